From an optimization exercise on the open Yosys and OpenROAD flow, aimed at small area; shortcuts taken in it are not production practice.
Where RTL was checked, it was by simulation tests only, not by an equivalence proof against the original.
Runs are listed by start time; runs that overlapped did not see each other's results, and the first one shown may already differ from the original design.
Not every run is shown, and edits may drop behaviour that the tests do not exercise.
For run 4, only the layout was checked, not whether the RTL still works.
The flow treats the clock pin as an ideal source, which a real chip does not have.

[design/flow/design.v]
`timescale 1ns / 1ps
module get_values(
    input clk,
    input rst,
    input [15:0] tdata_in,
    input tvalid_in,
    output tready_out,
    output [15:0] data_to_mult_a,
    output [11:0] data_to_mult_b0,
    output [11:0] data_to_mult_b1,
    output [11:0] data_to_mult_b2,
    output [11:0] data_to_mult_b3,
    output [11:0] data_to_mult_b4,
    output [11:0] data_to_mult_b5,
    output [11:0] data_to_mult_b6,
    output [11:0] data_to_mult_b7,
    output [11:0] data_to_mult_b8,
    output [11:0] data_to_mult_b9,
    output [11:0] data_to_mult_b10,
    output [11:0] data_to_mult_b11,
    output [11:0] data_to_mult_b12,
    output mult_valid
    );
    assign tready_out = 1'b1;
    reg [11:0] lookup0 [14:0];
    reg [11:0] lookup1 [14:0];
    reg [11:0] lookup2 [14:0];
    reg [11:0] lookup3 [14:0];
    reg [11:0] lookup4 [14:0];
    reg [11:0] lookup5 [14:0];
    reg [11:0] lookup6 [14:0];
    reg [11:0] lookup7 [14:0];
    reg [11:0] lookup8 [14:0];
    reg [11:0] lookup9 [14:0];
    reg [11:0] lookup10 [14:0];
    reg [11:0] lookup11 [14:0];
    reg [11:0] lookup12 [14:0];
    initial begin
        $readmemh("spec_cos0.mem", lookup0);
        $readmemh("spec_cos1.mem", lookup1);
        $readmemh("spec_cos2.mem", lookup2);
        $readmemh("spec_cos3.mem", lookup3);
        $readmemh("spec_cos4.mem", lookup4);
        $readmemh("spec_cos5.mem", lookup5);
        $readmemh("spec_cos6.mem", lookup6);
        $readmemh("spec_cos7.mem", lookup7);
        $readmemh("spec_cos8.mem", lookup8);
        $readmemh("spec_cos9.mem", lookup9);
        $readmemh("spec_cos10.mem", lookup10);
        $readmemh("spec_cos11.mem", lookup11);
        $readmemh("spec_cos12.mem", lookup12);
    end
    reg [15:0] data_to_mult_a_r;
    assign data_to_mult_a = data_to_mult_a_r;
    reg [3:0] filter_num_counter;
    assign data_to_mult_b0 = lookup0[filter_num_counter];
    assign data_to_mult_b1 = lookup1[filter_num_counter];
    assign data_to_mult_b2 = lookup2[filter_num_counter];
    assign data_to_mult_b3 = lookup3[filter_num_counter];
    assign data_to_mult_b4 = lookup4[filter_num_counter];
    assign data_to_mult_b5 = lookup5[filter_num_counter];
    assign data_to_mult_b6 = lookup6[filter_num_counter];
    assign data_to_mult_b7 = lookup7[filter_num_counter];
    assign data_to_mult_b8 = lookup8[filter_num_counter];
    assign data_to_mult_b9 = lookup9[filter_num_counter];
    assign data_to_mult_b10 = lookup10[filter_num_counter];
    assign data_to_mult_b11 = lookup11[filter_num_counter];
    assign data_to_mult_b12 = lookup12[filter_num_counter];
    reg mult_valid_r, mult_valid_rr, mult_valid_rrr, mult_valid_rrrr;
    assign mult_valid = mult_valid_rrrr;
    always @(posedge clk) begin
        if (rst) begin
            filter_num_counter <= 4'h0;
        end
        else if (tvalid_in) begin
            data_to_mult_a_r <= tdata_in;
            if (filter_num_counter == 4'he) begin
                filter_num_counter <= 4'h0;
            end
            else begin
                filter_num_counter <= filter_num_counter + 1;
            end
        end
        if (rst) begin
            mult_valid_rrrr <= 1'b0;
            mult_valid_rrr <= 1'b0;
            mult_valid_rr <= 1'b0;
            mult_valid_r <= 1'b0;
        end
        else begin
            mult_valid_rrrr <= mult_valid_rrr;
            mult_valid_rrr <= mult_valid_rr;
            mult_valid_rr <= mult_valid_r;
            mult_valid_r <= tvalid_in;
        end
    end
endmodule
`timescale 1ns / 1ps
module dct_mult(
    input clk,
    input [15:0] A,
    input [11:0] B,
    output [31:0] P
    );
    reg [15:0] a_r;
    reg [11:0] b_r;
    reg [31:0] p_r, p_rr;
    always @(posedge clk) begin
        a_r <= A;
        b_r <= B;
        p_r <= $signed({1'b0, a_r}) * $signed(b_r);
        p_rr <= p_r;
    end
    assign P = p_rr;
endmodule
`timescale 1ns / 1ps
module accumulate15(
    input clk,
    input rst,
    input mult_valid,
    input [31:0] mult_data,
    output [31:0] data_out,
    output valid_out
    );
    reg [3:0] counter;
    reg [31:0] sum;
    reg [31:0] sum_r;
    reg valid_out_r;
    always @(posedge clk) begin
        valid_out_r <= 1'b0;
        if (rst) begin
            counter <= 4'h0;
            sum <= 32'h0;
        end
        else if (mult_valid) begin
            sum <= sum + mult_data;
            if (counter == 4'he) begin
                counter <= 4'h0;
                sum_r <= sum + mult_data;
                sum <= 32'h0;
                valid_out_r <= 1'b1;
            end
            else begin
                counter <= counter + 4'h1;
            end
        end
    end
    assign data_out = sum_r;
    assign valid_out = valid_out_r;
endmodule
`timescale 1ns / 1ps
module deriv_maker(
    input clk,
    input rst,
    input [31:0] data_in,
    input valid_in,
    output valid_out,
    output [31:0] data_out
    );
parameter CEPSTRALS = 2'b00;
parameter DCEPSTRALS = 2'b01;
parameter DDCEPSTRALS = 2'b10;
reg [31:0] cep0, cep1, cep2, dcep0, dcep1, dcep2;
reg [5:0] counter;
reg [1:0] state;
reg valid_out_r;
reg [31:0] data_out_r;
always @(posedge clk) begin
  if (rst) begin
    counter <= 6'b0;
    state <= CEPSTRALS;
    valid_out_r <= 1'b0;
  end
  else begin
    case (state)
    CEPSTRALS: begin
        valid_out_r <= valid_in;
        data_out_r <= data_in;
        if (valid_in) begin
            cep0 <= data_in;
            cep1 <= cep0;
            cep2 <= cep1;
            counter <= counter + 1;
            if (counter >= 6'h2) begin
                state <= DCEPSTRALS;
            end
        end
    end
    DCEPSTRALS: begin
        valid_out_r <= 1'b1;
        data_out_r <= cep0 - cep2;
        dcep0 <= cep0 - cep2;
        dcep1 <= dcep0;
        dcep2 <= dcep1;
        if (counter > 6'h4 || counter == 6'h0) begin
            state <= DDCEPSTRALS;
        end
        else begin
            state <= CEPSTRALS;
        end
    end
    DDCEPSTRALS: begin
        valid_out_r <= 1'b1;
        data_out_r <= dcep0 - dcep2;
        state <= CEPSTRALS;
    end
    endcase
  end
end
assign valid_out = valid_out_r;
assign data_out = data_out_r;
endmodule
`timescale 1ns / 1ps
module mfcc_dct(
    input         clk,
    input         rst,
    input  [15:0] in_data,
    input         in_valid,
    output        c0_valid,
    output [31:0] c0_data,
    output        c1_valid,
    output [31:0] c1_data,
    output        c2_valid,
    output [31:0] c2_data,
    output        c3_valid,
    output [31:0] c3_data,
    output        c4_valid,
    output [31:0] c4_data,
    output        c5_valid,
    output [31:0] c5_data,
    output        c6_valid,
    output [31:0] c6_data,
    output        c7_valid,
    output [31:0] c7_data,
    output        c8_valid,
    output [31:0] c8_data,
    output        c9_valid,
    output [31:0] c9_data,
    output        c10_valid,
    output [31:0] c10_data,
    output        c11_valid,
    output [31:0] c11_data,
    output        c12_valid,
    output [31:0] c12_data
    );
    wire [15:0] mult_a;
    wire [11:0] mult_b [0:12];
    wire        mult_valid;
    get_values u_get_values(
        .clk(clk),
        .rst(rst),
        .tdata_in(in_data),
        .tvalid_in(in_valid),
        .tready_out(),
        .data_to_mult_a(mult_a),
        .data_to_mult_b0(mult_b[0]),
        .data_to_mult_b1(mult_b[1]),
        .data_to_mult_b2(mult_b[2]),
        .data_to_mult_b3(mult_b[3]),
        .data_to_mult_b4(mult_b[4]),
        .data_to_mult_b5(mult_b[5]),
        .data_to_mult_b6(mult_b[6]),
        .data_to_mult_b7(mult_b[7]),
        .data_to_mult_b8(mult_b[8]),
        .data_to_mult_b9(mult_b[9]),
        .data_to_mult_b10(mult_b[10]),
        .data_to_mult_b11(mult_b[11]),
        .data_to_mult_b12(mult_b[12]),
        .mult_valid(mult_valid)
    );
    wire [31:0] prod0, acc0;
    wire        acc_valid0;
    dct_mult u_mult0(.clk(clk), .A(mult_a), .B(mult_b[0]), .P(prod0));
    accumulate15 u_acc0(.clk(clk), .rst(rst), .mult_valid(mult_valid), .mult_data(prod0),
        .data_out(acc0), .valid_out(acc_valid0));
    deriv_maker u_deriv0(.clk(clk), .rst(rst), .data_in(acc0), .valid_in(acc_valid0),
        .valid_out(c0_valid), .data_out(c0_data));
    wire [31:0] prod1, acc1;
    wire        acc_valid1;
    dct_mult u_mult1(.clk(clk), .A(mult_a), .B(mult_b[1]), .P(prod1));
    accumulate15 u_acc1(.clk(clk), .rst(rst), .mult_valid(mult_valid), .mult_data(prod1),
        .data_out(acc1), .valid_out(acc_valid1));
    deriv_maker u_deriv1(.clk(clk), .rst(rst), .data_in(acc1), .valid_in(acc_valid1),
        .valid_out(c1_valid), .data_out(c1_data));
    wire [31:0] prod2, acc2;
    wire        acc_valid2;
    dct_mult u_mult2(.clk(clk), .A(mult_a), .B(mult_b[2]), .P(prod2));
    accumulate15 u_acc2(.clk(clk), .rst(rst), .mult_valid(mult_valid), .mult_data(prod2),
        .data_out(acc2), .valid_out(acc_valid2));
    deriv_maker u_deriv2(.clk(clk), .rst(rst), .data_in(acc2), .valid_in(acc_valid2),
        .valid_out(c2_valid), .data_out(c2_data));
    wire [31:0] prod3, acc3;
    wire        acc_valid3;
    dct_mult u_mult3(.clk(clk), .A(mult_a), .B(mult_b[3]), .P(prod3));
    accumulate15 u_acc3(.clk(clk), .rst(rst), .mult_valid(mult_valid), .mult_data(prod3),
        .data_out(acc3), .valid_out(acc_valid3));
    deriv_maker u_deriv3(.clk(clk), .rst(rst), .data_in(acc3), .valid_in(acc_valid3),
        .valid_out(c3_valid), .data_out(c3_data));
    wire [31:0] prod4, acc4;
    wire        acc_valid4;
    dct_mult u_mult4(.clk(clk), .A(mult_a), .B(mult_b[4]), .P(prod4));
    accumulate15 u_acc4(.clk(clk), .rst(rst), .mult_valid(mult_valid), .mult_data(prod4),
        .data_out(acc4), .valid_out(acc_valid4));
    deriv_maker u_deriv4(.clk(clk), .rst(rst), .data_in(acc4), .valid_in(acc_valid4),
        .valid_out(c4_valid), .data_out(c4_data));
    wire [31:0] prod5, acc5;
    wire        acc_valid5;
    dct_mult u_mult5(.clk(clk), .A(mult_a), .B(mult_b[5]), .P(prod5));
    accumulate15 u_acc5(.clk(clk), .rst(rst), .mult_valid(mult_valid), .mult_data(prod5),
        .data_out(acc5), .valid_out(acc_valid5));
    deriv_maker u_deriv5(.clk(clk), .rst(rst), .data_in(acc5), .valid_in(acc_valid5),
        .valid_out(c5_valid), .data_out(c5_data));
    wire [31:0] prod6, acc6;
    wire        acc_valid6;
    dct_mult u_mult6(.clk(clk), .A(mult_a), .B(mult_b[6]), .P(prod6));
    accumulate15 u_acc6(.clk(clk), .rst(rst), .mult_valid(mult_valid), .mult_data(prod6),
        .data_out(acc6), .valid_out(acc_valid6));
    deriv_maker u_deriv6(.clk(clk), .rst(rst), .data_in(acc6), .valid_in(acc_valid6),
        .valid_out(c6_valid), .data_out(c6_data));
    wire [31:0] prod7, acc7;
    wire        acc_valid7;
    dct_mult u_mult7(.clk(clk), .A(mult_a), .B(mult_b[7]), .P(prod7));
    accumulate15 u_acc7(.clk(clk), .rst(rst), .mult_valid(mult_valid), .mult_data(prod7),
        .data_out(acc7), .valid_out(acc_valid7));
    deriv_maker u_deriv7(.clk(clk), .rst(rst), .data_in(acc7), .valid_in(acc_valid7),
        .valid_out(c7_valid), .data_out(c7_data));
    wire [31:0] prod8, acc8;
    wire        acc_valid8;
    dct_mult u_mult8(.clk(clk), .A(mult_a), .B(mult_b[8]), .P(prod8));
    accumulate15 u_acc8(.clk(clk), .rst(rst), .mult_valid(mult_valid), .mult_data(prod8),
        .data_out(acc8), .valid_out(acc_valid8));
    deriv_maker u_deriv8(.clk(clk), .rst(rst), .data_in(acc8), .valid_in(acc_valid8),
        .valid_out(c8_valid), .data_out(c8_data));
    wire [31:0] prod9, acc9;
    wire        acc_valid9;
    dct_mult u_mult9(.clk(clk), .A(mult_a), .B(mult_b[9]), .P(prod9));
    accumulate15 u_acc9(.clk(clk), .rst(rst), .mult_valid(mult_valid), .mult_data(prod9),
        .data_out(acc9), .valid_out(acc_valid9));
    deriv_maker u_deriv9(.clk(clk), .rst(rst), .data_in(acc9), .valid_in(acc_valid9),
        .valid_out(c9_valid), .data_out(c9_data));
    wire [31:0] prod10, acc10;
    wire        acc_valid10;
    dct_mult u_mult10(.clk(clk), .A(mult_a), .B(mult_b[10]), .P(prod10));
    accumulate15 u_acc10(.clk(clk), .rst(rst), .mult_valid(mult_valid), .mult_data(prod10),
        .data_out(acc10), .valid_out(acc_valid10));
    deriv_maker u_deriv10(.clk(clk), .rst(rst), .data_in(acc10), .valid_in(acc_valid10),
        .valid_out(c10_valid), .data_out(c10_data));
    wire [31:0] prod11, acc11;
    wire        acc_valid11;
    dct_mult u_mult11(.clk(clk), .A(mult_a), .B(mult_b[11]), .P(prod11));
    accumulate15 u_acc11(.clk(clk), .rst(rst), .mult_valid(mult_valid), .mult_data(prod11),
        .data_out(acc11), .valid_out(acc_valid11));
    deriv_maker u_deriv11(.clk(clk), .rst(rst), .data_in(acc11), .valid_in(acc_valid11),
        .valid_out(c11_valid), .data_out(c11_data));
    wire [31:0] prod12, acc12;
    wire        acc_valid12;
    dct_mult u_mult12(.clk(clk), .A(mult_a), .B(mult_b[12]), .P(prod12));
    accumulate15 u_acc12(.clk(clk), .rst(rst), .mult_valid(mult_valid), .mult_data(prod12),
        .data_out(acc12), .valid_out(acc_valid12));
    deriv_maker u_deriv12(.clk(clk), .rst(rst), .data_in(acc12), .valid_in(acc_valid12),
        .valid_out(c12_valid), .data_out(c12_data));
endmodule
[design/flow/spec_cos0.mem]
400
400
400
400
400
400
400
400
400
400
400
400
400
400
400
[design/flow/spec_cos1.mem]
3fa
3fa
3cd
376
2f8
259
1a0
0d4
000
f2c
e60
da7
d08
c8a
c33
[design/flow/spec_cos10.mem]
200
200
c00
200
200
c00
200
200
c00
200
1ff
c00
200
200
c00
[design/flow/spec_cos11.mem]
1a0
1a0
c33
376
f2c
da7
3fa
d08
000
2f8
c06
259
0d4
c8a
3cd
[design/flow/spec_cos12.mem]
13c
13c
cc4
400
cc4
13c
13c
cc4
400
cc4
13c
13c
cc4
400
cc4
[design/flow/spec_cos2.mem]
3e9
3e9
33c
200
06b
ec4
d53
c59
c00
c59
d53
ec4
06b
200
33c
[design/flow/spec_cos3.mem]
3cd
3cd
259
000
da7
c33
c33
da7
000
259
3cd
3cd
259
000
da7
[design/flow/spec_cos4.mem]
3a7
3a7
13c
e01
c17
cc4
f95
2ad
400
2ad
f95
cc4
c17
e01
13c
[design/flow/spec_cos5.mem]
376
376
000
c8a
c8a
000
376
376
000
c8a
c8a
000
376
376
000
[design/flow/spec_cos6.mem]
33c
33c
ec4
c00
ec4
33c
33c
ec4
c00
ec4
33c
33c
ec4
c00
ec4
[design/flow/spec_cos7.mem]
2f8
2f8
da7
c8a
1a0
3cd
f2c
c06
000
3fa
0d4
c33
e60
376
259
[design/flow/spec_cos8.mem]
2ad
2ad
cc4
e00
3a7
13c
c17
f95
400
f95
c17
13c
3a7
e00
cc4
[design/flow/spec_cos9.mem]
259
259
c33
000
3cd
da7
da7
3cd
000
c33
259
259
c33
000
3cd
[design/flow/run.sh]
#!/bin/bash
# synth_recipe.tcl (not shown) runs the flow's synth.tcl, then flattens the netlist and writes it again
# the make line also repeats each setting of config.mk as NAME=value (left out here)
make -C /OpenROAD-flow-scripts/flow DESIGN_CONFIG=/design/flow/config.mk WORK_HOME=/design/flow/orfs CLKGATE_MAP_FILE= SYNTH_SCRIPT=/design/flow/synth_recipe.tcl finish
[design/flow/config.mk]
export PLATFORM = sky130hd
export DESIGN_NAME = mfcc_dct
export DESIGN_NICKNAME = mfcc_dct
export VERILOG_FILES = /design/flow/design.v
export SDC_FILE = /design/flow/constraint.sdc
export NUM_CORES = 4
export LEC_CHECK = 0
export CAP_MARGIN = 20
export CORE_MARGIN = 2
export CORE_UTILIZATION = 40
export PLACE_DENSITY = 0.6
export SLEW_MARGIN = 20
[design/flow/constraint.sdc]
create_clock -name core_clock -period 10.0 [get_ports {clk}]
set_input_delay 2.0000 -clock core_clock [delete_from_list [all_inputs] [get_ports {clk}]]
set_output_delay 2.0000 -clock core_clock [all_outputs]
set_load 0.01 [all_outputs]
==> results of run 1 <==
-- worst max-delay path by stage --
stage                          startpoint           endpoint  slack, ns  cells after the start
after CTS                 u_mult12.a_r[3]   u_mult12.p_r[30]       2.51                     23
after global routing      u_mult12.a_r[1]    u_mult3.p_r[27]       2.09                     24
after global placement    u_mult12.a_r[3]   u_mult12.p_r[30]       2.58                     23
final                     u_mult12.a_r[3]   u_mult12.p_r[30]       2.54                     23
after detailed placement  u_mult12.a_r[3]   u_mult12.p_r[30]       2.58                     23
after floorplan                       rst  u_deriv1.dcep0[0]       2.87                      3
-- cells in the final DEF (no fill, tap or decap), types with 533 or more instances in the layout --
cell,netlist,routed
a21oi_1,1468,1468
xnor2_1,909,909
nor2_1,1723,1676
dfxtp_1,1369,1351
nand2_1,1346,1346
a21o_1,620,620
inv_1,3417,3415
fa_1,1524,1524
clkbuf_16,0,533
edfxtp_1,3248,3248
ha_1,2309,2301
-- per-layer routing --
metal  vias to the layer above  share of wire  track usage
met1                     86400           0.47        0.284
met3                      1028          0.055       0.0291
met4                        32          0.031       0.0578
met2                      4399           0.45        0.310
met5                         -        0.00031            0
li1                      83600              -            -
-- critical path, cell delays in order (launching register included) --
cell	delay [ns]
dfxtp_4	0.90
buf_4	0.50
nand2_1	0.19
inv_1	0.21
fa_1	0.42
inv_1	0.08
fa_1	0.41
inv_1	0.06
ha_1	0.23
fa_1	0.48
inv_1	0.05
fa_1	0.48
inv_1	0.04
ha_1	0.33
a21o_1	0.24
a31o_2	0.29
a2111oi_1	0.61
o311ai_1	0.22
a21oi_1	0.27
o21ai_1	0.12
a21o_1	0.20
a221o_1	0.34
and4_1	0.21
or4_1	0.40
-- logic make-up after synthesis --
kind of cell | share of synthesized area
buf+inv | 0.0571
fa+ha+maj | 0.221
compound gates | 0.117
mux | 0.00115
flops | 0.466
simple gates | 0.0915
other cells | 0.0000280
xor+xnor | 0.0463
-- through the flow --
stage / worst slack, ns / instances / util / hold slack, ns
after floorplan: 2.87 / 24000 / - / 0.310
after global placement: 2.58 / 32800 / 0.424 / 0.310
after detailed placement: 2.58 / 32800 / 0.424 / 0.312
after CTS: 2.51 / 33800 / 0.451 / 0.305
after global routing: 2.09 / 33800 / 0.451 / 0.312
final: 2.54 / 33800 / 0.451 / 0.309
-- layout make-up --
class                   instances  area share
clock buffers                 681      0.0473
inverters                    3422      0.0427
well taps                    8909      0.0370
clock inverters               283      0.0115
multi-input cells           15300       0.427
flip-flops and latches       4617       0.415
diodes                         25    0.000208
repair buffers                619      0.0195
==> flow_metrics.env, run 1 <==
export IMPL_drc=0
export IMPL_layout_min_cycle_time_ns=7.46
export IMPL_synth_seq_cells=4617
export IMPL_crit_required_ns=10.93
export IMPL_post_cts_setup_buffer_count=0
export IMPL_drive_gt1_frac=0.0467
export IMPL_seq_area_frac_synth=0.466
export IMPL_netlist_cell_type_count=94
export IMPL_min_path_cells=0
export IMPL_regToRegEndpoint="u_mult12.p_r[30]"
export IMPL_grt_setup_unrepaired="false"
export IMPL_period_share=0.746
export IMPL_globalplace_congestion=0.928
export IMPL_cts_made_buffers=527
export IMPL_place_area_um2=283000
export IMPL_grt_pass1_vias=176000
export IMPL_grt_usage=0.197
export IMPL_vias=175000
export IMPL_grt_first_pass_wirelength_um=1050000
export IMPL_cts_root_buf="clkbuf_16"
export IMPL_worstHoldStart="u_mult8.p_r[13]"
export IMPL_maxCapViolCount=0
export IMPL_status="finished clean"
export IMPL_worst_hold_path_type="reg2reg"
export IMPL_report_final_slew_viol_count=0
export IMPL_ant_nets=0
export IMPL_clockBufferDepth=4
export IMPL_syn_instance_count=24000
export IMPL_nets=28300
export IMPL_port_buffers=447
export IMPL_regToRegSetupSlack_ns=2.54
export IMPL_cp_end_kind="flip-flop"
export IMPL_dr_pass1_iters=6
export IMPL_routed_wl_um=683000
export IMPL_die_y_um=823
export IMPL_fin_area_um2=301000
export IMPL_postSynthAreaPerCell_um2=11.2
export IMPL_synthArstFlopShare=0
export IMPL_synth_edf_count=3248
export IMPL_cts_htree_levels=6
export IMPL_dieArea_um2=677000
export IMPL_cts_tree="yes"
export IMPL_grt_max_degree=109
export IMPL_critPathLaunchType="flip-flop"
export IMPL_maxClockFrequency_mhz=134
export IMPL_r2r_start="u_mult12.a_r[3]"
export IMPL_start_util=0.402
export IMPL_tns_ns=0
export IMPL_hold_violations=0
export IMPL_multiInputGateArea_um2=128000
export IMPL_finalClockSkew_ns=0.0645
export IMPL_ios=448
export IMPL_yosys_cell_count_top_type="inv_1"
export IMPL_cts_resized=0
export IMPL_syn_to_final_growth_pct=12.2
export IMPL_clkLatencyLatePin_ns=1.11
export IMPL_ys_flop_type="edfxtp_1"
export IMPL_setup_viol=0
export IMPL_rows=300
export IMPL_fill_cells=61500
export IMPL_viasPerCell=5.19
export IMPL_synth_warnings=5
export IMPL_worst_slew_pin_slew_ns=1.12
export IMPL_coreArea_um2=668000
export IMPL_critPathMaxFanout=46
export IMPL_ctsHoldBuffers=0
export IMPL_drt_iter0_drc=13100
export IMPL_synth_area_leader_cell="edfxtp_1"
export IMPL_synth_top_area_frac=0.363
export IMPL_antenna_found_initial=55
export IMPL_synth_area_leaders="edfxtp_1, fa_1, ha_1"
export IMPL_arrival_ns=8.39
export IMPL_relSlewSlack=0.250
export IMPL_seqCellArea_um2=125000
export IMPL_globalRouteOverflowTotal=0
export IMPL_worstSetupPathType="reg2reg"
export IMPL_cts_sinks=4617
export IMPL_hpwl_um=513000
export IMPL_die_w_um=823
export IMPL_worstRegToRegCells=23
export IMPL_min_to="u_mult8.p_rr[13]"
export IMPL_syn_cell_area_um2=268000
export IMPL_path_clk_slew_ns=0.06
export IMPL_wl_per_cell_um=20.2
export IMPL_synth_commonest_cells="inv_1, edfxtp_1, ha_1, nor2_1, fa_1"
Power of run 1 is not shown: the default activity estimate is doubtful for this run.
==> run 2: too many edits to list; what changed since run 1 <==
design/flow/design.v: 362 -> 1654 lines; modules unchanged: 0
  mfcc_dct: edited, 149 -> 1653 lines, shown in part
  removed: get_values, dct_mult, accumulate15, deriv_maker
  code outside the modules changed too, not shown
==> module mfcc_dct as of run 2, first 61 of 1653 lines <==
module mfcc_dct(
    input         clk,
    input         rst,
    input  [15:0] in_data,
    input         in_valid,
    output        c0_valid,
    output [31:0] c0_data,
    output        c1_valid,
    output [31:0] c1_data,
    output        c2_valid,
    output [31:0] c2_data,
    output        c3_valid,
    output [31:0] c3_data,
    output        c4_valid,
    output [31:0] c4_data,
    output        c5_valid,
    output [31:0] c5_data,
    output        c6_valid,
    output [31:0] c6_data,
    output        c7_valid,
    output [31:0] c7_data,
    output        c8_valid,
    output [31:0] c8_data,
    output        c9_valid,
    output [31:0] c9_data,
    output        c10_valid,
    output [31:0] c10_data,
    output        c11_valid,
    output [31:0] c11_data,
    output        c12_valid,
    output [31:0] c12_data
    );
    reg [3:0] ph;
    reg [12:0] oh;           
    always @(posedge clk) begin
        if (rst) begin
            ph <= 4'd0;
            oh <= 13'd1;
        end else begin
            ph <= (ph == 4'd12) ? 4'd0 : ph + 4'd1;
            oh <= {oh[11:0], oh[12]};
        end
    end
    wire [12:0] oh1 = {oh[0], oh[12:1]};
    wire [12:0] oh2 = {oh1[0], oh1[12:1]};
    wire [12:0] oh3 = {oh2[0], oh2[12:1]};
    reg [3:0] n;             
    reg [5:0] fcnt;          
    reg [15:0] st0, st1, st2, st3, st4, st5, st6;    
    reg [15:0] x9;
    wire push = in_valid & (n <= 4'd6);
    wire pop  = in_valid & (n >= 4'd8);
    always @(posedge clk) begin
        if (rst) begin
            n <= 4'd0;
            fcnt <= 6'd0;
        end else if (in_valid) begin
            n <= (n == 4'd14) ? 4'd0 : n + 4'd1;
            if (n == 4'd14) fcnt <= fcnt + 6'd1;
        end
        if (push) begin
removed: design/flow/spec_cos0.mem
removed: design/flow/spec_cos1.mem
removed: design/flow/spec_cos10.mem
removed: design/flow/spec_cos11.mem
removed: design/flow/spec_cos12.mem
removed: design/flow/spec_cos2.mem
removed: design/flow/spec_cos3.mem
removed: design/flow/spec_cos4.mem
removed: design/flow/spec_cos5.mem
removed: design/flow/spec_cos6.mem
removed: design/flow/spec_cos7.mem
removed: design/flow/spec_cos8.mem
removed: design/flow/spec_cos9.mem
--- a/design/flow/config.mk
+++ b/design/flow/config.mk
@@ -5,6 +5,7 @@
 export SDC_FILE = /design/flow/constraint.sdc
 export NUM_CORES = 4
 export LEC_CHECK = 0
+export ABC_AREA = 1
 export CAP_MARGIN = 20
 export CORE_MARGIN = 2
 export CORE_UTILIZATION = 40
==> run 2 against run 1 <==
Final cell count decreased by 69%. Die area shrank 69%. Worst hold slack lost 0.020 ns. Clock skew is 0.0040 ns lower. Register-to-register slack got worse by 2.3 ns. Flip-flop and latch count decreased by 2125. Global-route usage decreased by 1.8 points. Synthesized cell count shrank 70%. Via count shrank 73%. Critical endpoint is now rA[1][30].
==> flow_metrics.env, run 2 <==
export IMPL_crit_top_cell="fa_2"
export IMPL_cts_root_buf="clkbuf_16"
export IMPL_path_clk_slew_ns=0.06
export IMPL_clockBufferDepth=3
export IMPL_antenna_found_initial=2
export IMPL_finalClockSkew_ns=0.0604
export IMPL_whs_ns=0.289
export IMPL_routed_wl_um=188000
export IMPL_layout_min_cycle_time_ns=9.72
export IMPL_drc=0
export IMPL_globalplace_congestion=0.870
export IMPL_netlist_cell_type_count=64
export IMPL_rows=165
export IMPL_drt_iter0_drc=3629
export IMPL_synth_edf_count=321
export IMPL_drive_gt1_frac=0.124
export IMPL_layout_common_cells="dfxtp_1, nand2_1, inv_1"
export IMPL_slowest_delay_ns=0.56
export IMPL_grt_setup_unrepaired="true"
export IMPL_synth_top_area_frac=0.532
export IMPL_start_util=0.403
export IMPL_fin_area_um2=97500
export IMPL_top_regs="rA x403, rD1 x403, rD2 x403"
export IMPL_fill_cells=18000
export IMPL_port_buffers=447
export IMPL_critPathLaunchType="flip-flop"
export IMPL_synth_area_leader_cell="dfxtp_1"
export IMPL_syn_to_final_growth_pct=19.3
export IMPL_cp_end_kind="flip-flop"
export IMPL_die_y_um=456
export IMPL_grt_first_pass_wirelength_um=289000
export IMPL_status="finished clean"
export IMPL_wl_per_cell_um=18.0
export IMPL_min_path_cells=0
export IMPL_yosys_cell_count_top_type="dfxtp_1"
export IMPL_synthArstFlopShare=0
export IMPL_syn_cell_area_um2=81700
export IMPL_grt_pass1_vias=48800
export IMPL_setup_viol=0
export IMPL_worst_hold_path_type="reg2reg"
export IMPL_vias=48200
export IMPL_ios=448
export IMPL_cts_tree="yes"
export IMPL_ys_flop_type="dfxtp_1"
export IMPL_worstRegToRegCells=50
export IMPL_ant_nets=0
export IMPL_crit_path_top_delay_cell="fa_1"
export IMPL_place_area_um2=88900
export IMPL_grt_usage=0.179
export IMPL_cts_sinks=2492
export IMPL_maxCapViolCount=0
export IMPL_postSynthAreaPerCell_um2=11.5
export IMPL_nets=7996
export IMPL_dieArea_um2=208000
export IMPL_synth_area_leaders="dfxtp_1, edfxtp_1, fa_1"
export IMPL_cts_made_buffers=229
export IMPL_coreArea_um2=203000
export IMPL_clkLatencyLatePin_ns=0.87
export IMPL_synth_commonest_cells="dfxtp_1, nand2_1, inv_1, o21ai_0, edfxtp_1"
export IMPL_synth_seq_cells=2492
export IMPL_worstSetupPathType="reg2reg"
export IMPL_hold_violations=0
export IMPL_report_final_slew_viol_count=0
export IMPL_arrival_ns=10.44
export IMPL_crit_required_ns=10.71
export IMPL_maxClockFrequency_mhz=103
export IMPL_dr_pass1_iters=6
export IMPL_globalRouteOverflowTotal=0
export IMPL_hpwl_um=133000
export IMPL_cts_htree_levels=4
export IMPL_seq_area_frac_synth=0.650
export IMPL_syn_instance_count=7099
export IMPL_layout_commonest_cell="dfxtp_1"
export IMPL_critPathMaxFanout=5
export IMPL_regToRegSetupSlack_ns=0.28
export IMPL_grt_max_degree=79
export IMPL_period_share=0.972
export IMPL_worst_slew_pin_slew_ns=1.05
export IMPL_die_w_um=456
export IMPL_relSlewSlack=0.301
export IMPL_viasPerCell=4.63
export IMPL_synth_warnings=6
run 2: cell type report:
class	instances	area (µm²)	area share
diodes	4	10.0	0.000103
flip-flops and latches	2492	53100	0.545
clock inverters	107	1390	0.0142
well taps	2672	3340	0.0343
clock buffers	315	6550	0.0672
repair buffers	780	7100	0.0728
multi-input cells	3332	23300	0.239
inverters	718	2710	0.0278
run 2: metal layers:
| metal | up-vias | track usage | share of wire |
|---|---|---|---|
| met2 | 1208 | 0.285 | 0.46 |
| li1 | 23400 | - | - |
| met1 | 23300 | 0.250 | 0.47 |
| met4 | 0 | 0.0615 | 0.027 |
| met3 | 283 | 0.0268 | 0.045 |
| met5 | - | 0 | 0 |
run 2: critical path, delay by kind of cell, from the launching register on:
kind	cells	cell delay, ns
DFF	1	0.49
xor gates and xnor gates	1	0.21
AOI/OAI and AO/OA	5	0.57
buffers and inverters	11	0.84
adders and majority gates	17	6.14
and+or+nand+nor	16	1.32
run 2: logic make-up after synthesis:
group | count (synthesis) | synth area share
DFF | 2492 | 0.650
xor gates and xnor gates | 283 | 0.0305
AOI/OAI and AO/OA | 1161 | 0.0806
muxes | 29 | 0.00355
buffers and inverters | 1275 | 0.0732
adders and majority gates | 424 | 0.0918
and+or+nand+nor | 1435 | 0.0705
run 2: what timing repair did:
| item | CTS | global route |
|---|---|---|
| pin swaps | 25 | 79 |
| gates resized for setup | 26 | 141 |
| endpoints found under the setup margin | 5 | 14 |
| buffers inserted | 3 | 11 |
| hold endpoints to repair | 0 | 0 |
| hold buffers | 0 | 0 |
run 2: final timing paths:
kind / end / start
min reg2reg: rA[10][1] / rA[9][1]
max reg2reg: rA[1][30] / j1[0]
min: rA[10][1] / rA[9][1]
max: rA[1][30] / j1[0]
run 2: stage by stage:
stage	cells	setup slack, ns	util	TNS, ns
global placement	9979	-0.414	0.439	-1.01
detailed placement	9981	-0.480	0.439	-1.39
finish	10400	0.275	0.481	0
global route	10400	-0.245	0.481	-0.470
floorplan	7099	0.0278	-	0
CTS	10400	0.0239	0.479	0
Power of run 2 is not shown: the default activity estimate is doubtful for this run.
==> run 3: changes to the inputs <==
--- a/design/flow/design.v
+++ b/design/flow/design.v
@@ -45,6 +45,7 @@
     wire [12:0] oh1 = {oh[0], oh[12:1]};
     wire [12:0] oh2 = {oh1[0], oh1[12:1]};
     wire [12:0] oh3 = {oh2[0], oh2[12:1]};
+    wire [12:0] oh4 = {oh3[0], oh3[12:1]};
     reg [3:0] n;             
     reg [5:0] fcnt;          
     reg [15:0] st0, st1, st2, st3, st4, st5, st6;    
@@ -368,20 +369,23 @@
     wire [30:0] dval = {g_m1082, g_m1081, g_m1080, g_m1079, g_m1078, g_m1077, g_m1076, g_m1075, g_m1074, g_m1073, g_m1072, g_m1071, g_m1070, g_m1069, g_m1068, g_s1006, g_s1004, g_s1002, g_s1000, g_s998, g_s996, g_s994, g_s992, g_s990, g_s988, g_s986, g_s984, g_s982, g_s980, g_s978, g_s976};
     wire [31:0] ddval = {g_m1194, g_m1193, g_m1192, g_m1191, g_m1190, g_m1189, g_m1188, g_m1187, g_m1186, g_m1185, g_m1184, g_m1183, g_m1182, g_m1181, g_m1180, g_m1179, g_s1113, g_s1111, g_s1109, g_s1107, g_s1105, g_s1103, g_s1101, g_s1099, g_s1097, g_s1095, g_s1093, g_s1091, g_s1089, g_s1087, g_s1085, g_s1083};
     wire act0 = (ocnt != 4'd0) && (ocnt != 4'd14);
-    reg act1, act2;
+    reg act1, act2, act3;
     reg [3:0] flc;
     wire flush = (flc != 4'd0);
     always @(posedge clk) begin
         if (rst) begin
             act1 <= 1'b0;
             act2 <= 1'b0;
+            act3 <= 1'b0;
             flc <= 4'd13;
         end else begin
             act1 <= act0;
             act2 <= act1;
+            act3 <= act2;
             if (flc != 4'd0) flc <= flc - 4'd1;
         end
     end
+    reg rA4h;    
     integer p;
     always @(posedge clk) begin
         for (p = 0; p < 12; p = p + 1) begin
@@ -403,31 +407,32 @@
             rC2[3] <= rC1[2];
         end
         if (act2) begin
+            rA[4] <= ddval[30:0];
             rD1[4] <= rA[3];
             rD2[4] <= rD1[3];
         end
-        if (act2 | flush | rst) rA[4] <= 31'd0;
+        rA4h <= ddval[31];
+        if (act3 | flush | rst) rA[5] <= 31'd0;
     end
-    wire [31:0] srcC = {rA[1][30], rA[1]};
-    wire [31:0] srcD = {dval[30], dval};
-    wire [31:0] srcDD = ddval;
+    wire [31:0] srcC = {rA[2][30], rA[2]};
+    wire [31:0] srcD = {rA[3][30], rA[3]};
+    wire [31:0] srcDD = {rA4h, rA[4]};
     wire den = ~(fcnt == 6'd1 || fcnt == 6'd2);
     wire dden = den & ~(fcnt == 6'd3 || fcnt == 6'd4);
-    reg [31:0] bus0, bus1, bus2, bus3;
     reg [12:0] vld;
-    wire bs0_c = oh1[0] | oh1[3] | oh1[6] | oh1[9];
-    wire bs0_d = oh2[0] | oh2[3] | oh2[6] | oh2[9];
-    wire bs1_c = oh1[1] | oh1[4] | oh1[7] | oh1[10];
-    wire bs1_d = oh2[1] | oh2[4] | oh2[7] | oh2[10];
-    wire bs2_c = oh1[2] | oh1[5] | oh1[8] | oh1[11];
-    wire bs2_d = oh2[2] | oh2[5] | oh2[8] | oh2[11];
-    wire bs3_c = oh1[12];
-    wire bs3_d = oh2[12];
+    wire bs0_c = oh2[0] | oh2[3] | oh2[6] | oh2[9];
+    wire bs0_d = oh3[0] | oh3[3] | oh3[6] | oh3[9];
+    wire [31:0] bus0 = bs0_c ? srcC : bs0_d ? srcD : srcDD;
+    wire bs1_c = oh2[1] | oh2[4] | oh2[7] | oh2[10];
+    wire bs1_d = oh3[1] | oh3[4] | oh3[7] | oh3[10];
+    wire [31:0] bus1 = bs1_c ? srcC : bs1_d ? srcD : srcDD;
+    wire bs2_c = oh2[2] | oh2[5] | oh2[8] | oh2[11];
+    wire bs2_d = oh3[2] | oh3[5] | oh3[8] | oh3[11];
+    wire [31:0] bus2 = bs2_c ? srcC : bs2_d ? srcD : srcDD;
+    wire bs3_c = oh2[12];
+    wire bs3_d = oh3[12];
+    wire [31:0] bus3 = bs3_c ? srcC : bs3_d ? srcD : srcDD;
     always @(posedge clk) begin
-        bus0 <= bs0_c ? srcC : bs0_d ? srcD : srcDD;
-        bus1 <= bs1_c ? srcC : bs1_d ? srcD : srcDD;
-        bus2 <= bs2_c ? srcC : bs2_d ? srcD : srcDD;
-        bus3 <= bs3_c ? srcC : bs3_d ? srcD : srcDD;
         if (rst) vld <= 13'd0;
         else vld <= ({13{act0}} & oh1) | ({13{act1 & den}} & oh2) | ({13{act2 & dden}} & oh3);
     end
--- a/design/flow/config.mk
+++ b/design/flow/config.mk
@@ -8,6 +8,8 @@
 export ABC_AREA = 1
 export CAP_MARGIN = 20
 export CORE_MARGIN = 2
-export CORE_UTILIZATION = 40
-export PLACE_DENSITY = 0.6
+export CORE_UTILIZATION = 65
+export CTS_BUF_LIST = sky130_fd_sc_hd__clkbuf_8
+export CTS_CLUSTER_SIZE = 30
+export PLACE_DENSITY = 0.75
 export SLEW_MARGIN = 20
==> run 3 against run 2 <==
First-iteration DRC count up 36%. Setup slack better by 0.094 ns. Register-to-register slack better by 0.09 ns. Core utilization up 28 points. Critical path depth down 4. Still clean. Count of clock-buffer cells in the layout up 105. Flip-flop and latch count down 126. Maximum frequency up 0.98%. Sequential share of layout area up 0.44 points. Worst hold slack worse by 0.027 ns. Synthesized cell count down 1.2%.
==> flow_metrics.env, run 3 <==
export IMPL_status="finished clean"
export IMPL_crit_required_ns=10.85
export IMPL_arrival_ns=10.48
export IMPL_ctsHoldBuffers=0
export IMPL_layout_common_cells="dfxtp_1, nand2_1, inv_1"
export IMPL_setup_viol=0
export IMPL_antenna_found_initial=13
export IMPL_seq_area_frac_synth=0.637
export IMPL_critPathMaxFanout=17
export IMPL_final_cells=9455
export IMPL_start_util=0.654
export IMPL_globalplace_congestion=1.01
export IMPL_critPathLaunchType="flip-flop"
export IMPL_grt_usage=0.318
export IMPL_synth_area_leader_cell="dfxtp_1"
export IMPL_vias=50700
export IMPL_routed_wl_um=198000
export IMPL_rows=128
export IMPL_finalClockSkew_ns=0.116
export IMPL_crit_top_cell="fa_2"
export IMPL_met1_usage=0.424
export IMPL_yosys_cell_count_top_type="dfxtp_1"
export IMPL_synth_edf_count=321
export IMPL_syn_cell_area_um2=79300
export IMPL_dp_cells=8844
export IMPL_drt_iter0_drc=4930
export IMPL_syn_instance_count=7014
export IMPL_ant_nets=0
export IMPL_relSlewSlack=0.197
export IMPL_grt_max_degree=111
export IMPL_dieArea_um2=125000
export IMPL_drc=0
export IMPL_worst_hold_path_type="reg2reg"
export IMPL_cts_made_buffers=349
export IMPL_grt_first_pass_wirelength_um=302000
export IMPL_synth_area_leaders="dfxtp_1, edfxtp_1, fa_1"
export IMPL_nets=8020
export IMPL_dr_pass1_iters=6
export IMPL_hpwl_um=136000
export IMPL_clockBufferDepth=4
export IMPL_cp_end_kind="flip-flop"
export IMPL_crit_path_top_delay_cell="fa_1"
export IMPL_cts_root_buf="clkbuf_8"
export IMPL_wl_per_cell_um=20.9
export IMPL_die_w_um=353
export IMPL_synth_seq_cells=2366
export IMPL_synth_top_area_frac=0.516
export IMPL_fill_cells=7775
export IMPL_globalRouteOverflowTotal=0
export IMPL_top_usage_layer="met2"
export IMPL_port_buffers=447
export IMPL_drive_gt1_frac=0.129
export IMPL_slowest_delay_ns=0.52
export IMPL_grt_use_met3=0.0697
export IMPL_worst_slew_pin_slew_ns=1.18
export IMPL_viasPerCell=5.36
export IMPL_ys_flop_type="dfxtp_1"
export IMPL_grt_pass1_vias=51700
export IMPL_met2_usage=0.496
export IMPL_report_final_slew_viol_count=0
export IMPL_clkLatencyLatePin_ns=1.01
export IMPL_cts_htree_levels=5
export IMPL_pre_cts_slack_ns=-0.393
export IMPL_synth_commonest_cells="dfxtp_1, nand2_1, o21ai_0, inv_1, edfxtp_1"
export IMPL_multiInputGateArea_um2=23300
export IMPL_cts_tree="yes"
export IMPL_worstSetupPathType="reg2reg"
export IMPL_synth_warnings=6
export IMPL_maxCapViolCount=0
export IMPL_period_share=0.963
export IMPL_cts_sinks=2366
export IMPL_coreArea_um2=121000
export IMPL_finalWorstSetupSlack_ns=0.369
export IMPL_die_y_um=353
export IMPL_tns_ns=0
export IMPL_ios=448
export IMPL_netlist_cell_type_count=58
export IMPL_path_clk_slew_ns=0.06
export IMPL_hold_violations=0
export IMPL_top_regs="rA x403, rD1 x403, rD2 x403"
export IMPL_postSynthAreaPerCell_um2=11.3
export IMPL_layout_min_cycle_time_ns=9.63
export IMPL_layout_commonest_cell="dfxtp_1"
export IMPL_synthArstFlopShare=0
export IMPL_maxClockFrequency_mhz=104
export IMPL_syn_to_final_growth_pct=16.1
export IMPL_seqCellArea_um2=50600
-- run 3: cell types whose count changed after synthesis, moves of 14 or more --
cell      previous run  this run
nand2_1           1082      1026
xnor2_1             47        61
o21ai_0            608       667
nor2_1             190       207
o211ai_1            81        22
a21oi_1            170       266
inv_1              684       652
dfxtp_1           2171      2045
-- run 3: final timing paths --
kind / from / endpoint / slack (ns) / cells after the start
max: j1[0] / rA[1][29] / 0.37 / 46
min: rC2[8][27] / rC2[9][27] / 0.26 / 0
max reg2reg: j1[0] / rA[1][29] / 0.37 / 46
min reg2reg: rC2[8][27] / rC2[9][27] / 0.26 / 0
-- run 3: cells by family after synthesis --
family                     count (synthesis)  synth area share
and+or+nand+nor                         1406            0.0713
xor gates and xnor gates                 282            0.0311
DFF                                     2366             0.637
AOI/OAI and AO/OA                       1257            0.0873
buffers and inverters                   1249            0.0744
muxes                                     30           0.00378
adders and majority gates                424            0.0946
-- run 3: metrics by stage --
stage           util  hold slack (ns)  cell area (µm²)
6_report       0.759            0.263            92100
5_1_grt        0.759            0.268            92100
4_1_cts        0.756            0.250            91800
3_5_place_dp   0.701            0.312            85100
3_3_place_gp   0.701            0.310            85100
2_1_floorplan      -            0.310            79400
-- run 3: worst max-delay path: cells and delay by family, from the launching register on --
kind                       cells  cell delay (ns)
buffers and inverters         12             1.47
AOI/OAI and AO/OA              5             0.65
and+or+nand+nor               11             0.95
adders and majority gates     16             5.74
DFF                            1             0.47
xor gates and xnor gates       2             0.28
-- run 3: metal layers --
metal | vias up | part of all wire
met4 | 10 | 0.046
met1 | 24400 | 0.42
met2 | 2305 | 0.46
met5 | - | 0.00029
met3 | 577 | 0.079
li1 | 23400 | -
-- run 3: what timing repair did --
action	in CTS	in global routing
pin swaps	9	41
resized for setup	11	64
cloned	0	0
setup endpoints to repair	4	17
setup buffers	2	5
-- run 3: cell type report --
type | count | share of cell area
sequential | 2366 | 0.549
inverter | 686 | 0.0281
clock inverter | 179 | 0.00970
antenna | 5 | 0.000136
tap | 1625 | 0.0221
multi-input combinational | 3399 | 0.253
clock buffer | 420 | 0.0628
timing repair buffer | 775 | 0.0755
Power of run 3 is not shown: the default activity estimate is doubtful for this run.
==> run 4: changes to the inputs <==
--- a/design/flow/design.v
+++ b/design/flow/design.v
@@ -51,7 +51,18 @@
     reg [15:0] st0, st1, st2, st3, st4, st5, st6;    
     reg [15:0] x9;
     wire push = in_valid & (n <= 4'd6);
-    wire pop  = in_valid & (n >= 4'd8);
+    reg [15:0] stk;      
+    always @(*) begin
+        case (n[2:0])
+        3'd0: stk = st0;
+        3'd1: stk = st1;
+        3'd2: stk = st2;
+        3'd3: stk = st3;
+        3'd4: stk = st4;
+        3'd5: stk = st5;
+        default: stk = st6;
+        endcase
+    end
     always @(posedge clk) begin
         if (rst) begin
             n <= 4'd0;
@@ -63,22 +74,21 @@
         if (push) begin
             st0 <= in_data; st1 <= st0; st2 <= st1; st3 <= st2;
             st4 <= st3; st5 <= st4; st6 <= st5;
-        end else if (pop) begin
-            st0 <= st1; st1 <= st2; st2 <= st3; st3 <= st4;
-            st4 <= st5; st5 <= st6;
         end
         if (in_valid && n == 4'd9) x9 <= in_data;
     end
     wire        nv = in_valid & (n >= 4'd7);
-    wire [2:0]  nj = (n == 4'd7) ? 3'd7 : (n == 4'd14) ? 3'd0 : 3'd6 - n[2:0];
     wire [16:0] u_add = {g_s33, g_s31, g_s29, g_s27, g_s25, g_s23, g_s21, g_s19, g_s17, g_s15, g_s13, g_s11, g_s9, g_s7, g_s5, g_s3, g_s1};
     wire [16:0] v_sub = {g_s67, g_s65, g_s63, g_s61, g_s59, g_s57, g_s55, g_s53, g_s51, g_s49, g_s47, g_s45, g_s43, g_s41, g_s39, g_s37, g_s35};
     wire [16:0] nu = (n == 4'd7) ? {1'b0, in_data} : u_add;
     wire [16:0] nvv = v_sub;
     reg [16:0] qu0, qu1, qu2;
     reg [16:0] qv0, qv1, qv2;
-    reg [2:0]  qj0, qj1, qj2;
+    reg [2:0]  dj;               
     reg [1:0]  qn;               
+    reg [1:0]  wp, rp;
+    wire [16:0] qhu = (rp == 2'd0) ? qu0 : (rp == 2'd1) ? qu1 : qu2;
+    wire [16:0] qhv = (rp == 2'd0) ? qv0 : (rp == 2'd1) ? qv1 : qv2;
     reg        b1, b2;           
     reg [3:0]  k1, k2;           
     reg [16:0] u1, v1, u2, v2;
@@ -87,9 +97,9 @@
     wire f1 = ~b1 | (k1 == 4'd12);
     wire f2 = ~b2 | (k2 == 4'd12);
     wire       have = (qn != 2'd0) | nv;
-    wire [16:0] hu = (qn != 2'd0) ? qu0 : nu;
-    wire [16:0] hv = (qn != 2'd0) ? qv0 : nvv;
-    wire [2:0]  hj = (qn != 2'd0) ? qj0 : nj;
+    wire [16:0] hu = (qn != 2'd0) ? qhu : nu;
+    wire [16:0] hv = (qn != 2'd0) ? qhv : nvv;
+    wire [2:0]  hj = dj;
     wire ld1 = have & f1;
     wire ld2 = have & ~f1 & f2;
     wire disp = ld1 | ld2;
@@ -98,22 +108,24 @@
     always @(posedge clk) begin
         if (rst) begin
             qn <= 2'd0;
+            wp <= 2'd0;
+            rp <= 2'd0;
+            dj <= 3'd7;
             b1 <= 1'b0;
             b2 <= 1'b0;
             ocnt <= 4'd0;
         end else begin
-            if (deq) begin
-                qu0 <= qu1; qv0 <= qv1; qj0 <= qj1;
-                qu1 <= qu2; qv1 <= qv2; qj1 <= qj2;
-            end
             if (enq) begin
-                case (qn - {1'b0, deq})
-                2'd0: begin qu0 <= nu; qv0 <= nvv; qj0 <= nj; end
-                2'd1: begin qu1 <= nu; qv1 <= nvv; qj1 <= nj; end
-                default: begin qu2 <= nu; qv2 <= nvv; qj2 <= nj; end
+                case (wp)
+                2'd0: begin qu0 <= nu; qv0 <= nvv; end
+                2'd1: begin qu1 <= nu; qv1 <= nvv; end
+                default: begin qu2 <= nu; qv2 <= nvv; end
                 endcase
+                wp <= (wp == 2'd2) ? 2'd0 : wp + 2'd1;
             end
+            if (deq) rp <= (rp == 2'd2) ? 2'd0 : rp + 2'd1;
             qn <= qn + {1'b0, enq} - {1'b0, deq};
+            if (disp) dj <= dj - 3'd1;
             if (ld1) begin
                 b1 <= 1'b1; k1 <= 4'd0; u1 <= hu; v1 <= hv; j1 <= hj;
             end else if (b1) begin
@@ -366,8 +378,8 @@
     reg [30:0] rD2 [0:12];
     wire [30:0] macA = {g_m975, g_m974, g_m973, g_m972, g_m971, g_m970, g_m969, g_m968, g_m967, g_m966, g_m965, g_m964, g_m963, g_m962, g_m961, g_s899, g_s897, g_s895, g_s893, g_s891, g_s889, g_s887, g_s885, g_s883, g_s881, g_s879, g_s877, g_s875, g_s873, g_s871, g_s869};
     wire c2x = oh2[0] ? 1'b0 : rC2[2][29];
-    wire [30:0] dval = {g_m1082, g_m1081, g_m1080, g_m1079, g_m1078, g_m1077, g_m1076, g_m1075, g_m1074, g_m1073, g_m1072, g_m1071, g_m1070, g_m1069, g_m1068, g_s1006, g_s1004, g_s1002, g_s1000, g_s998, g_s996, g_s994, g_s992, g_s990, g_s988, g_s986, g_s984, g_s982, g_s980, g_s978, g_s976};
-    wire [31:0] ddval = {g_m1194, g_m1193, g_m1192, g_m1191, g_m1190, g_m1189, g_m1188, g_m1187, g_m1186, g_m1185, g_m1184, g_m1183, g_m1182, g_m1181, g_m1180, g_m1179, g_s1113, g_s1111, g_s1109, g_s1107, g_s1105, g_s1103, g_s1101, g_s1099, g_s1097, g_s1095, g_s1093, g_s1091, g_s1089, g_s1087, g_s1085, g_s1083};
+    wire [30:0] dval = {g_s1036, g_s1034, g_s1032, g_s1030, g_s1028, g_s1026, g_s1024, g_s1022, g_s1020, g_s1018, g_s1016, g_s1014, g_s1012, g_s1010, g_s1008, g_s1006, g_s1004, g_s1002, g_s1000, g_s998, g_s996, g_s994, g_s992, g_s990, g_s988, g_s986, g_s984, g_s982, g_s980, g_s978, g_s976};
+    wire [31:0] ddval = {g_s1100, g_s1098, g_s1096, g_s1094, g_s1092, g_s1090, g_s1088, g_s1086, g_s1084, g_s1082, g_s1080, g_s1078, g_s1076, g_s1074, g_s1072, g_s1070, g_s1068, g_s1066, g_s1064, g_s1062, g_s1060, g_s1058, g_s1056, g_s1054, g_s1052, g_s1050, g_s1048, g_s1046, g_s1044, g_s1042, g_s1040, g_s1038};
     wire act0 = (ocnt != 4'd0) && (ocnt != 4'd14);
     reg act1, act2, act3;
     reg [3:0] flc;
@@ -419,7 +431,6 @@
     wire [31:0] srcDD = {rA4h, rA[4]};
     wire den = ~(fcnt == 6'd1 || fcnt == 6'd2);
     wire dden = den & ~(fcnt == 6'd3 || fcnt == 6'd4);
-    reg [12:0] vld;
     wire bs0_c = oh2[0] | oh2[3] | oh2[6] | oh2[9];
     wire bs0_d = oh3[0] | oh3[3] | oh3[6] | oh3[9];
     wire [31:0] bus0 = bs0_c ? srcC : bs0_d ? srcD : srcDD;
@@ -432,10 +443,7 @@
     wire bs3_c = oh2[12];
     wire bs3_d = oh3[12];
     wire [31:0] bus3 = bs3_c ? srcC : bs3_d ? srcD : srcDD;
-    always @(posedge clk) begin
-        if (rst) vld <= 13'd0;
-        else vld <= ({13{act0}} & oh1) | ({13{act1 & den}} & oh2) | ({13{act2 & dden}} & oh3);
-    end
+    wire [12:0] vld = ({13{act1}} & oh2) | ({13{act2 & den}} & oh3) | ({13{act3 & dden}} & oh4);
     assign c0_valid = vld[0];
     assign c0_data = bus0;
     assign c1_valid = vld[1];
@@ -462,72 +470,72 @@
     assign c11_data = bus2;
     assign c12_valid = vld[12];
     assign c12_data = bus3;
-  wire g_s1 = st0[0] ^ in_data[0] ^ 1'b0;
-  wire g_c2 = (st0[0] & in_data[0]) | (st0[0] & 1'b0) | (in_data[0] & 1'b0);
-  wire g_s3 = st0[1] ^ in_data[1] ^ g_c2;
-  wire g_c4 = (st0[1] & in_data[1]) | (st0[1] & g_c2) | (in_data[1] & g_c2);
-  wire g_s5 = st0[2] ^ in_data[2] ^ g_c4;
-  wire g_c6 = (st0[2] & in_data[2]) | (st0[2] & g_c4) | (in_data[2] & g_c4);
-  wire g_s7 = st0[3] ^ in_data[3] ^ g_c6;
-  wire g_c8 = (st0[3] & in_data[3]) | (st0[3] & g_c6) | (in_data[3] & g_c6);
-  wire g_s9 = st0[4] ^ in_data[4] ^ g_c8;
-  wire g_c10 = (st0[4] & in_data[4]) | (st0[4] & g_c8) | (in_data[4] & g_c8);
-  wire g_s11 = st0[5] ^ in_data[5] ^ g_c10;
-  wire g_c12 = (st0[5] & in_data[5]) | (st0[5] & g_c10) | (in_data[5] & g_c10);
-  wire g_s13 = st0[6] ^ in_data[6] ^ g_c12;
-  wire g_c14 = (st0[6] & in_data[6]) | (st0[6] & g_c12) | (in_data[6] & g_c12);
-  wire g_s15 = st0[7] ^ in_data[7] ^ g_c14;
-  wire g_c16 = (st0[7] & in_data[7]) | (st0[7] & g_c14) | (in_data[7] & g_c14);
-  wire g_s17 = st0[8] ^ in_data[8] ^ g_c16;
-  wire g_c18 = (st0[8] & in_data[8]) | (st0[8] & g_c16) | (in_data[8] & g_c16);
-  wire g_s19 = st0[9] ^ in_data[9] ^ g_c18;
-  wire g_c20 = (st0[9] & in_data[9]) | (st0[9] & g_c18) | (in_data[9] & g_c18);
-  wire g_s21 = st0[10] ^ in_data[10] ^ g_c20;
-  wire g_c22 = (st0[10] & in_data[10]) | (st0[10] & g_c20) | (in_data[10] & g_c20);
-  wire g_s23 = st0[11] ^ in_data[11] ^ g_c22;
-  wire g_c24 = (st0[11] & in_data[11]) | (st0[11] & g_c22) | (in_data[11] & g_c22);
-  wire g_s25 = st0[12] ^ in_data[12] ^ g_c24;
-  wire g_c26 = (st0[12] & in_data[12]) | (st0[12] & g_c24) | (in_data[12] & g_c24);
-  wire g_s27 = st0[13] ^ in_data[13] ^ g_c26;
-  wire g_c28 = (st0[13] & in_data[13]) | (st0[13] & g_c26) | (in_data[13] & g_c26);
-  wire g_s29 = st0[14] ^ in_data[14] ^ g_c28;
-  wire g_c30 = (st0[14] & in_data[14]) | (st0[14] & g_c28) | (in_data[14] & g_c28);
-  wire g_s31 = st0[15] ^ in_data[15] ^ g_c30;
-  wire g_c32 = (st0[15] & in_data[15]) | (st0[15] & g_c30) | (in_data[15] & g_c30);
+  wire g_s1 = stk[0] ^ in_data[0] ^ 1'b0;
+  wire g_c2 = (stk[0] & in_data[0]) | (stk[0] & 1'b0) | (in_data[0] & 1'b0);
+  wire g_s3 = stk[1] ^ in_data[1] ^ g_c2;
+  wire g_c4 = (stk[1] & in_data[1]) | (stk[1] & g_c2) | (in_data[1] & g_c2);
+  wire g_s5 = stk[2] ^ in_data[2] ^ g_c4;
+  wire g_c6 = (stk[2] & in_data[2]) | (stk[2] & g_c4) | (in_data[2] & g_c4);
+  wire g_s7 = stk[3] ^ in_data[3] ^ g_c6;
+  wire g_c8 = (stk[3] & in_data[3]) | (stk[3] & g_c6) | (in_data[3] & g_c6);
+  wire g_s9 = stk[4] ^ in_data[4] ^ g_c8;
+  wire g_c10 = (stk[4] & in_data[4]) | (stk[4] & g_c8) | (in_data[4] & g_c8);
+  wire g_s11 = stk[5] ^ in_data[5] ^ g_c10;
+  wire g_c12 = (stk[5] & in_data[5]) | (stk[5] & g_c10) | (in_data[5] & g_c10);
+  wire g_s13 = stk[6] ^ in_data[6] ^ g_c12;
+  wire g_c14 = (stk[6] & in_data[6]) | (stk[6] & g_c12) | (in_data[6] & g_c12);
+  wire g_s15 = stk[7] ^ in_data[7] ^ g_c14;
+  wire g_c16 = (stk[7] & in_data[7]) | (stk[7] & g_c14) | (in_data[7] & g_c14);
+  wire g_s17 = stk[8] ^ in_data[8] ^ g_c16;
+  wire g_c18 = (stk[8] & in_data[8]) | (stk[8] & g_c16) | (in_data[8] & g_c16);
+  wire g_s19 = stk[9] ^ in_data[9] ^ g_c18;
+  wire g_c20 = (stk[9] & in_data[9]) | (stk[9] & g_c18) | (in_data[9] & g_c18);
+  wire g_s21 = stk[10] ^ in_data[10] ^ g_c20;
+  wire g_c22 = (stk[10] & in_data[10]) | (stk[10] & g_c20) | (in_data[10] & g_c20);
+  wire g_s23 = stk[11] ^ in_data[11] ^ g_c22;
+  wire g_c24 = (stk[11] & in_data[11]) | (stk[11] & g_c22) | (in_data[11] & g_c22);
+  wire g_s25 = stk[12] ^ in_data[12] ^ g_c24;
+  wire g_c26 = (stk[12] & in_data[12]) | (stk[12] & g_c24) | (in_data[12] & g_c24);
+  wire g_s27 = stk[13] ^ in_data[13] ^ g_c26;
+  wire g_c28 = (stk[13] & in_data[13]) | (stk[13] & g_c26) | (in_data[13] & g_c26);
+  wire g_s29 = stk[14] ^ in_data[14] ^ g_c28;
+  wire g_c30 = (stk[14] & in_data[14]) | (stk[14] & g_c28) | (in_data[14] & g_c28);
+  wire g_s31 = stk[15] ^ in_data[15] ^ g_c30;
+  wire g_c32 = (stk[15] & in_data[15]) | (stk[15] & g_c30) | (in_data[15] & g_c30);
   wire g_s33 = 1'b0 ^ 1'b0 ^ g_c32;
   wire g_c34 = (1'b0 & 1'b0) | (1'b0 & g_c32) | (1'b0 & g_c32);
-  wire g_s35 = st0[0] ^ ~in_data[0] ^ 1'b1;
-  wire g_c36 = (st0[0] & ~in_data[0]) | (st0[0] & 1'b1) | (~in_data[0] & 1'b1);
-  wire g_s37 = st0[1] ^ ~in_data[1] ^ g_c36;
-  wire g_c38 = (st0[1] & ~in_data[1]) | (st0[1] & g_c36) | (~in_data[1] & g_c36);
-  wire g_s39 = st0[2] ^ ~in_data[2] ^ g_c38;
-  wire g_c40 = (st0[2] & ~in_data[2]) | (st0[2] & g_c38) | (~in_data[2] & g_c38);
-  wire g_s41 = st0[3] ^ ~in_data[3] ^ g_c40;
-  wire g_c42 = (st0[3] & ~in_data[3]) | (st0[3] & g_c40) | (~in_data[3] & g_c40);
-  wire g_s43 = st0[4] ^ ~in_data[4] ^ g_c42;
-  wire g_c44 = (st0[4] & ~in_data[4]) | (st0[4] & g_c42) | (~in_data[4] & g_c42);
-  wire g_s45 = st0[5] ^ ~in_data[5] ^ g_c44;
-  wire g_c46 = (st0[5] & ~in_data[5]) | (st0[5] & g_c44) | (~in_data[5] & g_c44);
-  wire g_s47 = st0[6] ^ ~in_data[6] ^ g_c46;
-  wire g_c48 = (st0[6] & ~in_data[6]) | (st0[6] & g_c46) | (~in_data[6] & g_c46);
-  wire g_s49 = st0[7] ^ ~in_data[7] ^ g_c48;
-  wire g_c50 = (st0[7] & ~in_data[7]) | (st0[7] & g_c48) | (~in_data[7] & g_c48);
-  wire g_s51 = st0[8] ^ ~in_data[8] ^ g_c50;
-  wire g_c52 = (st0[8] & ~in_data[8]) | (st0[8] & g_c50) | (~in_data[8] & g_c50);
-  wire g_s53 = st0[9] ^ ~in_data[9] ^ g_c52;
-  wire g_c54 = (st0[9] & ~in_data[9]) | (st0[9] & g_c52) | (~in_data[9] & g_c52);
-  wire g_s55 = st0[10] ^ ~in_data[10] ^ g_c54;
-  wire g_c56 = (st0[10] & ~in_data[10]) | (st0[10] & g_c54) | (~in_data[10] & g_c54);
-  wire g_s57 = st0[11] ^ ~in_data[11] ^ g_c56;
-  wire g_c58 = (st0[11] & ~in_data[11]) | (st0[11] & g_c56) | (~in_data[11] & g_c56);
-  wire g_s59 = st0[12] ^ ~in_data[12] ^ g_c58;
-  wire g_c60 = (st0[12] & ~in_data[12]) | (st0[12] & g_c58) | (~in_data[12] & g_c58);
-  wire g_s61 = st0[13] ^ ~in_data[13] ^ g_c60;
-  wire g_c62 = (st0[13] & ~in_data[13]) | (st0[13] & g_c60) | (~in_data[13] & g_c60);
-  wire g_s63 = st0[14] ^ ~in_data[14] ^ g_c62;
-  wire g_c64 = (st0[14] & ~in_data[14]) | (st0[14] & g_c62) | (~in_data[14] & g_c62);
-  wire g_s65 = st0[15] ^ ~in_data[15] ^ g_c64;
-  wire g_c66 = (st0[15] & ~in_data[15]) | (st0[15] & g_c64) | (~in_data[15] & g_c64);
+  wire g_s35 = stk[0] ^ ~in_data[0] ^ 1'b1;
+  wire g_c36 = (stk[0] & ~in_data[0]) | (stk[0] & 1'b1) | (~in_data[0] & 1'b1);
+  wire g_s37 = stk[1] ^ ~in_data[1] ^ g_c36;
+  wire g_c38 = (stk[1] & ~in_data[1]) | (stk[1] & g_c36) | (~in_data[1] & g_c36);
+  wire g_s39 = stk[2] ^ ~in_data[2] ^ g_c38;
+  wire g_c40 = (stk[2] & ~in_data[2]) | (stk[2] & g_c38) | (~in_data[2] & g_c38);
+  wire g_s41 = stk[3] ^ ~in_data[3] ^ g_c40;
+  wire g_c42 = (stk[3] & ~in_data[3]) | (stk[3] & g_c40) | (~in_data[3] & g_c40);
+  wire g_s43 = stk[4] ^ ~in_data[4] ^ g_c42;
+  wire g_c44 = (stk[4] & ~in_data[4]) | (stk[4] & g_c42) | (~in_data[4] & g_c42);
+  wire g_s45 = stk[5] ^ ~in_data[5] ^ g_c44;
+  wire g_c46 = (stk[5] & ~in_data[5]) | (stk[5] & g_c44) | (~in_data[5] & g_c44);
+  wire g_s47 = stk[6] ^ ~in_data[6] ^ g_c46;
+  wire g_c48 = (stk[6] & ~in_data[6]) | (stk[6] & g_c46) | (~in_data[6] & g_c46);
+  wire g_s49 = stk[7] ^ ~in_data[7] ^ g_c48;
+  wire g_c50 = (stk[7] & ~in_data[7]) | (stk[7] & g_c48) | (~in_data[7] & g_c48);
+  wire g_s51 = stk[8] ^ ~in_data[8] ^ g_c50;
+  wire g_c52 = (stk[8] & ~in_data[8]) | (stk[8] & g_c50) | (~in_data[8] & g_c50);
+  wire g_s53 = stk[9] ^ ~in_data[9] ^ g_c52;
+  wire g_c54 = (stk[9] & ~in_data[9]) | (stk[9] & g_c52) | (~in_data[9] & g_c52);
+  wire g_s55 = stk[10] ^ ~in_data[10] ^ g_c54;
+  wire g_c56 = (stk[10] & ~in_data[10]) | (stk[10] & g_c54) | (~in_data[10] & g_c54);
+  wire g_s57 = stk[11] ^ ~in_data[11] ^ g_c56;
+  wire g_c58 = (stk[11] & ~in_data[11]) | (stk[11] & g_c56) | (~in_data[11] & g_c56);
+  wire g_s59 = stk[12] ^ ~in_data[12] ^ g_c58;
+  wire g_c60 = (stk[12] & ~in_data[12]) | (stk[12] & g_c58) | (~in_data[12] & g_c58);
+  wire g_s61 = stk[13] ^ ~in_data[13] ^ g_c60;
+  wire g_c62 = (stk[13] & ~in_data[13]) | (stk[13] & g_c60) | (~in_data[13] & g_c60);
+  wire g_s63 = stk[14] ^ ~in_data[14] ^ g_c62;
+  wire g_c64 = (stk[14] & ~in_data[14]) | (stk[14] & g_c62) | (~in_data[14] & g_c62);
+  wire g_s65 = stk[15] ^ ~in_data[15] ^ g_c64;
+  wire g_c66 = (stk[15] & ~in_data[15]) | (stk[15] & g_c64) | (~in_data[15] & g_c64);
   wire g_s67 = 1'b0 ^ 1'b1 ^ g_c66;
   wire g_c68 = (1'b0 & 1'b1) | (1'b0 & g_c66) | (1'b1 & g_c66);
   wire g_ng69 = c1[1] & ~(c1[0] & 1'b0);
@@ -1469,8 +1477,8 @@
   wire g_c1005 = (rA[2][14] & ~rC2[2][14]) | (rA[2][14] & g_c1003) | (~rC2[2][14] & g_c1003);
   wire g_s1006 = rA[2][15] ^ ~rC2[2][15] ^ g_c1005;
   wire g_c1007 = (rA[2][15] & ~rC2[2][15]) | (rA[2][15] & g_c1005) | (~rC2[2][15] & g_c1005);
-  wire g_s1008 = rA[2][16] ^ ~rC2[2][16] ^ 1'b0;
-  wire g_c1009 = (rA[2][16] & ~rC2[2][16]) | (rA[2][16] & 1'b0) | (~rC2[2][16] & 1'b0);
+  wire g_s1008 = rA[2][16] ^ ~rC2[2][16] ^ g_c1007;
+  wire g_c1009 = (rA[2][16] & ~rC2[2][16]) | (rA[2][16] & g_c1007) | (~rC2[2][16] & g_c1007);
   wire g_s1010 = rA[2][17] ^ ~rC2[2][17] ^ g_c1009;
   wire g_c1011 = (rA[2][17] & ~rC2[2][17]) | (rA[2][17] & g_c1009) | (~rC2[2][17] & g_c1009);
   wire g_s1012 = rA[2][18] ^ ~rC2[2][18] ^ g_c1011;
@@ -1499,161 +1507,68 @@
   wire g_c1035 = (rA[2][29] & ~rC2[2][29]) | (rA[2][29] & g_c1033) | (~rC2[2][29] & g_c1033);
   wire g_s1036 = rA[2][30] ^ ~c2x ^ g_c1035;
   wire g_c1037 = (rA[2][30] & ~c2x) | (rA[2][30] & g_c1035) | (~c2x & g_c1035);
-  wire g_s1038 = rA[2][16] ^ ~rC2[2][16] ^ 1'b1;
-  wire g_c1039 = (rA[2][16] & ~rC2[2][16]) | (rA[2][16] & 1'b1) | (~rC2[2][16] & 1'b1);
-  wire g_s1040 = rA[2][17] ^ ~rC2[2][17] ^ g_c1039;
-  wire g_c1041 = (rA[2][17] & ~rC2[2][17]) | (rA[2][17] & g_c1039) | (~rC2[2][17] & g_c1039);
-  wire g_s1042 = rA[2][18] ^ ~rC2[2][18] ^ g_c1041;
-  wire g_c1043 = (rA[2][18] & ~rC2[2][18]) | (rA[2][18] & g_c1041) | (~rC2[2][18] & g_c1041);
-  wire g_s1044 = rA[2][19] ^ ~rC2[2][19] ^ g_c1043;
-  wire g_c1045 = (rA[2][19] & ~rC2[2][19]) | (rA[2][19] & g_c1043) | (~rC2[2][19] & g_c1043);
-  wire g_s1046 = rA[2][20] ^ ~rC2[2][20] ^ g_c1045;
-  wire g_c1047 = (rA[2][20] & ~rC2[2][20]) | (rA[2][20] & g_c1045) | (~rC2[2][20] & g_c1045);
-  wire g_s1048 = rA[2][21] ^ ~rC2[2][21] ^ g_c1047;
-  wire g_c1049 = (rA[2][21] & ~rC2[2][21]) | (rA[2][21] & g_c1047) | (~rC2[2][21] & g_c1047);
-  wire g_s1050 = rA[2][22] ^ ~rC2[2][22] ^ g_c1049;
-  wire g_c1051 = (rA[2][22] & ~rC2[2][22]) | (rA[2][22] & g_c1049) | (~rC2[2][22] & g_c1049);
-  wire g_s1052 = rA[2][23] ^ ~rC2[2][23] ^ g_c1051;
-  wire g_c1053 = (rA[2][23] & ~rC2[2][23]) | (rA[2][23] & g_c1051) | (~rC2[2][23] & g_c1051);
-  wire g_s1054 = rA[2][24] ^ ~rC2[2][24] ^ g_c1053;
-  wire g_c1055 = (rA[2][24] & ~rC2[2][24]) | (rA[2][24] & g_c1053) | (~rC2[2][24] & g_c1053);
-  wire g_s1056 = rA[2][25] ^ ~rC2[2][25] ^ g_c1055;
-  wire g_c1057 = (rA[2][25] & ~rC2[2][25]) | (rA[2][25] & g_c1055) | (~rC2[2][25] & g_c1055);
-  wire g_s1058 = rA[2][26] ^ ~rC2[2][26] ^ g_c1057;
-  wire g_c1059 = (rA[2][26] & ~rC2[2][26]) | (rA[2][26] & g_c1057) | (~rC2[2][26] & g_c1057);
-  wire g_s1060 = rA[2][27] ^ ~rC2[2][27] ^ g_c1059;
-  wire g_c1061 = (rA[2][27] & ~rC2[2][27]) | (rA[2][27] & g_c1059) | (~rC2[2][27] & g_c1059);
-  wire g_s1062 = rA[2][28] ^ ~rC2[2][28] ^ g_c1061;
-  wire g_c1063 = (rA[2][28] & ~rC2[2][28]) | (rA[2][28] & g_c1061) | (~rC2[2][28] & g_c1061);
-  wire g_s1064 = rA[2][29] ^ ~rC2[2][29] ^ g_c1063;
-  wire g_c1065 = (rA[2][29] & ~rC2[2][29]) | (rA[2][29] & g_c1063) | (~rC2[2][29] & g_c1063);
-  wire g_s1066 = rA[2][30] ^ ~c2x ^ g_c1065;
-  wire g_c1067 = (rA[2][30] & ~c2x) | (rA[2][30] & g_c1065) | (~c2x & g_c1065);
-  wire g_m1068 = g_c1007 ? g_s1038 : g_s1008;
-  wire g_m1069 = g_c1007 ? g_s1040 : g_s1010;
-  wire g_m1070 = g_c1007 ? g_s1042 : g_s1012;
-  wire g_m1071 = g_c1007 ? g_s1044 : g_s1014;
-  wire g_m1072 = g_c1007 ? g_s1046 : g_s1016;
-  wire g_m1073 = g_c1007 ? g_s1048 : g_s1018;
-  wire g_m1074 = g_c1007 ? g_s1050 : g_s1020;
-  wire g_m1075 = g_c1007 ? g_s1052 : g_s1022;
-  wire g_m1076 = g_c1007 ? g_s1054 : g_s1024;
-  wire g_m1077 = g_c1007 ? g_s1056 : g_s1026;
-  wire g_m1078 = g_c1007 ? g_s1058 : g_s1028;
-  wire g_m1079 = g_c1007 ? g_s1060 : g_s1030;
-  wire g_m1080 = g_c1007 ? g_s1062 : g_s1032;
-  wire g_m1081 = g_c1007 ? g_s1064 : g_s1034;
-  wire g_m1082 = g_c1007 ? g_s1066 : g_s1036;
-  wire g_s1083 = rA[3][0] ^ ~rD2[3][0] ^ 1'b1;
-  wire g_c1084 = (rA[3][0] & ~rD2[3][0]) | (rA[3][0] & 1'b1) | (~rD2[3][0] & 1'b1);
-  wire g_s1085 = rA[3][1] ^ ~rD2[3][1] ^ g_c1084;
-  wire g_c1086 = (rA[3][1] & ~rD2[3][1]) | (rA[3][1] & g_c1084) | (~rD2[3][1] & g_c1084);
-  wire g_s1087 = rA[3][2] ^ ~rD2[3][2] ^ g_c1086;
-  wire g_c1088 = (rA[3][2] & ~rD2[3][2]) | (rA[3][2] & g_c1086) | (~rD2[3][2] & g_c1086);
-  wire g_s1089 = rA[3][3] ^ ~rD2[3][3] ^ g_c1088;
-  wire g_c1090 = (rA[3][3] & ~rD2[3][3]) | (rA[3][3] & g_c1088) | (~rD2[3][3] & g_c1088);
-  wire g_s1091 = rA[3][4] ^ ~rD2[3][4] ^ g_c1090;
-  wire g_c1092 = (rA[3][4] & ~rD2[3][4]) | (rA[3][4] & g_c1090) | (~rD2[3][4] & g_c1090);
-  wire g_s1093 = rA[3][5] ^ ~rD2[3][5] ^ g_c1092;
-  wire g_c1094 = (rA[3][5] & ~rD2[3][5]) | (rA[3][5] & g_c1092) | (~rD2[3][5] & g_c1092);
-  wire g_s1095 = rA[3][6] ^ ~rD2[3][6] ^ g_c1094;
-  wire g_c1096 = (rA[3][6] & ~rD2[3][6]) | (rA[3][6] & g_c1094) | (~rD2[3][6] & g_c1094);
-  wire g_s1097 = rA[3][7] ^ ~rD2[3][7] ^ g_c1096;
-  wire g_c1098 = (rA[3][7] & ~rD2[3][7]) | (rA[3][7] & g_c1096) | (~rD2[3][7] & g_c1096);
-  wire g_s1099 = rA[3][8] ^ ~rD2[3][8] ^ g_c1098;
-  wire g_c1100 = (rA[3][8] & ~rD2[3][8]) | (rA[3][8] & g_c1098) | (~rD2[3][8] & g_c1098);
-  wire g_s1101 = rA[3][9] ^ ~rD2[3][9] ^ g_c1100;
-  wire g_c1102 = (rA[3][9] & ~rD2[3][9]) | (rA[3][9] & g_c1100) | (~rD2[3][9] & g_c1100);
-  wire g_s1103 = rA[3][10] ^ ~rD2[3][10] ^ g_c1102;
-  wire g_c1104 = (rA[3][10] & ~rD2[3][10]) | (rA[3][10] & g_c1102) | (~rD2[3][10] & g_c1102);
-  wire g_s1105 = rA[3][11] ^ ~rD2[3][11] ^ g_c1104;
-  wire g_c1106 = (rA[3][11] & ~rD2[3][11]) | (rA[3][11] & g_c1104) | (~rD2[3][11] & g_c1104);
-  wire g_s1107 = rA[3][12] ^ ~rD2[3][12] ^ g_c1106;
-  wire g_c1108 = (rA[3][12] & ~rD2[3][12]) | (rA[3][12] & g_c1106) | (~rD2[3][12] & g_c1106);
-  wire g_s1109 = rA[3][13] ^ ~rD2[3][13] ^ g_c1108;
-  wire g_c1110 = (rA[3][13] & ~rD2[3][13]) | (rA[3][13] & g_c1108) | (~rD2[3][13] & g_c1108);
-  wire g_s1111 = rA[3][14] ^ ~rD2[3][14] ^ g_c1110;
-  wire g_c1112 = (rA[3][14] & ~rD2[3][14]) | (rA[3][14] & g_c1110) | (~rD2[3][14] & g_c1110);
-  wire g_s1113 = rA[3][15] ^ ~rD2[3][15] ^ g_c1112;
-  wire g_c1114 = (rA[3][15] & ~rD2[3][15]) | (rA[3][15] & g_c1112) | (~rD2[3][15] & g_c1112);
-  wire g_s1115 = rA[3][16] ^ ~rD2[3][16] ^ 1'b0;
-  wire g_c1116 = (rA[3][16] & ~rD2[3][16]) | (rA[3][16] & 1'b0) | (~rD2[3][16] & 1'b0);
-  wire g_s1117 = rA[3][17] ^ ~rD2[3][17] ^ g_c1116;
-  wire g_c1118 = (rA[3][17] & ~rD2[3][17]) | (rA[3][17] & g_c1116) | (~rD2[3][17] & g_c1116);
-  wire g_s1119 = rA[3][18] ^ ~rD2[3][18] ^ g_c1118;
-  wire g_c1120 = (rA[3][18] & ~rD2[3][18]) | (rA[3][18] & g_c1118) | (~rD2[3][18] & g_c1118);
-  wire g_s1121 = rA[3][19] ^ ~rD2[3][19] ^ g_c1120;
-  wire g_c1122 = (rA[3][19] & ~rD2[3][19]) | (rA[3][19] & g_c1120) | (~rD2[3][19] & g_c1120);
-  wire g_s1123 = rA[3][20] ^ ~rD2[3][20] ^ g_c1122;
-  wire g_c1124 = (rA[3][20] & ~rD2[3][20]) | (rA[3][20] & g_c1122) | (~rD2[3][20] & g_c1122);
-  wire g_s1125 = rA[3][21] ^ ~rD2[3][21] ^ g_c1124;
-  wire g_c1126 = (rA[3][21] & ~rD2[3][21]) | (rA[3][21] & g_c1124) | (~rD2[3][21] & g_c1124);
-  wire g_s1127 = rA[3][22] ^ ~rD2[3][22] ^ g_c1126;
-  wire g_c1128 = (rA[3][22] & ~rD2[3][22]) | (rA[3][22] & g_c1126) | (~rD2[3][22] & g_c1126);
-  wire g_s1129 = rA[3][23] ^ ~rD2[3][23] ^ g_c1128;
-  wire g_c1130 = (rA[3][23] & ~rD2[3][23]) | (rA[3][23] & g_c1128) | (~rD2[3][23] & g_c1128);
-  wire g_s1131 = rA[3][24] ^ ~rD2[3][24] ^ g_c1130;
-  wire g_c1132 = (rA[3][24] & ~rD2[3][24]) | (rA[3][24] & g_c1130) | (~rD2[3][24] & g_c1130);
-  wire g_s1133 = rA[3][25] ^ ~rD2[3][25] ^ g_c1132;
-  wire g_c1134 = (rA[3][25] & ~rD2[3][25]) | (rA[3][25] & g_c1132) | (~rD2[3][25] & g_c1132);
-  wire g_s1135 = rA[3][26] ^ ~rD2[3][26] ^ g_c1134;
-  wire g_c1136 = (rA[3][26] & ~rD2[3][26]) | (rA[3][26] & g_c1134) | (~rD2[3][26] & g_c1134);
-  wire g_s1137 = rA[3][27] ^ ~rD2[3][27] ^ g_c1136;
-  wire g_c1138 = (rA[3][27] & ~rD2[3][27]) | (rA[3][27] & g_c1136) | (~rD2[3][27] & g_c1136);
-  wire g_s1139 = rA[3][28] ^ ~rD2[3][28] ^ g_c1138;
-  wire g_c1140 = (rA[3][28] & ~rD2[3][28]) | (rA[3][28] & g_c1138) | (~rD2[3][28] & g_c1138);
-  wire g_s1141 = rA[3][29] ^ ~rD2[3][29] ^ g_c1140;
-  wire g_c1142 = (rA[3][29] & ~rD2[3][29]) | (rA[3][29] & g_c1140) | (~rD2[3][29] & g_c1140);
-  wire g_s1143 = rA[3][30] ^ ~rD2[3][30] ^ g_c1142;
-  wire g_c1144 = (rA[3][30] & ~rD2[3][30]) | (rA[3][30] & g_c1142) | (~rD2[3][30] & g_c1142);
-  wire g_s1145 = rA[3][30] ^ ~rD2[3][30] ^ g_c1144;
-  wire g_c1146 = (rA[3][30] & ~rD2[3][30]) | (rA[3][30] & g_c1144) | (~rD2[3][30] & g_c1144);
-  wire g_s1147 = rA[3][16] ^ ~rD2[3][16] ^ 1'b1;
-  wire g_c1148 = (rA[3][16] & ~rD2[3][16]) | (rA[3][16] & 1'b1) | (~rD2[3][16] & 1'b1);
-  wire g_s1149 = rA[3][17] ^ ~rD2[3][17] ^ g_c1148;
-  wire g_c1150 = (rA[3][17] & ~rD2[3][17]) | (rA[3][17] & g_c1148) | (~rD2[3][17] & g_c1148);
-  wire g_s1151 = rA[3][18] ^ ~rD2[3][18] ^ g_c1150;
-  wire g_c1152 = (rA[3][18] & ~rD2[3][18]) | (rA[3][18] & g_c1150) | (~rD2[3][18] & g_c1150);
-  wire g_s1153 = rA[3][19] ^ ~rD2[3][19] ^ g_c1152;
-  wire g_c1154 = (rA[3][19] & ~rD2[3][19]) | (rA[3][19] & g_c1152) | (~rD2[3][19] & g_c1152);
-  wire g_s1155 = rA[3][20] ^ ~rD2[3][20] ^ g_c1154;
-  wire g_c1156 = (rA[3][20] & ~rD2[3][20]) | (rA[3][20] & g_c1154) | (~rD2[3][20] & g_c1154);
-  wire g_s1157 = rA[3][21] ^ ~rD2[3][21] ^ g_c1156;
-  wire g_c1158 = (rA[3][21] & ~rD2[3][21]) | (rA[3][21] & g_c1156) | (~rD2[3][21] & g_c1156);
-  wire g_s1159 = rA[3][22] ^ ~rD2[3][22] ^ g_c1158;
-  wire g_c1160 = (rA[3][22] & ~rD2[3][22]) | (rA[3][22] & g_c1158) | (~rD2[3][22] & g_c1158);
-  wire g_s1161 = rA[3][23] ^ ~rD2[3][23] ^ g_c1160;
-  wire g_c1162 = (rA[3][23] & ~rD2[3][23]) | (rA[3][23] & g_c1160) | (~rD2[3][23] & g_c1160);
-  wire g_s1163 = rA[3][24] ^ ~rD2[3][24] ^ g_c1162;
-  wire g_c1164 = (rA[3][24] & ~rD2[3][24]) | (rA[3][24] & g_c1162) | (~rD2[3][24] & g_c1162);
-  wire g_s1165 = rA[3][25] ^ ~rD2[3][25] ^ g_c1164;
-  wire g_c1166 = (rA[3][25] & ~rD2[3][25]) | (rA[3][25] & g_c1164) | (~rD2[3][25] & g_c1164);
-  wire g_s1167 = rA[3][26] ^ ~rD2[3][26] ^ g_c1166;
-  wire g_c1168 = (rA[3][26] & ~rD2[3][26]) | (rA[3][26] & g_c1166) | (~rD2[3][26] & g_c1166);
-  wire g_s1169 = rA[3][27] ^ ~rD2[3][27] ^ g_c1168;
-  wire g_c1170 = (rA[3][27] & ~rD2[3][27]) | (rA[3][27] & g_c1168) | (~rD2[3][27] & g_c1168);
-  wire g_s1171 = rA[3][28] ^ ~rD2[3][28] ^ g_c1170;
-  wire g_c1172 = (rA[3][28] & ~rD2[3][28]) | (rA[3][28] & g_c1170) | (~rD2[3][28] & g_c1170);
-  wire g_s1173 = rA[3][29] ^ ~rD2[3][29] ^ g_c1172;
-  wire g_c1174 = (rA[3][29] & ~rD2[3][29]) | (rA[3][29] & g_c1172) | (~rD2[3][29] & g_c1172);
-  wire g_s1175 = rA[3][30] ^ ~rD2[3][30] ^ g_c1174;
-  wire g_c1176 = (rA[3][30] & ~rD2[3][30]) | (rA[3][30] & g_c1174) | (~rD2[3][30] & g_c1174);
-  wire g_s1177 = rA[3][30] ^ ~rD2[3][30] ^ g_c1176;
-  wire g_c1178 = (rA[3][30] & ~rD2[3][30]) | (rA[3][30] & g_c1176) | (~rD2[3][30] & g_c1176);
-  wire g_m1179 = g_c1114 ? g_s1147 : g_s1115;
-  wire g_m1180 = g_c1114 ? g_s1149 : g_s1117;
-  wire g_m1181 = g_c1114 ? g_s1151 : g_s1119;
-  wire g_m1182 = g_c1114 ? g_s1153 : g_s1121;
-  wire g_m1183 = g_c1114 ? g_s1155 : g_s1123;
-  wire g_m1184 = g_c1114 ? g_s1157 : g_s1125;
-  wire g_m1185 = g_c1114 ? g_s1159 : g_s1127;
-  wire g_m1186 = g_c1114 ? g_s1161 : g_s1129;
-  wire g_m1187 = g_c1114 ? g_s1163 : g_s1131;
-  wire g_m1188 = g_c1114 ? g_s1165 : g_s1133;
-  wire g_m1189 = g_c1114 ? g_s1167 : g_s1135;
-  wire g_m1190 = g_c1114 ? g_s1169 : g_s1137;
-  wire g_m1191 = g_c1114 ? g_s1171 : g_s1139;
-  wire g_m1192 = g_c1114 ? g_s1173 : g_s1141;
-  wire g_m1193 = g_c1114 ? g_s1175 : g_s1143;
-  wire g_m1194 = g_c1114 ? g_s1177 : g_s1145;
+  wire g_s1038 = rA[3][0] ^ ~rD2[3][0] ^ 1'b1;
+  wire g_c1039 = (rA[3][0] & ~rD2[3][0]) | (rA[3][0] & 1'b1) | (~rD2[3][0] & 1'b1);
+  wire g_s1040 = rA[3][1] ^ ~rD2[3][1] ^ g_c1039;
+  wire g_c1041 = (rA[3][1] & ~rD2[3][1]) | (rA[3][1] & g_c1039) | (~rD2[3][1] & g_c1039);
+  wire g_s1042 = rA[3][2] ^ ~rD2[3][2] ^ g_c1041;
+  wire g_c1043 = (rA[3][2] & ~rD2[3][2]) | (rA[3][2] & g_c1041) | (~rD2[3][2] & g_c1041);
+  wire g_s1044 = rA[3][3] ^ ~rD2[3][3] ^ g_c1043;
+  wire g_c1045 = (rA[3][3] & ~rD2[3][3]) | (rA[3][3] & g_c1043) | (~rD2[3][3] & g_c1043);
+  wire g_s1046 = rA[3][4] ^ ~rD2[3][4] ^ g_c1045;
+  wire g_c1047 = (rA[3][4] & ~rD2[3][4]) | (rA[3][4] & g_c1045) | (~rD2[3][4] & g_c1045);
+  wire g_s1048 = rA[3][5] ^ ~rD2[3][5] ^ g_c1047;
+  wire g_c1049 = (rA[3][5] & ~rD2[3][5]) | (rA[3][5] & g_c1047) | (~rD2[3][5] & g_c1047);
+  wire g_s1050 = rA[3][6] ^ ~rD2[3][6] ^ g_c1049;
+  wire g_c1051 = (rA[3][6] & ~rD2[3][6]) | (rA[3][6] & g_c1049) | (~rD2[3][6] & g_c1049);
+  wire g_s1052 = rA[3][7] ^ ~rD2[3][7] ^ g_c1051;
+  wire g_c1053 = (rA[3][7] & ~rD2[3][7]) | (rA[3][7] & g_c1051) | (~rD2[3][7] & g_c1051);
+  wire g_s1054 = rA[3][8] ^ ~rD2[3][8] ^ g_c1053;
+  wire g_c1055 = (rA[3][8] & ~rD2[3][8]) | (rA[3][8] & g_c1053) | (~rD2[3][8] & g_c1053);
+  wire g_s1056 = rA[3][9] ^ ~rD2[3][9] ^ g_c1055;
+  wire g_c1057 = (rA[3][9] & ~rD2[3][9]) | (rA[3][9] & g_c1055) | (~rD2[3][9] & g_c1055);
+  wire g_s1058 = rA[3][10] ^ ~rD2[3][10] ^ g_c1057;
+  wire g_c1059 = (rA[3][10] & ~rD2[3][10]) | (rA[3][10] & g_c1057) | (~rD2[3][10] & g_c1057);
+  wire g_s1060 = rA[3][11] ^ ~rD2[3][11] ^ g_c1059;
+  wire g_c1061 = (rA[3][11] & ~rD2[3][11]) | (rA[3][11] & g_c1059) | (~rD2[3][11] & g_c1059);
+  wire g_s1062 = rA[3][12] ^ ~rD2[3][12] ^ g_c1061;
+  wire g_c1063 = (rA[3][12] & ~rD2[3][12]) | (rA[3][12] & g_c1061) | (~rD2[3][12] & g_c1061);
+  wire g_s1064 = rA[3][13] ^ ~rD2[3][13] ^ g_c1063;
+  wire g_c1065 = (rA[3][13] & ~rD2[3][13]) | (rA[3][13] & g_c1063) | (~rD2[3][13] & g_c1063);
+  wire g_s1066 = rA[3][14] ^ ~rD2[3][14] ^ g_c1065;
+  wire g_c1067 = (rA[3][14] & ~rD2[3][14]) | (rA[3][14] & g_c1065) | (~rD2[3][14] & g_c1065);
+  wire g_s1068 = rA[3][15] ^ ~rD2[3][15] ^ g_c1067;
+  wire g_c1069 = (rA[3][15] & ~rD2[3][15]) | (rA[3][15] & g_c1067) | (~rD2[3][15] & g_c1067);
+  wire g_s1070 = rA[3][16] ^ ~rD2[3][16] ^ g_c1069;
+  wire g_c1071 = (rA[3][16] & ~rD2[3][16]) | (rA[3][16] & g_c1069) | (~rD2[3][16] & g_c1069);
+  wire g_s1072 = rA[3][17] ^ ~rD2[3][17] ^ g_c1071;
+  wire g_c1073 = (rA[3][17] & ~rD2[3][17]) | (rA[3][17] & g_c1071) | (~rD2[3][17] & g_c1071);
+  wire g_s1074 = rA[3][18] ^ ~rD2[3][18] ^ g_c1073;
+  wire g_c1075 = (rA[3][18] & ~rD2[3][18]) | (rA[3][18] & g_c1073) | (~rD2[3][18] & g_c1073);
+  wire g_s1076 = rA[3][19] ^ ~rD2[3][19] ^ g_c1075;
+  wire g_c1077 = (rA[3][19] & ~rD2[3][19]) | (rA[3][19] & g_c1075) | (~rD2[3][19] & g_c1075);
+  wire g_s1078 = rA[3][20] ^ ~rD2[3][20] ^ g_c1077;
+  wire g_c1079 = (rA[3][20] & ~rD2[3][20]) | (rA[3][20] & g_c1077) | (~rD2[3][20] & g_c1077);
+  wire g_s1080 = rA[3][21] ^ ~rD2[3][21] ^ g_c1079;
+  wire g_c1081 = (rA[3][21] & ~rD2[3][21]) | (rA[3][21] & g_c1079) | (~rD2[3][21] & g_c1079);
+  wire g_s1082 = rA[3][22] ^ ~rD2[3][22] ^ g_c1081;
+  wire g_c1083 = (rA[3][22] & ~rD2[3][22]) | (rA[3][22] & g_c1081) | (~rD2[3][22] & g_c1081);
+  wire g_s1084 = rA[3][23] ^ ~rD2[3][23] ^ g_c1083;
+  wire g_c1085 = (rA[3][23] & ~rD2[3][23]) | (rA[3][23] & g_c1083) | (~rD2[3][23] & g_c1083);
+  wire g_s1086 = rA[3][24] ^ ~rD2[3][24] ^ g_c1085;
+  wire g_c1087 = (rA[3][24] & ~rD2[3][24]) | (rA[3][24] & g_c1085) | (~rD2[3][24] & g_c1085);
+  wire g_s1088 = rA[3][25] ^ ~rD2[3][25] ^ g_c1087;
+  wire g_c1089 = (rA[3][25] & ~rD2[3][25]) | (rA[3][25] & g_c1087) | (~rD2[3][25] & g_c1087);
+  wire g_s1090 = rA[3][26] ^ ~rD2[3][26] ^ g_c1089;
+  wire g_c1091 = (rA[3][26] & ~rD2[3][26]) | (rA[3][26] & g_c1089) | (~rD2[3][26] & g_c1089);
+  wire g_s1092 = rA[3][27] ^ ~rD2[3][27] ^ g_c1091;
+  wire g_c1093 = (rA[3][27] & ~rD2[3][27]) | (rA[3][27] & g_c1091) | (~rD2[3][27] & g_c1091);
+  wire g_s1094 = rA[3][28] ^ ~rD2[3][28] ^ g_c1093;
+  wire g_c1095 = (rA[3][28] & ~rD2[3][28]) | (rA[3][28] & g_c1093) | (~rD2[3][28] & g_c1093);
+  wire g_s1096 = rA[3][29] ^ ~rD2[3][29] ^ g_c1095;
+  wire g_c1097 = (rA[3][29] & ~rD2[3][29]) | (rA[3][29] & g_c1095) | (~rD2[3][29] & g_c1095);
+  wire g_s1098 = rA[3][30] ^ ~rD2[3][30] ^ g_c1097;
+  wire g_c1099 = (rA[3][30] & ~rD2[3][30]) | (rA[3][30] & g_c1097) | (~rD2[3][30] & g_c1097);
+  wire g_s1100 = rA[3][30] ^ ~rD2[3][30] ^ g_c1099;
+  wire g_c1101 = (rA[3][30] & ~rD2[3][30]) | (rA[3][30] & g_c1099) | (~rD2[3][30] & g_c1099);
 endmodule
--- a/design/flow/config.mk
+++ b/design/flow/config.mk
@@ -10,6 +10,6 @@
 export CORE_MARGIN = 2
 export CORE_UTILIZATION = 65
 export CTS_BUF_LIST = sky130_fd_sc_hd__clkbuf_8
-export CTS_CLUSTER_SIZE = 30
+export CTS_CLUSTER_SIZE = 14
 export PLACE_DENSITY = 0.75
 export SLEW_MARGIN = 20
==> run 4 against run 3 <==
The layout now fails its checks (setup timing). Setup slack got worse by 2.3 ns. Synthesized area down 3.3%. Sequential share of layout area rose by 0.78 points. Global-route usage fell by 1.1 points. Core utilization increased by 0.75 points. Via count decreased by 6.8%. First-iteration DRC count shrank 17%. Worst hold slack worse by 0.0098 ns. Count of clock-buffer cells in the layout decreased by 4. Critical path type unchanged. Highest routed layer unchanged.
==> flow_metrics.env, run 4 <==
export IMPL_layout_common_cells="dfxtp_1, inv_1, nand2_1"
export IMPL_grt_first_pass_wirelength_um=283000
export IMPL_top_regs="rA x403, rD1 x403, rD2 x403"
export IMPL_regToRegEndpoint="rA[4][30]"
export IMPL_ctsHoldBuffers=0
export IMPL_vias=47200
export IMPL_maxCapViolCount=0
export IMPL_checkFailReasons="setup timing"
export IMPL_critPathMaxFanout=2
export IMPL_globalplace_congestion=1.01
export IMPL_clockBufferDepth=4
export IMPL_grt_usage=0.307
export IMPL_synth_area_leaders="dfxtp_1, edfxtp_1, fa_1"
export IMPL_regToRegSetupSlack_ns=-1.92
export IMPL_min_to="rD2[1][4]"
export IMPL_slowest_delay_ns=0.53
export IMPL_drive_gt1_frac=0.148
export IMPL_worst_hold_path_type="reg2reg"
export IMPL_synth_area_leader_cell="dfxtp_1"
export IMPL_routed_wl_um=185000
export IMPL_postSynthAreaPerCell_um2=12.0
export IMPL_start_util=0.653
export IMPL_layout_commonest_cell="dfxtp_1"
export IMPL_status="complete, but fails checks"
export IMPL_synth_top_area_frac=0.532
export IMPL_maxClockFrequency_mhz=83.9
export IMPL_die_w_um=348
export IMPL_report_final_slew_viol_count=0
export IMPL_grt_setup_unrepaired="true"
export IMPL_yosys_cell_count_top_type="dfxtp_1"
export IMPL_hpwl_um=126000
export IMPL_nets=7464
export IMPL_synthArstFlopShare=0
export IMPL_globalRouteOverflowTotal=0
export IMPL_crit_required_ns=10.85
export IMPL_rows=126
export IMPL_relSlewSlack=0.269
export IMPL_min_path_cells=0
export IMPL_critPathLaunchType="flip-flop"
export IMPL_setup_viol=11
export IMPL_synth_warnings=6
export IMPL_worst_slew_pin_slew_ns=1.08
export IMPL_seqCellArea_um2=50200
export IMPL_crit_top_cell="fa_2"
export IMPL_cts_root_buf="clkbuf_8"
export IMPL_clkLatencyLatePin_ns=0.99
export IMPL_multiInputGateArea_um2=21400
export IMPL_path_clk_slew_ns=0.07
export IMPL_dr_pass1_iters=6
export IMPL_ios=448
export IMPL_port_buffers=447
export IMPL_synth_edf_count=312
export IMPL_syn_instance_count=6384
export IMPL_wl_per_cell_um=21.1
export IMPL_crit_path_top_delay_cell="fa_1"
export IMPL_grt_pass1_vias=48800
export IMPL_fill_cells=7178
export IMPL_whs_ns=0.253
export IMPL_hold_violations=0
export IMPL_pre_cts_slack_ns=-1.72
export IMPL_period_share=1.19
export IMPL_seq_area_frac_synth=0.654
export IMPL_cp_end_kind="flip-flop"
export IMPL_syn_to_final_growth_pct=17.4
export IMPL_cts_htree_levels=5
export IMPL_finalClockSkew_ns=0.116
export IMPL_ys_flop_type="dfxtp_1"
export IMPL_die_y_um=348
export IMPL_antenna_found_initial=9
export IMPL_worstRegToRegCells=33
export IMPL_worstSetupPathType="reg2reg"
export IMPL_finalWorstSetupSlack_ns=-1.92
export IMPL_synth_seq_cells=2351
export IMPL_drc=0
export IMPL_drt_iter0_drc=4099
export IMPL_arrival_ns=12.77
export IMPL_syn_cell_area_um2=76700
export IMPL_ant_nets=0
export IMPL_r2r_start="rA[3][0]"
export IMPL_viasPerCell=5.38
export IMPL_cts_tree="yes"
export IMPL_worstHoldStart="rD2[0][4]"
export IMPL_synth_commonest_cells="dfxtp_1, inv_1, nand2_1, o21ai_0, fa_1"
export IMPL_dieArea_um2=121000
export IMPL_cts_made_buffers=340
export IMPL_cts_sinks=2351
export IMPL_grt_max_degree=86
export IMPL_coreArea_um2=118000
export IMPL_layout_min_cycle_time_ns=11.92
export IMPL_netlist_cell_type_count=63
==> run 4: cell types whose count changed after synthesis, moves of 24 or more <==
cell and change:
fa_1 +30, ha_1 -29, o21ai_0 -106, xor2_1 -34, a22oi_1 +33, a221oi_1 +36, nand2_1 -435, inv_1 -42
nor2_1 +24
==> run 4: kinds of logic after synthesis <==
| kind of cell | Yosys count | share of synthesized area |
|---|---|---|
| multiplexers | 31 | 0.00404 |
| flip-flops | 2351 | 0.654 |
| AO/OA/AOI/OAI | 1185 | 0.0883 |
| buffers and inverters | 1177 | 0.0734 |
| adder cells (fa/ha/maj) | 425 | 0.101 |
| XOR/XNOR | 247 | 0.0282 |
| AND/OR/NAND/NOR | 968 | 0.0512 |
==> run 4: worst max path at each step <==
stage	startpoint	end	cells after the start	slack, ns
after global routing	rA[3][0]	rA[4][30]	33	-2.08
after global placement	rA[3][0]	rA[4][30]	33	-1.67
after floorplan	rA[3][0]	rA[4][30]	33	-1.07
final	rA[3][0]	rA[4][30]	33	-1.92
after detailed placement	rA[3][0]	rA[4][30]	33	-1.72
after CTS	rA[3][0]	rA[4][30]	33	-1.91
==> run 4: repair_timing <==
action	in CTS	in global routing
gates cloned	0	1
pin swaps	8	35
endpoints found under the setup margin	27	29
gates resized for setup	22	65
setup buffers	6	7
==> run 4: per-stage QoR <==
step,TNS (ns),utilization,cell area (µm²),instances
floorplan,-4.88,-,76900,6384
detailed placement,-18.31,0.706,83100,8201
CTS,-11.93,0.764,89800,8776
global route,-14.03,0.766,90100,8784
global placement,-14.85,0.706,83100,8201
finish,-12.02,0.766,90100,8785
==> run 4: layout make-up <==
type	instances	share of cell area
well taps	1536	0.0213
multi-input cells	2856	0.238
inverters	641	0.0269
clock inverters	153	0.0103
diodes	2	0.0000555
flip-flops and latches	2351	0.557
clock buffers	416	0.0635
repair buffers	830	0.0832
==> run 4: per-layer routing <==
metal,GRT usage,share of wire,up-vias
met5,0,0.000070,-
met4,0.112,0.033,2
met3,0.0556,0.069,450
met2,0.489,0.47,2045
met1,0.425,0.43,23000
li1,-,-,21700
==> run 4: critical path, delay by kind of cell (launching register included) <==
kind,cells,cell delay (ns)
adders and majority gates,31,11.28
AOI/OAI and AO/OA,1,0.08
DFF,1,0.34
buffers and inverters,1,0.05
Power of run 4 is not shown: the default activity estimate is doubtful for this run.
--- run 5: outline of the changes from run 4 ---
design/flow/design.v: 1574 -> 1633 lines; modules unchanged: 0
  mfcc_dct: edited, 1573 -> 1632 lines, shown in part
==> module mfcc_dct as of run 5, first 65 of 1632 lines <==
module mfcc_dct(
    input         clk,
    input         rst,
    input  [15:0] in_data,
    input         in_valid,
    output        c0_valid,
    output [31:0] c0_data,
    output        c1_valid,
    output [31:0] c1_data,
    output        c2_valid,
    output [31:0] c2_data,
    output        c3_valid,
    output [31:0] c3_data,
    output        c4_valid,
    output [31:0] c4_data,
    output        c5_valid,
    output [31:0] c5_data,
    output        c6_valid,
    output [31:0] c6_data,
    output        c7_valid,
    output [31:0] c7_data,
    output        c8_valid,
    output [31:0] c8_data,
    output        c9_valid,
    output [31:0] c9_data,
    output        c10_valid,
    output [31:0] c10_data,
    output        c11_valid,
    output [31:0] c11_data,
    output        c12_valid,
    output [31:0] c12_data
    );
    reg [3:0] ph;
    reg [12:0] oh;           
    always @(posedge clk) begin
        if (rst) begin
            ph <= 4'd0;
            oh <= 13'd1;
        end else begin
            ph <= (ph == 4'd12) ? 4'd0 : ph + 4'd1;
            oh <= {oh[11:0], oh[12]};
        end
    end
    wire [12:0] oh1 = {oh[0], oh[12:1]};
    wire [12:0] oh2 = {oh1[0], oh1[12:1]};
    wire [12:0] oh3 = {oh2[0], oh2[12:1]};
    wire [12:0] oh4 = {oh3[0], oh3[12:1]};
    reg [3:0] n;             
    reg [5:0] fcnt;          
    reg [15:0] st0, st1, st2, st3, st4, st5, st6;    
    reg [15:0] x9;
    wire push = in_valid & (n <= 4'd6);
    reg [15:0] stk;      
    always @(*) begin
        case (n[2:0])
        3'd0: stk = st0;
        3'd1: stk = st1;
        3'd2: stk = st2;
        3'd3: stk = st3;
        3'd4: stk = st4;
        3'd5: stk = st5;
        default: stk = st6;
        endcase
    end
    always @(posedge clk) begin
--- a/design/flow/config.mk
+++ b/design/flow/config.mk
@@ -10,6 +10,6 @@
 export CORE_MARGIN = 2
 export CORE_UTILIZATION = 65
 export CTS_BUF_LIST = sky130_fd_sc_hd__clkbuf_8
-export CTS_CLUSTER_SIZE = 14
+export CTS_CLUSTER_SIZE = 30
 export PLACE_DENSITY = 0.75
 export SLEW_MARGIN = 20
==> run 5 against run 4 <==
The run now finishes clean. Count of clock-buffer cells in the layout rose by 3. Synthesized area rose by 1.4%. Sequential share of layout area fell by 0.32 points. First-iteration DRC count rose by 15%. Clock skew rose by 0.0071 ns. Highest routed layer unchanged.
==> flow_metrics.env, run 5 <==
export IMPL_dieArea_um2=122000
export IMPL_pre_cts_slack_ns=-0.374
export IMPL_vias=48600
export IMPL_relSlewSlack=0.123
export IMPL_viasPerCell=5.40
export IMPL_finalClockSkew_ns=0.123
export IMPL_drc=0
export IMPL_worst_hold_path_type="reg2reg"
export IMPL_synth_seq_cells=2351
export IMPL_cp_end_kind="flip-flop"
export IMPL_critPathLaunchType="flip-flop"
export IMPL_cts_htree_levels=5
export IMPL_worstSetupPathType="reg2reg"
export IMPL_synth_commonest_cells="dfxtp_1, nand2_1, inv_1, o21ai_0, edfxtp_1"
export IMPL_synth_edf_count=312
export IMPL_cts_sinks=2351
export IMPL_hold_violations=0
export IMPL_maxCapViolCount=0
export IMPL_crit_path_top_delay_cell="fa_1"
export IMPL_yosys_cell_count_top_type="dfxtp_1"
export IMPL_cts_made_buffers=343
export IMPL_globalplace_congestion=0.945
export IMPL_nets=7568
export IMPL_dr_pass1_iters=6
export IMPL_syn_cell_area_um2=77800
export IMPL_fill_cells=7261
export IMPL_wl_per_cell_um=22.3
export IMPL_crit_required_ns=10.81
export IMPL_slowest_delay_ns=0.53
export IMPL_report_final_slew_viol_count=0
export IMPL_clockBufferDepth=4
export IMPL_place_area_um2=83400
export IMPL_port_buffers=447
export IMPL_grt_usage=0.326
export IMPL_grt_setup_unrepaired="true"
export IMPL_layout_min_cycle_time_ns=9.84
export IMPL_ios=448
export IMPL_grt_first_pass_wirelength_um=299000
export IMPL_arrival_ns=10.65
export IMPL_critPathMaxFanout=4
export IMPL_netlist_cell_type_count=75
export IMPL_antenna_found_initial=8
export IMPL_cts_tree="yes"
export IMPL_multiInputGateArea_um2=22200
export IMPL_postSynthAreaPerCell_um2=11.9
export IMPL_layout_common_cells="dfxtp_1, inv_1, nand2_1"
export IMPL_ys_flop_type="dfxtp_1"
export IMPL_top_regs="rA x403, rD1 x403, rD2 x403"
export IMPL_rows=126
export IMPL_period_share=0.984
export IMPL_die_w_um=350
export IMPL_layout_commonest_cell="dfxtp_1"
export IMPL_worst_slew_pin_slew_ns=1.30
export IMPL_syn_to_final_growth_pct=16.5
export IMPL_drive_gt1_frac=0.145
export IMPL_finalWorstSetupSlack_ns=0.157
export IMPL_synth_area_leader_cell="dfxtp_1"
export IMPL_routed_wl_um=200000
export IMPL_seqCellArea_um2=50200
export IMPL_ctsHoldBuffers=0
export IMPL_hpwl_um=140000
export IMPL_die_y_um=350
export IMPL_coreArea_um2=118000
export IMPL_clkLatencyLatePin_ns=1.01
export IMPL_grt_max_degree=84
export IMPL_start_util=0.657
export IMPL_status="finished clean"
export IMPL_setup_viol=0
export IMPL_synth_warnings=6
export IMPL_synth_top_area_frac=0.525
export IMPL_grt_pass1_vias=50000
export IMPL_drt_iter0_drc=4707
export IMPL_path_clk_slew_ns=0.07
export IMPL_globalRouteOverflowTotal=0
export IMPL_syn_instance_count=6551
export IMPL_synth_area_leaders="dfxtp_1, edfxtp_1, fa_1"
export IMPL_seq_area_frac_synth=0.645
export IMPL_ant_nets=0
export IMPL_cts_root_buf="clkbuf_8"
export IMPL_fin_area_um2=90600
export IMPL_maxClockFrequency_mhz=102
export IMPL_crit_top_cell="fa_2"
export IMPL_synthArstFlopShare=0
run 5: kinds of logic (layout without fill, tap and decap cells):
| family | after synthesis | after routing | synth area share |
|---|---|---|---|
| flip-flops | 2351 | 2351 | 0.645 |
| AO/OA/AOI/OAI | 1215 | 1215 | 0.0948 |
| buffers and inverters | 1201 | 2032 | 0.0748 |
| AND/OR/NAND/NOR | 1066 | 1066 | 0.0566 |
| adder cells (fa/ha/maj) | 414 | 414 | 0.0939 |
| XOR/XNOR | 275 | 275 | 0.0311 |
| multiplexers | 29 | 29 | 0.00373 |
| other | 0 | 3 | 0 |
run 5: final cells by class:
cell class	count	share of cell area
repair buffers	780	0.0779
diodes	3	0.0000828
clock inverters	173	0.0105
well taps	1600	0.0221
flip-flops and latches	2351	0.554
multi-input cells	2999	0.244
clock buffers	419	0.0636
inverters	660	0.0276
run 5: path summary, 6_finish.rpt:
kind / start / to / cells past startpoint / slack [ns]
setup / recovery: j1[0] / rA[1][29] / 47 / 0.16
hold / removal: rA[11][27] / rA[12][27] / 0 / 0.22
hold reg to reg: rA[11][27] / rA[12][27] / 0 / 0.22
setup reg to reg: j1[0] / rA[1][29] / 47 / 0.16
run 5: metrics by stage:
stage | util | setup TNS (ns) | instances | hold slack (ns)
final | 0.766 | 0 | 8985 | 0.220
after global routing | 0.766 | -0.564 | 8983 | 0.232
after CTS | 0.762 | 0 | 8964 | 0.220
after detailed placement | 0.704 | -3.25 | 8362 | 0.312
after global placement | 0.704 | -1.55 | 8362 | 0.310
after floorplan | - | -0.0549 | 6551 | 0.310
run 5: worst max-delay path: cells and delay by family (launching register included):
family	cells	cell delay, ns
XOR/XNOR	2	0.31
AO/OA/AOI/OAI	6	0.95
adder cells (fa/ha/maj)	18	6.44
flip-flops	1	0.44
buffers and inverters	11	0.80
AND/OR/NAND/NOR	10	0.78
run 5: what timing repair did:
item,in CTS,in global routing
pin swaps,22,51
gates resized for setup,14,73
setup endpoints to repair,7,9
buffers inserted,10,17
endpoints found under the hold margin,0,0
run 5: layer usage:
| metal | vias to the layer above | global-route usage | share of wire |
|---|---|---|---|
| li1 | 22200 | - | - |
| met1 | 23600 | 0.445 | 0.42 |
| met2 | 2269 | 0.500 | 0.45 |
| met3 | 488 | 0.0803 | 0.084 |
| met4 | 2 | 0.139 | 0.041 |
| met5 | - | 0 | 0.000035 |
Power of run 5 is not shown: the default activity estimate is doubtful for this run.
==> run 6: changes to the inputs <==
==> design/flow/flow/run.sh (new file) <==
#!/bin/bash
# Own flow: the standard layout (standard.sh: standard synthesis, floorplan, placement,
# CTS, routing) with two changes passed to ORFS through its own variables:
#  - the port buffers that buffer_ports inserts are sky130_fd_sc_hd__buf_1 (ORFS otherwise picks
#    clkdlybuf4s50_1, 10 um2 each); every port still gets its buffer;
#  - clock_tree_synthesis runs without dummy loads.
set -euo pipefail
cd "$(dirname "$0")/.."
export BUFFER_PORTS_ARGS="-buffer_cell sky130_fd_sc_hd__buf_1"
export CTS_ARGS="-sink_clustering_enable -repair_clock_nets -dont_use_dummy_load -buf_list sky130_fd_sc_hd__clkbuf_16 -sink_clustering_size 30 -sink_clustering_max_diameter 60"
bash standard.sh > standard_flow.log 2>&1
==> design/flow/standard.sh (new file) <==
#!/bin/bash
# synth_recipe.tcl (not shown) runs the flow's synth.tcl, then flattens the netlist and writes it again
# the make line also repeats each setting of config.mk as NAME=value (left out here)
make -C /OpenROAD-flow-scripts/flow DESIGN_CONFIG=/design/flow/config.mk WORK_HOME=/design/flow/orfs CLKGATE_MAP_FILE= SYNTH_SCRIPT=/design/flow/synth_recipe.tcl "${@:-finish}"
--- a/design/flow/config.mk
+++ b/design/flow/config.mk
@@ -9,7 +9,8 @@
 export CAP_MARGIN = 20
 export CORE_MARGIN = 2
 export CORE_UTILIZATION = 65
-export CTS_BUF_LIST = sky130_fd_sc_hd__clkbuf_8
+export CTS_BUF_LIST = sky130_fd_sc_hd__clkbuf_16
+export CTS_CLUSTER_DIAMETER = 60
 export CTS_CLUSTER_SIZE = 30
 export PLACE_DENSITY = 0.75
 export SLEW_MARGIN = 20
removed: design/flow/run.sh
==> run 6 against run 5 <==
Critical path depth up 2. Highest routed layer unchanged. Setup slack better by 0.11 ns. Register-to-register slack better by 0.11 ns. Critical endpoint is now rA[1][30]. Critical path type unchanged.
==> flow_metrics.env, run 6 <==
export IMPL_setup_viol=0
export IMPL_layout_common_cells="dfxtp_1, nand2_1, inv_1"
export IMPL_cts_tree="yes"
export IMPL_ios=448
export IMPL_yosys_cell_count_top_type="dfxtp_1"
export IMPL_layout_commonest_cell="dfxtp_1"
export IMPL_dieArea_um2=122000
export IMPL_synth_warnings=6
export IMPL_maxClockFrequency_mhz=103
export IMPL_syn_cell_area_um2=77800
export IMPL_die_w_um=350
export IMPL_report_final_slew_viol_count=0
export IMPL_whs_ns=0.256
export IMPL_wl_per_cell_um=22.1
export IMPL_critPathLaunchType="flip-flop"
export IMPL_hold_violations=0
export IMPL_worstRegToRegCells=49
export IMPL_cp_end_kind="flip-flop"
export IMPL_synth_top_area_frac=0.525
export IMPL_synth_edf_count=312
export IMPL_status="finished clean"
export IMPL_globalplace_congestion=0.990
export IMPL_relSlewSlack=0.120
export IMPL_seq_area_frac_synth=0.645
export IMPL_dr_pass1_iters=6
export IMPL_syn_instance_count=6551
export IMPL_clkLatencyLatePin_ns=0.72
export IMPL_ys_flop_type="dfxtp_1"
export IMPL_path_clk_slew_ns=0.10
export IMPL_period_share=0.973
export IMPL_layout_min_cycle_time_ns=9.73
export IMPL_worstSetupPathType="reg2reg"
export IMPL_postSynthAreaPerCell_um2=11.9
export IMPL_drt_iter0_drc=4885
export IMPL_grt_max_degree=86
export IMPL_grt_pass1_vias=45600
export IMPL_syn_to_final_growth_pct=7.47
export IMPL_synthArstFlopShare=0
export IMPL_crit_required_ns=10.59
export IMPL_top_regs="rA x403, rD1 x403, rD2 x403"
export IMPL_start_util=0.657
export IMPL_drc=0
export IMPL_antenna_found_initial=12
export IMPL_crit_path_top_delay_cell="fa_1"
export IMPL_coreArea_um2=118000
export IMPL_synth_area_leaders="dfxtp_1, edfxtp_1, fa_1"
export IMPL_worst_slew_pin_slew_ns=1.31
export IMPL_crit_top_cell="fa_2"
export IMPL_place_area_um2=80700
export IMPL_ant_nets=0
export IMPL_port_buffers=447
export IMPL_synth_area_leader_cell="dfxtp_1"
export IMPL_maxCapViolCount=0
export IMPL_grt_first_pass_wirelength_um=280000
export IMPL_cts_sinks=2351
export IMPL_die_y_um=350
export IMPL_finalClockSkew_ns=0.119
export IMPL_rows=126
export IMPL_critPathMaxFanout=4
export IMPL_arrival_ns=10.33
export IMPL_nets=7323
export IMPL_drive_gt1_frac=0.0996
export IMPL_globalRouteOverflowTotal=0
export IMPL_min_path_cells=0
export IMPL_grt_usage=0.305
export IMPL_routed_wl_um=188000
export IMPL_fin_area_um2=83600
export IMPL_slowest_delay_ns=0.55
export IMPL_cts_made_buffers=103
export IMPL_viasPerCell=5.49
export IMPL_worst_hold_path_type="reg2reg"
export IMPL_synth_seq_cells=2351
export IMPL_hpwl_um=138000
export IMPL_vias=46600
export IMPL_netlist_cell_type_count=75
export IMPL_synth_commonest_cells="dfxtp_1, nand2_1, inv_1, o21ai_0, edfxtp_1"
==> run 6: cell counts after synthesis <==
No cell type changed its count.
==> run 6: stage by stage <==
step	std cells	util	TNS (ns)	worst slack [ns]
6_report	8492	0.706	0	0.266
5_1_grt	8489	0.706	-0.0658	-0.0658
4_1_cts	8480	0.704	0	0.00655
3_5_place_dp	8376	0.682	-0.361	-0.227
3_3_place_gp	8376	0.682	-0.187	-0.153
2_1_floorplan	6551	-	-0.0549	-0.0549
==> run 6: layout make-up <==
type	instances	area [µm²]
Sequential cell	2351	50200
Fill cell	8216	34800
Multi-Input combinational cell	2999	22100
Timing Repair Buffer	775	4210
Clock buffer	103	2580
Inverter	660	2500
Tap cell	1600	2000
Antenna cell	4	10.0
==> run 6: kinds of logic (layout without fill, tap and decap cells) <==
| family | after synthesis | after routing | synth area share |
|---|---|---|---|
| DFF | 2351 | 2351 | 0.645 |
| xor gates and xnor gates | 275 | 275 | 0.0311 |
| AOI/OAI and AO/OA | 1215 | 1215 | 0.0948 |
| and+or+nand+nor | 1066 | 1066 | 0.0566 |
| other | 0 | 4 | 0 |
| buffers and inverters | 1201 | 1538 | 0.0748 |
| muxes | 29 | 29 | 0.00373 |
| adders and majority gates | 414 | 414 | 0.0939 |
==> run 6: worst max-delay path: cells and delay by family (launching register included) <==
kind,cells,cell delay [ns]
adders and majority gates,18,6.51
DFF,1,0.44
xor gates and xnor gates,1,0.19
buffers and inverters,9,0.63
AOI/OAI and AO/OA,7,0.80
and+or+nand+nor,14,1.09
==> run 6: what timing repair did <==
item | in CTS | in global routing
setup endpoints to repair | 2 | 14
buffers inserted | 1 | 6
hold buffers | 0 | 0
gates resized for setup | 4 | 63
pin swaps | 14 | 41
==> run 6: per-layer routing <==
layer / up-vias / part of all wire / global-route usage
met5: - / 0.00048 / 0.00275
met4: 12 / 0.035 / 0.101
met3: 369 / 0.092 / 0.0639
met2: 2096 / 0.44 / 0.462
met1: 22600 / 0.43 / 0.440
li1: 21500 / - / -
==> run 6: final timing paths <==
path,startpoint,end,slack [ns]
max,j1[1],rA[1][30],0.27
min reg2reg,rA[11][5],rA[12][5],0.26
min,rA[11][5],rA[12][5],0.26
max reg2reg,j1[1],rA[1][30],0.27
Power of run 6 is not shown: the default activity estimate is doubtful for this run.
==> run 7: changes to the inputs <==
==> design/flow/run.sh (new file) <==
#!/bin/bash
# synth_recipe.tcl (not shown) runs the flow's synth.tcl, then flattens the netlist and writes it again
# the make line also repeats each setting of config.mk as NAME=value (left out here)
make -C /OpenROAD-flow-scripts/flow DESIGN_CONFIG=/design/flow/config.mk WORK_HOME=/design/flow/orfs CLKGATE_MAP_FILE= SYNTH_SCRIPT=/design/flow/synth_recipe.tcl finish
removed: design/flow/flow/run.sh
removed: design/flow/standard.sh
==> run 7 against run 6 <==
Still clean on timing, DRC and antenna. Global-route usage is 0.79 points higher. Wire length is 2.8% higher. Setup slack worse by 0.046 ns. Count of clock-buffer cells in the layout is 5 higher. Critical endpoint is now rA[1][29].
==> flow_metrics.env, run 7 <==
export IMPL_layout_commonest_cell="dfxtp_1"
export IMPL_r2r_start="j1[0]"
export IMPL_cts_sinks=2351
export IMPL_relSlewSlack=0.130
export IMPL_wl_per_cell_um=22.5
export IMPL_port_buffers=447
export IMPL_syn_instance_count=6551
export IMPL_coreArea_um2=118000
export IMPL_clkLatencyLatePin_ns=0.76
export IMPL_synth_top_family_by_area="compound AO/OA/AOI/OAI gates"
export IMPL_report_final_slew_viol_count=0
export IMPL_grt_setup_unrepaired="true"
export IMPL_clockBufferDepth=3
export IMPL_netlist_cell_type_count=75
export IMPL_arrival_ns=10.40
export IMPL_drt_iter0_drc=4553
export IMPL_cts_made_buffers=108
export IMPL_layout_min_cycle_time_ns=9.78
export IMPL_path_clk_slew_ns=0.10
export IMPL_syn_cell_area_um2=77800
export IMPL_synth_compound_area_share=0.0948
export IMPL_synth_area_leader_cell="dfxtp_1"
export IMPL_final_cells=8562
export IMPL_rows=126
export IMPL_synth_warnings=6
export IMPL_crit_required_ns=10.62
export IMPL_worst_hold_path_type="reg2reg"
export IMPL_ios=448
export IMPL_layout_common_cells="dfxtp_1, nand2_1, inv_1"
export IMPL_antenna_found_initial=8
export IMPL_synth_area_leaders="dfxtp_1, edfxtp_1, fa_1"
export IMPL_maxCapViolCount=0
export IMPL_dp_cells=8362
export IMPL_globalRouteOverflowTotal=0
export IMPL_top_regs="rA x403, rD1 x403, rD2 x403"
export IMPL_crit_top_cell="fa_2"
export IMPL_synth_edf_count=312
export IMPL_grt_usage=0.313
export IMPL_drive_gt1_frac=0.108
export IMPL_vias=46600
export IMPL_startpoint="j1[0]"
export IMPL_grt_max_degree=84
export IMPL_ant_nets=0
export IMPL_synth_xor_area_frac=0.0311
export IMPL_worst_slew_pin_slew_ns=1.29
export IMPL_synth_commonest_cells="dfxtp_1, nand2_1, inv_1, o21ai_0, edfxtp_1"
export IMPL_hpwl_um=140000
export IMPL_finalClockSkew_ns=0.0867
export IMPL_drc=0
export IMPL_slowest_delay_ns=0.57
export IMPL_worstSetupPathType="reg2reg"
export IMPL_cts_root_buf="clkbuf_16"
export IMPL_die_y_um=350
export IMPL_synthArstFlopShare=0
export IMPL_syn_to_final_growth_pct=12.4
export IMPL_worstHoldStart="rD2[6][6]"
export IMPL_setup_viol=0
export IMPL_synthSimpleGateAreaFrac=0.0566
export IMPL_hold_violations=0
export IMPL_yosys_cell_count_top_type="dfxtp_1"
export IMPL_viasPerCell=5.44
export IMPL_globalplace_congestion=0.945
export IMPL_maxClockFrequency_mhz=102
export IMPL_seq_area_frac_synth=0.645
export IMPL_cp_end_kind="flip-flop"
export IMPL_yosys_area_share_adder=0.0939
export IMPL_critPathMaxFanout=4
export IMPL_period_share=0.978
export IMPL_synth_seq_cells=2351
export IMPL_postSynthAreaPerCell_um2=11.9
export IMPL_critPathLaunchType="flip-flop"
export IMPL_cts_htree_levels=3
export IMPL_grt_pass1_vias=46700
export IMPL_die_w_um=350
export IMPL_crit_path_top_delay_cell="fa_1"
export IMPL_ys_flop_type="dfxtp_1"
export IMPL_start_util=0.657
export IMPL_grt_first_pass_wirelength_um=287000
export IMPL_dr_pass1_iters=9
export IMPL_routed_wl_um=193000
export IMPL_nets=7333
export IMPL_dieArea_um2=122000
export IMPL_synth_top_area_frac=0.525
export IMPL_synth_mux_area_fraction=0.00373
export IMPL_cts_tree="yes"
export IMPL_status="finished clean"
==> run 7: final timing paths <==
check,end,slack (ns),cells after the start
min reg2reg,rD2[7][6],0.32,0
max reg2reg,rA[1][29],0.22,45
min,rD2[7][6],0.32,0
max,rA[1][29],0.22,45
==> run 7: worst max-delay path, delay by kind of cell (launching register included) <==
kind,cells,cell delay [ns]
flops,1,0.46
buf+inv,10,0.89
fa+ha+maj,17,6.36
xor+xnor,2,0.27
compound gates,7,0.91
simple gates,9,0.76
==> run 7: stage by stage <==
| stage | util | setup slack, ns | TNS, ns | cell area [µm²] | hold WS [ns] |
|---|---|---|---|---|---|
| floorplan | - | -0.0549 | -0.0549 | 77900 | 0.310 |
| global placement | 0.704 | -0.244 | -1.55 | 83400 | 0.310 |
| detailed placement | 0.704 | -0.374 | -3.25 | 83400 | 0.312 |
| CTS | 0.735 | 0.0432 | 0 | 87000 | 0.312 |
| global route | 0.738 | -0.207 | -0.609 | 87400 | 0.313 |
| finish | 0.738 | 0.221 | 0 | 87400 | 0.321 |
==> run 7: cells by family after synthesis <==
| logic type | after synthesis |
|---|---|
| compound gates | 1215 |
| fa+ha+maj | 414 |
| mux | 29 |
| simple gates | 1066 |
| xor+xnor | 275 |
| flops | 2351 |
| buf+inv | 1201 |
==> run 7: repair_timing <==
| item | 4_1_cts | 5_1_grt |
|---|---|---|
| endpoints found under the setup margin | 11 | 13 |
| resized for setup | 14 | 73 |
| hold endpoints to repair | 0 | 0 |
| pin swaps | 22 | 55 |
| hold buffers | 0 | 0 |
| buffers inserted | 10 | 18 |
==> run 7: area by class of cell <==
cell class	instances	area (µm²)
flip-flops and latches	2351	50200
fillers	7796	31000
multi-input cells	2999	22200
repair buffers	780	7060
clock buffers	108	2700
inverters	660	2500
well taps	1600	2000
clock inverters	61	815
diodes	3	7.51
==> run 7: per-layer routing <==
layer / routed length (µm) / up-vias / global-route usage
met3: 15400 / 403 / 0.0648
met2: 85700 / 1999 / 0.477
met1: 84400 / 22600 / 0.446
li1: - / 21600 / -
met4: 7420 / 0 / 0.112
met5: 0 / - / 0
Power of run 7 is not shown: the default activity estimate is doubtful for this run.
==> run 8: changes to the inputs <==
--- a/design/flow/design.v
+++ b/design/flow/design.v
@@ -376,10 +376,10 @@
     reg [29:0] rC2 [0:12];
     reg [30:0] rD1 [0:12];
     reg [30:0] rD2 [0:12];
-    wire [30:0] macA = {g_m941, g_m940, g_m939, g_m938, g_m937, g_m936, g_m935, g_m934, g_m933, g_m932, g_m931, g_m930, g_m929, g_m928, g_m927, g_s865, g_s863, g_s861, g_s859, g_s857, g_s855, g_s853, g_s851, g_s849, g_s847, g_s845, g_s843, g_s841, g_s839, g_s837, g_s835};
+    wire [30:0] macA = {g_m964, g_m963, g_m962, g_m961, g_m960, g_m959, g_m958, g_m957, g_m923, g_m922, g_m921, g_m920, g_m919, g_m918, g_m917, g_m887, g_m886, g_m885, g_m884, g_m883, g_m882, g_m881, g_s851, g_s849, g_s847, g_s845, g_s843, g_s841, g_s839, g_s837, g_s835};
     wire c2x = oh2[0] ? 1'b0 : rC2[2][29];
-    wire [30:0] dval = {g_m1048, g_m1047, g_m1046, g_m1045, g_m1044, g_m1043, g_m1042, g_m1041, g_m1040, g_m1039, g_m1038, g_m1037, g_m1036, g_m1035, g_m1034, g_s972, g_s970, g_s968, g_s966, g_s964, g_s962, g_s960, g_s958, g_s956, g_s954, g_s952, g_s950, g_s948, g_s946, g_s944, g_s942};
-    wire [31:0] ddval = {g_m1160, g_m1159, g_m1158, g_m1157, g_m1156, g_m1155, g_m1154, g_m1153, g_m1152, g_m1151, g_m1150, g_m1149, g_m1148, g_m1147, g_m1146, g_m1145, g_s1079, g_s1077, g_s1075, g_s1073, g_s1071, g_s1069, g_s1067, g_s1065, g_s1063, g_s1061, g_s1059, g_s1057, g_s1055, g_s1053, g_s1051, g_s1049};
+    wire [30:0] dval = {g_m1072, g_m1071, g_m1070, g_m1069, g_m1068, g_m1067, g_m1066, g_m1065, g_m1064, g_m1063, g_m1062, g_m1061, g_m1060, g_m1059, g_m1058, g_s996, g_s994, g_s992, g_s990, g_s988, g_s986, g_s984, g_s982, g_s980, g_s978, g_s976, g_s974, g_s972, g_s970, g_s968, g_s966};
+    wire [31:0] ddval = {g_m1184, g_m1183, g_m1182, g_m1181, g_m1180, g_m1179, g_m1178, g_m1177, g_m1176, g_m1175, g_m1174, g_m1173, g_m1172, g_m1171, g_m1170, g_m1169, g_s1103, g_s1101, g_s1099, g_s1097, g_s1095, g_s1093, g_s1091, g_s1089, g_s1087, g_s1085, g_s1083, g_s1081, g_s1079, g_s1077, g_s1075, g_s1073};
     wire act0 = (ocnt != 4'd0) && (ocnt != 4'd14);
     reg act1, act2, act3;
     reg [3:0] flc;
@@ -1322,8 +1322,8 @@
   wire g_c850 = (g_s787 & g_c786) | (g_s787 & g_c848) | (g_c786 & g_c848);
   wire g_s851 = g_s789 ^ g_c788 ^ g_c850;
   wire g_c852 = (g_s789 & g_c788) | (g_s789 & g_c850) | (g_c788 & g_c850);
-  wire g_s853 = g_s791 ^ g_c790 ^ g_c852;
-  wire g_c854 = (g_s791 & g_c790) | (g_s791 & g_c852) | (g_c790 & g_c852);
+  wire g_s853 = g_s791 ^ g_c790 ^ 1'b0;
+  wire g_c854 = (g_s791 & g_c790) | (g_s791 & 1'b0) | (g_c790 & 1'b0);
   wire g_s855 = g_s793 ^ g_c792 ^ g_c854;
   wire g_c856 = (g_s793 & g_c792) | (g_s793 & g_c854) | (g_c792 & g_c854);
   wire g_s857 = g_s795 ^ g_c794 ^ g_c856;
@@ -1336,298 +1336,322 @@
   wire g_c864 = (g_s801 & g_c800) | (g_s801 & g_c862) | (g_c800 & g_c862);
   wire g_s865 = g_s803 ^ g_c802 ^ g_c864;
   wire g_c866 = (g_s803 & g_c802) | (g_s803 & g_c864) | (g_c802 & g_c864);
-  wire g_s867 = g_s805 ^ g_c804 ^ 1'b0;
-  wire g_c868 = (g_s805 & g_c804) | (g_s805 & 1'b0) | (g_c804 & 1'b0);
-  wire g_s869 = g_s807 ^ g_c806 ^ g_c868;
-  wire g_c870 = (g_s807 & g_c806) | (g_s807 & g_c868) | (g_c806 & g_c868);
-  wire g_s871 = g_s809 ^ g_c808 ^ g_c870;
-  wire g_c872 = (g_s809 & g_c808) | (g_s809 & g_c870) | (g_c808 & g_c870);
-  wire g_s873 = g_s811 ^ g_c810 ^ g_c872;
-  wire g_c874 = (g_s811 & g_c810) | (g_s811 & g_c872) | (g_c810 & g_c872);
-  wire g_s875 = g_s813 ^ g_c812 ^ g_c874;
-  wire g_c876 = (g_s813 & g_c812) | (g_s813 & g_c874) | (g_c812 & g_c874);
-  wire g_s877 = g_s815 ^ g_c814 ^ g_c876;
-  wire g_c878 = (g_s815 & g_c814) | (g_s815 & g_c876) | (g_c814 & g_c876);
-  wire g_s879 = g_s817 ^ g_c816 ^ g_c878;
-  wire g_c880 = (g_s817 & g_c816) | (g_s817 & g_c878) | (g_c816 & g_c878);
-  wire g_s881 = g_s819 ^ g_c818 ^ g_c880;
-  wire g_c882 = (g_s819 & g_c818) | (g_s819 & g_c880) | (g_c818 & g_c880);
-  wire g_s883 = g_s821 ^ g_c820 ^ g_c882;
-  wire g_c884 = (g_s821 & g_c820) | (g_s821 & g_c882) | (g_c820 & g_c882);
-  wire g_s885 = g_s823 ^ g_c822 ^ g_c884;
-  wire g_c886 = (g_s823 & g_c822) | (g_s823 & g_c884) | (g_c822 & g_c884);
-  wire g_s887 = g_s825 ^ g_c824 ^ g_c886;
-  wire g_c888 = (g_s825 & g_c824) | (g_s825 & g_c886) | (g_c824 & g_c886);
-  wire g_s889 = g_s827 ^ g_c826 ^ g_c888;
-  wire g_c890 = (g_s827 & g_c826) | (g_s827 & g_c888) | (g_c826 & g_c888);
-  wire g_s891 = g_s829 ^ g_c828 ^ g_c890;
-  wire g_c892 = (g_s829 & g_c828) | (g_s829 & g_c890) | (g_c828 & g_c890);
-  wire g_s893 = g_s831 ^ g_c830 ^ g_c892;
-  wire g_c894 = (g_s831 & g_c830) | (g_s831 & g_c892) | (g_c830 & g_c892);
-  wire g_s895 = g_s833 ^ g_c832 ^ g_c894;
-  wire g_c896 = (g_s833 & g_c832) | (g_s833 & g_c894) | (g_c832 & g_c894);
-  wire g_s897 = g_s805 ^ g_c804 ^ 1'b1;
-  wire g_c898 = (g_s805 & g_c804) | (g_s805 & 1'b1) | (g_c804 & 1'b1);
-  wire g_s899 = g_s807 ^ g_c806 ^ g_c898;
-  wire g_c900 = (g_s807 & g_c806) | (g_s807 & g_c898) | (g_c806 & g_c898);
-  wire g_s901 = g_s809 ^ g_c808 ^ g_c900;
-  wire g_c902 = (g_s809 & g_c808) | (g_s809 & g_c900) | (g_c808 & g_c900);
-  wire g_s903 = g_s811 ^ g_c810 ^ g_c902;
-  wire g_c904 = (g_s811 & g_c810) | (g_s811 & g_c902) | (g_c810 & g_c902);
-  wire g_s905 = g_s813 ^ g_c812 ^ g_c904;
-  wire g_c906 = (g_s813 & g_c812) | (g_s813 & g_c904) | (g_c812 & g_c904);
-  wire g_s907 = g_s815 ^ g_c814 ^ g_c906;
-  wire g_c908 = (g_s815 & g_c814) | (g_s815 & g_c906) | (g_c814 & g_c906);
-  wire g_s909 = g_s817 ^ g_c816 ^ g_c908;
-  wire g_c910 = (g_s817 & g_c816) | (g_s817 & g_c908) | (g_c816 & g_c908);
-  wire g_s911 = g_s819 ^ g_c818 ^ g_c910;
-  wire g_c912 = (g_s819 & g_c818) | (g_s819 & g_c910) | (g_c818 & g_c910);
-  wire g_s913 = g_s821 ^ g_c820 ^ g_c912;
-  wire g_c914 = (g_s821 & g_c820) | (g_s821 & g_c912) | (g_c820 & g_c912);
-  wire g_s915 = g_s823 ^ g_c822 ^ g_c914;
-  wire g_c916 = (g_s823 & g_c822) | (g_s823 & g_c914) | (g_c822 & g_c914);
-  wire g_s917 = g_s825 ^ g_c824 ^ g_c916;
-  wire g_c918 = (g_s825 & g_c824) | (g_s825 & g_c916) | (g_c824 & g_c916);
-  wire g_s919 = g_s827 ^ g_c826 ^ g_c918;
-  wire g_c920 = (g_s827 & g_c826) | (g_s827 & g_c918) | (g_c826 & g_c918);
-  wire g_s921 = g_s829 ^ g_c828 ^ g_c920;
-  wire g_c922 = (g_s829 & g_c828) | (g_s829 & g_c920) | (g_c828 & g_c920);
-  wire g_s923 = g_s831 ^ g_c830 ^ g_c922;
-  wire g_c924 = (g_s831 & g_c830) | (g_s831 & g_c922) | (g_c830 & g_c922);
-  wire g_s925 = g_s833 ^ g_c832 ^ g_c924;
-  wire g_c926 = (g_s833 & g_c832) | (g_s833 & g_c924) | (g_c832 & g_c924);
-  wire g_m927 = g_c866 ? g_s897 : g_s867;
-  wire g_m928 = g_c866 ? g_s899 : g_s869;
-  wire g_m929 = g_c866 ? g_s901 : g_s871;
-  wire g_m930 = g_c866 ? g_s903 : g_s873;
-  wire g_m931 = g_c866 ? g_s905 : g_s875;
-  wire g_m932 = g_c866 ? g_s907 : g_s877;
-  wire g_m933 = g_c866 ? g_s909 : g_s879;
-  wire g_m934 = g_c866 ? g_s911 : g_s881;
-  wire g_m935 = g_c866 ? g_s913 : g_s883;
-  wire g_m936 = g_c866 ? g_s915 : g_s885;
-  wire g_m937 = g_c866 ? g_s917 : g_s887;
-  wire g_m938 = g_c866 ? g_s919 : g_s889;
-  wire g_m939 = g_c866 ? g_s921 : g_s891;
-  wire g_m940 = g_c866 ? g_s923 : g_s893;
-  wire g_m941 = g_c866 ? g_s925 : g_s895;
-  wire g_s942 = rA[2][0] ^ ~rC2[2][0] ^ 1'b1;
-  wire g_c943 = (rA[2][0] & ~rC2[2][0]) | (rA[2][0] & 1'b1) | (~rC2[2][0] & 1'b1);
-  wire g_s944 = rA[2][1] ^ ~rC2[2][1] ^ g_c943;
-  wire g_c945 = (rA[2][1] & ~rC2[2][1]) | (rA[2][1] & g_c943) | (~rC2[2][1] & g_c943);
-  wire g_s946 = rA[2][2] ^ ~rC2[2][2] ^ g_c945;
-  wire g_c947 = (rA[2][2] & ~rC2[2][2]) | (rA[2][2] & g_c945) | (~rC2[2][2] & g_c945);
-  wire g_s948 = rA[2][3] ^ ~rC2[2][3] ^ g_c947;
-  wire g_c949 = (rA[2][3] & ~rC2[2][3]) | (rA[2][3] & g_c947) | (~rC2[2][3] & g_c947);
-  wire g_s950 = rA[2][4] ^ ~rC2[2][4] ^ g_c949;
-  wire g_c951 = (rA[2][4] & ~rC2[2][4]) | (rA[2][4] & g_c949) | (~rC2[2][4] & g_c949);
-  wire g_s952 = rA[2][5] ^ ~rC2[2][5] ^ g_c951;
-  wire g_c953 = (rA[2][5] & ~rC2[2][5]) | (rA[2][5] & g_c951) | (~rC2[2][5] & g_c951);
-  wire g_s954 = rA[2][6] ^ ~rC2[2][6] ^ g_c953;
-  wire g_c955 = (rA[2][6] & ~rC2[2][6]) | (rA[2][6] & g_c953) | (~rC2[2][6] & g_c953);
-  wire g_s956 = rA[2][7] ^ ~rC2[2][7] ^ g_c955;
-  wire g_c957 = (rA[2][7] & ~rC2[2][7]) | (rA[2][7] & g_c955) | (~rC2[2][7] & g_c955);
-  wire g_s958 = rA[2][8] ^ ~rC2[2][8] ^ g_c957;
-  wire g_c959 = (rA[2][8] & ~rC2[2][8]) | (rA[2][8] & g_c957) | (~rC2[2][8] & g_c957);
-  wire g_s960 = rA[2][9] ^ ~rC2[2][9] ^ g_c959;
-  wire g_c961 = (rA[2][9] & ~rC2[2][9]) | (rA[2][9] & g_c959) | (~rC2[2][9] & g_c959);
-  wire g_s962 = rA[2][10] ^ ~rC2[2][10] ^ g_c961;
-  wire g_c963 = (rA[2][10] & ~rC2[2][10]) | (rA[2][10] & g_c961) | (~rC2[2][10] & g_c961);
-  wire g_s964 = rA[2][11] ^ ~rC2[2][11] ^ g_c963;
-  wire g_c965 = (rA[2][11] & ~rC2[2][11]) | (rA[2][11] & g_c963) | (~rC2[2][11] & g_c963);
-  wire g_s966 = rA[2][12] ^ ~rC2[2][12] ^ g_c965;
-  wire g_c967 = (rA[2][12] & ~rC2[2][12]) | (rA[2][12] & g_c965) | (~rC2[2][12] & g_c965);
-  wire g_s968 = rA[2][13] ^ ~rC2[2][13] ^ g_c967;
-  wire g_c969 = (rA[2][13] & ~rC2[2][13]) | (rA[2][13] & g_c967) | (~rC2[2][13] & g_c967);
-  wire g_s970 = rA[2][14] ^ ~rC2[2][14] ^ g_c969;
-  wire g_c971 = (rA[2][14] & ~rC2[2][14]) | (rA[2][14] & g_c969) | (~rC2[2][14] & g_c969);
-  wire g_s972 = rA[2][15] ^ ~rC2[2][15] ^ g_c971;
-  wire g_c973 = (rA[2][15] & ~rC2[2][15]) | (rA[2][15] & g_c971) | (~rC2[2][15] & g_c971);
-  wire g_s974 = rA[2][16] ^ ~rC2[2][16] ^ 1'b0;
-  wire g_c975 = (rA[2][16] & ~rC2[2][16]) | (rA[2][16] & 1'b0) | (~rC2[2][16] & 1'b0);
-  wire g_s976 = rA[2][17] ^ ~rC2[2][17] ^ g_c975;
-  wire g_c977 = (rA[2][17] & ~rC2[2][17]) | (rA[2][17] & g_c975) | (~rC2[2][17] & g_c975);
-  wire g_s978 = rA[2][18] ^ ~rC2[2][18] ^ g_c977;
-  wire g_c979 = (rA[2][18] & ~rC2[2][18]) | (rA[2][18] & g_c977) | (~rC2[2][18] & g_c977);
-  wire g_s980 = rA[2][19] ^ ~rC2[2][19] ^ g_c979;
-  wire g_c981 = (rA[2][19] & ~rC2[2][19]) | (rA[2][19] & g_c979) | (~rC2[2][19] & g_c979);
-  wire g_s982 = rA[2][20] ^ ~rC2[2][20] ^ g_c981;
-  wire g_c983 = (rA[2][20] & ~rC2[2][20]) | (rA[2][20] & g_c981) | (~rC2[2][20] & g_c981);
-  wire g_s984 = rA[2][21] ^ ~rC2[2][21] ^ g_c983;
-  wire g_c985 = (rA[2][21] & ~rC2[2][21]) | (rA[2][21] & g_c983) | (~rC2[2][21] & g_c983);
-  wire g_s986 = rA[2][22] ^ ~rC2[2][22] ^ g_c985;
-  wire g_c987 = (rA[2][22] & ~rC2[2][22]) | (rA[2][22] & g_c985) | (~rC2[2][22] & g_c985);
-  wire g_s988 = rA[2][23] ^ ~rC2[2][23] ^ g_c987;
-  wire g_c989 = (rA[2][23] & ~rC2[2][23]) | (rA[2][23] & g_c987) | (~rC2[2][23] & g_c987);
-  wire g_s990 = rA[2][24] ^ ~rC2[2][24] ^ g_c989;
-  wire g_c991 = (rA[2][24] & ~rC2[2][24]) | (rA[2][24] & g_c989) | (~rC2[2][24] & g_c989);
-  wire g_s992 = rA[2][25] ^ ~rC2[2][25] ^ g_c991;
-  wire g_c993 = (rA[2][25] & ~rC2[2][25]) | (rA[2][25] & g_c991) | (~rC2[2][25] & g_c991);
-  wire g_s994 = rA[2][26] ^ ~rC2[2][26] ^ g_c993;
-  wire g_c995 = (rA[2][26] & ~rC2[2][26]) | (rA[2][26] & g_c993) | (~rC2[2][26] & g_c993);
-  wire g_s996 = rA[2][27] ^ ~rC2[2][27] ^ g_c995;
-  wire g_c997 = (rA[2][27] & ~rC2[2][27]) | (rA[2][27] & g_c995) | (~rC2[2][27] & g_c995);
-  wire g_s998 = rA[2][28] ^ ~rC2[2][28] ^ g_c997;
-  wire g_c999 = (rA[2][28] & ~rC2[2][28]) | (rA[2][28] & g_c997) | (~rC2[2][28] & g_c997);
-  wire g_s1000 = rA[2][29] ^ ~rC2[2][29] ^ g_c999;
-  wire g_c1001 = (rA[2][29] & ~rC2[2][29]) | (rA[2][29] & g_c999) | (~rC2[2][29] & g_c999);
-  wire g_s1002 = rA[2][30] ^ ~c2x ^ g_c1001;
-  wire g_c1003 = (rA[2][30] & ~c2x) | (rA[2][30] & g_c1001) | (~c2x & g_c1001);
-  wire g_s1004 = rA[2][16] ^ ~rC2[2][16] ^ 1'b1;
-  wire g_c1005 = (rA[2][16] & ~rC2[2][16]) | (rA[2][16] & 1'b1) | (~rC2[2][16] & 1'b1);
-  wire g_s1006 = rA[2][17] ^ ~rC2[2][17] ^ g_c1005;
-  wire g_c1007 = (rA[2][17] & ~rC2[2][17]) | (rA[2][17] & g_c1005) | (~rC2[2][17] & g_c1005);
-  wire g_s1008 = rA[2][18] ^ ~rC2[2][18] ^ g_c1007;
-  wire g_c1009 = (rA[2][18] & ~rC2[2][18]) | (rA[2][18] & g_c1007) | (~rC2[2][18] & g_c1007);
-  wire g_s1010 = rA[2][19] ^ ~rC2[2][19] ^ g_c1009;
-  wire g_c1011 = (rA[2][19] & ~rC2[2][19]) | (rA[2][19] & g_c1009) | (~rC2[2][19] & g_c1009);
-  wire g_s1012 = rA[2][20] ^ ~rC2[2][20] ^ g_c1011;
-  wire g_c1013 = (rA[2][20] & ~rC2[2][20]) | (rA[2][20] & g_c1011) | (~rC2[2][20] & g_c1011);
-  wire g_s1014 = rA[2][21] ^ ~rC2[2][21] ^ g_c1013;
-  wire g_c1015 = (rA[2][21] & ~rC2[2][21]) | (rA[2][21] & g_c1013) | (~rC2[2][21] & g_c1013);
-  wire g_s1016 = rA[2][22] ^ ~rC2[2][22] ^ g_c1015;
-  wire g_c1017 = (rA[2][22] & ~rC2[2][22]) | (rA[2][22] & g_c1015) | (~rC2[2][22] & g_c1015);
-  wire g_s1018 = rA[2][23] ^ ~rC2[2][23] ^ g_c1017;
-  wire g_c1019 = (rA[2][23] & ~rC2[2][23]) | (rA[2][23] & g_c1017) | (~rC2[2][23] & g_c1017);
-  wire g_s1020 = rA[2][24] ^ ~rC2[2][24] ^ g_c1019;
-  wire g_c1021 = (rA[2][24] & ~rC2[2][24]) | (rA[2][24] & g_c1019) | (~rC2[2][24] & g_c1019);
-  wire g_s1022 = rA[2][25] ^ ~rC2[2][25] ^ g_c1021;
-  wire g_c1023 = (rA[2][25] & ~rC2[2][25]) | (rA[2][25] & g_c1021) | (~rC2[2][25] & g_c1021);
-  wire g_s1024 = rA[2][26] ^ ~rC2[2][26] ^ g_c1023;
-  wire g_c1025 = (rA[2][26] & ~rC2[2][26]) | (rA[2][26] & g_c1023) | (~rC2[2][26] & g_c1023);
-  wire g_s1026 = rA[2][27] ^ ~rC2[2][27] ^ g_c1025;
-  wire g_c1027 = (rA[2][27] & ~rC2[2][27]) | (rA[2][27] & g_c1025) | (~rC2[2][27] & g_c1025);
-  wire g_s1028 = rA[2][28] ^ ~rC2[2][28] ^ g_c1027;
-  wire g_c1029 = (rA[2][28] & ~rC2[2][28]) | (rA[2][28] & g_c1027) | (~rC2[2][28] & g_c1027);
-  wire g_s1030 = rA[2][29] ^ ~rC2[2][29] ^ g_c1029;
-  wire g_c1031 = (rA[2][29] & ~rC2[2][29]) | (rA[2][29] & g_c1029) | (~rC2[2][29] & g_c1029);
-  wire g_s1032 = rA[2][30] ^ ~c2x ^ g_c1031;
-  wire g_c1033 = (rA[2][30] & ~c2x) | (rA[2][30] & g_c1031) | (~c2x & g_c1031);
-  wire g_m1034 = g_c973 ? g_s1004 : g_s974;
-  wire g_m1035 = g_c973 ? g_s1006 : g_s976;
-  wire g_m1036 = g_c973 ? g_s1008 : g_s978;
-  wire g_m1037 = g_c973 ? g_s1010 : g_s980;
-  wire g_m1038 = g_c973 ? g_s1012 : g_s982;
-  wire g_m1039 = g_c973 ? g_s1014 : g_s984;
-  wire g_m1040 = g_c973 ? g_s1016 : g_s986;
-  wire g_m1041 = g_c973 ? g_s1018 : g_s988;
-  wire g_m1042 = g_c973 ? g_s1020 : g_s990;
-  wire g_m1043 = g_c973 ? g_s1022 : g_s992;
-  wire g_m1044 = g_c973 ? g_s1024 : g_s994;
-  wire g_m1045 = g_c973 ? g_s1026 : g_s996;
-  wire g_m1046 = g_c973 ? g_s1028 : g_s998;
-  wire g_m1047 = g_c973 ? g_s1030 : g_s1000;
-  wire g_m1048 = g_c973 ? g_s1032 : g_s1002;
-  wire g_s1049 = rA[3][0] ^ ~rD2[3][0] ^ 1'b1;
-  wire g_c1050 = (rA[3][0] & ~rD2[3][0]) | (rA[3][0] & 1'b1) | (~rD2[3][0] & 1'b1);
-  wire g_s1051 = rA[3][1] ^ ~rD2[3][1] ^ g_c1050;
-  wire g_c1052 = (rA[3][1] & ~rD2[3][1]) | (rA[3][1] & g_c1050) | (~rD2[3][1] & g_c1050);
-  wire g_s1053 = rA[3][2] ^ ~rD2[3][2] ^ g_c1052;
-  wire g_c1054 = (rA[3][2] & ~rD2[3][2]) | (rA[3][2] & g_c1052) | (~rD2[3][2] & g_c1052);
-  wire g_s1055 = rA[3][3] ^ ~rD2[3][3] ^ g_c1054;
-  wire g_c1056 = (rA[3][3] & ~rD2[3][3]) | (rA[3][3] & g_c1054) | (~rD2[3][3] & g_c1054);
-  wire g_s1057 = rA[3][4] ^ ~rD2[3][4] ^ g_c1056;
-  wire g_c1058 = (rA[3][4] & ~rD2[3][4]) | (rA[3][4] & g_c1056) | (~rD2[3][4] & g_c1056);
-  wire g_s1059 = rA[3][5] ^ ~rD2[3][5] ^ g_c1058;
-  wire g_c1060 = (rA[3][5] & ~rD2[3][5]) | (rA[3][5] & g_c1058) | (~rD2[3][5] & g_c1058);
-  wire g_s1061 = rA[3][6] ^ ~rD2[3][6] ^ g_c1060;
-  wire g_c1062 = (rA[3][6] & ~rD2[3][6]) | (rA[3][6] & g_c1060) | (~rD2[3][6] & g_c1060);
-  wire g_s1063 = rA[3][7] ^ ~rD2[3][7] ^ g_c1062;
-  wire g_c1064 = (rA[3][7] & ~rD2[3][7]) | (rA[3][7] & g_c1062) | (~rD2[3][7] & g_c1062);
-  wire g_s1065 = rA[3][8] ^ ~rD2[3][8] ^ g_c1064;
-  wire g_c1066 = (rA[3][8] & ~rD2[3][8]) | (rA[3][8] & g_c1064) | (~rD2[3][8] & g_c1064);
-  wire g_s1067 = rA[3][9] ^ ~rD2[3][9] ^ g_c1066;
-  wire g_c1068 = (rA[3][9] & ~rD2[3][9]) | (rA[3][9] & g_c1066) | (~rD2[3][9] & g_c1066);
-  wire g_s1069 = rA[3][10] ^ ~rD2[3][10] ^ g_c1068;
-  wire g_c1070 = (rA[3][10] & ~rD2[3][10]) | (rA[3][10] & g_c1068) | (~rD2[3][10] & g_c1068);
-  wire g_s1071 = rA[3][11] ^ ~rD2[3][11] ^ g_c1070;
-  wire g_c1072 = (rA[3][11] & ~rD2[3][11]) | (rA[3][11] & g_c1070) | (~rD2[3][11] & g_c1070);
-  wire g_s1073 = rA[3][12] ^ ~rD2[3][12] ^ g_c1072;
-  wire g_c1074 = (rA[3][12] & ~rD2[3][12]) | (rA[3][12] & g_c1072) | (~rD2[3][12] & g_c1072);
-  wire g_s1075 = rA[3][13] ^ ~rD2[3][13] ^ g_c1074;
-  wire g_c1076 = (rA[3][13] & ~rD2[3][13]) | (rA[3][13] & g_c1074) | (~rD2[3][13] & g_c1074);
-  wire g_s1077 = rA[3][14] ^ ~rD2[3][14] ^ g_c1076;
-  wire g_c1078 = (rA[3][14] & ~rD2[3][14]) | (rA[3][14] & g_c1076) | (~rD2[3][14] & g_c1076);
-  wire g_s1079 = rA[3][15] ^ ~rD2[3][15] ^ g_c1078;
-  wire g_c1080 = (rA[3][15] & ~rD2[3][15]) | (rA[3][15] & g_c1078) | (~rD2[3][15] & g_c1078);
-  wire g_s1081 = rA[3][16] ^ ~rD2[3][16] ^ 1'b0;
-  wire g_c1082 = (rA[3][16] & ~rD2[3][16]) | (rA[3][16] & 1'b0) | (~rD2[3][16] & 1'b0);
-  wire g_s1083 = rA[3][17] ^ ~rD2[3][17] ^ g_c1082;
-  wire g_c1084 = (rA[3][17] & ~rD2[3][17]) | (rA[3][17] & g_c1082) | (~rD2[3][17] & g_c1082);
-  wire g_s1085 = rA[3][18] ^ ~rD2[3][18] ^ g_c1084;
-  wire g_c1086 = (rA[3][18] & ~rD2[3][18]) | (rA[3][18] & g_c1084) | (~rD2[3][18] & g_c1084);
-  wire g_s1087 = rA[3][19] ^ ~rD2[3][19] ^ g_c1086;
-  wire g_c1088 = (rA[3][19] & ~rD2[3][19]) | (rA[3][19] & g_c1086) | (~rD2[3][19] & g_c1086);
-  wire g_s1089 = rA[3][20] ^ ~rD2[3][20] ^ g_c1088;
-  wire g_c1090 = (rA[3][20] & ~rD2[3][20]) | (rA[3][20] & g_c1088) | (~rD2[3][20] & g_c1088);
-  wire g_s1091 = rA[3][21] ^ ~rD2[3][21] ^ g_c1090;
-  wire g_c1092 = (rA[3][21] & ~rD2[3][21]) | (rA[3][21] & g_c1090) | (~rD2[3][21] & g_c1090);
-  wire g_s1093 = rA[3][22] ^ ~rD2[3][22] ^ g_c1092;
-  wire g_c1094 = (rA[3][22] & ~rD2[3][22]) | (rA[3][22] & g_c1092) | (~rD2[3][22] & g_c1092);
-  wire g_s1095 = rA[3][23] ^ ~rD2[3][23] ^ g_c1094;
-  wire g_c1096 = (rA[3][23] & ~rD2[3][23]) | (rA[3][23] & g_c1094) | (~rD2[3][23] & g_c1094);
-  wire g_s1097 = rA[3][24] ^ ~rD2[3][24] ^ g_c1096;
-  wire g_c1098 = (rA[3][24] & ~rD2[3][24]) | (rA[3][24] & g_c1096) | (~rD2[3][24] & g_c1096);
-  wire g_s1099 = rA[3][25] ^ ~rD2[3][25] ^ g_c1098;
-  wire g_c1100 = (rA[3][25] & ~rD2[3][25]) | (rA[3][25] & g_c1098) | (~rD2[3][25] & g_c1098);
-  wire g_s1101 = rA[3][26] ^ ~rD2[3][26] ^ g_c1100;
-  wire g_c1102 = (rA[3][26] & ~rD2[3][26]) | (rA[3][26] & g_c1100) | (~rD2[3][26] & g_c1100);
-  wire g_s1103 = rA[3][27] ^ ~rD2[3][27] ^ g_c1102;
-  wire g_c1104 = (rA[3][27] & ~rD2[3][27]) | (rA[3][27] & g_c1102) | (~rD2[3][27] & g_c1102);
-  wire g_s1105 = rA[3][28] ^ ~rD2[3][28] ^ g_c1104;
-  wire g_c1106 = (rA[3][28] & ~rD2[3][28]) | (rA[3][28] & g_c1104) | (~rD2[3][28] & g_c1104);
-  wire g_s1107 = rA[3][29] ^ ~rD2[3][29] ^ g_c1106;
-  wire g_c1108 = (rA[3][29] & ~rD2[3][29]) | (rA[3][29] & g_c1106) | (~rD2[3][29] & g_c1106);
-  wire g_s1109 = rA[3][30] ^ ~rD2[3][30] ^ g_c1108;
-  wire g_c1110 = (rA[3][30] & ~rD2[3][30]) | (rA[3][30] & g_c1108) | (~rD2[3][30] & g_c1108);
-  wire g_s1111 = rA[3][30] ^ ~rD2[3][30] ^ g_c1110;
-  wire g_c1112 = (rA[3][30] & ~rD2[3][30]) | (rA[3][30] & g_c1110) | (~rD2[3][30] & g_c1110);
-  wire g_s1113 = rA[3][16] ^ ~rD2[3][16] ^ 1'b1;
-  wire g_c1114 = (rA[3][16] & ~rD2[3][16]) | (rA[3][16] & 1'b1) | (~rD2[3][16] & 1'b1);
-  wire g_s1115 = rA[3][17] ^ ~rD2[3][17] ^ g_c1114;
-  wire g_c1116 = (rA[3][17] & ~rD2[3][17]) | (rA[3][17] & g_c1114) | (~rD2[3][17] & g_c1114);
-  wire g_s1117 = rA[3][18] ^ ~rD2[3][18] ^ g_c1116;
-  wire g_c1118 = (rA[3][18] & ~rD2[3][18]) | (rA[3][18] & g_c1116) | (~rD2[3][18] & g_c1116);
-  wire g_s1119 = rA[3][19] ^ ~rD2[3][19] ^ g_c1118;
-  wire g_c1120 = (rA[3][19] & ~rD2[3][19]) | (rA[3][19] & g_c1118) | (~rD2[3][19] & g_c1118);
-  wire g_s1121 = rA[3][20] ^ ~rD2[3][20] ^ g_c1120;
-  wire g_c1122 = (rA[3][20] & ~rD2[3][20]) | (rA[3][20] & g_c1120) | (~rD2[3][20] & g_c1120);
-  wire g_s1123 = rA[3][21] ^ ~rD2[3][21] ^ g_c1122;
-  wire g_c1124 = (rA[3][21] & ~rD2[3][21]) | (rA[3][21] & g_c1122) | (~rD2[3][21] & g_c1122);
-  wire g_s1125 = rA[3][22] ^ ~rD2[3][22] ^ g_c1124;
-  wire g_c1126 = (rA[3][22] & ~rD2[3][22]) | (rA[3][22] & g_c1124) | (~rD2[3][22] & g_c1124);
-  wire g_s1127 = rA[3][23] ^ ~rD2[3][23] ^ g_c1126;
-  wire g_c1128 = (rA[3][23] & ~rD2[3][23]) | (rA[3][23] & g_c1126) | (~rD2[3][23] & g_c1126);
-  wire g_s1129 = rA[3][24] ^ ~rD2[3][24] ^ g_c1128;
-  wire g_c1130 = (rA[3][24] & ~rD2[3][24]) | (rA[3][24] & g_c1128) | (~rD2[3][24] & g_c1128);
-  wire g_s1131 = rA[3][25] ^ ~rD2[3][25] ^ g_c1130;
-  wire g_c1132 = (rA[3][25] & ~rD2[3][25]) | (rA[3][25] & g_c1130) | (~rD2[3][25] & g_c1130);
-  wire g_s1133 = rA[3][26] ^ ~rD2[3][26] ^ g_c1132;
-  wire g_c1134 = (rA[3][26] & ~rD2[3][26]) | (rA[3][26] & g_c1132) | (~rD2[3][26] & g_c1132);
-  wire g_s1135 = rA[3][27] ^ ~rD2[3][27] ^ g_c1134;
-  wire g_c1136 = (rA[3][27] & ~rD2[3][27]) | (rA[3][27] & g_c1134) | (~rD2[3][27] & g_c1134);
-  wire g_s1137 = rA[3][28] ^ ~rD2[3][28] ^ g_c1136;
-  wire g_c1138 = (rA[3][28] & ~rD2[3][28]) | (rA[3][28] & g_c1136) | (~rD2[3][28] & g_c1136);
-  wire g_s1139 = rA[3][29] ^ ~rD2[3][29] ^ g_c1138;
-  wire g_c1140 = (rA[3][29] & ~rD2[3][29]) | (rA[3][29] & g_c1138) | (~rD2[3][29] & g_c1138);
-  wire g_s1141 = rA[3][30] ^ ~rD2[3][30] ^ g_c1140;
-  wire g_c1142 = (rA[3][30] & ~rD2[3][30]) | (rA[3][30] & g_c1140) | (~rD2[3][30] & g_c1140);
-  wire g_s1143 = rA[3][30] ^ ~rD2[3][30] ^ g_c1142;
-  wire g_c1144 = (rA[3][30] & ~rD2[3][30]) | (rA[3][30] & g_c1142) | (~rD2[3][30] & g_c1142);
-  wire g_m1145 = g_c1080 ? g_s1113 : g_s1081;
-  wire g_m1146 = g_c1080 ? g_s1115 : g_s1083;
-  wire g_m1147 = g_c1080 ? g_s1117 : g_s1085;
-  wire g_m1148 = g_c1080 ? g_s1119 : g_s1087;
-  wire g_m1149 = g_c1080 ? g_s1121 : g_s1089;
-  wire g_m1150 = g_c1080 ? g_s1123 : g_s1091;
-  wire g_m1151 = g_c1080 ? g_s1125 : g_s1093;
-  wire g_m1152 = g_c1080 ? g_s1127 : g_s1095;
-  wire g_m1153 = g_c1080 ? g_s1129 : g_s1097;
-  wire g_m1154 = g_c1080 ? g_s1131 : g_s1099;
-  wire g_m1155 = g_c1080 ? g_s1133 : g_s1101;
-  wire g_m1156 = g_c1080 ? g_s1135 : g_s1103;
-  wire g_m1157 = g_c1080 ? g_s1137 : g_s1105;
-  wire g_m1158 = g_c1080 ? g_s1139 : g_s1107;
-  wire g_m1159 = g_c1080 ? g_s1141 : g_s1109;
-  wire g_m1160 = g_c1080 ? g_s1143 : g_s1111;
+  wire g_s867 = g_s791 ^ g_c790 ^ 1'b1;
+  wire g_c868 = (g_s791 & g_c790) | (g_s791 & 1'b1) | (g_c790 & 1'b1);
+  wire g_s869 = g_s793 ^ g_c792 ^ g_c868;
+  wire g_c870 = (g_s793 & g_c792) | (g_s793 & g_c868) | (g_c792 & g_c868);
+  wire g_s871 = g_s795 ^ g_c794 ^ g_c870;
+  wire g_c872 = (g_s795 & g_c794) | (g_s795 & g_c870) | (g_c794 & g_c870);
+  wire g_s873 = g_s797 ^ g_c796 ^ g_c872;
+  wire g_c874 = (g_s797 & g_c796) | (g_s797 & g_c872) | (g_c796 & g_c872);
+  wire g_s875 = g_s799 ^ g_c798 ^ g_c874;
+  wire g_c876 = (g_s799 & g_c798) | (g_s799 & g_c874) | (g_c798 & g_c874);
+  wire g_s877 = g_s801 ^ g_c800 ^ g_c876;
+  wire g_c878 = (g_s801 & g_c800) | (g_s801 & g_c876) | (g_c800 & g_c876);
+  wire g_s879 = g_s803 ^ g_c802 ^ g_c878;
+  wire g_c880 = (g_s803 & g_c802) | (g_s803 & g_c878) | (g_c802 & g_c878);
+  wire g_m881 = g_c852 ? g_s867 : g_s853;
+  wire g_m882 = g_c852 ? g_s869 : g_s855;
+  wire g_m883 = g_c852 ? g_s871 : g_s857;
+  wire g_m884 = g_c852 ? g_s873 : g_s859;
+  wire g_m885 = g_c852 ? g_s875 : g_s861;
+  wire g_m886 = g_c852 ? g_s877 : g_s863;
+  wire g_m887 = g_c852 ? g_s879 : g_s865;
+  wire g_k888 = g_c866 | (g_c852 & g_c880);
+  wire g_s889 = g_s805 ^ g_c804 ^ 1'b0;
+  wire g_c890 = (g_s805 & g_c804) | (g_s805 & 1'b0) | (g_c804 & 1'b0);
+  wire g_s891 = g_s807 ^ g_c806 ^ g_c890;
+  wire g_c892 = (g_s807 & g_c806) | (g_s807 & g_c890) | (g_c806 & g_c890);
+  wire g_s893 = g_s809 ^ g_c808 ^ g_c892;
+  wire g_c894 = (g_s809 & g_c808) | (g_s809 & g_c892) | (g_c808 & g_c892);
+  wire g_s895 = g_s811 ^ g_c810 ^ g_c894;
+  wire g_c896 = (g_s811 & g_c810) | (g_s811 & g_c894) | (g_c810 & g_c894);
+  wire g_s897 = g_s813 ^ g_c812 ^ g_c896;
+  wire g_c898 = (g_s813 & g_c812) | (g_s813 & g_c896) | (g_c812 & g_c896);
+  wire g_s899 = g_s815 ^ g_c814 ^ g_c898;
+  wire g_c900 = (g_s815 & g_c814) | (g_s815 & g_c898) | (g_c814 & g_c898);
+  wire g_s901 = g_s817 ^ g_c816 ^ g_c900;
+  wire g_c902 = (g_s817 & g_c816) | (g_s817 & g_c900) | (g_c816 & g_c900);
+  wire g_s903 = g_s805 ^ g_c804 ^ 1'b1;
+  wire g_c904 = (g_s805 & g_c804) | (g_s805 & 1'b1) | (g_c804 & 1'b1);
+  wire g_s905 = g_s807 ^ g_c806 ^ g_c904;
+  wire g_c906 = (g_s807 & g_c806) | (g_s807 & g_c904) | (g_c806 & g_c904);
+  wire g_s907 = g_s809 ^ g_c808 ^ g_c906;
+  wire g_c908 = (g_s809 & g_c808) | (g_s809 & g_c906) | (g_c808 & g_c906);
+  wire g_s909 = g_s811 ^ g_c810 ^ g_c908;
+  wire g_c910 = (g_s811 & g_c810) | (g_s811 & g_c908) | (g_c810 & g_c908);
+  wire g_s911 = g_s813 ^ g_c812 ^ g_c910;
+  wire g_c912 = (g_s813 & g_c812) | (g_s813 & g_c910) | (g_c812 & g_c910);
+  wire g_s913 = g_s815 ^ g_c814 ^ g_c912;
+  wire g_c914 = (g_s815 & g_c814) | (g_s815 & g_c912) | (g_c814 & g_c912);
+  wire g_s915 = g_s817 ^ g_c816 ^ g_c914;
+  wire g_c916 = (g_s817 & g_c816) | (g_s817 & g_c914) | (g_c816 & g_c914);
+  wire g_m917 = g_k888 ? g_s903 : g_s889;
+  wire g_m918 = g_k888 ? g_s905 : g_s891;
+  wire g_m919 = g_k888 ? g_s907 : g_s893;
+  wire g_m920 = g_k888 ? g_s909 : g_s895;
+  wire g_m921 = g_k888 ? g_s911 : g_s897;
+  wire g_m922 = g_k888 ? g_s913 : g_s899;
+  wire g_m923 = g_k888 ? g_s915 : g_s901;
+  wire g_k924 = g_c902 | (g_k888 & g_c916);
+  wire g_s925 = g_s819 ^ g_c818 ^ 1'b0;
+  wire g_c926 = (g_s819 & g_c818) | (g_s819 & 1'b0) | (g_c818 & 1'b0);
+  wire g_s927 = g_s821 ^ g_c820 ^ g_c926;
+  wire g_c928 = (g_s821 & g_c820) | (g_s821 & g_c926) | (g_c820 & g_c926);
+  wire g_s929 = g_s823 ^ g_c822 ^ g_c928;
+  wire g_c930 = (g_s823 & g_c822) | (g_s823 & g_c928) | (g_c822 & g_c928);
+  wire g_s931 = g_s825 ^ g_c824 ^ g_c930;
+  wire g_c932 = (g_s825 & g_c824) | (g_s825 & g_c930) | (g_c824 & g_c930);
+  wire g_s933 = g_s827 ^ g_c826 ^ g_c932;
+  wire g_c934 = (g_s827 & g_c826) | (g_s827 & g_c932) | (g_c826 & g_c932);
+  wire g_s935 = g_s829 ^ g_c828 ^ g_c934;
+  wire g_c936 = (g_s829 & g_c828) | (g_s829 & g_c934) | (g_c828 & g_c934);
+  wire g_s937 = g_s831 ^ g_c830 ^ g_c936;
+  wire g_c938 = (g_s831 & g_c830) | (g_s831 & g_c936) | (g_c830 & g_c936);
+  wire g_s939 = g_s833 ^ g_c832 ^ g_c938;
+  wire g_c940 = (g_s833 & g_c832) | (g_s833 & g_c938) | (g_c832 & g_c938);
+  wire g_s941 = g_s819 ^ g_c818 ^ 1'b1;
+  wire g_c942 = (g_s819 & g_c818) | (g_s819 & 1'b1) | (g_c818 & 1'b1);
+  wire g_s943 = g_s821 ^ g_c820 ^ g_c942;
+  wire g_c944 = (g_s821 & g_c820) | (g_s821 & g_c942) | (g_c820 & g_c942);
+  wire g_s945 = g_s823 ^ g_c822 ^ g_c944;
+  wire g_c946 = (g_s823 & g_c822) | (g_s823 & g_c944) | (g_c822 & g_c944);
+  wire g_s947 = g_s825 ^ g_c824 ^ g_c946;
+  wire g_c948 = (g_s825 & g_c824) | (g_s825 & g_c946) | (g_c824 & g_c946);
+  wire g_s949 = g_s827 ^ g_c826 ^ g_c948;
+  wire g_c950 = (g_s827 & g_c826) | (g_s827 & g_c948) | (g_c826 & g_c948);
+  wire g_s951 = g_s829 ^ g_c828 ^ g_c950;
+  wire g_c952 = (g_s829 & g_c828) | (g_s829 & g_c950) | (g_c828 & g_c950);
+  wire g_s953 = g_s831 ^ g_c830 ^ g_c952;
+  wire g_c954 = (g_s831 & g_c830) | (g_s831 & g_c952) | (g_c830 & g_c952);
+  wire g_s955 = g_s833 ^ g_c832 ^ g_c954;
+  wire g_c956 = (g_s833 & g_c832) | (g_s833 & g_c954) | (g_c832 & g_c954);
+  wire g_m957 = g_k924 ? g_s941 : g_s925;
+  wire g_m958 = g_k924 ? g_s943 : g_s927;
+  wire g_m959 = g_k924 ? g_s945 : g_s929;
+  wire g_m960 = g_k924 ? g_s947 : g_s931;
+  wire g_m961 = g_k924 ? g_s949 : g_s933;
+  wire g_m962 = g_k924 ? g_s951 : g_s935;
+  wire g_m963 = g_k924 ? g_s953 : g_s937;
+  wire g_m964 = g_k924 ? g_s955 : g_s939;
+  wire g_k965 = g_c940 | (g_k924 & g_c956);
+  wire g_s966 = rA[2][0] ^ ~rC2[2][0] ^ 1'b1;
+  wire g_c967 = (rA[2][0] & ~rC2[2][0]) | (rA[2][0] & 1'b1) | (~rC2[2][0] & 1'b1);
+  wire g_s968 = rA[2][1] ^ ~rC2[2][1] ^ g_c967;
+  wire g_c969 = (rA[2][1] & ~rC2[2][1]) | (rA[2][1] & g_c967) | (~rC2[2][1] & g_c967);
+  wire g_s970 = rA[2][2] ^ ~rC2[2][2] ^ g_c969;
+  wire g_c971 = (rA[2][2] & ~rC2[2][2]) | (rA[2][2] & g_c969) | (~rC2[2][2] & g_c969);
+  wire g_s972 = rA[2][3] ^ ~rC2[2][3] ^ g_c971;
+  wire g_c973 = (rA[2][3] & ~rC2[2][3]) | (rA[2][3] & g_c971) | (~rC2[2][3] & g_c971);
+  wire g_s974 = rA[2][4] ^ ~rC2[2][4] ^ g_c973;
+  wire g_c975 = (rA[2][4] & ~rC2[2][4]) | (rA[2][4] & g_c973) | (~rC2[2][4] & g_c973);
+  wire g_s976 = rA[2][5] ^ ~rC2[2][5] ^ g_c975;
+  wire g_c977 = (rA[2][5] & ~rC2[2][5]) | (rA[2][5] & g_c975) | (~rC2[2][5] & g_c975);
+  wire g_s978 = rA[2][6] ^ ~rC2[2][6] ^ g_c977;
+  wire g_c979 = (rA[2][6] & ~rC2[2][6]) | (rA[2][6] & g_c977) | (~rC2[2][6] & g_c977);
+  wire g_s980 = rA[2][7] ^ ~rC2[2][7] ^ g_c979;
+  wire g_c981 = (rA[2][7] & ~rC2[2][7]) | (rA[2][7] & g_c979) | (~rC2[2][7] & g_c979);
+  wire g_s982 = rA[2][8] ^ ~rC2[2][8] ^ g_c981;
+  wire g_c983 = (rA[2][8] & ~rC2[2][8]) | (rA[2][8] & g_c981) | (~rC2[2][8] & g_c981);
+  wire g_s984 = rA[2][9] ^ ~rC2[2][9] ^ g_c983;
+  wire g_c985 = (rA[2][9] & ~rC2[2][9]) | (rA[2][9] & g_c983) | (~rC2[2][9] & g_c983);
+  wire g_s986 = rA[2][10] ^ ~rC2[2][10] ^ g_c985;
+  wire g_c987 = (rA[2][10] & ~rC2[2][10]) | (rA[2][10] & g_c985) | (~rC2[2][10] & g_c985);
+  wire g_s988 = rA[2][11] ^ ~rC2[2][11] ^ g_c987;
+  wire g_c989 = (rA[2][11] & ~rC2[2][11]) | (rA[2][11] & g_c987) | (~rC2[2][11] & g_c987);
+  wire g_s990 = rA[2][12] ^ ~rC2[2][12] ^ g_c989;
+  wire g_c991 = (rA[2][12] & ~rC2[2][12]) | (rA[2][12] & g_c989) | (~rC2[2][12] & g_c989);
+  wire g_s992 = rA[2][13] ^ ~rC2[2][13] ^ g_c991;
+  wire g_c993 = (rA[2][13] & ~rC2[2][13]) | (rA[2][13] & g_c991) | (~rC2[2][13] & g_c991);
+  wire g_s994 = rA[2][14] ^ ~rC2[2][14] ^ g_c993;
+  wire g_c995 = (rA[2][14] & ~rC2[2][14]) | (rA[2][14] & g_c993) | (~rC2[2][14] & g_c993);
+  wire g_s996 = rA[2][15] ^ ~rC2[2][15] ^ g_c995;
+  wire g_c997 = (rA[2][15] & ~rC2[2][15]) | (rA[2][15] & g_c995) | (~rC2[2][15] & g_c995);
+  wire g_s998 = rA[2][16] ^ ~rC2[2][16] ^ 1'b0;
+  wire g_c999 = (rA[2][16] & ~rC2[2][16]) | (rA[2][16] & 1'b0) | (~rC2[2][16] & 1'b0);
+  wire g_s1000 = rA[2][17] ^ ~rC2[2][17] ^ g_c999;
+  wire g_c1001 = (rA[2][17] & ~rC2[2][17]) | (rA[2][17] & g_c999) | (~rC2[2][17] & g_c999);
+  wire g_s1002 = rA[2][18] ^ ~rC2[2][18] ^ g_c1001;
+  wire g_c1003 = (rA[2][18] & ~rC2[2][18]) | (rA[2][18] & g_c1001) | (~rC2[2][18] & g_c1001);
+  wire g_s1004 = rA[2][19] ^ ~rC2[2][19] ^ g_c1003;
+  wire g_c1005 = (rA[2][19] & ~rC2[2][19]) | (rA[2][19] & g_c1003) | (~rC2[2][19] & g_c1003);
+  wire g_s1006 = rA[2][20] ^ ~rC2[2][20] ^ g_c1005;
+  wire g_c1007 = (rA[2][20] & ~rC2[2][20]) | (rA[2][20] & g_c1005) | (~rC2[2][20] & g_c1005);
+  wire g_s1008 = rA[2][21] ^ ~rC2[2][21] ^ g_c1007;
+  wire g_c1009 = (rA[2][21] & ~rC2[2][21]) | (rA[2][21] & g_c1007) | (~rC2[2][21] & g_c1007);
+  wire g_s1010 = rA[2][22] ^ ~rC2[2][22] ^ g_c1009;
+  wire g_c1011 = (rA[2][22] & ~rC2[2][22]) | (rA[2][22] & g_c1009) | (~rC2[2][22] & g_c1009);
+  wire g_s1012 = rA[2][23] ^ ~rC2[2][23] ^ g_c1011;
+  wire g_c1013 = (rA[2][23] & ~rC2[2][23]) | (rA[2][23] & g_c1011) | (~rC2[2][23] & g_c1011);
+  wire g_s1014 = rA[2][24] ^ ~rC2[2][24] ^ g_c1013;
+  wire g_c1015 = (rA[2][24] & ~rC2[2][24]) | (rA[2][24] & g_c1013) | (~rC2[2][24] & g_c1013);
+  wire g_s1016 = rA[2][25] ^ ~rC2[2][25] ^ g_c1015;
+  wire g_c1017 = (rA[2][25] & ~rC2[2][25]) | (rA[2][25] & g_c1015) | (~rC2[2][25] & g_c1015);
+  wire g_s1018 = rA[2][26] ^ ~rC2[2][26] ^ g_c1017;
+  wire g_c1019 = (rA[2][26] & ~rC2[2][26]) | (rA[2][26] & g_c1017) | (~rC2[2][26] & g_c1017);
+  wire g_s1020 = rA[2][27] ^ ~rC2[2][27] ^ g_c1019;
+  wire g_c1021 = (rA[2][27] & ~rC2[2][27]) | (rA[2][27] & g_c1019) | (~rC2[2][27] & g_c1019);
+  wire g_s1022 = rA[2][28] ^ ~rC2[2][28] ^ g_c1021;
+  wire g_c1023 = (rA[2][28] & ~rC2[2][28]) | (rA[2][28] & g_c1021) | (~rC2[2][28] & g_c1021);
+  wire g_s1024 = rA[2][29] ^ ~rC2[2][29] ^ g_c1023;
+  wire g_c1025 = (rA[2][29] & ~rC2[2][29]) | (rA[2][29] & g_c1023) | (~rC2[2][29] & g_c1023);
+  wire g_s1026 = rA[2][30] ^ ~c2x ^ g_c1025;
+  wire g_c1027 = (rA[2][30] & ~c2x) | (rA[2][30] & g_c1025) | (~c2x & g_c1025);
+  wire g_s1028 = rA[2][16] ^ ~rC2[2][16] ^ 1'b1;
+  wire g_c1029 = (rA[2][16] & ~rC2[2][16]) | (rA[2][16] & 1'b1) | (~rC2[2][16] & 1'b1);
+  wire g_s1030 = rA[2][17] ^ ~rC2[2][17] ^ g_c1029;
+  wire g_c1031 = (rA[2][17] & ~rC2[2][17]) | (rA[2][17] & g_c1029) | (~rC2[2][17] & g_c1029);
+  wire g_s1032 = rA[2][18] ^ ~rC2[2][18] ^ g_c1031;
+  wire g_c1033 = (rA[2][18] & ~rC2[2][18]) | (rA[2][18] & g_c1031) | (~rC2[2][18] & g_c1031);
+  wire g_s1034 = rA[2][19] ^ ~rC2[2][19] ^ g_c1033;
+  wire g_c1035 = (rA[2][19] & ~rC2[2][19]) | (rA[2][19] & g_c1033) | (~rC2[2][19] & g_c1033);
+  wire g_s1036 = rA[2][20] ^ ~rC2[2][20] ^ g_c1035;
+  wire g_c1037 = (rA[2][20] & ~rC2[2][20]) | (rA[2][20] & g_c1035) | (~rC2[2][20] & g_c1035);
+  wire g_s1038 = rA[2][21] ^ ~rC2[2][21] ^ g_c1037;
+  wire g_c1039 = (rA[2][21] & ~rC2[2][21]) | (rA[2][21] & g_c1037) | (~rC2[2][21] & g_c1037);
+  wire g_s1040 = rA[2][22] ^ ~rC2[2][22] ^ g_c1039;
+  wire g_c1041 = (rA[2][22] & ~rC2[2][22]) | (rA[2][22] & g_c1039) | (~rC2[2][22] & g_c1039);
+  wire g_s1042 = rA[2][23] ^ ~rC2[2][23] ^ g_c1041;
+  wire g_c1043 = (rA[2][23] & ~rC2[2][23]) | (rA[2][23] & g_c1041) | (~rC2[2][23] & g_c1041);
+  wire g_s1044 = rA[2][24] ^ ~rC2[2][24] ^ g_c1043;
+  wire g_c1045 = (rA[2][24] & ~rC2[2][24]) | (rA[2][24] & g_c1043) | (~rC2[2][24] & g_c1043);
+  wire g_s1046 = rA[2][25] ^ ~rC2[2][25] ^ g_c1045;
+  wire g_c1047 = (rA[2][25] & ~rC2[2][25]) | (rA[2][25] & g_c1045) | (~rC2[2][25] & g_c1045);
+  wire g_s1048 = rA[2][26] ^ ~rC2[2][26] ^ g_c1047;
+  wire g_c1049 = (rA[2][26] & ~rC2[2][26]) | (rA[2][26] & g_c1047) | (~rC2[2][26] & g_c1047);
+  wire g_s1050 = rA[2][27] ^ ~rC2[2][27] ^ g_c1049;
+  wire g_c1051 = (rA[2][27] & ~rC2[2][27]) | (rA[2][27] & g_c1049) | (~rC2[2][27] & g_c1049);
+  wire g_s1052 = rA[2][28] ^ ~rC2[2][28] ^ g_c1051;
+  wire g_c1053 = (rA[2][28] & ~rC2[2][28]) | (rA[2][28] & g_c1051) | (~rC2[2][28] & g_c1051);
+  wire g_s1054 = rA[2][29] ^ ~rC2[2][29] ^ g_c1053;
+  wire g_c1055 = (rA[2][29] & ~rC2[2][29]) | (rA[2][29] & g_c1053) | (~rC2[2][29] & g_c1053);
+  wire g_s1056 = rA[2][30] ^ ~c2x ^ g_c1055;
+  wire g_c1057 = (rA[2][30] & ~c2x) | (rA[2][30] & g_c1055) | (~c2x & g_c1055);
+  wire g_m1058 = g_c997 ? g_s1028 : g_s998;
+  wire g_m1059 = g_c997 ? g_s1030 : g_s1000;
+  wire g_m1060 = g_c997 ? g_s1032 : g_s1002;
+  wire g_m1061 = g_c997 ? g_s1034 : g_s1004;
+  wire g_m1062 = g_c997 ? g_s1036 : g_s1006;
+  wire g_m1063 = g_c997 ? g_s1038 : g_s1008;
+  wire g_m1064 = g_c997 ? g_s1040 : g_s1010;
+  wire g_m1065 = g_c997 ? g_s1042 : g_s1012;
+  wire g_m1066 = g_c997 ? g_s1044 : g_s1014;
+  wire g_m1067 = g_c997 ? g_s1046 : g_s1016;
+  wire g_m1068 = g_c997 ? g_s1048 : g_s1018;
+  wire g_m1069 = g_c997 ? g_s1050 : g_s1020;
+  wire g_m1070 = g_c997 ? g_s1052 : g_s1022;
+  wire g_m1071 = g_c997 ? g_s1054 : g_s1024;
+  wire g_m1072 = g_c997 ? g_s1056 : g_s1026;
+  wire g_s1073 = rA[3][0] ^ ~rD2[3][0] ^ 1'b1;
+  wire g_c1074 = (rA[3][0] & ~rD2[3][0]) | (rA[3][0] & 1'b1) | (~rD2[3][0] & 1'b1);
+  wire g_s1075 = rA[3][1] ^ ~rD2[3][1] ^ g_c1074;
+  wire g_c1076 = (rA[3][1] & ~rD2[3][1]) | (rA[3][1] & g_c1074) | (~rD2[3][1] & g_c1074);
+  wire g_s1077 = rA[3][2] ^ ~rD2[3][2] ^ g_c1076;
+  wire g_c1078 = (rA[3][2] & ~rD2[3][2]) | (rA[3][2] & g_c1076) | (~rD2[3][2] & g_c1076);
+  wire g_s1079 = rA[3][3] ^ ~rD2[3][3] ^ g_c1078;
+  wire g_c1080 = (rA[3][3] & ~rD2[3][3]) | (rA[3][3] & g_c1078) | (~rD2[3][3] & g_c1078);
+  wire g_s1081 = rA[3][4] ^ ~rD2[3][4] ^ g_c1080;
+  wire g_c1082 = (rA[3][4] & ~rD2[3][4]) | (rA[3][4] & g_c1080) | (~rD2[3][4] & g_c1080);
+  wire g_s1083 = rA[3][5] ^ ~rD2[3][5] ^ g_c1082;
+  wire g_c1084 = (rA[3][5] & ~rD2[3][5]) | (rA[3][5] & g_c1082) | (~rD2[3][5] & g_c1082);
+  wire g_s1085 = rA[3][6] ^ ~rD2[3][6] ^ g_c1084;
+  wire g_c1086 = (rA[3][6] & ~rD2[3][6]) | (rA[3][6] & g_c1084) | (~rD2[3][6] & g_c1084);
+  wire g_s1087 = rA[3][7] ^ ~rD2[3][7] ^ g_c1086;
+  wire g_c1088 = (rA[3][7] & ~rD2[3][7]) | (rA[3][7] & g_c1086) | (~rD2[3][7] & g_c1086);
+  wire g_s1089 = rA[3][8] ^ ~rD2[3][8] ^ g_c1088;
+  wire g_c1090 = (rA[3][8] & ~rD2[3][8]) | (rA[3][8] & g_c1088) | (~rD2[3][8] & g_c1088);
+  wire g_s1091 = rA[3][9] ^ ~rD2[3][9] ^ g_c1090;
+  wire g_c1092 = (rA[3][9] & ~rD2[3][9]) | (rA[3][9] & g_c1090) | (~rD2[3][9] & g_c1090);
+  wire g_s1093 = rA[3][10] ^ ~rD2[3][10] ^ g_c1092;
+  wire g_c1094 = (rA[3][10] & ~rD2[3][10]) | (rA[3][10] & g_c1092) | (~rD2[3][10] & g_c1092);
+  wire g_s1095 = rA[3][11] ^ ~rD2[3][11] ^ g_c1094;
+  wire g_c1096 = (rA[3][11] & ~rD2[3][11]) | (rA[3][11] & g_c1094) | (~rD2[3][11] & g_c1094);
+  wire g_s1097 = rA[3][12] ^ ~rD2[3][12] ^ g_c1096;
+  wire g_c1098 = (rA[3][12] & ~rD2[3][12]) | (rA[3][12] & g_c1096) | (~rD2[3][12] & g_c1096);
+  wire g_s1099 = rA[3][13] ^ ~rD2[3][13] ^ g_c1098;
+  wire g_c1100 = (rA[3][13] & ~rD2[3][13]) | (rA[3][13] & g_c1098) | (~rD2[3][13] & g_c1098);
+  wire g_s1101 = rA[3][14] ^ ~rD2[3][14] ^ g_c1100;
+  wire g_c1102 = (rA[3][14] & ~rD2[3][14]) | (rA[3][14] & g_c1100) | (~rD2[3][14] & g_c1100);
+  wire g_s1103 = rA[3][15] ^ ~rD2[3][15] ^ g_c1102;
+  wire g_c1104 = (rA[3][15] & ~rD2[3][15]) | (rA[3][15] & g_c1102) | (~rD2[3][15] & g_c1102);
+  wire g_s1105 = rA[3][16] ^ ~rD2[3][16] ^ 1'b0;
+  wire g_c1106 = (rA[3][16] & ~rD2[3][16]) | (rA[3][16] & 1'b0) | (~rD2[3][16] & 1'b0);
+  wire g_s1107 = rA[3][17] ^ ~rD2[3][17] ^ g_c1106;
+  wire g_c1108 = (rA[3][17] & ~rD2[3][17]) | (rA[3][17] & g_c1106) | (~rD2[3][17] & g_c1106);
+  wire g_s1109 = rA[3][18] ^ ~rD2[3][18] ^ g_c1108;
+  wire g_c1110 = (rA[3][18] & ~rD2[3][18]) | (rA[3][18] & g_c1108) | (~rD2[3][18] & g_c1108);
+  wire g_s1111 = rA[3][19] ^ ~rD2[3][19] ^ g_c1110;
+  wire g_c1112 = (rA[3][19] & ~rD2[3][19]) | (rA[3][19] & g_c1110) | (~rD2[3][19] & g_c1110);
+  wire g_s1113 = rA[3][20] ^ ~rD2[3][20] ^ g_c1112;
+  wire g_c1114 = (rA[3][20] & ~rD2[3][20]) | (rA[3][20] & g_c1112) | (~rD2[3][20] & g_c1112);
+  wire g_s1115 = rA[3][21] ^ ~rD2[3][21] ^ g_c1114;
+  wire g_c1116 = (rA[3][21] & ~rD2[3][21]) | (rA[3][21] & g_c1114) | (~rD2[3][21] & g_c1114);
+  wire g_s1117 = rA[3][22] ^ ~rD2[3][22] ^ g_c1116;
+  wire g_c1118 = (rA[3][22] & ~rD2[3][22]) | (rA[3][22] & g_c1116) | (~rD2[3][22] & g_c1116);
+  wire g_s1119 = rA[3][23] ^ ~rD2[3][23] ^ g_c1118;
+  wire g_c1120 = (rA[3][23] & ~rD2[3][23]) | (rA[3][23] & g_c1118) | (~rD2[3][23] & g_c1118);
+  wire g_s1121 = rA[3][24] ^ ~rD2[3][24] ^ g_c1120;
+  wire g_c1122 = (rA[3][24] & ~rD2[3][24]) | (rA[3][24] & g_c1120) | (~rD2[3][24] & g_c1120);
+  wire g_s1123 = rA[3][25] ^ ~rD2[3][25] ^ g_c1122;
+  wire g_c1124 = (rA[3][25] & ~rD2[3][25]) | (rA[3][25] & g_c1122) | (~rD2[3][25] & g_c1122);
+  wire g_s1125 = rA[3][26] ^ ~rD2[3][26] ^ g_c1124;
+  wire g_c1126 = (rA[3][26] & ~rD2[3][26]) | (rA[3][26] & g_c1124) | (~rD2[3][26] & g_c1124);
+  wire g_s1127 = rA[3][27] ^ ~rD2[3][27] ^ g_c1126;
+  wire g_c1128 = (rA[3][27] & ~rD2[3][27]) | (rA[3][27] & g_c1126) | (~rD2[3][27] & g_c1126);
+  wire g_s1129 = rA[3][28] ^ ~rD2[3][28] ^ g_c1128;
+  wire g_c1130 = (rA[3][28] & ~rD2[3][28]) | (rA[3][28] & g_c1128) | (~rD2[3][28] & g_c1128);
+  wire g_s1131 = rA[3][29] ^ ~rD2[3][29] ^ g_c1130;
+  wire g_c1132 = (rA[3][29] & ~rD2[3][29]) | (rA[3][29] & g_c1130) | (~rD2[3][29] & g_c1130);
+  wire g_s1133 = rA[3][30] ^ ~rD2[3][30] ^ g_c1132;
+  wire g_c1134 = (rA[3][30] & ~rD2[3][30]) | (rA[3][30] & g_c1132) | (~rD2[3][30] & g_c1132);
+  wire g_s1135 = rA[3][30] ^ ~rD2[3][30] ^ g_c1134;
+  wire g_c1136 = (rA[3][30] & ~rD2[3][30]) | (rA[3][30] & g_c1134) | (~rD2[3][30] & g_c1134);
+  wire g_s1137 = rA[3][16] ^ ~rD2[3][16] ^ 1'b1;
+  wire g_c1138 = (rA[3][16] & ~rD2[3][16]) | (rA[3][16] & 1'b1) | (~rD2[3][16] & 1'b1);
+  wire g_s1139 = rA[3][17] ^ ~rD2[3][17] ^ g_c1138;
+  wire g_c1140 = (rA[3][17] & ~rD2[3][17]) | (rA[3][17] & g_c1138) | (~rD2[3][17] & g_c1138);
+  wire g_s1141 = rA[3][18] ^ ~rD2[3][18] ^ g_c1140;
+  wire g_c1142 = (rA[3][18] & ~rD2[3][18]) | (rA[3][18] & g_c1140) | (~rD2[3][18] & g_c1140);
+  wire g_s1143 = rA[3][19] ^ ~rD2[3][19] ^ g_c1142;
+  wire g_c1144 = (rA[3][19] & ~rD2[3][19]) | (rA[3][19] & g_c1142) | (~rD2[3][19] & g_c1142);
+  wire g_s1145 = rA[3][20] ^ ~rD2[3][20] ^ g_c1144;
+  wire g_c1146 = (rA[3][20] & ~rD2[3][20]) | (rA[3][20] & g_c1144) | (~rD2[3][20] & g_c1144);
+  wire g_s1147 = rA[3][21] ^ ~rD2[3][21] ^ g_c1146;
+  wire g_c1148 = (rA[3][21] & ~rD2[3][21]) | (rA[3][21] & g_c1146) | (~rD2[3][21] & g_c1146);
+  wire g_s1149 = rA[3][22] ^ ~rD2[3][22] ^ g_c1148;
+  wire g_c1150 = (rA[3][22] & ~rD2[3][22]) | (rA[3][22] & g_c1148) | (~rD2[3][22] & g_c1148);
+  wire g_s1151 = rA[3][23] ^ ~rD2[3][23] ^ g_c1150;
+  wire g_c1152 = (rA[3][23] & ~rD2[3][23]) | (rA[3][23] & g_c1150) | (~rD2[3][23] & g_c1150);
+  wire g_s1153 = rA[3][24] ^ ~rD2[3][24] ^ g_c1152;
+  wire g_c1154 = (rA[3][24] & ~rD2[3][24]) | (rA[3][24] & g_c1152) | (~rD2[3][24] & g_c1152);
+  wire g_s1155 = rA[3][25] ^ ~rD2[3][25] ^ g_c1154;
+  wire g_c1156 = (rA[3][25] & ~rD2[3][25]) | (rA[3][25] & g_c1154) | (~rD2[3][25] & g_c1154);
+  wire g_s1157 = rA[3][26] ^ ~rD2[3][26] ^ g_c1156;
+  wire g_c1158 = (rA[3][26] & ~rD2[3][26]) | (rA[3][26] & g_c1156) | (~rD2[3][26] & g_c1156);
+  wire g_s1159 = rA[3][27] ^ ~rD2[3][27] ^ g_c1158;
+  wire g_c1160 = (rA[3][27] & ~rD2[3][27]) | (rA[3][27] & g_c1158) | (~rD2[3][27] & g_c1158);
+  wire g_s1161 = rA[3][28] ^ ~rD2[3][28] ^ g_c1160;
+  wire g_c1162 = (rA[3][28] & ~rD2[3][28]) | (rA[3][28] & g_c1160) | (~rD2[3][28] & g_c1160);
+  wire g_s1163 = rA[3][29] ^ ~rD2[3][29] ^ g_c1162;
+  wire g_c1164 = (rA[3][29] & ~rD2[3][29]) | (rA[3][29] & g_c1162) | (~rD2[3][29] & g_c1162);
+  wire g_s1165 = rA[3][30] ^ ~rD2[3][30] ^ g_c1164;
+  wire g_c1166 = (rA[3][30] & ~rD2[3][30]) | (rA[3][30] & g_c1164) | (~rD2[3][30] & g_c1164);
+  wire g_s1167 = rA[3][30] ^ ~rD2[3][30] ^ g_c1166;
+  wire g_c1168 = (rA[3][30] & ~rD2[3][30]) | (rA[3][30] & g_c1166) | (~rD2[3][30] & g_c1166);
+  wire g_m1169 = g_c1104 ? g_s1137 : g_s1105;
+  wire g_m1170 = g_c1104 ? g_s1139 : g_s1107;
+  wire g_m1171 = g_c1104 ? g_s1141 : g_s1109;
+  wire g_m1172 = g_c1104 ? g_s1143 : g_s1111;
+  wire g_m1173 = g_c1104 ? g_s1145 : g_s1113;
+  wire g_m1174 = g_c1104 ? g_s1147 : g_s1115;
+  wire g_m1175 = g_c1104 ? g_s1149 : g_s1117;
+  wire g_m1176 = g_c1104 ? g_s1151 : g_s1119;
+  wire g_m1177 = g_c1104 ? g_s1153 : g_s1121;
+  wire g_m1178 = g_c1104 ? g_s1155 : g_s1123;
+  wire g_m1179 = g_c1104 ? g_s1157 : g_s1125;
+  wire g_m1180 = g_c1104 ? g_s1159 : g_s1127;
+  wire g_m1181 = g_c1104 ? g_s1161 : g_s1129;
+  wire g_m1182 = g_c1104 ? g_s1163 : g_s1131;
+  wire g_m1183 = g_c1104 ? g_s1165 : g_s1133;
+  wire g_m1184 = g_c1104 ? g_s1167 : g_s1135;
 endmodule
==> design/flow/flow/run.sh (new file) <==
#!/bin/bash
# Own flow: the standard layout (standard.sh: standard synthesis, floorplan, placement,
# CTS, routing) with two changes passed to ORFS through its own variables:
#  - the port buffers that buffer_ports inserts are sky130_fd_sc_hd__buf_1 (ORFS otherwise picks
#    clkdlybuf4s50_1, 10 um2 each); every port still gets its buffer;
#  - clock_tree_synthesis runs without dummy loads.
set -euo pipefail
cd "$(dirname "$0")/.."
export BUFFER_PORTS_ARGS="-buffer_cell sky130_fd_sc_hd__buf_1"
export CTS_ARGS="-sink_clustering_enable -repair_clock_nets -dont_use_dummy_load -buf_list sky130_fd_sc_hd__clkbuf_16 -sink_clustering_size 30 -sink_clustering_max_diameter 60"
bash standard.sh > standard_flow.log 2>&1
==> design/flow/standard.sh (new file) <==
#!/bin/bash
# synth_recipe.tcl (not shown) runs the flow's synth.tcl, then flattens the netlist and writes it again
# the make line also repeats each setting of config.mk as NAME=value (left out here)
make -C /OpenROAD-flow-scripts/flow DESIGN_CONFIG=/design/flow/config.mk WORK_HOME=/design/flow/orfs CLKGATE_MAP_FILE= SYNTH_SCRIPT=/design/flow/synth_recipe.tcl "${@:-finish}"
removed: design/flow/run.sh
==> run 8 against run 7 <==
Still clean. Via count is 0.17% lower. Maximum frequency rose by 3.3%. Die area is 0.46% lower. Synthesized area fell by 0.46%. Critical endpoint is now rA4h.
==> flow_metrics.env, run 8 <==
export IMPL_relSlewSlack=0.0679
export IMPL_slowest_delay_ns=0.63
export IMPL_grt_max_degree=98
export IMPL_layout_commonest_cell="dfxtp_1"
export IMPL_netlist_cell_type_count=61
export IMPL_synth_commonest_cells="dfxtp_1, nand2_1, inv_1, o21ai_0, edfxtp_1"
export IMPL_clkLatencyLatePin_ns=0.76
export IMPL_drc=0
export IMPL_cpLargestDelayFamily="adder cells"
export IMPL_synth_top_family_by_area="adder cells"
export IMPL_synth_top_area_frac=0.527
export IMPL_yosys_cell_count_top_type="dfxtp_1"
export IMPL_maxCapViolCount=0
export IMPL_seq_area_frac_synth=0.648
export IMPL_ios=448
export IMPL_dr_pass1_iters=6
export IMPL_drt_iter0_drc=5176
export IMPL_setup_viol=0
export IMPL_start_util=0.656
export IMPL_cts_tree="yes"
export IMPL_critPathMaxFanout=12
export IMPL_grt_usage=0.297
export IMPL_cts_sinks=2351
export IMPL_cts_made_buffers=107
export IMPL_ys_flop_type="dfxtp_1"
export IMPL_ctsHoldBuffers=0
export IMPL_synth_warnings=6
export IMPL_status="finished clean"
export IMPL_synth_compound_area_share=0.0925
export IMPL_hpwl_um=131000
export IMPL_drive_gt1_frac=0.0522
export IMPL_routed_wl_um=183000
export IMPL_regToRegEndpoint="rA4h"
export IMPL_arrival_ns=10.06
export IMPL_grt_first_pass_wirelength_um=271000
export IMPL_syn_to_final_growth_pct=5.33
export IMPL_tns_ns=0
export IMPL_syn_instance_count=6598
export IMPL_grt_pass1_vias=45100
export IMPL_antenna_found_initial=6
export IMPL_synth_xor_area_frac=0.0321
export IMPL_synth_edf_count=312
export IMPL_worstSetupPathType="reg2reg"
export IMPL_layout_common_cells="dfxtp_1, nand2_1, inv_1"
export IMPL_crit_required_ns=10.60
export IMPL_cp_end_kind="flip-flop"
export IMPL_critPathLaunchType="flip-flop"
export IMPL_nets=7173
export IMPL_min_to="rC1[12][21]"
export IMPL_cts_resized=0
export IMPL_post_cts_setup_buffer_count=0
export IMPL_die_w_um=349
export IMPL_postSynthAreaPerCell_um2=11.7
export IMPL_worstRegToRegCells=35
export IMPL_critical_path_buf_inv_count=2
export IMPL_syn_cell_area_um2=77400
export IMPL_vias=46500
export IMPL_grt_setup_unrepaired="false"
export IMPL_synthArstFlopShare=0
export IMPL_worst_path_stages=35
export IMPL_yosys_area_share_adder=0.0938
export IMPL_die_y_um=349
export IMPL_period_share=0.947
export IMPL_synthSimpleGateAreaFrac=0.0545
export IMPL_crit_path_top_delay_cell="fa_1"
export IMPL_coreArea_um2=118000
export IMPL_dieArea_um2=122000
export IMPL_synth_seq_cells=2351
export IMPL_synth_area_leader_cell="dfxtp_1"
export IMPL_path_clk_slew_ns=0.10
export IMPL_hold_violations=0
export IMPL_layout_min_cycle_time_ns=9.47
export IMPL_globalplace_congestion=1.03
export IMPL_port_buffers=447
export IMPL_synth_area_leaders="dfxtp_1, edfxtp_1, fa_1"
export IMPL_rows=126
export IMPL_finalClockSkew_ns=0.144
export IMPL_synth_mux_area_fraction=0.00454
export IMPL_min_path_cells=0
export IMPL_wl_per_cell_um=22.2
export IMPL_worst_hold_path_type="reg2reg"
export IMPL_report_final_slew_viol_count=0
export IMPL_worst_slew_pin_slew_ns=1.38
export IMPL_regToRegSetupSlack_ns=0.53
export IMPL_worstHoldStart="rC1[11][21]"
export IMPL_viasPerCell=5.62
export IMPL_maxClockFrequency_mhz=106
export IMPL_globalRouteOverflowTotal=0
export IMPL_top_regs="rA x403, rD1 x403, rD2 x403"
export IMPL_ant_nets=0
export IMPL_r2r_start="rA[3][0]"
run 8: cell count changes after synthesis, sizes merged, moves of 9 or more:
cell   previous run  this run
a21oi           238       302
a22oi            37        46
buf             365       351
inv             647       667
nand2           721       691
nand3            80        65
nor2            204       236
o21ai           596       569
xor2            214       231
run 8: through the flow:
stage / cell area [µm²] / cells / hold WS (ns) / setup WS, ns / utilization
finish: 81600 / 8275 / 0.249 / 0.533 / 0.691
detailed placement: 78900 / 8166 / 0.312 / 0.165 / 0.668
CTS: 81600 / 8273 / 0.252 / 0.638 / 0.691
global route: 81600 / 8274 / 0.261 / 0.211 / 0.691
floorplan: 77400 / 6598 / 0.310 / 0.761 / -
global placement: 78900 / 8166 / 0.310 / 0.260 / 0.668
run 8: how the worst max path moves through the flow:
stage                          start      to  slack (ns)
after floorplan                 n[2]  u1[15]        0.76
after detailed placement  in_data[1]  u2[15]        0.17
after global placement    in_data[0]  u1[15]        0.26
after global routing        rA[3][0]    rA4h        0.21
after CTS                   rA[3][0]    rA4h        0.64
final                       rA[3][0]    rA4h        0.53
run 8: area by class of cell:
| class | instances | area, µm² |
|---|---|---|
| Sequential cell | 2351 | 50200 |
| Antenna cell | 2 | 5.00 |
| Tap cell | 1536 | 1920 |
| Clock buffer | 107 | 2680 |
| Inverter | 684 | 2570 |
| Timing Repair Buffer | 567 | 2580 |
| Fill cell | 8337 | 36500 |
| Multi-Input combinational cell | 3028 | 21600 |
run 8: metal layers:
| metal | GRT usage | wire, µm | up-vias |
|---|---|---|---|
| met5 | 0.00640 | 103 | - |
| met1 | 0.427 | 79100 | 22600 |
| li1 | - | - | 21300 |
| met3 | 0.0614 | 17000 | 404 |
| met4 | 0.112 | 7480 | 2 |
| met2 | 0.447 | 79800 | 2186 |
run 8: cells by family after synthesis:
family                     count (synthesis)
DFF                                     2351
AOI/OAI and AO/OA                       1246
buffers and inverters                   1219
and+or+nand+nor                         1048
adders and majority gates                415
xor gates and xnor gates                 284
muxes                                     35
Power of run 8 is not shown: the default activity estimate is doubtful for this run.
==> run 9: changes to the inputs <==
==> design/flow/flow/run.sh (replaced) <==
#!/bin/bash
# Own flow: the standard layout (standard.sh: standard synthesis, floorplan, placement,
# CTS, routing) with these changes passed to ORFS through its own variables:
#  - the port buffers that buffer_ports inserts are sky130_fd_sc_hd__buf_1 (ORFS otherwise picks
#    clkdlybuf4s50_1, 10 um2 each); every port still gets its buffer;
#  - clock_tree_synthesis: clkbuf_16 sink clusters of up to 30 registers within 60 um, and no
#    dummy loads.
set -euo pipefail
cd "$(dirname "$0")/.."
export REMOVE_ABC_BUFFERS=1
export BUFFER_PORTS_ARGS="-buffer_cell sky130_fd_sc_hd__buf_1"
export CTS_ARGS="-sink_clustering_enable -repair_clock_nets -dont_use_dummy_load -buf_list sky130_fd_sc_hd__clkbuf_16 -sink_clustering_size 30 -sink_clustering_max_diameter 60"
bash standard.sh > standard_flow.log 2>&1
--- a/design/flow/config.mk
+++ b/design/flow/config.mk
@@ -9,8 +9,6 @@
 export CAP_MARGIN = 20
 export CORE_MARGIN = 2
 export CORE_UTILIZATION = 65
-export CTS_BUF_LIST = sky130_fd_sc_hd__clkbuf_16
-export CTS_CLUSTER_DIAMETER = 60
-export CTS_CLUSTER_SIZE = 30
+export GPL_TIMING_DRIVEN = 0
 export PLACE_DENSITY = 0.75
 export SLEW_MARGIN = 20
==> run 9 against run 8 <==
Synthesized area did not move. Maximum frequency fell by 0.70%. Setup slack got worse by 0.067 ns. First-iteration DRC count fell by 4.7%. Clock skew rose by 0.0027 ns. Core utilization rose by 0.65 points. Final cell count barely moved. Register-to-register slack got worse by 0.07 ns. Critical endpoint is now rA[1][30].
==> flow_metrics.env, run 9 <==
export IMPL_status="finished clean"
export IMPL_fill_cells=8303
export IMPL_syn_instance_count=6598
export IMPL_port_buffers=447
export IMPL_postSynthAreaPerCell_um2=11.7
export IMPL_die_y_um=349
export IMPL_critPathLaunchType="flip-flop"
export IMPL_layout_min_cycle_time_ns=9.53
export IMPL_grt_max_degree=98
export IMPL_grt_pass1_vias=44400
export IMPL_synth_area_leaders="dfxtp_1, edfxtp_1, fa_1"
export IMPL_vias=45800
export IMPL_yosys_cell_count_top_type="dfxtp_1"
export IMPL_synth_commonest_cells="dfxtp_1, nand2_1, inv_1, o21ai_0, edfxtp_1"
export IMPL_ios=448
export IMPL_synth_area_leader_cell="dfxtp_1"
export IMPL_hold_violations=0
export IMPL_synth_top_area_frac=0.527
export IMPL_syn_cell_area_um2=77400
export IMPL_crit_path_top_delay_cell="dfxtp_1"
export IMPL_place_area_um2=79100
export IMPL_path_clk_slew_ns=0.10
export IMPL_maxClockFrequency_mhz=105
export IMPL_whs_ns=0.260
export IMPL_worst_slew_pin_slew_ns=1.19
export IMPL_top_regs="rA x403, rD1 x403, rD2 x403"
export IMPL_crit_required_ns=10.62
export IMPL_ctsHoldBuffers=0
export IMPL_synth_edf_count=312
export IMPL_worstSetupPathType="reg2reg"
export IMPL_relSlewSlack=0.198
export IMPL_crit_top_cell="fa_1"
export IMPL_period_share=0.953
export IMPL_synth_warnings=6
export IMPL_ys_flop_type="dfxtp_1"
export IMPL_regToRegSetupSlack_ns=0.47
export IMPL_layout_commonest_cell="dfxtp_1"
export IMPL_arrival_ns=10.15
export IMPL_cts_tree="yes"
export IMPL_die_w_um=349
export IMPL_dieArea_um2=122000
export IMPL_antenna_found_initial=6
export IMPL_clkLatencyLatePin_ns=0.74
export IMPL_dr_pass1_iters=6
export IMPL_synthArstFlopShare=0
export IMPL_viasPerCell=5.54
export IMPL_cts_made_buffers=109
export IMPL_cts_sinks=2351
export IMPL_worstRegToRegCells=35
export IMPL_globalRouteOverflowTotal=0
export IMPL_nets=7168
export IMPL_endpoint="rA[1][30]"
export IMPL_report_final_slew_viol_count=0
export IMPL_finalWorstSetupSlack_ns=0.467
export IMPL_maxCapViolCount=0
export IMPL_globalplace_congestion=1.00
export IMPL_layout_common_cells="dfxtp_1, nand2_1, inv_1"
export IMPL_finalClockSkew_ns=0.147
export IMPL_routed_wl_um=176000
export IMPL_coreArea_um2=118000
export IMPL_wl_per_cell_um=21.2
export IMPL_grt_setup_unrepaired="false"
export IMPL_drive_gt1_frac=0.0593
export IMPL_worst_hold_path_type="reg2reg"
export IMPL_rows=126
export IMPL_pre_cts_slack_ns=-1.24
export IMPL_slowest_delay_ns=0.79
export IMPL_grt_first_pass_wirelength_um=263000
export IMPL_syn_to_final_growth_pct=6.31
export IMPL_seq_area_frac_synth=0.648
export IMPL_cp_end_kind="flip-flop"
export IMPL_start_util=0.656
export IMPL_regToRegEndpoint="rA[1][30]"
export IMPL_netlist_cell_type_count=61
export IMPL_drc=0
export IMPL_drt_iter0_drc=4932
export IMPL_fin_area_um2=82300
export IMPL_setup_viol=0
export IMPL_tns_ns=0
export IMPL_grt_usage=0.286
export IMPL_hpwl_um=126000
export IMPL_synth_seq_cells=2351
export IMPL_ant_nets=0
export IMPL_critPathMaxFanout=17
export IMPL_startpoint="ph[3]"
export IMPL_r2r_start="ph[3]"
run 9: layer usage:
| layer | global-route usage | vias to the layer above | wire (µm) |
|---|---|---|---|
| met5 | 0.00520 | - | 102 |
| met4 | 0.102 | 4 | 6760 |
| met3 | 0.0439 | 377 | 12500 |
| met2 | 0.449 | 1797 | 80100 |
| met1 | 0.405 | 22300 | 76100 |
| li1 | - | 21300 | - |
run 9: worst min-delay path by stage:
stage / to / from / cells after the start / slack [ns]
floorplan: rA[0][0] / rA[12][0] / 0 / 0.31
global placement: rA[8][23] / rA[7][23] / 0 / 0.31
detailed placement: rC1[2][27] / rC1[1][27] / 0 / 0.31
CTS: rC1[12][2] / rC1[11][2] / 0 / 0.26
global route: rC1[12][2] / rC1[11][2] / 0 / 0.26
finish: rC1[12][2] / rC1[11][2] / 0 / 0.26
run 9: worst max-delay path, delay by kind of cell, from the launching register on:
kind	cells	cell delay, ns
AO/OA/AOI/OAI	9	2.11
AND/OR/NAND/NOR	10	1.69
adder cells (fa/ha/maj)	7	3.16
XOR/XNOR	2	0.41
flip-flops	1	0.79
buffers and inverters	7	1.27
run 9: area by class of cell:
type | instances | area [µm²] | share of cell area
flip-flops and latches | 2351 | 50200 | 0.610
multi-input cells | 3029 | 21800 | 0.265
repair buffers | 558 | 3020 | 0.0367
clock buffers | 109 | 2730 | 0.0331
inverters | 684 | 2620 | 0.0318
well taps | 1536 | 1920 | 0.0233
diodes | 3 | 7.51 | 0.0000912
repair inverters | 1 | 5.00 | 0.0000608
run 9: timing repair:
item | in CTS | in global routing
endpoints found under the hold margin | 0 | 0
endpoints found under the setup margin | 52 | 20
pin swaps | 4 | 4
buffers inserted | 8 | 31
resized for setup | 10 | 16
gates cloned | 2 | 0
run 9: kinds of logic (layout without fill, tap and decap cells):
kind of cell	Yosys count	count (layout)	synth area share
AOI/OAI and AO/OA	1246	1246	0.0925
adders and majority gates	415	415	0.0938
xor gates and xnor gates	284	284	0.0321
other	0	3	0
buffers and inverters	1219	1352	0.0744
and+or+nand+nor	1048	1049	0.0545
muxes	35	35	0.00454
DFF	2351	2351	0.648
run 9: stage by stage:
step,cells,utilization
CTS,8236,0.694
finish,8271,0.697
global placement,8046,0.659
global route,8269,0.697
detailed placement,8117,0.670
floorplan,6063,-
Power of run 9 is not shown: the default activity estimate is doubtful for this run.
==> run 10: changes to the inputs <==
==> design/flow/flow/run.sh (replaced) <==
#!/bin/bash
# Own flow: the standard layout (standard.sh: standard synthesis, floorplan, placement,
# CTS, routing) with two changes passed to ORFS through its own variables:
#  - the port buffers that buffer_ports inserts are sky130_fd_sc_hd__buf_1 (ORFS otherwise picks
#    clkdlybuf4s50_1, 10 um2 each); every port still gets its buffer;
#  - clock_tree_synthesis runs without dummy loads.
set -euo pipefail
cd "$(dirname "$0")/.."
export BUFFER_PORTS_ARGS="-buffer_cell sky130_fd_sc_hd__buf_1"
export CTS_ARGS="-sink_clustering_enable -repair_clock_nets -dont_use_dummy_load -buf_list sky130_fd_sc_hd__clkbuf_16 -sink_clustering_size 30 -sink_clustering_max_diameter 60"
bash standard.sh > standard_flow.log 2>&1
--- a/design/flow/config.mk
+++ b/design/flow/config.mk
@@ -8,7 +8,6 @@
 export ABC_AREA = 1
 export CAP_MARGIN = 20
 export CORE_MARGIN = 2
-export CORE_UTILIZATION = 65
-export GPL_TIMING_DRIVEN = 0
-export PLACE_DENSITY = 0.75
+export CORE_UTILIZATION = 75
+export PLACE_DENSITY = 0.85
 export SLEW_MARGIN = 20
==> run 10 against run 9 <==
Still clean. Non-clock buffer count is 4 lower. Clock skew is 0.0023 ns lower. First-iteration DRC count is 35% higher. Critical path depth is 3 higher. Synthesized cell count stayed put. Maximum frequency is 1.1% higher. Flip-flop and latch count stayed put. Via count is 7.7% higher. Worst hold slack worse by 0.011 ns. Critical path type unchanged. Critical endpoint unchanged. Highest routed layer unchanged.
==> flow_metrics.env, run 10 <==
export IMPL_dieArea_um2=106000
export IMPL_synth_edf_count=312
export IMPL_nets=7158
export IMPL_maxCapViolCount=0
export IMPL_grt_max_degree=98
export IMPL_rows=117
export IMPL_met2_usage=0.601
export IMPL_routed_wl_um=203000
export IMPL_die_w_um=325
export IMPL_synth_area_leaders="dfxtp_1, edfxtp_1, fa_1"
export IMPL_grt_setup_unrepaired="false"
export IMPL_worstHoldStart="rA[11][29]"
export IMPL_place_area_um2=78500
export IMPL_synthArstFlopShare=0
export IMPL_layout_common_cells="dfxtp_1, nand2_1, inv_1"
export IMPL_synth_top_area_frac=0.527
export IMPL_worst_slew_pin_slew_ns=1.23
export IMPL_synth_commonest_cells="dfxtp_1, nand2_1, inv_1, o21ai_0, edfxtp_1"
export IMPL_synth_area_leader_cell="dfxtp_1"
export IMPL_status="finished clean"
export IMPL_fin_area_um2=81200
export IMPL_dr_pass1_iters=10
export IMPL_netlist_cell_type_count=61
export IMPL_layout_commonest_cell="dfxtp_1"
export IMPL_seq_area_frac_synth=0.648
export IMPL_globalRouteOverflowTotal=0
export IMPL_postSynthAreaPerCell_um2=11.7
export IMPL_pre_cts_slack_ns=0.209
export IMPL_cts_sinks=2351
export IMPL_drive_gt1_frac=0.0492
export IMPL_worst_hold_path_type="reg2reg"
export IMPL_r2r_start="j2[0]"
export IMPL_cts_resized=0
export IMPL_worstSetupPathType="reg2reg"
export IMPL_syn_cell_area_um2=77400
export IMPL_ant_nets=0
export IMPL_clkLatencyLatePin_ns=0.79
export IMPL_crit_required_ns=10.64
export IMPL_grt_first_pass_wirelength_um=302000
export IMPL_arrival_ns=10.06
export IMPL_tns_ns=0
export IMPL_hpwl_um=134000
export IMPL_startpoint="j2[0]"
export IMPL_relSlewSlack=0.171
export IMPL_ys_flop_type="dfxtp_1"
export IMPL_period_share=0.942
export IMPL_finalWorstSetupSlack_ns=0.575
export IMPL_wl_per_cell_um=25.1
export IMPL_grt_use_met3=0.110
export IMPL_synth_warnings=6
export IMPL_maxClockFrequency_mhz=106
export IMPL_grt_usage=0.381
export IMPL_start_util=0.759
export IMPL_cp_end_kind="flip-flop"
export IMPL_layout_min_cycle_time_ns=9.42
export IMPL_setup_viol=0
export IMPL_whs_ns=0.249
export IMPL_hold_violations=0
export IMPL_ctsHoldBuffers=0
export IMPL_synth_seq_cells=2351
export IMPL_crit_path_top_delay_cell="clkinv_1"
export IMPL_slowest_delay_ns=0.61
export IMPL_vias=49300
export IMPL_path_clk_slew_ns=0.11
export IMPL_syn_to_final_growth_pct=4.83
export IMPL_ios=448
export IMPL_viasPerCell=6.10
export IMPL_port_buffers=447
export IMPL_antenna_found_initial=11
export IMPL_globalplace_congestion=1.03
export IMPL_finalClockSkew_ns=0.145
export IMPL_drc=0
export IMPL_critical_path_buf_inv_count=6
export IMPL_cts_made_buffers=105
export IMPL_met1_usage=0.476
export IMPL_top_regs="rA x403, rD1 x403, rD2 x403"
export IMPL_drt_iter0_drc=6672
export IMPL_cpLargestDelayFamily="adder cells"
export IMPL_fill_cells=5405
export IMPL_report_final_slew_viol_count=0
export IMPL_syn_instance_count=6598
export IMPL_critPathMaxFanout=18
export IMPL_critPathLaunchType="flip-flop"
export IMPL_cts_tree="yes"
export IMPL_coreArea_um2=102000
export IMPL_die_y_um=325
export IMPL_yosys_cell_count_top_type="dfxtp_1"
export IMPL_grt_pass1_vias=50000
export IMPL_post_cts_setup_buffer_count=0
export IMPL_top_usage_layer="met2"
==> run 10: cell counts after synthesis <==
Identical to the previous run, type by type.
==> run 10: layout make-up <==
cell class / count / area (µm²) / area share
clock buffer: 105 / 2630 / 0.0324
timing repair buffer: 554 / 2480 / 0.0306
multi-input combinational: 3028 / 21600 / 0.266
inverter: 684 / 2570 / 0.0317
sequential: 2351 / 50200 / 0.618
antenna: 1 / 2.50 / 0.0000308
tap: 1368 / 1710 / 0.0211
==> run 10: path summary, 6_finish.rpt <==
kind                end  slack, ns  depth (start not counted)
max reg2reg   rA[1][30]       0.58                         38
min reg2reg  rA[12][29]       0.25                          0
max           rA[1][30]       0.58                         38
min          rA[12][29]       0.25                          0
==> run 10: kinds of logic (layout without fill, tap and decap cells) <==
group	after synthesis	in the layout	share of synthesized area
DFF	2351	2351	0.648
other	0	1	0
muxes	35	35	0.00454
adders and majority gates	415	415	0.0938
buffers and inverters	1219	1343	0.0744
AOI/OAI and AO/OA	1246	1246	0.0925
and+or+nand+nor	1048	1048	0.0545
xor gates and xnor gates	284	284	0.0321
==> run 10: metal layers <==
metal	share of wire	up-vias	wire length [µm]
met5	0.00042	-	85
met1	0.36	23600	73900
met3	0.11	1043	22600
met4	0.065	12	13300
met2	0.46	3437	93200
li1	-	21200	-
==> run 10: stage by stage <==
| step | utilization | std cells |
|---|---|---|
| after floorplan | - | 6598 |
| after global placement | 0.770 | 7984 |
| after detailed placement | 0.770 | 7985 |
| after CTS | 0.796 | 8090 |
| after global routing | 0.796 | 8090 |
| final | 0.796 | 8091 |
==> run 10: worst register-to-register path, delay by kind of cell, from the launching register on <==
kind	cells	cell delay [ns]
XOR/XNOR	2	0.34
buffers and inverters	6	1.31
AO/OA/AOI/OAI	13	2.61
adder cells (fa/ha/maj)	8	3.28
flip-flops	1	0.53
AND/OR/NAND/NOR	9	1.34
Power of run 10 is not shown: the default activity estimate is doubtful for this run.
==> run 11: changes to the inputs <==
--- a/design/flow/design.v
+++ b/design/flow/design.v
@@ -32,16 +32,15 @@
     output [31:0] c12_data
     );
     reg [3:0] ph;
-    reg [12:0] oh;           
     always @(posedge clk) begin
-        if (rst) begin
-            ph <= 4'd0;
-            oh <= 13'd1;
-        end else begin
-            ph <= (ph == 4'd12) ? 4'd0 : ph + 4'd1;
-            oh <= {oh[11:0], oh[12]};
-        end
+        if (rst) ph <= 4'd0;
+        else ph <= (ph == 4'd12) ? 4'd0 : ph + 4'd1;
     end
+    wire [12:0] oh;          
+    genvar gk;
+    generate for (gk = 0; gk < 13; gk = gk + 1) begin : g_oh
+        assign oh[gk] = (ph == gk);
+    end endgenerate
     wire [12:0] oh1 = {oh[0], oh[12:1]};
     wire [12:0] oh2 = {oh1[0], oh1[12:1]};
     wire [12:0] oh3 = {oh2[0], oh2[12:1]};
@@ -145,14 +144,14 @@
     reg [11:0] cr1;
     always @(*) begin
         case ({ph, j1})
-        {4'd0, 3'd0}: cr1 = 12'h400;
-        {4'd0, 3'd1}: cr1 = 12'h400;
-        {4'd0, 3'd2}: cr1 = 12'h400;
-        {4'd0, 3'd3}: cr1 = 12'h400;
-        {4'd0, 3'd4}: cr1 = 12'h400;
-        {4'd0, 3'd5}: cr1 = 12'h400;
-        {4'd0, 3'd6}: cr1 = 12'h400;
-        {4'd0, 3'd7}: cr1 = 12'h400;
+        {4'd0, 3'd0}: cr1 = 12'h200;
+        {4'd0, 3'd1}: cr1 = 12'h200;
+        {4'd0, 3'd2}: cr1 = 12'h200;
+        {4'd0, 3'd3}: cr1 = 12'h200;
+        {4'd0, 3'd4}: cr1 = 12'h200;
+        {4'd0, 3'd5}: cr1 = 12'h200;
+        {4'd0, 3'd6}: cr1 = 12'h200;
+        {4'd0, 3'd7}: cr1 = 12'h200;
         {4'd1, 3'd0}: cr1 = 12'h3fa;
         {4'd1, 3'd1}: cr1 = 12'h3cd;
         {4'd1, 3'd2}: cr1 = 12'h376;
@@ -255,14 +254,14 @@
     reg [11:0] cr2;
     always @(*) begin
         case ({ph, j2})
-        {4'd0, 3'd0}: cr2 = 12'h400;
-        {4'd0, 3'd1}: cr2 = 12'h400;
-        {4'd0, 3'd2}: cr2 = 12'h400;
-        {4'd0, 3'd3}: cr2 = 12'h400;
-        {4'd0, 3'd4}: cr2 = 12'h400;
-        {4'd0, 3'd5}: cr2 = 12'h400;
-        {4'd0, 3'd6}: cr2 = 12'h400;
-        {4'd0, 3'd7}: cr2 = 12'h400;
+        {4'd0, 3'd0}: cr2 = 12'h200;
+        {4'd0, 3'd1}: cr2 = 12'h200;
+        {4'd0, 3'd2}: cr2 = 12'h200;
+        {4'd0, 3'd3}: cr2 = 12'h200;
+        {4'd0, 3'd4}: cr2 = 12'h200;
+        {4'd0, 3'd5}: cr2 = 12'h200;
+        {4'd0, 3'd6}: cr2 = 12'h200;
+        {4'd0, 3'd7}: cr2 = 12'h200;
         {4'd1, 3'd0}: cr2 = 12'h3fa;
         {4'd1, 3'd1}: cr2 = 12'h3cd;
         {4'd1, 3'd2}: cr2 = 12'h376;
@@ -371,15 +370,14 @@
     wire [17:0] z1 = useu1 ? {1'b0, u1} : {v1[16], v1};
     wire [17:0] z2 = useu2 ? {1'b0, u2} : {v2[16], v2};
     wire [17:0] zx = {2'b0, x9};
-    reg [30:0] rA [0:12];
+    reg [29:0] rA [0:12];
     reg [29:0] rC1 [0:12];
     reg [29:0] rC2 [0:12];
     reg [30:0] rD1 [0:12];
     reg [30:0] rD2 [0:12];
-    wire [30:0] macA = {g_m964, g_m963, g_m962, g_m961, g_m960, g_m959, g_m958, g_m957, g_m923, g_m922, g_m921, g_m920, g_m919, g_m918, g_m917, g_m887, g_m886, g_m885, g_m884, g_m883, g_m882, g_m881, g_s851, g_s849, g_s847, g_s845, g_s843, g_s841, g_s839, g_s837, g_s835};
-    wire c2x = oh2[0] ? 1'b0 : rC2[2][29];
-    wire [30:0] dval = {g_m1072, g_m1071, g_m1070, g_m1069, g_m1068, g_m1067, g_m1066, g_m1065, g_m1064, g_m1063, g_m1062, g_m1061, g_m1060, g_m1059, g_m1058, g_s996, g_s994, g_s992, g_s990, g_s988, g_s986, g_s984, g_s982, g_s980, g_s978, g_s976, g_s974, g_s972, g_s970, g_s968, g_s966};
-    wire [31:0] ddval = {g_m1184, g_m1183, g_m1182, g_m1181, g_m1180, g_m1179, g_m1178, g_m1177, g_m1176, g_m1175, g_m1174, g_m1173, g_m1172, g_m1171, g_m1170, g_m1169, g_s1103, g_s1101, g_s1099, g_s1097, g_s1095, g_s1093, g_s1091, g_s1089, g_s1087, g_s1085, g_s1083, g_s1081, g_s1079, g_s1077, g_s1075, g_s1073};
+    wire [29:0] macA = {g_m957, g_m956, g_m955, g_m954, g_m953, g_m952, g_m951, g_m921, g_m920, g_m919, g_m918, g_m917, g_m916, g_m915, g_m885, g_m884, g_m883, g_m882, g_m881, g_m880, g_m879, g_s849, g_s847, g_s845, g_s843, g_s841, g_s839, g_s837, g_s835, g_s833};
+    wire [30:0] dval = {g_m1065, g_m1064, g_m1063, g_m1062, g_m1061, g_m1060, g_m1059, g_m1058, g_m1057, g_m1056, g_m1055, g_m1054, g_m1053, g_m1052, g_m1051, g_s989, g_s987, g_s985, g_s983, g_s981, g_s979, g_s977, g_s975, g_s973, g_s971, g_s969, g_s967, g_s965, g_s963, g_s961, g_s959};
+    wire [31:0] ddval = {g_m1177, g_m1176, g_m1175, g_m1174, g_m1173, g_m1172, g_m1171, g_m1170, g_m1169, g_m1168, g_m1167, g_m1166, g_m1165, g_m1164, g_m1163, g_m1162, g_s1096, g_s1094, g_s1092, g_s1090, g_s1088, g_s1086, g_s1084, g_s1082, g_s1080, g_s1078, g_s1076, g_s1074, g_s1072, g_s1070, g_s1068, g_s1066};
     wire act0 = (ocnt != 4'd0) && (ocnt != 4'd14);
     reg act1, act2, act3;
     reg [3:0] flc;
@@ -397,7 +395,8 @@
             if (flc != 4'd0) flc <= flc - 4'd1;
         end
     end
-    reg rA4h;    
+    reg rA3x;         
+    reg [1:0] rA4x;   
     integer p;
     always @(posedge clk) begin
         for (p = 0; p < 12; p = p + 1) begin
@@ -414,21 +413,22 @@
         rD2[0] <= rD2[12];
         rA[1] <= macA;
         if (act1) begin
-            rA[3] <= dval;
+            rA[3] <= dval[29:0];
             rC1[3] <= rA[2][29:0];
             rC2[3] <= rC1[2];
         end
         if (act2) begin
-            rA[4] <= ddval[30:0];
-            rD1[4] <= rA[3];
+            rA[4] <= ddval[29:0];
+            rD1[4] <= {rA3x, rA[3]};
             rD2[4] <= rD1[3];
         end
-        rA4h <= ddval[31];
-        if (act3 | flush | rst) rA[5] <= 31'd0;
+        rA3x <= dval[30];
+        rA4x <= ddval[31:30];
+        if (act3 | flush | rst) rA[5] <= 30'd0;
     end
-    wire [31:0] srcC = {rA[2][30], rA[2]};
-    wire [31:0] srcD = {rA[3][30], rA[3]};
-    wire [31:0] srcDD = {rA4h, rA[4]};
+    wire [31:0] srcC = {{2{rA[2][29]}}, rA[2]};
+    wire [31:0] srcD = {rA3x, rA3x, rA[3]};
+    wire [31:0] srcDD = {rA4x, rA[4]};
     wire den = ~(fcnt == 6'd1 || fcnt == 6'd2);
     wire dden = den & ~(fcnt == 6'd3 || fcnt == 6'd4);
     wire bs0_c = oh2[0] | oh2[3] | oh2[6] | oh2[9];
@@ -445,7 +445,7 @@
     wire [31:0] bus3 = bs3_c ? srcC : bs3_d ? srcD : srcDD;
     wire [12:0] vld = ({13{act1}} & oh2) | ({13{act2 & den}} & oh3) | ({13{act3 & dden}} & oh4);
     assign c0_valid = vld[0];
-    assign c0_data = bus0;
+    assign c0_data = {bus0[30:0], 1'b0};   
     assign c1_valid = vld[1];
     assign c1_data = bus1;
     assign c2_valid = vld[2];
@@ -1302,356 +1302,349 @@
   wire g_c830 = (g_c712 & g_s771) | (g_c712 & g_c770) | (g_s771 & g_c770);
   wire g_s831 = rA[0][29] ^ g_c714 ^ g_c772;
   wire g_c832 = (rA[0][29] & g_c714) | (rA[0][29] & g_c772) | (g_c714 & g_c772);
-  wire g_s833 = 1'b1 ^ rA[0][30];
-  wire g_c834 = 1'b1 & rA[0][30];
-  wire g_s835 = g_s715 ^ g_s773 ^ 1'b0;
-  wire g_c836 = (g_s715 & g_s773) | (g_s715 & 1'b0) | (g_s773 & 1'b0);
-  wire g_s837 = g_s775 ^ g_c774 ^ g_c836;
-  wire g_c838 = (g_s775 & g_c774) | (g_s775 & g_c836) | (g_c774 & g_c836);
-  wire g_s839 = g_s777 ^ g_c776 ^ g_c838;
-  wire g_c840 = (g_s777 & g_c776) | (g_s777 & g_c838) | (g_c776 & g_c838);
-  wire g_s841 = g_s779 ^ g_c778 ^ g_c840;
-  wire g_c842 = (g_s779 & g_c778) | (g_s779 & g_c840) | (g_c778 & g_c840);
-  wire g_s843 = g_s781 ^ g_c780 ^ g_c842;
-  wire g_c844 = (g_s781 & g_c780) | (g_s781 & g_c842) | (g_c780 & g_c842);
-  wire g_s845 = g_s783 ^ g_c782 ^ g_c844;
-  wire g_c846 = (g_s783 & g_c782) | (g_s783 & g_c844) | (g_c782 & g_c844);
-  wire g_s847 = g_s785 ^ g_c784 ^ g_c846;
-  wire g_c848 = (g_s785 & g_c784) | (g_s785 & g_c846) | (g_c784 & g_c846);
-  wire g_s849 = g_s787 ^ g_c786 ^ g_c848;
-  wire g_c850 = (g_s787 & g_c786) | (g_s787 & g_c848) | (g_c786 & g_c848);
-  wire g_s851 = g_s789 ^ g_c788 ^ g_c850;
-  wire g_c852 = (g_s789 & g_c788) | (g_s789 & g_c850) | (g_c788 & g_c850);
-  wire g_s853 = g_s791 ^ g_c790 ^ 1'b0;
-  wire g_c854 = (g_s791 & g_c790) | (g_s791 & 1'b0) | (g_c790 & 1'b0);
-  wire g_s855 = g_s793 ^ g_c792 ^ g_c854;
-  wire g_c856 = (g_s793 & g_c792) | (g_s793 & g_c854) | (g_c792 & g_c854);
-  wire g_s857 = g_s795 ^ g_c794 ^ g_c856;
-  wire g_c858 = (g_s795 & g_c794) | (g_s795 & g_c856) | (g_c794 & g_c856);
-  wire g_s859 = g_s797 ^ g_c796 ^ g_c858;
-  wire g_c860 = (g_s797 & g_c796) | (g_s797 & g_c858) | (g_c796 & g_c858);
-  wire g_s861 = g_s799 ^ g_c798 ^ g_c860;
-  wire g_c862 = (g_s799 & g_c798) | (g_s799 & g_c860) | (g_c798 & g_c860);
-  wire g_s863 = g_s801 ^ g_c800 ^ g_c862;
-  wire g_c864 = (g_s801 & g_c800) | (g_s801 & g_c862) | (g_c800 & g_c862);
-  wire g_s865 = g_s803 ^ g_c802 ^ g_c864;
-  wire g_c866 = (g_s803 & g_c802) | (g_s803 & g_c864) | (g_c802 & g_c864);
-  wire g_s867 = g_s791 ^ g_c790 ^ 1'b1;
-  wire g_c868 = (g_s791 & g_c790) | (g_s791 & 1'b1) | (g_c790 & 1'b1);
-  wire g_s869 = g_s793 ^ g_c792 ^ g_c868;
-  wire g_c870 = (g_s793 & g_c792) | (g_s793 & g_c868) | (g_c792 & g_c868);
-  wire g_s871 = g_s795 ^ g_c794 ^ g_c870;
-  wire g_c872 = (g_s795 & g_c794) | (g_s795 & g_c870) | (g_c794 & g_c870);
-  wire g_s873 = g_s797 ^ g_c796 ^ g_c872;
-  wire g_c874 = (g_s797 & g_c796) | (g_s797 & g_c872) | (g_c796 & g_c872);
-  wire g_s875 = g_s799 ^ g_c798 ^ g_c874;
-  wire g_c876 = (g_s799 & g_c798) | (g_s799 & g_c874) | (g_c798 & g_c874);
-  wire g_s877 = g_s801 ^ g_c800 ^ g_c876;
-  wire g_c878 = (g_s801 & g_c800) | (g_s801 & g_c876) | (g_c800 & g_c876);
-  wire g_s879 = g_s803 ^ g_c802 ^ g_c878;
-  wire g_c880 = (g_s803 & g_c802) | (g_s803 & g_c878) | (g_c802 & g_c878);
-  wire g_m881 = g_c852 ? g_s867 : g_s853;
-  wire g_m882 = g_c852 ? g_s869 : g_s855;
-  wire g_m883 = g_c852 ? g_s871 : g_s857;
-  wire g_m884 = g_c852 ? g_s873 : g_s859;
-  wire g_m885 = g_c852 ? g_s875 : g_s861;
-  wire g_m886 = g_c852 ? g_s877 : g_s863;
-  wire g_m887 = g_c852 ? g_s879 : g_s865;
-  wire g_k888 = g_c866 | (g_c852 & g_c880);
-  wire g_s889 = g_s805 ^ g_c804 ^ 1'b0;
-  wire g_c890 = (g_s805 & g_c804) | (g_s805 & 1'b0) | (g_c804 & 1'b0);
-  wire g_s891 = g_s807 ^ g_c806 ^ g_c890;
-  wire g_c892 = (g_s807 & g_c806) | (g_s807 & g_c890) | (g_c806 & g_c890);
-  wire g_s893 = g_s809 ^ g_c808 ^ g_c892;
-  wire g_c894 = (g_s809 & g_c808) | (g_s809 & g_c892) | (g_c808 & g_c892);
-  wire g_s895 = g_s811 ^ g_c810 ^ g_c894;
-  wire g_c896 = (g_s811 & g_c810) | (g_s811 & g_c894) | (g_c810 & g_c894);
-  wire g_s897 = g_s813 ^ g_c812 ^ g_c896;
-  wire g_c898 = (g_s813 & g_c812) | (g_s813 & g_c896) | (g_c812 & g_c896);
-  wire g_s899 = g_s815 ^ g_c814 ^ g_c898;
-  wire g_c900 = (g_s815 & g_c814) | (g_s815 & g_c898) | (g_c814 & g_c898);
-  wire g_s901 = g_s817 ^ g_c816 ^ g_c900;
-  wire g_c902 = (g_s817 & g_c816) | (g_s817 & g_c900) | (g_c816 & g_c900);
-  wire g_s903 = g_s805 ^ g_c804 ^ 1'b1;
-  wire g_c904 = (g_s805 & g_c804) | (g_s805 & 1'b1) | (g_c804 & 1'b1);
-  wire g_s905 = g_s807 ^ g_c806 ^ g_c904;
-  wire g_c906 = (g_s807 & g_c806) | (g_s807 & g_c904) | (g_c806 & g_c904);
-  wire g_s907 = g_s809 ^ g_c808 ^ g_c906;
-  wire g_c908 = (g_s809 & g_c808) | (g_s809 & g_c906) | (g_c808 & g_c906);
-  wire g_s909 = g_s811 ^ g_c810 ^ g_c908;
-  wire g_c910 = (g_s811 & g_c810) | (g_s811 & g_c908) | (g_c810 & g_c908);
-  wire g_s911 = g_s813 ^ g_c812 ^ g_c910;
-  wire g_c912 = (g_s813 & g_c812) | (g_s813 & g_c910) | (g_c812 & g_c910);
-  wire g_s913 = g_s815 ^ g_c814 ^ g_c912;
-  wire g_c914 = (g_s815 & g_c814) | (g_s815 & g_c912) | (g_c814 & g_c912);
-  wire g_s915 = g_s817 ^ g_c816 ^ g_c914;
-  wire g_c916 = (g_s817 & g_c816) | (g_s817 & g_c914) | (g_c816 & g_c914);
-  wire g_m917 = g_k888 ? g_s903 : g_s889;
-  wire g_m918 = g_k888 ? g_s905 : g_s891;
-  wire g_m919 = g_k888 ? g_s907 : g_s893;
-  wire g_m920 = g_k888 ? g_s909 : g_s895;
-  wire g_m921 = g_k888 ? g_s911 : g_s897;
-  wire g_m922 = g_k888 ? g_s913 : g_s899;
-  wire g_m923 = g_k888 ? g_s915 : g_s901;
-  wire g_k924 = g_c902 | (g_k888 & g_c916);
-  wire g_s925 = g_s819 ^ g_c818 ^ 1'b0;
-  wire g_c926 = (g_s819 & g_c818) | (g_s819 & 1'b0) | (g_c818 & 1'b0);
-  wire g_s927 = g_s821 ^ g_c820 ^ g_c926;
-  wire g_c928 = (g_s821 & g_c820) | (g_s821 & g_c926) | (g_c820 & g_c926);
-  wire g_s929 = g_s823 ^ g_c822 ^ g_c928;
-  wire g_c930 = (g_s823 & g_c822) | (g_s823 & g_c928) | (g_c822 & g_c928);
-  wire g_s931 = g_s825 ^ g_c824 ^ g_c930;
-  wire g_c932 = (g_s825 & g_c824) | (g_s825 & g_c930) | (g_c824 & g_c930);
-  wire g_s933 = g_s827 ^ g_c826 ^ g_c932;
-  wire g_c934 = (g_s827 & g_c826) | (g_s827 & g_c932) | (g_c826 & g_c932);
-  wire g_s935 = g_s829 ^ g_c828 ^ g_c934;
-  wire g_c936 = (g_s829 & g_c828) | (g_s829 & g_c934) | (g_c828 & g_c934);
-  wire g_s937 = g_s831 ^ g_c830 ^ g_c936;
-  wire g_c938 = (g_s831 & g_c830) | (g_s831 & g_c936) | (g_c830 & g_c936);
-  wire g_s939 = g_s833 ^ g_c832 ^ g_c938;
-  wire g_c940 = (g_s833 & g_c832) | (g_s833 & g_c938) | (g_c832 & g_c938);
-  wire g_s941 = g_s819 ^ g_c818 ^ 1'b1;
-  wire g_c942 = (g_s819 & g_c818) | (g_s819 & 1'b1) | (g_c818 & 1'b1);
-  wire g_s943 = g_s821 ^ g_c820 ^ g_c942;
-  wire g_c944 = (g_s821 & g_c820) | (g_s821 & g_c942) | (g_c820 & g_c942);
-  wire g_s945 = g_s823 ^ g_c822 ^ g_c944;
-  wire g_c946 = (g_s823 & g_c822) | (g_s823 & g_c944) | (g_c822 & g_c944);
-  wire g_s947 = g_s825 ^ g_c824 ^ g_c946;
-  wire g_c948 = (g_s825 & g_c824) | (g_s825 & g_c946) | (g_c824 & g_c946);
-  wire g_s949 = g_s827 ^ g_c826 ^ g_c948;
-  wire g_c950 = (g_s827 & g_c826) | (g_s827 & g_c948) | (g_c826 & g_c948);
-  wire g_s951 = g_s829 ^ g_c828 ^ g_c950;
-  wire g_c952 = (g_s829 & g_c828) | (g_s829 & g_c950) | (g_c828 & g_c950);
-  wire g_s953 = g_s831 ^ g_c830 ^ g_c952;
-  wire g_c954 = (g_s831 & g_c830) | (g_s831 & g_c952) | (g_c830 & g_c952);
-  wire g_s955 = g_s833 ^ g_c832 ^ g_c954;
-  wire g_c956 = (g_s833 & g_c832) | (g_s833 & g_c954) | (g_c832 & g_c954);
-  wire g_m957 = g_k924 ? g_s941 : g_s925;
-  wire g_m958 = g_k924 ? g_s943 : g_s927;
-  wire g_m959 = g_k924 ? g_s945 : g_s929;
-  wire g_m960 = g_k924 ? g_s947 : g_s931;
-  wire g_m961 = g_k924 ? g_s949 : g_s933;
-  wire g_m962 = g_k924 ? g_s951 : g_s935;
-  wire g_m963 = g_k924 ? g_s953 : g_s937;
-  wire g_m964 = g_k924 ? g_s955 : g_s939;
-  wire g_k965 = g_c940 | (g_k924 & g_c956);
-  wire g_s966 = rA[2][0] ^ ~rC2[2][0] ^ 1'b1;
-  wire g_c967 = (rA[2][0] & ~rC2[2][0]) | (rA[2][0] & 1'b1) | (~rC2[2][0] & 1'b1);
-  wire g_s968 = rA[2][1] ^ ~rC2[2][1] ^ g_c967;
-  wire g_c969 = (rA[2][1] & ~rC2[2][1]) | (rA[2][1] & g_c967) | (~rC2[2][1] & g_c967);
-  wire g_s970 = rA[2][2] ^ ~rC2[2][2] ^ g_c969;
-  wire g_c971 = (rA[2][2] & ~rC2[2][2]) | (rA[2][2] & g_c969) | (~rC2[2][2] & g_c969);
-  wire g_s972 = rA[2][3] ^ ~rC2[2][3] ^ g_c971;
-  wire g_c973 = (rA[2][3] & ~rC2[2][3]) | (rA[2][3] & g_c971) | (~rC2[2][3] & g_c971);
-  wire g_s974 = rA[2][4] ^ ~rC2[2][4] ^ g_c973;
-  wire g_c975 = (rA[2][4] & ~rC2[2][4]) | (rA[2][4] & g_c973) | (~rC2[2][4] & g_c973);
-  wire g_s976 = rA[2][5] ^ ~rC2[2][5] ^ g_c975;
-  wire g_c977 = (rA[2][5] & ~rC2[2][5]) | (rA[2][5] & g_c975) | (~rC2[2][5] & g_c975);
-  wire g_s978 = rA[2][6] ^ ~rC2[2][6] ^ g_c977;
-  wire g_c979 = (rA[2][6] & ~rC2[2][6]) | (rA[2][6] & g_c977) | (~rC2[2][6] & g_c977);
-  wire g_s980 = rA[2][7] ^ ~rC2[2][7] ^ g_c979;
-  wire g_c981 = (rA[2][7] & ~rC2[2][7]) | (rA[2][7] & g_c979) | (~rC2[2][7] & g_c979);
-  wire g_s982 = rA[2][8] ^ ~rC2[2][8] ^ g_c981;
-  wire g_c983 = (rA[2][8] & ~rC2[2][8]) | (rA[2][8] & g_c981) | (~rC2[2][8] & g_c981);
-  wire g_s984 = rA[2][9] ^ ~rC2[2][9] ^ g_c983;
-  wire g_c985 = (rA[2][9] & ~rC2[2][9]) | (rA[2][9] & g_c983) | (~rC2[2][9] & g_c983);
-  wire g_s986 = rA[2][10] ^ ~rC2[2][10] ^ g_c985;
-  wire g_c987 = (rA[2][10] & ~rC2[2][10]) | (rA[2][10] & g_c985) | (~rC2[2][10] & g_c985);
-  wire g_s988 = rA[2][11] ^ ~rC2[2][11] ^ g_c987;
-  wire g_c989 = (rA[2][11] & ~rC2[2][11]) | (rA[2][11] & g_c987) | (~rC2[2][11] & g_c987);
-  wire g_s990 = rA[2][12] ^ ~rC2[2][12] ^ g_c989;
-  wire g_c991 = (rA[2][12] & ~rC2[2][12]) | (rA[2][12] & g_c989) | (~rC2[2][12] & g_c989);
-  wire g_s992 = rA[2][13] ^ ~rC2[2][13] ^ g_c991;
-  wire g_c993 = (rA[2][13] & ~rC2[2][13]) | (rA[2][13] & g_c991) | (~rC2[2][13] & g_c991);
-  wire g_s994 = rA[2][14] ^ ~rC2[2][14] ^ g_c993;
-  wire g_c995 = (rA[2][14] & ~rC2[2][14]) | (rA[2][14] & g_c993) | (~rC2[2][14] & g_c993);
-  wire g_s996 = rA[2][15] ^ ~rC2[2][15] ^ g_c995;
-  wire g_c997 = (rA[2][15] & ~rC2[2][15]) | (rA[2][15] & g_c995) | (~rC2[2][15] & g_c995);
-  wire g_s998 = rA[2][16] ^ ~rC2[2][16] ^ 1'b0;
-  wire g_c999 = (rA[2][16] & ~rC2[2][16]) | (rA[2][16] & 1'b0) | (~rC2[2][16] & 1'b0);
-  wire g_s1000 = rA[2][17] ^ ~rC2[2][17] ^ g_c999;
-  wire g_c1001 = (rA[2][17] & ~rC2[2][17]) | (rA[2][17] & g_c999) | (~rC2[2][17] & g_c999);
-  wire g_s1002 = rA[2][18] ^ ~rC2[2][18] ^ g_c1001;
-  wire g_c1003 = (rA[2][18] & ~rC2[2][18]) | (rA[2][18] & g_c1001) | (~rC2[2][18] & g_c1001);
-  wire g_s1004 = rA[2][19] ^ ~rC2[2][19] ^ g_c1003;
-  wire g_c1005 = (rA[2][19] & ~rC2[2][19]) | (rA[2][19] & g_c1003) | (~rC2[2][19] & g_c1003);
-  wire g_s1006 = rA[2][20] ^ ~rC2[2][20] ^ g_c1005;
-  wire g_c1007 = (rA[2][20] & ~rC2[2][20]) | (rA[2][20] & g_c1005) | (~rC2[2][20] & g_c1005);
-  wire g_s1008 = rA[2][21] ^ ~rC2[2][21] ^ g_c1007;
-  wire g_c1009 = (rA[2][21] & ~rC2[2][21]) | (rA[2][21] & g_c1007) | (~rC2[2][21] & g_c1007);
-  wire g_s1010 = rA[2][22] ^ ~rC2[2][22] ^ g_c1009;
-  wire g_c1011 = (rA[2][22] & ~rC2[2][22]) | (rA[2][22] & g_c1009) | (~rC2[2][22] & g_c1009);
-  wire g_s1012 = rA[2][23] ^ ~rC2[2][23] ^ g_c1011;
-  wire g_c1013 = (rA[2][23] & ~rC2[2][23]) | (rA[2][23] & g_c1011) | (~rC2[2][23] & g_c1011);
-  wire g_s1014 = rA[2][24] ^ ~rC2[2][24] ^ g_c1013;
-  wire g_c1015 = (rA[2][24] & ~rC2[2][24]) | (rA[2][24] & g_c1013) | (~rC2[2][24] & g_c1013);
-  wire g_s1016 = rA[2][25] ^ ~rC2[2][25] ^ g_c1015;
-  wire g_c1017 = (rA[2][25] & ~rC2[2][25]) | (rA[2][25] & g_c1015) | (~rC2[2][25] & g_c1015);
-  wire g_s1018 = rA[2][26] ^ ~rC2[2][26] ^ g_c1017;
-  wire g_c1019 = (rA[2][26] & ~rC2[2][26]) | (rA[2][26] & g_c1017) | (~rC2[2][26] & g_c1017);
-  wire g_s1020 = rA[2][27] ^ ~rC2[2][27] ^ g_c1019;
-  wire g_c1021 = (rA[2][27] & ~rC2[2][27]) | (rA[2][27] & g_c1019) | (~rC2[2][27] & g_c1019);
-  wire g_s1022 = rA[2][28] ^ ~rC2[2][28] ^ g_c1021;
-  wire g_c1023 = (rA[2][28] & ~rC2[2][28]) | (rA[2][28] & g_c1021) | (~rC2[2][28] & g_c1021);
-  wire g_s1024 = rA[2][29] ^ ~rC2[2][29] ^ g_c1023;
-  wire g_c1025 = (rA[2][29] & ~rC2[2][29]) | (rA[2][29] & g_c1023) | (~rC2[2][29] & g_c1023);
-  wire g_s1026 = rA[2][30] ^ ~c2x ^ g_c1025;
-  wire g_c1027 = (rA[2][30] & ~c2x) | (rA[2][30] & g_c1025) | (~c2x & g_c1025);
-  wire g_s1028 = rA[2][16] ^ ~rC2[2][16] ^ 1'b1;
-  wire g_c1029 = (rA[2][16] & ~rC2[2][16]) | (rA[2][16] & 1'b1) | (~rC2[2][16] & 1'b1);
-  wire g_s1030 = rA[2][17] ^ ~rC2[2][17] ^ g_c1029;
-  wire g_c1031 = (rA[2][17] & ~rC2[2][17]) | (rA[2][17] & g_c1029) | (~rC2[2][17] & g_c1029);
-  wire g_s1032 = rA[2][18] ^ ~rC2[2][18] ^ g_c1031;
-  wire g_c1033 = (rA[2][18] & ~rC2[2][18]) | (rA[2][18] & g_c1031) | (~rC2[2][18] & g_c1031);
-  wire g_s1034 = rA[2][19] ^ ~rC2[2][19] ^ g_c1033;
-  wire g_c1035 = (rA[2][19] & ~rC2[2][19]) | (rA[2][19] & g_c1033) | (~rC2[2][19] & g_c1033);
-  wire g_s1036 = rA[2][20] ^ ~rC2[2][20] ^ g_c1035;
-  wire g_c1037 = (rA[2][20] & ~rC2[2][20]) | (rA[2][20] & g_c1035) | (~rC2[2][20] & g_c1035);
-  wire g_s1038 = rA[2][21] ^ ~rC2[2][21] ^ g_c1037;
-  wire g_c1039 = (rA[2][21] & ~rC2[2][21]) | (rA[2][21] & g_c1037) | (~rC2[2][21] & g_c1037);
-  wire g_s1040 = rA[2][22] ^ ~rC2[2][22] ^ g_c1039;
-  wire g_c1041 = (rA[2][22] & ~rC2[2][22]) | (rA[2][22] & g_c1039) | (~rC2[2][22] & g_c1039);
-  wire g_s1042 = rA[2][23] ^ ~rC2[2][23] ^ g_c1041;
-  wire g_c1043 = (rA[2][23] & ~rC2[2][23]) | (rA[2][23] & g_c1041) | (~rC2[2][23] & g_c1041);
-  wire g_s1044 = rA[2][24] ^ ~rC2[2][24] ^ g_c1043;
-  wire g_c1045 = (rA[2][24] & ~rC2[2][24]) | (rA[2][24] & g_c1043) | (~rC2[2][24] & g_c1043);
-  wire g_s1046 = rA[2][25] ^ ~rC2[2][25] ^ g_c1045;
-  wire g_c1047 = (rA[2][25] & ~rC2[2][25]) | (rA[2][25] & g_c1045) | (~rC2[2][25] & g_c1045);
-  wire g_s1048 = rA[2][26] ^ ~rC2[2][26] ^ g_c1047;
-  wire g_c1049 = (rA[2][26] & ~rC2[2][26]) | (rA[2][26] & g_c1047) | (~rC2[2][26] & g_c1047);
-  wire g_s1050 = rA[2][27] ^ ~rC2[2][27] ^ g_c1049;
-  wire g_c1051 = (rA[2][27] & ~rC2[2][27]) | (rA[2][27] & g_c1049) | (~rC2[2][27] & g_c1049);
-  wire g_s1052 = rA[2][28] ^ ~rC2[2][28] ^ g_c1051;
-  wire g_c1053 = (rA[2][28] & ~rC2[2][28]) | (rA[2][28] & g_c1051) | (~rC2[2][28] & g_c1051);
-  wire g_s1054 = rA[2][29] ^ ~rC2[2][29] ^ g_c1053;
-  wire g_c1055 = (rA[2][29] & ~rC2[2][29]) | (rA[2][29] & g_c1053) | (~rC2[2][29] & g_c1053);
-  wire g_s1056 = rA[2][30] ^ ~c2x ^ g_c1055;
-  wire g_c1057 = (rA[2][30] & ~c2x) | (rA[2][30] & g_c1055) | (~c2x & g_c1055);
-  wire g_m1058 = g_c997 ? g_s1028 : g_s998;
-  wire g_m1059 = g_c997 ? g_s1030 : g_s1000;
-  wire g_m1060 = g_c997 ? g_s1032 : g_s1002;
-  wire g_m1061 = g_c997 ? g_s1034 : g_s1004;
-  wire g_m1062 = g_c997 ? g_s1036 : g_s1006;
-  wire g_m1063 = g_c997 ? g_s1038 : g_s1008;
-  wire g_m1064 = g_c997 ? g_s1040 : g_s1010;
-  wire g_m1065 = g_c997 ? g_s1042 : g_s1012;
-  wire g_m1066 = g_c997 ? g_s1044 : g_s1014;
-  wire g_m1067 = g_c997 ? g_s1046 : g_s1016;
-  wire g_m1068 = g_c997 ? g_s1048 : g_s1018;
-  wire g_m1069 = g_c997 ? g_s1050 : g_s1020;
-  wire g_m1070 = g_c997 ? g_s1052 : g_s1022;
-  wire g_m1071 = g_c997 ? g_s1054 : g_s1024;
-  wire g_m1072 = g_c997 ? g_s1056 : g_s1026;
-  wire g_s1073 = rA[3][0] ^ ~rD2[3][0] ^ 1'b1;
-  wire g_c1074 = (rA[3][0] & ~rD2[3][0]) | (rA[3][0] & 1'b1) | (~rD2[3][0] & 1'b1);
-  wire g_s1075 = rA[3][1] ^ ~rD2[3][1] ^ g_c1074;
-  wire g_c1076 = (rA[3][1] & ~rD2[3][1]) | (rA[3][1] & g_c1074) | (~rD2[3][1] & g_c1074);
-  wire g_s1077 = rA[3][2] ^ ~rD2[3][2] ^ g_c1076;
-  wire g_c1078 = (rA[3][2] & ~rD2[3][2]) | (rA[3][2] & g_c1076) | (~rD2[3][2] & g_c1076);
-  wire g_s1079 = rA[3][3] ^ ~rD2[3][3] ^ g_c1078;
-  wire g_c1080 = (rA[3][3] & ~rD2[3][3]) | (rA[3][3] & g_c1078) | (~rD2[3][3] & g_c1078);
-  wire g_s1081 = rA[3][4] ^ ~rD2[3][4] ^ g_c1080;
-  wire g_c1082 = (rA[3][4] & ~rD2[3][4]) | (rA[3][4] & g_c1080) | (~rD2[3][4] & g_c1080);
-  wire g_s1083 = rA[3][5] ^ ~rD2[3][5] ^ g_c1082;
-  wire g_c1084 = (rA[3][5] & ~rD2[3][5]) | (rA[3][5] & g_c1082) | (~rD2[3][5] & g_c1082);
-  wire g_s1085 = rA[3][6] ^ ~rD2[3][6] ^ g_c1084;
-  wire g_c1086 = (rA[3][6] & ~rD2[3][6]) | (rA[3][6] & g_c1084) | (~rD2[3][6] & g_c1084);
-  wire g_s1087 = rA[3][7] ^ ~rD2[3][7] ^ g_c1086;
-  wire g_c1088 = (rA[3][7] & ~rD2[3][7]) | (rA[3][7] & g_c1086) | (~rD2[3][7] & g_c1086);
-  wire g_s1089 = rA[3][8] ^ ~rD2[3][8] ^ g_c1088;
-  wire g_c1090 = (rA[3][8] & ~rD2[3][8]) | (rA[3][8] & g_c1088) | (~rD2[3][8] & g_c1088);
-  wire g_s1091 = rA[3][9] ^ ~rD2[3][9] ^ g_c1090;
-  wire g_c1092 = (rA[3][9] & ~rD2[3][9]) | (rA[3][9] & g_c1090) | (~rD2[3][9] & g_c1090);
-  wire g_s1093 = rA[3][10] ^ ~rD2[3][10] ^ g_c1092;
-  wire g_c1094 = (rA[3][10] & ~rD2[3][10]) | (rA[3][10] & g_c1092) | (~rD2[3][10] & g_c1092);
-  wire g_s1095 = rA[3][11] ^ ~rD2[3][11] ^ g_c1094;
-  wire g_c1096 = (rA[3][11] & ~rD2[3][11]) | (rA[3][11] & g_c1094) | (~rD2[3][11] & g_c1094);
-  wire g_s1097 = rA[3][12] ^ ~rD2[3][12] ^ g_c1096;
-  wire g_c1098 = (rA[3][12] & ~rD2[3][12]) | (rA[3][12] & g_c1096) | (~rD2[3][12] & g_c1096);
-  wire g_s1099 = rA[3][13] ^ ~rD2[3][13] ^ g_c1098;
-  wire g_c1100 = (rA[3][13] & ~rD2[3][13]) | (rA[3][13] & g_c1098) | (~rD2[3][13] & g_c1098);
-  wire g_s1101 = rA[3][14] ^ ~rD2[3][14] ^ g_c1100;
-  wire g_c1102 = (rA[3][14] & ~rD2[3][14]) | (rA[3][14] & g_c1100) | (~rD2[3][14] & g_c1100);
-  wire g_s1103 = rA[3][15] ^ ~rD2[3][15] ^ g_c1102;
-  wire g_c1104 = (rA[3][15] & ~rD2[3][15]) | (rA[3][15] & g_c1102) | (~rD2[3][15] & g_c1102);
-  wire g_s1105 = rA[3][16] ^ ~rD2[3][16] ^ 1'b0;
-  wire g_c1106 = (rA[3][16] & ~rD2[3][16]) | (rA[3][16] & 1'b0) | (~rD2[3][16] & 1'b0);
-  wire g_s1107 = rA[3][17] ^ ~rD2[3][17] ^ g_c1106;
-  wire g_c1108 = (rA[3][17] & ~rD2[3][17]) | (rA[3][17] & g_c1106) | (~rD2[3][17] & g_c1106);
-  wire g_s1109 = rA[3][18] ^ ~rD2[3][18] ^ g_c1108;
-  wire g_c1110 = (rA[3][18] & ~rD2[3][18]) | (rA[3][18] & g_c1108) | (~rD2[3][18] & g_c1108);
-  wire g_s1111 = rA[3][19] ^ ~rD2[3][19] ^ g_c1110;
-  wire g_c1112 = (rA[3][19] & ~rD2[3][19]) | (rA[3][19] & g_c1110) | (~rD2[3][19] & g_c1110);
-  wire g_s1113 = rA[3][20] ^ ~rD2[3][20] ^ g_c1112;
-  wire g_c1114 = (rA[3][20] & ~rD2[3][20]) | (rA[3][20] & g_c1112) | (~rD2[3][20] & g_c1112);
-  wire g_s1115 = rA[3][21] ^ ~rD2[3][21] ^ g_c1114;
-  wire g_c1116 = (rA[3][21] & ~rD2[3][21]) | (rA[3][21] & g_c1114) | (~rD2[3][21] & g_c1114);
-  wire g_s1117 = rA[3][22] ^ ~rD2[3][22] ^ g_c1116;
-  wire g_c1118 = (rA[3][22] & ~rD2[3][22]) | (rA[3][22] & g_c1116) | (~rD2[3][22] & g_c1116);
-  wire g_s1119 = rA[3][23] ^ ~rD2[3][23] ^ g_c1118;
-  wire g_c1120 = (rA[3][23] & ~rD2[3][23]) | (rA[3][23] & g_c1118) | (~rD2[3][23] & g_c1118);
-  wire g_s1121 = rA[3][24] ^ ~rD2[3][24] ^ g_c1120;
-  wire g_c1122 = (rA[3][24] & ~rD2[3][24]) | (rA[3][24] & g_c1120) | (~rD2[3][24] & g_c1120);
-  wire g_s1123 = rA[3][25] ^ ~rD2[3][25] ^ g_c1122;
-  wire g_c1124 = (rA[3][25] & ~rD2[3][25]) | (rA[3][25] & g_c1122) | (~rD2[3][25] & g_c1122);
-  wire g_s1125 = rA[3][26] ^ ~rD2[3][26] ^ g_c1124;
-  wire g_c1126 = (rA[3][26] & ~rD2[3][26]) | (rA[3][26] & g_c1124) | (~rD2[3][26] & g_c1124);
-  wire g_s1127 = rA[3][27] ^ ~rD2[3][27] ^ g_c1126;
-  wire g_c1128 = (rA[3][27] & ~rD2[3][27]) | (rA[3][27] & g_c1126) | (~rD2[3][27] & g_c1126);
-  wire g_s1129 = rA[3][28] ^ ~rD2[3][28] ^ g_c1128;
-  wire g_c1130 = (rA[3][28] & ~rD2[3][28]) | (rA[3][28] & g_c1128) | (~rD2[3][28] & g_c1128);
-  wire g_s1131 = rA[3][29] ^ ~rD2[3][29] ^ g_c1130;
-  wire g_c1132 = (rA[3][29] & ~rD2[3][29]) | (rA[3][29] & g_c1130) | (~rD2[3][29] & g_c1130);
-  wire g_s1133 = rA[3][30] ^ ~rD2[3][30] ^ g_c1132;
-  wire g_c1134 = (rA[3][30] & ~rD2[3][30]) | (rA[3][30] & g_c1132) | (~rD2[3][30] & g_c1132);
-  wire g_s1135 = rA[3][30] ^ ~rD2[3][30] ^ g_c1134;
-  wire g_c1136 = (rA[3][30] & ~rD2[3][30]) | (rA[3][30] & g_c1134) | (~rD2[3][30] & g_c1134);
-  wire g_s1137 = rA[3][16] ^ ~rD2[3][16] ^ 1'b1;
-  wire g_c1138 = (rA[3][16] & ~rD2[3][16]) | (rA[3][16] & 1'b1) | (~rD2[3][16] & 1'b1);
-  wire g_s1139 = rA[3][17] ^ ~rD2[3][17] ^ g_c1138;
-  wire g_c1140 = (rA[3][17] & ~rD2[3][17]) | (rA[3][17] & g_c1138) | (~rD2[3][17] & g_c1138);
-  wire g_s1141 = rA[3][18] ^ ~rD2[3][18] ^ g_c1140;
-  wire g_c1142 = (rA[3][18] & ~rD2[3][18]) | (rA[3][18] & g_c1140) | (~rD2[3][18] & g_c1140);
-  wire g_s1143 = rA[3][19] ^ ~rD2[3][19] ^ g_c1142;
-  wire g_c1144 = (rA[3][19] & ~rD2[3][19]) | (rA[3][19] & g_c1142) | (~rD2[3][19] & g_c1142);
-  wire g_s1145 = rA[3][20] ^ ~rD2[3][20] ^ g_c1144;
-  wire g_c1146 = (rA[3][20] & ~rD2[3][20]) | (rA[3][20] & g_c1144) | (~rD2[3][20] & g_c1144);
-  wire g_s1147 = rA[3][21] ^ ~rD2[3][21] ^ g_c1146;
-  wire g_c1148 = (rA[3][21] & ~rD2[3][21]) | (rA[3][21] & g_c1146) | (~rD2[3][21] & g_c1146);
-  wire g_s1149 = rA[3][22] ^ ~rD2[3][22] ^ g_c1148;
-  wire g_c1150 = (rA[3][22] & ~rD2[3][22]) | (rA[3][22] & g_c1148) | (~rD2[3][22] & g_c1148);
-  wire g_s1151 = rA[3][23] ^ ~rD2[3][23] ^ g_c1150;
-  wire g_c1152 = (rA[3][23] & ~rD2[3][23]) | (rA[3][23] & g_c1150) | (~rD2[3][23] & g_c1150);
-  wire g_s1153 = rA[3][24] ^ ~rD2[3][24] ^ g_c1152;
-  wire g_c1154 = (rA[3][24] & ~rD2[3][24]) | (rA[3][24] & g_c1152) | (~rD2[3][24] & g_c1152);
-  wire g_s1155 = rA[3][25] ^ ~rD2[3][25] ^ g_c1154;
-  wire g_c1156 = (rA[3][25] & ~rD2[3][25]) | (rA[3][25] & g_c1154) | (~rD2[3][25] & g_c1154);
-  wire g_s1157 = rA[3][26] ^ ~rD2[3][26] ^ g_c1156;
-  wire g_c1158 = (rA[3][26] & ~rD2[3][26]) | (rA[3][26] & g_c1156) | (~rD2[3][26] & g_c1156);
-  wire g_s1159 = rA[3][27] ^ ~rD2[3][27] ^ g_c1158;
-  wire g_c1160 = (rA[3][27] & ~rD2[3][27]) | (rA[3][27] & g_c1158) | (~rD2[3][27] & g_c1158);
-  wire g_s1161 = rA[3][28] ^ ~rD2[3][28] ^ g_c1160;
-  wire g_c1162 = (rA[3][28] & ~rD2[3][28]) | (rA[3][28] & g_c1160) | (~rD2[3][28] & g_c1160);
-  wire g_s1163 = rA[3][29] ^ ~rD2[3][29] ^ g_c1162;
-  wire g_c1164 = (rA[3][29] & ~rD2[3][29]) | (rA[3][29] & g_c1162) | (~rD2[3][29] & g_c1162);
-  wire g_s1165 = rA[3][30] ^ ~rD2[3][30] ^ g_c1164;
-  wire g_c1166 = (rA[3][30] & ~rD2[3][30]) | (rA[3][30] & g_c1164) | (~rD2[3][30] & g_c1164);
-  wire g_s1167 = rA[3][30] ^ ~rD2[3][30] ^ g_c1166;
-  wire g_c1168 = (rA[3][30] & ~rD2[3][30]) | (rA[3][30] & g_c1166) | (~rD2[3][30] & g_c1166);
-  wire g_m1169 = g_c1104 ? g_s1137 : g_s1105;
-  wire g_m1170 = g_c1104 ? g_s1139 : g_s1107;
-  wire g_m1171 = g_c1104 ? g_s1141 : g_s1109;
-  wire g_m1172 = g_c1104 ? g_s1143 : g_s1111;
-  wire g_m1173 = g_c1104 ? g_s1145 : g_s1113;
-  wire g_m1174 = g_c1104 ? g_s1147 : g_s1115;
-  wire g_m1175 = g_c1104 ? g_s1149 : g_s1117;
-  wire g_m1176 = g_c1104 ? g_s1151 : g_s1119;
-  wire g_m1177 = g_c1104 ? g_s1153 : g_s1121;
-  wire g_m1178 = g_c1104 ? g_s1155 : g_s1123;
-  wire g_m1179 = g_c1104 ? g_s1157 : g_s1125;
-  wire g_m1180 = g_c1104 ? g_s1159 : g_s1127;
-  wire g_m1181 = g_c1104 ? g_s1161 : g_s1129;
-  wire g_m1182 = g_c1104 ? g_s1163 : g_s1131;
-  wire g_m1183 = g_c1104 ? g_s1165 : g_s1133;
-  wire g_m1184 = g_c1104 ? g_s1167 : g_s1135;
+  wire g_s833 = g_s715 ^ g_s773 ^ 1'b0;
+  wire g_c834 = (g_s715 & g_s773) | (g_s715 & 1'b0) | (g_s773 & 1'b0);
+  wire g_s835 = g_s775 ^ g_c774 ^ g_c834;
+  wire g_c836 = (g_s775 & g_c774) | (g_s775 & g_c834) | (g_c774 & g_c834);
+  wire g_s837 = g_s777 ^ g_c776 ^ g_c836;
+  wire g_c838 = (g_s777 & g_c776) | (g_s777 & g_c836) | (g_c776 & g_c836);
+  wire g_s839 = g_s779 ^ g_c778 ^ g_c838;
+  wire g_c840 = (g_s779 & g_c778) | (g_s779 & g_c838) | (g_c778 & g_c838);
+  wire g_s841 = g_s781 ^ g_c780 ^ g_c840;
+  wire g_c842 = (g_s781 & g_c780) | (g_s781 & g_c840) | (g_c780 & g_c840);
+  wire g_s843 = g_s783 ^ g_c782 ^ g_c842;
+  wire g_c844 = (g_s783 & g_c782) | (g_s783 & g_c842) | (g_c782 & g_c842);
+  wire g_s845 = g_s785 ^ g_c784 ^ g_c844;
+  wire g_c846 = (g_s785 & g_c784) | (g_s785 & g_c844) | (g_c784 & g_c844);
+  wire g_s847 = g_s787 ^ g_c786 ^ g_c846;
+  wire g_c848 = (g_s787 & g_c786) | (g_s787 & g_c846) | (g_c786 & g_c846);
+  wire g_s849 = g_s789 ^ g_c788 ^ g_c848;
+  wire g_c850 = (g_s789 & g_c788) | (g_s789 & g_c848) | (g_c788 & g_c848);
+  wire g_s851 = g_s791 ^ g_c790 ^ 1'b0;
+  wire g_c852 = (g_s791 & g_c790) | (g_s791 & 1'b0) | (g_c790 & 1'b0);
+  wire g_s853 = g_s793 ^ g_c792 ^ g_c852;
+  wire g_c854 = (g_s793 & g_c792) | (g_s793 & g_c852) | (g_c792 & g_c852);
+  wire g_s855 = g_s795 ^ g_c794 ^ g_c854;
+  wire g_c856 = (g_s795 & g_c794) | (g_s795 & g_c854) | (g_c794 & g_c854);
+  wire g_s857 = g_s797 ^ g_c796 ^ g_c856;
+  wire g_c858 = (g_s797 & g_c796) | (g_s797 & g_c856) | (g_c796 & g_c856);
+  wire g_s859 = g_s799 ^ g_c798 ^ g_c858;
+  wire g_c860 = (g_s799 & g_c798) | (g_s799 & g_c858) | (g_c798 & g_c858);
+  wire g_s861 = g_s801 ^ g_c800 ^ g_c860;
+  wire g_c862 = (g_s801 & g_c800) | (g_s801 & g_c860) | (g_c800 & g_c860);
+  wire g_s863 = g_s803 ^ g_c802 ^ g_c862;
+  wire g_c864 = (g_s803 & g_c802) | (g_s803 & g_c862) | (g_c802 & g_c862);
+  wire g_s865 = g_s791 ^ g_c790 ^ 1'b1;
+  wire g_c866 = (g_s791 & g_c790) | (g_s791 & 1'b1) | (g_c790 & 1'b1);
+  wire g_s867 = g_s793 ^ g_c792 ^ g_c866;
+  wire g_c868 = (g_s793 & g_c792) | (g_s793 & g_c866) | (g_c792 & g_c866);
+  wire g_s869 = g_s795 ^ g_c794 ^ g_c868;
+  wire g_c870 = (g_s795 & g_c794) | (g_s795 & g_c868) | (g_c794 & g_c868);
+  wire g_s871 = g_s797 ^ g_c796 ^ g_c870;
+  wire g_c872 = (g_s797 & g_c796) | (g_s797 & g_c870) | (g_c796 & g_c870);
+  wire g_s873 = g_s799 ^ g_c798 ^ g_c872;
+  wire g_c874 = (g_s799 & g_c798) | (g_s799 & g_c872) | (g_c798 & g_c872);
+  wire g_s875 = g_s801 ^ g_c800 ^ g_c874;
+  wire g_c876 = (g_s801 & g_c800) | (g_s801 & g_c874) | (g_c800 & g_c874);
+  wire g_s877 = g_s803 ^ g_c802 ^ g_c876;
+  wire g_c878 = (g_s803 & g_c802) | (g_s803 & g_c876) | (g_c802 & g_c876);
+  wire g_m879 = g_c850 ? g_s865 : g_s851;
+  wire g_m880 = g_c850 ? g_s867 : g_s853;
+  wire g_m881 = g_c850 ? g_s869 : g_s855;
+  wire g_m882 = g_c850 ? g_s871 : g_s857;
+  wire g_m883 = g_c850 ? g_s873 : g_s859;
+  wire g_m884 = g_c850 ? g_s875 : g_s861;
+  wire g_m885 = g_c850 ? g_s877 : g_s863;
+  wire g_k886 = g_c864 | (g_c850 & g_c878);
+  wire g_s887 = g_s805 ^ g_c804 ^ 1'b0;
+  wire g_c888 = (g_s805 & g_c804) | (g_s805 & 1'b0) | (g_c804 & 1'b0);
+  wire g_s889 = g_s807 ^ g_c806 ^ g_c888;
+  wire g_c890 = (g_s807 & g_c806) | (g_s807 & g_c888) | (g_c806 & g_c888);
+  wire g_s891 = g_s809 ^ g_c808 ^ g_c890;
+  wire g_c892 = (g_s809 & g_c808) | (g_s809 & g_c890) | (g_c808 & g_c890);
+  wire g_s893 = g_s811 ^ g_c810 ^ g_c892;
+  wire g_c894 = (g_s811 & g_c810) | (g_s811 & g_c892) | (g_c810 & g_c892);
+  wire g_s895 = g_s813 ^ g_c812 ^ g_c894;
+  wire g_c896 = (g_s813 & g_c812) | (g_s813 & g_c894) | (g_c812 & g_c894);
+  wire g_s897 = g_s815 ^ g_c814 ^ g_c896;
+  wire g_c898 = (g_s815 & g_c814) | (g_s815 & g_c896) | (g_c814 & g_c896);
+  wire g_s899 = g_s817 ^ g_c816 ^ g_c898;
+  wire g_c900 = (g_s817 & g_c816) | (g_s817 & g_c898) | (g_c816 & g_c898);
+  wire g_s901 = g_s805 ^ g_c804 ^ 1'b1;
+  wire g_c902 = (g_s805 & g_c804) | (g_s805 & 1'b1) | (g_c804 & 1'b1);
+  wire g_s903 = g_s807 ^ g_c806 ^ g_c902;
+  wire g_c904 = (g_s807 & g_c806) | (g_s807 & g_c902) | (g_c806 & g_c902);
+  wire g_s905 = g_s809 ^ g_c808 ^ g_c904;
+  wire g_c906 = (g_s809 & g_c808) | (g_s809 & g_c904) | (g_c808 & g_c904);
+  wire g_s907 = g_s811 ^ g_c810 ^ g_c906;
+  wire g_c908 = (g_s811 & g_c810) | (g_s811 & g_c906) | (g_c810 & g_c906);
+  wire g_s909 = g_s813 ^ g_c812 ^ g_c908;
+  wire g_c910 = (g_s813 & g_c812) | (g_s813 & g_c908) | (g_c812 & g_c908);
+  wire g_s911 = g_s815 ^ g_c814 ^ g_c910;
+  wire g_c912 = (g_s815 & g_c814) | (g_s815 & g_c910) | (g_c814 & g_c910);
+  wire g_s913 = g_s817 ^ g_c816 ^ g_c912;
+  wire g_c914 = (g_s817 & g_c816) | (g_s817 & g_c912) | (g_c816 & g_c912);
+  wire g_m915 = g_k886 ? g_s901 : g_s887;
+  wire g_m916 = g_k886 ? g_s903 : g_s889;
+  wire g_m917 = g_k886 ? g_s905 : g_s891;
+  wire g_m918 = g_k886 ? g_s907 : g_s893;
+  wire g_m919 = g_k886 ? g_s909 : g_s895;
+  wire g_m920 = g_k886 ? g_s911 : g_s897;
+  wire g_m921 = g_k886 ? g_s913 : g_s899;
+  wire g_k922 = g_c900 | (g_k886 & g_c914);
+  wire g_s923 = g_s819 ^ g_c818 ^ 1'b0;
+  wire g_c924 = (g_s819 & g_c818) | (g_s819 & 1'b0) | (g_c818 & 1'b0);
+  wire g_s925 = g_s821 ^ g_c820 ^ g_c924;
+  wire g_c926 = (g_s821 & g_c820) | (g_s821 & g_c924) | (g_c820 & g_c924);
+  wire g_s927 = g_s823 ^ g_c822 ^ g_c926;
+  wire g_c928 = (g_s823 & g_c822) | (g_s823 & g_c926) | (g_c822 & g_c926);
+  wire g_s929 = g_s825 ^ g_c824 ^ g_c928;
+  wire g_c930 = (g_s825 & g_c824) | (g_s825 & g_c928) | (g_c824 & g_c928);
+  wire g_s931 = g_s827 ^ g_c826 ^ g_c930;
+  wire g_c932 = (g_s827 & g_c826) | (g_s827 & g_c930) | (g_c826 & g_c930);
+  wire g_s933 = g_s829 ^ g_c828 ^ g_c932;
+  wire g_c934 = (g_s829 & g_c828) | (g_s829 & g_c932) | (g_c828 & g_c932);
+  wire g_s935 = g_s831 ^ g_c830 ^ g_c934;
+  wire g_c936 = (g_s831 & g_c830) | (g_s831 & g_c934) | (g_c830 & g_c934);
+  wire g_s937 = g_s819 ^ g_c818 ^ 1'b1;
+  wire g_c938 = (g_s819 & g_c818) | (g_s819 & 1'b1) | (g_c818 & 1'b1);
+  wire g_s939 = g_s821 ^ g_c820 ^ g_c938;
+  wire g_c940 = (g_s821 & g_c820) | (g_s821 & g_c938) | (g_c820 & g_c938);
+  wire g_s941 = g_s823 ^ g_c822 ^ g_c940;
+  wire g_c942 = (g_s823 & g_c822) | (g_s823 & g_c940) | (g_c822 & g_c940);
+  wire g_s943 = g_s825 ^ g_c824 ^ g_c942;
+  wire g_c944 = (g_s825 & g_c824) | (g_s825 & g_c942) | (g_c824 & g_c942);
+  wire g_s945 = g_s827 ^ g_c826 ^ g_c944;
+  wire g_c946 = (g_s827 & g_c826) | (g_s827 & g_c944) | (g_c826 & g_c944);
+  wire g_s947 = g_s829 ^ g_c828 ^ g_c946;
+  wire g_c948 = (g_s829 & g_c828) | (g_s829 & g_c946) | (g_c828 & g_c946);
+  wire g_s949 = g_s831 ^ g_c830 ^ g_c948;
+  wire g_c950 = (g_s831 & g_c830) | (g_s831 & g_c948) | (g_c830 & g_c948);
+  wire g_m951 = g_k922 ? g_s937 : g_s923;
+  wire g_m952 = g_k922 ? g_s939 : g_s925;
+  wire g_m953 = g_k922 ? g_s941 : g_s927;
+  wire g_m954 = g_k922 ? g_s943 : g_s929;
+  wire g_m955 = g_k922 ? g_s945 : g_s931;
+  wire g_m956 = g_k922 ? g_s947 : g_s933;
+  wire g_m957 = g_k922 ? g_s949 : g_s935;
+  wire g_k958 = g_c936 | (g_k922 & g_c950);
+  wire g_s959 = rA[2][0] ^ ~rC2[2][0] ^ 1'b1;
+  wire g_c960 = (rA[2][0] & ~rC2[2][0]) | (rA[2][0] & 1'b1) | (~rC2[2][0] & 1'b1);
+  wire g_s961 = rA[2][1] ^ ~rC2[2][1] ^ g_c960;
+  wire g_c962 = (rA[2][1] & ~rC2[2][1]) | (rA[2][1] & g_c960) | (~rC2[2][1] & g_c960);
+  wire g_s963 = rA[2][2] ^ ~rC2[2][2] ^ g_c962;
+  wire g_c964 = (rA[2][2] & ~rC2[2][2]) | (rA[2][2] & g_c962) | (~rC2[2][2] & g_c962);
+  wire g_s965 = rA[2][3] ^ ~rC2[2][3] ^ g_c964;
+  wire g_c966 = (rA[2][3] & ~rC2[2][3]) | (rA[2][3] & g_c964) | (~rC2[2][3] & g_c964);
+  wire g_s967 = rA[2][4] ^ ~rC2[2][4] ^ g_c966;
+  wire g_c968 = (rA[2][4] & ~rC2[2][4]) | (rA[2][4] & g_c966) | (~rC2[2][4] & g_c966);
+  wire g_s969 = rA[2][5] ^ ~rC2[2][5] ^ g_c968;
+  wire g_c970 = (rA[2][5] & ~rC2[2][5]) | (rA[2][5] & g_c968) | (~rC2[2][5] & g_c968);
+  wire g_s971 = rA[2][6] ^ ~rC2[2][6] ^ g_c970;
+  wire g_c972 = (rA[2][6] & ~rC2[2][6]) | (rA[2][6] & g_c970) | (~rC2[2][6] & g_c970);
+  wire g_s973 = rA[2][7] ^ ~rC2[2][7] ^ g_c972;
+  wire g_c974 = (rA[2][7] & ~rC2[2][7]) | (rA[2][7] & g_c972) | (~rC2[2][7] & g_c972);
+  wire g_s975 = rA[2][8] ^ ~rC2[2][8] ^ g_c974;
+  wire g_c976 = (rA[2][8] & ~rC2[2][8]) | (rA[2][8] & g_c974) | (~rC2[2][8] & g_c974);
+  wire g_s977 = rA[2][9] ^ ~rC2[2][9] ^ g_c976;
+  wire g_c978 = (rA[2][9] & ~rC2[2][9]) | (rA[2][9] & g_c976) | (~rC2[2][9] & g_c976);
+  wire g_s979 = rA[2][10] ^ ~rC2[2][10] ^ g_c978;
+  wire g_c980 = (rA[2][10] & ~rC2[2][10]) | (rA[2][10] & g_c978) | (~rC2[2][10] & g_c978);
+  wire g_s981 = rA[2][11] ^ ~rC2[2][11] ^ g_c980;
+  wire g_c982 = (rA[2][11] & ~rC2[2][11]) | (rA[2][11] & g_c980) | (~rC2[2][11] & g_c980);
+  wire g_s983 = rA[2][12] ^ ~rC2[2][12] ^ g_c982;
+  wire g_c984 = (rA[2][12] & ~rC2[2][12]) | (rA[2][12] & g_c982) | (~rC2[2][12] & g_c982);
+  wire g_s985 = rA[2][13] ^ ~rC2[2][13] ^ g_c984;
+  wire g_c986 = (rA[2][13] & ~rC2[2][13]) | (rA[2][13] & g_c984) | (~rC2[2][13] & g_c984);
+  wire g_s987 = rA[2][14] ^ ~rC2[2][14] ^ g_c986;
+  wire g_c988 = (rA[2][14] & ~rC2[2][14]) | (rA[2][14] & g_c986) | (~rC2[2][14] & g_c986);
+  wire g_s989 = rA[2][15] ^ ~rC2[2][15] ^ g_c988;
+  wire g_c990 = (rA[2][15] & ~rC2[2][15]) | (rA[2][15] & g_c988) | (~rC2[2][15] & g_c988);
+  wire g_s991 = rA[2][16] ^ ~rC2[2][16] ^ 1'b0;
+  wire g_c992 = (rA[2][16] & ~rC2[2][16]) | (rA[2][16] & 1'b0) | (~rC2[2][16] & 1'b0);
+  wire g_s993 = rA[2][17] ^ ~rC2[2][17] ^ g_c992;
+  wire g_c994 = (rA[2][17] & ~rC2[2][17]) | (rA[2][17] & g_c992) | (~rC2[2][17] & g_c992);
+  wire g_s995 = rA[2][18] ^ ~rC2[2][18] ^ g_c994;
+  wire g_c996 = (rA[2][18] & ~rC2[2][18]) | (rA[2][18] & g_c994) | (~rC2[2][18] & g_c994);
+  wire g_s997 = rA[2][19] ^ ~rC2[2][19] ^ g_c996;
+  wire g_c998 = (rA[2][19] & ~rC2[2][19]) | (rA[2][19] & g_c996) | (~rC2[2][19] & g_c996);
+  wire g_s999 = rA[2][20] ^ ~rC2[2][20] ^ g_c998;
+  wire g_c1000 = (rA[2][20] & ~rC2[2][20]) | (rA[2][20] & g_c998) | (~rC2[2][20] & g_c998);
+  wire g_s1001 = rA[2][21] ^ ~rC2[2][21] ^ g_c1000;
+  wire g_c1002 = (rA[2][21] & ~rC2[2][21]) | (rA[2][21] & g_c1000) | (~rC2[2][21] & g_c1000);
+  wire g_s1003 = rA[2][22] ^ ~rC2[2][22] ^ g_c1002;
+  wire g_c1004 = (rA[2][22] & ~rC2[2][22]) | (rA[2][22] & g_c1002) | (~rC2[2][22] & g_c1002);
+  wire g_s1005 = rA[2][23] ^ ~rC2[2][23] ^ g_c1004;
+  wire g_c1006 = (rA[2][23] & ~rC2[2][23]) | (rA[2][23] & g_c1004) | (~rC2[2][23] & g_c1004);
+  wire g_s1007 = rA[2][24] ^ ~rC2[2][24] ^ g_c1006;
+  wire g_c1008 = (rA[2][24] & ~rC2[2][24]) | (rA[2][24] & g_c1006) | (~rC2[2][24] & g_c1006);
+  wire g_s1009 = rA[2][25] ^ ~rC2[2][25] ^ g_c1008;
+  wire g_c1010 = (rA[2][25] & ~rC2[2][25]) | (rA[2][25] & g_c1008) | (~rC2[2][25] & g_c1008);
+  wire g_s1011 = rA[2][26] ^ ~rC2[2][26] ^ g_c1010;
+  wire g_c1012 = (rA[2][26] & ~rC2[2][26]) | (rA[2][26] & g_c1010) | (~rC2[2][26] & g_c1010);
+  wire g_s1013 = rA[2][27] ^ ~rC2[2][27] ^ g_c1012;
+  wire g_c1014 = (rA[2][27] & ~rC2[2][27]) | (rA[2][27] & g_c1012) | (~rC2[2][27] & g_c1012);
+  wire g_s1015 = rA[2][28] ^ ~rC2[2][28] ^ g_c1014;
+  wire g_c1016 = (rA[2][28] & ~rC2[2][28]) | (rA[2][28] & g_c1014) | (~rC2[2][28] & g_c1014);
+  wire g_s1017 = rA[2][29] ^ ~rC2[2][29] ^ g_c1016;
+  wire g_c1018 = (rA[2][29] & ~rC2[2][29]) | (rA[2][29] & g_c1016) | (~rC2[2][29] & g_c1016);
+  wire g_s1019 = rA[2][29] ^ ~rC2[2][29] ^ g_c1018;
+  wire g_c1020 = (rA[2][29] & ~rC2[2][29]) | (rA[2][29] & g_c1018) | (~rC2[2][29] & g_c1018);
+  wire g_s1021 = rA[2][16] ^ ~rC2[2][16] ^ 1'b1;
+  wire g_c1022 = (rA[2][16] & ~rC2[2][16]) | (rA[2][16] & 1'b1) | (~rC2[2][16] & 1'b1);
+  wire g_s1023 = rA[2][17] ^ ~rC2[2][17] ^ g_c1022;
+  wire g_c1024 = (rA[2][17] & ~rC2[2][17]) | (rA[2][17] & g_c1022) | (~rC2[2][17] & g_c1022);
+  wire g_s1025 = rA[2][18] ^ ~rC2[2][18] ^ g_c1024;
+  wire g_c1026 = (rA[2][18] & ~rC2[2][18]) | (rA[2][18] & g_c1024) | (~rC2[2][18] & g_c1024);
+  wire g_s1027 = rA[2][19] ^ ~rC2[2][19] ^ g_c1026;
+  wire g_c1028 = (rA[2][19] & ~rC2[2][19]) | (rA[2][19] & g_c1026) | (~rC2[2][19] & g_c1026);
+  wire g_s1029 = rA[2][20] ^ ~rC2[2][20] ^ g_c1028;
+  wire g_c1030 = (rA[2][20] & ~rC2[2][20]) | (rA[2][20] & g_c1028) | (~rC2[2][20] & g_c1028);
+  wire g_s1031 = rA[2][21] ^ ~rC2[2][21] ^ g_c1030;
+  wire g_c1032 = (rA[2][21] & ~rC2[2][21]) | (rA[2][21] & g_c1030) | (~rC2[2][21] & g_c1030);
+  wire g_s1033 = rA[2][22] ^ ~rC2[2][22] ^ g_c1032;
+  wire g_c1034 = (rA[2][22] & ~rC2[2][22]) | (rA[2][22] & g_c1032) | (~rC2[2][22] & g_c1032);
+  wire g_s1035 = rA[2][23] ^ ~rC2[2][23] ^ g_c1034;
+  wire g_c1036 = (rA[2][23] & ~rC2[2][23]) | (rA[2][23] & g_c1034) | (~rC2[2][23] & g_c1034);
+  wire g_s1037 = rA[2][24] ^ ~rC2[2][24] ^ g_c1036;
+  wire g_c1038 = (rA[2][24] & ~rC2[2][24]) | (rA[2][24] & g_c1036) | (~rC2[2][24] & g_c1036);
+  wire g_s1039 = rA[2][25] ^ ~rC2[2][25] ^ g_c1038;
+  wire g_c1040 = (rA[2][25] & ~rC2[2][25]) | (rA[2][25] & g_c1038) | (~rC2[2][25] & g_c1038);
+  wire g_s1041 = rA[2][26] ^ ~rC2[2][26] ^ g_c1040;
+  wire g_c1042 = (rA[2][26] & ~rC2[2][26]) | (rA[2][26] & g_c1040) | (~rC2[2][26] & g_c1040);
+  wire g_s1043 = rA[2][27] ^ ~rC2[2][27] ^ g_c1042;
+  wire g_c1044 = (rA[2][27] & ~rC2[2][27]) | (rA[2][27] & g_c1042) | (~rC2[2][27] & g_c1042);
+  wire g_s1045 = rA[2][28] ^ ~rC2[2][28] ^ g_c1044;
+  wire g_c1046 = (rA[2][28] & ~rC2[2][28]) | (rA[2][28] & g_c1044) | (~rC2[2][28] & g_c1044);
+  wire g_s1047 = rA[2][29] ^ ~rC2[2][29] ^ g_c1046;
+  wire g_c1048 = (rA[2][29] & ~rC2[2][29]) | (rA[2][29] & g_c1046) | (~rC2[2][29] & g_c1046);
+  wire g_s1049 = rA[2][29] ^ ~rC2[2][29] ^ g_c1048;
+  wire g_c1050 = (rA[2][29] & ~rC2[2][29]) | (rA[2][29] & g_c1048) | (~rC2[2][29] & g_c1048);
+  wire g_m1051 = g_c990 ? g_s1021 : g_s991;
+  wire g_m1052 = g_c990 ? g_s1023 : g_s993;
+  wire g_m1053 = g_c990 ? g_s1025 : g_s995;
+  wire g_m1054 = g_c990 ? g_s1027 : g_s997;
+  wire g_m1055 = g_c990 ? g_s1029 : g_s999;
+  wire g_m1056 = g_c990 ? g_s1031 : g_s1001;
+  wire g_m1057 = g_c990 ? g_s1033 : g_s1003;
+  wire g_m1058 = g_c990 ? g_s1035 : g_s1005;
+  wire g_m1059 = g_c990 ? g_s1037 : g_s1007;
+  wire g_m1060 = g_c990 ? g_s1039 : g_s1009;
+  wire g_m1061 = g_c990 ? g_s1041 : g_s1011;
+  wire g_m1062 = g_c990 ? g_s1043 : g_s1013;
+  wire g_m1063 = g_c990 ? g_s1045 : g_s1015;
+  wire g_m1064 = g_c990 ? g_s1047 : g_s1017;
+  wire g_m1065 = g_c990 ? g_s1049 : g_s1019;
+  wire g_s1066 = rA[3][0] ^ ~rD2[3][0] ^ 1'b1;
+  wire g_c1067 = (rA[3][0] & ~rD2[3][0]) | (rA[3][0] & 1'b1) | (~rD2[3][0] & 1'b1);
+  wire g_s1068 = rA[3][1] ^ ~rD2[3][1] ^ g_c1067;
+  wire g_c1069 = (rA[3][1] & ~rD2[3][1]) | (rA[3][1] & g_c1067) | (~rD2[3][1] & g_c1067);
+  wire g_s1070 = rA[3][2] ^ ~rD2[3][2] ^ g_c1069;
+  wire g_c1071 = (rA[3][2] & ~rD2[3][2]) | (rA[3][2] & g_c1069) | (~rD2[3][2] & g_c1069);
+  wire g_s1072 = rA[3][3] ^ ~rD2[3][3] ^ g_c1071;
+  wire g_c1073 = (rA[3][3] & ~rD2[3][3]) | (rA[3][3] & g_c1071) | (~rD2[3][3] & g_c1071);
+  wire g_s1074 = rA[3][4] ^ ~rD2[3][4] ^ g_c1073;
+  wire g_c1075 = (rA[3][4] & ~rD2[3][4]) | (rA[3][4] & g_c1073) | (~rD2[3][4] & g_c1073);
+  wire g_s1076 = rA[3][5] ^ ~rD2[3][5] ^ g_c1075;
+  wire g_c1077 = (rA[3][5] & ~rD2[3][5]) | (rA[3][5] & g_c1075) | (~rD2[3][5] & g_c1075);
+  wire g_s1078 = rA[3][6] ^ ~rD2[3][6] ^ g_c1077;
+  wire g_c1079 = (rA[3][6] & ~rD2[3][6]) | (rA[3][6] & g_c1077) | (~rD2[3][6] & g_c1077);
+  wire g_s1080 = rA[3][7] ^ ~rD2[3][7] ^ g_c1079;
+  wire g_c1081 = (rA[3][7] & ~rD2[3][7]) | (rA[3][7] & g_c1079) | (~rD2[3][7] & g_c1079);
+  wire g_s1082 = rA[3][8] ^ ~rD2[3][8] ^ g_c1081;
+  wire g_c1083 = (rA[3][8] & ~rD2[3][8]) | (rA[3][8] & g_c1081) | (~rD2[3][8] & g_c1081);
+  wire g_s1084 = rA[3][9] ^ ~rD2[3][9] ^ g_c1083;
+  wire g_c1085 = (rA[3][9] & ~rD2[3][9]) | (rA[3][9] & g_c1083) | (~rD2[3][9] & g_c1083);
+  wire g_s1086 = rA[3][10] ^ ~rD2[3][10] ^ g_c1085;
+  wire g_c1087 = (rA[3][10] & ~rD2[3][10]) | (rA[3][10] & g_c1085) | (~rD2[3][10] & g_c1085);
+  wire g_s1088 = rA[3][11] ^ ~rD2[3][11] ^ g_c1087;
+  wire g_c1089 = (rA[3][11] & ~rD2[3][11]) | (rA[3][11] & g_c1087) | (~rD2[3][11] & g_c1087);
+  wire g_s1090 = rA[3][12] ^ ~rD2[3][12] ^ g_c1089;
+  wire g_c1091 = (rA[3][12] & ~rD2[3][12]) | (rA[3][12] & g_c1089) | (~rD2[3][12] & g_c1089);
+  wire g_s1092 = rA[3][13] ^ ~rD2[3][13] ^ g_c1091;
+  wire g_c1093 = (rA[3][13] & ~rD2[3][13]) | (rA[3][13] & g_c1091) | (~rD2[3][13] & g_c1091);
+  wire g_s1094 = rA[3][14] ^ ~rD2[3][14] ^ g_c1093;
+  wire g_c1095 = (rA[3][14] & ~rD2[3][14]) | (rA[3][14] & g_c1093) | (~rD2[3][14] & g_c1093);
+  wire g_s1096 = rA[3][15] ^ ~rD2[3][15] ^ g_c1095;
+  wire g_c1097 = (rA[3][15] & ~rD2[3][15]) | (rA[3][15] & g_c1095) | (~rD2[3][15] & g_c1095);
+  wire g_s1098 = rA[3][16] ^ ~rD2[3][16] ^ 1'b0;
+  wire g_c1099 = (rA[3][16] & ~rD2[3][16]) | (rA[3][16] & 1'b0) | (~rD2[3][16] & 1'b0);
+  wire g_s1100 = rA[3][17] ^ ~rD2[3][17] ^ g_c1099;
+  wire g_c1101 = (rA[3][17] & ~rD2[3][17]) | (rA[3][17] & g_c1099) | (~rD2[3][17] & g_c1099);
+  wire g_s1102 = rA[3][18] ^ ~rD2[3][18] ^ g_c1101;
+  wire g_c1103 = (rA[3][18] & ~rD2[3][18]) | (rA[3][18] & g_c1101) | (~rD2[3][18] & g_c1101);
+  wire g_s1104 = rA[3][19] ^ ~rD2[3][19] ^ g_c1103;
+  wire g_c1105 = (rA[3][19] & ~rD2[3][19]) | (rA[3][19] & g_c1103) | (~rD2[3][19] & g_c1103);
+  wire g_s1106 = rA[3][20] ^ ~rD2[3][20] ^ g_c1105;
+  wire g_c1107 = (rA[3][20] & ~rD2[3][20]) | (rA[3][20] & g_c1105) | (~rD2[3][20] & g_c1105);
+  wire g_s1108 = rA[3][21] ^ ~rD2[3][21] ^ g_c1107;
+  wire g_c1109 = (rA[3][21] & ~rD2[3][21]) | (rA[3][21] & g_c1107) | (~rD2[3][21] & g_c1107);
+  wire g_s1110 = rA[3][22] ^ ~rD2[3][22] ^ g_c1109;
+  wire g_c1111 = (rA[3][22] & ~rD2[3][22]) | (rA[3][22] & g_c1109) | (~rD2[3][22] & g_c1109);
+  wire g_s1112 = rA[3][23] ^ ~rD2[3][23] ^ g_c1111;
+  wire g_c1113 = (rA[3][23] & ~rD2[3][23]) | (rA[3][23] & g_c1111) | (~rD2[3][23] & g_c1111);
+  wire g_s1114 = rA[3][24] ^ ~rD2[3][24] ^ g_c1113;
+  wire g_c1115 = (rA[3][24] & ~rD2[3][24]) | (rA[3][24] & g_c1113) | (~rD2[3][24] & g_c1113);
+  wire g_s1116 = rA[3][25] ^ ~rD2[3][25] ^ g_c1115;
+  wire g_c1117 = (rA[3][25] & ~rD2[3][25]) | (rA[3][25] & g_c1115) | (~rD2[3][25] & g_c1115);
+  wire g_s1118 = rA[3][26] ^ ~rD2[3][26] ^ g_c1117;
+  wire g_c1119 = (rA[3][26] & ~rD2[3][26]) | (rA[3][26] & g_c1117) | (~rD2[3][26] & g_c1117);
+  wire g_s1120 = rA[3][27] ^ ~rD2[3][27] ^ g_c1119;
+  wire g_c1121 = (rA[3][27] & ~rD2[3][27]) | (rA[3][27] & g_c1119) | (~rD2[3][27] & g_c1119);
+  wire g_s1122 = rA[3][28] ^ ~rD2[3][28] ^ g_c1121;
+  wire g_c1123 = (rA[3][28] & ~rD2[3][28]) | (rA[3][28] & g_c1121) | (~rD2[3][28] & g_c1121);
+  wire g_s1124 = rA[3][29] ^ ~rD2[3][29] ^ g_c1123;
+  wire g_c1125 = (rA[3][29] & ~rD2[3][29]) | (rA[3][29] & g_c1123) | (~rD2[3][29] & g_c1123);
+  wire g_s1126 = rA3x ^ ~rD2[3][30] ^ g_c1125;
+  wire g_c1127 = (rA3x & ~rD2[3][30]) | (rA3x & g_c1125) | (~rD2[3][30] & g_c1125);
+  wire g_s1128 = rA3x ^ ~rD2[3][30] ^ g_c1127;
+  wire g_c1129 = (rA3x & ~rD2[3][30]) | (rA3x & g_c1127) | (~rD2[3][30] & g_c1127);
+  wire g_s1130 = rA[3][16] ^ ~rD2[3][16] ^ 1'b1;
+  wire g_c1131 = (rA[3][16] & ~rD2[3][16]) | (rA[3][16] & 1'b1) | (~rD2[3][16] & 1'b1);
+  wire g_s1132 = rA[3][17] ^ ~rD2[3][17] ^ g_c1131;
+  wire g_c1133 = (rA[3][17] & ~rD2[3][17]) | (rA[3][17] & g_c1131) | (~rD2[3][17] & g_c1131);
+  wire g_s1134 = rA[3][18] ^ ~rD2[3][18] ^ g_c1133;
+  wire g_c1135 = (rA[3][18] & ~rD2[3][18]) | (rA[3][18] & g_c1133) | (~rD2[3][18] & g_c1133);
+  wire g_s1136 = rA[3][19] ^ ~rD2[3][19] ^ g_c1135;
+  wire g_c1137 = (rA[3][19] & ~rD2[3][19]) | (rA[3][19] & g_c1135) | (~rD2[3][19] & g_c1135);
+  wire g_s1138 = rA[3][20] ^ ~rD2[3][20] ^ g_c1137;
+  wire g_c1139 = (rA[3][20] & ~rD2[3][20]) | (rA[3][20] & g_c1137) | (~rD2[3][20] & g_c1137);
+  wire g_s1140 = rA[3][21] ^ ~rD2[3][21] ^ g_c1139;
+  wire g_c1141 = (rA[3][21] & ~rD2[3][21]) | (rA[3][21] & g_c1139) | (~rD2[3][21] & g_c1139);
+  wire g_s1142 = rA[3][22] ^ ~rD2[3][22] ^ g_c1141;
+  wire g_c1143 = (rA[3][22] & ~rD2[3][22]) | (rA[3][22] & g_c1141) | (~rD2[3][22] & g_c1141);
+  wire g_s1144 = rA[3][23] ^ ~rD2[3][23] ^ g_c1143;
+  wire g_c1145 = (rA[3][23] & ~rD2[3][23]) | (rA[3][23] & g_c1143) | (~rD2[3][23] & g_c1143);
+  wire g_s1146 = rA[3][24] ^ ~rD2[3][24] ^ g_c1145;
+  wire g_c1147 = (rA[3][24] & ~rD2[3][24]) | (rA[3][24] & g_c1145) | (~rD2[3][24] & g_c1145);
+  wire g_s1148 = rA[3][25] ^ ~rD2[3][25] ^ g_c1147;
+  wire g_c1149 = (rA[3][25] & ~rD2[3][25]) | (rA[3][25] & g_c1147) | (~rD2[3][25] & g_c1147);
+  wire g_s1150 = rA[3][26] ^ ~rD2[3][26] ^ g_c1149;
+  wire g_c1151 = (rA[3][26] & ~rD2[3][26]) | (rA[3][26] & g_c1149) | (~rD2[3][26] & g_c1149);
+  wire g_s1152 = rA[3][27] ^ ~rD2[3][27] ^ g_c1151;
+  wire g_c1153 = (rA[3][27] & ~rD2[3][27]) | (rA[3][27] & g_c1151) | (~rD2[3][27] & g_c1151);
+  wire g_s1154 = rA[3][28] ^ ~rD2[3][28] ^ g_c1153;
+  wire g_c1155 = (rA[3][28] & ~rD2[3][28]) | (rA[3][28] & g_c1153) | (~rD2[3][28] & g_c1153);
+  wire g_s1156 = rA[3][29] ^ ~rD2[3][29] ^ g_c1155;
+  wire g_c1157 = (rA[3][29] & ~rD2[3][29]) | (rA[3][29] & g_c1155) | (~rD2[3][29] & g_c1155);
+  wire g_s1158 = rA3x ^ ~rD2[3][30] ^ g_c1157;
+  wire g_c1159 = (rA3x & ~rD2[3][30]) | (rA3x & g_c1157) | (~rD2[3][30] & g_c1157);
+  wire g_s1160 = rA3x ^ ~rD2[3][30] ^ g_c1159;
+  wire g_c1161 = (rA3x & ~rD2[3][30]) | (rA3x & g_c1159) | (~rD2[3][30] & g_c1159);
+  wire g_m1162 = g_c1097 ? g_s1130 : g_s1098;
+  wire g_m1163 = g_c1097 ? g_s1132 : g_s1100;
+  wire g_m1164 = g_c1097 ? g_s1134 : g_s1102;
+  wire g_m1165 = g_c1097 ? g_s1136 : g_s1104;
+  wire g_m1166 = g_c1097 ? g_s1138 : g_s1106;
+  wire g_m1167 = g_c1097 ? g_s1140 : g_s1108;
+  wire g_m1168 = g_c1097 ? g_s1142 : g_s1110;
+  wire g_m1169 = g_c1097 ? g_s1144 : g_s1112;
+  wire g_m1170 = g_c1097 ? g_s1146 : g_s1114;
+  wire g_m1171 = g_c1097 ? g_s1148 : g_s1116;
+  wire g_m1172 = g_c1097 ? g_s1150 : g_s1118;
+  wire g_m1173 = g_c1097 ? g_s1152 : g_s1120;
+  wire g_m1174 = g_c1097 ? g_s1154 : g_s1122;
+  wire g_m1175 = g_c1097 ? g_s1156 : g_s1124;
+  wire g_m1176 = g_c1097 ? g_s1158 : g_s1126;
+  wire g_m1177 = g_c1097 ? g_s1160 : g_s1128;
 endmodule
--- a/design/flow/config.mk
+++ b/design/flow/config.mk
@@ -8,6 +8,9 @@
 export ABC_AREA = 1
 export CAP_MARGIN = 20
 export CORE_MARGIN = 2
-export CORE_UTILIZATION = 75
-export PLACE_DENSITY = 0.85
+export CORE_UTILIZATION = 65
+export CTS_BUF_LIST = sky130_fd_sc_hd__clkbuf_16
+export CTS_CLUSTER_DIAMETER = 60
+export CTS_CLUSTER_SIZE = 30
+export PLACE_DENSITY = 0.75
 export SLEW_MARGIN = 20
==> run 11 against run 10 <==
Global-route usage shrank 7.7 points. Sequential share of layout area down 0.66 points. First-iteration DRC count fell by 33%. Flip-flop and latch count fell by 24. Synthesized area fell by 0.32%. Synthesized cell count shrank 1.3%. Critical path depth unchanged. Register-to-register slack lost 0.11 ns. Count of clock-buffer cells in the layout rose by 1. Wire length fell by 8.7%. Maximum frequency decreased by 1.1%. Die area grew 15%. Critical path type unchanged. Critical endpoint is now rA[1][29]. Largest cell class unchanged. Highest routed layer unchanged.
==> flow_metrics.env, run 11 <==
export IMPL_crit_path_top_delay_cell="a2111oi_2"
export IMPL_coreArea_um2=118000
export IMPL_ys_flop_type="dfxtp_1"
export IMPL_layout_min_cycle_time_ns=9.53
export IMPL_worst_slew_pin_slew_ns=1.31
export IMPL_critPathMaxFanout=18
export IMPL_grt_setup_unrepaired="false"
export IMPL_syn_to_final_growth_pct=5.28
export IMPL_cts_sinks=2327
export IMPL_die_w_um=349
export IMPL_port_buffers=446
export IMPL_synth_top_area_frac=0.523
export IMPL_final_cells=8211
export IMPL_syn_instance_count=6515
export IMPL_maxCapViolCount=0
export IMPL_syn_cell_area_um2=77200
export IMPL_grt_pass1_vias=45200
export IMPL_grt_max_degree=84
export IMPL_vias=45800
export IMPL_maxClockFrequency_mhz=105
export IMPL_start_util=0.655
export IMPL_antenna_found_initial=13
export IMPL_finalClockSkew_ns=0.116
export IMPL_ctsHoldBuffers=0
export IMPL_post_cts_setup_buffer_count=0
export IMPL_layout_common_cells="dfxtp_1, nand2_1, inv_1"
export IMPL_hpwl_um=134000
export IMPL_hold_violations=0
export IMPL_seqCellArea_um2=49700
export IMPL_rows=126
export IMPL_tns_ns=0
export IMPL_dr_pass1_iters=6
export IMPL_path_clk_slew_ns=0.08
export IMPL_wl_per_cell_um=22.6
export IMPL_viasPerCell=5.58
export IMPL_drc=0
export IMPL_cts_made_buffers=106
export IMPL_synth_commonest_cells="dfxtp_1, nand2_1, inv_1, o21ai_0, edfxtp_1"
export IMPL_seq_area_frac_synth=0.644
export IMPL_fin_area_um2=81300
export IMPL_ant_nets=0
export IMPL_crit_required_ns=10.55
export IMPL_synth_area_leader_cell="dfxtp_1"
export IMPL_status="finished clean"
export IMPL_clkLatencyLatePin_ns=0.74
export IMPL_grt_first_pass_wirelength_um=277000
export IMPL_worst_hold_path_type="reg2reg"
export IMPL_synth_area_leaders="dfxtp_1, edfxtp_1, fa_1"
export IMPL_min_path_cells=0
export IMPL_nets=7105
export IMPL_routed_wl_um=185000
export IMPL_place_area_um2=78600
export IMPL_drt_iter0_drc=4495
export IMPL_setup_viol=0
export IMPL_relSlewSlack=0.121
export IMPL_cts_tree="yes"
export IMPL_cts_resized=0
export IMPL_top_regs="rD1 x403, rD2 x403"
export IMPL_synth_edf_count=312
export IMPL_worstSetupPathType="reg2reg"
export IMPL_grt_usage=0.303
export IMPL_min_to="rC1[0][20]"
export IMPL_crit_top_cell="fa_1"
export IMPL_layout_commonest_cell="dfxtp_1"
export IMPL_synth_seq_cells=2327
export IMPL_regToRegSetupSlack_ns=0.47
export IMPL_slowest_delay_ns=0.76
export IMPL_worstRegToRegCells=38
export IMPL_fill_cells=8407
export IMPL_r2r_start="j2[1]"
export IMPL_postSynthAreaPerCell_um2=11.8
export IMPL_regToRegEndpoint="rA[1][29]"
export IMPL_globalRouteOverflowTotal=0
export IMPL_synth_warnings=6
export IMPL_report_final_slew_viol_count=0
export IMPL_fin_util=0.689
export IMPL_worstHoldStart="rC1[12][20]"
export IMPL_globalplace_congestion=0.955
export IMPL_ios=448
export IMPL_period_share=0.953
export IMPL_dp_cells=8099
export IMPL_die_y_um=349
export IMPL_critPathLaunchType="flip-flop"
export IMPL_cp_end_kind="flip-flop"
export IMPL_synthArstFlopShare=0
export IMPL_drive_gt1_frac=0.0633
export IMPL_dieArea_um2=122000
export IMPL_arrival_ns=10.08
export IMPL_multiInputGateArea_um2=21800
export IMPL_yosys_cell_count_top_type="dfxtp_1"
export IMPL_netlist_cell_type_count=77
-- run 11: changes by cell type after synthesis, moves of 11 or more --
cell      before   now
a21oi_1      302   290
a22oi_1       46    31
buf_6          2    13
clkbuf_1     184   156
dfxtp_1     2039  2015
nand2_1      689   678
nand2_2        2    17
nor2_1       220   204
o21ai_0      504   492
o22ai_1      158   126
o22ai_2       11    42
-- run 11: worst max-delay path by stage --
stage | startpoint | endpoint | slack [ns] | depth (start not counted)
6_report | j2[1] | rA[1][29] | 0.47 | 38
5_1_grt | j2[1] | rA[1][27] | 0.0007 | 37
4_1_cts | j2[1] | rA[1][29] | 0.63 | 38
2_1_floorplan | in_data[0] | u1[15] | 0.89 | 22
3_3_place_gp | in_data[1] | u1[15] | 0.17 | 22
3_5_place_dp | in_data[1] | u1[15] | 0.09 | 22
-- run 11: area by class of cell --
type | count | share of cell area
Antenna cell | 5 | 0.000154
Clock buffer | 106 | 0.0326
Inverter | 674 | 0.0312
Multi-Input combinational cell | 2991 | 0.268
Sequential cell | 2327 | 0.612
Tap cell | 1536 | 0.0236
Timing Repair Buffer | 572 | 0.0324
-- run 11: worst max-delay path, delay by kind of cell (launching register included) --
family / cells / cell delay [ns]
AOI/OAI and AO/OA: 6 / 1.47
xor gates and xnor gates: 2 / 0.37
adders and majority gates: 11 / 4.19
buffers and inverters: 8 / 1.09
DFF: 1 / 0.60
muxes: 1 / 0.34
and+or+nand+nor: 10 / 1.37
-- run 11: cells by family after synthesis --
kind of cell    count (synthesis)  synth area share
simple gates                 1042            0.0557
buf+inv                      1197            0.0749
mux                            38           0.00496
other cells                     1         0.0000486
flops                        2327             0.644
fa+ha+maj                     414            0.0939
compound gates               1211            0.0941
xor+xnor                      285            0.0324
-- run 11: layer usage --
layer  up-vias  GRT usage  part of all wire
met5         -    0.00720           0.00072
met2      2019      0.462              0.44
met3       371     0.0593             0.083
li1      21000          -                 -
met1     22400      0.438              0.44
met4         4      0.102             0.037
-- run 11: metrics by stage --
stage / hold WS (ns) / setup slack, ns
floorplan: 0.310 / 0.891
global placement: 0.310 / 0.167
detailed placement: 0.312 / 0.0913
CTS: 0.249 / 0.626
global route: 0.253 / 0.000681
finish: 0.254 / 0.469
Power of run 11 is not shown: the default activity estimate is doubtful for this run.
==> run 12: changes to the inputs <==
--- a/design/flow/design.v
+++ b/design/flow/design.v
@@ -91,7 +91,7 @@
     reg        b1, b2;           
     reg [3:0]  k1, k2;           
     reg [16:0] u1, v1, u2, v2;
-    reg [2:0]  j1, j2;
+    reg [1:0]  j1, j2;           
     reg [3:0]  ocnt;             
     wire f1 = ~b1 | (k1 == 4'd12);
     wire f2 = ~b2 | (k2 == 4'd12);
@@ -99,8 +99,8 @@
     wire [16:0] hu = (qn != 2'd0) ? qhu : nu;
     wire [16:0] hv = (qn != 2'd0) ? qhv : nvv;
     wire [2:0]  hj = dj;
-    wire ld1 = have & f1;
-    wire ld2 = have & ~f1 & f2;
+    wire ld1 = have & f1 & hj[0];    
+    wire ld2 = have & f2 & ~hj[0];   
     wire disp = ld1 | ld2;
     wire deq = disp & (qn != 2'd0);
     wire enq = nv & ~(disp & (qn == 2'd0));
@@ -126,13 +126,13 @@
             qn <= qn + {1'b0, enq} - {1'b0, deq};
             if (disp) dj <= dj - 3'd1;
             if (ld1) begin
-                b1 <= 1'b1; k1 <= 4'd0; u1 <= hu; v1 <= hv; j1 <= hj;
+                b1 <= 1'b1; k1 <= 4'd0; u1 <= hu; v1 <= hv; j1 <= hj[2:1];
             end else if (b1) begin
                 k1 <= k1 + 4'd1;
                 if (k1 == 4'd12) b1 <= 1'b0;
             end
             if (ld2) begin
-                b2 <= 1'b1; k2 <= 4'd0; u2 <= hu; v2 <= hv; j2 <= hj;
+                b2 <= 1'b1; k2 <= 4'd0; u2 <= hu; v2 <= hv; j2 <= hj[2:1];
             end else if (b2) begin
                 k2 <= k2 + 4'd1;
                 if (k2 == 4'd12) b2 <= 1'b0;
@@ -144,229 +144,125 @@
     reg [11:0] cr1;
     always @(*) begin
         case ({ph, j1})
-        {4'd0, 3'd0}: cr1 = 12'h200;
-        {4'd0, 3'd1}: cr1 = 12'h200;
-        {4'd0, 3'd2}: cr1 = 12'h200;
-        {4'd0, 3'd3}: cr1 = 12'h200;
-        {4'd0, 3'd4}: cr1 = 12'h200;
-        {4'd0, 3'd5}: cr1 = 12'h200;
-        {4'd0, 3'd6}: cr1 = 12'h200;
-        {4'd0, 3'd7}: cr1 = 12'h200;
-        {4'd1, 3'd0}: cr1 = 12'h3fa;
-        {4'd1, 3'd1}: cr1 = 12'h3cd;
-        {4'd1, 3'd2}: cr1 = 12'h376;
-        {4'd1, 3'd3}: cr1 = 12'h2f8;
-        {4'd1, 3'd4}: cr1 = 12'h259;
-        {4'd1, 3'd5}: cr1 = 12'h1a0;
-        {4'd1, 3'd6}: cr1 = 12'h0d4;
-        {4'd1, 3'd7}: cr1 = 12'h000;
-        {4'd2, 3'd0}: cr1 = 12'h3e9;
-        {4'd2, 3'd1}: cr1 = 12'h33c;
-        {4'd2, 3'd2}: cr1 = 12'h200;
-        {4'd2, 3'd3}: cr1 = 12'h06b;
-        {4'd2, 3'd4}: cr1 = 12'hec4;
-        {4'd2, 3'd5}: cr1 = 12'hd53;
-        {4'd2, 3'd6}: cr1 = 12'hc59;
-        {4'd2, 3'd7}: cr1 = 12'hc00;
-        {4'd3, 3'd0}: cr1 = 12'h3cd;
-        {4'd3, 3'd1}: cr1 = 12'h259;
-        {4'd3, 3'd2}: cr1 = 12'h000;
-        {4'd3, 3'd3}: cr1 = 12'hda7;
-        {4'd3, 3'd4}: cr1 = 12'hc33;
-        {4'd3, 3'd5}: cr1 = 12'hc33;
-        {4'd3, 3'd6}: cr1 = 12'hda7;
-        {4'd3, 3'd7}: cr1 = 12'h000;
-        {4'd4, 3'd0}: cr1 = 12'h3a7;
-        {4'd4, 3'd1}: cr1 = 12'h13c;
-        {4'd4, 3'd2}: cr1 = 12'he01;
-        {4'd4, 3'd3}: cr1 = 12'hc17;
-        {4'd4, 3'd4}: cr1 = 12'hcc4;
-        {4'd4, 3'd5}: cr1 = 12'hf95;
-        {4'd4, 3'd6}: cr1 = 12'h2ad;
-        {4'd4, 3'd7}: cr1 = 12'h400;
-        {4'd5, 3'd0}: cr1 = 12'h376;
-        {4'd5, 3'd1}: cr1 = 12'h000;
-        {4'd5, 3'd2}: cr1 = 12'hc8a;
-        {4'd5, 3'd3}: cr1 = 12'hc8a;
-        {4'd5, 3'd4}: cr1 = 12'h000;
-        {4'd5, 3'd5}: cr1 = 12'h376;
-        {4'd5, 3'd6}: cr1 = 12'h376;
-        {4'd5, 3'd7}: cr1 = 12'h000;
-        {4'd6, 3'd0}: cr1 = 12'h33c;
-        {4'd6, 3'd1}: cr1 = 12'hec4;
-        {4'd6, 3'd2}: cr1 = 12'hc00;
-        {4'd6, 3'd3}: cr1 = 12'hec4;
-        {4'd6, 3'd4}: cr1 = 12'h33c;
-        {4'd6, 3'd5}: cr1 = 12'h33c;
-        {4'd6, 3'd6}: cr1 = 12'hec4;
-        {4'd6, 3'd7}: cr1 = 12'hc00;
-        {4'd7, 3'd0}: cr1 = 12'h2f8;
-        {4'd7, 3'd1}: cr1 = 12'hda7;
-        {4'd7, 3'd2}: cr1 = 12'hc8a;
-        {4'd7, 3'd3}: cr1 = 12'h1a0;
-        {4'd7, 3'd4}: cr1 = 12'h3cd;
-        {4'd7, 3'd5}: cr1 = 12'hf2c;
-        {4'd7, 3'd6}: cr1 = 12'hc06;
-        {4'd7, 3'd7}: cr1 = 12'h000;
-        {4'd8, 3'd0}: cr1 = 12'h2ad;
-        {4'd8, 3'd1}: cr1 = 12'hcc4;
-        {4'd8, 3'd2}: cr1 = 12'he00;
-        {4'd8, 3'd3}: cr1 = 12'h3a7;
-        {4'd8, 3'd4}: cr1 = 12'h13c;
-        {4'd8, 3'd5}: cr1 = 12'hc17;
-        {4'd8, 3'd6}: cr1 = 12'hf95;
-        {4'd8, 3'd7}: cr1 = 12'h400;
-        {4'd9, 3'd0}: cr1 = 12'h259;
-        {4'd9, 3'd1}: cr1 = 12'hc33;
-        {4'd9, 3'd2}: cr1 = 12'h000;
-        {4'd9, 3'd3}: cr1 = 12'h3cd;
-        {4'd9, 3'd4}: cr1 = 12'hda7;
-        {4'd9, 3'd5}: cr1 = 12'hda7;
-        {4'd9, 3'd6}: cr1 = 12'h3cd;
-        {4'd9, 3'd7}: cr1 = 12'h000;
-        {4'd10, 3'd0}: cr1 = 12'h200;
-        {4'd10, 3'd1}: cr1 = 12'hc00;
-        {4'd10, 3'd2}: cr1 = 12'h200;
-        {4'd10, 3'd3}: cr1 = 12'h200;
-        {4'd10, 3'd4}: cr1 = 12'hc00;
-        {4'd10, 3'd5}: cr1 = 12'h200;
-        {4'd10, 3'd6}: cr1 = 12'h200;
-        {4'd10, 3'd7}: cr1 = 12'hc00;
-        {4'd11, 3'd0}: cr1 = 12'h1a0;
-        {4'd11, 3'd1}: cr1 = 12'hc33;
-        {4'd11, 3'd2}: cr1 = 12'h376;
-        {4'd11, 3'd3}: cr1 = 12'hf2c;
-        {4'd11, 3'd4}: cr1 = 12'hda7;
-        {4'd11, 3'd5}: cr1 = 12'h3fa;
-        {4'd11, 3'd6}: cr1 = 12'hd08;
-        {4'd11, 3'd7}: cr1 = 12'h000;
-        {4'd12, 3'd0}: cr1 = 12'h13c;
-        {4'd12, 3'd1}: cr1 = 12'hcc4;
-        {4'd12, 3'd2}: cr1 = 12'h400;
-        {4'd12, 3'd3}: cr1 = 12'hcc4;
-        {4'd12, 3'd4}: cr1 = 12'h13c;
-        {4'd12, 3'd5}: cr1 = 12'h13c;
-        {4'd12, 3'd6}: cr1 = 12'hcc4;
-        {4'd12, 3'd7}: cr1 = 12'h400;
+        {4'd0, 2'd0}: cr1 = 12'h200;
+        {4'd0, 2'd1}: cr1 = 12'h200;
+        {4'd0, 2'd2}: cr1 = 12'h200;
+        {4'd0, 2'd3}: cr1 = 12'h200;
+        {4'd1, 2'd0}: cr1 = 12'h3cd;
+        {4'd1, 2'd1}: cr1 = 12'h2f8;
+        {4'd1, 2'd2}: cr1 = 12'h1a0;
+        {4'd1, 2'd3}: cr1 = 12'h000;
+        {4'd2, 2'd0}: cr1 = 12'h33c;
+        {4'd2, 2'd1}: cr1 = 12'h06b;
+        {4'd2, 2'd2}: cr1 = 12'hd53;
+        {4'd2, 2'd3}: cr1 = 12'hc00;
+        {4'd3, 2'd0}: cr1 = 12'h259;
+        {4'd3, 2'd1}: cr1 = 12'hda7;
+        {4'd3, 2'd2}: cr1 = 12'hc33;
+        {4'd3, 2'd3}: cr1 = 12'h000;
+        {4'd4, 2'd0}: cr1 = 12'h13c;
+        {4'd4, 2'd1}: cr1 = 12'hc17;
+        {4'd4, 2'd2}: cr1 = 12'hf95;
+        {4'd4, 2'd3}: cr1 = 12'h400;
+        {4'd5, 2'd0}: cr1 = 12'h000;
+        {4'd5, 2'd1}: cr1 = 12'hc8a;
+        {4'd5, 2'd2}: cr1 = 12'h376;
+        {4'd5, 2'd3}: cr1 = 12'h000;
+        {4'd6, 2'd0}: cr1 = 12'hec4;
+        {4'd6, 2'd1}: cr1 = 12'hec4;
+        {4'd6, 2'd2}: cr1 = 12'h33c;
+        {4'd6, 2'd3}: cr1 = 12'hc00;
+        {4'd7, 2'd0}: cr1 = 12'hda7;
+        {4'd7, 2'd1}: cr1 = 12'h1a0;
+        {4'd7, 2'd2}: cr1 = 12'hf2c;
+        {4'd7, 2'd3}: cr1 = 12'h000;
+        {4'd8, 2'd0}: cr1 = 12'hcc4;
+        {4'd8, 2'd1}: cr1 = 12'h3a7;
+        {4'd8, 2'd2}: cr1 = 12'hc17;
+        {4'd8, 2'd3}: cr1 = 12'h400;
+        {4'd9, 2'd0}: cr1 = 12'hc33;
+        {4'd9, 2'd1}: cr1 = 12'h3cd;
+        {4'd9, 2'd2}: cr1 = 12'hda7;
+        {4'd9, 2'd3}: cr1 = 12'h000;
+        {4'd10, 2'd0}: cr1 = 12'hc00;
+        {4'd10, 2'd1}: cr1 = 12'h200;
+        {4'd10, 2'd2}: cr1 = 12'h200;
+        {4'd10, 2'd3}: cr1 = 12'hc00;
+        {4'd11, 2'd0}: cr1 = 12'hc33;
+        {4'd11, 2'd1}: cr1 = 12'hf2c;
+        {4'd11, 2'd2}: cr1 = 12'h3fa;
+        {4'd11, 2'd3}: cr1 = 12'h000;
+        {4'd12, 2'd0}: cr1 = 12'hcc4;
+        {4'd12, 2'd1}: cr1 = 12'hcc4;
+        {4'd12, 2'd2}: cr1 = 12'h13c;
+        {4'd12, 2'd3}: cr1 = 12'h400;
         default: cr1 = 12'h000;
         endcase
     end
     reg [11:0] cr2;
     always @(*) begin
         case ({ph, j2})
-        {4'd0, 3'd0}: cr2 = 12'h200;
-        {4'd0, 3'd1}: cr2 = 12'h200;
-        {4'd0, 3'd2}: cr2 = 12'h200;
-        {4'd0, 3'd3}: cr2 = 12'h200;
-        {4'd0, 3'd4}: cr2 = 12'h200;
-        {4'd0, 3'd5}: cr2 = 12'h200;
-        {4'd0, 3'd6}: cr2 = 12'h200;
-        {4'd0, 3'd7}: cr2 = 12'h200;
-        {4'd1, 3'd0}: cr2 = 12'h3fa;
-        {4'd1, 3'd1}: cr2 = 12'h3cd;
-        {4'd1, 3'd2}: cr2 = 12'h376;
-        {4'd1, 3'd3}: cr2 = 12'h2f8;
-        {4'd1, 3'd4}: cr2 = 12'h259;
-        {4'd1, 3'd5}: cr2 = 12'h1a0;
-        {4'd1, 3'd6}: cr2 = 12'h0d4;
-        {4'd1, 3'd7}: cr2 = 12'h000;
-        {4'd2, 3'd0}: cr2 = 12'h3e9;
-        {4'd2, 3'd1}: cr2 = 12'h33c;
-        {4'd2, 3'd2}: cr2 = 12'h200;
-        {4'd2, 3'd3}: cr2 = 12'h06b;
-        {4'd2, 3'd4}: cr2 = 12'hec4;
-        {4'd2, 3'd5}: cr2 = 12'hd53;
-        {4'd2, 3'd6}: cr2 = 12'hc59;
-        {4'd2, 3'd7}: cr2 = 12'hc00;
-        {4'd3, 3'd0}: cr2 = 12'h3cd;
-        {4'd3, 3'd1}: cr2 = 12'h259;
-        {4'd3, 3'd2}: cr2 = 12'h000;
-        {4'd3, 3'd3}: cr2 = 12'hda7;
-        {4'd3, 3'd4}: cr2 = 12'hc33;
-        {4'd3, 3'd5}: cr2 = 12'hc33;
-        {4'd3, 3'd6}: cr2 = 12'hda7;
-        {4'd3, 3'd7}: cr2 = 12'h000;
-        {4'd4, 3'd0}: cr2 = 12'h3a7;
-        {4'd4, 3'd1}: cr2 = 12'h13c;
-        {4'd4, 3'd2}: cr2 = 12'he01;
-        {4'd4, 3'd3}: cr2 = 12'hc17;
-        {4'd4, 3'd4}: cr2 = 12'hcc4;
-        {4'd4, 3'd5}: cr2 = 12'hf95;
-        {4'd4, 3'd6}: cr2 = 12'h2ad;
-        {4'd4, 3'd7}: cr2 = 12'h400;
-        {4'd5, 3'd0}: cr2 = 12'h376;
-        {4'd5, 3'd1}: cr2 = 12'h000;
-        {4'd5, 3'd2}: cr2 = 12'hc8a;
-        {4'd5, 3'd3}: cr2 = 12'hc8a;
-        {4'd5, 3'd4}: cr2 = 12'h000;
-        {4'd5, 3'd5}: cr2 = 12'h376;
-        {4'd5, 3'd6}: cr2 = 12'h376;
-        {4'd5, 3'd7}: cr2 = 12'h000;
-        {4'd6, 3'd0}: cr2 = 12'h33c;
-        {4'd6, 3'd1}: cr2 = 12'hec4;
-        {4'd6, 3'd2}: cr2 = 12'hc00;
-        {4'd6, 3'd3}: cr2 = 12'hec4;
-        {4'd6, 3'd4}: cr2 = 12'h33c;
-        {4'd6, 3'd5}: cr2 = 12'h33c;
-        {4'd6, 3'd6}: cr2 = 12'hec4;
-        {4'd6, 3'd7}: cr2 = 12'hc00;
-        {4'd7, 3'd0}: cr2 = 12'h2f8;
-        {4'd7, 3'd1}: cr2 = 12'hda7;
-        {4'd7, 3'd2}: cr2 = 12'hc8a;
-        {4'd7, 3'd3}: cr2 = 12'h1a0;
-        {4'd7, 3'd4}: cr2 = 12'h3cd;
-        {4'd7, 3'd5}: cr2 = 12'hf2c;
-        {4'd7, 3'd6}: cr2 = 12'hc06;
-        {4'd7, 3'd7}: cr2 = 12'h000;
-        {4'd8, 3'd0}: cr2 = 12'h2ad;
-        {4'd8, 3'd1}: cr2 = 12'hcc4;
-        {4'd8, 3'd2}: cr2 = 12'he00;
-        {4'd8, 3'd3}: cr2 = 12'h3a7;
-        {4'd8, 3'd4}: cr2 = 12'h13c;
-        {4'd8, 3'd5}: cr2 = 12'hc17;
-        {4'd8, 3'd6}: cr2 = 12'hf95;
-        {4'd8, 3'd7}: cr2 = 12'h400;
-        {4'd9, 3'd0}: cr2 = 12'h259;
-        {4'd9, 3'd1}: cr2 = 12'hc33;
-        {4'd9, 3'd2}: cr2 = 12'h000;
-        {4'd9, 3'd3}: cr2 = 12'h3cd;
-        {4'd9, 3'd4}: cr2 = 12'hda7;
-        {4'd9, 3'd5}: cr2 = 12'hda7;
-        {4'd9, 3'd6}: cr2 = 12'h3cd;
-        {4'd9, 3'd7}: cr2 = 12'h000;
-        {4'd10, 3'd0}: cr2 = 12'h200;
-        {4'd10, 3'd1}: cr2 = 12'hc00;
-        {4'd10, 3'd2}: cr2 = 12'h200;
-        {4'd10, 3'd3}: cr2 = 12'h200;
-        {4'd10, 3'd4}: cr2 = 12'hc00;
-        {4'd10, 3'd5}: cr2 = 12'h200;
-        {4'd10, 3'd6}: cr2 = 12'h200;
-        {4'd10, 3'd7}: cr2 = 12'hc00;
-        {4'd11, 3'd0}: cr2 = 12'h1a0;
-        {4'd11, 3'd1}: cr2 = 12'hc33;
-        {4'd11, 3'd2}: cr2 = 12'h376;
-        {4'd11, 3'd3}: cr2 = 12'hf2c;
-        {4'd11, 3'd4}: cr2 = 12'hda7;
-        {4'd11, 3'd5}: cr2 = 12'h3fa;
-        {4'd11, 3'd6}: cr2 = 12'hd08;
-        {4'd11, 3'd7}: cr2 = 12'h000;
-        {4'd12, 3'd0}: cr2 = 12'h13c;
-        {4'd12, 3'd1}: cr2 = 12'hcc4;
-        {4'd12, 3'd2}: cr2 = 12'h400;
-        {4'd12, 3'd3}: cr2 = 12'hcc4;
-        {4'd12, 3'd4}: cr2 = 12'h13c;
-        {4'd12, 3'd5}: cr2 = 12'h13c;
-        {4'd12, 3'd6}: cr2 = 12'hcc4;
-        {4'd12, 3'd7}: cr2 = 12'h400;
+        {4'd0, 2'd0}: cr2 = 12'h200;
+        {4'd0, 2'd1}: cr2 = 12'h200;
+        {4'd0, 2'd2}: cr2 = 12'h200;
+        {4'd0, 2'd3}: cr2 = 12'h200;
+        {4'd1, 2'd0}: cr2 = 12'h3fa;
+        {4'd1, 2'd1}: cr2 = 12'h376;
+        {4'd1, 2'd2}: cr2 = 12'h259;
+        {4'd1, 2'd3}: cr2 = 12'h0d4;
+        {4'd2, 2'd0}: cr2 = 12'h3e9;
+        {4'd2, 2'd1}: cr2 = 12'h200;
+        {4'd2, 2'd2}: cr2 = 12'hec4;
+        {4'd2, 2'd3}: cr2 = 12'hc59;
+        {4'd3, 2'd0}: cr2 = 12'h3cd;
+        {4'd3, 2'd1}: cr2 = 12'h000;
+        {4'd3, 2'd2}: cr2 = 12'hc33;
+        {4'd3, 2'd3}: cr2 = 12'hda7;
+        {4'd4, 2'd0}: cr2 = 12'h3a7;
+        {4'd4, 2'd1}: cr2 = 12'he01;
+        {4'd4, 2'd2}: cr2 = 12'hcc4;
+        {4'd4, 2'd3}: cr2 = 12'h2ad;
+        {4'd5, 2'd0}: cr2 = 12'h376;
+        {4'd5, 2'd1}: cr2 = 12'hc8a;
+        {4'd5, 2'd2}: cr2 = 12'h000;
+        {4'd5, 2'd3}: cr2 = 12'h376;
+        {4'd6, 2'd0}: cr2 = 12'h33c;
+        {4'd6, 2'd1}: cr2 = 12'hc00;
+        {4'd6, 2'd2}: cr2 = 12'h33c;
+        {4'd6, 2'd3}: cr2 = 12'hec4;
+        {4'd7, 2'd0}: cr2 = 12'h2f8;
+        {4'd7, 2'd1}: cr2 = 12'hc8a;
+        {4'd7, 2'd2}: cr2 = 12'h3cd;
+        {4'd7, 2'd3}: cr2 = 12'hc06;
+        {4'd8, 2'd0}: cr2 = 12'h2ad;
+        {4'd8, 2'd1}: cr2 = 12'he00;
+        {4'd8, 2'd2}: cr2 = 12'h13c;
+        {4'd8, 2'd3}: cr2 = 12'hf95;
+        {4'd9, 2'd0}: cr2 = 12'h259;
+        {4'd9, 2'd1}: cr2 = 12'h000;
+        {4'd9, 2'd2}: cr2 = 12'hda7;
+        {4'd9, 2'd3}: cr2 = 12'h3cd;
+        {4'd10, 2'd0}: cr2 = 12'h200;
+        {4'd10, 2'd1}: cr2 = 12'h200;
+        {4'd10, 2'd2}: cr2 = 12'hc00;
+        {4'd10, 2'd3}: cr2 = 12'h200;
+        {4'd11, 2'd0}: cr2 = 12'h1a0;
+        {4'd11, 2'd1}: cr2 = 12'h376;
+        {4'd11, 2'd2}: cr2 = 12'hda7;
+        {4'd11, 2'd3}: cr2 = 12'hd08;
+        {4'd12, 2'd0}: cr2 = 12'h13c;
+        {4'd12, 2'd1}: cr2 = 12'h400;
+        {4'd12, 2'd2}: cr2 = 12'h13c;
+        {4'd12, 2'd3}: cr2 = 12'hcc4;
         default: cr2 = 12'h000;
         endcase
     end
     wire [11:0] c1 = b1 ? cr1 : 12'd0;
     wire [11:0] c2 = b2 ? cr2 : 12'd0;
-    wire sp1 = b1 & (ph == 4'd10) & (j1 == 3'd5);
-    wire sp2 = b2 & (ph == 4'd10) & (j2 == 3'd5);
-    wire useu1 = ~ph[0] | (j1 == 3'd0);
-    wire useu2 = ~ph[0] | (j2 == 3'd0);
+    wire sp1 = b1 & (ph == 4'd10) & (j1 == 2'd2);    
+    wire sp2 = 1'b0;
+    wire useu1 = ~ph[0];
+    wire useu2 = ~ph[0] | (j2 == 2'd0);
     wire [17:0] z1 = useu1 ? {1'b0, u1} : {v1[16], v1};
     wire [17:0] z2 = useu2 ? {1'b0, u2} : {v2[16], v2};
     wire [17:0] zx = {2'b0, x9};
==> design/flow/config.mk (replaced) <==
export PLATFORM = sky130hd
export DESIGN_NAME = mfcc_dct
export DESIGN_NICKNAME = mfcc_dct
export VERILOG_FILES = /design/flow/design.v
export SDC_FILE = /design/flow/constraint.sdc
export NUM_CORES = 4
export LEC_CHECK = 0
export ABC_AREA = 1
export CAP_MARGIN = 20
export CORE_MARGIN = 2
export CORE_UTILIZATION = 70
export PLACE_DENSITY = 0.8
export SLEW_MARGIN = 20
==> run 12 against run 11 <==
Worst hold slack improved by 0.012 ns. Non-clock buffer count fell by 50. Global-route usage rose by 1.1 points. Via count fell by 2.8%. Critical path type unchanged.
==> flow_metrics.env, run 12 <==
export IMPL_cts_sinks=2325
export IMPL_globalplace_congestion=0.978
export IMPL_hold_violations=0
export IMPL_ys_flop_type="dfxtp_1"
export IMPL_regToRegEndpoint="rA[1][27]"
export IMPL_die_w_um=333
export IMPL_post_cts_setup_buffer_count=0
export IMPL_drt_iter0_drc=5013
export IMPL_globalRouteOverflowTotal=0
export IMPL_worstSetupPathType="reg2reg"
export IMPL_die_y_um=333
export IMPL_tns_ns=0
export IMPL_clkLatencyLatePin_ns=0.72
export IMPL_hpwl_um=121000
export IMPL_seq_area_frac_synth=0.656
export IMPL_antenna_found_initial=10
export IMPL_start_util=0.706
export IMPL_syn_to_final_growth_pct=4.76
export IMPL_synth_commonest_cells="dfxtp_1, nand2_1, inv_1, o21ai_0, edfxtp_1"
export IMPL_ctsHoldBuffers=0
export IMPL_yosys_cell_count_top_type="dfxtp_1"
export IMPL_drc=0
export IMPL_coreArea_um2=107000
export IMPL_cts_resized=0
export IMPL_status="finished clean"
export IMPL_layout_common_cells="dfxtp_1, nand2_1, inv_1"
export IMPL_maxClockFrequency_mhz=109
export IMPL_endpoint="rA[1][27]"
export IMPL_syn_instance_count=6284
export IMPL_cts_made_buffers=106
export IMPL_crit_top_cell="fa_1"
export IMPL_postSynthAreaPerCell_um2=12.0
export IMPL_dieArea_um2=111000
export IMPL_place_area_um2=76600
export IMPL_ant_nets=0
export IMPL_cpLargestDelayFamily="adder cells"
export IMPL_netlist_cell_type_count=68
export IMPL_report_final_slew_viol_count=0
export IMPL_synth_top_area_frac=0.533
export IMPL_worst_slew_pin_slew_ns=1.28
export IMPL_synth_seq_cells=2325
export IMPL_layout_commonest_cell="dfxtp_1"
export IMPL_nets=6818
export IMPL_synthArstFlopShare=0
export IMPL_top_regs="rD1 x403, rD2 x403"
export IMPL_synth_warnings=6
export IMPL_grt_max_degree=85
export IMPL_r2r_start="j1[1]"
export IMPL_worstRegToRegCells=33
export IMPL_worst_hold_path_type="reg2reg"
export IMPL_critical_path_buf_inv_count=4
export IMPL_critPathMaxFanout=14
export IMPL_wl_per_cell_um=22.4
export IMPL_relSlewSlack=0.136
export IMPL_synth_area_leaders="dfxtp_1, edfxtp_1, fa_1"
export IMPL_startpoint="j1[1]"
export IMPL_grt_first_pass_wirelength_um=262000
export IMPL_maxCapViolCount=0
export IMPL_final_cells=7801
export IMPL_fin_area_um2=79300
export IMPL_cp_end_kind="flip-flop"
export IMPL_cts_tree="yes"
export IMPL_synth_edf_count=310
export IMPL_dr_pass1_iters=8
export IMPL_rows=120
export IMPL_worst_path_stages=33
export IMPL_path_clk_slew_ns=0.10
export IMPL_routed_wl_um=175000
export IMPL_dp_cells=7692
export IMPL_synth_area_leader_cell="dfxtp_1"
export IMPL_ios=448
export IMPL_syn_cell_area_um2=75700
export IMPL_arrival_ns=9.83
export IMPL_critPathLaunchType="flip-flop"
export IMPL_grt_usage=0.314
export IMPL_period_share=0.921
export IMPL_regToRegSetupSlack_ns=0.79
export IMPL_finalClockSkew_ns=0.106
export IMPL_crit_path_top_delay_cell="nor2_1"
export IMPL_crit_required_ns=10.62
export IMPL_setup_viol=0
export IMPL_layout_min_cycle_time_ns=9.21
export IMPL_slowest_delay_ns=0.68
export IMPL_viasPerCell=5.71
export IMPL_vias=44500
export IMPL_grt_pass1_vias=44000
export IMPL_grt_setup_unrepaired="false"
export IMPL_port_buffers=446
export IMPL_drive_gt1_frac=0.0543
[run 12: changes by cell type in the layout (fill, tap and decap cells not counted), sizes merged, moves of 6 or more]
cell    previous run  this run
ha               139       127
o21ai            549       526
or2                6        12
buf              571       522
o22ai            169       193
a22oi             32        24
a31oi             17         9
a22o              17         9
inv              661       605
o311ai             9         0
o211ai            19         7
nor2             224       169
a21oi            294       273
nor3              23        16
[run 12: worst min path at each step]
stage,slack [ns],end,depth (start not counted),start
after floorplan,0.31,rA[0][0],0,rA[12][0]
after CTS,0.27,rA[10][2],0,rA[9][2]
after detailed placement,0.31,rC1[5][19],0,rC1[4][19]
final,0.27,rA[10][2],0,rA[9][2]
after global routing,0.26,rA[10][2],0,rA[9][2]
after global placement,0.31,rD2[7][5],0,rD2[6][5]
[run 12: per-stage QoR]
| stage | setup WS [ns] | hold WS (ns) | utilization |
|---|---|---|---|
| after floorplan | 0.794 | 0.310 | - |
| after global placement | 0.253 | 0.310 | 0.715 |
| after detailed placement | 0.199 | 0.312 | 0.715 |
| after CTS | 0.851 | 0.270 | 0.739 |
| after global routing | 0.216 | 0.262 | 0.739 |
| final | 0.789 | 0.267 | 0.740 |
[run 12: cell type report]
| class | instances | area, µm² |
|---|---|---|
| antenna | 3 | 7.51 |
| clock buffer | 106 | 2650 |
| fill | 6808 | 27900 |
| inverter | 618 | 2330 |
| multi-input combinational | 2824 | 20600 |
| sequential | 2325 | 49700 |
| tap | 1403 | 1760 |
| timing repair buffer | 522 | 2240 |
[run 12: logic make-up (layout without fill, tap and decap cells)]
family | after synthesis | in the layout | synth area share
multiplexers | 33 | 33 | 0.00437
adder cells (fa/ha/maj) | 402 | 402 | 0.0937
AND/OR/NAND/NOR | 976 | 976 | 0.0535
AO/OA/AOI/OAI | 1129 | 1129 | 0.0869
buffers and inverters | 1135 | 1246 | 0.0726
other | 1 | 4 | 0.0000496
XOR/XNOR | 283 | 283 | 0.0328
flip-flops | 2325 | 2325 | 0.656
[run 12: worst reg2reg max path, delay by kind of cell, from the launching register on]
kind	cells	cell delay [ns]
and+or+nand+nor	7	1.68
buffers and inverters	4	0.45
xor gates and xnor gates	2	0.53
DFF	1	0.57
AOI/OAI and AO/OA	9	1.33
adders and majority gates	11	4.65
[run 12: metal layers]
layer  up-vias  wire (µm)  global-route usage  part of all wire
met1     21700      71800               0.435              0.41
li1      20100          -                   -                 -
met2      2248      78400               0.482              0.45
met4         0       8370               0.141             0.048
met3       443      16500              0.0654             0.094
met5         -          0                   0                 0
Power of run 12 is not shown: the default activity estimate is doubtful for this run.
==> run 13: changes to the inputs <==
--- a/design/flow/config.mk
+++ b/design/flow/config.mk
@@ -8,6 +8,9 @@
 export ABC_AREA = 1
 export CAP_MARGIN = 20
 export CORE_MARGIN = 2
-export CORE_UTILIZATION = 70
-export PLACE_DENSITY = 0.8
+export CORE_UTILIZATION = 65
+export CTS_BUF_LIST = sky130_fd_sc_hd__clkbuf_16
+export CTS_CLUSTER_DIAMETER = 60
+export CTS_CLUSTER_SIZE = 30
+export PLACE_DENSITY = 0.75
 export SLEW_MARGIN = 20
==> run 13 against run 12 <==
Non-clock buffer count up 6. Via count down 1.8%. Synthesized area unchanged. Setup slack worse by 0.081 ns. Maximum frequency down 0.88%. Sequential share of layout area down 0.11 points. Critical path type unchanged. Cell area up 0.18%. Flip-flop and latch count unchanged. Clock skew up 0.011 ns. Count of clock-buffer cells in the layout down 2. Die area up 7.6%.
==> flow_metrics.env, run 13 <==
export IMPL_status="finished clean"
export IMPL_place_area_um2=76800
export IMPL_vias=43700
export IMPL_worst_slew_pin_slew_ns=1.17
export IMPL_globalRouteOverflowTotal=0
export IMPL_worst_hold_path_type="reg2reg"
export IMPL_cts_made_buffers=104
export IMPL_clkLatencyLatePin_ns=0.75
export IMPL_netlist_cell_type_count=68
export IMPL_drt_iter0_drc=4545
export IMPL_synth_top_area_frac=0.533
export IMPL_die_y_um=345
export IMPL_startpoint="n[2]"
export IMPL_synth_edf_count=310
export IMPL_cpLargestDelayFamily="adder cells"
export IMPL_slowest_delay_ns=0.48
export IMPL_critPathMaxFanout=11
export IMPL_ant_nets=0
export IMPL_r2r_start="n[2]"
export IMPL_yosys_cell_count_top_type="dfxtp_1"
export IMPL_drc=0
export IMPL_grt_setup_unrepaired="false"
export IMPL_finalWorstSetupSlack_ns=0.707
export IMPL_pre_cts_slack_ns=0.134
export IMPL_syn_cell_area_um2=75700
export IMPL_syn_instance_count=6284
export IMPL_start_util=0.653
export IMPL_cts_sinks=2325
export IMPL_hold_violations=0
export IMPL_tns_ns=0
export IMPL_path_clk_slew_ns=0.10
export IMPL_port_buffers=446
export IMPL_maxClockFrequency_mhz=108
export IMPL_maxCapViolCount=0
export IMPL_dr_pass1_iters=6
export IMPL_rows=125
export IMPL_finalClockSkew_ns=0.117
export IMPL_dieArea_um2=119000
export IMPL_postSynthAreaPerCell_um2=12.0
export IMPL_report_final_slew_viol_count=0
export IMPL_period_share=0.929
export IMPL_synth_commonest_cells="dfxtp_1, nand2_1, inv_1, o21ai_0, edfxtp_1"
export IMPL_ys_flop_type="dfxtp_1"
export IMPL_layout_min_cycle_time_ns=9.29
export IMPL_die_w_um=345
export IMPL_critical_path_buf_inv_count=5
export IMPL_cts_tree="yes"
export IMPL_crit_path_top_delay_cell="fa_1"
export IMPL_drive_gt1_frac=0.0545
export IMPL_grt_pass1_vias=42700
export IMPL_cp_end_kind="flip-flop"
export IMPL_grt_max_degree=73
export IMPL_cts_resized=0
export IMPL_setup_viol=0
export IMPL_antenna_found_initial=13
export IMPL_synthArstFlopShare=0
export IMPL_seq_area_frac_synth=0.656
export IMPL_grt_first_pass_wirelength_um=254000
export IMPL_layout_common_cells="dfxtp_1, nand2_1, inv_1"
export IMPL_layout_commonest_cell="dfxtp_1"
export IMPL_hpwl_um=119000
export IMPL_arrival_ns=9.68
export IMPL_worstHoldStart="rC2[11][2]"
export IMPL_routed_wl_um=169000
export IMPL_syn_to_final_growth_pct=4.95
export IMPL_crit_top_cell="fa_1"
export IMPL_worstSetupPathType="reg2reg"
export IMPL_wl_per_cell_um=21.4
export IMPL_crit_required_ns=10.39
export IMPL_critPathLaunchType="flip-flop"
export IMPL_whs_ns=0.276
export IMPL_viasPerCell=5.52
export IMPL_synth_warnings=6
export IMPL_ios=448
export IMPL_post_cts_setup_buffer_count=0
export IMPL_synth_area_leaders="dfxtp_1, edfxtp_1, fa_1"
export IMPL_ctsHoldBuffers=0
export IMPL_synth_seq_cells=2325
export IMPL_relSlewSlack=0.222
export IMPL_coreArea_um2=116000
export IMPL_nets=6822
export IMPL_globalplace_congestion=0.955
export IMPL_fin_area_um2=79400
export IMPL_top_regs="rD1 x403, rD2 x403"
export IMPL_grt_usage=0.282
export IMPL_synth_area_leader_cell="dfxtp_1"
-- run 13: cell types whose count changed in the layout (fill, tap and decap cells not counted) --
cell,before,now
buf_4,76,82
or2_1,7,6
mux2i_1,27,30
o21ai_1,66,69
mux2i_4,0,1
mux2i_2,6,2
or2_2,5,6
clkbuf_16,106,104
o21ai_0,446,443
-- run 13: area by class of cell --
class,count,area [µm²]
sequential,2325,49700
fill,8050,36500
multi-input combinational,2824,20600
clock buffer,104,2600
inverter,618,2330
timing repair buffer,528,2290
tap,1524,1910
antenna,3,7.51
-- run 13: final timing paths --
check | to | slack, ns | cells past startpoint
worst max-delay path | u1[15] | 0.71 | 27
worst min-delay path | rC2[12][2] | 0.28 | 0
worst max register to register | u1[15] | 0.71 | 27
worst min register to register | rC2[12][2] | 0.28 | 0
-- run 13: layer usage --
layer,routed length [µm],up-vias,track usage
met5,34,-,0
li1,-,20200,-
met3,14900,397,0.0572
met2,74900,2049,0.436
met1,71800,21100,0.391
met4,7540,6,0.117
-- run 13: logic make-up after synthesis --
| logic type | Yosys count | share of synthesized area |
|---|---|---|
| adder cells (fa/ha/maj) | 402 | 0.0937 |
| other | 1 | 0.0000496 |
| flip-flops | 2325 | 0.656 |
| AO/OA/AOI/OAI | 1129 | 0.0869 |
| buffers and inverters | 1135 | 0.0726 |
| XOR/XNOR | 283 | 0.0328 |
| AND/OR/NAND/NOR | 976 | 0.0535 |
| multiplexers | 33 | 0.00437 |
-- run 13: worst register-to-register path, stage by stage, from the launching register on --
cell	delay (ns)
dfxtp_1	0.42
inv_1	0.12
ha_1	0.22
nor3_1	0.34
inv_1	0.26
buf_4	0.25
nand4_1	0.11
o21a_1	0.17
inv_1	0.06
fa_1	0.39
fa_1	0.46
fa_1	0.44
fa_1	0.42
fa_1	0.48
fa_1	0.45
fa_1	0.44
fa_1	0.43
fa_1	0.43
fa_1	0.43
fa_1	0.43
fa_1	0.43
fa_1	0.43
fa_1	0.41
inv_1	0.08
fa_1	0.40
or2_2	0.29
o21ai_0	0.10
a22oi_1	0.13
-- run 13: per-stage QoR --
step,instances,utilization
final,7926,0.685
after global routing,7923,0.685
after CTS,7923,0.685
after detailed placement,7819,0.663
after global placement,7819,0.663
after floorplan,6284,-
Power of run 13 is not shown: the default activity estimate is doubtful for this run.
==> run 14: changes to the inputs <==
--- a/design/flow/design.v
+++ b/design/flow/design.v
@@ -95,15 +95,15 @@
     reg [3:0]  ocnt;             
     wire f1 = ~b1 | (k1 == 4'd12);
     wire f2 = ~b2 | (k2 == 4'd12);
-    wire       have = (qn != 2'd0) | nv;
-    wire [16:0] hu = (qn != 2'd0) ? qhu : nu;
-    wire [16:0] hv = (qn != 2'd0) ? qhv : nvv;
+    wire       have = (qn != 2'd0);    
+    wire [16:0] hu = qhu;
+    wire [16:0] hv = qhv;
     wire [2:0]  hj = dj;
     wire ld1 = have & f1 & hj[0];    
     wire ld2 = have & f2 & ~hj[0];   
     wire disp = ld1 | ld2;
-    wire deq = disp & (qn != 2'd0);
-    wire enq = nv & ~(disp & (qn == 2'd0));
+    wire deq = disp;
+    wire enq = nv;
     always @(posedge clk) begin
         if (rst) begin
             qn <= 2'd0;
==> run 14 against run 13 <==
Synthesized area fell by 0.67%. Final cell count fell by 0.43%. Flip-flop and latch count did not move. Maximum frequency fell by 0.29%. Register-to-register slack got worse by 0.03 ns. Synthesized cell count fell by 0.56%. Die area fell by 0.66%. Critical path depth rose by 11. Sequential share of layout area rose by 0.30 points. Count of clock-buffer cells in the layout rose by 3. Critical endpoint is now rA[1][29]. Largest cell class unchanged.
==> flow_metrics.env, run 14 <==
export IMPL_status="finished clean"
export IMPL_path_clk_slew_ns=0.10
export IMPL_globalRouteOverflowTotal=0
export IMPL_grt_setup_unrepaired="false"
export IMPL_clkLatencyLatePin_ns=0.72
export IMPL_r2r_start="j1[1]"
export IMPL_regToRegSetupSlack_ns=0.68
export IMPL_nets=6803
export IMPL_crit_top_cell="fa_1"
export IMPL_netlist_cell_type_count=67
export IMPL_regToRegEndpoint="rA[1][29]"
export IMPL_multiInputGateArea_um2=20200
export IMPL_finalClockSkew_ns=0.100
export IMPL_postSynthAreaPerCell_um2=12.0
export IMPL_hold_violations=0
export IMPL_synth_seq_cells=2325
export IMPL_viasPerCell=5.46
export IMPL_syn_instance_count=6249
export IMPL_hpwl_um=119000
export IMPL_die_w_um=344
export IMPL_dr_pass1_iters=8
export IMPL_grt_max_degree=78
export IMPL_synth_commonest_cells="dfxtp_1, nand2_1, inv_1, o21ai_0, edfxtp_1"
export IMPL_seq_area_frac_synth=0.661
export IMPL_grt_first_pass_wirelength_um=249000
export IMPL_worstHoldStart="rC2[10][15]"
export IMPL_ant_nets=0
export IMPL_crit_path_top_delay_cell="edfxtp_1"
export IMPL_routed_wl_um=169000
export IMPL_worst_slew_pin_slew_ns=1.18
export IMPL_setup_viol=0
export IMPL_die_y_um=344
export IMPL_syn_to_final_growth_pct=5.16
export IMPL_worstSetupPathType="reg2reg"
export IMPL_ys_flop_type="dfxtp_1"
export IMPL_synthArstFlopShare=0
export IMPL_vias=43100
export IMPL_cts_sinks=2325
export IMPL_layout_common_cells="dfxtp_1, nand2_1, inv_1"
export IMPL_drc=0
export IMPL_cts_made_buffers=107
export IMPL_min_path_cells=0
export IMPL_critPathLaunchType="flip-flop"
export IMPL_coreArea_um2=115000
export IMPL_start_util=0.656
export IMPL_maxClockFrequency_mhz=107
export IMPL_cp_end_kind="flip-flop"
export IMPL_drt_iter0_drc=4441
export IMPL_dieArea_um2=118000
export IMPL_fill_cells=8034
export IMPL_relSlewSlack=0.200
export IMPL_maxCapViolCount=0
export IMPL_synth_edf_count=310
export IMPL_layout_commonest_cell="dfxtp_1"
export IMPL_period_share=0.932
export IMPL_grt_usage=0.282
export IMPL_seqCellArea_um2=49700
export IMPL_worstRegToRegCells=38
export IMPL_critPathMaxFanout=19
export IMPL_layout_min_cycle_time_ns=9.32
export IMPL_synth_top_area_frac=0.537
export IMPL_antenna_found_initial=8
export IMPL_globalplace_congestion=0.953
export IMPL_drive_gt1_frac=0.0486
export IMPL_worst_hold_path_type="reg2reg"
export IMPL_syn_cell_area_um2=75200
export IMPL_grt_pass1_vias=41600
export IMPL_crit_required_ns=10.59
export IMPL_cts_tree="yes"
export IMPL_rows=124
export IMPL_synth_area_leaders="dfxtp_1, edfxtp_1, fa_1"
export IMPL_synth_warnings=6
export IMPL_port_buffers=446
export IMPL_tns_ns=0
export IMPL_min_to="rC2[11][15]"
export IMPL_report_final_slew_viol_count=0
export IMPL_ios=448
export IMPL_post_cts_setup_buffer_count=0
export IMPL_arrival_ns=9.91
export IMPL_synth_area_leader_cell="dfxtp_1"
export IMPL_yosys_cell_count_top_type="dfxtp_1"
export IMPL_n_antenna_cell=0
export IMPL_wl_per_cell_um=21.4
export IMPL_top_regs="rD1 x403, rD2 x403"
export IMPL_slowest_delay_ns=0.55
-- run 14: cell type report --
cell class / count / share of cell area
Inverter: 597 / 0.0285
Multi-Input combinational cell: 2819 / 0.256
Sequential cell: 2325 / 0.628
Clock buffer: 107 / 0.0339
Timing Repair Buffer: 532 / 0.0293
Tap cell: 1512 / 0.0239
-- run 14: per-layer routing --
| layer | vias to the layer above | global-route usage | part of all wire |
|---|---|---|---|
| li1 | 20000 | - | - |
| met1 | 20900 | 0.417 | 0.44 |
| met2 | 1890 | 0.426 | 0.44 |
| met3 | 299 | 0.0428 | 0.079 |
| met5 | - | 0.00321 | 0.00033 |
| met4 | 2 | 0.100 | 0.036 |
-- run 14: logic make-up (layout without fill, tap and decap cells) --
logic type,after synthesis,after routing,share of synthesized area
xor gates and xnor gates,284,284,0.0331
and+or+nand+nor,1024,1024,0.0559
other,1,1,0.0000499
DFF,2325,2325,0.661
muxes,34,34,0.00459
adders and majority gates,402,402,0.0944
AOI/OAI and AO/OA,1074,1074,0.0801
buffers and inverters,1105,1236,0.0714
-- run 14: repair_timing --
item,4_1_cts,5_1_grt
resized for setup,0,1
endpoints found under the setup margin,0,4
hold buffers,0,0
endpoints found under the hold margin,0,0
-- run 14: critical path, delay by kind of cell, from the launching register on --
kind	cells	cell delay (ns)
fa+ha+maj	12	5.09
simple gates	10	1.64
buf+inv	8	0.94
compound gates	6	0.74
flops	1	0.55
xor+xnor	2	0.29
-- run 14: through the flow --
stage	setup WS (ns)	std cells	utilization	cell area [µm²]	hold slack [ns]
final	0.681	7892	0.690	79000	0.273
after global routing	0.0874	7892	0.690	79000	0.270
after floorplan	1.10	6249	-	75200	0.310
after global placement	0.575	7785	0.667	76400	0.310
after CTS	0.567	7892	0.690	79000	0.269
after detailed placement	0.461	7785	0.667	76400	0.312
-- run 14: how the worst max path moves through the flow --
stage / from / slack, ns / endpoint / cells past startpoint
after global placement: in_data[0] / 0.57 / qu0[15] / 21
after floorplan: in_data[0] / 1.10 / qu0[15] / 20
after detailed placement: in_data[1] / 0.46 / qu2[15] / 20
after global routing: j1[1] / 0.09 / rA[1][29] / 37
final: j1[1] / 0.68 / rA[1][29] / 38
after CTS: j1[1] / 0.57 / rA[1][29] / 39
Power of run 14 is not shown: the default activity estimate is doubtful for this run.
==> run 15: changes to the inputs <==
==> design/flow/flow/run.sh (replaced) <==
#!/bin/bash
# Own flow: the standard layout (standard.sh: standard synthesis, floorplan, placement,
# CTS, routing) with these changes passed to ORFS through its own variables:
#  - the port buffers that buffer_ports inserts are sky130_fd_sc_hd__buf_1 (ORFS otherwise picks
#    clkdlybuf4s50_1, 10 um2 each); every port still gets its buffer;
#  - clock_tree_synthesis: clkbuf_16 sink clusters of up to 30 registers within 60 um, and no
#    dummy loads.
set -euo pipefail
cd "$(dirname "$0")/.."
export REMOVE_ABC_BUFFERS=1
export BUFFER_PORTS_ARGS="-buffer_cell sky130_fd_sc_hd__buf_1"
export CTS_ARGS="-sink_clustering_enable -repair_clock_nets -dont_use_dummy_load -buf_list sky130_fd_sc_hd__clkbuf_16 -sink_clustering_size 30 -sink_clustering_max_diameter 60"
bash standard.sh > standard_flow.log 2>&1
--- a/design/flow/config.mk
+++ b/design/flow/config.mk
@@ -9,8 +9,6 @@
 export CAP_MARGIN = 20
 export CORE_MARGIN = 2
 export CORE_UTILIZATION = 65
-export CTS_BUF_LIST = sky130_fd_sc_hd__clkbuf_16
-export CTS_CLUSTER_DIAMETER = 60
-export CTS_CLUSTER_SIZE = 30
+export GPL_TIMING_DRIVEN = 0
 export PLACE_DENSITY = 0.75
 export SLEW_MARGIN = 20
==> run 15 against run 14 <==
Synthesized cell count unchanged. Cell area increased by 0.74%. Still clean on timing, DRC and antenna. Sequential share of layout area decreased by 0.45 points.
==> flow_metrics.env, run 15 <==
export IMPL_die_w_um=344
export IMPL_maxCapViolCount=0
export IMPL_syn_to_final_growth_pct=5.94
export IMPL_yosys_cell_count_top_type="dfxtp_1"
export IMPL_hold_violations=0
export IMPL_finalClockSkew_ns=0.101
export IMPL_top_regs="rD1 x403, rD2 x403"
export IMPL_ios=448
export IMPL_antenna_found_initial=3
export IMPL_grt_max_degree=92
export IMPL_layout_min_cycle_time_ns=9.58
export IMPL_synthArstFlopShare=0
export IMPL_clkLatencyLatePin_ns=0.74
export IMPL_cts_tree="yes"
export IMPL_synth_edf_count=310
export IMPL_wl_per_cell_um=20.0
export IMPL_seqCellArea_um2=49700
export IMPL_final_cells=7875
export IMPL_start_util=0.656
export IMPL_status="finished clean"
export IMPL_synth_top_area_frac=0.537
export IMPL_multiInputGateArea_um2=20500
export IMPL_worstRegToRegCells=26
export IMPL_die_y_um=344
export IMPL_slowest_delay_ns=0.52
export IMPL_grt_usage=0.264
export IMPL_layout_common_cells="dfxtp_1, nand2_1, inv_1"
export IMPL_syn_instance_count=6249
export IMPL_fin_area_um2=79600
export IMPL_report_final_slew_viol_count=0
export IMPL_wl_met1_um=68100
export IMPL_nets=6785
export IMPL_dp_cells=7748
export IMPL_synth_commonest_cells="dfxtp_1, nand2_1, inv_1, o21ai_0, edfxtp_1"
export IMPL_drive_gt1_frac=0.0522
export IMPL_wl_met3_um=11400
export IMPL_hpwl_um=110000
export IMPL_synth_area_leader_cell="dfxtp_1"
export IMPL_place_area_um2=76700
export IMPL_crit_top_cell="fa_1"
export IMPL_crit_required_ns=10.40
export IMPL_cts_sinks=2325
export IMPL_port_buffers=446
export IMPL_cp_end_kind="flip-flop"
export IMPL_worst_path_stages=26
export IMPL_fill_cells=7962
export IMPL_netlist_cell_type_count=67
export IMPL_period_share=0.958
export IMPL_vias=42500
export IMPL_globalplace_congestion=0.960
export IMPL_path_clk_slew_ns=0.10
export IMPL_setup_viol=0
export IMPL_layout_commonest_cell="dfxtp_1"
export IMPL_synth_area_leaders="dfxtp_1, edfxtp_1, fa_1"
export IMPL_synth_seq_cells=2325
export IMPL_globalRouteOverflowTotal=0
export IMPL_critPathLaunchType="flip-flop"
export IMPL_cts_made_buffers=108
export IMPL_ys_flop_type="dfxtp_1"
export IMPL_coreArea_um2=115000
export IMPL_grt_first_pass_wirelength_um=238000
export IMPL_syn_cell_area_um2=75200
export IMPL_highest_layer="met5"
export IMPL_worst_slew_pin_slew_ns=1.21
export IMPL_grt_pass1_vias=41400
export IMPL_cpLargestDelayFamily="adder cells"
export IMPL_r2r_start="n[2]"
export IMPL_worstSetupPathType="reg2reg"
export IMPL_rows=124
export IMPL_met2_wirelength_um=72500
export IMPL_regToRegSetupSlack_ns=0.42
export IMPL_seq_area_frac_synth=0.661
export IMPL_maxClockFrequency_mhz=104
export IMPL_crit_path_top_delay_cell="fa_1"
export IMPL_regToRegEndpoint="qu1[15]"
export IMPL_postSynthAreaPerCell_um2=12.0
export IMPL_arrival_ns=9.97
export IMPL_critical_path_buf_inv_count=4
export IMPL_drt_iter0_drc=3892
export IMPL_min_to="rA[7][1]"
export IMPL_drc=0
export IMPL_routed_wl_um=157000
export IMPL_ant_nets=0
export IMPL_whs_ns=0.220
export IMPL_dr_pass1_iters=6
export IMPL_worstHoldStart="rA[6][1]"
export IMPL_min_path_cells=0
export IMPL_dieArea_um2=118000
export IMPL_worst_hold_path_type="reg2reg"
export IMPL_critPathMaxFanout=27
export IMPL_startpoint="n[2]"
export IMPL_viasPerCell=5.40
export IMPL_synth_warnings=6
export IMPL_relSlewSlack=0.168
-- run 15: layer usage --
| layer | vias to the layer above | GRT usage |
|---|---|---|
| li1 | 20000 | - |
| met1 | 20500 | 0.370 |
| met2 | 1670 | 0.422 |
| met3 | 331 | 0.0444 |
| met4 | 2 | 0.0861 |
| met5 | - | 0 |
-- run 15: timing repair --
item | in CTS | in global routing
cloned | 1 | 0
resized for setup | 9 | 10
setup endpoints to repair | 34 | 19
endpoints found under the hold margin | 0 | 0
setup buffers | 2 | 15
pin swaps | 2 | 3
hold buffers | 0 | 0
-- run 15: logic make-up (layout without fill, tap and decap cells) --
| family | Yosys count | count (layout) | synth area share |
|---|---|---|---|
| AND/OR/NAND/NOR | 1024 | 1025 | 0.0559 |
| adder cells (fa/ha/maj) | 402 | 402 | 0.0944 |
| buffers and inverters | 1105 | 1217 | 0.0714 |
| other | 1 | 2 | 0.0000499 |
| flip-flops | 2325 | 2325 | 0.661 |
| multiplexers | 34 | 34 | 0.00459 |
| AO/OA/AOI/OAI | 1074 | 1074 | 0.0801 |
| XOR/XNOR | 284 | 284 | 0.0331 |
-- run 15: how the worst max path moves through the flow --
stage | endpoint | slack, ns
finish | qu1[15] | 0.42
global route | rA[1][29] | -0.0006
CTS | qu0[15] | 0.0004
detailed placement | qu0[15] | -0.87
global placement | c3_data[20] | -3.74
floorplan | rA[1][29] | 0.41
-- run 15: area by class of cell --
cell class,instances,share of cell area
sequential,2325,0.624
tap,1512,0.0238
multi-input combinational,2820,0.257
inverter,597,0.0286
clock buffer,108,0.0339
timing repair buffer,512,0.0329
antenna,1,0.0000314
-- run 15: through the flow --
step	util	setup slack, ns	setup TNS, ns
2_1_floorplan	-	0.412	0
3_3_place_gp	0.660	-3.74	-1351.56
3_5_place_dp	0.670	-0.873	-13.04
4_1_cts	0.694	0.000392	0
5_1_grt	0.695	-0.000582	-0.000582
6_report	0.695	0.424	0
Power of run 15 is not shown: the default activity estimate is doubtful for this run.
==> run 16: changes to the inputs <==
==> design/flow/flow/run.sh (replaced) <==
#!/bin/bash
# Own flow: the standard layout (standard.sh: standard synthesis, floorplan, placement,
# CTS, routing) with two changes passed to ORFS through its own variables:
#  - the port buffers that buffer_ports inserts are sky130_fd_sc_hd__buf_1 (ORFS otherwise picks
#    clkdlybuf4s50_1, 10 um2 each); every port still gets its buffer;
#  - clock_tree_synthesis runs without dummy loads.
set -euo pipefail
cd "$(dirname "$0")/.."
export BUFFER_PORTS_ARGS="-buffer_cell sky130_fd_sc_hd__buf_1"
export CTS_ARGS="-sink_clustering_enable -repair_clock_nets -dont_use_dummy_load -buf_list sky130_fd_sc_hd__clkbuf_16 -sink_clustering_size 34 -sink_clustering_max_diameter 70"
bash standard.sh > standard_flow.log 2>&1
--- a/design/flow/config.mk
+++ b/design/flow/config.mk
@@ -9,6 +9,8 @@
 export CAP_MARGIN = 20
 export CORE_MARGIN = 2
 export CORE_UTILIZATION = 65
-export GPL_TIMING_DRIVEN = 0
+export CTS_BUF_LIST = sky130_fd_sc_hd__clkbuf_16
+export CTS_CLUSTER_DIAMETER = 60
+export CTS_CLUSTER_SIZE = 30
 export PLACE_DENSITY = 0.75
 export SLEW_MARGIN = 20
==> run 16 against run 15 <==
First-iteration DRC count rose by 19%. Flip-flop and latch count stayed put. Global-route usage grew 1.8 points. Largest cell class unchanged. Core utilization down 0.84 points. Highest routed layer unchanged. Critical path depth grew 12. Still clean.
==> flow_metrics.env, run 16 <==
export IMPL_grt_first_pass_wirelength_um=248000
export IMPL_grt_max_degree=78
export IMPL_cp_end_kind="flip-flop"
export IMPL_vias=43000
export IMPL_post_cts_setup_buffer_count=0
export IMPL_worstSetupPathType="reg2reg"
export IMPL_antenna_found_initial=6
export IMPL_crit_path_top_delay_cell="edfxtp_1"
export IMPL_synth_edf_count=310
export IMPL_min_path_cells=0
export IMPL_drive_gt1_frac=0.0463
export IMPL_layout_common_cells="dfxtp_1, nand2_1, inv_1"
export IMPL_worst_hold_path_type="reg2reg"
export IMPL_fin_util=0.687
export IMPL_hold_violations=0
export IMPL_wl_per_cell_um=21.4
export IMPL_ant_nets=0
export IMPL_maxCapViolCount=0
export IMPL_critPathLaunchType="flip-flop"
export IMPL_synth_commonest_cells="dfxtp_1, nand2_1, inv_1, o21ai_0, edfxtp_1"
export IMPL_syn_instance_count=6249
export IMPL_layout_min_cycle_time_ns=9.29
export IMPL_cts_resized=0
export IMPL_cts_made_buffers=92
export IMPL_port_buffers=446
export IMPL_start_util=0.656
export IMPL_synth_compound_area_share=0.0801
export IMPL_crit_top_cell="fa_1"
export IMPL_r2r_start="j1[1]"
export IMPL_dieArea_um2=118000
export IMPL_drc=0
export IMPL_crit_required_ns=10.58
export IMPL_seq_area_frac_synth=0.661
export IMPL_grt_pass1_vias=41400
export IMPL_critPathMaxFanout=19
export IMPL_globalRouteOverflowTotal=0
export IMPL_rows=124
export IMPL_dr_pass1_iters=8
export IMPL_top_regs="rD1 x403, rD2 x403"
export IMPL_startpoint="j1[1]"
export IMPL_syn_to_final_growth_pct=4.66
export IMPL_pre_cts_slack_ns=0.461
export IMPL_finalWorstSetupSlack_ns=0.711
export IMPL_whs_ns=0.264
export IMPL_worst_slew_pin_slew_ns=1.16
export IMPL_endpoint="rA[1][29]"
export IMPL_finalClockSkew_ns=0.0902
export IMPL_slowest_delay_ns=0.54
export IMPL_nets=6788
export IMPL_synthSimpleGateAreaFrac=0.0559
export IMPL_status="finished clean"
export IMPL_yosys_area_share_adder=0.0944
export IMPL_clkLatencyLatePin_ns=0.70
export IMPL_synth_seq_cells=2325
export IMPL_synth_top_area_frac=0.537
export IMPL_cts_tree="yes"
export IMPL_setup_viol=0
export IMPL_path_clk_slew_ns=0.11
export IMPL_fill_cells=8081
export IMPL_arrival_ns=9.87
export IMPL_report_final_slew_viol_count=0
export IMPL_layout_commonest_cell="dfxtp_1"
export IMPL_viasPerCell=5.46
export IMPL_grt_usage=0.281
export IMPL_synth_mux_area_fraction=0.00459
export IMPL_ys_flop_type="dfxtp_1"
export IMPL_grt_setup_unrepaired="false"
export IMPL_regToRegSetupSlack_ns=0.71
export IMPL_hpwl_um=119000
export IMPL_regToRegEndpoint="rA[1][29]"
export IMPL_globalplace_congestion=0.953
export IMPL_cts_sinks=2325
export IMPL_worstRegToRegCells=38
export IMPL_worstHoldStart="rD1[5][0]"
export IMPL_routed_wl_um=168000
export IMPL_synth_area_leaders="dfxtp_1, edfxtp_1, fa_1"
export IMPL_yosys_cell_count_top_type="dfxtp_1"
export IMPL_maxClockFrequency_mhz=108
export IMPL_period_share=0.929
export IMPL_coreArea_um2=115000
export IMPL_ios=448
export IMPL_syn_cell_area_um2=75200
export IMPL_relSlewSlack=0.209
export IMPL_synth_xor_area_frac=0.0331
export IMPL_tns_ns=0
export IMPL_synthArstFlopShare=0
export IMPL_synth_top_family_by_area="adder cells"
export IMPL_postSynthAreaPerCell_um2=12.0
export IMPL_die_y_um=344
export IMPL_drt_iter0_drc=4632
export IMPL_die_w_um=344
export IMPL_synth_warnings=6
export IMPL_synth_area_leader_cell="dfxtp_1"
export IMPL_netlist_cell_type_count=67
export IMPL_ctsHoldBuffers=0
## run 16: cell counts after synthesis
Identical to the previous run, type by type.
## run 16: how the worst min path moves through the flow
stage | end
finish | rD1[6][0]
global route | rD1[6][0]
CTS | rD1[6][0]
detailed placement | rC1[6][25]
global placement | rD2[2][5]
floorplan | rA[0][0]
## run 16: area by class of cell
class                      instances  area, µm²  area share
tap                             1512       1890      0.0240
sequential                      2325      49700       0.631
timing repair buffer             532       2320      0.0295
clock buffer                      92       2300      0.0293
inverter                         597       2250      0.0286
multi-input combinational       2819      20200       0.257
antenna                            1       2.50   0.0000318
## run 16: per-stage QoR
step | instances | instance area [µm²]
6_report | 7878 | 78700
5_1_grt | 7877 | 78700
4_1_cts | 7877 | 78700
3_5_place_dp | 7785 | 76400
3_3_place_gp | 7785 | 76400
2_1_floorplan | 6249 | 75200
## run 16: critical path: cells and delay by family (launching register included)
kind / cells / cell delay [ns]
adders and majority gates: 12 / 5.09
and+or+nand+nor: 10 / 1.65
buffers and inverters: 8 / 0.91
AOI/OAI and AO/OA: 6 / 0.73
DFF: 1 / 0.54
xor gates and xnor gates: 2 / 0.29
## run 16: kinds of logic after synthesis
kind of cell / Yosys count
buf+inv: 1105
mux: 34
fa+ha+maj: 402
compound gates: 1074
flops: 2325
xor+xnor: 284
other cells: 1
simple gates: 1024
## run 16: metal layers
layer | track usage | routed length [µm] | up-vias
met5 | 0 | 28 | -
met4 | 0.103 | 6440 | 4
met3 | 0.0450 | 13100 | 330
met2 | 0.423 | 73900 | 1835
met1 | 0.416 | 74900 | 20900
li1 | - | - | 19900
Power of run 16 is not shown: the default activity estimate is doubtful for this run.
==> run 17: changes to the inputs <==
--- a/design/flow/flow/run.sh
+++ b/design/flow/flow/run.sh
@@ -7,5 +7,5 @@
 set -euo pipefail
 cd "$(dirname "$0")/.."
 export BUFFER_PORTS_ARGS="-buffer_cell sky130_fd_sc_hd__buf_1"
-export CTS_ARGS="-sink_clustering_enable -repair_clock_nets -dont_use_dummy_load -buf_list sky130_fd_sc_hd__clkbuf_16 -sink_clustering_size 34 -sink_clustering_max_diameter 70"
+export CTS_ARGS="-sink_clustering_enable -repair_clock_nets -dont_use_dummy_load -buf_list sky130_fd_sc_hd__clkbuf_16 -tree_buf sky130_fd_sc_hd__clkbuf_8 -sink_clustering_size 30 -sink_clustering_max_diameter 60"
 bash standard.sh > standard_flow.log 2>&1
==> run 17 against run 16 <==
Non-clock buffer count unchanged. Via count about the same. Global-route usage increased by 0.053 points. Sequential share of layout area decreased by 0.30 points. Register-to-register slack got worse by 0.03 ns. Core utilization increased by 0.33 points. Flip-flop and latch count unchanged. Wire length increased by 0.39%. Count of clock-buffer cells in the layout increased by 15.
==> flow_metrics.env, run 17 <==
export IMPL_status="finished clean"
export IMPL_netlist_cell_type_count=67
export IMPL_cts_made_buffers=107
export IMPL_dieArea_um2=118000
export IMPL_relSlewSlack=0.200
export IMPL_finalWorstSetupSlack_ns=0.681
export IMPL_rows=124
export IMPL_synthArstFlopShare=0
export IMPL_path_clk_slew_ns=0.10
export IMPL_cts_sinks=2325
export IMPL_r2r_start="j1[1]"
export IMPL_top_regs="rD1 x403, rD2 x403"
export IMPL_worst_slew_pin_slew_ns=1.18
export IMPL_syn_to_final_growth_pct=5.16
export IMPL_regToRegSetupSlack_ns=0.68
export IMPL_synth_warnings=6
export IMPL_report_final_slew_viol_count=0
export IMPL_wl_per_cell_um=21.4
export IMPL_n_antenna_cell=0
export IMPL_die_y_um=344
export IMPL_worstRegToRegCells=38
export IMPL_yosys_cell_count_top_type="dfxtp_1"
export IMPL_synth_edf_count=310
export IMPL_port_buffers=446
export IMPL_critPathMaxFanout=19
export IMPL_worst_hold_path_type="reg2reg"
export IMPL_grt_usage=0.282
export IMPL_layout_commonest_cell="dfxtp_1"
export IMPL_synth_area_leader_cell="dfxtp_1"
export IMPL_clkLatencyLatePin_ns=0.72
export IMPL_fin_area_um2=79000
export IMPL_hold_violations=0
export IMPL_grt_first_pass_wirelength_um=249000
export IMPL_syn_instance_count=6249
export IMPL_synth_area_leaders="dfxtp_1, edfxtp_1, fa_1"
export IMPL_ant_nets=0
export IMPL_post_cts_setup_buffer_count=0
export IMPL_pre_cts_slack_ns=0.461
export IMPL_synth_top_area_frac=0.537
export IMPL_nets=6803
export IMPL_start_util=0.656
export IMPL_globalRouteOverflowTotal=0
export IMPL_slowest_delay_ns=0.55
export IMPL_ys_flop_type="dfxtp_1"
export IMPL_postSynthAreaPerCell_um2=12.0
export IMPL_regToRegEndpoint="rA[1][29]"
export IMPL_critPathLaunchType="flip-flop"
export IMPL_seq_area_frac_synth=0.661
export IMPL_period_share=0.932
export IMPL_cts_tree="yes"
export IMPL_syn_cell_area_um2=75200
export IMPL_routed_wl_um=169000
export IMPL_startpoint="j1[1]"
export IMPL_drt_iter0_drc=4441
export IMPL_endpoint="rA[1][29]"
export IMPL_die_w_um=344
export IMPL_finalClockSkew_ns=0.100
export IMPL_worstSetupPathType="reg2reg"
export IMPL_layout_common_cells="dfxtp_1, nand2_1, inv_1"
export IMPL_crit_path_top_delay_cell="edfxtp_1"
export IMPL_setup_viol=0
export IMPL_dr_pass1_iters=8
export IMPL_globalplace_congestion=0.953
export IMPL_fill_cells=8034
export IMPL_hpwl_um=119000
export IMPL_synth_seq_cells=2325
export IMPL_arrival_ns=9.91
export IMPL_coreArea_um2=115000
export IMPL_synth_commonest_cells="dfxtp_1, nand2_1, inv_1, o21ai_0, edfxtp_1"
export IMPL_grt_max_degree=78
export IMPL_ctsHoldBuffers=0
export IMPL_maxClockFrequency_mhz=107
export IMPL_ios=448
export IMPL_final_cells=7892
export IMPL_grt_setup_unrepaired="false"
export IMPL_crit_required_ns=10.59
export IMPL_drive_gt1_frac=0.0486
export IMPL_viasPerCell=5.46
export IMPL_drc=0
export IMPL_crit_top_cell="fa_1"
export IMPL_antenna_found_initial=8
export IMPL_tns_ns=0
export IMPL_vias=43100
export IMPL_layout_min_cycle_time_ns=9.32
export IMPL_cp_end_kind="flip-flop"
export IMPL_grt_pass1_vias=41600
export IMPL_place_area_um2=76400
export IMPL_dp_cells=7785
export IMPL_maxCapViolCount=0
==> run 17: metal layers <==
metal | track usage | routed length [µm]
met5 | 0.00321 | 55
met4 | 0.100 | 6020
met3 | 0.0428 | 13400
met2 | 0.426 | 74700
met1 | 0.417 | 74800
==> run 17: critical path, delay by kind of cell, from the launching register on <==
kind | cells | cell delay [ns]
adders and majority gates | 12 | 5.09
buffers and inverters | 8 | 0.94
DFF | 1 | 0.55
xor gates and xnor gates | 2 | 0.29
and+or+nand+nor | 10 | 1.64
AOI/OAI and AO/OA | 6 | 0.74
==> run 17: area by class of cell <==
cell class / instances / area, µm² / area share
sequential: 2325 / 49700 / 0.628
multi-input combinational: 2819 / 20200 / 0.256
clock buffer: 107 / 2680 / 0.0339
timing repair buffer: 532 / 2320 / 0.0293
inverter: 597 / 2250 / 0.0285
tap: 1512 / 1890 / 0.0239
==> run 17: repair_timing <==
action / 4_1_cts / 5_1_grt
setup endpoints to repair: 0 / 4
resized for setup: 0 / 1
hold endpoints to repair: 0 / 0
==> run 17: through the flow <==
step	hold slack, ns	util
floorplan	0.310	-
global placement	0.310	0.667
detailed placement	0.312	0.667
CTS	0.269	0.690
global route	0.270	0.690
finish	0.273	0.690
==> run 17: worst min path at each step <==
stage / startpoint / to / slack (ns) / depth (start not counted)
3_5_place_dp: rC1[5][25] / rC1[6][25] / 0.31 / 0
6_report: rC2[10][15] / rC2[11][15] / 0.27 / 0
5_1_grt: rC2[10][15] / rC2[11][15] / 0.27 / 0
3_3_place_gp: rD2[1][5] / rD2[2][5] / 0.31 / 0
4_1_cts: rC2[10][15] / rC2[11][15] / 0.27 / 0
2_1_floorplan: rA[12][0] / rA[0][0] / 0.31 / 0
==> run 17: kinds of logic after synthesis <==
family	count (synthesis)	share of synthesized area
compound gates	1074	0.0801
xor+xnor	284	0.0331
fa+ha+maj	402	0.0944
buf+inv	1105	0.0714
flops	2325	0.661
mux	34	0.00459
other cells	1	0.0000499
simple gates	1024	0.0559
Power of run 17 is not shown: the default activity estimate is doubtful for this run.
==> run 18: changes to the inputs <==
--- a/design/flow/flow/run.sh
+++ b/design/flow/flow/run.sh
@@ -7,5 +7,5 @@
 set -euo pipefail
 cd "$(dirname "$0")/.."
 export BUFFER_PORTS_ARGS="-buffer_cell sky130_fd_sc_hd__buf_1"
-export CTS_ARGS="-sink_clustering_enable -repair_clock_nets -dont_use_dummy_load -buf_list sky130_fd_sc_hd__clkbuf_16 -tree_buf sky130_fd_sc_hd__clkbuf_8 -sink_clustering_size 30 -sink_clustering_max_diameter 60"
+export CTS_ARGS="-sink_clustering_enable -repair_clock_nets -dont_use_dummy_load -buf_list sky130_fd_sc_hd__clkbuf_16 -sink_clustering_size 34 -sink_clustering_max_diameter 70"
 bash standard.sh > standard_flow.log 2>&1
==> design/flow/config.mk (replaced) <==
export PLATFORM = sky130hd
export DESIGN_NAME = mfcc_dct
export DESIGN_NICKNAME = mfcc_dct
export VERILOG_FILES = /design/flow/design.v
export SDC_FILE = /design/flow/constraint.sdc
export NUM_CORES = 4
export LEC_CHECK = 0
export ABC_AREA = 1
export CAP_MARGIN = 20
export CORE_MARGIN = 2
export CORE_UTILIZATION = 72
export PLACE_DENSITY = 0.82
export SLEW_MARGIN = 20
==> run 18 against run 17 <==
Die area down 9.6%. Register-to-register slack worse by 0.02 ns. Wire length up 9.0%. Critical path depth up 1. Clock skew up 0.0015 ns. Global-route usage up 6.0 points. Via count up 4.9%. Sequential share of layout area up 0.47 points. Count of clock-buffer cells in the layout down 19. Non-clock buffer count up 2.
==> flow_metrics.env, run 18 <==
export IMPL_grt_use_met3=0.0653
export IMPL_seq_area_frac_synth=0.661
export IMPL_regToRegSetupSlack_ns=0.66
export IMPL_regToRegEndpoint="rA[1][29]"
export IMPL_cts_resized=0
export IMPL_postSynthAreaPerCell_um2=12.0
export IMPL_drc=0
export IMPL_r2r_start="j1[1]"
export IMPL_synth_commonest_cells="dfxtp_1, nand2_1, inv_1, o21ai_0, edfxtp_1"
export IMPL_path_clk_slew_ns=0.11
export IMPL_cts_made_buffers=88
export IMPL_crit_required_ns=10.58
export IMPL_crit_top_cell="fa_1"
export IMPL_antenna_found_initial=10
export IMPL_met1_usage=0.476
export IMPL_slowest_delay_ns=0.56
export IMPL_grt_setup_unrepaired="false"
export IMPL_final_cells=7746
export IMPL_viasPerCell=5.83
export IMPL_fin_area_um2=78500
export IMPL_min_path_cells=0
export IMPL_grt_usage=0.342
export IMPL_start_util=0.726
export IMPL_worstSetupPathType="reg2reg"
export IMPL_place_area_um2=76200
export IMPL_relSlewSlack=0.161
export IMPL_synth_compound_area_share=0.0801
export IMPL_hpwl_um=126000
export IMPL_yosys_area_share_adder=0.0944
export IMPL_synth_top_family_by_area="adder cells"
export IMPL_finalClockSkew_ns=0.102
export IMPL_dp_cells=7655
export IMPL_cp_end_kind="flip-flop"
export IMPL_vias=45200
export IMPL_maxCapViolCount=0
export IMPL_synth_warnings=6
export IMPL_status="finished clean"
export IMPL_layout_common_cells="dfxtp_1, nand2_1, inv_1"
export IMPL_ys_flop_type="dfxtp_1"
export IMPL_coreArea_um2=103000
export IMPL_nets=6786
export IMPL_cts_sinks=2325
export IMPL_synthArstFlopShare=0
export IMPL_worstHoldStart="rA[12][28]"
export IMPL_hold_violations=0
export IMPL_drive_gt1_frac=0.0470
export IMPL_routed_wl_um=184000
export IMPL_tns_ns=0
export IMPL_synth_edf_count=310
export IMPL_fill_cells=6116
export IMPL_die_w_um=327
export IMPL_synth_area_leader_cell="dfxtp_1"
export IMPL_setup_viol=0
export IMPL_syn_instance_count=6249
export IMPL_die_y_um=327
export IMPL_clkLatencyLatePin_ns=0.73
export IMPL_arrival_ns=9.92
export IMPL_yosys_cell_count_top_type="dfxtp_1"
export IMPL_critPathLaunchType="flip-flop"
export IMPL_globalplace_congestion=0.946
export IMPL_worst_hold_path_type="reg2reg"
export IMPL_layout_min_cycle_time_ns=9.34
export IMPL_met2_usage=0.523
export IMPL_grt_max_degree=101
export IMPL_top_usage_layer="met2"
export IMPL_cts_tree="yes"
export IMPL_globalRouteOverflowTotal=0
export IMPL_grt_first_pass_wirelength_um=272000
export IMPL_netlist_cell_type_count=67
export IMPL_crit_path_top_delay_cell="edfxtp_1"
export IMPL_grt_pass1_vias=44500
export IMPL_cpLargestDelayFamily="adder cells"
export IMPL_synth_top_area_frac=0.537
export IMPL_dr_pass1_iters=7
export IMPL_port_buffers=446
export IMPL_top_regs="rD1 x403, rD2 x403"
export IMPL_synth_xor_area_frac=0.0331
export IMPL_ctsHoldBuffers=0
export IMPL_critical_path_buf_inv_count=8
export IMPL_synth_mux_area_fraction=0.00459
export IMPL_startpoint="j1[1]"
export IMPL_layout_commonest_cell="dfxtp_1"
export IMPL_worst_slew_pin_slew_ns=1.23
export IMPL_dieArea_um2=107000
export IMPL_worst_path_stages=39
export IMPL_ios=448
export IMPL_maxClockFrequency_mhz=107
export IMPL_period_share=0.934
export IMPL_post_cts_setup_buffer_count=0
export IMPL_synth_area_leaders="dfxtp_1, edfxtp_1, fa_1"
export IMPL_drt_iter0_drc=5804
export IMPL_critPathMaxFanout=15
export IMPL_rows=118
export IMPL_endpoint="rA[1][29]"
export IMPL_ant_nets=0
export IMPL_syn_cell_area_um2=75200
export IMPL_fin_util=0.758
export IMPL_syn_to_final_growth_pct=4.37
export IMPL_worstRegToRegCells=39
export IMPL_wl_per_cell_um=23.8
export IMPL_synthSimpleGateAreaFrac=0.0559
export IMPL_synth_seq_cells=2325
export IMPL_report_final_slew_viol_count=0
## run 18: cell count changes in the layout (fill, tap and decap cells not counted), sizes merged
cell    previous run  this run
diode              0         3
buf              532       534
clkbuf           107        88
## run 18: cells by family (layout without fill, tap and decap cells)
group,after synthesis,after routing
and+or+nand+nor,1024,1024
buffers and inverters,1105,1219
DFF,2325,2325
muxes,34,34
AOI/OAI and AO/OA,1074,1074
adders and majority gates,402,402
xor gates and xnor gates,284,284
other,1,4
## run 18: cell type report
cell class                 count  area [µm²]  share of cell area
timing repair buffer         534        2340              0.0298
tap                         1380        1730              0.0220
clock buffer                  88        2200              0.0281
sequential                  2325       49700               0.633
antenna                        3        7.51           0.0000957
inverter                     597        2250              0.0287
multi-input combinational   2819       20300               0.258
## run 18: metrics by stage
step | setup slack (ns) | hold WS (ns)
after floorplan | 1.10 | 0.310
final | 0.662 | 0.283
after CTS | 0.503 | 0.280
after global routing | 0.0802 | 0.279
after global placement | 0.620 | 0.310
after detailed placement | 0.520 | 0.312
## run 18: worst min-delay path by stage
stage	to	slack, ns
floorplan	rA[0][0]	0.31
global placement	rD1[5][13]	0.31
detailed placement	rC2[2][7]	0.31
CTS	rA[0][28]	0.28
global route	rA[8][14]	0.28
finish	rA[0][28]	0.28
## run 18: per-layer routing
metal	vias up	part of all wire	wire length, µm
met5	-	0.00015	27
met3	597	0.099	18200
met2	2700	0.45	82500
li1	20000	-	-
met1	21900	0.40	73500
met4	4	0.055	10000
Power of run 18 is not shown: the default activity estimate is doubtful for this run.

separate check: timing with driven ports:
Ports are ideal in the flow. The routed layouts listed here were re-timed in OpenROAD. Step 1: set_driving_cell puts a clkbuf_16 on clk and a buf_2 on each other input, an assumption about the parent block. Step 2 adds t to the input delays and takes it off the output delays; t is the mean of the earliest and latest rising clock arrival at the registers after step 1. Input paths then give back, and output paths get back, about the clock's delay inside the block. Slacks: ideal / step 1 / step 2; pairs: ideal / step 1.
| run | t (ns) | slack for setup (ns) | hold slack, ns | slew at the worst register clock pin (ns) | worst data-port slew with drivers (ns) |
|---|---|---|---|---|---|
| run 1 | 1.202 | 2.537 / 2.537 / 2.537 | 0.309 / 0.309 / 0.309 | 0.08 / 0.08 | 0.07 |
| run 2 | 0.925 | 0.275 / 0.275 / 0.275 | 0.289 / 0.289 / 0.289 | 0.07 / 0.07 | 0.05 |
| run 3 | 1.035 | 0.369 / 0.369 / 0.005 | 0.263 / 0.263 / 0.263 | 0.08 / 0.08 | 0.10 |
| run 4 | 1.028 | -1.916 / -1.916 / -1.916 | 0.253 / 0.253 / 0.253 | 0.08 / 0.08 | 0.15 |
| run 5 | 1.022 | 0.157 / 0.157 / -0.418 | 0.220 / 0.220 / 0.220 | 0.08 / 0.08 | 0.13 |
| run 6 | 0.740 | 0.266 / 0.266 / -0.071 | 0.256 / 0.256 / 0.256 | 0.11 / 0.11 | 0.07 |
| run 7 | 0.792 | 0.221 / 0.221 / -0.372 | 0.321 / 0.321 / 0.321 | 0.11 / 0.11 | 0.13 |
| run 8 | 0.778 | 0.533 / 0.533 / 0.024 | 0.249 / 0.249 / 0.249 | 0.11 / 0.11 | 0.07 |
| run 9 | 0.748 | 0.467 / 0.467 / -0.114 | 0.260 / 0.260 / 0.260 | 0.11 / 0.11 | 0.14 |
| run 10 | 0.793 | 0.575 / 0.575 / 0.116 | 0.249 / 0.249 / 0.249 | 0.11 / 0.11 | 0.07 |
| run 11 | 0.751 | 0.469 / 0.469 / 0.042 | 0.254 / 0.254 / 0.254 | 0.11 / 0.11 | 0.15 |
| run 12 | 0.749 | 0.789 / 0.789 / 0.171 | 0.267 / 0.267 / 0.267 | 0.11 / 0.11 | 0.12 |
| run 13 | 0.765 | 0.707 / 0.707 / 0.081 | 0.276 / 0.276 / 0.276 | 0.11 / 0.11 | 0.12 |
| run 14 | 0.749 | 0.681 / 0.681 / 0.466 | 0.273 / 0.273 / 0.273 | 0.11 / 0.11 | 0.05 |
| run 15 | 0.762 | 0.424 / 0.424 / 0.166 | 0.220 / 0.220 / 0.220 | 0.11 / 0.11 | 0.04 |
| run 16 | 0.742 | 0.711 / 0.711 / 0.489 | 0.264 / 0.264 / 0.264 | 0.12 / 0.12 | 0.05 |
| run 17 | 0.749 | 0.681 / 0.681 / 0.466 | 0.273 / 0.273 / 0.273 | 0.11 / 0.11 | 0.05 |
| run 18 | 0.757 | 0.662 / 0.662 / 0.511 | 0.283 / 0.283 / 0.283 | 0.12 / 0.12 | 0.07 |
Met with ideal ports but missed after step 2: setup timing in run 5, run 6, run 7 and run 9. The setup slack of run 13, which loses most, moves by 0.000 ns with the drivers and by -0.626 ns with both steps.
